Source: an optimization exercise on an open RTL-to-GDS flow (aim: small area and a short achievable clock period). Production flows keep margins and buffers that such runs may drop. Where RTL was checked, it was by simulation tests only, not by an equivalence proof against the original. Order is by start time. A run may have started before the one above it ended, and the first run may already hold edits. Some runs may be left out. An edit can pass the tests and still lose a function that they never use. No functional check of the RTL was part of runs 3 to 10, 15, 20, 21, 24, 25 and 30. The clock port is modelled as an ideal driver; clocking choices that lean on that would not hold on a real chip. No activity file was given, so power comes from the tool's default toggle rates.

==> flow/run.sh <==
#!/bin/bash
# synth_recipe.tcl (not shown) runs the flow's synth.tcl, then flattens the netlist and writes it again
# the make line also repeats each setting of config.mk as NAME=value (left out here)
make -C /OpenROAD-flow-scripts/flow DESIGN_CONFIG=/design/flow/config.mk WORK_HOME=/design/flow/orfs CLKGATE_MAP_FILE= SYNTH_SCRIPT=/design/flow/synth_recipe.tcl finish
==> flow/config.mk <==
export PLATFORM = sky130hd
export DESIGN_NAME = best_offset_prefetcher
export DESIGN_NICKNAME = best_offset_prefetcher
export VERILOG_FILES = /design/flow/design.v
export SDC_FILE = /design/flow/constraint.sdc
export NUM_CORES = 4
export LEC_CHECK = 0
export CAP_MARGIN = 20
export CORE_MARGIN = 2
export CORE_UTILIZATION = 40
export SLEW_MARGIN = 20
==> flow/constraint.sdc <==
create_clock -name core_clock -period 17.0 [get_ports {clk}]
set_input_delay 3.4000 -clock core_clock [delete_from_list [all_inputs] [get_ports {clk}]]
set_output_delay 3.4000 -clock core_clock [all_outputs]
set_load 0.01 [all_outputs]
==> flow/design.v <==
module bank #(
	parameter 	WIDTH 		= 64,
	parameter 	TAG_WIDTH 	= 12,
	parameter 	INDEX_WIDTH = 6,
	parameter 	SIZE 		= 1 << INDEX_WIDTH,
	parameter 	SIDE 		= 1 				 
)(
	input 		logic 					clk,
	input		logic 					rst,
	input 		logic 					read_i,
	input 		logic 					write_i,
	input 		logic 	[WIDTH - 1:0] 	data_i,
	input 		logic 	[WIDTH - 1:0]	read_address_i,
	output 		logic 					hit_o,				
	output	 	logic 					data_o,
	output 		logic 					valid_o
);
	logic 	[TAG_WIDTH - 1:0] bank_data [SIZE - 1:0];
	task reset_bank();
		for(int i = 0; i < SIZE; i++) begin 
			bank_data[i] 	<= '0;
		end 
	endtask
	task insert(logic [WIDTH - 1:0] data);
		bank_data[get_index(data)] <= get_tag(data);
	endtask
	function logic [WIDTH - 1:0] TRUNCATE(logic	[WIDTH - 1:0] x, int nbits);
		TRUNCATE = x & unsigned'((1 << nbits) - 1);
	endfunction
	function logic [TAG_WIDTH - 1:0] get_tag(logic [WIDTH - 1:0] data);
		get_tag = TRUNCATE(data >> INDEX_WIDTH, TAG_WIDTH);
	endfunction
	function logic [INDEX_WIDTH - 1:0] get_index(logic [WIDTH - 1:0] data);
		get_index = TRUNCATE(data ^ (data >> (INDEX_WIDTH << SIDE)), INDEX_WIDTH);
	endfunction
	assign hit_o 	= read_i & bank_data[get_index(read_address_i)] == get_tag(read_address_i);
	assign data_o 	= bank_data[get_index(read_address_i)];
	assign valid_o 	= read_i;
	always_ff @(posedge clk) begin
		if(rst) begin
			reset_bank();
		end else begin
			if(write_i)
				insert(data_i);
		end
	end
endmodule
module circular_queue #(parameter width = 32,
						parameter size 	= 8
) (
	input 	logic 				clk,
	input 	logic 				rst,
	input 	logic 				enq,
	input 	logic 				deq,
	input 	logic 	[width-1:0] in,
	output	logic 				empty,
	output 	logic 				full,
	output 	logic 				ready,
	output 	logic 	[width-1:0] out
);
	logic 	[width-1:0] 	arr 	[size];
	int 	front, rear;
	assign 	full 	= (front == 0 && rear == size - 1) || (rear == (front - 1) % (size - 1));
	assign 	empty 	= front == -1;
	task enqueue(logic [width-1:0] data_in);
		ready 				<= 0;
		if((front == 0 && rear == size - 1) || (rear == (front - 1) % (size - 1))) begin 
		end 
		else if(front == -1) begin 
			front 			<= 0;
			rear 			<= 0;
			arr[0]			<= data_in;
		end
		else begin 
			rear 					<= (rear + 1) % size;
			arr[(rear + 1) % size] 	<= data_in; 
		end 
	endtask
	task dequeue();
		if(front == -1) begin
			ready 				<= 0;
		end 
		else begin 
			out 				<= arr[front];
			arr[front] 			<= -1;
			ready 				<= 1;
			if(front == rear) begin 
				front 			<= -1;
				rear 			<= -1;
			end
			else begin 
				front 			<= (front + 1) % size;
			end
		end 
	endtask
	task endequeue(logic [width-1:0] data_in);
		if(front == -1) begin 
			out 					<= data_in;
			ready 					<= 0;
		end 
		else begin 
			out 					<= arr[front];
			arr[front] 				<= -1;
			front 					<= (front + 1) % size;
			rear 					<= (rear + 1) % size;
			arr[(rear + 1) % size] 	<= data_in; 
			ready 					<= 1;
		end 
	endtask
	always_ff @(posedge clk) begin
		if(rst) begin
			front 	<= -1;
			rear 	<= -1;
			ready 	<= 	0;
			for(int i = 0; i < size; i++) begin 
				arr[i] <= 0;
			end 
		end
		else if(enq && ~deq) begin
			enqueue(in);
		end 
		else if(~enq && deq) begin 
			dequeue();
		end 
		else if(enq && deq) begin 
			endequeue(in);
		end 
	end
endmodule
module best_offset_prefetcher #(
	parameter 	WIDTH 			= 64,
	parameter 	TAG_WIDTH 		= 12,
	parameter 	UP_NUM_SET 		= 8,
	parameter 	UP_NUM_ASSO 	= 0
) (
	input   	logic 					clk,
	input   	logic 					rst,
	input 		logic 	[WIDTH - 1:0] 	up_address_i,			 
	input 		logic 					up_miss_i,				 
	input 		logic 					up_valid_i,				 
	input 		logic 					up_prefetched_i,		 
	input 		logic 					lo_ready_i,				 
	output 		logic 	[WIDTH - 1:0]	lo_prefetch_address_o,	 
	output 		logic 					lo_prefetch_valid_o	 
);
	localparam 	int 	DEFAULT_OFFSET 		=  	1;
	localparam 	int 	SCORE_MAX 			=  	31;
	localparam 	int 	ROUND_MAX 			=  	100;
	localparam 	int 	RRINDEX 			=  	6;
	localparam 	int 	RRTAG 				=  	12;
	localparam 	int 	DELAYQSIZE 			=  	15;
	localparam 	int 	DELAY 				=  	60;
	localparam 	int 	TIME_BITS 			=  	12;
	localparam 	int 	LLC_RATE_MAX 		=  	255;
	localparam 	int 	GAUGE_MAX 			=  	8191;
	localparam 	int 	MSHR_THRESHOLD_MIN 	=  	2;
	localparam 	int 	LOW_SCORE 			=  	20;
	localparam 	int 	BAD_SCORE 			=  	1;  
	localparam 	int 	LINE_SIZE 			= 	256;
	localparam 	int 	LOGLINE				= 	6;
	typedef enum 	logic	{LEFT, RIGHT} 			rr_side;
	logic 	signed 	[$clog2(40) - 1:0] 	prefetch_offset;
	logic 			[$clog2(SCORE_MAX) 	- 1:0]	 	prefetch_score;
	logic 											prefetched_table 	[UP_NUM_SET];
	logic 			[$clog2(SCORE_MAX) - 1:0] 		score 				[46 - 1:0];
	logic 			[$clog2(SCORE_MAX) - 1:0] 		curr_max_score, next_max_score;
	logic 			[$clog2(46)  - 1:0] 		best_offset_idx, next_best_offset_idx;
	logic 			[$clog2(ROUND_MAX) - 1:0]		curr_round;
	logic 			[$clog2(46)  - 1:0]		curr_offset_idx;	 
	logic 											read_left, 			read_right;
	logic 											write_left, 		write_right;
	logic 			[TAG_WIDTH - 1:0] 				data_left, 			data_right;
	logic 											hit_left, 			hit_right;
	logic 											data_left_out, 		data_right_out;
	logic 											valid_left, 		valid_right;
	logic 											rr_hit;
	logic 			[TAG_WIDTH - 1:0]				read_address_left, 	read_address_right;		
	logic 											delay_queue_enq;
	logic 			[TAG_WIDTH - 1:0]				delay_queue_in;
	logic 											delay_queue_empty;
	logic 											delay_queue_full;
	logic 											delay_queue_ready;
	logic 			[TAG_WIDTH - 1:0]				delay_queue_out;
	assign 			next_max_score 			= 	score[curr_offset_idx] + 1 >= curr_max_score ? score[curr_offset_idx] + 1 : curr_max_score;
	assign 			next_best_offset_idx	= 	score[curr_offset_idx] + 1 >= curr_max_score ? curr_offset_idx : best_offset_idx;
	function automatic int offset_of(logic [$clog2(46) - 1:0] i);
		case (i)
			0: offset_of = -40;
			1: offset_of = 40;
			2: offset_of = -36;
			3: offset_of = 36;
			4: offset_of = -32;
			5: offset_of = 32;
			6: offset_of = -30;
			7: offset_of = 30;
			8: offset_of = -24;
			9: offset_of = 24;
			10: offset_of = -20;
			11: offset_of = 20;
			12: offset_of = -18;
			13: offset_of = 18;
			14: offset_of = -16;
			15: offset_of = 16;
			16: offset_of = -15;
			17: offset_of = 15;
			18: offset_of = -14;
			19: offset_of = 14;
			20: offset_of = -13;
			21: offset_of = 13;
			22: offset_of = -12;
			23: offset_of = 12;
			24: offset_of = -11;
			25: offset_of = 11;
			26: offset_of = -10;
			27: offset_of = 10;
			28: offset_of = -9;
			29: offset_of = 9;
			30: offset_of = -8;
			31: offset_of = 8;
			32: offset_of = -7;
			33: offset_of = 7;
			34: offset_of = -6;
			35: offset_of = 6;
			36: offset_of = -5;
			37: offset_of = 5;
			38: offset_of = -4;
			39: offset_of = 4;
			40: offset_of = -3;
			41: offset_of = 3;
			42: offset_of = -2;
			43: offset_of = 2;
			44: offset_of = -1;
			45: offset_of = 1;
			default: offset_of = 0;
		endcase
	endfunction
	bank #(TAG_WIDTH, RRTAG, RRINDEX, 1 << RRINDEX, LEFT) rr_table_left (
		.read_i(read_left),
		.write_i(write_left),
		.data_i(data_left),
		.read_address_i(read_address_left),
		.hit_o(hit_left),
		.data_o(data_left_out),
		.valid_o(valid_left),
		.*
	);
	bank #(TAG_WIDTH, RRTAG, RRINDEX, 1 << RRINDEX, RIGHT) rr_table_right (
		.read_i(read_right),
		.write_i(write_right),
		.data_i(data_right),
		.read_address_i(read_address_right),
		.hit_o(hit_right),
		.data_o(data_right_out),
		.valid_o(valid_right),
		.*
	);
	circular_queue #(TAG_WIDTH, DELAY) delay_queue (
		.enq(delay_queue_enq),
		.deq(1'b1),
		.in(delay_queue_in),
		.empty(delay_queue_empty),
		.full(delay_queue_full),
		.ready(delay_queue_ready),
		.out(delay_queue_out),
		.*
	);
	task reset();
		reset_offset_score();
		reset_prefetched_table();
		prefetch_offset <= '0;
		prefetch_score 	<= '0;
		lo_prefetch_address_o	<= '0;
		lo_prefetch_valid_o		<= '0;
	endtask
	task reset_offset_score();
		for(int i = 0; i < 46; i++) begin 
			score[i] 	<= '0;
		end 
		curr_max_score	<= '0;
		best_offset_idx	<= '0;
		curr_round		<= '0;
		curr_offset_idx	<= '0;
	endtask
	task reset_prefetched_table();
		for(int i = 0; i < UP_NUM_SET; i++) begin 
				prefetched_table [i] <= '0; 
		end 
	endtask
	function void set_defaults();
		read_left			= '0;
		read_right			= '0;
		write_left			= '0;
		write_right			= '0;
		data_left			= '0;
		data_right			= '0;
	endfunction
	function void rr_table_insert(logic [TAG_WIDTH - 1:0] data, rr_side side);
		unique case(side)
			LEFT: 	begin 
				write_right	= 0;
				write_left	= 1'b1;
				data_left	= data;
			end 
			RIGHT:	begin 
				write_right	= 1'b1;
				write_left	= 0;
				data_right	= data;
			end 
		endcase
	endfunction
	task delay_queue_push(logic [TAG_WIDTH - 1:0] data);
		delay_queue_enq 	<= 1'b1;
		delay_queue_in 		<= data;
	endtask
	function void dq_pop_rr_left_insert();
		if(delay_queue_ready) begin 
			rr_table_insert(delay_queue_out, LEFT);
		end else begin
			write_right	= 0;
			write_left	= 0;
			data_right	= '0;
		end
	endfunction
	task learn_best_offset(logic [TAG_WIDTH - 1:0] address);
		if (rr_hit) begin 
			score[curr_offset_idx] 	<= score[curr_offset_idx] + 1 == SCORE_MAX ? SCORE_MAX : score[curr_offset_idx] + 1;
			curr_max_score 			<= next_max_score;
			best_offset_idx 		<= next_best_offset_idx;
		end 
		if (curr_offset_idx == unsigned'(46 - 1)) begin
			curr_round 				<= curr_round + 1;
			if(next_max_score == SCORE_MAX || (curr_round + 1) == ROUND_MAX) begin 
				prefetch_offset 	<= offset_of(next_best_offset_idx) != 0 ? offset_of(next_best_offset_idx) : DEFAULT_OFFSET;
				prefetch_score 		<= next_max_score;
				if (next_max_score 	<= BAD_SCORE)
					prefetch_offset <= 0;
				reset_offset_score();
			end 
		end 
		curr_offset_idx 			<= curr_offset_idx == unsigned'(46 - 1) ? 0 : curr_offset_idx + 1;
	endtask
	task issue_prefetch(logic [TAG_WIDTH - 1:0] address, logic [$clog2(40) - 1:0] offset);
		delay_queue_push(address);
		if(offset != 0 && lo_ready_i) begin 
			lo_prefetch_address_o	<= address + offset;
			lo_prefetch_valid_o		<= 1;
		end 
	endtask
	task prefetcher_operate(logic [TAG_WIDTH - 1:0] address, logic hit);	 
		if (hit) begin
			prefetched_table[get_up_set(address)] <= 0;
		end
		if (~hit | (hit & prefetched_table[get_up_set(address)])) begin 
			learn_best_offset(address);
			issue_prefetch(address, prefetch_offset);
		end 
	endtask
	task fill_cache(logic [WIDTH - 1:0] address, logic prefetch_bit);
		prefetched_table[get_up_set(address)] 	<= prefetch_bit;
	endtask
	function logic [$clog2(UP_NUM_SET) - 1:0] get_up_set(logic [TAG_WIDTH - 1:0] address);
		get_up_set = (address >> $clog2(LINE_SIZE)) & unsigned'((1 << $clog2(UP_NUM_SET)) - 1);
	endfunction
	function logic [$clog2(UP_NUM_ASSO) - 1:0] get_up_way(logic [TAG_WIDTH - 1:0] address);
		get_up_way = 0;
	endfunction
	function void rr_check_hit (logic [TAG_WIDTH - 1:0] address, logic valid);
		read_left 			= valid;
		read_right			= valid;
		read_address_left	= address;
		read_address_right	= address;
		rr_hit 		= valid & (hit_left | hit_right);
	endfunction
	always_ff @(posedge clk) begin
		if (rst) begin
			reset();
		end else begin
			prefetcher_operate(up_address_i[WIDTH - 1 -: TAG_WIDTH], ~up_miss_i & up_valid_i);
			if (~up_miss_i & up_valid_i) begin 
				fill_cache(up_address_i[WIDTH - 1 -: TAG_WIDTH], up_prefetched_i & up_valid_i);
			end 
		end
	end
	always_comb begin 
		set_defaults();
		if (offset_of(curr_offset_idx) < 0)
			rr_check_hit(up_address_i + unsigned'(~offset_of(curr_offset_idx) + 1), up_valid_i);
		else
			rr_check_hit(up_address_i - unsigned'(offset_of(curr_offset_idx)), up_valid_i);
		dq_pop_rr_left_insert();
		if (up_prefetched_i || prefetch_offset == 0) begin 
			if (prefetch_offset < 0)
				rr_table_insert(up_address_i + unsigned'(~prefetch_offset + 1), RIGHT);
			else
				rr_table_insert(up_address_i - unsigned'(prefetch_offset), RIGHT);
		end 
	end
endmodule
==> qor.yml, run 1 <==
sta:
  max_slew_margin_pct: 16.71
  period_minus_slack_ns: 16.32
  hold_viol_final: 0
  fmax_mhz: 61.26
  fin_ws_ns: 0.6764
  min_period_over_period_pct: 96.02
  setup_viol: 0
  setup_tns_ns: 0
  final-max-slew-violation-count: 0
  tightest_slew_ns: 1.244
  finClkSkew_ns: 0.05819
layout:
  drive_gt1_share_pct: 23.45
  seq_area_um2: 59290
  area_growth_pct: 11.82
  fin_nets: 8290
  multi_input_area_um2: 44980
  nFillCells: 23480
pwr:
  p_per_area_nw_per_um2: 99.34
  vdd_drop_max_uv: 96.01
  swShare_pct: 25.28
  pwr-share-comb_pct: 13.0
  p_clk_share_pct: 38.6
  p_int_w: 0.008810
  p_leak_nw: 41.01
  p_sw_w: 0.002981
  p_seq_share_pct: 48.3
clock_network:
  clockRootBuffer: "clkbuf_16"
  path_clk_slew_ns: 0.06
  clock_sinks: 2016
  cts_hold_buf: 0
  cts_buffers: 209
  cts_tree: "done"
  htreeDepth: 4
  clk_latency_ns: 0.89
  clock_path_buffers: 3
routing:
  first_iter_violations: 7732
  totalWireLength_mm: 297.2
  num_vias: 71950
  drtAntennaViolNets: 0
  wl_per_cell_um: 25.00
  post_drt_via_cell_ratio: 6.052
  drc_errors: 0
  first_pass_iters: 5
grt:
  grt_pass1_vias: 70300
  grt_max_degree: 97
  grt_antenna_before_repair: 12
  grt_pass1_wl_mm: 446.6
  grt_use_total_pct: 21.40
  overflow: 0
synth:
  synth-seq-cells: 2016
  synthCells: 8320
  synth_warnings: 4
  synthDistinctLibCells: 138
  synthTopCellsByArea: "edfxtp_1 (53%), mux4_2 (13%), nor2_1 (4.5%)"
  ys_seq_area_share_pct: 55.83
  synth_common_cells: "edfxtp_1 (1888), nor2_1 (1281), nand2_1 (691)"
  synth-main-ff-cell: "edfxtp_1"
  synth_edf_count: 1888
  yosysTopAreaCell: "edfxtp_1"
  synth.avg_cell_area_um2: 12.76
  synth_most_common_cell: "edfxtp_1"
  async_flop_share_pct: 0
  netlist_area_um2: 106100
  yosysTopAreaCellShare_pct: 53.41
die:
  start_util_pct: 40.11
  fp.dieArea_um2: 269500
  die_width_um: 519.1
  core_um2: 264600
  die_h_um: 519.1
  pin_count: 135
  fp-row-count: 189
critical_path:
  start_kind: "register"
  r2r_setup_slack_ns: 0.68
  crit_path_max_incr_delay_ns: 0.65
  critPathCaptureType: "register"
  crit_fanout: 16
  crit_required_ns: 17.72
  r2r_cells: 53
  worstReg2RegStart: "delay_queue.rear[0]$_SDFFE_PP1N_"
  crit_slowest_cell: "a21oi_2"
  cp_common_cell: "buf_4"
  r2r-end: "delay_queue.arr[43][1]$_DFFE_PP_"
  critPathKind: "register to register"
  worstPathArrival_ns: 17.04
hold_path:
  whs_path_depth: 2
  min_from: "lo_prefetch_valid_o$_SDFFE_PP0P_"
  hp-class: "register to register"
  worstHoldEndpoint: "lo_prefetch_valid_o$_SDFFE_PP0P_"
placed_design:
  dp_hpwl_mm: 192.1
  place_congestion: 0.8783
  portBuffers: 43
  place_ws_ns: -0.3574
status:
  status: "timing/DRC/antenna clean"
run:
  cap_violations: 0
layout by cell type, fill, tap and decap left out, types with 51 or more instances in the layout:
| master | n |
|---|---|
| edfxtp_1 | 1888 |
| nor2_1 | 1275 |
| nand2_1 | 680 |
| mux4_2 | 611 |
| a31o_2 | 309 |
| buf_4 | 297 |
| clkbuf_16 | 210 |
| o21bai_1 | 174 |
| xnor2_1 | 160 |
| a31o_1 | 154 |
| a21oi_1 | 149 |
| a21o_1 | 149 |
| o21ai_0 | 140 |
| nand3_1 | 132 |
| dfxtp_1 | 117 |
| xor2_1 | 96 |
| nor3_1 | 92 |
| inv_1 | 81 |
| o211ai_1 | 78 |
| and3_1 | 72 |
| or2_2 | 58 |
| and2_1 | 57 |
| nand4_1 | 52 |
| conb_1 | 51 |
worst max path at each step:
stage                                      startpoint                                  to  slack (ns)  cells after the start
global route         delay_queue.rear[0]$_SDFFE_PP1N_     delay_queue.arr[0][9]$_DFFE_PP_       -0.14                     54
floorplan            delay_queue.rear[0]$_SDFFE_PP1N_    delay_queue.arr[57][0]$_DFFE_PP_        1.35                     59
detailed placement   delay_queue.rear[1]$_SDFFE_PP1N_     delay_queue.arr[5][2]$_DFFE_PP_       -0.36                     52
CTS                 delay_queue.front[0]$_SDFFE_PP1N_  delay_queue.front[29]$_SDFFE_PP1N_      0.0006                     56
global placement     delay_queue.rear[1]$_SDFFE_PP1N_   delay_queue.arr[17][10]$_DFFE_PP_       -0.05                     52
finish               delay_queue.rear[0]$_SDFFE_PP1N_    delay_queue.arr[43][1]$_DFFE_PP_        0.68                     53
cells by family after synthesis:
logic type | after synthesis | share of synthesized area (%)
muxes | 662 | 13.48
DFF | 2016 | 55.83
adders and majority gates | 47 | 0.5729
other | 1 | 0.003533
AOI/OAI and AO/OA | 1740 | 12.70
and+or+nand+nor | 2729 | 11.51
xor gates and xnor gates | 279 | 2.334
buffers and inverters | 846 | 3.575
layer usage:
metal,wire (um),global-route usage [%],up-vias
met2,143200,35.04,3083
met1,121200,29.33,36620
met5,44,0,-
met4,10940,7.436,6
li1,-,-,31730
met3,21810,2.779,515
sequential cells by signal (all words and copies together), names as in the netlist, 7 cells and up, named ones only:
signal	cells
delay_queue.arr	768
prefetched_table	8
delay_queue_in	12
rr_table_right.bank_data	384
delay_queue.front	32
lo_prefetch_address_o	13
score	320
delay_queue.rear	32
curr_round	7
delay_queue.out	12
rr_table_left.bank_data	384
what timing repair did:
action / CTS / global route
buffers inserted: 3 / 16
resized for setup: 39 / 176
gates cloned: 0 / 3
pin swaps: 2 / 26
setup endpoints to repair: 1052 / 1598
power groups by stage:
stage	Combinational [W]	Clock [W]	Sequential, W
after global routing	0.00162	0.00482	0.00571
after detailed placement	0.00154	0	0.00580
after CTS	0.00155	0.00463	0.00570
after global placement	0.00153	0	0.00579
final	0.00154	0.00456	0.00570
after floorplan	0.00107	0	0.00575
critical path, delay by kind of cell, from the launching register on:
family	cells	cell delay, ns
AOI/OAI and AO/OA	30	8.85
xor gates and xnor gates	1	0.26
adders and majority gates	2	0.54
buffers and inverters	4	0.80
DFF	1	0.37
muxes	1	0.36
and+or+nand+nor	15	4.96
per-stage QoR:
step / instance area (um2) / power (W) / hold slack (ns) / std cells / util, %
after floorplan: 106300 / 0.006824 / 0.4257 / 8370 / -
after detailed placement: 110500 / 0.007343 / 0.4652 / 11470 / 41.75
after global placement: 110400 / 0.007319 / 0.4489 / 11470 / 41.73
after CTS: 117500 / 0.01187 / 0.4800 / 11860 / 44.42
after global routing: 118700 / 0.01215 / 0.4998 / 11890 / 44.85
final: 118700 / 0.01179 / 0.4765 / 11890 / 44.85
cell type report:
type                            instances  area share, %
Clock inverter                        133          1.157
Sequential cell                      2016          49.95
Tap cell                             3533          3.724
Multi-Input combinational cell       5511          37.89
Inverter                               83         0.2688
Timing Repair Buffer                  353          2.407
Clock buffer                          255          4.587
Antenna cell                            5        0.01054
==> inputs of run 2 (changes only) <==
==> flow/design.v (replaced) <==
module bank (
	input	logic			clk,
	input	logic			clr,
	input	logic			we,
	input	logic	[5:0]	waddr,
	input	logic	[5:0]	wdata,
	input	logic	[5:0]	raddr,
	output	logic	[5:0]	rdata
);
	logic	[6*64-1:0]	mem;
	genvar i;
	generate
		for (i = 0; i < 64; i++) begin : g_entry
			always_ff @(posedge clk) begin
				if (clr)
					mem[6*i +: 6] <= '0;
				else if (we && waddr == i)
					mem[6*i +: 6] <= wdata;
			end
		end
	endgenerate
	assign rdata = mem[6*raddr +: 6];
endmodule
module best_offset_prefetcher #(
	parameter	WIDTH		= 64,
	parameter	TAG_WIDTH	= 12,
	parameter	UP_NUM_SET	= 8,
	parameter	UP_NUM_ASSO	= 0
) (
	input		logic					clk,
	input		logic					rst,
	input		logic	[WIDTH - 1:0]	up_address_i,
	input		logic					up_miss_i,
	input		logic					up_valid_i,
	input		logic					up_prefetched_i,
	input		logic					lo_ready_i,
	output		logic	[WIDTH - 1:0]	lo_prefetch_address_o,
	output		logic					lo_prefetch_valid_o
);
	localparam int NOFF = 46;
	function automatic logic [5:0] mag_of(logic [4:0] k);
		case (k)
			0: mag_of = 40;  1: mag_of = 36;  2: mag_of = 32;  3: mag_of = 30;
			4: mag_of = 24;  5: mag_of = 20;  6: mag_of = 18;  7: mag_of = 16;
			8: mag_of = 15;  9: mag_of = 14; 10: mag_of = 13; 11: mag_of = 12;
			12: mag_of = 11; 13: mag_of = 10; 14: mag_of = 9; 15: mag_of = 8;
			16: mag_of = 7;  17: mag_of = 6;  18: mag_of = 5; 19: mag_of = 4;
			20: mag_of = 3;  21: mag_of = 2;  default: mag_of = 1;
		endcase
	endfunction
	function automatic logic [11:0] off12(logic [5:0] i);
		logic [11:0] m;
		m = {6'd0, mag_of(i[5:1])};
		off12 = i[0] ? m : -m;
	endfunction
	logic	[5:0]	cur;			 
	logic	[6:0]	round_q;		 
	logic	[4:0]	cmax_q;			 
	logic	[5:0]	best_q;			 
	logic	[4:0]	nm_p;			 
	logic	[5:0]	nbo_p;			 
	logic			pnd;			 
	logic	[11:0]	ra_q;			 
	logic			qd;				 
	logic			r0d;			 
	logic	[5:0]	po;				 
	logic	[7:0]	pt;				 
	logic			wr_en;			 
	logic	[11:0]	wr_data;
	logic			rst_d;
	logic	[12:0]	out_a;
	logic			out_v;
	logic	[4:0]	ring [NOFF];
	logic	[5:0]	rd_tag;
	bank rr_table (
		.clk	(clk),
		.clr	(rst_d),
		.we		(wr_en),
		.waddr	(wr_data[5:0]),
		.wdata	(wr_data[11:6]),
		.raddr	(ra_q[5:0]),
		.rdata	(rd_tag)
	);
	logic hitp;
	assign hitp = pnd & (ra_q[11:6] == 6'd0 || rd_tag == ra_q[11:6]);
	logic	[4:0]	cmax_e;
	logic	[5:0]	best_e;
	logic	[4:0]	s0;
	logic	[5:0]	s1;
	logic			ge;
	logic	[4:0]	nm;
	logic	[5:0]	nbo;
	logic			last, eol;
	logic	[5:0]	newpo;
	logic	[4:0]	tail;
	logic	[11:0]	cur_off;
	assign cur_off	= off12(cur);
	assign cmax_e	= hitp ? nm_p : cmax_q;
	assign best_e	= hitp ? nbo_p : best_q;
	assign s0		= (round_q == 7'd0) ? 5'd0 : (qd ? ring[1] : ring[0]);
	assign s1		= {1'b0, s0} + 6'd1;
	assign ge		= s1 >= {1'b0, cmax_e};
	assign nm		= ge ? s1[4:0] : cmax_e;
	assign nbo		= ge ? cur_off[5:0] : best_e;
	assign last		= cur == NOFF - 1;
	assign eol		= last && (nm == 5'd31 || round_q == 7'd99);
	assign newpo	= (nm <= 5'd1) ? 6'd0 : nbo;
	assign tail		= (r0d ? 5'd0 : ring[0]) + {4'd0, hitp};
	logic	hit, q;
	assign hit	= ~up_miss_i & up_valid_i;
	assign q	= ~hit | pt[up_address_i[62:60]];
	always_ff @(posedge clk) begin
		if (rst) begin
			cur		<= '0;
			round_q	<= '0;
			cmax_q	<= '0;
			best_q	<= 6'd24;
			pnd		<= 1'b0;
			qd		<= 1'b0;
			po		<= '0;
			pt		<= '0;
			wr_en	<= 1'b0;
			out_a	<= '0;
			out_v	<= 1'b0;
		end else begin
			if (q) begin
				cur		<= last ? 6'd0 : cur + 6'd1;
				round_q	<= eol ? 7'd0 : last ? round_q + 7'd1 : round_q;
				cmax_q	<= eol ? 5'd0 : cmax_e;
				best_q	<= eol ? 6'd24 : best_e;
				if (eol)
					po	<= newpo;
			end else begin
				cmax_q	<= cmax_e;
				best_q	<= best_e;
			end
			pnd		<= q & up_valid_i & ~eol;
			qd		<= q;
			if (hit)
				pt[up_address_i[62:60]] <= up_prefetched_i;
			wr_en	<= up_prefetched_i | po == 6'd0;
			if (q && po != 6'd0 && lo_ready_i) begin
				out_a	<= {1'b0, up_address_i[63:52]} + {7'd0, po};
				out_v	<= 1'b1;
			end
		end
	end
	always_ff @(posedge clk) begin
		rst_d	<= rst;
		nm_p	<= nm;
		nbo_p	<= nbo;
		r0d		<= round_q == 7'd0;
		ra_q	<= up_address_i[11:0] - cur_off;
		wr_data	<= up_address_i[11:0] - {{6{po[5]}}, po};
	end
	genvar i;
	generate
		for (i = 0; i < NOFF; i++) begin : g_ring
			always_ff @(posedge clk) begin
				if (qd)
					ring[i] <= (i == NOFF - 1) ? tail : ring[(i + 1) % NOFF];
			end
		end
	endgenerate
	assign lo_prefetch_address_o	= {{(WIDTH - 13){1'b0}}, out_a};
	assign lo_prefetch_valid_o		= out_v;
endmodule
==> run 2 against run 1 <==
Effect of this change: via count fell by 70%; critical path depth is 31 lower; clock power is 65% lower; global-route usage is 2.7 points lower; design area shrank 72%; utilization about the same; die area fell by 71%; synthesized cell count fell by 65%; sequential power decreased by 67%; sequential share of layout area decreased by 0.46 points; combinational power fell by 68%; area after synthesis shrank 72%; critical path type unchanged; critical endpoint is now best_q[3]$_SDFF_PP1_; largest cell class unchanged.
==> qor.yml, run 2 <==
routing:
  first_iter_violations: 2109  # -73%
  drtAntennaViolNets: 0  # unchanged
  num_vias: 21260  # -70%
  top_layer_used: "met5"
  wl_met3_mm: 4.258  # -80%
  wl_met2_mm: 33.95  # -76%
  first_pass_iters: 6  # +1
  totalWireLength_mm: 73.94  # -75%
  met1Wirelength_mm: 33.31  # -73%
  drc_errors: 0  # unchanged
  post_drt_via_cell_ratio: 5.509  # -9.0%
  wl_per_cell_um: 19.17  # -23%
sta:
  rsz0062_at_grt: "false"
  period_minus_slack_ns: 8.352  # -7.971 ns
  final-max-slew-violation-count: 0  # unchanged
  fin_ws_ns: 8.648  # +7.971 ns
  setup_viol: 0  # unchanged
  setup_tns_ns: 0  # unchanged
  tightest_slew_ns: 1.092  # -0.1521 ns
  fmax_mhz: 119.7  # +95%
  finClkSkew_ns: 0.02156  # -0.03663 ns
  hold_viol_final: 0  # unchanged
  min_period_over_period_pct: 49.13  # -47 points
  max_slew_margin_pct: 26.88  # +10 points
synth:
  yosysTopAreaCell: "dfxtp_1"
  synth-main-ff-cell: "dfxtp_1"
  synth-seq-cells: 712  # -65%
  synth_warnings: 3  # -1
  async_flop_share_pct: 0  # unchanged
  synth_edf_count: 225  # -88%
  synth_common_cells: "dfxtp_1 (487), nand2_1 (362), nand3_1 (306)"
  synthDistinctLibCells: 73  # -47%
  synth.avg_cell_area_um2: 10.39  # -19%
  yosysTopAreaCellShare_pct: 32.44  # -21 points
  synthCells: 2892  # -65%
  synth_most_common_cell: "dfxtp_1"
  netlist_area_um2: 30050  # -72%
  ys_seq_area_share_pct: 54.92  # -0.91 points
  synthTopCellsByArea: "dfxtp_1 (32%), edfxtp_1 (22%), mux2i_1 (7.9%)"
critical_path:
  worstPathArrival_ns: 8.90  # -8.14 ns
  critPathCaptureType: "register"
  crit_path_max_incr_delay_ns: 0.88  # +0.23 ns
  start_kind: "register"
  crit_slowest_cell: "dfxtp_4"
  cp_cell_sequence: "buf_4 > mux4_2 > mux4_2 > o2bb2ai_1 > nor3_1 > a31oi_2 > xor2_1 > nand2_1 > o31ai_4 > mux2_4 > ha_1 > nand2b_1 > a21o_1 > a21o_1 > a21oi_1 > o21a_1 > o21ai_0 > a31o_2 > a21oi_2 > o211ai_4 > o311ai_4 > or2_2"
  crit_buf_inv: 1  # -3
  crit_family: "compound AO/OA/AOI/OAI gates"
  critPathKind: "register to register"
  crit_required_ns: 17.55  # -0.17 ns
  crit_fanout: 50  # +34
die:
  pin_count: 135  # unchanged
  die_width_um: 278.1  # -46%
  start_util_pct: 40.37  # +0.26 points
  fp.dieArea_um2: 77340  # -71%
  core_um2: 74450  # -72%
  fp-row-count: 100  # -47%
  die_h_um: 278.1  # -46%
layout:
  reg.largest.list: "rr_table.mem x384, ring x230, out_a x13"
  area_growth_pct: 11.12
  nFillCells: 6824  # -71%
  regMostFlops: "rr_table.mem"
  fin_nets: 2959  # -64%
  diodes: 0  # -5
  drive_gt1_share_pct: 9.311  # -14 points
  design_area_um2: 33390  # -72%
  mostFrequentLayoutCell: "dfxtp_1"
  largest_reg_flops: 384  # -50%
  layout_common_cells: "dfxtp_1 (475), nand2_1 (362), nand3_1 (306)"
placed_design:
  dpl_cell_area_um2: 31010  # -72%
  dp_hpwl_mm: 44.66  # -77%
  portBuffers: 43  # unchanged
  place_congestion: 0.8279  # -5.7%
  place_ws_ns: 8.714  # +9.071 ns
hold_path:
  hp-class: "register to register"
clock_network:
  cts_tree: "done"
  cts_buffers: 72  # -66%
  path_clk_slew_ns: 0.06  # about the same
  htreeDepth: 3  # -1
  clock_path_buffers: 3  # unchanged
  cts_hold_buf: 0  # unchanged
  cts_resized: 0  # -100%
  cts_setup_buffers: 0  # -3
  clk_latency_ns: 0.62  # -0.27 ns
  clockRootBuffer: "clkbuf_16"
  clock_sinks: 712  # -65%
status:
  status: "timing/DRC/antenna clean"
pwr:
  vdd_drop_max_uv: 90.65  # -5.6%
  p_leak_nw: 11.37  # -72%
  p_per_area_nw_per_um2: 118.1  # +19%
grt:
  overflow: 0  # unchanged
  grt_pass1_wl_mm: 115.2  # -74%
  grt_pass1_vias: 20470  # -71%
  grt_antenna_before_repair: 1  # -11
  grt_max_degree: 193  # +99%
  grt_use_total_pct: 18.71  # -2.7 points
run:
  cap_violations: 0  # unchanged
run 2: power breakdown:
part / internal (W) / switching, W / leakage (nW)
Clock: 0.000938 / 0.000650 / 1.16
Combinational: 0.000153 / 0.000343 / 4.11
Sequential: 0.00181 / 0.0000442 / 6.10
Total: 0.00291 / 0.00104 / 11.4
run 2: cells by family (layout without fill, tap and decap cells):
| kind of cell | count (synthesis) | in the layout | share of synthesized area (%) |
|---|---|---|---|
| AOI/OAI and AO/OA | 437 | 437 | 8.551 |
| xor gates and xnor gates | 50 | 50 | 1.457 |
| adders and majority gates | 53 | 53 | 2.281 |
| buffers and inverters | 314 | 261 | 4.846 |
| DFF | 712 | 712 | 54.92 |
| muxes | 309 | 309 | 13.01 |
| other | 1 | 51 | 0.01248 |
| and+or+nand+nor | 1016 | 1016 | 14.92 |
run 2: path summary, 6_finish.rpt:
| check | startpoint | to | slack (ns) | cells after the start |
|---|---|---|---|---|
| min | ring[8][3]$_DFFE_PP_ | ring[7][3]$_DFFE_PP_ | 0.41 | 0 |
| max reg2reg | ra_q[2]$_DFF_P_ | best_q[3]$_SDFF_PP1_ | 8.65 | 22 |
| max | ra_q[2]$_DFF_P_ | best_q[3]$_SDFF_PP1_ | 8.65 | 22 |
| min reg2reg | ring[8][3]$_DFFE_PP_ | ring[7][3]$_DFFE_PP_ | 0.41 | 0 |
run 2: stage by stage:
step           hold WS [ns]  utilization (%)  total power [W]  instances
2_1_floorplan        0.4003                -         0.002233       2942
3_3_place_gp         0.4058            41.66         0.002374       3730
3_5_place_dp         0.4045            41.66         0.002381       3730
4_1_cts              0.4046            44.83         0.003972       3857
5_1_grt              0.4161            44.86         0.004084       3858
6_report             0.4084            44.86         0.003943       3858
run 2: area by class of cell:
class                      count  area [um2]  share of cell area (%)
clock inverter                33       356.6                   1.068
timing repair buffer          82       748.2                   2.241
multi-input combinational   1916       12350                   36.97
inverter                      52       195.2                  0.5845
clock buffer                  94        2007                   6.010
tap                          969        1212                   3.631
sequential                   712       16530                   49.49
run 2: layer usage:
metal,track usage (%),vias to the layer above
met5,0,-
met2,29.54,682
met4,6.930,2
met3,3.156,155
met1,25.81,10430
li1,-,9983
==> inputs of run 3 (changes only) <==
--- a/flow/design.v
+++ b/flow/design.v
@@ -8,14 +8,14 @@
 	output	logic	[5:0]	rdata
 );
 	logic	[6*64-1:0]	mem;
+	logic	[5:0]		dbus;
+	assign dbus = wdata & {6{~clr}};
 	genvar i;
 	generate
 		for (i = 0; i < 64; i++) begin : g_entry
 			always_ff @(posedge clk) begin
-				if (clr)
-					mem[6*i +: 6] <= '0;
-				else if (we && waddr == i)
-					mem[6*i +: 6] <= wdata;
+				if (clr || (we && waddr == i))
+					mem[6*i +: 6] <= dbus;
 			end
 		end
 	endgenerate
@@ -53,15 +53,16 @@
 		m = {6'd0, mag_of(i[5:1])};
 		off12 = i[0] ? m : -m;
 	endfunction
-	logic	[5:0]	cur;			 
+	logic	[5:0]	cur_q;			 
 	logic	[6:0]	round_q;		 
+	logic			qd;				 
+	logic			clr_d;			 
 	logic	[4:0]	cmax_q;			 
 	logic	[5:0]	best_q;			 
 	logic	[4:0]	nm_p;			 
 	logic	[5:0]	nbo_p;			 
 	logic			pnd;			 
 	logic	[11:0]	ra_q;			 
-	logic			qd;				 
 	logic			r0d;			 
 	logic	[5:0]	po;				 
 	logic	[7:0]	pt;				 
@@ -83,59 +84,71 @@
 	);
 	logic hitp;
 	assign hitp = pnd & (ra_q[11:6] == 6'd0 || rd_tag == ra_q[11:6]);
-	logic	[4:0]	cmax_e;
-	logic	[5:0]	best_e;
+	logic	[5:0]	cur;
+	logic	[6:0]	round_c;
+	logic			last;
+	logic	[11:0]	cur_off;
 	logic	[4:0]	s0;
 	logic	[5:0]	s1;
-	logic			ge;
-	logic	[4:0]	nm;
-	logic	[5:0]	nbo;
-	logic			last, eol;
-	logic	[5:0]	newpo;
+	logic	[4:0]	c0;
+	logic			ge0, ge1;
+	logic	[4:0]	nm0, nm1, nm;
+	logic	[5:0]	nbo0, nbo1, nbo;
+	logic			end_c, eol0, eol1, eol;
+	logic	[5:0]	newpo0, newpo1, newpo;
 	logic	[4:0]	tail;
-	logic	[11:0]	cur_off;
+	assign cur		= clr_d ? 6'd0 : !qd ? cur_q : (cur_q == NOFF - 1) ? 6'd0 : cur_q + 6'd1;
+	assign round_c	= clr_d ? 7'd0 : (qd && cur_q == NOFF - 1) ? round_q + 7'd1 : round_q;
+	assign last		= cur == NOFF - 1;
+	assign end_c	= round_c == 7'd99;
 	assign cur_off	= off12(cur);
-	assign cmax_e	= hitp ? nm_p : cmax_q;
-	assign best_e	= hitp ? nbo_p : best_q;
-	assign s0		= (round_q == 7'd0) ? 5'd0 : (qd ? ring[1] : ring[0]);
+	assign s0		= (round_c == 7'd0) ? 5'd0 : (qd ? ring[1] : ring[0]);
 	assign s1		= {1'b0, s0} + 6'd1;
-	assign ge		= s1 >= {1'b0, cmax_e};
-	assign nm		= ge ? s1[4:0] : cmax_e;
-	assign nbo		= ge ? cur_off[5:0] : best_e;
-	assign last		= cur == NOFF - 1;
-	assign eol		= last && (nm == 5'd31 || round_q == 7'd99);
-	assign newpo	= (nm <= 5'd1) ? 6'd0 : nbo;
+	assign c0		= clr_d ? 5'd0 : cmax_q;
+	assign ge0		= s1 >= {1'b0, c0};
+	assign nm0		= ge0 ? s1[4:0] : c0;
+	assign nbo0		= ge0 ? cur_off[5:0] : best_q;
+	assign eol0		= last && (nm0 == 5'd31 || end_c);
+	assign newpo0	= (nm0 <= 5'd1) ? 6'd0 : nbo0;
+	assign ge1		= s1 >= {1'b0, nm_p};
+	assign nm1		= ge1 ? s1[4:0] : nm_p;
+	assign nbo1		= ge1 ? cur_off[5:0] : nbo_p;
+	assign eol1		= last && (nm1 == 5'd31 || end_c);
+	assign newpo1	= (nm1 <= 5'd1) ? 6'd0 : nbo1;
+	assign nm		= hitp ? nm1 : nm0;
+	assign nbo		= hitp ? nbo1 : nbo0;
+	assign eol		= hitp ? eol1 : eol0;
+	assign newpo	= hitp ? newpo1 : newpo0;
 	assign tail		= (r0d ? 5'd0 : ring[0]) + {4'd0, hitp};
 	logic	hit, q;
 	assign hit	= ~up_miss_i & up_valid_i;
 	assign q	= ~hit | pt[up_address_i[62:60]];
 	always_ff @(posedge clk) begin
+		cur_q	<= cur;
+		round_q	<= round_c;
+		cmax_q	<= hitp ? nm_p : c0;
+		best_q	<= hitp ? nbo_p : best_q;
+		nm_p	<= nm;
+		nbo_p	<= nbo;
+		r0d		<= round_c == 7'd0;
+		rst_d	<= rst;
+		ra_q	<= up_address_i[11:0] - cur_off;
+		wr_data	<= up_address_i[11:0] - {{6{po[5]}}, po};
 		if (rst) begin
-			cur		<= '0;
-			round_q	<= '0;
-			cmax_q	<= '0;
-			best_q	<= 6'd24;
+			qd		<= 1'b0;
+			clr_d	<= 1'b1;
 			pnd		<= 1'b0;
-			qd		<= 1'b0;
 			po		<= '0;
 			pt		<= '0;
 			wr_en	<= 1'b0;
 			out_a	<= '0;
 			out_v	<= 1'b0;
 		end else begin
-			if (q) begin
-				cur		<= last ? 6'd0 : cur + 6'd1;
-				round_q	<= eol ? 7'd0 : last ? round_q + 7'd1 : round_q;
-				cmax_q	<= eol ? 5'd0 : cmax_e;
-				best_q	<= eol ? 6'd24 : best_e;
-				if (eol)
-					po	<= newpo;
-			end else begin
-				cmax_q	<= cmax_e;
-				best_q	<= best_e;
-			end
+			qd		<= q;
+			clr_d	<= q & eol;
 			pnd		<= q & up_valid_i & ~eol;
-			qd		<= q;
+			if (q && eol)
+				po	<= newpo;
 			if (hit)
 				pt[up_address_i[62:60]] <= up_prefetched_i;
 			wr_en	<= up_prefetched_i | po == 6'd0;
@@ -144,14 +157,6 @@
 				out_v	<= 1'b1;
 			end
 		end
-	end
-	always_ff @(posedge clk) begin
-		rst_d	<= rst;
-		nm_p	<= nm;
-		nbo_p	<= nbo;
-		r0d		<= round_q == 7'd0;
-		ra_q	<= up_address_i[11:0] - cur_off;
-		wr_data	<= up_address_i[11:0] - {{6{po[5]}}, po};
 	end
 	genvar i;
 	generate
==> run 3 against run 2 <==
Effect of this change: still clean; fmax rose by 45%; worst setup slack gained 2.6 ns; global-route usage fell by 2.6 points; count of clock-buffer cells in the layout is 12 lower; design area shrank 2.9%; final cell count down 26%; first-iteration DRC count shrank 38%; sequential power rose by 12%; clock skew decreased by 0.0069 ns; critical endpoint is now ring[45][4]$_DFFE_PP_.
==> qor.yml, run 3 <==
grt:
  grt_max_degree: 230  # +19%
  grt_pass1_vias: 15030  # -27%
  grt_use_total_pct: 16.14  # -2.6 points
  overflow: 0  # unchanged
  grt.busiest_layer: "met2"
  grt_antenna_before_repair: 0  # -1
  grt_pass1_wl_mm: 91.35  # -21%
  grt_util_met1_pct: 22.75  # -3.1 points
  use_met2_pct: 25.61  # -3.9 points
  grtUsageMet3_pct: 2.741  # -0.42 points
synth:
  yosysTopAreaCellShare_pct: 64.05  # +32 points
  synthTopCellsByArea: "edfxtp_1 (64%), dfxtp_1 (6.4%), mux4_2 (5.6%)"
  synth_warnings: 3  # unchanged
  yosysTopAreaCell: "edfxtp_1"
  ys_seq_area_share_pct: 70.43  # +16 points
  synth_most_common_cell: "edfxtp_1"
  synth.avg_cell_area_um2: 16.19  # +56%
  synth_edf_count: 615  # +170%
  netlist_area_um2: 28840  # -4.1%
  synth_common_cells: "edfxtp_1 (615), dfxtp_1 (92), mux2i_1 (81), nor2_1 (81), nand2_1 (79)"
  synth-seq-cells: 707  # -0.70%
  async_flop_share_pct: 0  # unchanged
  synth-main-ff-cell: "edfxtp_1"
  synthDistinctLibCells: 82  # +12%
  synthCells: 1781  # -38%
clock_network:
  path_clk_slew_ns: 0.06  # about the same
  cts_buffers: 71  # -1.4%
  clock_path_buffers: 3  # unchanged
  cts_setup_buffers: 0  # unchanged
  clockRootBuffer: "clkbuf_16"
  clk_latency_ns: 0.60  # -0.02 ns
  htreeDepth: 3  # unchanged
  cts_hold_buf: 0  # unchanged
  cts_tree: "done"
  cts_resized: 0  # unchanged
  clock_sinks: 707  # -0.70%
critical_path:
  worstReg2RegStart: "ra_q[2]$_DFF_P_"
  startpoint: "ra_q[2]$_DFF_P_"
  r2r-end: "ring[45][4]$_DFFE_PP_"
  critPathKind: "register to register"
  critPathCaptureType: "register"
  worstPathArrival_ns: 6.13  # -2.77 ns
  r2r_setup_slack_ns: 11.23  # +2.58 ns
  crit_slowest_cell: "dfxtp_4"
  crit_buf_inv: 3  # +2
  crit_fanout: 52  # +4.0%
  r2r_cells: 14  # -36%
  start_kind: "register"
  crit_family: "multiplexers"
  crit_path_max_incr_delay_ns: 0.94  # +0.06 ns
  cp_cell_sequence: "buf_4 > mux4_1 > mux4_2 > mux2i_1 > xnor2_1 > mux2i_1 > a31oi_2 > buf_4 > inv_1 > ha_1 > ha_1 > nand3_1 > xor2_1 > nor2_1"
  crit_required_ns: 17.36  # -0.19 ns
sta:
  hold-worst-slack_ns: 0.4112  # +0.002851 ns
  period_minus_slack_ns: 5.770  # -2.583 ns
  min_period_over_period_pct: 33.94  # -15 points
  tightest_slew_ns: 0.9775  # -0.1144 ns
  hold_viol_final: 0  # unchanged
  setup_viol: 0  # unchanged
  max_slew_margin_pct: 34.23  # +7.4 points
  final-max-slew-violation-count: 0  # unchanged
  finClkSkew_ns: 0.01467  # -0.006894 ns
  fmax_mhz: 173.3  # +45%
  rsz0062_at_grt: "false"
  setup_tns_ns: 0  # unchanged
  fin_ws_ns: 11.23  # +2.583 ns
status:
  status: "timing/DRC/antenna clean"
routing:
  drtAntennaViolNets: 0  # unchanged
  first_pass_iters: 6  # unchanged
  first_iter_violations: 1305  # -38%
  drc_errors: 0  # unchanged
  totalWireLength_mm: 59.78  # -19%
  num_vias: 15220  # -28%
  wl_per_cell_um: 20.97  # +9.4%
  post_drt_via_cell_ratio: 5.341  # -3.1%
layout:
  drive_gt1_share_pct: 12.47  # +3.2 points
  multi_input_area_um2: 7804  # -37%
  largest_reg_flops: 384  # unchanged
  reg.largest.list: "rr_table.mem x384, ring x230, out_a x13"
  regMostFlops: "rr_table.mem"
  mostFrequentLayoutCell: "edfxtp_1"
  seq_area_um2: 20320  # +23%
  design_area_um2: 32430  # -2.9%
  layout_common_cells: "edfxtp_1 (615), dfxtp_1 (86), mux2i_1 (81), nor2_1 (81), nand2_1 (79)"
  nFillCells: 6164  # -9.7%
  area_growth_pct: 12.48
  diodes: 0  # unchanged
  instances_no_fill: 2850  # -26%
  fin_nets: 1970  # -33%
die:
  fp.dieArea_um2: 74250  # -4.0%
  fp-row-count: 98  # -2.0%
  core_um2: 71490  # -4.0%
  die_width_um: 272.5  # -2.0%
  pin_count: 135  # unchanged
  start_util_pct: 40.34  # about the same
  die_h_um: 272.5  # -2.0%
hold_path:
  min_from: "ring[35][0]$_DFFE_PP_"
  whs_path_depth: 0  # unchanged
  worstHoldEndpoint: "ring[34][0]$_DFFE_PP_"
  hp-class: "register to register"
placed_design:
  place_congestion: 0.8057  # -2.7%
  dp_hpwl_mm: 37.18  # -17%
  dpl_cell_area_um2: 30100  # -2.9%
  portBuffers: 43  # unchanged
  placed_cells: 2721  # -27%
  place_ws_ns: 10.76  # +2.048 ns
run:
  cap_violations: 0  # unchanged
pwr:
  vdd_drop_max_uv: 82.37  # -9.1%
  p_per_area_nw_per_um2: 126.6  # +7.2%
  p_leak_nw: 11.68  # +2.7%
-- run 3: how the worst max path moves through the flow --
stage,end,depth (start not counted)
2_1_floorplan,po[5]$_SDFFE_PP0P_,18
3_3_place_gp,wr_data[11]$_DFF_P_,13
3_5_place_dp,wr_data[11]$_DFF_P_,13
4_1_cts,ring[45][4]$_DFFE_PP_,14
5_1_grt,ring[45][4]$_DFFE_PP_,14
6_report,ring[45][4]$_DFFE_PP_,14
-- run 3: metrics by stage --
stage,total power (W),utilization [%]
4_1_cts,0.004143,45.33
3_5_place_dp,0.002589,42.11
2_1_floorplan,0.002438,-
6_report,0.004106,45.37
3_3_place_gp,0.002575,42.10
5_1_grt,0.004252,45.37
-- run 3: cells by family (layout without fill, tap and decap cells) --
group           count (synthesis)  in the layout  share of synthesized area [%]
compound gates                276            276                          6.674
buf+inv                       175            244                          3.328
flops                         707            707                          70.43
xor+xnor                       61             61                          1.853
simple gates                  340            340                          5.966
fa+ha+maj                      55             55                          2.465
other cells                     1             51                        0.01300
mux                           166            166                          9.268
-- run 3: layout make-up --
class,instances,area share (%)
Clock inverter,46,1.339
Multi-Input combinational cell,949,24.06
Sequential cell,707,62.66
Inverter,53,0.6134
Clock buffer,82,5.767
Timing Repair Buffer,63,1.890
Tap cell,950,3.665
-- run 3: worst reg2reg max path, delay by kind of cell (launching register included) --
family	cells	cell delay, ns
multiplexers	4	1.73
buffers and inverters	3	1.53
flip-flops	1	0.94
adder cells (fa/ha/maj)	2	0.56
XOR/XNOR	2	0.33
AO/OA/AOI/OAI	1	0.31
AND/OR/NAND/NOR	2	0.16
-- run 3: per-layer routing --
| layer | wire [um] | share of wire, % |
|---|---|---|
| met5 | 0 | 0 |
| met4 | 1277 | 2.1 |
| met3 | 3611 | 6.0 |
| met2 | 28500 | 48 |
| met1 | 26390 | 44 |
-- run 3: where the power goes --
| part | switching, W | total, W | internal [W] |
|---|---|---|---|
| clock | 0.000651 | 0.00155 | 0.000900 |
| combinational | 0.000284 | 0.000460 | 0.000176 |
| sequential | 0.0000583 | 0.00209 | 0.00204 |
| total | 0.000994 | 0.00411 | 0.00311 |
==> inputs of run 4 (changes only) <==
--- a/flow/config.mk
+++ b/flow/config.mk
@@ -8,4 +8,6 @@
 export CAP_MARGIN = 20
 export CORE_MARGIN = 2
 export CORE_UTILIZATION = 40
+export CTS_CLUSTER_DIAMETER = 100
+export CTS_CLUSTER_SIZE = 30
 export SLEW_MARGIN = 20
==> run 4 against run 3 <==
Effect of this change: still clean on timing, DRC and antenna; critical path depth is the same; via count fell by 2.1%; non-clock buffer count unchanged; register-to-register slack worse by 0.09 ns; design area decreased by 4.8%; combinational power about the same; worst setup slack worse by 0.090 ns; clock skew increased by 0.031 ns; worst hold slack better by 0.0061 ns; critical path type unchanged.
==> qor.yml, run 4 <==
layout:
  diodes: 0  # unchanged
  reg.largest.list: "rr_table.mem x384, ring x230, out_a x13"
  mostFrequentLayoutCell: "edfxtp_1"
  drive_gt1_share_pct: 8.736  # -3.7 points
  area_growth_pct: 7.129
  largest_reg_flops: 384  # unchanged
  fin_nets: 1926  # -2.2%
  postLayoutCoreUtil_pct: 43.21  # -2.2 points
  layout_common_cells: "edfxtp_1 (615), dfxtp_1 (86), mux2i_1 (81), nor2_1 (81), nand2_1 (79)"
  regMostFlops: "rr_table.mem"
pwr:
  p_leak_nw: 10.91  # -6.6%
  p_per_area_nw_per_um2: 108.4  # -14%
  total_power_w: 0.003348  # -18%
  vdd_drop_max_uv: 78.32  # -4.9%
critical_path:
  critPathKind: "register to register"
  crit_family: "multiplexers"
  crit_slowest_cell: "dfxtp_4"
  cp_cell_sequence: "buf_4 > mux4_1 > mux4_2 > mux2i_1 > xnor2_1 > mux2i_1 > a31oi_2 > buf_4 > inv_1 > ha_1 > ha_1 > nand3_1 > xor2_1 > nor2_1"
  crit_path_max_incr_delay_ns: 0.98  # +0.04 ns
  crit_buf_inv: 3  # unchanged
  crit_required_ns: 17.35  # about the same
  worstPathArrival_ns: 6.21  # +0.08 ns
  start_kind: "register"
  critPathCaptureType: "register"
  crit_fanout: 52  # unchanged
sta:
  tightest_slew_ns: 1.001  # +0.02326 ns
  final-max-slew-violation-count: 0  # unchanged
  min_period_over_period_pct: 34.47  # +0.53 points
  hold_viol_final: 0  # unchanged
  rsz0062_at_grt: "false"
  fmax_mhz: 170.6  # -1.5%
  setup_viol: 0  # unchanged
  finClkSkew_ns: 0.04590  # +0.03123 ns
  period_minus_slack_ns: 5.860  # +0.09040 ns
  setup_tns_ns: 0  # unchanged
  max_slew_margin_pct: 32.67  # -1.6 points
clock_network:
  clock_path_buffers: 3  # unchanged
  clk_latency_ns: 0.62  # +0.02 ns
  cts_setup_buffers: 0  # unchanged
  path_clk_slew_ns: 0.12  # +0.06 ns
  cts_tree: "done"
  clockRootBuffer: "clkbuf_16"
  htreeDepth: 1  # -2
  cts_resized: 0  # unchanged
  clock_sinks: 707  # unchanged
  cts_hold_buf: 0  # unchanged
  cts_buffers: 27  # -62%
die:
  pin_count: 135  # unchanged
  core_um2: 71490  # unchanged
  die_h_um: 272.5  # unchanged
  fp-row-count: 98  # unchanged
  die_width_um: 272.5  # unchanged
  start_util_pct: 40.34  # unchanged
  fp.dieArea_um2: 74250  # unchanged
hold_path:
  hp-class: "register to register"
status:
  status: "timing/DRC/antenna clean"
synth:
  yosysTopAreaCellShare_pct: 64.05  # unchanged
  synth-main-ff-cell: "edfxtp_1"
  synthDistinctLibCells: 82  # unchanged
  synthCells: 1781  # unchanged
  synth_warnings: 3  # unchanged
  synth-seq-cells: 707  # unchanged
  synthTopCellsByArea: "edfxtp_1 (64%), dfxtp_1 (6.4%), mux4_2 (5.6%)"
  synth_most_common_cell: "edfxtp_1"
  netlist_area_um2: 28840  # unchanged
  synth_common_cells: "edfxtp_1 (615), dfxtp_1 (92), mux2i_1 (81), nor2_1 (81), nand2_1 (79)"
  yosysTopAreaCell: "edfxtp_1"
  synth_edf_count: 615  # unchanged
  async_flop_share_pct: 0  # unchanged
  ys_seq_area_share_pct: 70.43  # unchanged
  synth.avg_cell_area_um2: 16.19  # unchanged
placed_design:
  dp_hpwl_mm: 37.18  # unchanged
  portBuffers: 43  # unchanged
  place_congestion: 0.8057  # unchanged
grt:
  grt_pass1_vias: 14510  # -3.5%
  grt_pass1_wl_mm: 89.27  # -2.3%
  grt_antenna_before_repair: 0  # unchanged
  overflow: 0  # unchanged
  grt_max_degree: 230  # unchanged
  grt_use_total_pct: 15.60  # -0.54 points
routing:
  post_drt_via_cell_ratio: 5.381  # +0.74%
  totalWireLength_mm: 58.41  # -2.3%
  first_iter_violations: 1383  # +6.0%
  drc_errors: 0  # unchanged
  drtAntennaViolNets: 0  # unchanged
  num_vias: 14900  # -2.1%
  first_pass_iters: 5  # -1
  wl_per_cell_um: 21.09  # +0.54%
run:
  cap_violations: 0  # unchanged
## run 4: cell counts after synthesis
No cell type changed its count.
## run 4: path summary, 6_finish.rpt
check                       startpoint               endpoint  slack (ns)  cells past startpoint
hold / removal    ring[3][1]$_DFFE_PP_   ring[2][1]$_DFFE_PP_        0.42                      0
hold reg to reg   ring[3][1]$_DFFE_PP_   ring[2][1]$_DFFE_PP_        0.42                      0
setup reg to reg       ra_q[2]$_DFF_P_  ring[45][4]$_DFFE_PP_       11.14                     14
setup / recovery       ra_q[2]$_DFF_P_  ring[45][4]$_DFFE_PP_       11.14                     14
## run 4: cells by family (layout without fill, tap and decap cells)
kind of cell | count (synthesis) | in the layout | synth area share (%)
AOI/OAI and AO/OA | 276 | 276 | 6.674
xor gates and xnor gates | 61 | 61 | 1.853
adders and majority gates | 55 | 55 | 2.465
buffers and inverters | 175 | 164 | 3.328
DFF | 707 | 707 | 70.43
muxes | 166 | 166 | 9.268
other | 1 | 51 | 0.01300
and+or+nand+nor | 340 | 340 | 5.966
## run 4: final cells by class
cell class              count  area [um2]
fillers                  6298       40600
repair buffers             63       613.1
clock buffers              46       747.0
flip-flops and latches    707       20320
clock inverters             2       15.01
multi-input cells         949        7804
inverters                  53       198.9
well taps                 950        1189
## run 4: power breakdown
group / leakage [nW] / total (W) / switching (W) / internal [W]
clock network: 0.364 / 0.000798 / 0.000492 / 0.000306
logic: 3.67 / 0.000460 / 0.000284 / 0.000176
registers: 6.88 / 0.00209 / 0.0000583 / 0.00203
total: 10.9 / 0.00335 / 0.000834 / 0.00251
## run 4: per-layer routing
| layer | wire length [um] | vias to the layer above | track usage, % |
|---|---|---|---|
| met5 | 0 | - | 0 |
| met4 | 1062 | 0 | 3.311 |
| met3 | 3555 | 60 | 2.003 |
| met2 | 27820 | 440 | 25.32 |
| met1 | 25980 | 7631 | 22.61 |
| li1 | - | 6773 | - |
## run 4: per-stage QoR
step	hold slack [ns]	area, um2	std cells	setup WS [ns]
final	0.4173	30890	2770	11.14
after global routing	0.4231	30890	2770	10.78
after CTS	0.4197	30860	2769	11.09
after detailed placement	0.4045	30100	2721	10.76
after global placement	0.4044	30100	2721	10.78
after floorplan	0.4003	29020	1831	6.776
==> inputs of run 5 (changes only) <==
--- a/flow/design.v
+++ b/flow/design.v
@@ -53,40 +53,76 @@
 		m = {6'd0, mag_of(i[5:1])};
 		off12 = i[0] ? m : -m;
 	endfunction
-	logic	[5:0]	cur_q;			 
+	function automatic logic [6:0] add6(logic [5:0] a, logic [5:0] b, logic ci);
+		logic [5:0] g, p, gg, pp;
+		logic [6:0] c;
+		g = a & b;
+		p = a ^ b;
+		gg[0] = g[0] | (p[0] & ci);
+		pp[0] = 1'b0;
+		for (int k = 1; k < 6; k++) begin
+			gg[k] = g[k];
+			pp[k] = p[k];
+		end
+		gg[1] = gg[1] | (pp[1] & gg[0]);
+		gg[3] = gg[3] | (pp[3] & gg[2]);  pp[3] = pp[3] & pp[2];
+		gg[5] = gg[5] | (pp[5] & gg[4]);  pp[5] = pp[5] & pp[4];
+		gg[2] = gg[2] | (pp[2] & gg[1]);
+		gg[3] = gg[3] | (pp[3] & gg[1]);
+		gg[4] = gg[4] | (pp[4] & gg[3]);
+		gg[5] = gg[5] | (pp[5] & gg[3]);
+		c[0] = ci;
+		for (int k = 0; k < 6; k++)
+			c[k + 1] = gg[k];
+		add6 = {c[6], p ^ c[5:0]};
+	endfunction
+	function automatic logic [5:0] inc6(logic [5:0] a);
+		inc6 = a ^ {&a[4:0], &a[3:0], &a[2:0], &a[1:0], a[0], 1'b1};
+	endfunction
+	function automatic logic [5:0] dec6(logic [5:0] a);
+		dec6 = a ^ {~|a[4:0], ~|a[3:0], ~|a[2:0], ~|a[1:0], ~a[0], 1'b1};
+	endfunction
+	logic	[5:0]	cur;			 
 	logic	[6:0]	round_q;		 
 	logic			qd;				 
+	logic			qr;				 
 	logic			clr_d;			 
 	logic	[4:0]	cmax_q;			 
 	logic	[5:0]	best_q;			 
 	logic	[4:0]	nm_p;			 
 	logic	[5:0]	nbo_p;			 
 	logic			pnd;			 
-	logic	[11:0]	ra_q;			 
+	logic	[5:0]	ra_lo;			 
+	logic			ra_inc, ra_dec;	 
+	logic	[5:0]	a_hi;			 
 	logic			r0d;			 
 	logic	[5:0]	po;				 
 	logic	[7:0]	pt;				 
 	logic			wr_en;			 
-	logic	[11:0]	wr_data;
+	logic	[5:0]	wr_lo;
+	logic			wr_inc, wr_dec;
 	logic			rst_d;
 	logic	[12:0]	out_a;
 	logic			out_v;
 	logic	[4:0]	ring [NOFF];
-	logic	[5:0]	rd_tag;
+	logic	[5:0]	a_hi_inc, a_hi_dec;
+	assign a_hi_inc = inc6(a_hi);
+	assign a_hi_dec = dec6(a_hi);
+	logic	[5:0]	rd_tag, ra_hi, wr_hi;
+	assign ra_hi = ra_inc ? a_hi_inc : ra_dec ? a_hi_dec : a_hi;
+	assign wr_hi = wr_inc ? a_hi_inc : wr_dec ? a_hi_dec : a_hi;
 	bank rr_table (
 		.clk	(clk),
 		.clr	(rst_d),
 		.we		(wr_en),
-		.waddr	(wr_data[5:0]),
-		.wdata	(wr_data[11:6]),
-		.raddr	(ra_q[5:0]),
+		.waddr	(wr_lo),
+		.wdata	(wr_hi),
+		.raddr	(ra_lo),
 		.rdata	(rd_tag)
 	);
 	logic hitp;
-	assign hitp = pnd & (ra_q[11:6] == 6'd0 || rd_tag == ra_q[11:6]);
-	logic	[5:0]	cur;
-	logic	[6:0]	round_c;
-	logic			last;
+	assign hitp = pnd & (ra_hi == 6'd0 || rd_tag == ra_hi);
+	logic			last, end_c;
 	logic	[11:0]	cur_off;
 	logic	[4:0]	s0;
 	logic	[5:0]	s1;
@@ -94,15 +130,13 @@
 	logic			ge0, ge1;
 	logic	[4:0]	nm0, nm1, nm;
 	logic	[5:0]	nbo0, nbo1, nbo;
-	logic			end_c, eol0, eol1, eol;
+	logic			eol0, eol1, eol;
 	logic	[5:0]	newpo0, newpo1, newpo;
-	logic	[4:0]	tail;
-	assign cur		= clr_d ? 6'd0 : !qd ? cur_q : (cur_q == NOFF - 1) ? 6'd0 : cur_q + 6'd1;
-	assign round_c	= clr_d ? 7'd0 : (qd && cur_q == NOFF - 1) ? round_q + 7'd1 : round_q;
+	logic	[4:0]	tl, tl1;
 	assign last		= cur == NOFF - 1;
-	assign end_c	= round_c == 7'd99;
+	assign end_c	= round_q == 7'd99;
 	assign cur_off	= off12(cur);
-	assign s0		= (round_c == 7'd0) ? 5'd0 : (qd ? ring[1] : ring[0]);
+	assign s0		= (round_q == 7'd0) ? 5'd0 : (qd ? ring[1] : ring[0]);
 	assign s1		= {1'b0, s0} + 6'd1;
 	assign c0		= clr_d ? 5'd0 : cmax_q;
 	assign ge0		= s1 >= {1'b0, c0};
@@ -119,22 +153,36 @@
 	assign nbo		= hitp ? nbo1 : nbo0;
 	assign eol		= hitp ? eol1 : eol0;
 	assign newpo	= hitp ? newpo1 : newpo0;
-	assign tail		= (r0d ? 5'd0 : ring[0]) + {4'd0, hitp};
+	assign tl		= r0d ? 5'd0 : ring[0];
+	assign tl1		= tl + 5'd1;
 	logic	hit, q;
 	assign hit	= ~up_miss_i & up_valid_i;
 	assign q	= ~hit | pt[up_address_i[62:60]];
+	logic	[6:0]	rs, ws, os;
+	logic	[5:0]	oh, oh1;
+	assign rs	= add6(up_address_i[5:0], ~cur_off[5:0], 1'b1);
+	assign ws	= add6(up_address_i[5:0], ~po, 1'b1);
+	assign os	= add6(up_address_i[57:52], po, 1'b0);
+	assign oh	= up_address_i[63:58];
+	assign oh1	= inc6(oh);
 	always_ff @(posedge clk) begin
-		cur_q	<= cur;
-		round_q	<= round_c;
 		cmax_q	<= hitp ? nm_p : c0;
 		best_q	<= hitp ? nbo_p : best_q;
 		nm_p	<= nm;
 		nbo_p	<= nbo;
-		r0d		<= round_c == 7'd0;
+		r0d		<= round_q == 7'd0;
 		rst_d	<= rst;
-		ra_q	<= up_address_i[11:0] - cur_off;
-		wr_data	<= up_address_i[11:0] - {{6{po[5]}}, po};
+		qr		<= q;
+		ra_lo	<= rs[5:0];
+		ra_inc	<= cur_off[11] & rs[6];
+		ra_dec	<= ~cur_off[11] & ~rs[6];
+		wr_lo	<= ws[5:0];
+		wr_inc	<= po[5] & ws[6];
+		wr_dec	<= ~po[5] & ~ws[6];
+		a_hi	<= up_address_i[11:6];
 		if (rst) begin
+			cur		<= '0;
+			round_q	<= '0;
 			qd		<= 1'b0;
 			clr_d	<= 1'b1;
 			pnd		<= 1'b0;
@@ -144,16 +192,20 @@
 			out_a	<= '0;
 			out_v	<= 1'b0;
 		end else begin
+			if (q) begin
+				cur		<= last ? 6'd0 : cur + 6'd1;
+				round_q	<= eol ? 7'd0 : last ? round_q + 7'd1 : round_q;
+				if (eol)
+					po	<= newpo;
+			end
 			qd		<= q;
 			clr_d	<= q & eol;
 			pnd		<= q & up_valid_i & ~eol;
-			if (q && eol)
-				po	<= newpo;
 			if (hit)
 				pt[up_address_i[62:60]] <= up_prefetched_i;
 			wr_en	<= up_prefetched_i | po == 6'd0;
 			if (q && po != 6'd0 && lo_ready_i) begin
-				out_a	<= {1'b0, up_address_i[63:52]} + {7'd0, po};
+				out_a	<= {os[6] & (&oh), os[6] ? oh1 : oh, os[5:0]};
 				out_v	<= 1'b1;
 			end
 		end
@@ -162,8 +214,8 @@
 	generate
 		for (i = 0; i < NOFF; i++) begin : g_ring
 			always_ff @(posedge clk) begin
-				if (qd)
-					ring[i] <= (i == NOFF - 1) ? tail : ring[(i + 1) % NOFF];
+				if (qr)
+					ring[i] <= (i == NOFF - 1) ? (hitp ? tl1 : tl) : ring[(i + 1) % NOFF];
 			end
 		end
 	endgenerate
==> run 5 against run 4 <==
Effect of this change: clock skew decreased by 0.023 ns; critical path type is now input pin to register; highest routed layer unchanged; first-iteration DRC count decreased by 25%; worst setup slack got worse by 0.52 ns; sequential share of layout area increased by 0.83 points.
==> qor.yml, run 5 <==
synth:
  synthDistinctLibCells: 60  # -27%
  ys_seq_area_share_pct: 71.46  # +1.0 points
  netlist_area_um2: 28630  # -0.70%
  synth_most_common_cell: "edfxtp_1"
  synthTopCellsByArea: "edfxtp_1 (65%), dfxtp_1 (6.4%), mux4_2 (5.1%)"
  synth.avg_cell_area_um2: 16.31  # +0.77%
  synth-main-ff-cell: "edfxtp_1"
  async_flop_share_pct: 0  # unchanged
  synth_warnings: 3  # unchanged
  yosysTopAreaCellShare_pct: 65.02  # +0.98 points
  synth_edf_count: 620  # +0.81%
  synth-seq-cells: 712  # +0.71%
  synthCells: 1755  # -1.5%
  synth_common_cells: "edfxtp_1 (620), mux2i_1 (106), dfxtp_1 (92)"
  yosysTopAreaCell: "edfxtp_1"
layout:
  diodes: 0  # unchanged
  mostFrequentLayoutCell: "edfxtp_1"
  reg.largest.list: "rr_table.mem x384, ring x230, out_a x13"
  area_growth_pct: 7.337
  regMostFlops: "rr_table.mem"
  fin_nets: 1897  # -1.5%
  largest_reg_flops: 384  # unchanged
  layout_common_cells: "edfxtp_1 (620), mux2i_1 (106), dfxtp_1 (87)"
  drive_gt1_share_pct: 9.050  # +0.31 points
status:
  status: "timing/DRC/antenna clean"
die:
  core_um2: 71120  # -0.51%
  fp-row-count: 98  # unchanged
  die_width_um: 271.5  # -0.35%
  fp.dieArea_um2: 73740  # -0.69%
  start_util_pct: 40.26  # -0.076 points
  die_h_um: 271.5  # -0.35%
  pin_count: 135  # unchanged
run:
  cap_violations: 0  # unchanged
placed_design:
  dp_hpwl_mm: 35.41  # -4.8%
  portBuffers: 43  # unchanged
  place_congestion: 0.8112  # +0.68%
routing:
  wl_per_cell_um: 20.24  # -4.0%
  num_vias: 14280  # -4.2%
  post_drt_via_cell_ratio: 5.212  # -3.1%
  totalWireLength_mm: 55.45  # -5.1%
  drtAntennaViolNets: 0  # unchanged
  first_pass_iters: 5  # unchanged
  first_iter_violations: 1042  # -25%
  drc_errors: 0  # unchanged
sta:
  setup_viol: 0  # unchanged
  hold-worst-slack_ns: 0.4232  # +0.005910 ns
  tightest_slew_ns: 1.186  # +0.1855 ns
  period_minus_slack_ns: 6.377  # +0.5163 ns
  max_slew_margin_pct: 20.76  # -12 points
  rsz0062_at_grt: "false"
  min_period_over_period_pct: 37.51  # +3.0 points
  finClkSkew_ns: 0.02251  # -0.02339 ns
  final-max-slew-violation-count: 0  # unchanged
  setup_tns_ns: 0  # unchanged
  hold_viol_final: 0  # unchanged
  fmax_mhz: 156.8  # -8.1%
clock_network:
  htreeDepth: 1  # unchanged
  clockRootBuffer: "clkbuf_16"
  cts_hold_buf: 0  # unchanged
  clock_sinks: 712  # +0.71%
  path_clk_slew_ns: 0.11  # about the same
  cts_setup_buffers: 0  # unchanged
  cts_resized: 0  # unchanged
  cts_tree: "done"
  clk_latency_ns: 0.63  # about the same
  cts_buffers: 28  # +3.7%
  clock_path_buffers: 3  # unchanged
grt:
  grt_pass1_vias: 14050  # -3.1%
  overflow: 0  # unchanged
  grt_pass1_wl_mm: 84.15  # -5.7%
  grt_max_degree: 88  # -62%
  grt_antenna_before_repair: 1  # +1
  grt_use_total_pct: 14.69  # -0.90 points
pwr:
  p_per_area_nw_per_um2: 110.5  # +1.9%
  swShare_pct: 24.99  # +0.093 points
  pwr-share-comb_pct: 12.9  # -0.8 points
  p_seq_share_pct: 62.8  # +0.3 points
  vdd_drop_max_uv: 69.67  # -11%
  p_clk_share_pct: 24.3  # +0.5 points
  p_leak_nw: 11.11  # +1.8%
  p_int_w: 0.002546  # +1.3%
  p_sw_w: 0.0008485  # +1.8%
critical_path:
  crit_slowest_cell: "clkdlybuf4s50_1"
  crit_required_ns: 17.53  # +0.18 ns
  cp_common_cell: "nand2_1"
  cp_cell_sequence: "clkdlybuf4s50_1 > mux4_2 > nand2_1 > nand3_1 > nand2_1 > nand2b_1 > nor2_1 > inv_1 > ha_1 > and3_1 > a21oi_1 > o22ai_1 > a22o_1"
  start_kind: "input pin"
  critPathKind: "input pin to register"
  crit_fanout: 10  # -81%
  crit_path_max_incr_delay_ns: 0.74  # -0.24 ns
  worstPathArrival_ns: 6.91  # +0.70 ns
  critPathCaptureType: "register"
hold_path:
  hp-class: "register to register"
==> run 5: kinds of logic after synthesis <==
kind of cell             Yosys count  synth area share [%]
other                              1               0.01310
adder cells (fa/ha/maj)           59                 2.814
AND/OR/NAND/NOR                  322                 5.633
flip-flops                       712                 71.46
buffers and inverters            187                 3.374
AO/OA/AOI/OAI                    246                 6.074
multiplexers                     178                 9.107
XOR/XNOR                          50                 1.529
==> run 5: worst paths after layout <==
check / startpoint / endpoint / slack [ns] / cells past startpoint
setup reg to reg: round_q[0]$_SDFFE_PP0P_ / po[3]$_SDFFE_PP0P_ / 11.56 / 17
setup / recovery: up_address_i[60] / register / 10.62 / 13
hold reg to reg: ring[3][1]$_DFFE_PP_ / ring[2][1]$_DFFE_PP_ / 0.42 / 0
hold / removal: ring[3][1]$_DFFE_PP_ / ring[2][1]$_DFFE_PP_ / 0.42 / 0
==> run 5: through the flow <==
stage	power, W	worst slack, ns	std cells	instance area [um2]	utilization, %
after CTS	0.003434	10.67	2740	30730	43.21
final	0.003395	10.62	2740	30730	43.21
after detailed placement	0.002611	9.974	2688	29900	42.04
after floorplan	0.002457	10.94	1805	28820	-
after global placement	0.002599	10.07	2688	29890	42.03
after global routing	0.003529	10.34	2740	30730	43.21
==> run 5: layer usage <==
layer	share of wire [%]	global-route usage (%)
met1	45	20.78
met2	48	24.15
met3	5.0	1.981
met4	1.9	3.557
met5	0	0
==> run 5: cell type report <==
class,instances,area [um2]
fillers,6367,40390
repair buffers,60,553.0
well taps,950,1189
clock buffers,46,768.2
clock inverters,6,63.81
flip-flops and latches,712,20480
inverters,60,225.2
multi-input cells,906,7458
==> run 5: critical path, delay by kind of cell <==
family | cells | cell delay [ns]
buffers and inverters | 2 | 0.85
muxes | 1 | 0.57
adders and majority gates | 1 | 0.22
AOI/OAI and AO/OA | 3 | 0.46
and+or+nand+nor | 6 | 1.40
==> run 5: power by group through the flow <==
stage	registers, W	logic [W]	clock network (W)
CTS	0.00213	0.000441	0.000859
global placement	0.00217	0.000433	0
floorplan	0.00215	0.000311	0
global route	0.00215	0.000473	0.000908
finish	0.00213	0.000438	0.000825
detailed placement	0.00217	0.000440	0
==> inputs of run 6 (changes only) <==
--- a/flow/config.mk
+++ b/flow/config.mk
@@ -7,7 +7,7 @@
 export LEC_CHECK = 0
 export CAP_MARGIN = 20
 export CORE_MARGIN = 2
-export CORE_UTILIZATION = 40
+export CORE_UTILIZATION = 65
 export CTS_CLUSTER_DIAMETER = 100
 export CTS_CLUSTER_SIZE = 30
 export SLEW_MARGIN = 20
==> run 6 against run 5 <==
Effect of this change: sequential share of layout area grew 1.1 points; design area shrank 1.7%; fmax shrank 3.7%; register-to-register slack improved by 0.09 ns; synthesized cell count unchanged; largest cell class unchanged.
==> qor.yml, run 6 <==
routing:
  first_pass_iters: 5  # unchanged
  drc_errors: 0  # unchanged
  wl_per_cell_um: 22.01  # +8.8%
  drtAntennaViolNets: 0  # unchanged
  post_drt_via_cell_ratio: 6.018  # +15%
  totalWireLength_mm: 52.30  # -5.7%
  first_iter_violations: 1246  # +20%
  num_vias: 14300  # +0.13%
grt:
  grt_use_total_pct: 23.25  # +8.6 points
  grt_pass1_wl_mm: 79.97  # -5.0%
  grt_util_met1_pct: 35.30  # +15 points
  grt_max_degree: 87  # -1.1%
  grt.busiest_layer: "met2"
  grt_antenna_before_repair: 0  # -1
  use_met2_pct: 37.08  # +13 points
  grt_pass1_vias: 13840  # -1.5%
  overflow: 0  # unchanged
  grtUsageMet3_pct: 2.519  # +0.54 points
hold_path:
  worstHoldEndpoint: "ring[11][2]$_DFFE_PP_"
  min_from: "ring[12][2]$_DFFE_PP_"
  whs_path_depth: 0  # unchanged
  hp-class: "register to register"
critical_path:
  r2r_cells: 13  # -4
  worstReg2RegStart: "ra_lo[2]$_DFF_P_"
  crit_required_ns: 17.49  # -0.04 ns
  r2r-end: "po[1]$_SDFFE_PP0P_"
  start_kind: "input pin"
  crit_fanout: 10  # unchanged
  critPathCaptureType: "register"
  worstPathArrival_ns: 7.11  # +0.20 ns
  r2r_setup_slack_ns: 11.65  # +0.09 ns
  critPathKind: "input pin to register"
die:
  fp.dieArea_um2: 45740  # -38%
  pin_count: 135  # unchanged
  core_um2: 43270  # -39%
  start_util_pct: 66.18  # +26 points
  fp-row-count: 76  # -22%
  die_h_um: 213.9  # -21%
  die_width_um: 213.9  # -21%
layout:
  nFillCells: 2843  # -55%
  design_area_um2: 30220  # -1.7%
  seq_area_um2: 20480  # unchanged
  multi_input_area_um2: 7445  # -0.18%
  fin_nets: 1900  # +0.16%
  layout_common_cells: "edfxtp_1 (620), mux2i_1 (106), dfxtp_1 (87)"
  drive_gt1_share_pct: 8.878  # -0.17 points
  postLayoutCoreUtil_pct: 69.86  # +27 points
  largest_reg_flops: 384  # unchanged
  regMostFlops: "rr_table.mem"
  reg.largest.list: "rr_table.mem x384, ring x230, out_a x13"
  area_growth_pct: 5.559
  mostFrequentLayoutCell: "edfxtp_1"
  diodes: 0  # unchanged
synth:
  synth_edf_count: 620  # unchanged
  synth.avg_cell_area_um2: 16.31  # unchanged
  ys_seq_area_share_pct: 71.46  # unchanged
  yosysTopAreaCellShare_pct: 65.02  # unchanged
  synth-seq-cells: 712  # unchanged
  yosysTopAreaCell: "edfxtp_1"
  netlist_area_um2: 28630  # unchanged
  async_flop_share_pct: 0  # unchanged
  synthDistinctLibCells: 60  # unchanged
  synthTopCellsByArea: "edfxtp_1 (65%), dfxtp_1 (6.4%), mux4_2 (5.1%)"
  synth-main-ff-cell: "edfxtp_1"
  synth_warnings: 3  # unchanged
  synth_most_common_cell: "edfxtp_1"
  synth_common_cells: "edfxtp_1 (620), mux2i_1 (106), dfxtp_1 (92)"
  synthCells: 1755  # unchanged
clock_network:
  cts_tree: "done"
  htreeDepth: 1  # unchanged
  clock_path_buffers: 3  # unchanged
  cts_buffers: 27  # -3.6%
  cts_hold_buf: 0  # unchanged
  clockRootBuffer: "clkbuf_16"
  path_clk_slew_ns: 0.11  # about the same
  cts_setup_buffers: 0  # unchanged
  clock_sinks: 712  # unchanged
  clk_latency_ns: 0.60  # -0.03 ns
  cts_resized: 0  # unchanged
placed_design:
  place_congestion: 0.8506  # +4.9%
  dp_hpwl_mm: 33.13  # -6.4%
  portBuffers: 43  # unchanged
  dpl_cell_area_um2: 29460  # -1.5%
sta:
  max_slew_margin_pct: 27.18  # +6.4 points
  fmax_mhz: 151.1  # -3.7%
  setup_viol: 0  # unchanged
  rsz0062_at_grt: "false"
  final-max-slew-violation-count: 0  # unchanged
  finClkSkew_ns: 0.01590  # -0.006609 ns
  setup_tns_ns: 0  # unchanged
  min_period_over_period_pct: 38.93  # +1.4 points
  period_minus_slack_ns: 6.619  # +0.2421 ns
  hold-worst-slack_ns: 0.4231  # -0.0001810 ns
  hold_viol_final: 0  # unchanged
  tightest_slew_ns: 1.088  # -0.09785 ns
pwr:
  p_leak_nw: 11.10  # about the same
  p_per_area_nw_per_um2: 110.7  # +0.25%
  vdd_drop_max_uv: 81.17  # +17%
status:
  status: "timing/DRC/antenna clean"
run:
  cap_violations: 0  # unchanged
[run 6: cell counts after synthesis]
No cell type changed its count.
[run 6: per-layer routing]
| layer | part of all wire (%) | routed length [um] |
|---|---|---|
| met5 | 0 | 0 |
| met4 | 1.9 | 968 |
| met3 | 5.4 | 2830 |
| met2 | 47 | 24540 |
| met1 | 46 | 23950 |
[run 6: area by class of cell]
type	count	area share [%]
Clock inverter	2	0.04140
Timing Repair Buffer	64	1.929
Sequential cell	712	67.75
Tap cell	585	2.422
Clock buffer	47	2.484
Inverter	60	0.7452
Multi-Input combinational cell	906	24.63
[run 6: where the power goes]
group	switching [W]	internal (W)	total, W
Clock	0.000478	0.000306	0.000784
Sequential	0.0000699	0.00207	0.00214
Combinational	0.000265	0.000162	0.000427
Total	0.000813	0.00253	0.00335
[run 6: per-stage QoR]
| step | setup slack, ns | instances | total power (W) |
|---|---|---|---|
| CTS | 10.48 | 2376 | 0.003372 |
| detailed placement | 9.883 | 2327 | 0.002600 |
| floorplan | 10.94 | 1805 | 0.002457 |
| global route | 10.18 | 2376 | 0.003476 |
| global placement | 9.984 | 2327 | 0.002586 |
| finish | 10.38 | 2376 | 0.003347 |
[run 6: worst max path at each step]
stage / start / end / slack, ns / depth (start not counted)
after floorplan: up_address_i[60] / register / 10.94 / 14
after global placement: up_address_i[60] / register / 9.98 / 13
after detailed placement: up_address_i[60] / register / 9.88 / 13
after CTS: up_address_i[60] / register / 10.48 / 13
after global routing: up_address_i[60] / register / 10.18 / 13
final: up_address_i[60] / register / 10.38 / 13
[run 6: worst max-delay path, stage by stage]
cell,delay (ns)
clkdlybuf4s50_1,0.74
mux4_2,0.57
nand2b_1,0.11
nand3_1,0.39
nand2_1,0.36
nand2b_1,0.30
nor2_1,0.31
inv_1,0.11
ha_1,0.21
and3_1,0.15
a21oi_1,0.14
o22ai_1,0.10
a22o_1,0.23
[run 6: cell families after synthesis]
kind of cell / count (synthesis) / share of synthesized area [%]
buf+inv: 187 / 3.374
mux: 178 / 9.107
other cells: 1 / 0.01310
xor+xnor: 50 / 1.529
compound gates: 246 / 6.074
flops: 712 / 71.46
fa+ha+maj: 59 / 2.814
simple gates: 322 / 5.633
==> inputs of run 7 (changes only) <==
--- a/flow/design.v
+++ b/flow/design.v
@@ -38,15 +38,12 @@
 	output		logic					lo_prefetch_valid_o
 );
 	localparam int NOFF = 46;
+	localparam logic [23*6-1:0] MAGS = {
+		6'd1,  6'd2,  6'd3,  6'd4,  6'd5,  6'd6,  6'd7,  6'd8,
+		6'd9,  6'd10, 6'd11, 6'd12, 6'd13, 6'd14, 6'd15, 6'd16,
+		6'd18, 6'd20, 6'd24, 6'd30, 6'd32, 6'd36, 6'd40};
 	function automatic logic [5:0] mag_of(logic [4:0] k);
-		case (k)
-			0: mag_of = 40;  1: mag_of = 36;  2: mag_of = 32;  3: mag_of = 30;
-			4: mag_of = 24;  5: mag_of = 20;  6: mag_of = 18;  7: mag_of = 16;
-			8: mag_of = 15;  9: mag_of = 14; 10: mag_of = 13; 11: mag_of = 12;
-			12: mag_of = 11; 13: mag_of = 10; 14: mag_of = 9; 15: mag_of = 8;
-			16: mag_of = 7;  17: mag_of = 6;  18: mag_of = 5; 19: mag_of = 4;
-			20: mag_of = 3;  21: mag_of = 2;  default: mag_of = 1;
-		endcase
+		mag_of = (k < 5'd23) ? MAGS[6*k +: 6] : 6'd1;
 	endfunction
 	function automatic logic [11:0] off12(logic [5:0] i);
 		logic [11:0] m;
==> flow/flow/run.sh (new file) <==
#!/bin/bash
# Layout: the standard flow (standard.sh) with two changes to how it is
# made: Yosys leaves adders to ABC instead of mapping them to ha/fa cells
# first (ADDER_MAP_FILE empty), and the port buffers are buf_2 cells.
set -euo pipefail
bash standard.sh "ADDER_MAP_FILE=" "BUFFER_PORTS_ARGS=-buffer_cell sky130_fd_sc_hd__buf_2" finish > standard_flow.log 2>&1
==> flow/standard.sh (new file) <==
#!/bin/bash
# synth_recipe.tcl (not shown) runs the flow's synth.tcl, then flattens the netlist and writes it again
# the make line also repeats each setting of config.mk as NAME=value (left out here)
make -C /OpenROAD-flow-scripts/flow DESIGN_CONFIG=/design/flow/config.mk WORK_HOME=/design/flow/orfs CLKGATE_MAP_FILE= SYNTH_SCRIPT=/design/flow/synth_recipe.tcl "${@:-finish}"
--- a/flow/config.mk
+++ b/flow/config.mk
@@ -7,7 +7,7 @@
 export LEC_CHECK = 0
 export CAP_MARGIN = 20
 export CORE_MARGIN = 2
-export CORE_UTILIZATION = 65
+export CORE_UTILIZATION = 40
 export CTS_CLUSTER_DIAMETER = 100
 export CTS_CLUSTER_SIZE = 30
 export SLEW_MARGIN = 20
removed: flow/run.sh
==> run 7 against run 6 <==
Effect of this change: still clean on timing, DRC and antenna; register-to-register slack got worse by 0.45 ns; routed wire length rose by 6.3%; worst hold slack got worse by 0.011 ns; sequential share of layout area fell by 0.29 points; power fell by 1.3%; global-route usage fell by 8.4 points; utilization fell by 27 points; area after synthesis fell by 1.1%; synthesized cell count fell by 1.6%; die area rose by 59%; largest cell class unchanged; highest routed layer is now met5.
==> qor.yml, run 7 <==
sta:
  setup_tns_ns: 0  # unchanged
  finClkSkew_ns: 0.03033  # +0.01443 ns
  hold_viol_final: 0  # unchanged
  max_slew_margin_pct: 24.12  # -3.1 points
  tightest_slew_ns: 1.128  # +0.03944 ns
  period_minus_slack_ns: 5.802  # -0.8162 ns
  min_period_over_period_pct: 34.13  # -4.8 points
  setup_viol: 0  # unchanged
  fmax_mhz: 172.3  # +14%
  final-max-slew-violation-count: 0  # unchanged
  rsz0062_at_grt: "false"
placed_design:
  place_congestion: 0.8443  # -0.74%
  dp_hpwl_mm: 34.45  # +4.0%
  portBuffers: 43  # unchanged
  placed_cells: 2631  # +13%
grt:
  grt_util_met1_pct: 21.00  # -14 points
  grt_max_degree: 215  # +150%
  overflow: 0  # unchanged
  use_met2_pct: 24.31  # -13 points
  grt_pass1_vias: 14110  # +2.0%
  grt_pass1_wl_mm: 84.82  # +6.1%
  grt.busiest_layer: "met2"
  grt_antenna_before_repair: 1  # +1
  grt_use_total_pct: 14.83  # -8.4 points
  grtUsageMet3_pct: 2.036  # -0.48 points
synth:
  async_flop_share_pct: 0  # unchanged
  synth_common_cells: "edfxtp_1 (620), mux2i_1 (88), dfxtp_1 (86)"
  synth_edf_count: 620  # unchanged
  yosys.area_share.xor_xnor_pct: 2.213  # +0.68 points
  ys_seq_area_share_pct: 71.81  # +0.36 points
  synth_warnings: 3  # unchanged
  synth_compound_area_share_pct: 6.728  # +0.65 points
  synth-main-ff-cell: "edfxtp_1"
  synth_top_family_by_area: "multiplexers"
  synthCells: 1727  # -1.6%
  yosysTopAreaCellShare_pct: 65.73  # +0.71 points
  synthSimpleGateAreaFrac_pct: 5.646  # +0.013 points
  muxShareOfSynthArea_pct: 10.01  # +0.91 points
  synth_most_common_cell: "edfxtp_1"
  yosysTopAreaCell: "edfxtp_1"
  synthAdderAreaFrac_pct: 0.3181  # -2.5 points
  synth-seq-cells: 706  # -0.84%
  synthDistinctLibCells: 76  # +27%
  netlist_area_um2: 28320  # -1.1%
  synth.avg_cell_area_um2: 16.40  # +0.52%
  synthTopCellsByArea: "edfxtp_1 (66%), dfxtp_1 (6.1%), mux4_2 (5.7%)"
routing:
  first_pass_iters: 5  # unchanged
  totalWireLength_mm: 55.59  # +6.3%
  wl_per_cell_um: 20.70  # -6.0%
  first_iter_violations: 1401  # +12%
  post_drt_via_cell_ratio: 5.300  # -12%
  drc_errors: 0  # unchanged
  num_vias: 14240  # -0.43%
  drtAntennaViolNets: 0  # unchanged
clock_network:
  cts_hold_buf: 0  # unchanged
  cts_setup_buffers: 0  # unchanged
  path_clk_slew_ns: 0.11  # about the same
  clockRootBuffer: "clkbuf_16"
  clk_latency_ns: 0.62  # +0.02 ns
  cts_resized: 0  # unchanged
  cts_tree: "done"
  clock_sinks: 706  # -0.84%
  htreeDepth: 1  # unchanged
  clock_path_buffers: 3  # unchanged
  cts_buffers: 29  # +7.4%
layout:
  largest_reg_flops: 384  # unchanged
  reg.largest.list: "rr_table.mem x384, ring x230, out_a x13"
  fin_nets: 1793  # -5.6%
  area_growth_pct: 6.525
  diodes: 0  # unchanged
  drive_gt1_share_pct: 12.37  # +3.5 points
  nFillCells: 6202  # +120%
  regMostFlops: "rr_table.mem"
  layout_common_cells: "edfxtp_1 (620), mux2i_1 (88), dfxtp_1 (81)"
  instances_no_fill: 2686  # +13%
  mostFrequentLayoutCell: "edfxtp_1"
die:
  core_um2: 70030  # +62%
  pin_count: 135  # unchanged
  die_width_um: 270.1  # +26%
  start_util_pct: 40.45  # -26 points
  fp.dieArea_um2: 72950  # +59%
  fp-row-count: 97  # +28%
  die_h_um: 270.1  # +26%
critical_path:
  r2r_setup_slack_ns: 11.20  # -0.45 ns
  critPathCaptureType: "register"
  crit_buf_inv: 2  # unchanged
  crit_fanout: 57  # +47
  cp_common_cell: "buf_4"
  crit_family: "compound AO/OA/AOI/OAI gates"
  critPathKind: "register to register"
  crit_path_max_incr_delay_ns: 0.98  # +0.24 ns
  crit_slowest_cell: "dfxtp_4"
  cp_cell_sequence: "buf_4 > nor2b_1 > a2111oi_0 > nor3_1 > nor4_1 > xor2_1 > o211ai_1 > o41a_1 > buf_4 > mux2_4 > a31o_1 > mux2_1"
  crit_required_ns: 17.51  # +0.02 ns
  start_kind: "register"
  worstPathArrival_ns: 6.32  # -0.79 ns
hold_path:
  hp-class: "register to register"
status:
  status: "timing/DRC/antenna clean"
run:
  cap_violations: 0  # unchanged
pwr:
  p_per_area_nw_per_um2: 109.5  # -1.1%
  p_leak_nw: 10.68  # -3.7%
  vdd_drop_max_uv: 87.88  # +8.3%
run 7: final cells by class:
type	count	area, um2	share of cell area [%]
Clock buffer	46	799.5	2.650
Clock inverter	8	118.9	0.3940
Inverter	17	63.81	0.2115
Multi-Input combinational cell	911	7300	24.19
Sequential cell	706	20350	67.46
Tap cell	940	1176	3.898
Timing Repair Buffer	58	360.3	1.194
run 7: where the power goes:
group,internal (W),switching (W)
registers,0.00203,0.0000631
clock network,0.000347,0.000517
logic,0.000140,0.000207
total,0.00252,0.000787
run 7: worst reg2reg max path, delay by kind of cell, from the launching register on:
kind / cells / cell delay (ns)
flops: 1 / 0.98
xor+xnor: 1 / 0.21
simple gates: 3 / 1.16
compound gates: 4 / 1.45
mux: 2 / 0.78
buf+inv: 2 / 1.13
run 7: worst paths after layout:
path                          from               endpoint  cells past startpoint
max reg2reg       ra_lo[2]$_DFF_P_     po[0]$_SDFFE_PP0P_                     12
max               ra_lo[2]$_DFF_P_     po[0]$_SDFFE_PP0P_                     12
min reg2reg  ring[21][3]$_DFFE_PP_  ring[20][3]$_DFFE_PP_                      0
min          ring[21][3]$_DFFE_PP_  ring[20][3]$_DFFE_PP_                      0
run 7: routing by layer:
layer / up-vias / wire [um]
met2: 349 / 26640
met1: 7294 / 25120
met5: - / 13
li1: 6521 / -
met3: 71 / 2727
met4: 2 / 1093
run 7: cell families after synthesis:
logic type               count (synthesis)
adder cells (fa/ha/maj)                  9
AND/OR/NAND/NOR                        319
buffers and inverters                  160
AO/OA/AOI/OAI                          274
other                                    1
flip-flops                             706
XOR/XNOR                                70
multiplexers                           188
run 7: stage by stage:
step	hold slack (ns)	total power, W	setup WS [ns]	instance area, um2	util, %
2_1_floorplan	0.4003	0.002371	11.07	28510	-
3_3_place_gp	0.4072	0.002471	11.11	29230	41.73
3_5_place_dp	0.4045	0.002479	11.05	29230	41.73
4_1_cts	0.4148	0.003341	11.13	30140	43.05
5_1_grt	0.4217	0.003434	10.88	30170	43.08
6_report	0.4125	0.003304	11.20	30170	43.08
==> inputs of run 8 (changes only) <==
==> flow/run.sh (new file) <==
#!/bin/bash
# synth_recipe.tcl (not shown) runs the flow's synth.tcl, then flattens the netlist and writes it again
# the make line also repeats each setting of config.mk as NAME=value (left out here)
make -C /OpenROAD-flow-scripts/flow DESIGN_CONFIG=/design/flow/config.mk WORK_HOME=/design/flow/orfs CLKGATE_MAP_FILE= SYNTH_SCRIPT=/design/flow/synth_recipe.tcl finish
removed: flow/flow/run.sh
removed: flow/standard.sh
==> run 8 against run 7 <==
Effect of this change: still clean; non-clock buffer count up 4; worst hold slack gained 0.0042 ns; register-to-register slack worse by 0.097 ns; final cell count decreased by 0.11%; routed wire length up 2.0%; critical path type unchanged; critical endpoint is now pnd$_SDFF_PP0_; largest cell class unchanged; largest power group unchanged.
==> qor.yml, run 8 <==
status:
  status: "timing/DRC/antenna clean"
critical_path:
  worstPathArrival_ns: 6.37  # +0.05 ns
  worstReg2RegStart: "ra_lo[0]$_DFF_P_"
  startpoint: "ra_lo[0]$_DFF_P_"
  crit_fanout: 48  # -16%
  crit_slowest_cell: "nor2b_1"
  critPathKind: "register to register"
  crit_path_max_incr_delay_ns: 0.83  # -0.15 ns
  crit_family: "compound AO/OA/AOI/OAI gates"
  cp_common_cell: "buf_4"
  crit_required_ns: 17.47  # -0.04 ns
  start_kind: "register"
  crit_buf_inv: 2  # unchanged
  critPathCaptureType: "register"
  cp_cell_sequence: "buf_4 > nor2b_1 > a22oi_1 > nand3_1 > nand4_1 > o21ai_1 > xor2_1 > o2111ai_1 > o31ai_4 > buf_4 > mux2i_1 > nand2_1 > a21oi_1"
sta:
  tightest_slew_ns: 1.264  # +0.1357 ns
  finClkSkew_ns: 0.03759  # +0.007253 ns
  final-max-slew-violation-count: 0  # unchanged
  rsz0062_at_grt: "false"
  min_period_over_period_pct: 34.70  # +0.57 points
  hold_viol_final: 0  # unchanged
  fmax_mhz: 169.5  # -1.6%
  max_slew_margin_pct: 15.12  # -9.0 points
  setup_viol: 0  # unchanged
  period_minus_slack_ns: 5.899  # +0.09690 ns
  setup_tns_ns: 0  # unchanged
clock_network:
  cts_resized: 0  # unchanged
  clock_path_buffers: 3  # unchanged
  htreeDepth: 1  # unchanged
  clock_sinks: 706  # unchanged
  clockRootBuffer: "clkbuf_16"
  path_clk_slew_ns: 0.11  # about the same
  cts_tree: "done"
  clk_latency_ns: 0.64  # +0.02 ns
  cts_buffers: 28  # -3.4%
  cts_hold_buf: 0  # unchanged
  cts_setup_buffers: 0  # unchanged
pwr:
  vdd_drop_max_uv: 111.0  # +26%
  p_clk_share_pct: 23.8  # -2.4 points
  p_sw_w: 0.0009376  # +19%
  p_per_area_nw_per_um2: 116.7  # +6.5%
  pwr-share-comb_pct: 15.9  # +5.4 points
  p_leak_nw: 10.99  # +2.8%
  swShare_pct: 26.37  # +2.5 points
  p_int_w: 0.002618  # +4.0%
  p_seq_share_pct: 60.3  # -3.0 points
layout:
  diodes: 0  # unchanged
  mostFrequentLayoutCell: "edfxtp_1"
  regMostFlops: "rr_table.mem"
  fin_nets: 1849  # +3.1%
  layout_common_cells: "edfxtp_1 (620), nor2_1 (93), mux2i_1 (87)"
  area_growth_pct: 7.461
  largest_reg_flops: 384  # unchanged
  drive_gt1_share_pct: 9.409  # -3.0 points
  reg.largest.list: "rr_table.mem x384, ring x230, out_a x13"
  design_area_um2: 30470  # +1.0%
synth:
  synth.avg_cell_area_um2: 16.62  # +1.3%
  synth_common_cells: "edfxtp_1 (620), nor2_1 (99), mux2i_1 (87)"
  synthDistinctLibCells: 61  # -20%
  yosysTopAreaCell: "edfxtp_1"
  synth_warnings: 3  # unchanged
  async_flop_share_pct: 0  # unchanged
  ys_seq_area_share_pct: 71.73  # -0.082 points
  synth_most_common_cell: "edfxtp_1"
  synthCells: 1706  # -1.2%
  synthTopCellsByArea: "edfxtp_1 (66%), mux4_2 (6.2%), dfxtp_1 (6.1%)"
  netlist_area_um2: 28360  # +0.11%
  yosysTopAreaCellShare_pct: 65.66  # -0.075 points
  synth-main-ff-cell: "edfxtp_1"
  synth-seq-cells: 706  # unchanged
  synth_edf_count: 620  # unchanged
routing:
  num_vias: 14070  # -1.2%
  wl_per_cell_um: 21.13  # +2.1%
  drc_errors: 0  # unchanged
  drtAntennaViolNets: 0  # unchanged
  post_drt_via_cell_ratio: 5.245  # -1.1%
  first_pass_iters: 5  # unchanged
  first_iter_violations: 1292  # -7.8%
  totalWireLength_mm: 56.69  # +2.0%
die:
  die_width_um: 270.3  # about the same
  start_util_pct: 40.42  # about the same
  fp-row-count: 97  # unchanged
  fp.dieArea_um2: 73040  # +0.11%
  die_h_um: 270.3  # about the same
  pin_count: 135  # unchanged
  core_um2: 70150  # +0.17%
grt:
  overflow: 0  # unchanged
  grt_pass1_wl_mm: 86.23  # +1.7%
  grt_pass1_vias: 14030  # -0.55%
  grt_max_degree: 90  # -58%
  grt_use_total_pct: 15.23  # +0.41 points
  grt_antenna_before_repair: 0  # -1
run:
  cap_violations: 0  # unchanged
placed_design:
  portBuffers: 43  # unchanged
  dpl_cell_area_um2: 29600  # +1.3%
  place_congestion: 0.8430  # -0.15%
  dp_hpwl_mm: 36.13  # +4.9%
hold_path:
  min_from: "ring[36][1]$_DFFE_PP_"
  hp-class: "register to register"
## run 8: cell types whose count changed after synthesis, sizes merged, moves of 14 or more
| cell | previous run | this run |
|---|---|---|
| mux2 | 27 | 8 |
| o21ai | 41 | 19 |
| nand3 | 14 | 28 |
| a21oi | 45 | 30 |
| ha | 0 | 49 |
| inv | 15 | 51 |
| a22oi | 18 | 33 |
| nor2 | 79 | 99 |
| xnor2 | 47 | 25 |
## run 8: final cells by class
type	instances	area, um2
well taps	940	1176
fillers	6297	39680
inverters	52	195.2
clock inverters	5	53.80
repair buffers	62	576.8
flip-flops and latches	706	20350
multi-input cells	871	7302
clock buffers	47	814.5
## run 8: worst paths after layout
| check | end | slack [ns] | cells after the start |
|---|---|---|---|
| max | pnd$_SDFF_PP0_ | 11.10 | 13 |
| min | ring[35][1]$_DFFE_PP_ | 0.42 | 0 |
| max reg2reg | pnd$_SDFF_PP0_ | 11.10 | 13 |
| min reg2reg | ring[35][1]$_DFFE_PP_ | 0.42 | 0 |
## run 8: power by group through the flow
| stage | clock, W | sequential (W) | combinational (W) |
|---|---|---|---|
| 2_1_floorplan | 0 | 0.00215 | 0.000405 |
| 3_3_place_gp | 0 | 0.00218 | 0.000556 |
| 3_5_place_dp | 0 | 0.00218 | 0.000563 |
| 4_1_cts | 0.000874 | 0.00214 | 0.000565 |
| 5_1_grt | 0.000929 | 0.00216 | 0.000607 |
| 6_report | 0.000848 | 0.00214 | 0.000565 |
## run 8: through the flow
step	setup WS, ns	cells	utilization, %	hold WS, ns	power, W
final	11.10	2683	43.44	0.4167	0.003556
after global routing	10.67	2683	43.44	0.4243	0.003697
after CTS	11.03	2683	43.43	0.4195	0.003583
after detailed placement	10.68	2631	42.19	0.4045	0.002744
after global placement	10.69	2631	42.19	0.4050	0.002732
after floorplan	11.07	1756	-	0.4003	0.002558
## run 8: worst register-to-register path: stages, from the launching register on
cell	delay, ns
dfxtp_4	0.64
buf_4	0.78
nor2b_1	0.88
a22oi_1	0.26
nand3_1	0.19
nand4_1	0.15
o21ai_1	0.29
xor2_1	0.20
o2111ai_1	0.18
o31ai_4	0.34
buf_4	0.49
mux2i_1	0.68
nand2_1	0.20
a21oi_1	0.43
## run 8: cell families after synthesis
family	Yosys count	synth area share, %
other	1	0.01322
xor gates and xnor gates	48	1.483
buffers and inverters	179	3.349
and+or+nand+nor	314	5.335
adders and majority gates	58	2.798
AOI/OAI and AO/OA	227	5.710
DFF	706	71.73
muxes	173	9.584
## run 8: per-layer routing
layer / vias up / global-route usage, % / wire length [um]
li1: 6432 / - / -
met3: 70 / 2.116 / 2826
met5: - / 0 / 0
met1: 7221 / 22.26 / 25900
met4: 0 / 3.053 / 1231
met2: 348 / 24.50 / 26740
==> inputs of run 9 (changes only) <==
==> flow/flow/run.sh (new file) <==
#!/bin/bash
# Layout: the standard flow (standard.sh) with two changes to how it is
# made: Yosys leaves adders to ABC instead of mapping them to ha/fa cells
# first (ADDER_MAP_FILE empty), and the port buffers are buf_2 cells.
set -euo pipefail
bash standard.sh "ADDER_MAP_FILE=" "BUFFER_PORTS_ARGS=-buffer_cell sky130_fd_sc_hd__buf_2" "SETUP_SLACK_MARGIN=12.6" finish > standard_flow.log 2>&1
==> flow/standard.sh (new file) <==
#!/bin/bash
# synth_recipe.tcl (not shown) runs the flow's synth.tcl, then flattens the netlist and writes it again
# the make line also repeats each setting of config.mk as NAME=value (left out here)
make -C /OpenROAD-flow-scripts/flow DESIGN_CONFIG=/design/flow/config.mk WORK_HOME=/design/flow/orfs CLKGATE_MAP_FILE= SYNTH_SCRIPT=/design/flow/synth_recipe.tcl "${@:-finish}"
removed: flow/run.sh
==> run 9 against run 8 <==
Effect of this change: clock power fell by 0.8%; flip-flop and latch count unchanged; register-to-register slack improved by 1.5 ns; sequential share of layout area shrank 1.1 points; global-route usage is essentially flat; fmax increased by 20%; clock skew fell by 0.012 ns; worst setup slack better by 1.0 ns; critical path type is now input pin to register; critical endpoint is now out_a[11]$_SDFFE_PP0P_; highest routed layer unchanged.
==> qor.yml, run 9 <==
hold_path:
  whs_path_depth: 0  # unchanged
  hp-class: "register to register"
  worstHoldEndpoint: "ring[29][0]$_DFFE_PP_"
  min_from: "ring[30][0]$_DFFE_PP_"
critical_path:
  worstPathArrival_ns: 5.43  # -0.94 ns
  crit_buf_inv: 1  # -1
  critPathKind: "input pin to register"
  crit_path_max_incr_delay_ns: 0.37  # -0.46 ns
  r2r-end: "po[0]$_SDFFE_PP0P_"
  path_depth: 10  # -3
  crit_family: "adder cells"
  start_kind: "input pin"
  crit_slowest_cell: "maj3_2"
  r2r_setup_slack_ns: 12.61  # +1.51 ns
  crit_required_ns: 17.54  # +0.07 ns
  critPathCaptureType: "register"
  worstReg2RegStart: "ra_lo[0]$_DFF_P_"
  crit_fanout: 4  # -92%
  cp_common_cell: "maj3_2"
  cp_cell_sequence: "buf_8 > o211ai_1 > a31oi_2 > maj3_2 > maj3_2 > maj3_2 > nand3_4 > nor3_4 > xnor2_1 > a211oi_1"
  r2r_cells: 12  # -1
pwr:
  p_seq_share_pct: 62.9  # +2.6 points
  p_clk_share_pct: 25.4  # +1.6 points
  swShare_pct: 23.88  # -2.5 points
  p_per_area_nw_per_um2: 106.6  # -8.6%
  p_int_w: 0.002518  # -3.8%
  pwr-share-comb_pct: 11.7  # -4.2 points
  p_sw_w: 0.0007900  # -16%
  total_power_w: 0.003308  # -7.0%
  vdd_drop_max_uv: 84.35  # -24%
  p_leak_nw: 11.01  # +0.17%
synth:
  synth_edf_count: 620  # unchanged
  synth_compound_area_share_pct: 6.728  # +1.0 points
  muxShareOfSynthArea_pct: 10.01  # +0.43 points
  yosysTopAreaCellShare_pct: 65.73  # +0.075 points
  synth_top_family_by_area: "multiplexers"
  synthSimpleGateAreaFrac_pct: 5.646  # +0.31 points
  synth_most_common_cell: "edfxtp_1"
  synth-seq-cells: 706  # unchanged
  async_flop_share_pct: 0  # unchanged
  synth_common_cells: "edfxtp_1 (620), mux2i_1 (88), dfxtp_1 (86)"
  yosysTopAreaCell: "edfxtp_1"
  synth-main-ff-cell: "edfxtp_1"
  ys_seq_area_share_pct: 71.81  # +0.082 points
  yosys.area_share.xor_xnor_pct: 2.213  # +0.73 points
  synthTopCellsByArea: "edfxtp_1 (66%), dfxtp_1 (6.1%), mux4_2 (5.7%)"
  synth.avg_cell_area_um2: 16.40  # -1.3%
  synth_warnings: 3  # unchanged
  synthDistinctLibCells: 76  # +25%
  synthAdderAreaFrac_pct: 0.3181  # -2.5 points
  netlist_area_um2: 28320  # -0.11%
  synthCells: 1727  # +1.2%
grt:
  grt_antenna_before_repair: 0  # unchanged
  grt_use_total_pct: 15.23  # about the same
  grt_max_degree: 87  # -3.3%
  grt_pass1_vias: 14130  # +0.67%
  overflow: 0  # unchanged
  grt_pass1_wl_mm: 87.13  # +1.0%
die:
  pin_count: 135  # unchanged
  die_h_um: 270.1  # about the same
  start_util_pct: 40.45  # about the same
  core_um2: 70030  # -0.17%
  fp-row-count: 97  # unchanged
  fp.dieArea_um2: 72950  # -0.11%
  die_width_um: 270.1  # about the same
placed_design:
  portBuffers: 43  # unchanged
  dpl_cell_area_um2: 29360  # -0.81%
  place_congestion: 0.8316  # -1.4%
  dp_hpwl_mm: 34.12  # -5.6%
routing:
  post_drt_via_cell_ratio: 5.374  # +2.5%
  drtAntennaViolNets: 0  # unchanged
  drc_errors: 0  # unchanged
  wl_per_cell_um: 21.19  # +0.30%
  totalWireLength_mm: 57.79  # +1.9%
  first_iter_violations: 1369  # +6.0%
  first_pass_iters: 5  # unchanged
  num_vias: 14660  # +4.2%
sta:
  hold-worst-slack_ns: 0.4203  # +0.003582 ns
  period_minus_slack_ns: 4.896  # -1.003 ns
  max_slew_margin_pct: 26.15  # +11 points
  setup_viol: 0  # unchanged
  tightest_slew_ns: 1.104  # -0.1598 ns
  min_period_over_period_pct: 28.80  # -5.9 points
  fmax_mhz: 204.2  # +20%
  final-max-slew-violation-count: 0  # unchanged
  finClkSkew_ns: 0.02533  # -0.01226 ns
  hold_viol_final: 0  # unchanged
  rsz0062_at_grt: "true"
  setup_tns_ns: 0  # unchanged
layout:
  fin_nets: 1835  # -0.76%
  mostFrequentLayoutCell: "edfxtp_1"
  drive_gt1_share_pct: 18.30  # +8.9 points
  multi_input_area_um2: 7601  # +4.1%
  largest_reg_flops: 384  # unchanged
  seq_area_um2: 20370  # about the same
  nFillCells: 6120  # -2.8%
  postLayoutCoreUtil_pct: 44.29  # +0.86 points
  reg.largest.list: "rr_table.mem x384, ring x230, out_a x13"
  regMostFlops: "rr_table.mem"
  layout_common_cells: "edfxtp_1 (620), mux2i_1 (86), mux4_2 (72)"
  area_growth_pct: 9.515
  design_area_um2: 31020  # +1.8%
  diodes: 0  # unchanged
clock_network:
  cts_tree: "done"
  htreeDepth: 1  # unchanged
  cts_hold_buf: 0  # unchanged
  cts_buffers: 28  # unchanged
  clockRootBuffer: "clkbuf_16"
  path_clk_slew_ns: 0.12  # about the same
  clock_sinks: 706  # unchanged
  clock_path_buffers: 3  # unchanged
  clk_latency_ns: 0.62  # -0.02 ns
status:
  status: "timing/DRC/antenna clean"
run:
  cap_violations: 0  # unchanged
[run 9: cell count changes after synthesis, sizes merged, moves of 19 or more]
cell,before,now
inv,51,15
mux2,8,27
nor2,99,79
xnor2,25,47
ha,49,0
o21ai,19,41
[run 9: area by class of cell]
type                       instances  share of cell area, %
sequential                       706                  65.67
tap                              940                  3.792
clock inverter                     6                 0.2057
timing repair buffer              98                  3.062
multi-input combinational        914                  24.50
clock buffer                      46                  2.545
inverter                          17                 0.2219
[run 9: how the worst max path moves through the flow]
stage / from / endpoint / slack (ns)
final: up_address_i[53] / out_a[11]$_SDFFE_PP0P_ / 12.10
after detailed placement: ra_lo[2]$_DFF_P_ / po[0]$_SDFFE_PP0P_ / 11.08
after global placement: ra_lo[2]$_DFF_P_ / po[0]$_SDFFE_PP0P_ / 11.07
after CTS: up_address_i[53] / out_a[11]$_SDFFE_PP0P_ / 12.14
after global routing: up_address_i[53] / out_a[11]$_SDFFE_PP0P_ / 11.98
after floorplan: up_address_i[53] / out_a[11]$_SDFFE_PP0P_ / 11.76
[run 9: power groups by stage]
stage / logic, W / clock network, W / registers (W)
CTS: 0.000378 / 0.000873 / 0.00208
detailed placement: 0.000352 / 0 / 0.00213
floorplan: 0.000269 / 0 / 0.00210
global placement: 0.000349 / 0 / 0.00212
global route: 0.000413 / 0.000924 / 0.00209
finish: 0.000387 / 0.000841 / 0.00208
[run 9: logic make-up (layout without fill, tap and decap cells)]
| logic type | after synthesis | in the layout |
|---|---|---|
| xor gates and xnor gates | 70 | 70 |
| other | 1 | 51 |
| AOI/OAI and AO/OA | 274 | 274 |
| DFF | 706 | 706 |
| and+or+nand+nor | 319 | 322 |
| muxes | 188 | 188 |
| buffers and inverters | 160 | 167 |
| adders and majority gates | 9 | 9 |
[run 9: metal layers]
layer | vias up | routed length, um | share of wire (%) | GRT usage [%]
met5 | - | 0 | 0 | 0
met4 | 0 | 1237 | 2.1 | 3.450
met3 | 66 | 2850 | 4.9 | 1.716
met2 | 399 | 27100 | 47 | 24.12
met1 | 7560 | 26600 | 46 | 22.66
li1 | 6630 | - | - | -
[run 9: repair_timing]
item / 4_1_cts / 5_1_grt
buffers inserted: 21 / 12
gates cloned: 1 / 5
setup endpoints to repair: 79 / 52
pin swaps: 16 / 9
resized for setup: 67 / 25
[run 9: through the flow]
stage | setup slack [ns] | cells
6_report | 12.10 | 2727
5_1_grt | 11.98 | 2727
4_1_cts | 12.14 | 2709
3_5_place_dp | 11.08 | 2635
3_3_place_gp | 11.07 | 2635
2_1_floorplan | 11.76 | 1777
==> inputs of run 10 (changes only) <==
==> flow/flow/run.sh (replaced) <==
#!/bin/bash
# Layout: the standard flow (standard.sh) with two changes to how it is
# made: Yosys leaves adders to ABC instead of mapping them to ha/fa cells
# first (ADDER_MAP_FILE empty), and the port buffers are buf_2 cells.
set -euo pipefail
bash standard.sh "ADDER_MAP_FILE=" "BUFFER_PORTS_ARGS=-buffer_cell sky130_fd_sc_hd__buf_2" finish > standard_flow.log 2>&1
--- a/flow/config.mk
+++ b/flow/config.mk
@@ -5,9 +5,9 @@
 export SDC_FILE = /design/flow/constraint.sdc
 export NUM_CORES = 4
 export LEC_CHECK = 0
-export CAP_MARGIN = 20
+export CAP_MARGIN = 50
 export CORE_MARGIN = 2
 export CORE_UTILIZATION = 40
 export CTS_CLUSTER_DIAMETER = 100
 export CTS_CLUSTER_SIZE = 30
-export SLEW_MARGIN = 20
+export SLEW_MARGIN = 70
==> run 10 against run 9 <==
Effect of this change: still clean on timing, DRC and antenna; first-iteration DRC count decreased by 9.6%; count of clock-buffer cells in the layout is 3 higher; area after synthesis stayed put; register-to-register slack worse by 0.41 ns; worst hold slack worse by 0.0033 ns; critical path depth did not move; power grew 0.40%; sequential power barely moved; worst setup slack worse by 0.37 ns; via count decreased by 1.7%; clock power barely moved; critical endpoint unchanged; largest power group unchanged.
==> qor.yml, run 10 <==
synth:
  async_flop_share_pct: 0  # unchanged
  yosysTopAreaCellShare_pct: 65.73  # unchanged
  netlist_area_um2: 28320  # unchanged
  synth-main-ff-cell: "edfxtp_1"
  synth_warnings: 3  # unchanged
  synth_common_cells: "edfxtp_1 (620), mux2i_1 (88), dfxtp_1 (86)"
  synth.avg_cell_area_um2: 16.40  # unchanged
  synth-seq-cells: 706  # unchanged
  synth_edf_count: 620  # unchanged
  synth_most_common_cell: "edfxtp_1"
  synthTopCellsByArea: "edfxtp_1 (66%), dfxtp_1 (6.1%), mux4_2 (5.7%)"
  synthCells: 1727  # unchanged
  ys_seq_area_share_pct: 71.81  # unchanged
  yosysTopAreaCell: "edfxtp_1"
  synthDistinctLibCells: 76  # unchanged
clock_network:
  clk_latency_ns: 0.62  # about the same
  cts_resized: 0  # -100%
  cts_setup_buffers: 0  # -100%
  clock_path_buffers: 3  # unchanged
  cts_buffers: 28  # unchanged
  path_clk_slew_ns: 0.11  # about the same
  cts_hold_buf: 0  # unchanged
  clock_sinks: 706  # unchanged
  clockRootBuffer: "clkbuf_16"
  cts_tree: "done"
  htreeDepth: 1  # unchanged
critical_path:
  startpoint: "up_address_i[53]"
  start_kind: "input pin"
  crit_fanout: 4  # unchanged
  r2r-end: "po[0]$_SDFFE_PP0P_"
  crit_slowest_cell: "maj3_1"
  endpoint: "out_a[11]$_SDFFE_PP0P_"
  cp_common_cell: "maj3_1"
  crit_path_max_incr_delay_ns: 0.44  # +0.07 ns
  r2r_setup_slack_ns: 12.20  # -0.41 ns
  critPathCaptureType: "register"
  critPathKind: "input pin to register"
  r2r_cells: 13  # +1
  cp_cell_sequence: "buf_2 > o211ai_1 > a31oi_1 > maj3_1 > maj3_1 > maj3_1 > nand3_1 > nor3_1 > xnor2_1 > a211oi_1"
  worstReg2RegStart: "ra_lo[2]$_DFF_P_"
  worstPathArrival_ns: 5.81  # +0.38 ns
  crit_required_ns: 17.54  # about the same
grt:
  overflow: 0  # unchanged
  grt_max_degree: 65  # -25%
  grt_pass1_vias: 14200  # +0.52%
  grt_antenna_before_repair: 5  # +5
  grt_pass1_wl_mm: 85.80  # -1.5%
  grt_use_total_pct: 14.98  # -0.25 points
sta:
  period_minus_slack_ns: 5.266  # +0.3694 ns
  setup_tns_ns: 0  # unchanged
  setup_viol: 0  # unchanged
  hold_viol_final: 0  # unchanged
  finClkSkew_ns: 0.02519  # -0.0001342 ns
  final-max-slew-violation-count: 0  # unchanged
  rsz0062_at_grt: "false"
  min_period_over_period_pct: 30.97  # +2.2 points
  fmax_mhz: 189.9  # -7.0%
  fin_ws_ns: 11.73  # -0.3694 ns
hold_path:
  min_from: "ring[28][0]$_DFFE_PP_"
  whs_path_depth: 0  # unchanged
  hp-class: "register to register"
layout:
  regMostFlops: "rr_table.mem"
  instances_no_fill: 2713  # -0.51%
  postLayoutCoreUtil_pct: 44.58  # +0.28 points
  area_growth_pct: 10.21
  layout_common_cells: "edfxtp_1 (620), mux2i_1 (86), nand2_1 (72), mux4_2 (72), dfxtp_1 (68)"
  reg.largest.list: "rr_table.mem x384, ring x230, out_a x13"
  design_area_um2: 31220  # +0.64%
  drive_gt1_share_pct: 18.10  # -0.19 points
  diodes: 0  # unchanged
  largest_reg_flops: 384  # unchanged
  fin_nets: 1821  # -0.76%
  mostFrequentLayoutCell: "edfxtp_1"
  nFillCells: 6115  # -0.082%
run:
  cap_violations: 0  # unchanged
die:
  fp-row-count: 97  # unchanged
  die_h_um: 270.1  # unchanged
  die_width_um: 270.1  # unchanged
  start_util_pct: 40.45  # unchanged
  fp.dieArea_um2: 72950  # unchanged
  pin_count: 135  # unchanged
  core_um2: 70030  # unchanged
pwr:
  swShare_pct: 23.89  # about the same
  pwr-share-comb_pct: 12.0  # +0.3 points
  p_per_area_nw_per_um2: 106.4  # -0.24%
  p_seq_share_pct: 62.8  # about the same
  p_sw_w: 0.0007933  # +0.41%
  p_int_w: 0.002528  # +0.39%
  p_leak_nw: 11.04  # +0.30%
  vdd_drop_max_uv: 96.40  # +14%
  p_clk_share_pct: 25.2  # -0.2 points
status:
  status: "timing/DRC/antenna clean"
routing:
  num_vias: 14410  # -1.7%
  wl_per_cell_um: 20.64  # -2.6%
  met1Wirelength_mm: 25.02  # -6.0%
  wl_met2_mm: 27.19  # +0.34%
  drtAntennaViolNets: 0  # unchanged
  totalWireLength_mm: 56.00  # -3.1%
  first_iter_violations: 1238  # -9.6%
  post_drt_via_cell_ratio: 5.312  # -1.2%
  drc_errors: 0  # unchanged
  top_layer_used: "met5"
  first_pass_iters: 5  # unchanged
  wl_met3_mm: 2.740  # -3.9%
placed_design:
  place_ws_ns: 11.09  # +0.01190 ns
  dpl_cell_area_um2: 30130  # +2.6%
  place_congestion: 0.8443  # +1.5%
  dp_hpwl_mm: 36.31  # +6.4%
  portBuffers: 43  # unchanged
  placed_cells: 2657  # +0.83%
==> run 10: cell count changes in the layout (fill, tap and decap cells not counted), moves of 6 or more <==
cell,change
buf_4,-35
buf_2,+20
o21bai_1,-20
o21bai_4,+18
buf_6,-17
maj3_1,+9
maj3_2,-9
nand2_1,+9
nand2_2,-8
buf_12,+7
nor3_1,-7
a2111oi_0,-6
buf_8,+6
==> run 10: critical path, delay by kind of cell <==
kind | cells | cell delay, ns
adder cells (fa/ha/maj) | 3 | 1.26
AO/OA/AOI/OAI | 3 | 0.59
AND/OR/NAND/NOR | 2 | 0.31
XOR/XNOR | 1 | 0.13
buffers and inverters | 1 | 0.12
==> run 10: layout make-up <==
class	count	area, um2	share of cell area, %
clock inverter	3	66.31	0.2124
timing repair buffer	87	913.4	2.926
tap	940	1176	3.768
inverter	17	63.81	0.2044
multi-input combinational	911	7838	25.11
sequential	706	20370	65.25
clock buffer	49	789.5	2.529
==> run 10: cells by family (layout without fill, tap and decap cells) <==
logic type	Yosys count	count (layout)	synth area share, %
other	1	51	0.01324
XOR/XNOR	70	70	2.213
flip-flops	706	706	71.81
adder cells (fa/ha/maj)	9	9	0.3181
multiplexers	188	188	10.01
AO/OA/AOI/OAI	274	274	6.728
buffers and inverters	160	156	3.256
AND/OR/NAND/NOR	319	319	5.646
==> run 10: power by group through the flow <==
stage	clock network, W	registers (W)	logic (W)
floorplan	0	0.00210	0.000267
global placement	0	0.00213	0.000344
detailed placement	0	0.00212	0.000397
CTS	0.000867	0.00208	0.000398
global route	0.000920	0.00210	0.000428
finish	0.000838	0.00208	0.000399
==> run 10: worst min path at each step <==
| stage | end | slack, ns |
|---|---|---|
| 4_1_cts | ring[27][0]$_DFFE_PP_ | 0.42 |
| 3_3_place_gp | ring[16][0]$_DFFE_PP_ | 0.41 |
| 2_1_floorplan | ring[10][0]$_DFFE_PP_ | 0.40 |
| 5_1_grt | ring[27][0]$_DFFE_PP_ | 0.42 |
| 3_5_place_dp | ring[37][4]$_DFFE_PP_ | 0.40 |
| 6_report | ring[27][0]$_DFFE_PP_ | 0.42 |
==> run 10: per-stage QoR <==
step	total power (W)	hold slack, ns
finish	0.003321	0.4170
global placement	0.002471	0.4072
CTS	0.003349	0.4170
detailed placement	0.002517	0.4045
global route	0.003445	0.4184
floorplan	0.002371	0.4003
==> run 10: layer usage <==
metal  track usage (%)  vias up
li1                  -     6598
met1             20.96     7406
met2             25.00      324
met3             2.196       73
met4             3.041       10
met5                 0        -
==> inputs of run 11 (changes only) <==
==> flow/design.v (replaced) <==
module bo_in (
	input	logic	[63:0]	a,
	input	logic			miss,
	input	logic			valid,
	input	logic			ready,
	input	logic	[7:0]	pt,
	input	logic	[5:0]	po,
	input	logic	[5:0]	cur_off,	 
	input	logic			cur_neg,	 
	output	logic			hit,
	output	logic			q,			 
	output	logic			issue,		 
	output	logic	[12:0]	pf_addr,
	output	logic	[5:0]	ra_lo,
	output	logic			ra_inc,
	output	logic			ra_dec,
	output	logic	[5:0]	wr_lo,
	output	logic			wr_inc,
	output	logic			wr_dec
);
	function automatic logic [5:0] inc6(logic [5:0] a);
		inc6 = a ^ {&a[4:0], &a[3:0], &a[2:0], &a[1:0], a[0], 1'b1};
	endfunction
	logic	[6:0]	rs, ws, os;
	logic	[5:0]	oh;
	assign hit		= ~miss & valid;
	assign q		= ~hit | pt[a[62:60]];
	assign issue	= q & ready & po != 6'd0;
	assign rs		= {1'b0, a[5:0]} + {1'b0, ~cur_off} + 7'd1;
	assign ws		= {1'b0, a[5:0]} + {1'b0, ~po} + 7'd1;
	assign ra_lo	= rs[5:0];
	assign wr_lo	= ws[5:0];
	assign ra_inc	= cur_neg & rs[6];
	assign ra_dec	= ~cur_neg & ~rs[6];
	assign wr_inc	= po[5] & ws[6];
	assign wr_dec	= ~po[5] & ~ws[6];
	assign os		= {1'b0, a[57:52]} + {1'b0, po};
	assign oh		= a[63:58];
	assign pf_addr	= {os[6] & (&oh), os[6] ? inc6(oh) : oh, os[5:0]};
endmodule
module bo_learn (
	input	logic	[6*64-1:0]	mem,	 
	input	logic	[5:0]	ra_lo,		 
	input	logic	[5:0]	a_hi,
	input	logic			ra_inc,
	input	logic			ra_dec,
	input	logic			pnd,
	input	logic	[4:0]	s0,			 
	input	logic	[4:0]	c0,			 
	input	logic	[5:0]	best_q,
	input	logic	[4:0]	nm_p,		 
	input	logic	[5:0]	nbo_p,
	input	logic	[5:0]	cur_off,
	input	logic			last,
	input	logic			end_c,
	input	logic	[4:0]	tl,			 
	output	logic			hitp,
	output	logic	[4:0]	nm,
	output	logic	[5:0]	nbo,
	output	logic			eol,
	output	logic	[5:0]	newpo,
	output	logic	[4:0]	cmax_n,
	output	logic	[5:0]	best_n,
	output	logic	[4:0]	tail
);
	function automatic logic [5:0] inc6(logic [5:0] a);
		inc6 = a ^ {&a[4:0], &a[3:0], &a[2:0], &a[1:0], a[0], 1'b1};
	endfunction
	function automatic logic [5:0] dec6(logic [5:0] a);
		dec6 = a ^ {~|a[4:0], ~|a[3:0], ~|a[2:0], ~|a[1:0], ~a[0], 1'b1};
	endfunction
	logic	[5:0]	rd_tag, ra_hi;
	logic	[5:0]	s1;
	logic			ge0, ge1;
	logic	[4:0]	nm0, nm1;
	logic	[5:0]	nbo0, nbo1;
	logic			eol0, eol1;
	logic	[5:0]	newpo0, newpo1;
	logic	[4:0]	tl1;
	assign rd_tag	= mem[6*ra_lo +: 6];
	assign ra_hi	= ra_inc ? inc6(a_hi) : ra_dec ? dec6(a_hi) : a_hi;
	assign hitp		= pnd & (ra_hi == 6'd0 || rd_tag == ra_hi);
	assign s1		= {1'b0, s0} + 6'd1;
	assign ge0		= s1 >= {1'b0, c0};
	assign nm0		= ge0 ? s1[4:0] : c0;
	assign nbo0		= ge0 ? cur_off : best_q;
	assign eol0		= last && (nm0 == 5'd31 || end_c);
	assign newpo0	= (nm0 <= 5'd1) ? 6'd0 : nbo0;
	assign ge1		= s1 >= {1'b0, nm_p};
	assign nm1		= ge1 ? s1[4:0] : nm_p;
	assign nbo1		= ge1 ? cur_off : nbo_p;
	assign eol1		= last && (nm1 == 5'd31 || end_c);
	assign newpo1	= (nm1 <= 5'd1) ? 6'd0 : nbo1;
	assign nm		= hitp ? nm1 : nm0;
	assign nbo		= hitp ? nbo1 : nbo0;
	assign eol		= hitp ? eol1 : eol0;
	assign newpo	= hitp ? newpo1 : newpo0;
	assign cmax_n	= hitp ? nm_p : c0;
	assign best_n	= hitp ? nbo_p : best_q;
	assign tl1		= tl + 5'd1;
	assign tail		= hitp ? tl1 : tl;
endmodule
module best_offset_prefetcher #(
	parameter	WIDTH		= 64,
	parameter	TAG_WIDTH	= 12,
	parameter	UP_NUM_SET	= 8,
	parameter	UP_NUM_ASSO	= 0
) (
	input		logic					clk,
	input		logic					rst,
	input		logic	[WIDTH - 1:0]	up_address_i,
	input		logic					up_miss_i,
	input		logic					up_valid_i,
	input		logic					up_prefetched_i,
	input		logic					lo_ready_i,
	output		logic	[WIDTH - 1:0]	lo_prefetch_address_o,
	output		logic					lo_prefetch_valid_o
);
	localparam int NOFF = 46;
	function automatic logic [5:0] inc6(logic [5:0] a);
		inc6 = a ^ {&a[4:0], &a[3:0], &a[2:0], &a[1:0], a[0], 1'b1};
	endfunction
	function automatic logic [5:0] dec6(logic [5:0] a);
		dec6 = a ^ {~|a[4:0], ~|a[3:0], ~|a[2:0], ~|a[1:0], ~a[0], 1'b1};
	endfunction
	localparam logic [23*6-1:0] MAGS = {
		6'd1,  6'd2,  6'd3,  6'd4,  6'd5,  6'd6,  6'd7,  6'd8,
		6'd9,  6'd10, 6'd11, 6'd12, 6'd13, 6'd14, 6'd15, 6'd16,
		6'd18, 6'd20, 6'd24, 6'd30, 6'd32, 6'd36, 6'd40};
	function automatic logic [5:0] mag_of(logic [4:0] k);
		mag_of = (k < 5'd23) ? MAGS[6*k +: 6] : 6'd1;
	endfunction
	logic	[5:0]	cur;			 
	logic	[6:0]	round_q;		 
	logic			qd;				 
	logic			qr;				 
	logic			clr_d;			 
	logic	[4:0]	cmax_q;			 
	logic	[5:0]	best_q;			 
	logic	[4:0]	nm_p;			 
	logic	[5:0]	nbo_p;			 
	logic			pnd;			 
	logic	[5:0]	ra_lo;			 
	logic			ra_inc, ra_dec;	 
	logic	[5:0]	a_hi;			 
	logic			r0d;			 
	logic	[5:0]	po;				 
	logic	[7:0]	pt;				 
	logic			wr_en;			 
	logic	[5:0]	wr_lo;
	logic			wr_inc, wr_dec;
	logic			rst_d;
	logic	[12:0]	out_a;
	logic			out_v;
	logic	[4:0]	ring [NOFF];
	logic	[6*64-1:0]	mem;		 
	logic	[5:0]	mag, cur_off;
	logic			hit, q, issue;
	logic	[12:0]	pf_addr;
	logic	[5:0]	ra_lo_n, wr_lo_n;
	logic			ra_inc_n, ra_dec_n, wr_inc_n, wr_dec_n;
	assign mag		= mag_of(cur[5:1]);
	assign cur_off	= cur[0] ? mag : -mag;
	bo_in u_in (
		.a		(up_address_i),
		.miss	(up_miss_i),
		.valid	(up_valid_i),
		.ready	(lo_ready_i),
		.pt		(pt),
		.po		(po),
		.cur_off(cur_off),
		.cur_neg(~cur[0]),
		.hit	(hit),
		.q		(q),
		.issue	(issue),
		.pf_addr(pf_addr),
		.ra_lo	(ra_lo_n),
		.ra_inc	(ra_inc_n),
		.ra_dec	(ra_dec_n),
		.wr_lo	(wr_lo_n),
		.wr_inc	(wr_inc_n),
		.wr_dec	(wr_dec_n)
	);
	logic	[5:0]	wr_hi, dbus;
	assign wr_hi	= wr_inc ? inc6(a_hi) : wr_dec ? dec6(a_hi) : a_hi;
	assign dbus		= wr_hi & {6{~rst_d}};
	genvar i;
	generate
		for (i = 0; i < 64; i++) begin : g_entry
			always_ff @(posedge clk) begin
				if (rst_d || (wr_en && wr_lo == i))
					mem[6*i +: 6] <= dbus;
			end
		end
	endgenerate
	logic			last, end_c, hitp, eol;
	logic	[4:0]	s0, c0, tl, nm, cmax_n, tail;
	logic	[5:0]	nbo, newpo, best_n;
	assign last		= cur == NOFF - 1;
	assign end_c	= round_q == 7'd99;
	assign s0		= (round_q == 7'd0) ? 5'd0 : (qd ? ring[1] : ring[0]);
	assign c0		= clr_d ? 5'd0 : cmax_q;
	assign tl		= r0d ? 5'd0 : ring[0];
	bo_learn u_learn (
		.mem	(mem),
		.ra_lo	(ra_lo),
		.a_hi	(a_hi),
		.ra_inc	(ra_inc),
		.ra_dec	(ra_dec),
		.pnd	(pnd),
		.s0		(s0),
		.c0		(c0),
		.best_q	(best_q),
		.nm_p	(nm_p),
		.nbo_p	(nbo_p),
		.cur_off(cur_off),
		.last	(last),
		.end_c	(end_c),
		.tl		(tl),
		.hitp	(hitp),
		.nm		(nm),
		.nbo	(nbo),
		.eol	(eol),
		.newpo	(newpo),
		.cmax_n	(cmax_n),
		.best_n	(best_n),
		.tail	(tail)
	);
	always_ff @(posedge clk) begin
		cmax_q	<= cmax_n;
		best_q	<= best_n;
		nm_p	<= nm;
		nbo_p	<= nbo;
		r0d		<= round_q == 7'd0;
		rst_d	<= rst;
		qr		<= q;
		ra_lo	<= ra_lo_n;
		ra_inc	<= ra_inc_n;
		ra_dec	<= ra_dec_n;
		wr_lo	<= wr_lo_n;
		wr_inc	<= wr_inc_n;
		wr_dec	<= wr_dec_n;
		a_hi	<= up_address_i[11:6];
		if (rst) begin
			cur		<= '0;
			round_q	<= '0;
			qd		<= 1'b0;
			clr_d	<= 1'b1;
			pnd		<= 1'b0;
			po		<= '0;
			pt		<= '0;
			wr_en	<= 1'b0;
			out_a	<= '0;
			out_v	<= 1'b0;
		end else begin
			if (q) begin
				cur		<= last ? 6'd0 : cur + 6'd1;
				round_q	<= eol ? 7'd0 : last ? round_q + 7'd1 : round_q;
				if (eol)
					po	<= newpo;
			end
			qd		<= q;
			clr_d	<= q & eol;
			pnd		<= q & up_valid_i & ~eol;
			if (hit)
				pt[up_address_i[62:60]] <= up_prefetched_i;
			wr_en	<= up_prefetched_i | po == 6'd0;
			if (issue) begin
				out_a	<= pf_addr;
				out_v	<= 1'b1;
			end
		end
	end
	generate
		for (i = 0; i < NOFF; i++) begin : g_ring
			always_ff @(posedge clk) begin
				if (qr)
					ring[i] <= (i == NOFF - 1) ? tail : ring[(i + 1) % NOFF];
			end
		end
	endgenerate
	assign lo_prefetch_address_o	= {{(WIDTH - 13){1'b0}}, out_a};
	assign lo_prefetch_valid_o		= out_v;
endmodule
==> flow/flow/run.sh (replaced) <==
#!/bin/bash
# Layout: the standard flow (standard.sh) with two changes to how it is
# made: Yosys leaves adders to ABC instead of mapping them to ha/fa cells
# first (ADDER_MAP_FILE empty), and the port buffers are buf_2 cells.
set -euo pipefail
bash standard.sh "ADDER_MAP_FILE=" "BUFFER_PORTS_ARGS=-buffer_cell sky130_fd_sc_hd__buf_2" "SETUP_SLACK_MARGIN=12.6" finish > standard_flow.log 2>&1
--- a/flow/config.mk
+++ b/flow/config.mk
@@ -5,9 +5,9 @@
 export SDC_FILE = /design/flow/constraint.sdc
 export NUM_CORES = 4
 export LEC_CHECK = 0
-export CAP_MARGIN = 50
+export CAP_MARGIN = 20
 export CORE_MARGIN = 2
 export CORE_UTILIZATION = 40
 export CTS_CLUSTER_DIAMETER = 100
 export CTS_CLUSTER_SIZE = 30
-export SLEW_MARGIN = 70
+export SLEW_MARGIN = 20
==> run 11 against run 10 <==
Effect of this change: combinational power grew 7.3%; largest cell class unchanged; sequential power is essentially flat; design area grew 0.32%; non-clock buffer count grew 21; highest routed layer is now met4; synthesized cell count grew 0.29%; critical endpoint is now out_a[10]$_SDFFE_PP0P_.
==> qor.yml, run 11 <==
routing:
  wl_per_cell_um: 22.21  # +7.6%
  drtAntennaViolNets: 0  # unchanged
  post_drt_via_cell_ratio: 5.473  # +3.0%
  drc_errors: 0  # unchanged
  first_iter_violations: 1518  # +23%
  totalWireLength_mm: 60.93  # +8.8%
  num_vias: 15020  # +4.2%
  first_pass_iters: 7  # +2
die:
  die_h_um: 271.0  # +0.33%
  pin_count: 135  # unchanged
  core_um2: 70270  # +0.35%
  fp.dieArea_um2: 73430  # +0.66%
  start_util_pct: 40.57  # +0.13 points
  die_width_um: 271.0  # +0.33%
  fp-row-count: 97  # unchanged
critical_path:
  crit_buf_inv: 1  # unchanged
  cp_common_cell: "maj3_2"
  crit_fanout: 4  # unchanged
  r2r_setup_slack_ns: 12.78  # +0.58 ns
  crit_family: "adder cells"
  crit_path_max_incr_delay_ns: 0.37  # -0.07 ns
  worstPathArrival_ns: 5.45  # -0.36 ns
  crit_slowest_cell: "maj3_2"
  critPathCaptureType: "register"
  worstReg2RegStart: "ra_lo[0]$_DFF_P_"
  start_kind: "input pin"
  r2r-end: "po[0]$_SDFFE_PP0P_"
  cp_cell_sequence: "buf_8 > o211ai_1 > a31oi_2 > maj3_2 > maj3_2 > maj3_2 > nand3_4 > nor2_4 > xnor2_1 > a211oi_1"
  startpoint: "up_address_i[53]"
  crit_required_ns: 17.54  # about the same
  critPathKind: "input pin to register"
  path_depth: 10  # unchanged
  r2r_cells: 12  # -1
layout:
  nFillCells: 6108  # -0.11%
  largest_reg_flops: 384  # unchanged
  layout_common_cells: "edfxtp_1 (620), mux4_2 (93), nor2_1 (83)"
  diodes: 0  # unchanged
  seq_area_um2: 20370  # about the same
  area_growth_pct: 9.834
  multi_input_area_um2: 7838  # unchanged
  mostFrequentLayoutCell: "edfxtp_1"
  regMostFlops: "mem"
  drive_gt1_share_pct: 20.01  # +1.9 points
  instances_no_fill: 2744  # +1.1%
  reg.largest.list: "mem x384, ring x230, out_a x13"
  fin_nets: 1852  # +1.7%
grt:
  grt_pass1_vias: 14690  # +3.4%
  grt.busiest_layer: "met2"
  grt_antenna_before_repair: 0  # -5
  grtUsageMet3_pct: 2.494  # +0.30 points
  overflow: 0  # unchanged
  grt_max_degree: 86  # +32%
  use_met2_pct: 26.56  # +1.6 points
  grt_util_met1_pct: 22.92  # +2.0 points
  grt_pass1_wl_mm: 91.51  # +6.7%
  grt_use_total_pct: 16.24  # +1.3 points
synth:
  synth-main-ff-cell: "edfxtp_1"
  yosys.area_share.xor_xnor_pct: 1.935  # -0.28 points
  yosysTopAreaCell: "edfxtp_1"
  synthAdderAreaFrac_pct: 0.4564  # +0.14 points
  synthTopCellsByArea: "edfxtp_1 (65%), mux4_2 (7.3%), dfxtp_1 (6.0%)"
  synth_top_family_by_area: "multiplexers"
  async_flop_share_pct: 0  # unchanged
  synthDistinctLibCells: 80  # +5.3%
  muxShareOfSynthArea_pct: 10.78  # +0.76 points
  synth_warnings: 4  # +1
  netlist_area_um2: 28510  # +0.67%
  synth_most_common_cell: "edfxtp_1"
  synth_compound_area_share_pct: 6.517  # -0.21 points
  synthCells: 1732  # +0.29%
  yosysTopAreaCellShare_pct: 65.30  # -0.44 points
  synth.avg_cell_area_um2: 16.46  # +0.38%
  synth-seq-cells: 706  # unchanged
  ys_seq_area_share_pct: 71.34  # -0.48 points
  synth_common_cells: "edfxtp_1 (620), mux4_2 (93), nor2_1 (93)"
  synth_edf_count: 620  # unchanged
  synthSimpleGateAreaFrac_pct: 5.819  # +0.17 points
clock_network:
  cts_tree: "done"
  path_clk_slew_ns: 0.12  # about the same
  clock_path_buffers: 3  # unchanged
  htreeDepth: 1  # unchanged
  clock_sinks: 706  # unchanged
  cts_hold_buf: 0  # unchanged
  cts_buffers: 29  # +3.6%
  clockRootBuffer: "clkbuf_16"
  clk_latency_ns: 0.62  # about the same
sta:
  finClkSkew_ns: 0.03739  # +0.01220 ns
  setup_tns_ns: 0  # unchanged
  min_period_over_period_pct: 28.88  # -2.1 points
  setup_viol: 0  # unchanged
  hold_viol_final: 0  # unchanged
  rsz0062_at_grt: "true"
  period_minus_slack_ns: 4.909  # -0.3561 ns
  fmax_mhz: 203.7  # +7.3%
  max_slew_margin_pct: 21.47
  hold-worst-slack_ns: 0.4064  # -0.01055 ns
  final-max-slew-violation-count: 0  # unchanged
  tightest_slew_ns: 1.167
hold_path:
  hp-class: "register to register"
  min_from: "ring[18][1]$_DFFE_PP_"
  whs_path_depth: 0  # unchanged
  worstHoldEndpoint: "ring[17][1]$_DFFE_PP_"
status:
  status: "timing/DRC/antenna clean"
placed_design:
  dp_hpwl_mm: 37.72  # +3.9%
  placed_cells: 2643  # -0.53%
  portBuffers: 43  # unchanged
  place_congestion: 0.8650  # +2.5%
run:
  cap_violations: 0  # unchanged
pwr:
  p_per_area_nw_per_um2: 108.4  # +1.9%
  vdd_drop_max_uv: 89.88  # -6.8%
  p_leak_nw: 10.91  # -1.1%
==> run 11: cell count changes in the layout (fill, tap and decap cells not counted), moves of 15 or more <==
cell and delta:
o21bai_1 +21, mux2i_1 -15, nor2_1 +16, buf_2 -20
mux4_2 +21, buf_4 +51, nand2_1 -15, o21bai_4 -18
==> run 11: how the worst max path moves through the flow <==
stage / slack (ns) / end
4_1_cts: 12.10 / out_a[11]$_SDFFE_PP0P_
5_1_grt: 12.01 / out_a[11]$_SDFFE_PP0P_
3_3_place_gp: 10.96 / nm_p[4]$_DFF_P_
2_1_floorplan: 11.73 / out_a[11]$_SDFFE_PP0P_
6_report: 12.09 / out_a[10]$_SDFFE_PP0P_
3_5_place_dp: 10.91 / nm_p[4]$_DFF_P_
==> run 11: through the flow <==
stage / power [W] / setup slack (ns) / utilization [%] / area (um2)
final: 0.003396 / 12.09 / 44.56 / 31320
after CTS: 0.003423 / 12.10 / 44.25 / 31090
after floorplan: 0.002407 / 11.73 / - / 28860
after detailed placement: 0.002540 / 10.91 / 42.15 / 29620
after global placement: 0.002532 / 10.96 / 42.14 / 29610
after global routing: 0.003524 / 12.01 / 44.56 / 31320
==> run 11: logic make-up after synthesis <==
kind of cell | after synthesis
flops | 706
simple gates | 326
compound gates | 267
mux | 188
buf+inv | 168
xor+xnor | 63
fa+ha+maj | 13
other cells | 1
==> run 11: timing repair <==
action	CTS	global route
cloned	1	2
pin swaps	26	29
setup buffers	35	10
resized for setup	66	24
endpoints found under the setup margin	79	53
==> run 11: report_power, final <==
group / leakage (nW) / switching, W / internal [W] / total, W
registers: 7.04 / 0.0000618 / 0.00204 / 0.00210
clock network: 0.428 / 0.000521 / 0.000344 / 0.000865
logic: 3.45 / 0.000257 / 0.000171 / 0.000428
==> run 11: final cells by class <==
class / instances / area share (%)
clock inverter: 6 / 0.2917
timing repair buffer: 108 / 2.957
sequential: 706 / 65.06
inverter: 26 / 0.3116
clock buffer: 47 / 2.601
multi-input combinational: 911 / 25.03
tap: 940 / 3.756
==> run 11: routing by layer <==
layer	up-vias	share of wire, %
met5	-	0
met4	0	2.1
met3	79	5.9
met2	461	48
met1	7723	44
li1	6754	-
==> inputs of run 12 (changes only) <==
--- a/flow/config.mk
+++ b/flow/config.mk
@@ -11,3 +11,5 @@
 export CTS_CLUSTER_DIAMETER = 100
 export CTS_CLUSTER_SIZE = 30
 export SLEW_MARGIN = 20
+export SYNTH_HIERARCHICAL = 1
+export SYNTH_MINIMUM_KEEP_SIZE = 0
==> run 12 against run 11 <==
Effect of this change: clock power decreased by 7.6%; fmax increased by 9.8%; die area increased by 0.38%; non-clock buffer count decreased by 2.
==> qor.yml, run 12 <==
status:
  status: "timing/DRC/antenna clean"
critical_path:
  crit_fanout: 2  # -2
  startpoint: "out_a[3]$_SDFFE_PP0P_"
  crit_path_max_incr_delay_ns: 0.36  # about the same
  worstPathArrival_ns: 1.07  # -4.38 ns
  crit_family: "flip-flops"
  path_depth: 1  # -9
  critPathKind: "register to output port"
  crit_buf_inv: 1  # unchanged
  worstReg2RegStart: "ra_lo[1]$_DFF_P_"
  start_kind: "register"
  critPathCaptureType: "output port"
  crit_slowest_cell: "dfxtp_2"
  crit_required_ns: 13.60  # -3.94 ns
  cp_cell_sequence: "buf_6"
  r2r_cells: 15  # +3
sta:
  hold_viol_final: 0  # unchanged
  fin_ws_ns: 12.53  # +0.4386 ns
  setup_viol: 0  # unchanged
  finClkSkew_ns: 0.02525  # -0.01214 ns
  max_slew_margin_pct: 31.89  # +10 points
  final-max-slew-violation-count: 0  # unchanged
  tightest_slew_ns: 1.022  # -0.1456 ns
  rsz0062_at_grt: "true"
  setup_tns_ns: 0  # unchanged
  min_period_over_period_pct: 26.30  # -2.6 points
  hold-worst-slack_ns: 0.4255  # +0.01903 ns
  period_minus_slack_ns: 4.471  # -0.4386 ns
  fmax_mhz: 223.7  # +9.8%
synth:
  synth_edf_count: 614  # -0.97%
  async_flop_share_pct: 0  # unchanged
  netlist_area_um2: 28620  # +0.39%
  synthCells: 1761  # +1.7%
  yosysTopAreaCellShare_pct: 64.42  # -0.88 points
  synth.avg_cell_area_um2: 16.25  # -1.3%
  synth-main-ff-cell: "edfxtp_1"
  ys_seq_area_share_pct: 70.85  # -0.48 points
  synth_warnings: 10  # +6
  synthTopCellsByArea: "edfxtp_1 (64%), dfxtp_1 (6.4%), mux4_2 (5.4%)"
  synth-seq-cells: 706  # unchanged
  synth_common_cells: "edfxtp_1 (614), dfxtp_1 (92), mux2i_1 (91)"
  yosysTopAreaCell: "edfxtp_1"
  synthDistinctLibCells: 89  # +11%
  synth_most_common_cell: "edfxtp_1"
routing:
  drtAntennaViolNets: 0  # unchanged
  drc_errors: 0  # unchanged
  num_vias: 15090  # +0.49%
  post_drt_via_cell_ratio: 5.428  # -0.81%
  wl_per_cell_um: 21.43  # -3.5%
  totalWireLength_mm: 59.56  # -2.2%
  first_iter_violations: 1597  # +5.2%
  first_pass_iters: 6  # -1
grt:
  grt_pass1_vias: 14520  # -1.1%
  grt_util_met1_pct: 22.36  # -0.56 points
  grt_use_total_pct: 15.51  # -0.72 points
  grt_pass1_wl_mm: 88.29  # -3.5%
  overflow: 0  # unchanged
  grtUsageMet3_pct: 2.026  # -0.47 points
  grt.busiest_layer: "met2"
  use_met2_pct: 25.32  # -1.2 points
  grt_max_degree: 89  # +3.5%
  grt_antenna_before_repair: 0  # unchanged
die:
  start_util_pct: 40.25  # -0.33 points
  die_width_um: 271.5  # +0.19%
  fp.dieArea_um2: 73710  # +0.38%
  pin_count: 135  # unchanged
  core_um2: 71120  # +1.2%
  fp-row-count: 98  # +1.0%
  die_h_um: 271.5  # +0.19%
layout:
  area_growth_pct: 9.626
  largest_reg_flops: 384  # unchanged
  reg.largest.list: "mem x384, ring x230, out_a x13"
  fin_nets: 1880  # +1.5%
  layout_common_cells: "edfxtp_1 (614), mux2i_1 (88), nor2_1 (76)"
  mostFrequentLayoutCell: "edfxtp_1"
  diodes: 0  # unchanged
  regMostFlops: "mem"
  drive_gt1_share_pct: 17.27  # -2.7 points
placed_design:
  portBuffers: 43  # unchanged
  place_congestion: 0.8052  # -6.9%
  place_ws_ns: 10.91  # +0.0002000 ns
  dp_hpwl_mm: 36.28  # -3.8%
clock_network:
  cts_buffers: 27  # -6.9%
  clk_latency_ns: 0.62  # about the same
  path_clk_slew_ns: 0.12  # about the same
  clock_sinks: 706  # unchanged
  clock_path_buffers: 3  # unchanged
  htreeDepth: 1  # unchanged
  cts_hold_buf: 0  # unchanged
  cts_tree: "done"
  clockRootBuffer: "clkbuf_16"
hold_path:
  whs_path_depth: 0  # unchanged
  min_from: "ring[9][3]$_DFFE_PP_"
  hp-class: "register to register"
run:
  cap_violations: 0  # unchanged
pwr:
  p_per_area_nw_per_um2: 106.3  # -1.9%
  vdd_drop_max_uv: 87.28  # -2.9%
  p_leak_nw: 11.05  # +1.2%
## run 12: final timing paths
| check | to | slack, ns |
|---|---|---|
| max | lo_prefetch_address_o[3] | 12.53 |
| min | ring[8][3]$_DFFE_PP_ | 0.43 |
| max reg2reg | round_q[4]$_SDFFE_PP0P_ | 12.67 |
| min reg2reg | ring[8][3]$_DFFE_PP_ | 0.43 |
## run 12: cell families after synthesis
kind of cell	after synthesis	share of synthesized area, %
adder cells (fa/ha/maj)	8	0.2885
other	1	0.01310
AND/OR/NAND/NOR	333	6.251
flip-flops	706	70.85
XOR/XNOR	64	1.958
AO/OA/AOI/OAI	290	7.217
buffers and inverters	180	3.589
multiplexers	179	9.831
## run 12: per-stage QoR
step | util, % | total power [W] | cells | instance area (um2)
4_1_cts | 43.45 | 0.003351 | 2754 | 30900
3_3_place_gp | 41.56 | 0.002520 | 2683 | 29560
5_1_grt | 44.12 | 0.003464 | 2780 | 31380
3_5_place_dp | 41.56 | 0.002530 | 2683 | 29560
6_report | 44.12 | 0.003337 | 2780 | 31380
2_1_floorplan | - | 0.002402 | 1811 | 28860
## run 12: what timing repair did
item	4_1_cts	5_1_grt
resized for setup	73	39
setup buffers	17	20
setup endpoints to repair	78	51
gates cloned	5	5
pin swaps	5	11
hold endpoints to repair	0	0
## run 12: routing by layer
layer / share of wire, % / wire (um)
met1: 45 / 27060
met2: 48 / 28800
met3: 4.5 / 2672
met4: 1.7 / 1032
met5: 0 / 0
## run 12: per-module statistics from Yosys, one instance, submodules excluded
module | area (um2) | cells
bo_learn | 4771 | 502
best_offset_prefetcher | 22890 | 1125
bo_in | 960.9 | 134
## run 12: power by group
group	internal [W]	total [W]	switching (W)	leakage (nW)
registers	0.00204	0.00209	0.0000523	7.10
logic	0.000168	0.000446	0.000277	3.58
clock network	0.000308	0.000799	0.000491	0.368
total	0.00252	0.00334	0.000821	11.0
## run 12: layout make-up
| cell class | instances | area (um2) |
|---|---|---|
| clock inverter | 2 | 25.02 |
| tap | 950 | 1189 |
| inverter | 41 | 158.9 |
| multi-input combinational | 928 | 7881 |
| timing repair buffer | 106 | 1059 |
| clock buffer | 47 | 750.7 |
| sequential | 706 | 20310 |
| fill | 6297 | 39740 |
==> inputs of run 13 (changes only) <==
--- a/flow/config.mk
+++ b/flow/config.mk
@@ -8,8 +8,8 @@
 export CAP_MARGIN = 20
 export CORE_MARGIN = 2
 export CORE_UTILIZATION = 40
-export CTS_CLUSTER_DIAMETER = 100
-export CTS_CLUSTER_SIZE = 30
+export CTS_CLUSTER_DIAMETER = 80
+export CTS_CLUSTER_SIZE = 24
 export SLEW_MARGIN = 20
 export SYNTH_HIERARCHICAL = 1
 export SYNTH_MINIMUM_KEEP_SIZE = 0
==> run 13 against run 12 <==
Effect of this change: highest routed layer unchanged; via count fell by 0.44%; utilization is 0.38 points higher; design area up 0.86%; still clean on timing, DRC and antenna; routed wire length grew 0.70%; non-clock buffer count fell by 7; synthesized cell count did not move; worst setup slack improved by 0.018 ns; power grew 5.3%.
==> qor.yml, run 13 <==
routing:
  drc_errors: 0  # unchanged
  first_iter_violations: 1599  # +0.13%
  post_drt_via_cell_ratio: 5.400  # -0.52%
  wl_per_cell_um: 21.56  # +0.63%
  num_vias: 15020  # -0.44%
  totalWireLength_mm: 59.98  # +0.70%
  drtAntennaViolNets: 0  # unchanged
  first_pass_iters: 6  # unchanged
layout:
  fin_nets: 1884  # +0.21%
  area_growth_pct: 10.57
  design_area_um2: 31650  # +0.86%
  mostFrequentLayoutCell: "edfxtp_1"
  layout_common_cells: "edfxtp_1 (614), mux2i_1 (89), nor2_1 (76)"
  seq_area_um2: 20310  # about the same
  largest_reg_flops: 384  # unchanged
  diodes: 0  # unchanged
  multi_input_area_um2: 7856  # -0.32%
  drive_gt1_share_pct: 17.96  # +0.69 points
  regMostFlops: "mem"
  reg.largest.list: "mem x384, ring x230, out_a x13"
  nFillCells: 6236  # -0.97%
sta:
  fin_ws_ns: 12.55  # +0.01770 ns
  hold-worst-slack_ns: 0.4091  # -0.01635 ns
  max_slew_margin_pct: 31.29  # -0.60 points
  period_minus_slack_ns: 4.453  # -0.01770 ns
  finClkSkew_ns: 0.03372  # +0.008472 ns
  tightest_slew_ns: 1.031  # +0.009040 ns
  hold_viol_final: 0  # unchanged
  rsz0062_at_grt: "true"
  setup_tns_ns: 0  # unchanged
  final-max-slew-violation-count: 0  # unchanged
  min_period_over_period_pct: 26.20  # -0.10 points
  setup_viol: 0  # unchanged
  fmax_mhz: 224.6  # +0.40%
pwr:
  p_leak_nw: 11.20  # +1.4%
  p_per_area_nw_per_um2: 111.0  # +4.4%
  vdd_drop_max_uv: 75.95  # -13%
synth:
  ys_seq_area_share_pct: 70.85  # unchanged
  synth_common_cells: "edfxtp_1 (614), dfxtp_1 (92), mux2i_1 (91)"
  synth_warnings: 10  # unchanged
  synthTopCellsByArea: "edfxtp_1 (64%), dfxtp_1 (6.4%), mux4_2 (5.4%)"
  synthCells: 1761  # unchanged
  netlist_area_um2: 28620  # unchanged
  yosysTopAreaCellShare_pct: 64.42  # unchanged
  synth.avg_cell_area_um2: 16.25  # unchanged
  synth_edf_count: 614  # unchanged
  yosysTopAreaCell: "edfxtp_1"
  async_flop_share_pct: 0  # unchanged
  synth-seq-cells: 706  # unchanged
  synthDistinctLibCells: 89  # unchanged
  synth_most_common_cell: "edfxtp_1"
  synth-main-ff-cell: "edfxtp_1"
placed_design:
  place_ws_ns: 10.91  # unchanged
  dp_hpwl_mm: 36.28  # unchanged
  place_congestion: 0.8052  # unchanged
  portBuffers: 43  # unchanged
  dpl_cell_area_um2: 29560  # unchanged
grt:
  grt_pass1_vias: 14600  # +0.54%
  grt_use_total_pct: 15.77  # +0.25 points
  grt_max_degree: 89  # unchanged
  grt_antenna_before_repair: 0  # unchanged
  overflow: 0  # unchanged
  grt_pass1_wl_mm: 89.33  # +1.2%
clock_network:
  clk_latency_ns: 0.60  # -0.02 ns
  clockRootBuffer: "clkbuf_16"
  path_clk_slew_ns: 0.09  # -0.03 ns
  htreeDepth: 2  # +1
  clock_sinks: 706  # unchanged
  cts_tree: "done"
  cts_buffers: 38  # +41%
  clock_path_buffers: 3  # unchanged
critical_path:
  crit_required_ns: 17.49  # +3.89 ns
  startpoint: "up_address_i[60]"
  crit_path_max_incr_delay_ns: 0.53  # +0.17 ns
  crit_family: "multiplexers"
  worstReg2RegStart: "ra_lo[1]$_DFF_P_"
  crit_fanout: 5  # +3
  start_kind: "input pin"
  critPathCaptureType: "register"
  cp_cell_sequence: "buf_12 > mux4_2 > mux2i_4 > nand2_4 > and4_4 > nand3_4 > xnor2_2 > a211oi_2"
  critPathKind: "input pin to register"
  worstPathArrival_ns: 4.94  # +3.87 ns
  crit_buf_inv: 1  # unchanged
  crit_slowest_cell: "mux4_2"
run:
  cap_violations: 0  # unchanged
die:
  die_width_um: 271.5  # unchanged
  core_um2: 71120  # unchanged
  die_h_um: 271.5  # unchanged
  fp.dieArea_um2: 73710  # unchanged
  start_util_pct: 40.25  # unchanged
  fp-row-count: 98  # unchanged
  pin_count: 135  # unchanged
hold_path:
  min_from: "ring[4][4]$_DFFE_PP_"
  hp-class: "register to register"
status:
  status: "timing/DRC/antenna clean"
==> run 13: cell counts after synthesis <==
Identical to the previous run, type by type.
==> run 13: worst register-to-register path: stages, from the launching register on <==
cell and delay, ns:
dfxtp_4 0.40, buf_4 0.18, bufbuf_16 0.31, or2_2 0.32
a221oi_2 0.24, a22oi_1 0.17, and4_1 0.25, o41ai_4 0.49
nand2_1 0.16, o41ai_4 0.42, buf_12 0.20, a211oi_1 0.07
a211oi_2 0.25, buf_4 0.20, a21oi_1 0.10, or3_1 0.39
a21oi_1 0.14
==> run 13: cell type report <==
cell class,instances,share of cell area [%]
well taps,950,3.756
multi-input cells,928,24.83
flip-flops and latches,706,64.19
clock buffers,46,3.167
repair buffers,99,3.155
clock inverters,12,0.4072
inverters,41,0.5021
==> run 13: logic make-up (layout without fill, tap and decap cells) <==
| group | Yosys count | count (layout) | synth area share (%) |
|---|---|---|---|
| compound gates | 290 | 291 | 7.217 |
| xor+xnor | 64 | 64 | 1.958 |
| fa+ha+maj | 8 | 8 | 0.2885 |
| buf+inv | 180 | 198 | 3.589 |
| flops | 706 | 706 | 70.85 |
| mux | 179 | 179 | 9.831 |
| other cells | 1 | 51 | 0.01310 |
| simple gates | 333 | 335 | 6.251 |
==> run 13: metrics by stage <==
| step | utilization (%) | total power, W | instances |
|---|---|---|---|
| 6_report | 44.50 | 0.003514 | 2782 |
| 5_1_grt | 44.50 | 0.003651 | 2782 |
| 4_1_cts | 44.01 | 0.003537 | 2765 |
| 3_5_place_dp | 41.56 | 0.002530 | 2683 |
| 3_3_place_gp | 41.56 | 0.002520 | 2683 |
| 2_1_floorplan | - | 0.002402 | 1811 |
==> run 13: path summary, 6_finish.rpt <==
| kind | end | slack (ns) | depth (start not counted) |
|---|---|---|---|
| min | ring[3][4]$_DFFE_PP_ | 0.41 | 0 |
| max reg2reg | round_q[4]$_SDFFE_PP0P_ | 12.65 | 16 |
| min reg2reg | ring[3][4]$_DFFE_PP_ | 0.41 | 0 |
| max | cur[5]$_SDFFE_PP0P_ | 12.55 | 8 |
==> run 13: modules after synthesis, one instance, submodules excluded <==
module / flip-flops and latches / times used
bo_in: 0 / 1
bo_learn: 0 / 1
best_offset_prefetcher: 706 / 1
==> run 13: report_power, final <==
part | internal (W) | switching, W | total, W | leakage (nW)
clock | 0.000436 | 0.000543 | 0.000979 | 0.557
sequential | 0.00204 | 0.0000526 | 0.00209 | 7.10
combinational | 0.000167 | 0.000275 | 0.000442 | 3.54
==> run 13: what timing repair did <==
action,4_1_cts,5_1_grt
setup endpoints to repair,78,55
gates cloned,5,5
pin swaps,8,12
hold buffers,0,0
resized for setup,78,28
setup buffers,19,11
==> run 13: metal layers <==
layer	share of wire [%]	global-route usage, %
met1	46	22.79
met3	4.6	2.264
met4	1.6	3.456
met2	48	25.43
met5	0	0
==> inputs of run 14 (changes only) <==
--- a/flow/config.mk
+++ b/flow/config.mk
@@ -7,7 +7,7 @@
 export LEC_CHECK = 0
 export CAP_MARGIN = 20
 export CORE_MARGIN = 2
-export CORE_UTILIZATION = 40
+export CORE_UTILIZATION = 65
 export CTS_CLUSTER_DIAMETER = 80
 export CTS_CLUSTER_SIZE = 24
 export SLEW_MARGIN = 20
==> run 14 against run 13 <==
Effect of this change: still clean on timing, DRC and antenna; worst hold slack worse by 0.0068 ns; clock power is 1% lower; register-to-register slack hardly changed; count of clock-buffer cells in the layout shrank 1; design area is 1.9% lower; synthesized cell count did not move; global-route usage increased by 10 points; combinational power decreased by 3%; sequential share of layout area grew 1.2 points; power is 0.49% lower.
==> qor.yml, run 14 <==
grt:
  grt_pass1_wl_mm: 87.31  # -2.3%
  grt_pass1_vias: 14320  # -1.9%
  grt_antenna_before_repair: 0  # unchanged
  grt_max_degree: 93  # +4.5%
  grt_use_total_pct: 26.08  # +10 points
  overflow: 0  # unchanged
synth:
  yosysTopAreaCellShare_pct: 64.42  # unchanged
  synthTopCellsByArea: "edfxtp_1 (64%), dfxtp_1 (6.4%), mux4_2 (5.4%)"
  synthDistinctLibCells: 89  # unchanged
  synth_most_common_cell: "edfxtp_1"
  synth_common_cells: "edfxtp_1 (614), dfxtp_1 (92), mux2i_1 (91)"
  muxShareOfSynthArea_pct: 9.831  # unchanged
  synthCells: 1761  # unchanged
  synthAdderAreaFrac_pct: 0.2885  # unchanged
  ys_seq_area_share_pct: 70.85  # unchanged
  synth_top_family_by_area: "multiplexers"
  synthSimpleGateAreaFrac_pct: 6.251  # unchanged
  synth-main-ff-cell: "edfxtp_1"
  async_flop_share_pct: 0  # unchanged
  yosysTopAreaCell: "edfxtp_1"
  yosys.area_share.xor_xnor_pct: 1.958  # unchanged
  synth.avg_cell_area_um2: 16.25  # unchanged
  netlist_area_um2: 28620  # unchanged
  synth_warnings: 10  # unchanged
  synth_edf_count: 614  # unchanged
  synth-seq-cells: 706  # unchanged
  synth_compound_area_share_pct: 7.217  # unchanged
critical_path:
  critPathCaptureType: "register"
  startpoint: "up_address_i[60]"
  crit_fanout: 7  # +2
  endpoint: "round_q[6]$_SDFFE_PP0P_"
  crit_required_ns: 17.52  # +0.03 ns
  critPathKind: "input pin to register"
  r2r_cells: 12  # -4
  worstReg2RegStart: "ra_lo[4]$_DFF_P_"
  r2r-end: "nbo_p[2]$_DFF_P_"
  r2r_setup_slack_ns: 12.65  # about the same
  start_kind: "input pin"
  worstPathArrival_ns: 4.95  # about the same
run:
  cap_violations: 0  # unchanged
die:
  fp-row-count: 76  # -22%
  pin_count: 135  # unchanged
  core_um2: 43270  # -39%
  start_util_pct: 66.15  # +26 points
  die_h_um: 213.8  # -21%
  fp.dieArea_um2: 45730  # -38%
  die_width_um: 213.8  # -21%
pwr:
  p_leak_nw: 11.13  # -0.57%
  vdd_drop_max_uv: 93.71  # +23%
  p_per_area_nw_per_um2: 112.6  # +1.4%
sta:
  hold_viol_final: 0  # unchanged
  max_slew_margin_pct: 29.80  # -1.5 points
  period_minus_slack_ns: 4.428  # -0.02510 ns
  rsz0062_at_grt: "true"
  tightest_slew_ns: 1.043  # +0.01274 ns
  fmax_mhz: 225.8  # +0.57%
  finClkSkew_ns: 0.02749  # -0.006230 ns
  final-max-slew-violation-count: 0  # unchanged
  setup_viol: 0  # unchanged
  setup_tns_ns: 0  # unchanged
  min_period_over_period_pct: 26.05  # -0.15 points
placed_design:
  dp_hpwl_mm: 34.33  # -5.4%
  place_congestion: 0.8518  # +5.8%
  portBuffers: 43  # unchanged
  placed_cells: 2316  # -14%
clock_network:
  clk_latency_ns: 0.59  # about the same
  cts_tree: "done"
  cts_buffers: 37  # -2.6%
  clock_sinks: 706  # unchanged
  cts_hold_buf: 0  # unchanged
  clockRootBuffer: "clkbuf_16"
  path_clk_slew_ns: 0.10  # about the same
  htreeDepth: 2  # unchanged
  clock_path_buffers: 3  # unchanged
layout:
  area_growth_pct: 8.502
  diodes: 0  # unchanged
  layout_common_cells: "edfxtp_1 (614), mux2i_1 (88), nor2_1 (76)"
  instances_no_fill: 2407  # -13%
  mostFrequentLayoutCell: "edfxtp_1"
  fin_nets: 1876  # -0.42%
  drive_gt1_share_pct: 16.79  # -1.2 points
  reg.largest.list: "mem x384, ring x230, out_a x13"
  postLayoutCoreUtil_pct: 71.78  # +27 points
  regMostFlops: "mem"
  largest_reg_flops: 384  # unchanged
hold_path:
  whs_path_depth: 0  # unchanged
  hp-class: "register to register"
routing:
  first_iter_violations: 1708  # +6.8%
  drtAntennaViolNets: 0  # unchanged
  first_pass_iters: 6  # unchanged
  wl_per_cell_um: 24.37  # +13%
  drc_errors: 0  # unchanged
  num_vias: 15190  # +1.1%
  totalWireLength_mm: 58.67  # -2.2%
  post_drt_via_cell_ratio: 6.312  # +17%
status:
  status: "timing/DRC/antenna clean"
==> run 14: cell counts after synthesis <==
Identical to the previous run, type by type.
==> run 14: through the flow <==
stage               setup WS (ns)  cell area, um2  total power, W  hold WS [ns]
floorplan                   12.18           28860        0.002402        0.4003
global placement            11.11           29090        0.002513        0.4016
detailed placement          11.06           29090        0.002526        0.4045
CTS                         12.55           30860        0.003505        0.4104
global route                12.52           31060        0.003607        0.4076
finish                      12.57           31060        0.003496        0.4023
==> run 14: cell families after synthesis <==
| logic type | Yosys count |
|---|---|
| fa+ha+maj | 8 |
| simple gates | 333 |
| buf+inv | 180 |
| other cells | 1 |
| mux | 179 |
| xor+xnor | 64 |
| flops | 706 |
| compound gates | 290 |
==> run 14: what timing repair did <==
| item | in CTS | in global routing |
|---|---|---|
| gates resized for setup | 70 | 16 |
| pin swaps | 8 | 8 |
| endpoints found under the setup margin | 78 | 46 |
| buffers inserted | 21 | 5 |
| gates cloned | 7 | 1 |
==> run 14: cell type report <==
| type | count | area (um2) |
|---|---|---|
| timing repair buffer | 92 | 999.7 |
| clock inverter | 10 | 141.4 |
| fill | 2793 | 12210 |
| sequential | 706 | 20310 |
| inverter | 41 | 158.9 |
| tap | 585 | 732.0 |
| multi-input combinational | 928 | 7755 |
| clock buffer | 45 | 955.9 |
==> run 14: Yosys stat by module, one instance, submodules excluded <==
module,flops+latches,cells
best_offset_prefetcher,706,1125
bo_learn,0,502
bo_in,0,134
==> run 14: per-layer routing <==
| layer | GRT usage (%) | wire length [um] | vias up |
|---|---|---|---|
| met1 | 38.51 | 24900 | 7631 |
| met3 | 4.306 | 4716 | 105 |
| met2 | 40.49 | 27450 | 634 |
| li1 | - | - | 6824 |
| met5 | 0 | 0 | - |
| met4 | 8.261 | 1600 | 0 |
==> run 14: report_power, final <==
group	total (W)	switching (W)	internal (W)
registers	0.00210	0.0000594	0.00204
logic	0.000429	0.000268	0.000161
clock network	0.000968	0.000527	0.000441
==> run 14: worst min path at each step <==
| stage | to | startpoint | slack [ns] |
|---|---|---|---|
| finish | ring[25][0]$_DFFE_PP_ | ring[26][0]$_DFFE_PP_ | 0.40 |
| global route | ring[21][0]$_DFFE_PP_ | ring[22][0]$_DFFE_PP_ | 0.41 |
| CTS | ring[25][0]$_DFFE_PP_ | ring[26][0]$_DFFE_PP_ | 0.41 |
| detailed placement | ring[16][1]$_DFFE_PP_ | ring[17][1]$_DFFE_PP_ | 0.40 |
| global placement | ring[31][4]$_DFFE_PP_ | ring[32][4]$_DFFE_PP_ | 0.40 |
| floorplan | ring[10][0]$_DFFE_PP_ | ring[11][0]$_DFFE_PP_ | 0.40 |
==> run 14: worst max-delay path, stage by stage <==
cell,delay [ns]
buf_12,0.11
mux4_2,0.35
mux2i_4,0.09
nand2_4,0.16
and4_4,0.25
nand4_1,0.11
or3_1,0.34
a21oi_2,0.14
==> inputs of run 15 (changes only) <==
--- a/flow/design.v
+++ b/flow/design.v
@@ -1,16 +1,20 @@
 module bo_in (
+	input	logic			rst,
 	input	logic	[63:0]	a,
 	input	logic			miss,
 	input	logic			valid,
+	input	logic			pref,
 	input	logic			ready,
 	input	logic	[7:0]	pt,
+	input	logic	[12:0]	out_a,
+	input	logic			out_v,
 	input	logic	[5:0]	po,
 	input	logic	[5:0]	cur_off,	 
 	input	logic			cur_neg,	 
-	output	logic			hit,
 	output	logic			q,			 
-	output	logic			issue,		 
-	output	logic	[12:0]	pf_addr,
+	output	logic	[7:0]	pt_n,		 
+	output	logic	[12:0]	out_a_n,	 
+	output	logic			out_v_n,
 	output	logic	[5:0]	ra_lo,
 	output	logic			ra_inc,
 	output	logic			ra_dec,
@@ -23,9 +27,20 @@
 	endfunction
 	logic	[6:0]	rs, ws, os;
 	logic	[5:0]	oh;
+	logic	[12:0]	pf_addr;
+	logic			hit, issue;
 	assign hit		= ~miss & valid;
 	assign q		= ~hit | pt[a[62:60]];
 	assign issue	= q & ready & po != 6'd0;
+	always_comb begin
+		pt_n = pt;
+		if (hit)
+			pt_n[a[62:60]] = pref;
+		if (rst)
+			pt_n = '0;
+	end
+	assign out_a_n	= rst ? 13'd0 : issue ? pf_addr : out_a;
+	assign out_v_n	= ~rst & (issue | out_v);
 	assign rs		= {1'b0, a[5:0]} + {1'b0, ~cur_off} + 7'd1;
 	assign ws		= {1'b0, a[5:0]} + {1'b0, ~po} + 7'd1;
 	assign ra_lo	= rs[5:0];
@@ -155,25 +170,31 @@
 	logic	[4:0]	ring [NOFF];
 	logic	[6*64-1:0]	mem;		 
 	logic	[5:0]	mag, cur_off;
-	logic			hit, q, issue;
-	logic	[12:0]	pf_addr;
+	logic			q;
+	logic	[7:0]	pt_n;
+	logic	[12:0]	out_a_n;
+	logic			out_v_n;
 	logic	[5:0]	ra_lo_n, wr_lo_n;
 	logic			ra_inc_n, ra_dec_n, wr_inc_n, wr_dec_n;
 	assign mag		= mag_of(cur[5:1]);
 	assign cur_off	= cur[0] ? mag : -mag;
 	bo_in u_in (
+		.rst	(rst),
 		.a		(up_address_i),
 		.miss	(up_miss_i),
 		.valid	(up_valid_i),
+		.pref	(up_prefetched_i),
 		.ready	(lo_ready_i),
 		.pt		(pt),
+		.out_a	(out_a),
+		.out_v	(out_v),
 		.po		(po),
 		.cur_off(cur_off),
 		.cur_neg(~cur[0]),
-		.hit	(hit),
 		.q		(q),
-		.issue	(issue),
-		.pf_addr(pf_addr),
+		.pt_n	(pt_n),
+		.out_a_n(out_a_n),
+		.out_v_n(out_v_n),
 		.ra_lo	(ra_lo_n),
 		.ra_inc	(ra_inc_n),
 		.ra_dec	(ra_dec_n),
@@ -241,6 +262,9 @@
 		wr_inc	<= wr_inc_n;
 		wr_dec	<= wr_dec_n;
 		a_hi	<= up_address_i[11:6];
+		pt		<= pt_n;
+		out_a	<= out_a_n;
+		out_v	<= out_v_n;
 		if (rst) begin
 			cur		<= '0;
 			round_q	<= '0;
@@ -248,10 +272,7 @@
 			clr_d	<= 1'b1;
 			pnd		<= 1'b0;
 			po		<= '0;
-			pt		<= '0;
 			wr_en	<= 1'b0;
-			out_a	<= '0;
-			out_v	<= 1'b0;
 		end else begin
 			if (q) begin
 				cur		<= last ? 6'd0 : cur + 6'd1;
@@ -262,13 +283,7 @@
 			qd		<= q;
 			clr_d	<= q & eol;
 			pnd		<= q & up_valid_i & ~eol;
-			if (hit)
-				pt[up_address_i[62:60]] <= up_prefetched_i;
 			wr_en	<= up_prefetched_i | po == 6'd0;
-			if (issue) begin
-				out_a	<= pf_addr;
-				out_v	<= 1'b1;
-			end
 		end
 	end
 	generate
==> run 15 against run 14 <==
Effect of this change: combinational power is 15% higher; global-route usage is 0.83 points lower; register-to-register slack better by 0.05 ns; flip-flop and latch count stayed put; still clean; routed wire length is 0.62% lower; non-clock buffer count is 13 higher; die area is 0.25% higher; sequential share of layout area is 0.28 points lower.
==> qor.yml, run 15 <==
status:
  status: "timing/DRC/antenna clean"
placed_design:
  dp_hpwl_mm: 34.41  # +0.25%
  place_congestion: 0.8413  # -1.2%
  place_ws_ns: 11.25  # +0.1894 ns
  portBuffers: 43  # unchanged
die:
  die_width_um: 214.1  # +0.13%
  die_h_um: 214.1  # +0.13%
  core_um2: 43360  # +0.22%
  fp.dieArea_um2: 45850  # +0.25%
  start_util_pct: 66.18  # about the same
  fp-row-count: 76  # unchanged
  pin_count: 135  # unchanged
grt:
  overflow: 0  # unchanged
  grt_antenna_before_repair: 0  # unchanged
  grt_pass1_vias: 14550  # +1.6%
  grt_max_degree: 165  # +77%
  grt_pass1_wl_mm: 87.24  # about the same
  grt_use_total_pct: 25.25  # -0.83 points
synth:
  synth-seq-cells: 706  # unchanged
  netlist_area_um2: 28700  # +0.26%
  synthTopCellsByArea: "edfxtp_1 (64%), dfxtp_1 (6.4%), mux4_2 (5.4%)"
  synth_edf_count: 614  # unchanged
  synthSimpleGateAreaFrac_pct: 5.917  # -0.33 points
  synth_compound_area_share_pct: 8.079  # +0.86 points
  synth_most_common_cell: "edfxtp_1"
  synthCells: 1765  # +0.23%
  synth-main-ff-cell: "edfxtp_1"
  yosysTopAreaCell: "edfxtp_1"
  synth_warnings: 10  # unchanged
  ys_seq_area_share_pct: 70.67  # -0.18 points
  yosysTopAreaCellShare_pct: 64.25  # -0.17 points
  synth.avg_cell_area_um2: 16.26  # about the same
  synthDistinctLibCells: 89  # unchanged
  muxShareOfSynthArea_pct: 9.213  # -0.62 points
  synth_top_family_by_area: "multiplexers"
  synthAdderAreaFrac_pct: 0.4317  # +0.14 points
  async_flop_share_pct: 0  # unchanged
  synth_common_cells: "edfxtp_1 (614), dfxtp_1 (92), mux2i_1 (74)"
  yosys.area_share.xor_xnor_pct: 1.892  # -0.066 points
sta:
  min_period_over_period_pct: 26.09  # +0.038 points
  final-max-slew-violation-count: 0  # unchanged
  tightest_slew_ns: 1.004  # -0.03912 ns
  finClkSkew_ns: 0.01727  # -0.01022 ns
  max_slew_margin_pct: 32.43  # +2.6 points
  period_minus_slack_ns: 4.435  # +0.006400 ns
  fin_ws_ns: 12.57  # -0.006400 ns
  setup_tns_ns: 0  # unchanged
  rsz0062_at_grt: "true"
  fmax_mhz: 225.5  # -0.14%
  setup_viol: 0  # unchanged
  hold_viol_final: 0  # unchanged
layout:
  regMostFlops: "mem"
  drive_gt1_share_pct: 18.22  # +1.4 points
  mostFrequentLayoutCell: "edfxtp_1"
  diodes: 0  # unchanged
  layout_common_cells: "edfxtp_1 (614), mux2i_1 (71), dfxtp_1 (71)"
  nFillCells: 2806  # +0.47%
  fin_nets: 1895  # +1.0%
  largest_reg_flops: 384  # unchanged
  area_growth_pct: 8.681
  postLayoutCoreUtil_pct: 71.92  # +0.15 points
  reg.largest.list: "mem x384, ring x230, out_a x13"
critical_path:
  crit_required_ns: 13.60  # -3.92 ns
  start_kind: "register"
  cp_cell_sequence: "buf_6"
  worstPathArrival_ns: 1.03  # -3.92 ns
  crit_fanout: 2  # -5
  r2r_setup_slack_ns: 12.70  # +0.05 ns
  critPathCaptureType: "output port"
  crit_family: "flip-flops"
  critPathKind: "register to output port"
  crit_slowest_cell: "dfxtp_2"
  crit_path_max_incr_delay_ns: 0.36  # about the same
  crit_buf_inv: 1  # unchanged
pwr:
  total_power_w: 0.003600  # +3.0%
  p_leak_nw: 11.16  # +0.19%
  vdd_drop_max_uv: 93.47  # -0.26%
  p_per_area_nw_per_um2: 115.4  # +2.5%
clock_network:
  clk_latency_ns: 0.58  # about the same
  clockRootBuffer: "clkbuf_16"
  clock_path_buffers: 3  # unchanged
  cts_tree: "done"
  htreeDepth: 2  # unchanged
  cts_hold_buf: 0  # unchanged
  cts_buffers: 38  # +2.7%
  clock_sinks: 706  # unchanged
  path_clk_slew_ns: 0.09  # about the same
routing:
  drtAntennaViolNets: 0  # unchanged
  first_pass_iters: 6  # unchanged
  post_drt_via_cell_ratio: 6.301  # -0.19%
  first_iter_violations: 1766  # +3.4%
  totalWireLength_mm: 58.30  # -0.62%
  num_vias: 15300  # +0.72%
  drc_errors: 0  # unchanged
  wl_per_cell_um: 24.00  # -1.5%
run:
  cap_violations: 0  # unchanged
hold_path:
  hp-class: "register to register"
run 15: cell types whose count changed after synthesis, sizes merged, moves of 7 or more:
cell,previous run,this run
mux2i,91,74
nor2,81,65
a21oi,42,52
o21ai,50,59
buf,93,100
run 15: cell type report:
class                      instances  area, um2  share of cell area [%]
inverter                          47      186.4                  0.5978
sequential                       706      20310                   65.13
clock inverter                    12      112.6                  0.3611
timing repair buffer             105       1022                   3.278
clock buffer                      47       1006                   3.226
multi-input combinational        925       7805                   25.03
tap                              585      732.0                   2.347
timing repair inverter             2      10.01                 0.03210
run 15: metal layers:
| layer | GRT usage (%) | up-vias | wire length, um |
|---|---|---|---|
| met5 | 0 | - | 0 |
| met4 | 6.644 | 0 | 1289 |
| met3 | 4.681 | 69 | 4777 |
| met2 | 38.78 | 591 | 27300 |
| met1 | 37.99 | 7760 | 24930 |
| li1 | - | 6884 | - |
run 15: logic make-up (layout without fill, tap and decap cells):
family                   count (synthesis)  after routing
adder cells (fa/ha/maj)                 12             12
buffers and inverters                  187            213
other                                    1             51
multiplexers                           162            162
AO/OA/AOI/OAI                          318            318
AND/OR/NAND/NOR                        317            320
flip-flops                             706            706
XOR/XNOR                                62             62
run 15: modules after synthesis, one instance, submodules excluded:
module                  copies in the design  cell area, um2
best_offset_prefetcher                     1           22510
bo_in                                      1            1418
bo_learn                                   1            4771
run 15: path summary, 6_finish.rpt:
path,from,cells after the start,end
setup / recovery,out_a[4]$_DFF_P_,1,lo_prefetch_address_o[4]
hold / removal,ring[45][1]$_DFFE_PP_,0,ring[44][1]$_DFFE_PP_
setup reg to reg,ra_lo[0]$_DFF_P_,15,round_q[6]$_SDFFE_PP0P_
hold reg to reg,ring[45][1]$_DFFE_PP_,0,ring[44][1]$_DFFE_PP_
run 15: repair_timing:
item / 4_1_cts / 5_1_grt
endpoints found under the setup margin: 77 / 51
gates resized for setup: 66 / 38
buffers inserted: 23 / 20
cloned: 4 / 5
pin swaps: 4 / 18
run 15: report_power, final:
group / internal, W / switching, W / total [W]
Clock: 0.000434 / 0.000535 / 0.000969
Sequential: 0.00207 / 0.0000633 / 0.00214
Combinational: 0.000186 / 0.000307 / 0.000493
run 15: through the flow:
| step | hold WS, ns | area (um2) | instances |
|---|---|---|---|
| 2_1_floorplan | 0.4003 | 28920 | 1815 |
| 3_3_place_gp | 0.4035 | 29120 | 2318 |
| 3_5_place_dp | 0.4045 | 29130 | 2318 |
| 4_1_cts | 0.4103 | 30790 | 2404 |
| 5_1_grt | 0.4171 | 31190 | 2429 |
| 6_report | 0.4151 | 31190 | 2429 |
==> inputs of run 16 (changes only) <==
--- a/flow/design.v
+++ b/flow/design.v
@@ -145,7 +145,7 @@
 	function automatic logic [5:0] mag_of(logic [4:0] k);
 		mag_of = (k < 5'd23) ? MAGS[6*k +: 6] : 6'd1;
 	endfunction
-	logic	[5:0]	cur;			 
+	logic	[5:0]	cur_q;			 
 	logic	[6:0]	round_q;		 
 	logic			qd;				 
 	logic			qr;				 
@@ -176,6 +176,10 @@
 	logic			out_v_n;
 	logic	[5:0]	ra_lo_n, wr_lo_n;
 	logic			ra_inc_n, ra_dec_n, wr_inc_n, wr_dec_n;
+	logic	[5:0]	cur;
+	logic	[6:0]	round_c;
+	assign cur		= clr_d ? 6'd0 : !qd ? cur_q : (cur_q == NOFF - 1) ? 6'd0 : cur_q + 6'd1;
+	assign round_c	= clr_d ? 7'd0 : (qd && cur_q == NOFF - 1) ? round_q + 7'd1 : round_q;
 	assign mag		= mag_of(cur[5:1]);
 	assign cur_off	= cur[0] ? mag : -mag;
 	bo_in u_in (
@@ -218,8 +222,8 @@
 	logic	[4:0]	s0, c0, tl, nm, cmax_n, tail;
 	logic	[5:0]	nbo, newpo, best_n;
 	assign last		= cur == NOFF - 1;
-	assign end_c	= round_q == 7'd99;
-	assign s0		= (round_q == 7'd0) ? 5'd0 : (qd ? ring[1] : ring[0]);
+	assign end_c	= round_c == 7'd99;
+	assign s0		= (round_c == 7'd0) ? 5'd0 : (qd ? ring[1] : ring[0]);
 	assign c0		= clr_d ? 5'd0 : cmax_q;
 	assign tl		= r0d ? 5'd0 : ring[0];
 	bo_learn u_learn (
@@ -252,7 +256,9 @@
 		best_q	<= best_n;
 		nm_p	<= nm;
 		nbo_p	<= nbo;
-		r0d		<= round_q == 7'd0;
+		r0d		<= round_c == 7'd0;
+		cur_q	<= cur;
+		round_q	<= round_c;
 		rst_d	<= rst;
 		qr		<= q;
 		ra_lo	<= ra_lo_n;
@@ -266,20 +272,14 @@
 		out_a	<= out_a_n;
 		out_v	<= out_v_n;
 		if (rst) begin
-			cur		<= '0;
-			round_q	<= '0;
 			qd		<= 1'b0;
 			clr_d	<= 1'b1;
 			pnd		<= 1'b0;
 			po		<= '0;
 			wr_en	<= 1'b0;
 		end else begin
-			if (q) begin
-				cur		<= last ? 6'd0 : cur + 6'd1;
-				round_q	<= eol ? 7'd0 : last ? round_q + 7'd1 : round_q;
-				if (eol)
-					po	<= newpo;
-			end
+			if (q && eol)
+				po	<= newpo;
 			qd		<= q;
 			clr_d	<= q & eol;
 			pnd		<= q & up_valid_i & ~eol;
==> run 16 against run 15 <==
Effect of this change: still clean on timing, DRC and antenna; register-to-register slack gained 0.10 ns; worst setup slack better by 0.011 ns; sequential power barely moved; global-route usage shrank 0.34 points; critical endpoint is now lo_prefetch_address_o[0]; critical path depth did not move; die area up 0.67%; combinational power shrank about 20%; count of clock-buffer cells in the layout up 1; final cell count down 0.33%; synthesized cell count increased by 0.74%; routed wire length decreased by 1.3%; flip-flop and latch count stayed put; largest cell class unchanged.
==> qor.yml, run 16 <==
status:
  status: "timing/DRC/antenna clean"
pwr:
  p_sw_w: 0.0008671  # -4.2%
  p_per_area_nw_per_um2: 113.6  # -1.6%
  pwr-share-comb_pct: 11.2  # -2.5 points
  p_int_w: 0.002659  # -1.3%
  p_seq_share_pct: 60.6  # +1.2 points
  p_leak_nw: 11.07  # -0.78%
  vdd_drop_max_uv: 101.5  # +8.6%
  swShare_pct: 24.59  # -0.56 points
  p_clk_share_pct: 28.3  # +1.4 points
  total_power_w: 0.003526  # -2.0%
routing:
  first_pass_iters: 6  # unchanged
  drtAntennaViolNets: 0  # unchanged
  post_drt_via_cell_ratio: 6.219  # -1.3%
  first_iter_violations: 1571  # -11%
  totalWireLength_mm: 57.57  # -1.3%
  drc_errors: 0  # unchanged
  num_vias: 15060  # -1.6%
  wl_per_cell_um: 23.78  # -0.94%
synth:
  ys_seq_area_share_pct: 70.19  # -0.48 points
  synth_common_cells: "edfxtp_1 (614), dfxtp_1 (92), mux2i_1 (73)"
  synth-main-ff-cell: "edfxtp_1"
  synthCells: 1778  # +0.74%
  yosysTopAreaCellShare_pct: 63.81  # -0.44 points
  async_flop_share_pct: 0  # unchanged
  synthTopCellsByArea: "edfxtp_1 (64%), dfxtp_1 (6.4%), mux4_2 (5.4%)"
  synth-seq-cells: 706  # unchanged
  yosysTopAreaCell: "edfxtp_1"
  synthDistinctLibCells: 98  # +10%
  netlist_area_um2: 28890  # +0.69%
  synth_most_common_cell: "edfxtp_1"
  synth.avg_cell_area_um2: 16.25  # about the same
  synth_edf_count: 614  # unchanged
  synth_warnings: 10  # unchanged
sta:
  min_period_over_period_pct: 26.02  # -0.065 points
  setup_viol: 0  # unchanged
  hold_viol_final: 0  # unchanged
  setup_tns_ns: 0  # unchanged
  finClkSkew_ns: 0.03337  # +0.01610 ns
  max_slew_margin_pct: 31.37  # -1.1 points
  period_minus_slack_ns: 4.423  # -0.01110 ns
  tightest_slew_ns: 1.029  # +0.02520 ns
  fmax_mhz: 226.1  # +0.25%
  final-max-slew-violation-count: 0  # unchanged
  rsz0062_at_grt: "true"
layout:
  regMostFlops: "mem"
  mostFrequentLayoutCell: "edfxtp_1"
  largest_reg_flops: 384  # unchanged
  reg.largest.list: "mem x384, ring x230, out_a x13"
  layout_common_cells: "edfxtp_1 (614), mux2i_1 (71), mux4_2 (69)"
  fin_nets: 1877  # -0.95%
  drive_gt1_share_pct: 17.61  # -0.62 points
  area_growth_pct: 7.474
  diodes: 0  # unchanged
clock_network:
  cts_tree: "done"
  clock_sinks: 706  # unchanged
  htreeDepth: 2  # unchanged
  clockRootBuffer: "clkbuf_16"
  path_clk_slew_ns: 0.09  # about the same
  cts_buffers: 39  # +2.6%
  clk_latency_ns: 0.60  # +0.02 ns
  clock_path_buffers: 3  # unchanged
critical_path:
  crit_required_ns: 13.60  # about the same
  critPathCaptureType: "output port"
  crit_path_max_incr_delay_ns: 0.34  # -0.02 ns
  crit_family: "flip-flops"
  worstPathArrival_ns: 1.02  # about the same
  crit_buf_inv: 1  # unchanged
  r2r_setup_slack_ns: 12.80  # +0.10 ns
  startpoint: "out_a[0]$_DFF_P_"
  cp_cell_sequence: "buf_6"
  start_kind: "register"
  crit_fanout: 2  # unchanged
  crit_slowest_cell: "dfxtp_2"
  critPathKind: "register to output port"
  worstReg2RegStart: "ra_lo[4]$_DFF_P_"
placed_design:
  dp_hpwl_mm: 36.13  # +5.0%
  place_congestion: 0.8380  # -0.39%
  portBuffers: 43  # unchanged
grt:
  grt_pass1_vias: 14540  # -0.048%
  grt_use_total_pct: 24.91  # -0.34 points
  grt_antenna_before_repair: 0  # unchanged
  grt_max_degree: 92  # -44%
  overflow: 0  # unchanged
  grt_pass1_wl_mm: 86.62  # -0.71%
die:
  core_um2: 44030  # +1.5%
  die_h_um: 214.8  # +0.34%
  start_util_pct: 65.63  # -0.55 points
  fp.dieArea_um2: 46150  # +0.67%
  fp-row-count: 77  # +1.3%
  pin_count: 135  # unchanged
  die_width_um: 214.8  # +0.34%
hold_path:
  min_from: "ring[45][3]$_DFFE_PP_"
  hp-class: "register to register"
run:
  cap_violations: 0  # unchanged
## run 16: logic make-up after synthesis
family                     share of synthesized area [%]
xor gates and xnor gates                           2.304
other                                            0.01298
adders and majority gates                         0.4287
AOI/OAI and AO/OA                                  8.189
buffers and inverters                              3.902
DFF                                                70.19
muxes                                              9.128
and+or+nand+nor                                    5.850
## run 16: routing by layer
metal  wire length, um  GRT usage [%]
met1             25200          37.12
met2             27190          38.76
met3              3775          3.808
met4              1403          7.431
met5                 0              0
## run 16: worst reg2reg max path: cells and delay by family, from the launching register on
kind                      cells  cell delay [ns]
xor gates and xnor gates      1             0.13
and+or+nand+nor               1             0.08
AOI/OAI and AO/OA             8             2.18
DFF                           1             0.33
buffers and inverters         5             1.41
## run 16: layout make-up
type	instances	area, um2
clock inverters	15	167.7
flip-flops and latches	706	20330
fillers	2847	12970
well taps	592	740.7
inverters	49	188.9
repair buffers	79	688.2
clock buffers	48	1031
multi-input cells	932	7906
## run 16: timing repair
item                                    CTS  global route
gates resized for setup                  68            28
endpoints found under the setup margin   63            34
hold buffers                              0             0
setup buffers                            14             5
gates cloned                              1             0
pin swaps                                 4             3
## run 16: worst paths after layout
path,end,cells past startpoint
setup / recovery,lo_prefetch_address_o[0],1
hold / removal,ring[44][3]$_DFFE_PP_,0
setup reg to reg,po[5]$_SDFFE_PP0P_,15
hold reg to reg,ring[44][3]$_DFFE_PP_,0
## run 16: modules after synthesis, one instance, submodules excluded
module,flops+latches,copies in the design,cells inside,area [um2]
bo_learn,0,1,502,4771
bo_in,0,1,198,1418
best_offset_prefetcher,706,1,1078,22710
## run 16: stage by stage
| step | worst slack [ns] | cells | utilization (%) | hold WS (ns) | area (um2) |
|---|---|---|---|---|---|
| after global placement | 10.75 | 2338 | 66.56 | 0.4044 | 29310 |
| final | 12.58 | 2421 | 70.53 | 0.4186 | 31050 |
| after detailed placement | 10.64 | 2338 | 66.56 | 0.4045 | 29310 |
| after global routing | 12.54 | 2421 | 70.53 | 0.4155 | 31050 |
| after floorplan | 12.21 | 1828 | - | 0.4003 | 29120 |
| after CTS | 12.54 | 2416 | 70.19 | 0.4159 | 30900 |
## run 16: power by group through the flow
| stage | registers (W) | logic [W] | clock network, W |
|---|---|---|---|
| 5_1_grt | 0.00215 | 0.000419 | 0.00108 |
| 3_5_place_dp | 0.00217 | 0.000367 | 0 |
| 6_report | 0.00214 | 0.000394 | 0.000997 |
| 2_1_floorplan | 0.00215 | 0.000270 | 0 |
| 3_3_place_gp | 0.00217 | 0.000362 | 0 |
| 4_1_cts | 0.00214 | 0.000384 | 0.00102 |
==> inputs of run 17 (changes only) <==
--- a/flow/config.mk
+++ b/flow/config.mk
@@ -8,8 +8,9 @@
 export CAP_MARGIN = 20
 export CORE_MARGIN = 2
 export CORE_UTILIZATION = 65
-export CTS_CLUSTER_DIAMETER = 80
-export CTS_CLUSTER_SIZE = 24
+export CTS_BUF_LIST = sky130_fd_sc_hd__clkbuf_8
+export CTS_CLUSTER_DIAMETER = 60
+export CTS_CLUSTER_SIZE = 14
 export SLEW_MARGIN = 20
 export SYNTH_HIERARCHICAL = 1
 export SYNTH_MINIMUM_KEEP_SIZE = 0
==> run 17 against run 16 <==
Effect of this change: still clean; sequential power about the same; area after synthesis unchanged; synthesized cell count unchanged; global-route usage fell by 0.091 points; count of clock-buffer cells in the layout is 10 higher; non-clock buffer count down 4; worst setup slack got worse by 0.10 ns; sequential share of layout area increased by 0.68 points.
==> qor.yml, run 17 <==
sta:
  max_slew_margin_pct: 30.76  # -0.61 points
  min_period_over_period_pct: 26.61  # +0.59 points
  fmax_mhz: 221.0  # -2.2%
  rsz0062_at_grt: "true"
  hold_viol_final: 0  # unchanged
  final-max-slew-violation-count: 0  # unchanged
  finClkSkew_ns: 0.03798  # +0.004616 ns
  hold-worst-slack_ns: 0.4195  # +0.0009090 ns
  setup_viol: 0  # unchanged
  period_minus_slack_ns: 4.524  # +0.1007 ns
  tightest_slew_ns: 1.039  # +0.009099 ns
  setup_tns_ns: 0  # unchanged
routing:
  first_iter_violations: 1516  # -3.5%
  num_vias: 15110  # +0.33%
  wl_per_cell_um: 23.59  # -0.81%
  drtAntennaViolNets: 0  # unchanged
  drc_errors: 0  # unchanged
  first_pass_iters: 6  # unchanged
  totalWireLength_mm: 57.53  # about the same
  post_drt_via_cell_ratio: 6.194  # -0.41%
critical_path:
  startpoint: "out_a[2]$_DFF_P_"
  path_depth: 1  # unchanged
  cp_cell_sequence: "buf_6"
  start_kind: "register"
  crit_path_max_incr_delay_ns: 0.34  # about the same
  crit_family: "flip-flops"
  worstReg2RegStart: "ra_lo[0]$_DFF_P_"
  r2r-end: "po[5]$_SDFFE_PP0P_"
  r2r_cells: 16  # +1
  crit_slowest_cell: "dfxtp_2"
  critPathKind: "register to output port"
  crit_fanout: 2  # unchanged
  endpoint: "lo_prefetch_address_o[2]"
  crit_required_ns: 13.60  # about the same
  r2r_setup_slack_ns: 12.81  # about the same
  crit_buf_inv: 1  # unchanged
  critPathCaptureType: "output port"
  worstPathArrival_ns: 1.12  # +0.10 ns
synth:
  synth.avg_cell_area_um2: 16.25  # unchanged
  ys_seq_area_share_pct: 70.19  # unchanged
  netlist_area_um2: 28890  # unchanged
  synth_warnings: 10  # unchanged
  synth-main-ff-cell: "edfxtp_1"
  synthCells: 1778  # unchanged
  synth_most_common_cell: "edfxtp_1"
  async_flop_share_pct: 0  # unchanged
  synth_edf_count: 614  # unchanged
  yosysTopAreaCellShare_pct: 63.81  # unchanged
  synthDistinctLibCells: 98  # unchanged
  yosysTopAreaCell: "edfxtp_1"
  synth-seq-cells: 706  # unchanged
  synth_common_cells: "edfxtp_1 (614), dfxtp_1 (92), mux2i_1 (73)"
  synthTopCellsByArea: "edfxtp_1 (64%), dfxtp_1 (6.4%), mux4_2 (5.4%)"
grt:
  grt_pass1_wl_mm: 86.43  # -0.22%
  grt_antenna_before_repair: 1  # +1
  grt_pass1_vias: 14650  # +0.79%
  overflow: 0  # unchanged
  grt_use_total_pct: 24.82  # -0.091 points
  grt_max_degree: 92  # unchanged
pwr:
  p_per_area_nw_per_um2: 110.3  # -2.8%
  p_int_w: 0.002542  # -4.4%
  p_seq_share_pct: 62.9  # +2.3 points
  p_leak_nw: 11.02  # -0.46%
  vdd_drop_max_uv: 78.58  # -23%
  swShare_pct: 25.03  # +0.44 points
  p_clk_share_pct: 25.5  # -2.8 points
  p_sw_w: 0.0008489  # -2.1%
  pwr-share-comb_pct: 11.6  # +0.4 points
placed_design:
  placed_cells: 2338  # unchanged
  portBuffers: 43  # unchanged
  dp_hpwl_mm: 36.13  # unchanged
  place_congestion: 0.8380  # unchanged
  dpl_cell_area_um2: 29310  # unchanged
die:
  die_h_um: 214.8  # unchanged
  core_um2: 44030  # unchanged
  start_util_pct: 65.63  # unchanged
  fp-row-count: 77  # unchanged
  pin_count: 135  # unchanged
  fp.dieArea_um2: 46150  # unchanged
  die_width_um: 214.8  # unchanged
layout:
  drive_gt1_share_pct: 17.60  # about the same
  area_growth_pct: 6.365
  mostFrequentLayoutCell: "edfxtp_1"
  instances_no_fill: 2439  # +0.74%
  fin_nets: 1891  # +0.75%
  regMostFlops: "mem"
  reg.largest.list: "mem x384, ring x230, out_a x13"
  largest_reg_flops: 384  # unchanged
  layout_common_cells: "edfxtp_1 (614), mux2i_1 (71), mux4_2 (69)"
  design_area_um2: 30730  # -1.0%
  diodes: 0  # unchanged
clock_network:
  cts_tree: "done"
  clockRootBuffer: "clkbuf_8"
  clk_latency_ns: 0.70  # +0.10 ns
  htreeDepth: 2  # unchanged
  cts_buffers: 58  # +49%
  cts_hold_buf: 0  # unchanged
  path_clk_slew_ns: 0.09  # about the same
  clock_path_buffers: 3  # unchanged
  clock_sinks: 706  # unchanged
status:
  status: "timing/DRC/antenna clean"
hold_path:
  hp-class: "register to register"
run:
  cap_violations: 0  # unchanged
run 17: layer usage:
layer | track usage, % | vias up | part of all wire [%]
li1 | - | 6872 | -
met1 | 36.99 | 7634 | 45
met2 | 37.83 | 503 | 46
met3 | 4.260 | 97 | 6.1
met4 | 8.333 | 0 | 2.7
met5 | 0 | - | 0
run 17: cell type report:
type / count / area [um2]
sequential: 706 / 20330
clock inverter: 28 / 171.4
timing repair buffer: 75 / 626.9
clock buffer: 58 / 798.3
inverter: 49 / 188.9
fill: 2881 / 13300
tap: 592 / 740.7
multi-input combinational: 931 / 7876
run 17: what timing repair did:
action | 4_1_cts | 5_1_grt
endpoints found under the setup margin | 63 | 31
pin swaps | 3 | 3
setup buffers | 10 | 5
gates resized for setup | 64 | 21
run 17: worst min-delay path by stage:
stage / startpoint / end / slack, ns / depth (start not counted)
floorplan: ring[11][0]$_DFFE_PP_ / ring[10][0]$_DFFE_PP_ / 0.40 / 0
global route: ring[44][2]$_DFFE_PP_ / ring[43][2]$_DFFE_PP_ / 0.42 / 0
finish: ring[30][2]$_DFFE_PP_ / ring[29][2]$_DFFE_PP_ / 0.42 / 0
global placement: ring[28][4]$_DFFE_PP_ / ring[27][4]$_DFFE_PP_ / 0.40 / 0
detailed placement: ring[22][1]$_DFFE_PP_ / ring[21][1]$_DFFE_PP_ / 0.40 / 0
CTS: ring[16][4]$_DFFE_PP_ / ring[15][4]$_DFFE_PP_ / 0.42 / 0
run 17: power by group through the flow:
stage	Clock (W)	Sequential, W	Combinational (W)
final	0.000865	0.00213	0.000392
after global routing	0.000945	0.00215	0.000416
after CTS	0.000889	0.00214	0.000381
after detailed placement	0	0.00217	0.000367
after global placement	0	0.00217	0.000362
after floorplan	0	0.00215	0.000270
run 17: Yosys stat by module (local to each module, per instance):
module / cell area (um2) / flip-flops and latches / cells inside / copies in the design
best_offset_prefetcher: 22710 / 706 / 1078 / 1
bo_in: 1418 / 0 / 198 / 1
bo_learn: 4771 / 0 / 502 / 1
run 17: cells by family after synthesis:
group / after synthesis / synth area share, %
AO/OA/AOI/OAI: 311 / 8.189
XOR/XNOR: 76 / 2.304
adder cells (fa/ha/maj): 12 / 0.4287
buffers and inverters: 191 / 3.902
flip-flops: 706 / 70.19
multiplexers: 161 / 9.128
other: 1 / 0.01298
AND/OR/NAND/NOR: 320 / 5.850
run 17: per-stage QoR:
step | setup slack (ns) | total power (W) | utilization (%)
after CTS | 12.42 | 0.003409 | 69.52
final | 12.48 | 0.003391 | 69.80
after global routing | 12.42 | 0.003510 | 69.80
after detailed placement | 10.64 | 0.002541 | 66.56
after floorplan | 12.21 | 0.002415 | -
after global placement | 10.75 | 0.002533 | 66.56
==> inputs of run 18 (changes only) <==
==> flow/flow/run.sh (replaced) <==
#!/bin/bash
# Layout: the standard flow (standard.sh) with two changes to how it is
# made: Yosys leaves adders to ABC instead of mapping them to ha/fa cells
# first (ADDER_MAP_FILE empty), and the port buffers are buf_2 cells.
set -euo pipefail
bash standard.sh "ADDER_MAP_FILE=" "BUFFER_PORTS_ARGS=-buffer_cell sky130_fd_sc_hd__buf_2" "SETUP_SLACK_MARGIN=12.3" finish > standard_flow.log 2>&1
--- a/flow/config.mk
+++ b/flow/config.mk
@@ -8,9 +8,8 @@
 export CAP_MARGIN = 20
 export CORE_MARGIN = 2
 export CORE_UTILIZATION = 65
-export CTS_BUF_LIST = sky130_fd_sc_hd__clkbuf_8
-export CTS_CLUSTER_DIAMETER = 60
-export CTS_CLUSTER_SIZE = 14
+export CTS_CLUSTER_DIAMETER = 80
+export CTS_CLUSTER_SIZE = 24
 export SLEW_MARGIN = 20
 export SYNTH_HIERARCHICAL = 1
 export SYNTH_MINIMUM_KEEP_SIZE = 0
==> run 18 against run 17 <==
Effect of this change: via count down 0.98%; power rose by 2.0%; area after synthesis is the same; worst setup slack worse by 0.069 ns; clock skew decreased by 0.012 ns; critical endpoint is now pnd$_SDFF_PP0_.
==> qor.yml, run 18 <==
status:
  status: "timing/DRC/antenna clean"
synth:
  synthDistinctLibCells: 98  # unchanged
  yosysTopAreaCellShare_pct: 63.81  # unchanged
  synth-seq-cells: 706  # unchanged
  synth_edf_count: 614  # unchanged
  synth.avg_cell_area_um2: 16.25  # unchanged
  synth_common_cells: "edfxtp_1 (614), dfxtp_1 (92), mux2i_1 (73)"
  yosysTopAreaCell: "edfxtp_1"
  synth-main-ff-cell: "edfxtp_1"
  synth_warnings: 10  # unchanged
  synthCells: 1778  # unchanged
  ys_seq_area_share_pct: 70.19  # unchanged
  synthTopCellsByArea: "edfxtp_1 (64%), dfxtp_1 (6.4%), mux4_2 (5.4%)"
  netlist_area_um2: 28890  # unchanged
  synth_most_common_cell: "edfxtp_1"
  async_flop_share_pct: 0  # unchanged
pwr:
  p_clk_share_pct: 27.4  # +1.9 points
  total_power_w: 0.003459  # +2.0%
  swShare_pct: 24.28  # -0.76 points
  p_sw_w: 0.0008397  # -1.1%
  p_per_area_nw_per_um2: 113.2  # +2.6%
  p_leak_nw: 10.86  # -1.4%
  vdd_drop_max_uv: 132.7  # +69%
  pwr-share-comb_pct: 10.8  # -0.8 points
  p_int_w: 0.002619  # +3.0%
  p_seq_share_pct: 61.7  # -1.2 points
grt:
  grt_use_total_pct: 24.72  # -0.10 points
  grt_antenna_before_repair: 0  # -1
  grt_pass1_wl_mm: 86.25  # -0.21%
  overflow: 0  # unchanged
  grt_max_degree: 83  # -9.8%
  grt_pass1_vias: 14360  # -2.0%
routing:
  drc_errors: 0  # unchanged
  drtAntennaViolNets: 0  # unchanged
  num_vias: 14960  # -0.98%
  first_pass_iters: 5  # -1
  post_drt_via_cell_ratio: 6.220  # +0.42%
  wl_per_cell_um: 23.48  # -0.45%
  first_iter_violations: 1381  # -8.9%
  totalWireLength_mm: 56.47  # -1.8%
layout:
  postLayoutCoreUtil_pct: 69.39  # -0.41 points
  reg.largest.list: "mem x384, ring x230, out_a x13"
  drive_gt1_share_pct: 14.95  # -2.6 points
  area_growth_pct: 5.742
  largest_reg_flops: 384  # unchanged
  mostFrequentLayoutCell: "edfxtp_1"
  fin_nets: 1859  # -1.7%
  layout_common_cells: "edfxtp_1 (614), dfxtp_1 (81), mux2i_1 (71)"
  regMostFlops: "mem"
  diodes: 0  # unchanged
critical_path:
  crit_fanout: 11  # +9
  r2r_setup_slack_ns: 12.53  # -0.28 ns
  crit_required_ns: 17.48  # +3.88 ns
  start_kind: "input pin"
  critPathKind: "input pin to register"
  critPathCaptureType: "register"
  worstPathArrival_ns: 5.07  # +3.95 ns
placed_design:
  dp_hpwl_mm: 35.67  # -1.3%
  place_congestion: 0.8369  # -0.13%
  portBuffers: 43  # unchanged
sta:
  setup_tns_ns: 0  # unchanged
  final-max-slew-violation-count: 0  # unchanged
  finClkSkew_ns: 0.02591  # -0.01207 ns
  tightest_slew_ns: 0.9349  # -0.1037 ns
  period_minus_slack_ns: 4.593  # +0.06920 ns
  min_period_over_period_pct: 27.02  # +0.41 points
  max_slew_margin_pct: 37.68  # +6.9 points
  setup_viol: 0  # unchanged
  rsz0062_at_grt: "true"
  fmax_mhz: 217.7  # -1.5%
  hold_viol_final: 0  # unchanged
die:
  die_width_um: 214.8  # unchanged
  fp-row-count: 77  # unchanged
  fp.dieArea_um2: 46150  # unchanged
  pin_count: 135  # unchanged
  die_h_um: 214.8  # unchanged
  core_um2: 44030  # unchanged
  start_util_pct: 65.63  # unchanged
clock_network:
  cts_tree: "done"
  clk_latency_ns: 0.59  # -0.11 ns
  cts_buffers: 37  # -36%
  clock_sinks: 706  # unchanged
  clockRootBuffer: "clkbuf_16"
  htreeDepth: 2  # unchanged
  path_clk_slew_ns: 0.09  # about the same
  cts_hold_buf: 0  # unchanged
  clock_path_buffers: 3  # unchanged
hold_path:
  hp-class: "register to register"
run:
  cap_violations: 0  # unchanged
-- run 18: changes by cell type in the layout (fill, tap and decap cells not counted), sizes merged --
cell      previous run  this run
bufinv               1         0
clkbuf              58        50
inv                 70        52
clkinvlp             1         3
buf                 75        64
clkinv               5         7
-- run 18: power by group through the flow --
stage	logic, W	clock network, W	registers [W]
finish	0.000375	0.000949	0.00213
global route	0.000402	0.00103	0.00215
CTS	0.000373	0.000973	0.00214
detailed placement	0.000368	0	0.00217
global placement	0.000364	0	0.00217
floorplan	0.000270	0	0.00215
-- run 18: cell families after synthesis --
family	count (synthesis)	synth area share, %
AND/OR/NAND/NOR	320	5.850
flip-flops	706	70.19
XOR/XNOR	76	2.304
multiplexers	161	9.128
other	1	0.01298
AO/OA/AOI/OAI	311	8.189
buffers and inverters	191	3.902
adder cells (fa/ha/maj)	12	0.4287
-- run 18: modules after synthesis (local to each module, per instance) --
| module | times used | cell area (um2) | cells | flip-flops and latches |
|---|---|---|---|---|
| best_offset_prefetcher | 1 | 22710 | 1078 | 706 |
| bo_in | 1 | 1418 | 198 | 0 |
| bo_learn | 1 | 4771 | 502 | 0 |
-- run 18: area by class of cell --
cell class                      count  area, um2
Fill cell                        2965      13480
Clock inverter                     13      116.4
Sequential cell                   706      20310
Inverter                           49      186.4
Tap cell                          592      740.7
Multi-Input combinational cell    931       7823
Timing Repair Buffer               64      406.6
Clock buffer                       50      974.7
-- run 18: worst max-delay path, cell delays in order --
cell and delay, ns:
buf_2 0.21, mux4_2 0.56, o22ai_4 0.32, inv_2 0.18, nor2b_1 0.18, and3b_1 0.21
-- run 18: layer usage --
| layer | GRT usage, % | up-vias | wire, um |
|---|---|---|---|
| met5 | 0 | - | 0 |
| met4 | 5.671 | 0 | 995 |
| met3 | 4.331 | 72 | 3702 |
| met2 | 37.82 | 491 | 26310 |
| met1 | 37.81 | 7581 | 25460 |
| li1 | - | 6814 | - |
-- run 18: path summary, 6_finish.rpt --
kind,startpoint,endpoint,depth (start not counted)
max,up_address_i[60],pnd$_SDFF_PP0_,6
min reg2reg,ring[4][4]$_DFFE_PP_,ring[3][4]$_DFFE_PP_,0
min,ring[4][4]$_DFFE_PP_,ring[3][4]$_DFFE_PP_,0
max reg2reg,ra_lo[0]$_DFF_P_,po[1]$_SDFFE_PP0P_,15
-- run 18: timing repair --
item,in CTS,in global routing
gates resized for setup,18,19
setup endpoints to repair,23,15
pin swaps,1,1
setup buffers,0,3
-- run 18: through the flow --
| stage | worst slack [ns] | std cells | hold WS [ns] | area (um2) |
|---|---|---|---|---|
| floorplan | 12.21 | 1828 | 0.4003 | 29110 |
| global placement | 11.25 | 2339 | 0.4027 | 29310 |
| detailed placement | 11.22 | 2339 | 0.4045 | 29310 |
| CTS | 12.31 | 2402 | 0.4190 | 30470 |
| global route | 12.28 | 2405 | 0.4231 | 30550 |
| finish | 12.41 | 2405 | 0.4154 | 30550 |
==> inputs of run 19 (changes only) <==
==> flow/flow/run.sh (replaced) <==
#!/bin/bash
# Layout: the standard flow (standard.sh) with two changes to how it is
# made: Yosys leaves adders to ABC instead of mapping them to ha/fa cells
# first (ADDER_MAP_FILE empty), and the port buffers are buf_2 cells.
set -euo pipefail
bash standard.sh "ADDER_MAP_FILE=" "BUFFER_PORTS_ARGS=-buffer_cell sky130_fd_sc_hd__buf_2" "SETUP_SLACK_MARGIN=12.9" finish > standard_flow.log 2>&1
==> run 19 against run 18 <==
Effect of this change: non-clock buffer count rose by 59; power rose by 1.3%; still clean; fmax rose by 3.6%; flip-flop and latch count did not move; design area rose by 4.0%; final cell count rose by 2.4%.
==> qor.yml, run 19 <==
clock_network:
  clk_latency_ns: 0.59  # about the same
  clock_sinks: 706  # unchanged
  htreeDepth: 2  # unchanged
  cts_tree: "done"
  clock_path_buffers: 3  # unchanged
  clockRootBuffer: "clkbuf_16"
  path_clk_slew_ns: 0.09  # about the same
  cts_buffers: 37  # unchanged
synth:
  synth_top_family_by_area: "multiplexers"
  synthAdderAreaFrac_pct: 0.4287  # unchanged
  synthCells: 1778  # unchanged
  synthDistinctLibCells: 98  # unchanged
  synth_edf_count: 614  # unchanged
  synth_common_cells: "edfxtp_1 (614), dfxtp_1 (92), mux2i_1 (73)"
  async_flop_share_pct: 0  # unchanged
  synthSimpleGateAreaFrac_pct: 5.850  # unchanged
  synth_compound_area_share_pct: 8.189  # unchanged
  yosys.area_share.xor_xnor_pct: 2.304  # unchanged
  synth-main-ff-cell: "edfxtp_1"
  yosysTopAreaCellShare_pct: 63.81  # unchanged
  synth.avg_cell_area_um2: 16.25  # unchanged
  yosysTopAreaCell: "edfxtp_1"
  netlist_area_um2: 28890  # unchanged
  synth_warnings: 10  # unchanged
  synth-seq-cells: 706  # unchanged
  ys_seq_area_share_pct: 70.19  # unchanged
  muxShareOfSynthArea_pct: 9.128  # unchanged
  synthTopCellsByArea: "edfxtp_1 (64%), dfxtp_1 (6.4%), mux4_2 (5.4%)"
  synth_most_common_cell: "edfxtp_1"
critical_path:
  start_kind: "register"
  startpoint: "out_a[12]$_DFF_P_"
  worstPathArrival_ns: 1.03  # -4.04 ns
  crit_path_max_incr_delay_ns: 0.36  # -0.20 ns
  crit_buf_inv: 1  # -1
  worstReg2RegStart: "ra_lo[1]$_DFF_P_"
  crit_family: "flip-flops"
  cp_cell_sequence: "buf_6"
  critPathCaptureType: "output port"
  crit_fanout: 2  # -9
  crit_required_ns: 13.60  # -3.88 ns
  critPathKind: "register to output port"
  crit_slowest_cell: "dfxtp_2"
pwr:
  p_seq_share_pct: 60.6  # -1.1 points
  p_per_area_nw_per_um2: 110.3  # -2.5%
  swShare_pct: 24.17  # -0.11 points
  p_clk_share_pct: 27.3  # about the same
  vdd_drop_max_uv: 112.0  # -16%
  p_sw_w: 0.0008471  # +0.88%
  pwr-share-comb_pct: 12.1  # +1.3 points
  p_leak_nw: 11.38  # +4.7%
  p_int_w: 0.002658  # +1.5%
routing:
  drtAntennaViolNets: 0  # unchanged
  drc_errors: 0  # unchanged
  post_drt_via_cell_ratio: 6.312  # +1.5%
  wl_per_cell_um: 24.36  # +3.7%
  num_vias: 15550  # +3.9%
  first_iter_violations: 1465  # +6.1%
  totalWireLength_mm: 59.99  # +6.2%
  first_pass_iters: 6  # +1
sta:
  period_minus_slack_ns: 4.432  # -0.1612 ns
  setup_tns_ns: 0  # unchanged
  finClkSkew_ns: 0.02480  # -0.001111 ns
  fmax_mhz: 225.6  # +3.6%
  max_slew_margin_pct: 29.05  # -8.6 points
  final-max-slew-violation-count: 0  # unchanged
  hold-worst-slack_ns: 0.4154  # +0.00005500 ns
  tightest_slew_ns: 1.055  # +0.1196 ns
  setup_viol: 0  # unchanged
  min_period_over_period_pct: 26.07  # -0.95 points
  hold_viol_final: 0  # unchanged
  fin_ws_ns: 12.57  # +0.1612 ns
  rsz0062_at_grt: "true"
layout:
  diodes: 0  # unchanged
  instances_no_fill: 2463  # +2.4%
  mostFrequentLayoutCell: "edfxtp_1"
  largest_reg_flops: 384  # unchanged
  postLayoutCoreUtil_pct: 72.14  # +2.8 points
  layout_common_cells: "edfxtp_1 (614), mux2i_1 (70), mux4_2 (69)"
  fin_nets: 1921  # +3.3%
  drive_gt1_share_pct: 21.59  # +6.6 points
  reg.largest.list: "mem x384, ring x230, out_a x13"
  regMostFlops: "mem"
  area_growth_pct: 9.934
grt:
  grt_max_degree: 199  # +140%
  grt_pass1_vias: 14730  # +2.6%
  grt_use_total_pct: 25.54  # +0.82 points
  overflow: 0  # unchanged
  grt_pass1_wl_mm: 88.62  # +2.8%
  grt_antenna_before_repair: 0  # unchanged
die:
  pin_count: 135  # unchanged
  die_width_um: 214.8  # unchanged
  fp.dieArea_um2: 46150  # unchanged
  fp-row-count: 77  # unchanged
  die_h_um: 214.8  # unchanged
  core_um2: 44030  # unchanged
  start_util_pct: 65.63  # unchanged
hold_path:
  hp-class: "register to register"
  min_from: "ring[4][3]$_DFFE_PP_"
run:
  cap_violations: 0  # unchanged
placed_design:
  place_ws_ns: 10.93  # -0.2848 ns
  portBuffers: 43  # unchanged
  placed_cells: 2337  # -0.086%
  place_congestion: 0.8076  # -3.5%
  dp_hpwl_mm: 35.30  # -1.0%
status:
  status: "timing/DRC/antenna clean"
-- run 19: cell counts after synthesis --
No cell type changed its count.
-- run 19: power by group through the flow --
stage	Clock (W)	Combinational [W]	Sequential, W
5_1_grt	0.00104	0.000447	0.00214
3_3_place_gp	0	0.000371	0.00216
3_5_place_dp	0	0.000378	0.00217
2_1_floorplan	0	0.000271	0.00215
6_report	0.000958	0.000422	0.00212
4_1_cts	0.000984	0.000405	0.00213
-- run 19: area by class of cell --
cell class	instances	area, um2
fillers	2782	12260
flip-flops and latches	706	20330
well taps	592	740.7
repair buffers	123	1196
multi-input cells	934	8187
inverters	49	209.0
clock inverters	10	108.9
clock buffers	49	992.2
-- run 19: worst paths after layout --
kind / end / slack [ns] / cells after the start
setup / recovery: lo_prefetch_address_o[12] / 12.57 / 1
hold / removal: ring[3][3]$_DFFE_PP_ / 0.42 / 0
setup reg to reg: po[0]$_SDFFE_PP0P_ / 12.81 / 15
hold reg to reg: ring[3][3]$_DFFE_PP_ / 0.42 / 0
-- run 19: stage by stage --
stage	area (um2)	total power, W
final	31760	0.003505
after global routing	31760	0.003628
after CTS	31320	0.003518
after detailed placement	29390	0.002544
after global placement	29390	0.002532
after floorplan	29200	0.002416
-- run 19: repair_timing --
item | CTS | global route
resized for setup | 132 | 43
hold buffers | 0 | 0
setup buffers | 35 | 25
cloned | 2 | 5
pin swaps | 31 | 29
endpoints found under the setup margin | 69 | 49
-- run 19: Yosys stat by module (local to each module, per instance) --
module,flops+latches,cells,copies in the design
bo_in,0,198,1
best_offset_prefetcher,706,1078,1
bo_learn,0,502,1
-- run 19: logic make-up (layout without fill, tap and decap cells) --
kind of cell,after synthesis,count (layout)
fa+ha+maj,12,12
xor+xnor,76,76
flops,706,706
other cells,1,51
compound gates,311,311
buf+inv,191,231
simple gates,320,323
mux,161,161
-- run 19: per-layer routing --
metal  vias up  wire length [um]  GRT usage [%]
li1       6958                 -              -
met1      7969             26220          38.11
met2       513             28090          39.09
met3       106              4010          4.827
met4         0              1667          7.431
met5         -                 0              0
==> inputs of run 20 (changes only) <==
--- a/flow/design.v
+++ b/flow/design.v
@@ -10,14 +10,12 @@
 	input	logic			out_v,
 	input	logic	[5:0]	po,
 	input	logic	[5:0]	cur_off,	 
-	input	logic			cur_neg,	 
 	output	logic			q,			 
 	output	logic	[7:0]	pt_n,		 
 	output	logic	[12:0]	out_a_n,	 
 	output	logic			out_v_n,
 	output	logic	[5:0]	ra_lo,
-	output	logic			ra_inc,
-	output	logic			ra_dec,
+	output	logic			ra_c,		 
 	output	logic	[5:0]	wr_lo,
 	output	logic			wr_inc,
 	output	logic			wr_dec
@@ -45,8 +43,7 @@
 	assign ws		= {1'b0, a[5:0]} + {1'b0, ~po} + 7'd1;
 	assign ra_lo	= rs[5:0];
 	assign wr_lo	= ws[5:0];
-	assign ra_inc	= cur_neg & rs[6];
-	assign ra_dec	= ~cur_neg & ~rs[6];
+	assign ra_c		= rs[6];
 	assign wr_inc	= po[5] & ws[6];
 	assign wr_dec	= ~po[5] & ~ws[6];
 	assign os		= {1'b0, a[57:52]} + {1'b0, po};
@@ -57,8 +54,8 @@
 	input	logic	[6*64-1:0]	mem,	 
 	input	logic	[5:0]	ra_lo,		 
 	input	logic	[5:0]	a_hi,
-	input	logic			ra_inc,
-	input	logic			ra_dec,
+	input	logic			ra_c,
+	input	logic			ra_pos,		 
 	input	logic			pnd,
 	input	logic	[4:0]	s0,			 
 	input	logic	[4:0]	c0,			 
@@ -93,7 +90,7 @@
 	logic	[5:0]	newpo0, newpo1;
 	logic	[4:0]	tl1;
 	assign rd_tag	= mem[6*ra_lo +: 6];
-	assign ra_hi	= ra_inc ? inc6(a_hi) : ra_dec ? dec6(a_hi) : a_hi;
+	assign ra_hi	= (~ra_pos & ra_c) ? inc6(a_hi) : (ra_pos & ~ra_c) ? dec6(a_hi) : a_hi;
 	assign hitp		= pnd & (ra_hi == 6'd0 || rd_tag == ra_hi);
 	assign s1		= {1'b0, s0} + 6'd1;
 	assign ge0		= s1 >= {1'b0, c0};
@@ -156,9 +153,8 @@
 	logic	[5:0]	nbo_p;			 
 	logic			pnd;			 
 	logic	[5:0]	ra_lo;			 
-	logic			ra_inc, ra_dec;	 
+	logic			ra_c;			 
 	logic	[5:0]	a_hi;			 
-	logic			r0d;			 
 	logic	[5:0]	po;				 
 	logic	[7:0]	pt;				 
 	logic			wr_en;			 
@@ -175,7 +171,7 @@
 	logic	[12:0]	out_a_n;
 	logic			out_v_n;
 	logic	[5:0]	ra_lo_n, wr_lo_n;
-	logic			ra_inc_n, ra_dec_n, wr_inc_n, wr_dec_n;
+	logic			ra_c_n, wr_inc_n, wr_dec_n;
 	logic	[5:0]	cur;
 	logic	[6:0]	round_c;
 	assign cur		= clr_d ? 6'd0 : !qd ? cur_q : (cur_q == NOFF - 1) ? 6'd0 : cur_q + 6'd1;
@@ -194,14 +190,12 @@
 		.out_v	(out_v),
 		.po		(po),
 		.cur_off(cur_off),
-		.cur_neg(~cur[0]),
 		.q		(q),
 		.pt_n	(pt_n),
 		.out_a_n(out_a_n),
 		.out_v_n(out_v_n),
 		.ra_lo	(ra_lo_n),
-		.ra_inc	(ra_inc_n),
-		.ra_dec	(ra_dec_n),
+		.ra_c	(ra_c_n),
 		.wr_lo	(wr_lo_n),
 		.wr_inc	(wr_inc_n),
 		.wr_dec	(wr_dec_n)
@@ -225,13 +219,13 @@
 	assign end_c	= round_c == 7'd99;
 	assign s0		= (round_c == 7'd0) ? 5'd0 : (qd ? ring[1] : ring[0]);
 	assign c0		= clr_d ? 5'd0 : cmax_q;
-	assign tl		= r0d ? 5'd0 : ring[0];
+	assign tl		= (round_q == 7'd0) ? 5'd0 : ring[0];
 	bo_learn u_learn (
 		.mem	(mem),
 		.ra_lo	(ra_lo),
 		.a_hi	(a_hi),
-		.ra_inc	(ra_inc),
-		.ra_dec	(ra_dec),
+		.ra_c	(ra_c),
+		.ra_pos	(cur_q[0]),
 		.pnd	(pnd),
 		.s0		(s0),
 		.c0		(c0),
@@ -256,14 +250,12 @@
 		best_q	<= best_n;
 		nm_p	<= nm;
 		nbo_p	<= nbo;
-		r0d		<= round_c == 7'd0;
 		cur_q	<= cur;
 		round_q	<= round_c;
 		rst_d	<= rst;
 		qr		<= q;
 		ra_lo	<= ra_lo_n;
-		ra_inc	<= ra_inc_n;
-		ra_dec	<= ra_dec_n;
+		ra_c	<= ra_c_n;
 		wr_lo	<= wr_lo_n;
 		wr_inc	<= wr_inc_n;
 		wr_dec	<= wr_dec_n;
==> flow/flow/run.sh (replaced) <==
#!/bin/bash
# Layout: the standard flow (standard.sh) with these changes to how it is
# made:
#  - Yosys leaves adders to ABC instead of mapping them to ha/fa cells first
#    (ADDER_MAP_FILE empty);
#  - the port buffers that buffer_ports inserts are buf_2 cells;
#  - timing repair works towards a setup slack of 12.6 ns, not 0;
#  - clock tree synthesis clusters up to 24 sinks within 100 um per leaf
#    buffer and adds no dummy loads.
set -euo pipefail
bash standard.sh "ADDER_MAP_FILE=" \
	"BUFFER_PORTS_ARGS=-buffer_cell sky130_fd_sc_hd__buf_2" \
	"SETUP_SLACK_MARGIN=12.6" \
	"CTS_ARGS=-sink_clustering_enable -repair_clock_nets -sink_clustering_size 24 -sink_clustering_max_diameter 100 -dont_use_dummy_load" \
	finish > standard_flow.log 2>&1
==> run 20 against run 19 <==
Effect of this change: area after synthesis about the same; routed wire length down 3.5%; worst setup slack better by 0.010 ns; critical path type unchanged; final cell count up 0.37%; largest power group unchanged; flip-flop and latch count down 2; utilization down 1.7 points; count of clock-buffer cells in the layout down 14; still clean; sequential power about the same; clock skew up 0.012 ns.
==> qor.yml, run 20 <==
clock_network:
  cts_buffers: 35  # -5.4%
  cts_tree: "done"
  clk_latency_ns: 0.56  # -0.03 ns
  clock_sinks: 704  # -0.28%
  clockRootBuffer: "clkbuf_16"
  htreeDepth: 2  # unchanged
  clock_path_buffers: 3  # unchanged
  path_clk_slew_ns: 0.09  # about the same
  cts_hold_buf: 0  # unchanged
critical_path:
  start_kind: "register"
  cp_cell_sequence: "buf_6"
  crit_slowest_cell: "dfxtp_2"
  crit_family: "flip-flops"
  critPathKind: "register to output port"
  crit_buf_inv: 1  # unchanged
  crit_fanout: 2  # unchanged
  critPathCaptureType: "output port"
  worstPathArrival_ns: 1.02  # about the same
  crit_required_ns: 13.60  # about the same
  crit_path_max_incr_delay_ns: 0.37  # about the same
synth:
  ys_seq_area_share_pct: 70.09  # -0.096 points
  synth_most_common_cell: "edfxtp_1"
  synthCells: 1810  # +1.8%
  synth-main-ff-cell: "edfxtp_1"
  synth.avg_cell_area_um2: 15.95  # -1.8%
  yosysTopAreaCell: "edfxtp_1"
  synth-seq-cells: 704  # -0.28%
  synthTopCellsByArea: "edfxtp_1 (64%), dfxtp_1 (6.2%), mux4_2 (4.9%)"
  synth_edf_count: 614  # unchanged
  synth_common_cells: "edfxtp_1 (614), dfxtp_1 (90), nor2_1 (89)"
  netlist_area_um2: 28880  # about the same
  async_flop_share_pct: 0  # unchanged
  synthDistinctLibCells: 104  # +6.1%
  yosysTopAreaCellShare_pct: 63.85  # about the same
  synth_warnings: 10  # unchanged
layout:
  layout_common_cells: "edfxtp_1 (614), nand2_1 (82), nor2_1 (79)"
  reg.largest.list: "mem x384, ring x230, out_a x13"
  largest_reg_flops: 384  # unchanged
  nFillCells: 2925  # +5.1%
  area_growth_pct: 7.427
  drive_gt1_share_pct: 17.33  # -4.3 points
  fin_nets: 1947  # +1.4%
  regMostFlops: "mem"
  postLayoutCoreUtil_pct: 70.46  # -1.7 points
  mostFrequentLayoutCell: "edfxtp_1"
routing:
  drtAntennaViolNets: 0  # unchanged
  drc_errors: 0  # unchanged
  totalWireLength_mm: 57.92  # -3.5%
  num_vias: 15150  # -2.5%
  post_drt_via_cell_ratio: 6.129  # -2.9%
  first_pass_iters: 6  # unchanged
  first_iter_violations: 1341  # -8.5%
  wl_per_cell_um: 23.43  # -3.8%
sta:
  setup_viol: 0  # unchanged
  fin_ws_ns: 12.58  # +0.01000 ns
  setup_tns_ns: 0  # unchanged
  max_slew_margin_pct: 24.43  # -4.6 points
  min_period_over_period_pct: 26.01  # -0.059 points
  rsz0062_at_grt: "true"
  final-max-slew-violation-count: 0  # unchanged
  hold_viol_final: 0  # unchanged
  fmax_mhz: 226.1  # +0.22%
  tightest_slew_ns: 1.123  # +0.06867 ns
  period_minus_slack_ns: 4.422  # -0.01000 ns
  finClkSkew_ns: 0.03703  # +0.01223 ns
die:
  die_h_um: 214.8  # about the same
  fp-row-count: 77  # unchanged
  start_util_pct: 65.59  # about the same
  die_width_um: 214.8  # about the same
  core_um2: 44030  # unchanged
  pin_count: 135  # unchanged
  fp.dieArea_um2: 46130  # about the same
pwr:
  vdd_drop_max_uv: 100.5  # -10%
  p_leak_nw: 11.18  # -1.8%
  p_per_area_nw_per_um2: 110.9  # +0.51%
grt:
  overflow: 0  # unchanged
  grt_antenna_before_repair: 9  # +9
  grt_pass1_wl_mm: 87.31  # -1.5%
  grt_use_total_pct: 24.95  # -0.59 points
  grt_pass1_vias: 14480  # -1.7%
  grt_max_degree: 93  # -53%
placed_design:
  place_congestion: 0.8848  # +9.6%
  portBuffers: 43  # unchanged
  dp_hpwl_mm: 36.17  # +2.5%
  place_ws_ns: 11.65  # +0.7203 ns
status:
  status: "timing/DRC/antenna clean"
hold_path:
  hp-class: "register to register"
run:
  cap_violations: 0  # unchanged
-- run 20: cell count changes after synthesis, sizes merged, moves of 6 or more --
cell	change
nor2	+21
o21ai	-8
nand3	-8
nand2	+24
a22oi	-17
a21oi	+18
nor2b	-6
-- run 20: kinds of logic after synthesis --
group | count (synthesis) | share of synthesized area, %
AND/OR/NAND/NOR | 369 | 6.582
AO/OA/AOI/OAI | 300 | 7.591
adder cells (fa/ha/maj) | 11 | 0.3813
buffers and inverters | 182 | 3.796
multiplexers | 167 | 9.216
flip-flops | 704 | 70.09
other | 1 | 0.01299
XOR/XNOR | 76 | 2.331
-- run 20: metal layers --
metal  vias up  wire length, um  track usage [%]
li1       6987                -                -
met1      7650            25550            36.77
met2       420            27770            39.95
met3        87             3344            3.737
met4         8             1205            6.181
met5         -               51                0
-- run 20: cell type report --
type | instances | area, um2 | share of cell area [%]
well taps | 592 | 740.7 | 2.388
inverters | 48 | 193.9 | 0.6252
repair buffers | 113 | 1002 | 3.231
multi-input cells | 975 | 7905 | 25.48
flip-flops and latches | 704 | 20290 | 65.41
clock buffers | 35 | 875.8 | 2.823
diodes | 5 | 12.51 | 0.04033
-- run 20: final timing paths --
check	endpoint	from	cells after the start	slack, ns
max	lo_prefetch_address_o[0]	out_a[0]$_DFF_P_	1	12.58
min	ring[34][1]$_DFFE_PP_	ring[35][1]$_DFFE_PP_	0	0.38
max reg2reg	po[5]$_SDFFE_PP0P_	ra_lo[1]$_DFF_P_	16	12.82
min reg2reg	ring[34][1]$_DFFE_PP_	ring[35][1]$_DFFE_PP_	0	0.38
-- run 20: repair_timing --
item	4_1_cts	5_1_grt
cloned	1	2
resized for setup	56	35
setup endpoints to repair	49	42
pin swaps	7	10
endpoints found under the hold margin	0	0
buffers inserted	13	34
-- run 20: power by group --
group / switching [W] / leakage, nW / internal, W
logic: 0.000275 / 3.66 / 0.000185
registers: 0.0000614 / 7.08 / 0.00206
clock network: 0.000490 / 0.431 / 0.000370
-- run 20: per-module statistics from Yosys (local to each module, per instance) --
module | cells inside | flip-flops and latches
best_offset_prefetcher | 1077 | 704
bo_in | 196 | 0
bo_learn | 537 | 0
-- run 20: per-stage QoR --
stage / std cells / area, um2 / hold slack (ns) / power, W
floorplan: 1860 / 29100 / 0.4003 / 0.002454
global placement: 2382 / 29340 / 0.4026 / 0.002568
detailed placement: 2382 / 29340 / 0.4045 / 0.002582
CTS: 2431 / 30560 / 0.3852 / 0.003439
global route: 2470 / 31020 / 0.3883 / 0.003555
finish: 2472 / 31020 / 0.3801 / 0.003441
==> inputs of run 21 (changes only) <==
==> flow/flow/run.sh (replaced) <==
#!/bin/bash
# Layout: the standard flow (standard.sh) with two changes to how it is
# made: Yosys leaves adders to ABC instead of mapping them to ha/fa cells
# first (ADDER_MAP_FILE empty), and the port buffers are buf_2 cells.
set -euo pipefail
bash standard.sh "ADDER_MAP_FILE=" "BUFFER_PORTS_ARGS=-buffer_cell sky130_fd_sc_hd__buf_2" "SETUP_SLACK_MARGIN=12.6" finish > standard_flow.log 2>&1
==> run 21 against run 20 <==
Effect of this change: still clean; via count up 0.19%; register-to-register slack lost 0.04 ns; worst setup slack improved by 0.0013 ns; critical path depth unchanged; design area up 0.37%; sequential share of layout area decreased by 0.24 points; fmax about the same.
==> qor.yml, run 21 <==
critical_path:
  crit_required_ns: 13.60  # about the same
  start_kind: "register"
  crit_fanout: 2  # unchanged
  critPathKind: "register to output port"
  crit_family: "flip-flops"
  crit_slowest_cell: "dfxtp_2"
  worstPathArrival_ns: 1.02  # about the same
  critPathCaptureType: "output port"
  crit_path_max_incr_delay_ns: 0.36  # about the same
  crit_buf_inv: 1  # unchanged
  cp_cell_sequence: "buf_6"
layout:
  fin_nets: 1936  # -0.56%
  multi_input_area_um2: 7893  # -0.16%
  nFillCells: 2936  # +0.38%
  postLayoutCoreUtil_pct: 70.72  # +0.26 points
  drive_gt1_share_pct: 17.18  # -0.15 points
  design_area_um2: 31140  # +0.37%
  layout_common_cells: "edfxtp_1 (614), nand2_1 (82), nor2_1 (80)"
  mostFrequentLayoutCell: "edfxtp_1"
  regMostFlops: "mem"
  area_growth_pct: 7.825
  largest_reg_flops: 384  # unchanged
  instances_no_fill: 2483  # +0.44%
  seq_area_um2: 20290  # unchanged
  reg.largest.list: "mem x384, ring x230, out_a x13"
pwr:
  p_per_area_nw_per_um2: 114.1  # +2.9%
  p_clk_share_pct: 27.6  # +2.6 points
  swShare_pct: 24.33  # +0.31 points
  total_power_w: 0.003552  # +3.2%
  p_leak_nw: 11.22  # +0.36%
  p_sw_w: 0.0008644  # +4.6%
  vdd_drop_max_uv: 82.36  # -18%
  p_seq_share_pct: 59.7  # -1.9 points
  p_int_w: 0.002688  # +2.8%
  pwr-share-comb_pct: 12.6  # -0.7 points
sta:
  setup_tns_ns: 0  # unchanged
  final-max-slew-violation-count: 0  # unchanged
  hold_viol_final: 0  # unchanged
  fmax_mhz: 226.2  # about the same
  setup_viol: 0  # unchanged
  max_slew_margin_pct: 26.27  # +1.8 points
  finClkSkew_ns: 0.03225  # -0.004781 ns
  tightest_slew_ns: 1.096  # -0.02731 ns
  rsz0062_at_grt: "true"
  period_minus_slack_ns: 4.421  # -0.001300 ns
  min_period_over_period_pct: 26.00  # about the same
synth:
  synth-seq-cells: 704  # unchanged
  synthSimpleGateAreaFrac_pct: 6.582  # unchanged
  async_flop_share_pct: 0  # unchanged
  muxShareOfSynthArea_pct: 9.216  # unchanged
  synth_most_common_cell: "edfxtp_1"
  synthCells: 1810  # unchanged
  synth-main-ff-cell: "edfxtp_1"
  yosysTopAreaCellShare_pct: 63.85  # unchanged
  synth_common_cells: "edfxtp_1 (614), dfxtp_1 (90), nor2_1 (89)"
  synth_compound_area_share_pct: 7.591  # unchanged
  synth.avg_cell_area_um2: 15.95  # unchanged
  synth_edf_count: 614  # unchanged
  synthTopCellsByArea: "edfxtp_1 (64%), dfxtp_1 (6.2%), mux4_2 (4.9%)"
  yosysTopAreaCell: "edfxtp_1"
  synthAdderAreaFrac_pct: 0.3813  # unchanged
  synthDistinctLibCells: 104  # unchanged
  yosys.area_share.xor_xnor_pct: 2.331  # unchanged
  synth_warnings: 10  # unchanged
  synth_top_family_by_area: "multiplexers"
  ys_seq_area_share_pct: 70.09  # unchanged
  netlist_area_um2: 28880  # unchanged
grt:
  grt_antenna_before_repair: 8  # -1
  grt_max_degree: 93  # unchanged
  grt_pass1_vias: 14540  # +0.43%
  grt_use_total_pct: 25.03  # +0.080 points
  grt_pass1_wl_mm: 87.49  # +0.20%
  overflow: 0  # unchanged
die:
  core_um2: 44030  # unchanged
  die_width_um: 214.8  # unchanged
  start_util_pct: 65.59  # unchanged
  fp-row-count: 77  # unchanged
  pin_count: 135  # unchanged
  fp.dieArea_um2: 46130  # unchanged
  die_h_um: 214.8  # unchanged
routing:
  num_vias: 15180  # +0.19%
  wl_per_cell_um: 23.23  # -0.84%
  first_pass_iters: 5  # -1
  drtAntennaViolNets: 0  # unchanged
  totalWireLength_mm: 57.69  # -0.40%
  first_iter_violations: 1400  # +4.4%
  drc_errors: 0  # unchanged
  post_drt_via_cell_ratio: 6.114  # -0.25%
clock_network:
  cts_tree: "done"
  clk_latency_ns: 0.59  # +0.03 ns
  path_clk_slew_ns: 0.09  # about the same
  clock_path_buffers: 3  # unchanged
  cts_buffers: 38  # +8.6%
  clockRootBuffer: "clkbuf_16"
  htreeDepth: 2  # unchanged
  clock_sinks: 704  # unchanged
placed_design:
  place_congestion: 0.8848  # unchanged
  dp_hpwl_mm: 36.17  # unchanged
  dpl_cell_area_um2: 29340  # unchanged
  placed_cells: 2382  # unchanged
  portBuffers: 43  # unchanged
hold_path:
  hp-class: "register to register"
status:
  status: "timing/DRC/antenna clean"
run:
  cap_violations: 0  # unchanged
## run 21: modules after synthesis (local to each module, per instance)
module	cells	area, um2	flip-flops and latches
best_offset_prefetcher	1077	22670	704
bo_in	196	1345	0
bo_learn	537	4865	0
## run 21: path summary, 6_finish.rpt
check             depth (start not counted)  slack (ns)                        to                   from
setup reg to reg                         13       12.78        po[2]$_SDFFE_PP0P_       ra_lo[0]$_DFF_P_
hold reg to reg                           0        0.42     ring[15][0]$_DFFE_PP_  ring[16][0]$_DFFE_PP_
hold / removal                            0        0.42     ring[15][0]$_DFFE_PP_  ring[16][0]$_DFFE_PP_
setup / recovery                          1       12.58  lo_prefetch_address_o[0]       out_a[0]$_DFF_P_
## run 21: final cells by class
type,count,area share [%]
repair buffers,99,2.737
multi-input cells,975,25.35
clock inverters,13,0.4420
clock buffers,47,3.263
well taps,592,2.379
flip-flops and latches,704,65.17
inverters,48,0.6229
diodes,5,0.04018
## run 21: repair_timing
item	4_1_cts	5_1_grt
setup endpoints to repair	49	42
setup buffers	13	21
hold buffers	0	0
pin swaps	6	9
gates cloned	1	1
resized for setup	54	32
## run 21: through the flow
| stage | hold slack, ns | setup slack (ns) |
|---|---|---|
| detailed placement | 0.4045 | 11.65 |
| CTS | 0.4181 | 12.55 |
| finish | 0.4169 | 12.58 |
| floorplan | 0.4003 | 12.21 |
| global placement | 0.4026 | 11.69 |
| global route | 0.4225 | 12.54 |
## run 21: power by group through the flow
stage	Combinational, W	Sequential, W	Clock, W
5_1_grt	0.000479	0.00214	0.00106
2_1_floorplan	0.000314	0.00214	0
6_report	0.000448	0.00212	0.000982
3_3_place_gp	0.000407	0.00216	0
3_5_place_dp	0.000413	0.00217	0
4_1_cts	0.000427	0.00213	0.00101
## run 21: metal layers
layer	global-route usage (%)	up-vias	routed length, um
li1	-	6980	-
met1	36.48	7702	25140
met2	39.81	403	27660
met3	4.558	88	3573
met4	6.366	8	1259
met5	0	-	51
## run 21: cells by family (layout without fill, tap and decap cells)
logic type	after synthesis	after routing
and+or+nand+nor	369	370
muxes	167	167
other	1	56
buffers and inverters	182	207
DFF	704	704
xor gates and xnor gates	76	76
AOI/OAI and AO/OA	300	300
adders and majority gates	11	11
==> inputs of run 22 (changes only) <==
==> flow/design.v: back to that of run 16 <==
--- a/flow/config.mk
+++ b/flow/config.mk
@@ -7,9 +7,10 @@
 export LEC_CHECK = 0
 export CAP_MARGIN = 20
 export CORE_MARGIN = 2
-export CORE_UTILIZATION = 65
+export CORE_UTILIZATION = 75
 export CTS_CLUSTER_DIAMETER = 80
 export CTS_CLUSTER_SIZE = 24
+export PLACE_DENSITY = 0.8
 export SLEW_MARGIN = 20
 export SYNTH_HIERARCHICAL = 1
 export SYNTH_MINIMUM_KEEP_SIZE = 0
==> run 22 against run 21 <==
Effect of this change: still clean on timing, DRC and antenna; first-iteration DRC count grew 67%; flip-flop and latch count grew 2; utilization grew 11 points; clock skew grew 0.015 ns; area after synthesis is essentially flat; non-clock buffer count shrank 11; die area shrank 13%; critical path type unchanged; largest cell class unchanged; highest routed layer unchanged.
==> qor.yml, run 22 <==
status:
  status: "timing/DRC/antenna clean"
sta:
  final-max-slew-violation-count: 0  # unchanged
  min_period_over_period_pct: 26.12  # +0.12 points
  setup_tns_ns: 0  # unchanged
  setup_viol: 0  # unchanged
  hold-worst-slack_ns: 0.4147  # -0.002230 ns
  hold_viol_final: 0  # unchanged
  rsz0062_at_grt: "true"
  tightest_slew_ns: 1.119  # +0.02309 ns
  max_slew_margin_pct: 24.71  # -1.6 points
  finClkSkew_ns: 0.04730  # +0.01505 ns
  fmax_mhz: 225.2  # -0.45%
  period_minus_slack_ns: 4.441  # +0.01970 ns
die:
  core_um2: 37840  # -14%
  fp-row-count: 71  # -7.8%
  start_util_pct: 76.35  # +11 points
  pin_count: 135  # unchanged
  die_width_um: 200.3  # -6.7%
  fp.dieArea_um2: 40110  # -13%
  die_h_um: 200.3  # -6.7%
grt:
  grt_max_degree: 88  # -5.4%
  grt_pass1_vias: 15800  # +8.6%
  grt_use_total_pct: 32.44  # +7.4 points
  overflow: 0  # unchanged
  grt_pass1_wl_mm: 97.34  # +11%
  grt_antenna_before_repair: 1  # -7
synth:
  synthTopCellsByArea: "edfxtp_1 (64%), dfxtp_1 (6.4%), mux4_2 (5.4%)"
  ys_seq_area_share_pct: 70.19  # +0.096 points
  synthCells: 1778  # -1.8%
  yosysTopAreaCell: "edfxtp_1"
  netlist_area_um2: 28890  # about the same
  yosysTopAreaCellShare_pct: 63.81  # about the same
  synth.avg_cell_area_um2: 16.25  # +1.9%
  synth-seq-cells: 706  # +0.28%
  async_flop_share_pct: 0  # unchanged
  synth_edf_count: 614  # unchanged
  synth_common_cells: "edfxtp_1 (614), dfxtp_1 (92), mux2i_1 (73)"
  synthDistinctLibCells: 98  # -5.8%
  synth_most_common_cell: "edfxtp_1"
  synth_warnings: 10  # unchanged
  synth-main-ff-cell: "edfxtp_1"
clock_network:
  htreeDepth: 2  # unchanged
  clock_path_buffers: 3  # unchanged
  clk_latency_ns: 0.60  # about the same
  cts_buffers: 36  # -5.3%
  cts_hold_buf: 0  # unchanged
  path_clk_slew_ns: 0.12  # +0.03 ns
  cts_tree: "done"
  clockRootBuffer: "clkbuf_16"
  clock_sinks: 706  # +0.28%
critical_path:
  r2r_setup_slack_ns: 12.63  # -0.15 ns
  startpoint: "out_a[6]$_DFF_P_"
  crit_family: "flip-flops"
  start_kind: "register"
  crit_fanout: 2  # unchanged
  crit_path_max_incr_delay_ns: 0.37  # about the same
  cp_cell_sequence: "buf_6"
  critPathCaptureType: "output port"
  crit_buf_inv: 1  # unchanged
  path_depth: 1  # unchanged
  worstPathArrival_ns: 1.04  # +0.02 ns
  endpoint: "lo_prefetch_address_o[6]"
  r2r_cells: 15  # +2
  worstReg2RegStart: "ra_lo[4]$_DFF_P_"
  crit_required_ns: 13.60  # about the same
  r2r-end: "po[3]$_SDFFE_PP0P_"
  critPathKind: "register to output port"
  crit_slowest_cell: "dfxtp_2"
placed_design:
  portBuffers: 43  # unchanged
  place_congestion: 0.9141  # +3.3%
  dp_hpwl_mm: 37.45  # +3.5%
  dpl_cell_area_um2: 29210  # -0.46%
routing:
  drc_errors: 0  # unchanged
  wl_per_cell_um: 27.69  # +19%
  post_drt_via_cell_ratio: 6.880  # +13%
  num_vias: 16140  # +6.3%
  first_iter_violations: 2336  # +67%
  first_pass_iters: 8  # +3
  totalWireLength_mm: 64.97  # +13%
  drtAntennaViolNets: 0  # unchanged
layout:
  fin_nets: 1884  # -2.7%
  postLayoutCoreUtil_pct: 81.87  # +11 points
  largest_reg_flops: 384  # unchanged
  layout_common_cells: "edfxtp_1 (614), mux2i_1 (70), mux4_2 (69)"
  reg.largest.list: "mem x384, ring x230, out_a x13"
  drive_gt1_share_pct: 17.98  # +0.80 points
  regMostFlops: "mem"
  area_growth_pct: 7.223
  diodes: 0  # -5
  design_area_um2: 30980  # -0.50%
  mostFrequentLayoutCell: "edfxtp_1"
pwr:
  p_per_area_nw_per_um2: 114.0  # -0.10%
  total_power_w: 0.003531  # -0.60%
  vdd_drop_max_uv: 94.87  # +15%
  p_leak_nw: 11.09  # -1.2%
run:
  cap_violations: 0  # unchanged
hold_path:
  hp-class: "register to register"
[run 22: metal layers]
layer / wire [um] / part of all wire, % / global-route usage (%) / vias to the layer above
met5: 12 / 0.018 / 0 / -
met4: 2195 / 3.4 / 10.19 / 2
met3: 6721 / 10 / 6.102 / 168
met2: 31330 / 48 / 51.70 / 1076
met1: 24710 / 38 / 46.60 / 8040
li1: - / - / - / 6855
[run 22: area by class of cell]
cell class              instances  area, um2
multi-input cells             933       7948
repair buffers                 88      789.5
fillers                      1861       6863
flip-flops and latches        706      20330
inverters                      49      192.7
well taps                     511      639.4
clock inverters                 6      62.56
clock buffers                  53       1021
[run 22: modules after synthesis, one instance, submodules excluded]
module	times used	area, um2	flops+latches	cells
bo_learn	1	4771	0	502
bo_in	1	1418	0	198
best_offset_prefetcher	1	22710	706	1078
[run 22: per-stage QoR]
step / cells / setup WS, ns
floorplan: 1828 / 12.21
global placement: 2258 / 10.79
detailed placement: 2258 / 10.63
CTS: 2327 / 12.56
global route: 2346 / 12.53
finish: 2346 / 12.56
[run 22: how the worst min path moves through the flow]
stage | from | endpoint | slack, ns | cells past startpoint
6_report | ring[32][2]$_DFFE_PP_ | ring[31][2]$_DFFE_PP_ | 0.41 | 0
4_1_cts | ring[32][2]$_DFFE_PP_ | ring[31][2]$_DFFE_PP_ | 0.40 | 0
3_3_place_gp | ring[40][1]$_DFFE_PP_ | ring[39][1]$_DFFE_PP_ | 0.40 | 0
5_1_grt | ring[32][2]$_DFFE_PP_ | ring[31][2]$_DFFE_PP_ | 0.41 | 0
3_5_place_dp | ring[18][4]$_DFFE_PP_ | ring[17][4]$_DFFE_PP_ | 0.40 | 0
2_1_floorplan | ring[11][0]$_DFFE_PP_ | ring[10][0]$_DFFE_PP_ | 0.40 | 0
[run 22: where the power goes]
group          switching, W  total [W]  internal [W]
Clock              0.000543   0.000971      0.000428
Sequential        0.0000720    0.00214       0.00207
Combinational      0.000273   0.000419      0.000146
[run 22: cell families (layout without fill, tap and decap cells)]
group           after synthesis  count (layout)  synth area share (%)
flops                       706             706                 70.19
simple gates                320             322                 5.850
compound gates              311             311                 8.189
buf+inv                     191             196                 3.902
mux                         161             161                 9.128
xor+xnor                     76              76                 2.304
fa+ha+maj                    12              12                0.4287
other cells                   1              51               0.01298
[run 22: repair_timing]
item                       CTS  global route
setup endpoints to repair   63            42
gates resized for setup     71            32
buffers inserted             9            17
pin swaps                    3             6
cloned                       1             1
==> inputs of run 23 (changes only) <==
--- a/flow/config.mk
+++ b/flow/config.mk
@@ -7,10 +7,9 @@
 export LEC_CHECK = 0
 export CAP_MARGIN = 20
 export CORE_MARGIN = 2
-export CORE_UTILIZATION = 75
+export CORE_UTILIZATION = 50
 export CTS_CLUSTER_DIAMETER = 80
 export CTS_CLUSTER_SIZE = 24
-export PLACE_DENSITY = 0.8
 export SLEW_MARGIN = 20
 export SYNTH_HIERARCHICAL = 1
 export SYNTH_MINIMUM_KEEP_SIZE = 0
==> run 23 against run 22 <==
Effect of this change: still clean on timing, DRC and antenna; routed wire length decreased by 8.0%; global-route usage down 12 points; area after synthesis is the same; power is 0.54% higher; sequential share of layout area down 0.86 points; largest cell class unchanged.
==> qor.yml, run 23 <==
status:
  status: "timing/DRC/antenna clean"
critical_path:
  crit_buf_inv: 1  # unchanged
  worstPathArrival_ns: 1.04  # about the same
  worstReg2RegStart: "ra_lo[1]$_DFF_P_"
  crit_family: "flip-flops"
  critPathCaptureType: "output port"
  startpoint: "out_a[9]$_DFF_P_"
  start_kind: "register"
  critPathKind: "register to output port"
  crit_fanout: 2  # unchanged
  cp_cell_sequence: "buf_6"
  crit_slowest_cell: "dfxtp_2"
  crit_path_max_incr_delay_ns: 0.36  # about the same
  crit_required_ns: 13.60  # about the same
sta:
  finClkSkew_ns: 0.02244  # -0.02486 ns
  setup_tns_ns: 0  # unchanged
  max_slew_margin_pct: 30.48  # +5.8 points
  hold_viol_final: 0  # unchanged
  rsz0062_at_grt: "true"
  tightest_slew_ns: 1.040  # -0.07859 ns
  fmax_mhz: 225.2  # about the same
  final-max-slew-violation-count: 0  # unchanged
  setup_viol: 0  # unchanged
  period_minus_slack_ns: 4.441  # unchanged
  min_period_over_period_pct: 26.12  # unchanged
routing:
  num_vias: 15170  # -6.0%
  drc_errors: 0  # unchanged
  first_pass_iters: 5  # -3
  totalWireLength_mm: 59.77  # -8.0%
  drtAntennaViolNets: 0  # unchanged
  post_drt_via_cell_ratio: 5.816  # -15%
  first_iter_violations: 1515  # -35%
  wl_per_cell_um: 22.91  # -17%
clock_network:
  path_clk_slew_ns: 0.09  # -0.03 ns
  cts_tree: "done"
  clockRootBuffer: "clkbuf_16"
  htreeDepth: 2  # unchanged
  cts_buffers: 39  # +8.3%
  clock_sinks: 706  # unchanged
  clk_latency_ns: 0.60  # about the same
  clock_path_buffers: 3  # unchanged
  cts_hold_buf: 0  # unchanged
synth:
  synth_most_common_cell: "edfxtp_1"
  synthDistinctLibCells: 98  # unchanged
  synth_common_cells: "edfxtp_1 (614), dfxtp_1 (92), mux2i_1 (73)"
  synth_edf_count: 614  # unchanged
  yosysTopAreaCell: "edfxtp_1"
  yosysTopAreaCellShare_pct: 63.81  # unchanged
  synth-seq-cells: 706  # unchanged
  netlist_area_um2: 28890  # unchanged
  synth-main-ff-cell: "edfxtp_1"
  synth.avg_cell_area_um2: 16.25  # unchanged
  synthTopCellsByArea: "edfxtp_1 (64%), dfxtp_1 (6.4%), mux4_2 (5.4%)"
  synth_warnings: 10  # unchanged
  ys_seq_area_share_pct: 70.19  # unchanged
  async_flop_share_pct: 0  # unchanged
  synthCells: 1778  # unchanged
die:
  core_um2: 57370  # +52%
  pin_count: 135  # unchanged
  start_util_pct: 50.37  # -26 points
  fp.dieArea_um2: 59730  # +49%
  die_width_um: 244.4  # +22%
  fp-row-count: 88  # +24%
  die_h_um: 244.4  # +22%
grt:
  grt_pass1_vias: 14690  # -7.0%
  grt_use_total_pct: 19.96  # -12 points
  grt.busiest_layer: "met2"
  overflow: 0  # unchanged
  grt_max_degree: 90  # +2.3%
  grt_util_met1_pct: 30.01  # -17 points
  grtUsageMet3_pct: 2.579  # -3.5 points
  grt_pass1_wl_mm: 89.97  # -7.6%
  grt_antenna_before_repair: 0  # -1
  use_met2_pct: 31.19  # -21 points
pwr:
  vdd_drop_max_uv: 93.03  # -1.9%
  p_per_area_nw_per_um2: 113.1  # -0.81%
  p_leak_nw: 11.14  # +0.46%
  total_power_w: 0.003550  # +0.54%
placed_design:
  portBuffers: 43  # unchanged
  place_congestion: 0.8512  # -6.9%
  placed_cells: 2512  # +11%
  dp_hpwl_mm: 37.69  # +0.66%
  dpl_cell_area_um2: 29520  # +1.1%
layout:
  regMostFlops: "mem"
  seq_area_um2: 20330  # about the same
  multi_input_area_um2: 7878  # -0.88%
  largest_reg_flops: 384  # unchanged
  drive_gt1_share_pct: 17.68  # -0.30 points
  instances_no_fill: 2609  # +11%
  fin_nets: 1886  # +0.11%
  reg.largest.list: "mem x384, ring x230, out_a x13"
  layout_common_cells: "edfxtp_1 (614), mux2i_1 (70), mux4_2 (69)"
  nFillCells: 4522  # +140%
  diodes: 0  # unchanged
  mostFrequentLayoutCell: "edfxtp_1"
  design_area_um2: 31400  # +1.4%
  area_growth_pct: 8.678
hold_path:
  hp-class: "register to register"
  min_from: "ring[37][0]$_DFFE_PP_"
run:
  cap_violations: 0  # unchanged
[run 23: cell types whose count changed in the layout (fill, tap and decap cells not counted), sizes merged]
cell    previous run  this run
clkinv             5         9
bufinv             0         1
clkbuf            53        57
buf               88        86
nor2              71        70
inv               48        51
[run 23: area by class of cell]
| type | count | share of cell area, % |
|---|---|---|
| inverter | 49 | 0.5977 |
| clock inverter | 14 | 0.6096 |
| multi-input combinational | 932 | 25.09 |
| sequential | 706 | 64.75 |
| clock buffer | 55 | 3.399 |
| timing repair buffer | 88 | 2.506 |
| tap | 765 | 3.048 |
[run 23: worst paths after layout]
check / slack (ns) / end / cells past startpoint
worst max-delay path: 12.56 / lo_prefetch_address_o[9] / 1
worst min-delay path: 0.42 / ring[36][0]$_DFFE_PP_ / 0
worst max register to register: 12.80 / po[0]$_SDFFE_PP0P_ / 15
worst min register to register: 0.42 / ring[36][0]$_DFFE_PP_ / 0
[run 23: power by group]
| part | internal [W] | switching (W) | leakage (nW) |
|---|---|---|---|
| Combinational | 0.000140 | 0.000246 | 3.44 |
| Sequential | 0.00207 | 0.0000614 | 7.10 |
| Clock | 0.000475 | 0.000561 | 0.600 |
[run 23: modules after synthesis (local to each module, per instance)]
module,copies in the design,flip-flops and latches,cells,cell area [um2]
best_offset_prefetcher,1,706,1078,22710
bo_in,1,0,198,1418
bo_learn,1,0,502,4771
[run 23: logic make-up after synthesis]
group,synth area share [%]
other cells,0.01298
compound gates,8.189
xor+xnor,2.304
fa+ha+maj,0.4287
buf+inv,3.902
flops,70.19
simple gates,5.850
mux,9.128
[run 23: metal layers]
| metal | up-vias | wire, um |
|---|---|---|
| met4 | 0 | 1108 |
| li1 | 6881 | - |
| met5 | - | 0 |
| met3 | 76 | 3165 |
| met1 | 7841 | 27360 |
| met2 | 376 | 28130 |
[run 23: metrics by stage]
stage / utilization (%) / hold WS (ns) / setup slack (ns)
after detailed placement: 51.47 / 0.4045 / 11.14
after CTS: 54.31 / 0.4155 / 12.52
final: 54.74 / 0.4218 / 12.56
after global placement: 51.47 / 0.4032 / 11.22
after global routing: 54.74 / 0.4226 / 12.52
after floorplan: - / 0.4003 / 12.21
[run 23: what timing repair did]
item	CTS	global route
buffers inserted	14	11
resized for setup	65	26
pin swaps	4	7
setup endpoints to repair	63	34
gates cloned	1	1
==> inputs of run 24 (changes only) <==
==> flow/design.v: back to that of run 20 <==
==> flow/flow/run.sh (replaced) <==
#!/bin/bash
# Layout: the standard flow (standard.sh) with these changes to how it is
# made:
#  - Yosys leaves adders to ABC instead of mapping them to ha/fa cells first
#    (ADDER_MAP_FILE empty);
#  - the port buffers that buffer_ports inserts are buf_2 cells;
#  - timing repair works towards a setup slack of 12.6 ns, not 0;
#  - clock tree synthesis clusters up to 24 sinks within 100 um per leaf
#    buffer and adds no dummy loads;
#  - after clock tree synthesis, flow/cts_downsize.tcl swaps oversized cells
#    back to smaller sizes where the worst slack does not change.
set -euo pipefail
bash standard.sh "ADDER_MAP_FILE=" \
	"BUFFER_PORTS_ARGS=-buffer_cell sky130_fd_sc_hd__buf_2" \
	"SETUP_SLACK_MARGIN=12.6" \
	"CTS_ARGS=-sink_clustering_enable -repair_clock_nets -sink_clustering_size 24 -sink_clustering_max_diameter 100 -dont_use_dummy_load" \
	"POST_CTS_TCL=$PWD/flow/cts_downsize.tcl" \
	finish > standard_flow.log 2>&1
==> flow/flow/cts_downsize.tcl (new file) <==
# Hook run at the end of ORFS's clock tree step (POST_CTS_TCL), before global
# routing and its repair of slew, capacitance and timing.
# Area recovery: cells that synthesis or timing repair made larger than the
# timing needs are swapped back, one at a time, to smaller sizes of the same
# cell, keeping the worst setup slack and adding no max slew or max
# capacitance violation. A smaller cell keeps its origin, so the placement
# stays legal.

proc ds_worst {} { return [sta::worst_slack_cmd max] }
proc ds_viol {} {
  return [expr {[sta::max_slew_violation_count] + [sta::max_capacitance_violation_count]}]
}

log_cmd estimate_parasitics -placement

set ds_db [ord::get_db]
set ds_s0 [ds_worst]
set ds_v0 [ds_viol]
puts "downsize: start worst slack $ds_s0, slew/cap violations $ds_v0"
set ds_cands {}
foreach inst [[ord::get_db_block] getInsts] {
  set m [$inst getMaster]
  set n [$m getName]
  if {[string match *clkbuf* $n] || [string match *clkinv* $n] || [string match *fill* $n]
      || [string match *tap* $n] || [string match *conb* $n] || [$inst isFixed]} {
    continue
  }
  if {[regexp {^(sky130_fd_sc_hd__.*)_([0-9]+)$} $n -> base sz] && $sz > 1} {
    lappend ds_cands [list [$m getWidth] [$inst getName] $base $sz]
  }
}
set ds_cands [lsort -decreasing -integer -index 0 $ds_cands]
set ds_saved 0
set ds_count 0
foreach c $ds_cands {
  lassign $c w iname base sz
  set inst [[ord::get_db_block] findInst $iname]
  set orig [[$inst getMaster] getName]
  foreach s {1 2 4 6 8 12} {
    if {$s >= $sz} { break }
    set m1 [$ds_db findMaster ${base}_$s]
    if {$m1 == "NULL" || $m1 == ""} { continue }
    if {[$m1 getWidth] >= $w} { continue }
    replace_cell $iname ${base}_$s
    if {[ds_worst] >= $ds_s0 - 1e-12 && [ds_viol] <= $ds_v0} {
      set ds_saved [expr {$ds_saved + ($w - [$m1 getWidth]) * [$m1 getHeight] / 1e6}]
      incr ds_count
      break
    }
    replace_cell $iname $orig
  }
}
puts "downsize: $ds_count cells, saved $ds_saved um2, worst slack [ds_worst], violations [ds_viol]"

check_placement -verbose
--- a/flow/config.mk
+++ b/flow/config.mk
@@ -7,7 +7,7 @@
 export LEC_CHECK = 0
 export CAP_MARGIN = 20
 export CORE_MARGIN = 2
-export CORE_UTILIZATION = 50
+export CORE_UTILIZATION = 65
 export CTS_CLUSTER_DIAMETER = 80
 export CTS_CLUSTER_SIZE = 24
 export SLEW_MARGIN = 20
==> run 24 against run 23 <==
Effect of this change: still clean; critical path depth grew 7; utilization increased by 15 points; first-iteration DRC count fell by 12%; fmax increased by 0.24%; count of clock-buffer cells in the layout decreased by 20; sequential power hardly changed; routed wire length fell by 3.1%; via count decreased by 0.43%; worst hold slack got worse by 0.041 ns; synthesized cell count grew 1.8%; critical endpoint is now po[0]$_SDFFE_PP0P_; highest routed layer is now met5.
==> qor.yml, run 24 <==
hold_path:
  hp-class: "register to register"
critical_path:
  crit_family: "buffers and inverters"
  crit_buf_inv: 4  # +3
  start_kind: "input pin"
  crit_required_ns: 17.42  # +3.82 ns
  r2r_setup_slack_ns: 12.77  # -0.03 ns
  crit_slowest_cell: "mux4_2"
  crit_path_max_incr_delay_ns: 0.52  # +0.16 ns
  critPathKind: "input pin to register"
  critPathCaptureType: "register"
  cp_common_cell: "buf_6"
  worstPathArrival_ns: 4.85  # +3.81 ns
  crit_fanout: 8  # +6
  cp_cell_sequence: "buf_12 > mux4_2 > o22ai_4 > buf_6 > clkinvlp_4 > buf_6 > nand3_1 > a21oi_2"
sta:
  hold-worst-slack_ns: 0.3805  # -0.04136 ns
  min_period_over_period_pct: 26.06  # -0.062 points
  max_slew_margin_pct: 26.34  # -4.1 points
  tightest_slew_ns: 1.095  # +0.05445 ns
  setup_viol: 0  # unchanged
  hold_viol_final: 0  # unchanged
  setup_tns_ns: 0  # unchanged
  rsz0062_at_grt: "true"
  final-max-slew-violation-count: 0  # unchanged
  period_minus_slack_ns: 4.430  # -0.01050 ns
  fmax_mhz: 225.7  # +0.24%
  finClkSkew_ns: 0.03659  # +0.01415 ns
synth:
  synth-main-ff-cell: "edfxtp_1"
  synth_common_cells: "edfxtp_1 (614), dfxtp_1 (90), nor2_1 (89)"
  yosysTopAreaCell: "edfxtp_1"
  synth_most_common_cell: "edfxtp_1"
  async_flop_share_pct: 0  # unchanged
  synthTopCellsByArea: "edfxtp_1 (64%), dfxtp_1 (6.2%), mux4_2 (4.9%)"
  yosysTopAreaCellShare_pct: 63.85  # about the same
  synthCells: 1810  # +1.8%
  synth-seq-cells: 704  # -0.28%
  synthDistinctLibCells: 104  # +6.1%
  synth_warnings: 10  # unchanged
  synth.avg_cell_area_um2: 15.95  # -1.8%
  netlist_area_um2: 28880  # about the same
  ys_seq_area_share_pct: 70.09  # -0.096 points
  synth_edf_count: 614  # unchanged
layout:
  regMostFlops: "mem"
  fin_nets: 1948  # +3.3%
  area_growth_pct: 6.560
  largest_reg_flops: 384  # unchanged
  reg.largest.list: "mem x384, ring x230, out_a x13"
  mostFrequentLayoutCell: "edfxtp_1"
  drive_gt1_share_pct: 14.66  # -3.0 points
  layout_common_cells: "edfxtp_1 (614), nor2_1 (83), nand2_1 (79)"
placed_design:
  portBuffers: 43  # unchanged
  place_congestion: 0.8848  # +3.9%
  dp_hpwl_mm: 36.17  # -4.0%
pwr:
  p_per_area_nw_per_um2: 111.4  # -1.5%
  pwr-share-comb_pct: 13.0  # +2.1 points
  p_sw_w: 0.0008209  # -5.4%
  p_int_w: 0.002605  # -2.8%
  p_seq_share_pct: 61.9  # +1.9 points
  swShare_pct: 23.96  # -0.50 points
  vdd_drop_max_uv: 100.5  # +8.0%
  p_leak_nw: 11.06  # -0.67%
  p_clk_share_pct: 25.1  # -4.1 points
clock_network:
  clock_sinks: 704  # -0.28%
  cts_tree: "done"
  path_clk_slew_ns: 0.10  # about the same
  clk_latency_ns: 0.56  # -0.04 ns
routing:
  first_pass_iters: 7  # +2
  wl_per_cell_um: 23.45  # +2.4%
  totalWireLength_mm: 57.92  # -3.1%
  num_vias: 15110  # -0.43%
  post_drt_via_cell_ratio: 6.117  # +5.2%
  drc_errors: 0  # unchanged
  first_iter_violations: 1334  # -12%
  drtAntennaViolNets: 0  # unchanged
die:
  start_util_pct: 65.59  # +15 points
  die_h_um: 214.8  # -12%
  fp.dieArea_um2: 46130  # -23%
  die_width_um: 214.8  # -12%
  pin_count: 135  # unchanged
  fp-row-count: 77  # -13%
  core_um2: 44030  # -23%
grt:
  grt_antenna_before_repair: 4  # +4
  grt_pass1_vias: 14480  # -1.4%
  grt_use_total_pct: 25.00  # +5.0 points
  overflow: 0  # unchanged
  grt_pass1_wl_mm: 87.53  # -2.7%
  grt_max_degree: 93  # +3.3%
status:
  status: "timing/DRC/antenna clean"
run:
  cap_violations: 0  # unchanged
[run 24: per-layer routing]
metal	GRT usage [%]	vias up	wire length, um	part of all wire, %
met5	0	-	26	0.045
met4	6.574	4	1350	2.3
met3	3.765	87	3639	6.3
met2	39.71	422	27570	48
met1	36.97	7610	25330	44
li1	-	6986	-	-
[run 24: path summary, 6_finish.rpt]
kind,startpoint,endpoint,cells past startpoint
worst min-delay path,ring[35][1]$_DFFE_PP_,ring[34][1]$_DFFE_PP_,0
worst max register to register,ra_lo[0]$_DFF_P_,po[0]$_SDFFE_PP0P_,16
worst min register to register,ring[35][1]$_DFFE_PP_,ring[34][1]$_DFFE_PP_,0
worst max-delay path,up_address_i[60],po[0]$_SDFFE_PP0P_,8
[run 24: final cells by class]
cell class	count	area, um2
sequential	704	20290
fill	2976	13260
multi-input combinational	975	7775
timing repair buffer	114	895.9
clock buffer	35	875.8
tap	592	740.7
inverter	48	191.4
antenna	2	5.005
[run 24: metrics by stage]
step	utilization [%]	cell area, um2	setup slack [ns]	power, W	instances
final	69.89	30770	12.57	0.003426	2470
after global routing	69.88	30770	12.52	0.003542	2468
after detailed placement	66.64	29340	11.65	0.002582	2382
after global placement	66.64	29340	11.69	0.002568	2382
after floorplan	-	29100	12.21	0.002454	1860
[run 24: power by group through the flow]
| stage | clock [W] | combinational [W] | sequential (W) |
|---|---|---|---|
| after global placement | 0 | 0.000407 | 0.00216 |
| final | 0.000861 | 0.000444 | 0.00212 |
| after global routing | 0.000929 | 0.000476 | 0.00214 |
| after floorplan | 0 | 0.000314 | 0.00214 |
| after detailed placement | 0 | 0.000413 | 0.00217 |
[run 24: modules after synthesis, one instance, submodules excluded]
module	flops+latches	cell area, um2	cells
bo_learn	0	4865	537
bo_in	0	1345	196
best_offset_prefetcher	704	22670	1077
[run 24: cell families (layout without fill, tap and decap cells)]
| logic type | Yosys count | in the layout | share of synthesized area (%) |
|---|---|---|---|
| simple gates | 369 | 370 | 6.582 |
| mux | 167 | 167 | 9.216 |
| fa+ha+maj | 11 | 11 | 0.3813 |
| xor+xnor | 76 | 76 | 2.331 |
| other cells | 1 | 53 | 0.01299 |
| flops | 704 | 704 | 70.09 |
| buf+inv | 182 | 197 | 3.796 |
| compound gates | 300 | 300 | 7.591 |
[run 24: worst reg2reg max path: cells and delay by family (launching register included)]
kind            cells  cell delay [ns]
simple gates        6             1.02
flops               1             0.50
buf+inv             3             0.88
mux                 2             1.01
compound gates      5             0.78
==> inputs of run 25 (changes only) <==
==> flow/flow/run.sh (replaced) <==
#!/bin/bash
# Layout: the standard flow (standard.sh) with these changes to how it is
# made:
#  - Yosys leaves adders to ABC instead of mapping them to ha/fa cells first
#    (ADDER_MAP_FILE empty);
#  - the port buffers that buffer_ports inserts are buf_2 cells;
#  - timing repair works towards a setup slack of 12.6 ns, not 0;
#  - clock tree synthesis clusters up to 24 sinks within 100 um per leaf
#    buffer and adds no dummy loads;
#  - after global routing, flow/grt_downsize.tcl swaps oversized cells back
#    to smaller sizes where the worst slack does not change.
set -euo pipefail
bash standard.sh "ADDER_MAP_FILE=" \
	"BUFFER_PORTS_ARGS=-buffer_cell sky130_fd_sc_hd__buf_2" \
	"SETUP_SLACK_MARGIN=12.6" \
	"CTS_ARGS=-sink_clustering_enable -repair_clock_nets -sink_clustering_size 24 -sink_clustering_max_diameter 100 -dont_use_dummy_load" \
	"POST_GLOBAL_ROUTE_TCL=$PWD/flow/grt_downsize.tcl" \
	finish > standard_flow.log 2>&1
==> flow/flow/grt_downsize.tcl (new file) <==
# Hook run at the end of ORFS's global route step (POST_GLOBAL_ROUTE_TCL).
# Area recovery: cells off the near-critical paths that synthesis or timing
# repair made larger than needed are swapped back, one at a time, to smaller
# sizes of the same cell. A swap is kept only if the worst setup slack does
# not change, the cell's output slew stays small (0.45 ns, or what it was)
# and no max slew or max capacitance violation appears. A smaller cell keeps
# its origin, so the placement stays legal. Global routing is then updated
# for the changed nets and the route guides are written again.

proc ds_worst {} { return [sta::worst_slack_cmd max] }
proc ds_viol {} {
  return [expr {[sta::max_slew_violation_count] + [sta::max_capacitance_violation_count]}]
}
proc ds_outs {iname} {
  set outs {}
  foreach p [get_pins -of_objects [get_cells $iname]] {
    if {[get_property $p direction] == "output"} { lappend outs $p }
  }
  return $outs
}
proc ds_slew {outs} {
  set w 0.0
  foreach p $outs {
    set s [get_property $p slew_max]
    if {$s ne "" && $s > $w} { set w $s }
  }
  return $w
}
proc ds_slack {outs} {
  set w 1e9
  foreach p $outs {
    set s [get_property $p slack_max]
    if {$s ne "" && $s < $w} { set w $s }
  }
  return $w
}

log_cmd estimate_parasitics -global_routing
global_route -start_incremental

set ds_db [ord::get_db]
set ds_s0 [ds_worst]
set ds_s0_ns [expr {$ds_s0 * 1e9}]
set ds_v0 [ds_viol]
puts "downsize: start worst slack $ds_s0, slew/cap violations $ds_v0"
set ds_cands {}
foreach inst [[ord::get_db_block] getInsts] {
  set m [$inst getMaster]
  set n [$m getName]
  if {[string match *clkbuf* $n] || [string match *clkinv* $n] || [string match *fill* $n]
      || [string match *tap* $n] || [string match *conb* $n] || [$inst isFixed]} {
    continue
  }
  if {[regexp {^(sky130_fd_sc_hd__.*)_([0-9]+)$} $n -> base sz] && $sz > 1} {
    lappend ds_cands [list [$m getWidth] [$inst getName] $base $sz]
  }
}
set ds_cands [lsort -decreasing -integer -index 0 $ds_cands]
set ds_saved 0
set ds_count 0
foreach c $ds_cands {
  lassign $c w iname base sz
  set outs [ds_outs $iname]
  if {[ds_slack $outs] < $ds_s0_ns + 0.2} { continue }
  set slew0 [ds_slew $outs]
  set inst [[ord::get_db_block] findInst $iname]
  set orig [[$inst getMaster] getName]
  foreach s {1 2 4 6 8 12} {
    if {$s >= $sz} { break }
    set m1 [$ds_db findMaster ${base}_$s]
    if {$m1 == "NULL" || $m1 == ""} { continue }
    if {[$m1 getWidth] >= $w} { continue }
    replace_cell $iname ${base}_$s
    if {[ds_worst] >= $ds_s0 - 1e-12 && [ds_viol] <= $ds_v0
        && [ds_slew $outs] <= max(0.45, $slew0)} {
      set ds_saved [expr {$ds_saved + ($w - [$m1 getWidth]) * [$m1 getHeight] / 1e6}]
      incr ds_count
      break
    }
    replace_cell $iname $orig
  }
}
puts "downsize: $ds_count cells, saved $ds_saved um2, worst slack [ds_worst], violations [ds_viol]"

global_route -end_incremental
log_cmd estimate_parasitics -global_routing
write_guides $::env(RESULTS_DIR)/route.guide
removed: flow/flow/cts_downsize.tcl
==> run 25 against run 24 <==
Effect of this change: die area is the same; worst hold slack about the same; flip-flop and latch count unchanged; fmax decreased by 10%; power barely moved; via count up 0.21%; still clean on timing, DRC and antenna; routed wire length decreased by 0.23%; clock skew hardly changed.
==> qor.yml, run 25 <==
routing:
  wl_per_cell_um: 23.38  # -0.31%
  met1Wirelength_mm: 25.41  # +0.30%
  wl_met2_mm: 27.61  # +0.15%
  top_layer_used: "met5"
  first_pass_iters: 5  # -2
  wl_met3_mm: 3.545  # -2.6%
  num_vias: 15140  # +0.21%
  post_drt_via_cell_ratio: 6.125  # +0.12%
  drc_errors: 0  # unchanged
  totalWireLength_mm: 57.78  # -0.23%
  drtAntennaViolNets: 0  # unchanged
  first_iter_violations: 1394  # +4.5%
synth:
  netlist_area_um2: 28880  # unchanged
  synthCells: 1810  # unchanged
  yosysTopAreaCell: "edfxtp_1"
  ys_seq_area_share_pct: 70.09  # unchanged
  synth.avg_cell_area_um2: 15.95  # unchanged
  synth_most_common_cell: "edfxtp_1"
  yosysTopAreaCellShare_pct: 63.85  # unchanged
  synth_edf_count: 614  # unchanged
  synth_common_cells: "edfxtp_1 (614), dfxtp_1 (90), nor2_1 (89)"
  async_flop_share_pct: 0  # unchanged
  synth-main-ff-cell: "edfxtp_1"
  synth_warnings: 10  # unchanged
  synthDistinctLibCells: 104  # unchanged
  synthTopCellsByArea: "edfxtp_1 (64%), dfxtp_1 (6.2%), mux4_2 (4.9%)"
  synth-seq-cells: 704  # unchanged
sta:
  max_slew_margin_pct: 15.38  # -11 points
  setup_viol: 0  # unchanged
  setup_tns_ns: 0  # unchanged
  tightest_slew_ns: 1.265  # +0.1699 ns
  fmax_mhz: 203.0  # -10%
  hold_viol_final: 0  # unchanged
  finClkSkew_ns: 0.03675  # +0.0001625 ns
  final-max-slew-violation-count: 0  # unchanged
  period_minus_slack_ns: 4.927  # +0.4969 ns
  min_period_over_period_pct: 28.98  # +2.9 points
run:
  cap_violations: 0  # unchanged
clock_network:
  clock_sinks: 704  # unchanged
  cts_resized: 56
  htreeDepth: 2
  path_clk_slew_ns: 0.10  # about the same
  clock_path_buffers: 3
  cts_buffers: 35
  cts_tree: "done"
  cts_setup_buffers: 13
  cts_hold_buf: 0
  clockRootBuffer: "clkbuf_16"
  clk_latency_ns: 0.56  # about the same
critical_path:
  r2r_setup_slack_ns: 12.07  # -0.70 ns
  crit_fanout: 38  # +30
  r2r-end: "po[5]$_SDFFE_PP0P_"
  crit_required_ns: 17.48  # +0.06 ns
  cp_cell_sequence: "buf_1 > buf_2 > nor2_1 > a221oi_1 > o31ai_1 > o32ai_2 > xnor2_1 > a2111oi_2 > a2bb2oi_1 > o22a_1 > buf_4 > and3_1 > o31a_1 > buf_12 > nand2_4 > nand2_1 > a21oi_1"
  critPathKind: "register to register"
  startpoint: "ra_lo[2]$_DFF_P_"
  worstReg2RegStart: "ra_lo[2]$_DFF_P_"
  crit_path_max_incr_delay_ns: 0.96  # +0.44 ns
  start_kind: "register"
  critPathCaptureType: "register"
  crit_slowest_cell: "nor2_1"
  r2r_cells: 17  # +1
  worstPathArrival_ns: 5.41  # +0.56 ns
grt:
  grt_pass1_wl_mm: 87.31  # -0.25%
  grt_antenna_before_repair: 9  # +5
  grt_max_degree: 93  # unchanged
  grt_pass1_vias: 14480  # +0.021%
  grt_use_total_pct: 24.95  # -0.053 points
  overflow: 0  # unchanged
pwr:
  p_sw_w: 0.0008225  # +0.19%
  swShare_pct: 24.02  # +0.061 points
  p_clk_share_pct: 25.1  # about the same
  p_per_area_nw_per_um2: 111.3  # about the same
  pwr-share-comb_pct: 13.0  # about the same
  p_seq_share_pct: 61.9  # about the same
  p_leak_nw: 10.99  # -0.64%
  total_power_w: 0.003424  # about the same
  vdd_drop_max_uv: 100.6  # about the same
  p_int_w: 0.002602  # -0.14%
die:
  pin_count: 135  # unchanged
  fp-row-count: 77  # unchanged
  die_width_um: 214.8  # unchanged
  fp.dieArea_um2: 46130  # unchanged
  die_h_um: 214.8  # unchanged
  core_um2: 44030  # unchanged
  start_util_pct: 65.59  # unchanged
layout:
  reg.largest.list: "mem x384, ring x230, out_a x13"
  nFillCells: 2966  # -0.34%
  layout_common_cells: "edfxtp_1 (614), nor2_1 (83), nand2_1 (82)"
  fin_nets: 1947  # -0.051%
  largest_reg_flops: 384  # unchanged
  seq_area_um2: 20290  # about the same
  regMostFlops: "mem"
  multi_input_area_um2: 7823  # +0.61%
  mostFrequentLayoutCell: "edfxtp_1"
  area_growth_pct: 6.504  # about the same
  drive_gt1_share_pct: 13.87  # -0.79 points
placed_design:
  portBuffers: 43  # unchanged
  dp_hpwl_mm: 36.17  # unchanged
  place_congestion: 0.8848  # unchanged
status:
  status: "timing/DRC/antenna clean"
hold_path:
  whs_path_depth: 0  # unchanged
  min_from: "ring[35][1]$_DFFE_PP_"
  worstHoldEndpoint: "ring[34][1]$_DFFE_PP_"
  hp-class: "register to register"
==> run 25: metrics by stage <==
step                      area [um2]  hold slack (ns)  util (%)  instances  setup WS [ns]
after floorplan                29100           0.4003         -       1860          12.21
after global placement         29340           0.4026     66.64       2382          11.69
after detailed placement       29340           0.4045     66.64       2382          11.65
after CTS                      30560           0.3852     69.40       2431          12.55
final                          30750           0.3804     69.85       2472          12.07
==> run 25: layout make-up <==
cell class | count | share of cell area [%]
inverters | 48 | 0.6306
flip-flops and latches | 704 | 65.96
multi-input cells | 975 | 25.44
clock buffers | 35 | 2.848
well taps | 592 | 2.408
diodes | 5 | 0.04068
repair buffers | 113 | 2.677
==> run 25: cell families (layout without fill, tap and decap cells) <==
family	after synthesis	count (layout)	share of synthesized area, %
and+or+nand+nor	369	370	6.582
DFF	704	704	70.09
other	1	56	0.01299
xor gates and xnor gates	76	76	2.331
adders and majority gates	11	11	0.3813
buffers and inverters	182	196	3.796
muxes	167	167	9.216
AOI/OAI and AO/OA	300	300	7.591
==> run 25: worst max-delay path: cells and delay by family (launching register included) <==
| family | cells | cell delay (ns) |
|---|---|---|
| compound gates | 8 | 1.91 |
| simple gates | 4 | 1.29 |
| buf+inv | 4 | 1.09 |
| flops | 1 | 0.36 |
| xor+xnor | 1 | 0.16 |
==> run 25: layer usage <==
metal  track usage, %  vias up
met5                0        -
met1            36.77     7643
met4            6.181        8
met2            39.95      427
met3            3.737       81
li1                 -     6981
==> run 25: power groups by stage <==
stage	Combinational (W)	Sequential, W	Clock, W
2_1_floorplan	0.000314	0.00214	0
3_3_place_gp	0.000407	0.00216	0
3_5_place_dp	0.000413	0.00217	0
4_1_cts	0.000427	0.00213	0.000883
6_report	0.000444	0.00212	0.000860
==> run 25: worst max path at each step <==
stage | slack [ns] | endpoint | cells past startpoint
CTS | 12.55 | lo_prefetch_address_o[0] | 1
floorplan | 12.21 | out_a[5]$_DFF_P_ | 6
detailed placement | 11.65 | out_a[5]$_DFF_P_ | 6
finish | 12.07 | po[5]$_SDFFE_PP0P_ | 17
global placement | 11.69 | out_a[5]$_DFF_P_ | 6
==> run 25: per-module statistics from Yosys (local to each module, per instance) <==
| module | cell area [um2] | cells inside | copies in the design |
|---|---|---|---|
| best_offset_prefetcher | 22670 | 1077 | 1 |
| bo_learn | 4865 | 537 | 1 |
| bo_in | 1345 | 196 | 1 |
==> inputs of run 26 (changes only) <==
==> flow/design.v: back to that of run 16 <==
==> flow/flow/run.sh (replaced) <==
#!/bin/bash
# Layout: the standard flow (standard.sh) with these changes to how it is
# made:
#  - Yosys leaves adders to ABC instead of mapping them to ha/fa cells first
#    (ADDER_MAP_FILE empty);
#  - the port buffers that buffer_ports inserts are buf_2 cells;
#  - timing repair works towards a setup slack of 12.6 ns, not 0;
#  - clock tree synthesis clusters up to 24 sinks within 80 um per leaf
#    buffer and adds no dummy loads;
#  - the constant outputs share one tie cell (no tie fanout repair).
set -euo pipefail
bash standard.sh "ADDER_MAP_FILE=" \
	"BUFFER_PORTS_ARGS=-buffer_cell sky130_fd_sc_hd__buf_2" \
	"SETUP_SLACK_MARGIN=12.6" \
	"CTS_ARGS=-sink_clustering_enable -repair_clock_nets -sink_clustering_size 24 -sink_clustering_max_diameter 80 -dont_use_dummy_load" \
	"SKIP_REPAIR_TIE_FANOUT=1" \
	finish > standard_flow.log 2>&1
removed: flow/flow/grt_downsize.tcl
==> run 26 against run 25 <==
Effect of this change: still clean on timing, DRC and antenna; design area is 0.35% lower; combinational power shrank 12%; clock power rose by 4.1%; critical path depth is 16 lower; highest routed layer is now met4.
==> qor.yml, run 26 <==
synth:
  synth_warnings: 10  # unchanged
  ys_seq_area_share_pct: 70.19  # +0.096 points
  synth-main-ff-cell: "edfxtp_1"
  netlist_area_um2: 28890  # about the same
  yosysTopAreaCell: "edfxtp_1"
  synth-seq-cells: 706  # +0.28%
  synth_common_cells: "edfxtp_1 (614), dfxtp_1 (92), mux2i_1 (73)"
  synth_edf_count: 614  # unchanged
  synthDistinctLibCells: 98  # -5.8%
  synthCells: 1778  # -1.8%
  synthTopCellsByArea: "edfxtp_1 (64%), dfxtp_1 (6.4%), mux4_2 (5.4%)"
  synth.avg_cell_area_um2: 16.25  # +1.9%
  synth_most_common_cell: "edfxtp_1"
  async_flop_share_pct: 0  # unchanged
  yosysTopAreaCellShare_pct: 63.81  # about the same
run:
  cap_violations: 0  # unchanged
layout:
  drive_gt1_share_pct: 17.35  # +3.5 points
  fin_nets: 1830  # -6.0%
  regMostFlops: "mem"
  mostFrequentLayoutCell: "edfxtp_1"
  reg.largest.list: "mem x384, ring x230, out_a x13"
  largest_reg_flops: 384  # unchanged
  area_growth_pct: 6.071
  diodes: 0  # -5
  layout_common_cells: "edfxtp_1 (614), mux2i_1 (70), mux4_2 (69)"
routing:
  post_drt_via_cell_ratio: 6.397  # +4.4%
  drc_errors: 0  # unchanged
  num_vias: 15030  # -0.71%
  wl_per_cell_um: 24.64  # +5.4%
  first_pass_iters: 5  # unchanged
  drtAntennaViolNets: 0  # unchanged
  totalWireLength_mm: 57.90  # +0.21%
  first_iter_violations: 1713  # +23%
hold_path:
  hp-class: "register to register"
critical_path:
  start_kind: "register"
  crit_fanout: 2  # -95%
  critPathKind: "register to output port"
  cp_cell_sequence: "buf_6"
  crit_required_ns: 13.60  # -3.88 ns
  worstPathArrival_ns: 1.02  # -4.39 ns
  crit_buf_inv: 1  # -3
  critPathCaptureType: "output port"
  crit_family: "flip-flops"
  crit_slowest_cell: "dfxtp_2"
  crit_path_max_incr_delay_ns: 0.33  # -0.63 ns
clock_network:
  cts_buffers: 38  # +8.6%
  clock_path_buffers: 3  # unchanged
  cts_hold_buf: 0  # unchanged
  clockRootBuffer: "clkbuf_16"
  clock_sinks: 706  # +0.28%
  cts_tree: "done"
  clk_latency_ns: 0.59  # +0.03 ns
  htreeDepth: 2  # unchanged
  path_clk_slew_ns: 0.08  # -0.02 ns
sta:
  min_period_over_period_pct: 26.00  # -3.0 points
  finClkSkew_ns: 0.04312  # +0.006370 ns
  hold-worst-slack_ns: 0.4228  # +0.04239 ns
  setup_viol: 0  # unchanged
  final-max-slew-violation-count: 0  # unchanged
  max_slew_margin_pct: 29.35  # +14 points
  fmax_mhz: 226.2  # +11%
  hold_viol_final: 0  # unchanged
  period_minus_slack_ns: 4.421  # -0.5061 ns
  rsz0062_at_grt: "true"
  tightest_slew_ns: 1.050  # -0.2146 ns
  setup_tns_ns: 0  # unchanged
  fin_ws_ns: 12.58  # +0.5061 ns
grt:
  grt_max_degree: 90  # -3.2%
  grt_pass1_vias: 14280  # -1.4%
  grt_antenna_before_repair: 0  # -9
  overflow: 0  # unchanged
  grt_use_total_pct: 25.22  # +0.27 points
  grt_pass1_wl_mm: 86.80  # -0.59%
placed_design:
  place_ws_ns: 10.89  # -0.7660 ns
  place_congestion: 0.8726  # -1.4%
  dp_hpwl_mm: 35.94  # -0.62%
  portBuffers: 43  # unchanged
die:
  start_util_pct: 65.63  # about the same
  die_h_um: 214.8  # about the same
  fp.dieArea_um2: 46150  # about the same
  core_um2: 44030  # unchanged
  die_width_um: 214.8  # about the same
  fp-row-count: 77  # unchanged
  pin_count: 135  # unchanged
status:
  status: "timing/DRC/antenna clean"
pwr:
  p_per_area_nw_per_um2: 111.4  # about the same
  p_leak_nw: 10.82  # -1.5%
  vdd_drop_max_uv: 112.3  # +12%
-- run 26: changes by cell type after synthesis, moves of 7 or more --
cell      before  now
nand2_1       84   60
a22oi_1       13   29
o21ai_0       42   50
nor2b_1       30   37
nor2_1        89   68
nand3_1       30   37
a21oi_1       62   44
a211oi_1      14    7
-- run 26: area by class of cell --
type | count | area, um2
Fill cell | 2878 | 13380
Multi-Input combinational cell | 882 | 7697
Inverter | 49 | 188.9
Tap cell | 592 | 740.7
Timing Repair Buffer | 83 | 739.5
Sequential cell | 706 | 20330
Clock buffer | 38 | 950.9
-- run 26: timing repair --
action,CTS,global route
endpoints found under the setup margin,63,37
resized for setup,65,22
cloned,2,0
buffers inserted,16,5
pin swaps,4,4
-- run 26: logic make-up after synthesis --
| kind of cell | synth area share [%] |
|---|---|
| AOI/OAI and AO/OA | 8.189 |
| xor gates and xnor gates | 2.304 |
| and+or+nand+nor | 5.850 |
| adders and majority gates | 0.4287 |
| other | 0.01298 |
| DFF | 70.19 |
| buffers and inverters | 3.902 |
| muxes | 9.128 |
-- run 26: layer usage --
layer  vias up  part of all wire, %  track usage, %
met3        85                  6.6           3.652
met4         0                  2.2           6.319
met2       567                   46           38.06
met1      7591                   45           39.40
li1       6790                    -               -
met5         -                    0               0
-- run 26: Yosys stat by module, one instance, submodules excluded --
| module | flip-flops and latches | cell area (um2) |
|---|---|---|
| best_offset_prefetcher | 706 | 22710 |
| bo_in | 0 | 1418 |
| bo_learn | 0 | 4771 |
-- run 26: stage by stage --
| step | area [um2] | instances | utilization [%] | power [W] |
|---|---|---|---|---|
| 3_5_place_dp | 29130 | 2289 | 66.15 | 0.002540 |
| 5_1_grt | 30650 | 2350 | 69.61 | 0.003532 |
| 3_3_place_gp | 29130 | 2289 | 66.15 | 0.002531 |
| 4_1_cts | 30500 | 2345 | 69.28 | 0.003434 |
| 6_report | 30650 | 2350 | 69.61 | 0.003415 |
| 2_1_floorplan | 28930 | 1778 | - | 0.002415 |
-- run 26: worst paths after layout --
path                            slack (ns)  depth (start not counted)                  start                   endpoint
worst max-delay path                 12.58                          1      out_a[11]$_DFF_P_  lo_prefetch_address_o[11]
worst min-delay path                  0.42                          0  ring[11][2]$_DFFE_PP_      ring[10][2]$_DFFE_PP_
worst max register to register       12.82                         15       ra_lo[2]$_DFF_P_         po[1]$_SDFFE_PP0P_
worst min register to register        0.42                          0  ring[11][2]$_DFFE_PP_      ring[10][2]$_DFFE_PP_
-- run 26: power breakdown --
| part | switching, W | internal, W | total (W) |
|---|---|---|---|
| registers | 0.0000597 | 0.00207 | 0.00213 |
| clock network | 0.000495 | 0.000400 | 0.000895 |
| logic | 0.000253 | 0.000139 | 0.000392 |
| total | 0.000808 | 0.00261 | 0.00341 |
==> inputs of run 27 (changes only) <==
==> flow/flow/run.sh (replaced) <==
#!/bin/bash
# Layout: the standard flow (standard.sh) with these changes to how it is
# made:
#  - Yosys leaves adders to ABC instead of mapping them to ha/fa cells first
#    (ADDER_MAP_FILE empty);
#  - the port buffers that buffer_ports inserts are buf_2 cells;
#  - timing repair works towards a setup slack of 12.6 ns, not 0;
#  - clock tree synthesis clusters up to 28 sinks within 100 um per leaf
#    buffer and adds no dummy loads;
#  - the constant outputs share one tie cell (no tie fanout repair).
set -euo pipefail
bash standard.sh "ADDER_MAP_FILE=" \
	"BUFFER_PORTS_ARGS=-buffer_cell sky130_fd_sc_hd__buf_2" \
	"SETUP_SLACK_MARGIN=12.6" \
	"CTS_ARGS=-sink_clustering_enable -repair_clock_nets -sink_clustering_size 28 -sink_clustering_max_diameter 100 -dont_use_dummy_load" \
	"SKIP_REPAIR_TIE_FANOUT=1" \
	finish > standard_flow.log 2>&1
==> run 27 against run 26 <==
Effect of this change: utilization decreased by 0.51 points; critical path depth unchanged; largest cell class unchanged; worst setup slack worse by 0.039 ns; routed wire length is 0.51% lower; highest routed layer unchanged; still clean on timing, DRC and antenna; critical path type unchanged.
==> qor.yml, run 27 <==
critical_path:
  worstPathArrival_ns: 1.06  # +0.04 ns
  critPathCaptureType: "output port"
  start_kind: "register"
  crit_buf_inv: 1  # unchanged
  crit_family: "flip-flops"
  crit_slowest_cell: "dfxtp_2"
  r2r_setup_slack_ns: 12.75  # -0.07 ns
  critPathKind: "register to output port"
  crit_required_ns: 13.60  # about the same
  crit_fanout: 2  # unchanged
  crit_path_max_incr_delay_ns: 0.35  # +0.02 ns
  cp_cell_sequence: "buf_6"
routing:
  wl_per_cell_um: 24.60  # -0.17%
  totalWireLength_mm: 57.61  # -0.51%
  num_vias: 15080  # +0.33%
  drtAntennaViolNets: 0  # unchanged
  first_pass_iters: 5  # unchanged
  post_drt_via_cell_ratio: 6.440  # +0.68%
  first_iter_violations: 1647  # -3.9%
  drc_errors: 0  # unchanged
die:
  die_h_um: 214.8  # unchanged
  die_width_um: 214.8  # unchanged
  core_um2: 44030  # unchanged
  pin_count: 135  # unchanged
  fp-row-count: 77  # unchanged
  fp.dieArea_um2: 46150  # unchanged
  start_util_pct: 65.63  # unchanged
synth:
  synth_common_cells: "edfxtp_1 (614), dfxtp_1 (92), mux2i_1 (73)"
  synthTopCellsByArea: "edfxtp_1 (64%), dfxtp_1 (6.4%), mux4_2 (5.4%)"
  synth_edf_count: 614  # unchanged
  async_flop_share_pct: 0  # unchanged
  synth-main-ff-cell: "edfxtp_1"
  ys_seq_area_share_pct: 70.19  # unchanged
  synthDistinctLibCells: 98  # unchanged
  synth_warnings: 10  # unchanged
  synthCells: 1778  # unchanged
  yosysTopAreaCell: "edfxtp_1"
  netlist_area_um2: 28890  # unchanged
  synth-seq-cells: 706  # unchanged
  synth.avg_cell_area_um2: 16.25  # unchanged
  synth_most_common_cell: "edfxtp_1"
  yosysTopAreaCellShare_pct: 63.81  # unchanged
clock_network:
  path_clk_slew_ns: 0.11  # +0.03 ns
  cts_buffers: 29  # -24%
  htreeDepth: 1  # -1
  cts_tree: "done"
  clockRootBuffer: "clkbuf_16"
  cts_hold_buf: 0  # unchanged
  clock_path_buffers: 3  # unchanged
  clock_sinks: 706  # unchanged
  clk_latency_ns: 0.63  # +0.04 ns
layout:
  area_growth_pct: 5.287
  diodes: 0  # unchanged
  layout_common_cells: "edfxtp_1 (614), mux2i_1 (70), mux4_2 (69)"
  design_area_um2: 30420  # -0.74%
  fin_nets: 1822  # -0.44%
  regMostFlops: "mem"
  reg.largest.list: "mem x384, ring x230, out_a x13"
  mostFrequentLayoutCell: "edfxtp_1"
  largest_reg_flops: 384  # unchanged
  drive_gt1_share_pct: 17.03  # -0.32 points
sta:
  rsz0062_at_grt: "true"
  max_slew_margin_pct: 29.66  # +0.31 points
  hold_viol_final: 0  # unchanged
  finClkSkew_ns: 0.06383  # +0.02071 ns
  tightest_slew_ns: 1.046  # -0.004539 ns
  setup_viol: 0  # unchanged
  final-max-slew-violation-count: 0  # unchanged
  period_minus_slack_ns: 4.460  # +0.03910 ns
  fin_ws_ns: 12.54  # -0.03910 ns
  setup_tns_ns: 0  # unchanged
  fmax_mhz: 224.2  # -0.88%
  min_period_over_period_pct: 26.23  # +0.23 points
pwr:
  p_leak_nw: 10.71  # -1.0%
  p_clk_share_pct: 23.7  # -2.5 points
  p_sw_w: 0.0007911  # -2.1%
  swShare_pct: 23.94  # +0.29 points
  pwr-share-comb_pct: 12.0  # +0.5 points
  p_int_w: 0.002513  # -3.6%
  p_seq_share_pct: 64.4  # +2.1 points
  p_per_area_nw_per_um2: 108.6  # -2.5%
  vdd_drop_max_uv: 88.08  # -22%
grt:
  grt_pass1_vias: 14200  # -0.52%
  grt_pass1_wl_mm: 85.73  # -1.2%
  overflow: 0  # unchanged
  grt_max_degree: 90  # unchanged
  grt_antenna_before_repair: 0  # unchanged
  grt_use_total_pct: 24.60  # -0.62 points
placed_design:
  dp_hpwl_mm: 35.94  # unchanged
  place_ws_ns: 10.89  # unchanged
  portBuffers: 43  # unchanged
  place_congestion: 0.8726  # unchanged
  dpl_cell_area_um2: 29130  # unchanged
hold_path:
  hp-class: "register to register"
status:
  status: "timing/DRC/antenna clean"
run:
  cap_violations: 0  # unchanged
run 27: cell counts after synthesis:
Identical to the previous run, type by type.
run 27: path summary, 6_finish.rpt:
kind / endpoint / depth (start not counted) / start
max: lo_prefetch_address_o[11] / 1 / out_a[11]$_DFF_P_
min: ring[10][2]$_DFFE_PP_ / 0 / ring[11][2]$_DFFE_PP_
max reg2reg: po[3]$_SDFFE_PP0P_ / 15 / ra_lo[2]$_DFF_P_
min reg2reg: ring[10][2]$_DFFE_PP_ / 0 / ring[11][2]$_DFFE_PP_
run 27: logic make-up (layout without fill, tap and decap cells):
kind of cell / after synthesis / after routing / synth area share, %
AO/OA/AOI/OAI: 311 / 311 / 8.189
XOR/XNOR: 76 / 76 / 2.304
adder cells (fa/ha/maj): 12 / 12 / 0.4287
buffers and inverters: 191 / 162 / 3.902
flip-flops: 706 / 706 / 70.19
multiplexers: 161 / 161 / 9.128
other: 1 / 1 / 0.01298
AND/OR/NAND/NOR: 320 / 321 / 5.850
run 27: timing repair:
item	4_1_cts	5_1_grt
endpoints found under the setup margin	63	37
buffers inserted	16	6
hold endpoints to repair	0	0
pin swaps	4	4
cloned	1	1
gates resized for setup	63	25
run 27: modules after synthesis (local to each module, per instance):
module,times used,area [um2],flops+latches
best_offset_prefetcher,1,22710,706
bo_learn,1,4771,0
bo_in,1,1418,0
run 27: per-layer routing:
| layer | vias up | wire, um | GRT usage (%) |
|---|---|---|---|
| met5 | - | 0 | 0 |
| met4 | 0 | 1390 | 5.602 |
| met3 | 91 | 3791 | 2.633 |
| met2 | 584 | 26580 | 37.64 |
| met1 | 7633 | 25850 | 38.88 |
| li1 | 6775 | - | - |
run 27: layout make-up:
cell class              count  area, um2
flip-flops and latches    706      20330
fillers                  2905      13610
multi-input cells         882       7699
well taps                 592      740.7
repair buffers             84      737.0
clock buffers              29      725.7
inverters                  49      188.9
run 27: metrics by stage:
stage                     total power, W  util (%)  hold slack (ns)  cells
final                           0.003304     69.10           0.4189   2342
after global routing            0.003411     69.10           0.4286   2342
after CTS                       0.003311     68.67           0.4221   2335
after detailed placement        0.002540     66.15           0.4045   2289
after global placement          0.002531     66.15           0.4031   2289
after floorplan                 0.002415         -           0.4003   1778
run 27: power by group through the flow:
stage          clock network [W]  registers (W)  logic [W]
2_1_floorplan                  0        0.00215   0.000270
3_5_place_dp                   0        0.00217   0.000374
5_1_grt                 0.000849        0.00214   0.000420
4_1_cts                 0.000798        0.00213   0.000383
6_report                0.000782        0.00213   0.000395
3_3_place_gp                   0        0.00216   0.000370
==> inputs of run 28 (changes only) <==
--- a/flow/design.v
+++ b/flow/design.v
@@ -63,15 +63,14 @@
 	input	logic	[4:0]	s0,			 
 	input	logic	[4:0]	c0,			 
 	input	logic	[5:0]	best_q,
-	input	logic	[4:0]	nm_p,		 
-	input	logic	[5:0]	nbo_p,
+	input	logic			ge_q,		 
+	input	logic	[5:0]	prev_off,	 
 	input	logic	[5:0]	cur_off,
 	input	logic			last,
 	input	logic			end_c,
 	input	logic	[4:0]	tl,			 
 	output	logic			hitp,
-	output	logic	[4:0]	nm,
-	output	logic	[5:0]	nbo,
+	output	logic			ge,
 	output	logic			eol,
 	output	logic	[5:0]	newpo,
 	output	logic	[4:0]	cmax_n,
@@ -92,6 +91,8 @@
 	logic			eol0, eol1;
 	logic	[5:0]	newpo0, newpo1;
 	logic	[4:0]	tl1;
+	logic	[4:0]	nm_p;
+	logic	[5:0]	nbo_p;
 	assign rd_tag	= mem[6*ra_lo +: 6];
 	assign ra_hi	= ra_inc ? inc6(a_hi) : ra_dec ? dec6(a_hi) : a_hi;
 	assign hitp		= pnd & (ra_hi == 6'd0 || rd_tag == ra_hi);
@@ -101,13 +102,14 @@
 	assign nbo0		= ge0 ? cur_off : best_q;
 	assign eol0		= last && (nm0 == 5'd31 || end_c);
 	assign newpo0	= (nm0 <= 5'd1) ? 6'd0 : nbo0;
+	assign nm_p		= ge_q ? tl1 : c0;
+	assign nbo_p	= ge_q ? prev_off : best_q;
 	assign ge1		= s1 >= {1'b0, nm_p};
 	assign nm1		= ge1 ? s1[4:0] : nm_p;
 	assign nbo1		= ge1 ? cur_off : nbo_p;
 	assign eol1		= last && (nm1 == 5'd31 || end_c);
 	assign newpo1	= (nm1 <= 5'd1) ? 6'd0 : nbo1;
-	assign nm		= hitp ? nm1 : nm0;
-	assign nbo		= hitp ? nbo1 : nbo0;
+	assign ge		= hitp ? ge1 : ge0;
 	assign eol		= hitp ? eol1 : eol0;
 	assign newpo	= hitp ? newpo1 : newpo0;
 	assign cmax_n	= hitp ? nm_p : c0;
@@ -152,8 +154,7 @@
 	logic			clr_d;			 
 	logic	[4:0]	cmax_q;			 
 	logic	[5:0]	best_q;			 
-	logic	[4:0]	nm_p;			 
-	logic	[5:0]	nbo_p;			 
+	logic			ge_q;			 
 	logic			pnd;			 
 	logic	[5:0]	ra_lo;			 
 	logic			ra_inc, ra_dec;	 
@@ -182,6 +183,9 @@
 	assign round_c	= clr_d ? 7'd0 : (qd && cur_q == NOFF - 1) ? round_q + 7'd1 : round_q;
 	assign mag		= mag_of(cur[5:1]);
 	assign cur_off	= cur[0] ? mag : -mag;
+	logic	[5:0]	prev_mag;
+	assign prev_mag	= mag_of(cur_q[5:1]);
+	assign prev_off	= cur_q[0] ? prev_mag : -prev_mag;
 	bo_in u_in (
 		.rst	(rst),
 		.a		(up_address_i),
@@ -219,8 +223,9 @@
 		end
 	endgenerate
 	logic			last, end_c, hitp, eol;
-	logic	[4:0]	s0, c0, tl, nm, cmax_n, tail;
-	logic	[5:0]	nbo, newpo, best_n;
+	logic			ge;
+	logic	[4:0]	s0, c0, tl, cmax_n, tail;
+	logic	[5:0]	newpo, best_n, prev_off;
 	assign last		= cur == NOFF - 1;
 	assign end_c	= round_c == 7'd99;
 	assign s0		= (round_c == 7'd0) ? 5'd0 : (qd ? ring[1] : ring[0]);
@@ -236,15 +241,14 @@
 		.s0		(s0),
 		.c0		(c0),
 		.best_q	(best_q),
-		.nm_p	(nm_p),
-		.nbo_p	(nbo_p),
+		.ge_q	(ge_q),
+		.prev_off(prev_off),
 		.cur_off(cur_off),
 		.last	(last),
 		.end_c	(end_c),
 		.tl		(tl),
 		.hitp	(hitp),
-		.nm		(nm),
-		.nbo	(nbo),
+		.ge		(ge),
 		.eol	(eol),
 		.newpo	(newpo),
 		.cmax_n	(cmax_n),
@@ -254,8 +258,7 @@
 	always_ff @(posedge clk) begin
 		cmax_q	<= cmax_n;
 		best_q	<= best_n;
-		nm_p	<= nm;
-		nbo_p	<= nbo;
+		ge_q	<= ge;
 		r0d		<= round_c == 7'd0;
 		cur_q	<= cur;
 		round_q	<= round_c;
==> flow/flow/run.sh (replaced) <==
#!/bin/bash
# Layout: the standard flow (standard.sh) with these changes to how it is
# made:
#  - Yosys leaves adders to ABC instead of mapping them to ha/fa cells first
#    (ADDER_MAP_FILE empty);
#  - the port buffers that buffer_ports inserts are buf_2 cells;
#  - timing repair works towards a setup slack of 12.6 ns, not 0;
#  - clock tree synthesis clusters up to 24 sinks within 80 um per leaf
#    buffer and adds no dummy loads;
#  - the constant outputs share one tie cell (no tie fanout repair).
set -euo pipefail
bash standard.sh "ADDER_MAP_FILE=" \
	"BUFFER_PORTS_ARGS=-buffer_cell sky130_fd_sc_hd__buf_2" \
	"SETUP_SLACK_MARGIN=12.6" \
	"CTS_ARGS=-sink_clustering_enable -repair_clock_nets -sink_clustering_size 24 -sink_clustering_max_diameter 80 -dont_use_dummy_load" \
	"SKIP_REPAIR_TIE_FANOUT=1" \
	finish > standard_flow.log 2>&1
==> run 28 against run 27 <==
Effect of this change: still clean on timing, DRC and antenna; clock skew is 0.016 ns higher; sequential share of layout area is 1.3 points lower; die area is 0.15% higher; critical path depth stayed put; global-route usage is 1.8 points higher; clock power is 11% higher; critical endpoint is now lo_prefetch_address_o[6]; highest routed layer unchanged.
==> qor.yml, run 28 <==
status:
  status: "timing/DRC/antenna clean"
sta:
  finClkSkew_ns: 0.07945  # +0.01562 ns
  tightest_slew_ns: 1.104  # +0.05804 ns
  setup_tns_ns: 0  # unchanged
  max_slew_margin_pct: 25.86  # -3.8 points
  rsz0062_at_grt: "true"
  fin_ws_ns: 12.62  # +0.08440 ns
  period_minus_slack_ns: 4.376  # -0.08440 ns
  final-max-slew-violation-count: 0  # unchanged
  hold_viol_final: 0  # unchanged
  setup_viol: 0  # unchanged
  fmax_mhz: 228.5  # +1.9%
  min_period_over_period_pct: 25.74  # -0.50 points
critical_path:
  critPathCaptureType: "output port"
  critPathKind: "register to output port"
  crit_required_ns: 13.60  # about the same
  crit_family: "flip-flops"
  crit_slowest_cell: "dfxtp_2"
  worstPathArrival_ns: 0.98  # -0.08 ns
  cp_cell_sequence: "buf_6"
  crit_path_max_incr_delay_ns: 0.34  # about the same
  crit_buf_inv: 1  # unchanged
  start_kind: "register"
  crit_fanout: 2  # unchanged
pwr:
  p_leak_nw: 10.93  # +2.0%
  p_seq_share_pct: 63.3  # -1.1 points
  p_int_w: 0.002548  # +1.4%
  total_power_w: 0.003339  # +1.1%
  p_clk_share_pct: 26.0  # +2.3 points
  vdd_drop_max_uv: 103.6  # +18%
  p_sw_w: 0.0007904  # about the same
  p_per_area_nw_per_um2: 108.6  # about the same
  pwr-share-comb_pct: 10.6  # -1.4 points
  swShare_pct: 23.67  # -0.27 points
synth:
  synth.avg_cell_area_um2: 15.16  # -6.7%
  synth_warnings: 10  # unchanged
  synthCells: 1909  # +7.4%
  netlist_area_um2: 28940  # +0.16%
layout:
  area_growth_pct: 6.196
  largest_reg_flops: 384  # unchanged
  fin_nets: 1954  # +7.2%
  diodes: 0  # unchanged
  mostFrequentLayoutCell: "edfxtp_1"
  layout_common_cells: "edfxtp_1 (614), mux2i_1 (127), nand2_1 (97)"
  drive_gt1_share_pct: 15.57  # -1.5 points
  regMostFlops: "mem"
  nFillCells: 3023  # +4.1%
  postLayoutCoreUtil_pct: 69.65  # +0.55 points
  reg.largest.list: "mem x384, ring x230, out_a x13"
placed_design:
  dp_hpwl_mm: 37.82  # +5.2%
  place_congestion: 0.8881  # +1.8%
  place_ws_ns: 11.55  # +0.6599 ns
  portBuffers: 43  # unchanged
clock_network:
  cts_hold_buf: 0  # unchanged
  clock_sinks: 696  # -1.4%
  clock_path_buffers: 3  # unchanged
  clockRootBuffer: "clkbuf_16"
  cts_buffers: 36  # +24%
  clk_latency_ns: 0.60  # -0.03 ns
  htreeDepth: 2  # +1
  path_clk_slew_ns: 0.08  # -0.03 ns
  cts_tree: "done"
die:
  fp-row-count: 77  # unchanged
  fp.dieArea_um2: 46230  # +0.15%
  pin_count: 135  # unchanged
  die_width_um: 215  # about the same
  start_util_pct: 65.58  # about the same
  core_um2: 44120  # +0.22%
  die_h_um: 215  # about the same
grt:
  overflow: 0  # unchanged
  grt_pass1_wl_mm: 91.94  # +7.3%
  grt_pass1_vias: 15100  # +6.3%
  grt_max_degree: 99  # +10%
  grt_use_total_pct: 26.43  # +1.8 points
  grt_antenna_before_repair: 0  # unchanged
hold_path:
  hp-class: "register to register"
routing:
  first_iter_violations: 1654  # +0.43%
  num_vias: 15960  # +5.8%
  first_pass_iters: 5  # unchanged
  drtAntennaViolNets: 0  # unchanged
  wl_met2_mm: 27.64  # +4.0%
  post_drt_via_cell_ratio: 6.452  # +0.18%
  top_layer_used: "met4"
  met1Wirelength_mm: 27.53  # +6.5%
  wl_met3_mm: 4.673  # +23%
  totalWireLength_mm: 61.39  # +6.6%
  wl_per_cell_um: 24.81  # +0.88%
  drc_errors: 0  # unchanged
run:
  cap_violations: 0  # unchanged
## run 28: per-layer routing
metal	global-route usage (%)	vias to the layer above
met1	40.72	8055
met3	5.053	92
li1	-	7213
met4	7.632	0
met2	39.02	602
met5	0	-
## run 28: cell type report
class	count	area, um2	area share (%)
inverters	34	130.1	0.4234
multi-input cells	1030	8130	26.46
clock buffers	36	900.9	2.931
repair buffers	86	695.7	2.264
well taps	592	740.7	2.410
flip-flops and latches	696	20130	65.52
## run 28: path summary, 6_finish.rpt
| kind | slack, ns | end | from | depth (start not counted) |
|---|---|---|---|---|
| min reg2reg | 0.42 | ring[25][2]$_DFFE_PP_ | ring[26][2]$_DFFE_PP_ | 0 |
| min | 0.42 | ring[25][2]$_DFFE_PP_ | ring[26][2]$_DFFE_PP_ | 0 |
| max reg2reg | 12.67 | po[3]$_SDFFE_PP0P_ | ra_lo[1]$_DFF_P_ | 15 |
| max | 12.62 | lo_prefetch_address_o[6] | out_a[6]$_DFF_P_ | 1 |
## run 28: worst reg2reg max path, delay by kind of cell, from the launching register on
family / cells / cell delay (ns)
buffers and inverters: 3 / 0.86
DFF: 1 / 0.36
muxes: 1 / 0.58
and+or+nand+nor: 5 / 1.40
AOI/OAI and AO/OA: 6 / 1.05
## run 28: stage by stage
stage	cells	hold WS (ns)	area, um2
5_1_grt	2474	0.4248	30730
2_1_floorplan	1909	0.4003	28980
4_1_cts	2460	0.4259	30450
3_5_place_dp	2416	0.4045	29230
6_report	2474	0.4226	30730
3_3_place_gp	2416	0.4032	29230
## run 28: repair_timing
action,4_1_cts,5_1_grt
setup endpoints to repair,49,24
gates cloned,1,1
buffers inserted,7,13
resized for setup,72,36
pin swaps,3,9
## run 28: power by group through the flow
| stage | logic (W) | registers, W | clock network (W) |
|---|---|---|---|
| finish | 0.000354 | 0.00211 | 0.000870 |
| global route | 0.000377 | 0.00213 | 0.000940 |
| CTS | 0.000344 | 0.00212 | 0.000888 |
| detailed placement | 0.000332 | 0.00215 | 0 |
| global placement | 0.000326 | 0.00215 | 0 |
| floorplan | 0.000247 | 0.00212 | 0 |
==> inputs of run 29 (changes only) <==
==> flow/flow/run.sh (replaced) <==
#!/bin/bash
# Layout: the standard flow (standard.sh) with these changes to how it is
# made:
#  - Yosys leaves adders to ABC instead of mapping them to ha/fa cells first
#    (ADDER_MAP_FILE empty);
#  - the port buffers that buffer_ports inserts are buf_2 cells;
#  - timing repair works towards a setup slack of 12.6 ns, not 0;
#  - clock tree synthesis clusters up to 28 sinks within 100 um per leaf
#    buffer and adds no dummy loads;
#  - the constant outputs share one tie cell (no tie fanout repair).
set -euo pipefail
bash standard.sh "ADDER_MAP_FILE=" \
	"BUFFER_PORTS_ARGS=-buffer_cell sky130_fd_sc_hd__buf_2" \
	"SETUP_SLACK_MARGIN=12.6" \
	"CTS_ARGS=-sink_clustering_enable -repair_clock_nets -sink_clustering_size 28 -sink_clustering_max_diameter 100 -dont_use_dummy_load" \
	"SKIP_REPAIR_TIE_FANOUT=1" \
	finish > standard_flow.log 2>&1
==> run 29 against run 28 <==
Effect of this change: fmax fell by 2.2%; non-clock buffer count rose by 2; global-route usage down 0.31 points; still clean; largest cell class unchanged.
==> qor.yml, run 29 <==
layout:
  fin_nets: 1949  # -0.26%
  drive_gt1_share_pct: 14.97  # -0.60 points
  reg.largest.list: "mem x384, ring x230, out_a x13"
  diodes: 0  # unchanged
  largest_reg_flops: 384  # unchanged
  mostFrequentLayoutCell: "edfxtp_1"
  regMostFlops: "mem"
  area_growth_pct: 5.612
  layout_common_cells: "edfxtp_1 (614), mux2i_1 (127), nand2_1 (97)"
critical_path:
  start_kind: "register"
  worstPathArrival_ns: 1.07  # +0.09 ns
  r2r_setup_slack_ns: 12.76  # +0.09 ns
  r2r_cells: 14  # -1
  crit_path_max_incr_delay_ns: 0.36  # +0.02 ns
  crit_required_ns: 13.60  # about the same
  crit_slowest_cell: "dfxtp_2"
  critPathKind: "register to output port"
  cp_cell_sequence: "buf_6"
  crit_buf_inv: 1  # unchanged
  crit_fanout: 2  # unchanged
  crit_family: "flip-flops"
  worstReg2RegStart: "ra_lo[2]$_DFF_P_"
  critPathCaptureType: "output port"
  r2r-end: "po[3]$_SDFFE_PP0P_"
sta:
  period_minus_slack_ns: 4.474  # +0.09800 ns
  final-max-slew-violation-count: 0  # unchanged
  setup_viol: 0  # unchanged
  finClkSkew_ns: 0.05800  # -0.02146 ns
  hold-worst-slack_ns: 0.4211  # -0.001532 ns
  fmax_mhz: 223.5  # -2.2%
  min_period_over_period_pct: 26.31  # +0.58 points
  setup_tns_ns: 0  # unchanged
  max_slew_margin_pct: 27.36  # +1.5 points
  hold_viol_final: 0  # unchanged
  tightest_slew_ns: 1.081  # -0.02226 ns
  rsz0062_at_grt: "true"
clock_network:
  clockRootBuffer: "clkbuf_16"
  cts_hold_buf: 0  # unchanged
  clk_latency_ns: 0.62  # +0.02 ns
  htreeDepth: 1  # -1
  cts_tree: "done"
  cts_buffers: 29  # -19%
  clock_path_buffers: 3  # unchanged
  path_clk_slew_ns: 0.11  # +0.03 ns
  clock_sinks: 696  # unchanged
placed_design:
  place_congestion: 0.8881  # unchanged
  portBuffers: 43  # unchanged
  dp_hpwl_mm: 37.82  # unchanged
die:
  pin_count: 135  # unchanged
  die_h_um: 215  # unchanged
  die_width_um: 215  # unchanged
  fp.dieArea_um2: 46230  # unchanged
  start_util_pct: 65.58  # unchanged
  fp-row-count: 77  # unchanged
  core_um2: 44120  # unchanged
grt:
  grt_antenna_before_repair: 0  # unchanged
  grt_use_total_pct: 26.12  # -0.31 points
  grt.busiest_layer: "met1"
  grt_max_degree: 99  # unchanged
  overflow: 0  # unchanged
  grt_util_met1_pct: 40.61  # -0.11 points
  grt_pass1_vias: 14960  # -0.91%
  grtUsageMet3_pct: 4.515  # -0.54 points
  grt_pass1_wl_mm: 91.58  # -0.39%
  use_met2_pct: 38.98  # -0.043 points
synth:
  synth_warnings: 10  # unchanged
  synth.avg_cell_area_um2: 15.16  # unchanged
  synthCells: 1909  # unchanged
  netlist_area_um2: 28940  # unchanged
routing:
  post_drt_via_cell_ratio: 6.487  # +0.54%
  totalWireLength_mm: 61.24  # -0.25%
  drtAntennaViolNets: 0  # unchanged
  wl_per_cell_um: 24.80  # about the same
  num_vias: 16020  # +0.34%
  first_iter_violations: 1673  # +1.1%
  drc_errors: 0  # unchanged
  first_pass_iters: 6  # +1
hold_path:
  min_from: "ring[40][1]$_DFFE_PP_"
  hp-class: "register to register"
  whs_path_depth: 0  # unchanged
  worstHoldEndpoint: "ring[39][1]$_DFFE_PP_"
status:
  status: "timing/DRC/antenna clean"
pwr:
  p_per_area_nw_per_um2: 106.3  # -2.2%
  vdd_drop_max_uv: 97.68  # -5.7%
  p_leak_nw: 10.84  # -0.76%
run:
  cap_violations: 0  # unchanged
run 29: timing repair:
item	in CTS	in global routing
endpoints found under the setup margin	53	35
buffers inserted	4	17
pin swaps	1	8
gates resized for setup	76	22
cloned	0	3
run 29: worst max-delay path by stage:
| stage | startpoint | end | slack, ns | depth (start not counted) |
|---|---|---|---|---|
| 2_1_floorplan | up_address_i[60] | pnd$_SDFF_PP0_ | 12.21 | 7 |
| 3_3_place_gp | cur_q[2]$_DFF_P_ | po[2]$_SDFFE_PP0P_ | 11.60 | 17 |
| 6_report | out_a[10]$_DFF_P_ | lo_prefetch_address_o[10] | 12.53 | 1 |
| 3_5_place_dp | cur_q[2]$_DFF_P_ | po[4]$_SDFFE_PP0P_ | 11.55 | 17 |
| 5_1_grt | out_a[10]$_DFF_P_ | lo_prefetch_address_o[10] | 12.48 | 1 |
| 4_1_cts | out_a[2]$_DFF_P_ | lo_prefetch_address_o[2] | 12.49 | 1 |
run 29: area by class of cell:
type	count	area [um2]
flip-flops and latches	696	20140
fillers	3048	13560
multi-input cells	1030	8078
repair buffers	88	750.7
well taps	592	740.7
clock buffers	29	725.7
inverters	34	130.1
run 29: through the flow:
| stage | total power [W] | instance area, um2 | cells | setup slack (ns) | util (%) |
|---|---|---|---|---|---|
| floorplan | 0.002369 | 28980 | 1909 | 12.21 | - |
| global route | 0.003353 | 30560 | 2469 | 12.48 | 69.27 |
| global placement | 0.002474 | 29230 | 2416 | 11.60 | 66.24 |
| CTS | 0.003258 | 30280 | 2449 | 12.49 | 68.61 |
| finish | 0.003249 | 30560 | 2469 | 12.53 | 69.27 |
| detailed placement | 0.002485 | 29230 | 2416 | 11.55 | 66.25 |
run 29: metal layers:
metal | share of wire (%) | vias up
li1 | - | 7203
met1 | 44 | 8092
met2 | 45 | 618
met3 | 8.0 | 103
met4 | 2.6 | 0
met5 | 0 | -
run 29: where the power goes:
group / internal (W) / switching (W) / leakage (nW)
sequential: 0.00204 / 0.0000717 / 7.01
clock: 0.000305 / 0.000476 / 0.357
combinational: 0.000125 / 0.000228 / 3.47
total: 0.00247 / 0.000775 / 10.8
==> inputs of run 30 (changes only) <==
--- a/flow/design.v
+++ b/flow/design.v
@@ -10,14 +10,12 @@
 	input	logic			out_v,
 	input	logic	[5:0]	po,
 	input	logic	[5:0]	cur_off,	 
-	input	logic			cur_neg,	 
 	output	logic			q,			 
 	output	logic	[7:0]	pt_n,		 
 	output	logic	[12:0]	out_a_n,	 
 	output	logic			out_v_n,
 	output	logic	[5:0]	ra_lo,
-	output	logic			ra_inc,
-	output	logic			ra_dec,
+	output	logic			ra_c,		 
 	output	logic	[5:0]	wr_lo,
 	output	logic			wr_inc,
 	output	logic			wr_dec
@@ -45,8 +43,7 @@
 	assign ws		= {1'b0, a[5:0]} + {1'b0, ~po} + 7'd1;
 	assign ra_lo	= rs[5:0];
 	assign wr_lo	= ws[5:0];
-	assign ra_inc	= cur_neg & rs[6];
-	assign ra_dec	= ~cur_neg & ~rs[6];
+	assign ra_c		= rs[6];
 	assign wr_inc	= po[5] & ws[6];
 	assign wr_dec	= ~po[5] & ~ws[6];
 	assign os		= {1'b0, a[57:52]} + {1'b0, po};
@@ -57,8 +54,8 @@
 	input	logic	[6*64-1:0]	mem,	 
 	input	logic	[5:0]	ra_lo,		 
 	input	logic	[5:0]	a_hi,
-	input	logic			ra_inc,
-	input	logic			ra_dec,
+	input	logic			ra_c,
+	input	logic			ra_pos,		 
 	input	logic			pnd,
 	input	logic	[4:0]	s0,			 
 	input	logic	[4:0]	c0,			 
@@ -94,7 +91,7 @@
 	logic	[4:0]	nm_p;
 	logic	[5:0]	nbo_p;
 	assign rd_tag	= mem[6*ra_lo +: 6];
-	assign ra_hi	= ra_inc ? inc6(a_hi) : ra_dec ? dec6(a_hi) : a_hi;
+	assign ra_hi	= (~ra_pos & ra_c) ? inc6(a_hi) : (ra_pos & ~ra_c) ? dec6(a_hi) : a_hi;
 	assign hitp		= pnd & (ra_hi == 6'd0 || rd_tag == ra_hi);
 	assign s1		= {1'b0, s0} + 6'd1;
 	assign ge0		= s1 >= {1'b0, c0};
@@ -149,7 +146,6 @@
 	endfunction
 	logic	[5:0]	cur_q;			 
 	logic	[6:0]	round_q;		 
-	logic			qd;				 
 	logic			qr;				 
 	logic			clr_d;			 
 	logic	[4:0]	cmax_q;			 
@@ -157,9 +153,8 @@
 	logic			ge_q;			 
 	logic			pnd;			 
 	logic	[5:0]	ra_lo;			 
-	logic			ra_inc, ra_dec;	 
+	logic			ra_c;			 
 	logic	[5:0]	a_hi;			 
-	logic			r0d;			 
 	logic	[5:0]	po;				 
 	logic	[7:0]	pt;				 
 	logic			wr_en;			 
@@ -176,11 +171,11 @@
 	logic	[12:0]	out_a_n;
 	logic			out_v_n;
 	logic	[5:0]	ra_lo_n, wr_lo_n;
-	logic			ra_inc_n, ra_dec_n, wr_inc_n, wr_dec_n;
+	logic			ra_c_n, wr_inc_n, wr_dec_n;
 	logic	[5:0]	cur;
 	logic	[6:0]	round_c;
-	assign cur		= clr_d ? 6'd0 : !qd ? cur_q : (cur_q == NOFF - 1) ? 6'd0 : cur_q + 6'd1;
-	assign round_c	= clr_d ? 7'd0 : (qd && cur_q == NOFF - 1) ? round_q + 7'd1 : round_q;
+	assign cur		= clr_d ? 6'd0 : !qr ? cur_q : (cur_q == NOFF - 1) ? 6'd0 : cur_q + 6'd1;
+	assign round_c	= clr_d ? 7'd0 : (qr && cur_q == NOFF - 1) ? round_q + 7'd1 : round_q;
 	assign mag		= mag_of(cur[5:1]);
 	assign cur_off	= cur[0] ? mag : -mag;
 	logic	[5:0]	prev_mag;
@@ -198,14 +193,12 @@
 		.out_v	(out_v),
 		.po		(po),
 		.cur_off(cur_off),
-		.cur_neg(~cur[0]),
 		.q		(q),
 		.pt_n	(pt_n),
 		.out_a_n(out_a_n),
 		.out_v_n(out_v_n),
 		.ra_lo	(ra_lo_n),
-		.ra_inc	(ra_inc_n),
-		.ra_dec	(ra_dec_n),
+		.ra_c	(ra_c_n),
 		.wr_lo	(wr_lo_n),
 		.wr_inc	(wr_inc_n),
 		.wr_dec	(wr_dec_n)
@@ -228,15 +221,15 @@
 	logic	[5:0]	newpo, best_n, prev_off;
 	assign last		= cur == NOFF - 1;
 	assign end_c	= round_c == 7'd99;
-	assign s0		= (round_c == 7'd0) ? 5'd0 : (qd ? ring[1] : ring[0]);
+	assign s0		= (round_c == 7'd0) ? 5'd0 : (qr ? ring[1] : ring[0]);
 	assign c0		= clr_d ? 5'd0 : cmax_q;
-	assign tl		= r0d ? 5'd0 : ring[0];
+	assign tl		= (round_q == 7'd0) ? 5'd0 : ring[0];
 	bo_learn u_learn (
 		.mem	(mem),
 		.ra_lo	(ra_lo),
 		.a_hi	(a_hi),
-		.ra_inc	(ra_inc),
-		.ra_dec	(ra_dec),
+		.ra_c	(ra_c),
+		.ra_pos	(cur_q[0]),
 		.pnd	(pnd),
 		.s0		(s0),
 		.c0		(c0),
@@ -259,14 +252,12 @@
 		cmax_q	<= cmax_n;
 		best_q	<= best_n;
 		ge_q	<= ge;
-		r0d		<= round_c == 7'd0;
 		cur_q	<= cur;
 		round_q	<= round_c;
 		rst_d	<= rst;
 		qr		<= q;
 		ra_lo	<= ra_lo_n;
-		ra_inc	<= ra_inc_n;
-		ra_dec	<= ra_dec_n;
+		ra_c	<= ra_c_n;
 		wr_lo	<= wr_lo_n;
 		wr_inc	<= wr_inc_n;
 		wr_dec	<= wr_dec_n;
@@ -275,7 +266,6 @@
 		out_a	<= out_a_n;
 		out_v	<= out_v_n;
 		if (rst) begin
-			qd		<= 1'b0;
 			clr_d	<= 1'b1;
 			pnd		<= 1'b0;
 			po		<= '0;
@@ -283,7 +273,6 @@
 		end else begin
 			if (q && eol)
 				po	<= newpo;
-			qd		<= q;
 			clr_d	<= q & eol;
 			pnd		<= q & up_valid_i & ~eol;
 			wr_en	<= up_prefetched_i | po == 6'd0;
==> flow/flow/run.sh (replaced) <==
#!/bin/bash
# Layout: the standard flow (standard.sh) with these changes to how it is
# made:
#  - Yosys leaves adders to ABC instead of mapping them to ha/fa cells first
#    (ADDER_MAP_FILE empty);
#  - the port buffers that buffer_ports inserts are buf_2 cells;
#  - timing repair works towards a setup slack of 12.6 ns, not 0;
#  - clock tree synthesis clusters up to 24 sinks within 80 um per leaf
#    buffer and adds no dummy loads;
#  - the constant outputs share one tie cell (no tie fanout repair).
set -euo pipefail
bash standard.sh "ADDER_MAP_FILE=" \
	"BUFFER_PORTS_ARGS=-buffer_cell sky130_fd_sc_hd__buf_2" \
	"SETUP_SLACK_MARGIN=12.6" \
	"CTS_ARGS=-sink_clustering_enable -repair_clock_nets -sink_clustering_size 24 -sink_clustering_max_diameter 80 -dont_use_dummy_load" \
	"SKIP_REPAIR_TIE_FANOUT=1" \
	finish > standard_flow.log 2>&1
==> run 30 against run 29 <==
Effect of this change: power increased by 3.8%; register-to-register slack worse by 0.05 ns; die area decreased by 1.4%; sequential share of layout area down 0.46 points; first-iteration DRC count rose by 0.36%.
==> qor.yml, run 30 <==
run:
  cap_violations: 0  # unchanged
sta:
  finClkSkew_ns: 0.05217  # -0.005829 ns
  period_minus_slack_ns: 4.397  # -0.07610 ns
  setup_tns_ns: 0  # unchanged
  rsz0062_at_grt: "true"
  final-max-slew-violation-count: 0  # unchanged
  max_slew_margin_pct: 22.78  # -4.6 points
  hold_viol_final: 0  # unchanged
  tightest_slew_ns: 1.149  # +0.06815 ns
  setup_viol: 0  # unchanged
  fmax_mhz: 227.4  # +1.7%
  min_period_over_period_pct: 25.87  # -0.45 points
routing:
  first_pass_iters: 6  # unchanged
  num_vias: 15680  # -2.1%
  post_drt_via_cell_ratio: 6.425  # -0.96%
  drtAntennaViolNets: 0  # unchanged
  drc_errors: 0  # unchanged
  wl_per_cell_um: 24.89  # +0.34%
  first_iter_violations: 1679  # +0.36%
  totalWireLength_mm: 60.73  # -0.84%
layout:
  diodes: 0  # unchanged
  fin_nets: 1927  # -1.1%
  largest_reg_flops: 384  # unchanged
  drive_gt1_share_pct: 16.23  # +1.3 points
  mostFrequentLayoutCell: "edfxtp_1"
  reg.largest.list: "mem x384, ring x230, out_a x13"
  regMostFlops: "mem"
  layout_common_cells: "edfxtp_1 (609), mux2i_1 (118), nand2_1 (83)"
  postLayoutCoreUtil_pct: 70.89  # +1.6 points
  area_growth_pct: 7.328
die:
  die_h_um: 213.4  # -0.72%
  pin_count: 135  # unchanged
  fp-row-count: 76  # -1.3%
  core_um2: 43170  # -2.2%
  start_util_pct: 66.05  # +0.46 points
  die_width_um: 213.4  # -0.72%
  fp.dieArea_um2: 45560  # -1.4%
pwr:
  p_sw_w: 0.0008146  # +5.1%
  pwr-share-comb_pct: 11.8  # +1.0 points
  p_per_area_nw_per_um2: 110.2  # +3.7%
  total_power_w: 0.003373  # +3.8%
  p_clk_share_pct: 26.0  # +2.0 points
  vdd_drop_max_uv: 118.2  # +21%
  p_leak_nw: 11.10  # +2.3%
  swShare_pct: 24.15  # +0.29 points
  p_int_w: 0.002558  # +3.4%
  p_seq_share_pct: 62.3  # -2.8 points
hold_path:
  hp-class: "register to register"
critical_path:
  start_kind: "register"
  crit_slowest_cell: "dfxtp_2"
  crit_path_max_incr_delay_ns: 0.34  # -0.02 ns
  critPathCaptureType: "output port"
  crit_family: "flip-flops"
  crit_fanout: 2  # unchanged
  cp_cell_sequence: "buf_6"
  critPathKind: "register to output port"
  crit_buf_inv: 1  # unchanged
  worstPathArrival_ns: 1.00  # -0.07 ns
  crit_required_ns: 13.60  # about the same
clock_network:
  cts_buffers: 37  # +28%
  clockRootBuffer: "clkbuf_16"
  htreeDepth: 2  # +1
  cts_tree: "done"
  clock_path_buffers: 3  # unchanged
  path_clk_slew_ns: 0.08  # -0.03 ns
  cts_hold_buf: 0  # unchanged
  clk_latency_ns: 0.57  # -0.05 ns
  clock_sinks: 693  # -0.43%
placed_design:
  portBuffers: 43  # unchanged
  place_congestion: 0.8761  # -1.4%
  dp_hpwl_mm: 37.59  # -0.60%
grt:
  grt_antenna_before_repair: 0  # unchanged
  grt_use_total_pct: 26.62  # +0.50 points
  grt_max_degree: 89  # -10%
  grt_pass1_wl_mm: 89.17  # -2.6%
  overflow: 0  # unchanged
  grt_pass1_vias: 14690  # -1.8%
synth:
  synth_warnings: 10  # unchanged
  netlist_area_um2: 28510  # -1.5%
  synth.avg_cell_area_um2: 15.33  # +1.1%
  async_flop_share_pct: 0
  ys_seq_area_share_pct: 70.03
  synth_most_common_cell: "edfxtp_1"
  synth_edf_count: 609
  yosysTopAreaCellShare_pct: 64.14
  synth-seq-cells: 693
  synthTopCellsByArea: "edfxtp_1 (64%), dfxtp_1 (5.9%), mux2i_1 (4.1%)"
  synth_common_cells: "edfxtp_1 (609), mux2i_1 (118), nand2_1 (88)"
  synthCells: 1860  # -2.6%
  synthDistinctLibCells: 88
  synth-main-ff-cell: "edfxtp_1"
  yosysTopAreaCell: "edfxtp_1"
status:
  status: "timing/DRC/antenna clean"
[run 30: cell types whose count changed in the layout (fill, tap and decap cells not counted), moves of 7 or more]
cell	delta
a21o_1	+8
a22oi_1	+7
buf_4	+7
clkbuf_16	+7
mux2_1	+7
mux2i_1	-9
nand2_1	-14
nand3_1	-9
nor2b_1	-7
o211ai_1	-10
o21ai_0	+7
o31a_1	-7
[run 30: logic make-up (layout without fill, tap and decap cells)]
logic type / count (synthesis) / in the layout / synth area share (%)
buffers and inverters: 175 / 169 / 3.361
AND/OR/NAND/NOR: 386 / 387 / 7.008
other: 1 / 1 / 0.01315
multiplexers: 180 / 180 / 8.487
AO/OA/AOI/OAI: 343 / 343 / 8.539
adder cells (fa/ha/maj): 9 / 9 / 0.3160
flip-flops: 693 / 693 / 70.03
XOR/XNOR: 73 / 73 / 2.242
[run 30: path summary, 6_finish.rpt]
check	startpoint	end	slack (ns)	cells after the start
max	out_a[9]$_DFF_P_	lo_prefetch_address_o[9]	12.60	1
min reg2reg	ring[4][3]$_DFFE_PP_	ring[3][3]$_DFFE_PP_	0.40	0
min	ring[4][3]$_DFFE_PP_	ring[3][3]$_DFFE_PP_	0.40	0
max reg2reg	ra_lo[0]$_DFF_P_	pnd$_SDFF_PP0_	12.71	14
[run 30: layout make-up]
class	count	area, um2
inverter	29	115.1
timing repair buffer	103	925.9
tap	585	732.0
sequential	693	20020
clock buffer	37	925.9
multi-input combinational	993	7881
fill	2834	12570
[run 30: metrics by stage]
stage	hold WS, ns	instance area, um2	setup slack, ns	cells
3_5_place_dp	0.4045	29010	11.67	2365
6_report	0.4017	30600	12.60	2440
3_3_place_gp	0.4014	29010	11.66	2365
2_1_floorplan	0.4003	28710	11.69	1860
5_1_grt	0.3945	30600	12.57	2440
4_1_cts	0.3981	30360	12.58	2421
[run 30: power by group through the flow]
stage	Clock [W]	Combinational, W	Sequential, W
5_1_grt	0.000948	0.000422	0.00211
3_5_place_dp	0	0.000368	0.00214
4_1_cts	0.000891	0.000383	0.00210
3_3_place_gp	0	0.000362	0.00214
6_report	0.000876	0.000397	0.00210
2_1_floorplan	0	0.000259	0.00211
[run 30: timing repair]
item / 4_1_cts / 5_1_grt
gates cloned: 2 / 1
resized for setup: 64 / 17
buffers inserted: 17 / 18
setup endpoints to repair: 50 / 32
pin swaps: 8 / 12
[run 30: modules after synthesis (local to each module, per instance)]
module	area [um2]	cells
best_offset_prefetcher	22600	1117
bo_learn	4568	547
bo_in	1345	196
[run 30: metal layers]
metal	vias up	wire length (um)	global-route usage, %
met3	103	4619	4.364
li1	7069	-	-
met4	0	1697	7.926
met2	616	27760	41.03
met1	7888	26650	39.72
met5	-	0	0
==> inputs of run 31 (changes only) <==
==> flow/design.v: back to that of run 28 <==
--- a/flow/config.mk
+++ b/flow/config.mk
@@ -10,6 +10,7 @@
 export CORE_UTILIZATION = 65
 export CTS_CLUSTER_DIAMETER = 80
 export CTS_CLUSTER_SIZE = 24
+export PLACE_DENSITY = 0.9
 export SLEW_MARGIN = 20
 export SYNTH_HIERARCHICAL = 1
 export SYNTH_MINIMUM_KEEP_SIZE = 0
==> run 31 against run 30 <==
Effect of this change: die area grew 1.5%; clock skew rose by 0.021 ns; sequential power about the same; worst setup slack worse by 0.067 ns; critical path type is now input pin to register; critical endpoint is now out_a[5]$_DFF_P_; highest routed layer unchanged.
==> qor.yml, run 31 <==
die:
  pin_count: 135  # unchanged
  die_h_um: 215  # +0.73%
  fp.dieArea_um2: 46230  # +1.5%
  fp-row-count: 77  # +1.3%
  start_util_pct: 65.58  # -0.46 points
  core_um2: 44120  # +2.2%
  die_width_um: 215  # +0.73%
layout:
  multi_input_area_um2: 8103  # +2.8%
  regMostFlops: "mem"
  design_area_um2: 30910  # +1.0%
  drive_gt1_share_pct: 15.77  # -0.46 points
  diodes: 0  # unchanged
  fin_nets: 1968  # +2.1%
  largest_reg_flops: 384  # unchanged
  layout_common_cells: "edfxtp_1 (614), mux2i_1 (126), nand2_1 (97)"
  seq_area_um2: 20140  # +0.58%
  area_growth_pct: 6.814
  mostFrequentLayoutCell: "edfxtp_1"
  nFillCells: 2671  # -5.8%
  postLayoutCoreUtil_pct: 70.05  # -0.83 points
  reg.largest.list: "mem x384, ring x230, out_a x13"
grt:
  grt_antenna_before_repair: 1  # +1
  grt_max_degree: 98  # +10%
  grt_pass1_vias: 16320  # +11%
  grt_use_total_pct: 27.57  # +0.95 points
  grt_pass1_wl_mm: 96.91  # +8.7%
  overflow: 0  # unchanged
hold_path:
  hp-class: "register to register"
  whs_path_depth: 0  # unchanged
  min_from: "ring[29][3]$_DFFE_PP_"
  worstHoldEndpoint: "ring[28][3]$_DFFE_PP_"
clock_network:
  path_clk_slew_ns: 0.10  # +0.02 ns
  clockRootBuffer: "clkbuf_16"
  clk_latency_ns: 0.60  # +0.03 ns
  clock_path_buffers: 3  # unchanged
  htreeDepth: 2  # unchanged
  cts_tree: "done"
  cts_buffers: 36  # -2.7%
  clock_sinks: 696  # +0.43%
routing:
  num_vias: 17300  # +10%
  first_pass_iters: 6  # unchanged
  totalWireLength_mm: 66.24  # +9.1%
  drtAntennaViolNets: 0  # unchanged
  post_drt_via_cell_ratio: 6.953  # +8.2%
  wl_per_cell_um: 26.63  # +7.0%
  drc_errors: 0  # unchanged
  first_iter_violations: 2576  # +53%
sta:
  final-max-slew-violation-count: 0  # unchanged
  finClkSkew_ns: 0.07314  # +0.02097 ns
  min_period_over_period_pct: 26.26  # +0.39 points
  hold_viol_final: 0  # unchanged
  setup_viol: 0  # unchanged
  fmax_mhz: 224.0  # -1.5%
  rsz0062_at_grt: "true"
  max_slew_margin_pct: 9.358  # -13 points
  setup_tns_ns: 0  # unchanged
  period_minus_slack_ns: 4.464  # +0.06650 ns
  tightest_slew_ns: 1.349  # +0.1998 ns
pwr:
  vdd_drop_max_uv: 128.0  # +8.3%
  p_per_area_nw_per_um2: 109.2  # -0.95%
  p_leak_nw: 11.01  # -0.76%
placed_design:
  dp_hpwl_mm: 38.81  # +3.3%
  dpl_cell_area_um2: 29230  # +0.75%
  portBuffers: 43  # unchanged
  place_congestion: 0.9560  # +9.1%
critical_path:
  cp_cell_sequence: "buf_2 > or3b_4 > o22ai_4 > buf_12 > buf_6 > nor3_4 > mux2i_2 > o211a_1"
  worstReg2RegStart: "qd$_SDFF_PP0_"
  crit_required_ns: 17.50  # +3.90 ns
  r2r_setup_slack_ns: 12.72  # about the same
  worstPathArrival_ns: 4.96  # +3.96 ns
  critPathKind: "input pin to register"
  critPathCaptureType: "register"
  crit_fanout: 5  # +3
  crit_path_max_incr_delay_ns: 0.43  # +0.09 ns
  crit_slowest_cell: "or3b_4"
  crit_buf_inv: 3  # +2
  r2r-end: "po[5]$_SDFFE_PP0P_"
  crit_family: "simple AND/OR/NAND/NOR gates"
  r2r_cells: 19  # +5
  start_kind: "input pin"
status:
  status: "timing/DRC/antenna clean"
synth:
  synth_warnings: 10  # unchanged
  netlist_area_um2: 28940  # +1.5%
  synthCells: 1909  # +2.6%
  synth.avg_cell_area_um2: 15.16  # -1.1%
run:
  cap_violations: 0  # unchanged
==> run 31: worst max-delay path by stage <==
stage	start	end	slack, ns	cells after the start
after floorplan	up_address_i[60]	pnd$_SDFF_PP0_	12.21	7
after global placement	up_address_i[60]	out_a[1]$_DFF_P_	11.69	6
after detailed placement	cur_q[2]$_DFF_P_	po[1]$_SDFFE_PP0P_	11.52	17
after CTS	out_a[3]$_DFF_P_	lo_prefetch_address_o[3]	12.55	1
after global routing	out_a[8]$_DFF_P_	lo_prefetch_address_o[8]	12.52	1
final	up_valid_i	out_a[5]$_DFF_P_	12.54	8
==> run 31: metal layers <==
| metal | global-route usage [%] | up-vias | part of all wire, % |
|---|---|---|---|
| met3 | 5.407 | 275 | 12 |
| met1 | 37.70 | 8442 | 36 |
| met4 | 11.33 | 0 | 4.9 |
| li1 | - | 7230 | - |
| met5 | 0 | - | 0 |
| met2 | 44.15 | 1351 | 47 |
==> run 31: repair_timing <==
| item | in CTS | in global routing |
|---|---|---|
| buffers inserted | 6 | 28 |
| pin swaps | 3 | 15 |
| gates resized for setup | 78 | 34 |
| hold buffers | 0 | 0 |
| setup endpoints to repair | 52 | 31 |
| gates cloned | 1 | 2 |
==> run 31: power breakdown <==
| group | leakage, nW | internal [W] | total (W) | switching, W |
|---|---|---|---|---|
| clock network | 0.444 | 0.000380 | 0.000883 | 0.000503 |
| logic | 3.55 | 0.000129 | 0.000366 | 0.000236 |
| registers | 7.01 | 0.00204 | 0.00213 | 0.0000813 |
| total | 11.0 | 0.00255 | 0.00337 | 0.000821 |
==> run 31: stage by stage <==
step	power [W]	cells	hold WS, ns	worst slack, ns
3_5_place_dp	0.002487	2415	0.4045	11.52
5_1_grt	0.003455	2488	0.4098	12.52
3_3_place_gp	0.002460	2414	0.4028	11.69
4_1_cts	0.003353	2458	0.3902	12.55
2_1_floorplan	0.002369	1909	0.4003	12.21
6_report	0.003374	2488	0.3902	12.54
==> run 31: layout make-up <==
cell class / count / area share, %
multi-input combinational: 1031 / 26.21
timing repair buffer: 99 / 2.894
sequential: 696 / 65.15
tap: 592 / 2.396
inverter: 34 / 0.4291
clock buffer: 36 / 2.914
==> run 31: worst register-to-register path, cell delays in order, from the launching register on <==
cell     delay, ns
dfxtp_1       0.31
buf_6         0.16
nand4_4       0.16
nor3_4        0.06
and2_2        0.25
and3_1        0.22
a211o_4       0.41
nor2_4        0.19
nor2b_4       0.23
mux2i_1       0.12
o32ai_1       0.32
o21ai_1       0.16
a22oi_2       0.35
o22a_1        0.19
nor3_1        0.05
or4b_1        0.47
and4_4        0.23
nand2_4       0.10
nand2_1       0.06
a21oi_1       0.16
==> inputs of run 32 (changes only) <==
--- a/flow/config.mk
+++ b/flow/config.mk
@@ -10,7 +10,7 @@
 export CORE_UTILIZATION = 65
 export CTS_CLUSTER_DIAMETER = 80
 export CTS_CLUSTER_SIZE = 24
-export PLACE_DENSITY = 0.9
+export PLACE_DENSITY = 0.75
 export SLEW_MARGIN = 20
 export SYNTH_HIERARCHICAL = 1
 export SYNTH_MINIMUM_KEEP_SIZE = 0
==> run 32 against run 31 <==
Effect of this change: still clean; utilization about the same; sequential power about the same; global-route usage shrank 1.6 points; critical path type is now register to output port; largest power group unchanged.
==> qor.yml, run 32 <==
status:
  status: "timing/DRC/antenna clean"
grt:
  grt_util_met1_pct: 39.30  # +1.6 points
  grt_antenna_before_repair: 0  # -1
  grt_use_total_pct: 25.93  # -1.6 points
  grt_max_degree: 98  # unchanged
  grtUsageMet3_pct: 4.232  # -1.2 points
  grt_pass1_wl_mm: 90.98  # -6.1%
  overflow: 0  # unchanged
  grt.busiest_layer: "met2"
  use_met2_pct: 39.47  # -4.7 points
  grt_pass1_vias: 15380  # -5.8%
layout:
  nFillCells: 2930  # +9.7%
  layout_common_cells: "edfxtp_1 (614), mux2i_1 (127), nand2_1 (97)"
  drive_gt1_share_pct: 16.00  # +0.23 points
  diodes: 0  # unchanged
  postLayoutCoreUtil_pct: 70.02  # about the same
  area_growth_pct: 6.762  # about the same
  largest_reg_flops: 384  # unchanged
  mostFrequentLayoutCell: "edfxtp_1"
  fin_nets: 1972  # +0.20%
  reg.largest.list: "mem x384, ring x230, out_a x13"
  regMostFlops: "mem"
clock_network:
  cts_hold_buf: 0  # unchanged
  clk_latency_ns: 0.58  # -0.02 ns
  clock_path_buffers: 3  # unchanged
  clockRootBuffer: "clkbuf_16"
  htreeDepth: 2  # unchanged
  cts_buffers: 36  # unchanged
  path_clk_slew_ns: 0.08  # -0.02 ns
  cts_tree: "done"
  clock_sinks: 696  # unchanged
die:
  core_um2: 44120  # unchanged
  fp-row-count: 77  # unchanged
  die_h_um: 215  # unchanged
  start_util_pct: 65.58  # unchanged
  fp.dieArea_um2: 46230  # unchanged
  die_width_um: 215  # unchanged
  pin_count: 135  # unchanged
routing:
  first_iter_violations: 1628  # -37%
  first_pass_iters: 5  # -1
  wl_per_cell_um: 24.29  # -8.8%
  post_drt_via_cell_ratio: 6.535  # -6.0%
  totalWireLength_mm: 60.54  # -8.6%
  num_vias: 16280  # -5.9%
  drc_errors: 0  # unchanged
  drtAntennaViolNets: 0  # unchanged
hold_path:
  worstHoldEndpoint: "ring[41][3]$_DFFE_PP_"
  whs_path_depth: 0  # unchanged
  min_from: "ring[42][3]$_DFFE_PP_"
  hp-class: "register to register"
critical_path:
  crit_fanout: 2  # -3
  r2r_cells: 20  # +1
  r2r_setup_slack_ns: 12.79  # +0.07 ns
  crit_path_max_incr_delay_ns: 0.35  # -0.08 ns
  worstPathArrival_ns: 0.98  # -3.98 ns
  crit_buf_inv: 1  # -2
  crit_slowest_cell: "dfxtp_2"
  start_kind: "register"
  r2r-end: "po[2]$_SDFFE_PP0P_"
  crit_required_ns: 13.60  # -3.90 ns
  critPathCaptureType: "output port"
  cp_cell_sequence: "buf_6"
  worstReg2RegStart: "qd$_SDFF_PP0_"
  critPathKind: "register to output port"
  crit_family: "flip-flops"
sta:
  final-max-slew-violation-count: 0  # unchanged
  fmax_mhz: 228.4  # +1.9%
  finClkSkew_ns: 0.05574  # -0.01740 ns
  max_slew_margin_pct: 19.22  # +9.9 points
  rsz0062_at_grt: "true"
  setup_viol: 0  # unchanged
  tightest_slew_ns: 1.202  # -0.1468 ns
  hold_viol_final: 0  # unchanged
  setup_tns_ns: 0  # unchanged
  period_minus_slack_ns: 4.379  # -0.08500 ns
  min_period_over_period_pct: 25.76  # -0.50 points
pwr:
  p_leak_nw: 11.02  # about the same
  p_per_area_nw_per_um2: 108.1  # -1.0%
  vdd_drop_max_uv: 91.20  # -29%
placed_design:
  portBuffers: 43  # unchanged
  place_congestion: 0.8934  # -6.5%
  dp_hpwl_mm: 36.89  # -5.0%
synth:
  synth.avg_cell_area_um2: 15.16  # unchanged
  synth_warnings: 10  # unchanged
  netlist_area_um2: 28940  # unchanged
  synthCells: 1909  # unchanged
run:
  cap_violations: 0  # unchanged
run 32: where the power goes:
part,total (W),internal (W),leakage (nW),switching [W]
registers,0.00212,0.00204,7.01,0.0000804
clock network,0.000868,0.000380,0.444,0.000488
logic,0.000347,0.000128,3.56,0.000220
run 32: through the flow:
step	power [W]	worst slack, ns	instances	hold slack [ns]	instance area, um2
2_1_floorplan	0.002369	12.21	1909	0.4003	28980
3_3_place_gp	0.002469	11.67	2414	0.4013	29210
3_5_place_dp	0.002482	11.50	2414	0.4045	29210
4_1_cts	0.003345	12.59	2466	0.3690	30540
5_1_grt	0.003447	12.56	2492	0.3689	30900
6_report	0.003339	12.62	2492	0.3687	30900
run 32: worst max path at each step:
stage / depth (start not counted) / from / to
2_1_floorplan: 7 / up_address_i[60] / pnd$_SDFF_PP0_
4_1_cts: 1 / out_a[7]$_DFF_P_ / lo_prefetch_address_o[7]
3_5_place_dp: 17 / cur_q[2]$_DFF_P_ / po[4]$_SDFFE_PP0P_
6_report: 1 / out_a[5]$_DFF_P_ / lo_prefetch_address_o[5]
5_1_grt: 6 / up_address_i[53] / out_a[9]$_DFF_P_
3_3_place_gp: 17 / cur_q[2]$_DFF_P_ / po[5]$_SDFFE_PP0P_
run 32: repair_timing:
| action | CTS | global route |
|---|---|---|
| buffers inserted | 15 | 25 |
| resized for setup | 79 | 27 |
| cloned | 1 | 1 |
| setup endpoints to repair | 53 | 24 |
| pin swaps | 4 | 11 |
run 32: cell type report:
class	instances	area [um2]	share of cell area, %
repair buffers	103	898.4	2.908
flip-flops and latches	696	20140	65.19
multi-input cells	1031	8085	26.17
inverters	34	130.1	0.4212
clock buffers	36	900.9	2.916
well taps	592	740.7	2.397
run 32: metal layers:
| metal | wire [um] | vias up |
|---|---|---|
| met4 | 1731 | 0 |
| met5 | 0 | - |
| li1 | - | 7261 |
| met1 | 25620 | 8152 |
| met3 | 5409 | 113 |
| met2 | 27770 | 758 |

[what the ideal ports hide]
The results above use ideal ports. As a check the final layouts listed here were re-extracted and re-timed, cells and wires unchanged. Step 1 sets driving cells, clkbuf_16 on the clock port and buf_2 on the other inputs (assumed; they add their load-dependent delay and slew). Step 2, shift: input delay + t, output delay - t, t = (earliest + latest rising clock arrival at the registers) / 2. This alone moves slack from input paths to output paths. Slacks: ideal / step 1 / step 2; pairs: ideal / step 1.
run	t (ns)	setup WS [ns]	hold WS [ns]	worst setup path at the end
run 1	0.958	0.676 / 0.676 / 0.676	0.477 / 0.477 / 0.477	register to register
run 2	0.663	8.648 / 8.648 / 8.648	0.408 / 0.408 / 0.408	register to register
run 3	0.657	11.230 / 11.230 / 10.758	0.411 / 0.411 / 0.411	input to register
run 4	0.656	11.140 / 11.140 / 10.756	0.417 / 0.417 / 0.417	input to register
run 5	0.680	10.623 / 10.654 / 9.974	0.423 / 0.423 / 0.423	input to register
run 6	0.651	10.381 / 10.418 / 9.767	0.423 / 0.423 / 0.423	input to register
run 7	0.660	11.198 / 11.198 / 11.058	0.412 / 0.412 / 0.412	input to register
run 8	0.680	11.101 / 11.101 / 10.677	0.417 / 0.417 / 0.417	input to register
run 9	0.671	12.104 / 12.124 / 11.453	0.420 / 0.420 / 0.420	input to register
run 10	0.669	11.734 / 11.771 / 11.103	0.417 / 0.417 / 0.417	input to register
run 11	0.665	12.090 / 12.099 / 11.433	0.406 / 0.406 / 0.406	input to register
run 12	0.657	12.529 / 12.471 / 11.838	0.425 / 0.425 / 0.425	input to register
run 13	0.637	12.547 / 12.510 / 11.903	0.409 / 0.409 / 0.409	input to register
run 14	0.640	12.572 / 12.513 / 11.937	0.402 / 0.402 / 0.402	input to register
run 15	0.629	12.565 / 12.508 / 11.943	0.415 / 0.415 / 0.415	input to register
run 16	0.637	12.577 / 12.520 / 11.993	0.419 / 0.419 / 0.419	input to register
run 17	0.738	12.476 / 12.421 / 11.905	0.420 / 0.420 / 0.420	input to register
run 18	0.631	12.407 / 12.439 / 11.808	0.415 / 0.415 / 0.415	input to register
run 19	0.637	12.568 / 12.506 / 11.998	0.415 / 0.415 / 0.415	input to register
run 20	0.607	12.578 / 12.521 / 12.009	0.380 / 0.380 / 0.380	input to register
run 21	0.633	12.579 / 12.519 / 11.997	0.417 / 0.417 / 0.417	input to register
run 22	0.633	12.559 / 12.504 / 12.009	0.415 / 0.415 / 0.415	input to register
run 23	0.649	12.559 / 12.494 / 12.008	0.422 / 0.422 / 0.422	input to register
run 24	0.609	12.570 / 12.519 / 11.937	0.380 / 0.380 / 0.380	input to register
run 25	0.609	12.073 / 12.073 / 11.994	0.380 / 0.380 / 0.380	input to register
run 26	0.623	12.579 / 12.524 / 12.025	0.423 / 0.423 / 0.423	input to register
run 27	0.654	12.540 / 12.486 / 12.040	0.419 / 0.419 / 0.419	input to register
run 28	0.614	12.624 / 12.566 / 12.029	0.423 / 0.423 / 0.423	input to register
run 29	0.651	12.526 / 12.466 / 12.009	0.421 / 0.421 / 0.421	input to register
run 30	0.603	12.603 / 12.547 / 11.967	0.402 / 0.402 / 0.402	input to register
run 31	0.625	12.536 / 12.491 / 11.890	0.390 / 0.390 / 0.390	input to register
run 32	0.608	12.621 / 12.564 / 12.024	0.369 / 0.369 / 0.369	input to register
After both steps setup and hold are still met in every run listed. The setup slack of run 12, which loses most, moves by -0.058 ns with the drivers and by -0.691 ns with both steps.
